This design comes from an exercise in tuning for small area on the open sky130 flow, not from production work.
RTL that was checked went through simulation tests only; none was proved equivalent to the original.
Order is by start time. A run may have started before the one above it ended, and the first run may already hold edits.
Some runs may be left out. An edit can pass the tests and still lose a function that they never use.
Function not checked in runs 3 and 4: the RTL went through the layout flow alone.

==> design.v <==
package ntt_defines_pkg;
parameter NTT_REG_SIZE = 23;  
localparam ct =3'd0,
           gs =3'd1,
           pwm=3'd2,
           pwa=3'd3,
           pws=3'd4;
typedef logic [2:0] mode_t;
typedef struct packed {
    logic [NTT_REG_SIZE-1:0] u00_i;
    logic [NTT_REG_SIZE-1:0] u01_i;
    logic [NTT_REG_SIZE-1:0] v00_i;
    logic [NTT_REG_SIZE-1:0] v01_i;
    logic [NTT_REG_SIZE-1:0] w00_i;
    logic [NTT_REG_SIZE-1:0] w01_i;
    logic [NTT_REG_SIZE-1:0] w10_i;
    logic [NTT_REG_SIZE-1:0] w11_i;
} bf_uvwi_t;
typedef struct packed {
    logic [NTT_REG_SIZE-1:0] u20_o;
    logic [NTT_REG_SIZE-1:0] u21_o;
    logic [NTT_REG_SIZE-1:0] v20_o;
    logic [NTT_REG_SIZE-1:0] v21_o;
} bf_uvo_t;
typedef struct packed {
    logic [13:0] src_base_addr;
    logic [13:0] interim_base_addr;
    logic [13:0] dest_base_addr;
} ntt_mem_addr_t;
typedef struct packed {
    logic [13:0] pw_base_addr_a;
    logic [13:0] pw_base_addr_b;
    logic [13:0] pw_base_addr_c;
} pwo_mem_addr_t;
typedef struct packed {
    logic [NTT_REG_SIZE-1:0] u0_i;
    logic [NTT_REG_SIZE-1:0] u1_i;
    logic [NTT_REG_SIZE-1:0] u2_i;
    logic [NTT_REG_SIZE-1:0] u3_i;
    logic [NTT_REG_SIZE-1:0] v0_i;
    logic [NTT_REG_SIZE-1:0] v1_i;
    logic [NTT_REG_SIZE-1:0] v2_i;
    logic [NTT_REG_SIZE-1:0] v3_i;
    logic [NTT_REG_SIZE-1:0] w0_i;
    logic [NTT_REG_SIZE-1:0] w1_i;
    logic [NTT_REG_SIZE-1:0] w2_i;
    logic [NTT_REG_SIZE-1:0] w3_i;
} pwo_uvwi_t;
typedef struct packed {
    logic [NTT_REG_SIZE-1:0] uv0;
    logic [NTT_REG_SIZE-1:0] uv1;
    logic [NTT_REG_SIZE-1:0] uv2;
    logic [NTT_REG_SIZE-1:0] uv3;
} pwo_t;
typedef enum logic [2:0] {RD_IDLE, RD_STAGE, RD_BUF, RD_EXEC, EXEC_WAIT} ntt_read_state_t;
typedef enum logic [2:0] {WR_IDLE, WR_STAGE, WR_BUF, WR_MEM, WR_WAIT} ntt_write_state_t;
endpackage
module abr_adder #(
    parameter RADIX          = 8
)
(
    input  wire [RADIX-1:0]  a_i,
    input  wire [RADIX-1:0]  b_i,
    input  wire              cin_i,
    output wire [RADIX-1:0]  s_o,
    output wire              cout_o
);
    logic [RADIX : 0]   s_full;
    always_comb begin
        s_full = a_i + b_i + cin_i;
    end
    assign s_o = s_full[RADIX-1 : 0];
    assign cout_o = s_full[RADIX];
endmodule
module abr_add_sub_mod #(
    parameter REG_SIZE      = 384
    )
    (
    input wire           clk,
    input wire           reset_n,
    input wire           zeroize,
    input  wire                 add_en_i,
    input  wire                 sub_i,
    input  wire  [REG_SIZE-1:0] opa_i,
    input  wire  [REG_SIZE-1:0] opb_i,
    input  wire  [REG_SIZE-1:0] prime_i,
    output logic [REG_SIZE-1:0] res_o,
    output logic                ready_o
);
    logic [REG_SIZE-1 : 0] opb0;
    logic [REG_SIZE-1 : 0] opb1;
    logic [REG_SIZE-1 : 0] r0;
    logic [REG_SIZE-1 : 0] r1;
    logic                  carry0; 
    logic                  sub_n;
    logic [REG_SIZE-1 : 0] r0_reg;
    logic                  carry0_reg;
    logic                  carry1;
    logic [1 : 0]          push_result_reg;
    abr_adder #(
        .RADIX(REG_SIZE)
        ) 
        adder_inst_0(
        .a_i(opa_i),
        .b_i(opb0),
        .cin_i(sub_i),
        .s_o(r0),
        .cout_o(carry0)
    );
    abr_adder #(
        .RADIX(REG_SIZE)
        ) 
        adder_inst_1(
        .a_i(r0_reg),
        .b_i(opb1),
        .cin_i(sub_n),
        .s_o(r1),
        .cout_o(carry1)
    );
    assign opb0 = sub_i ? ~opb_i : opb_i;
    always_ff @(posedge clk or negedge reset_n) 
    begin
        if(!reset_n) begin
            r0_reg <= '0;
            carry0_reg <= '0;
            sub_n <= '0;
            opb1 <= '0;
        end
        else if (zeroize) begin
            r0_reg <= '0;
            carry0_reg <= '0;
            sub_n <= '0;
            opb1 <= '0;
        end
        else if (add_en_i) begin 
            r0_reg <= r0;
            carry0_reg <= carry0;
            sub_n <= !sub_i;
            if (sub_i)
                opb1 <= prime_i;
            else
                opb1 <= ~prime_i;
        end
    end
    always_ff @(posedge clk or negedge reset_n) begin
        if (!reset_n)
            push_result_reg <= 2'b0;
        else if (zeroize)
            push_result_reg <= 2'b0;
        else if (add_en_i)
            push_result_reg <= 2'b10;
        else  
            push_result_reg <= 2'(push_result_reg >> 1);
    end
    assign ready_o = push_result_reg[0];
    assign res_o = sub_n ? (carry0_reg ^ carry1)? r1 : r0_reg : (carry0_reg) ? r0_reg : r1;
endmodule
module ntt_mult_dsp #(
    parameter RADIX = 32
)
(
    input  wire  [RADIX-1 : 0]        A_i,
    input  wire  [RADIX-1 : 0]        B_i,
    output logic [(2*RADIX)-1 : 0]    P_o
);
    always_comb begin
        P_o = A_i * B_i;
    end
endmodule
module ntt_special_adder #(
    parameter REG_SIZE      = 24
    )
    (
    input wire           clk,
    input wire           reset_n,
    input wire           zeroize,
    input  wire                 add_en_i,
    input  wire  [10:0]         opa_i,
    input  wire  [12:0]         opb_i,
    input  wire  [REG_SIZE-1:0] prime_i,
    output logic [REG_SIZE-1:0] res_o,
    output logic                ready_o
);
    logic [REG_SIZE-1 : 0] opb1;
    logic [REG_SIZE-1 : 0] r0;
    logic [REG_SIZE-1 : 0] r1;
    logic                  carry0; 
    logic [REG_SIZE-1 : 0] r0_reg;
    logic                  carry0_reg;
    logic                  carry1;
    logic [1 : 0]          push_result_reg;
    always_comb {carry0, r0} = {opa_i, opb_i};
    always_comb opb1 = ~prime_i;
    abr_adder #(
        .RADIX(REG_SIZE)
        ) 
        adder_inst_1(
        .a_i(r0_reg),
        .b_i(opb1),
        .cin_i(1'b1),
        .s_o(r1),
        .cout_o(carry1)
    );
    always_ff @(posedge clk or negedge reset_n) 
    begin
        if(!reset_n) begin
            r0_reg <= '0;
            carry0_reg <= '0;
        end
        else if (zeroize) begin
            r0_reg <= '0;
            carry0_reg <= '0;
        end
        else if (add_en_i) begin 
            r0_reg <= r0;
            carry0_reg <= carry0;
        end
    end
    always_ff @(posedge clk or negedge reset_n) begin
        if (!reset_n)
            push_result_reg <= 2'b0;
        else if (zeroize)
            push_result_reg <= 2'b0;
        else if (add_en_i)
            push_result_reg <= 2'b10;
        else  
            push_result_reg <= 2'(push_result_reg >> 1);
    end
    assign ready_o = push_result_reg[0];
    assign res_o = (carry0_reg ^ carry1)? r1 : r0_reg;
endmodule
module ntt_div2
    #(
        parameter REG_SIZE      = 23,
        parameter MLDSA_Q   = 23'd8380417,
        parameter MLDSA_Q_DIV2_ODD = (MLDSA_Q + 1) / 2
    )
    (
        input  wire  [REG_SIZE-1:0] op_i,
        output logic [REG_SIZE-1:0] res_o
    );
    always_comb res_o = op_i[0] ? (op_i >> 1) + MLDSA_Q_DIV2_ODD
                                             : REG_SIZE'(op_i >> 1);
endmodule
module ntt_mult_reduction #(
    parameter REG_SIZE = 23,
    parameter PRIME = 23'd8380417
)
(
    input wire clk,
    input wire reset_n,
    input wire zeroize,
    input wire [(2*REG_SIZE)-1:0] opa_i,
    output logic [REG_SIZE-1:0] res_o,
    output logic ready_o
);
    logic [2*REG_SIZE-1:0] z;
    logic [2*REG_SIZE-1:0] z_f;
    logic [11:0] c;
    logic [10:0] d;
    logic [REG_SIZE-1:0] e;
    logic [13:0] f;
    logic [REG_SIZE-1:0] g_reduced;
    logic [REG_SIZE-1:0] res;
    logic ready;
    logic ready_e, ready_g_reduced;
    logic enable_reg;
    logic [1:0] push_result_reg;
    always_ff @(posedge clk or negedge reset_n) begin
        if (!reset_n) begin
            z_f <= 'h0;
        end
        else if (zeroize) begin
            z_f <= 'h0;
        end
        else begin
            z_f <= opa_i;
        end
    end
    always_comb begin
        c = z_f[45:43] + z_f[42:33] + z_f[32:23] + z_f[22:13];
        d = c[11:10] + c[9:0];
        f = z_f[45:43] + z_f[45:33] + c[11:10];
    end
    abr_add_sub_mod #(
        .REG_SIZE(REG_SIZE)
        )
        mod_add_inst_0(
        .clk(clk),
        .reset_n(reset_n),
        .zeroize(zeroize),
        .add_en_i(1'b1),  
        .sub_i(1'b0),
        .opa_i({{REG_SIZE-14{1'b0}},f[13:0]}),
        .opb_i(z_f[45:23]),
        .prime_i(PRIME),
        .res_o(e),
        .ready_o()  
    );
    ntt_special_adder #(
        .REG_SIZE(REG_SIZE)
        )
        mod_add_inst_1(
        .clk(clk),
        .reset_n(reset_n),
        .zeroize(zeroize),
        .add_en_i(1'b1),  
        .opa_i(d[10:0]),
        .opb_i(z_f[12:0]),  
        .prime_i(PRIME),
        .res_o(g_reduced),
        .ready_o()  
    );
    abr_add_sub_mod #(
        .REG_SIZE(REG_SIZE)
        )
        mod_sub_inst_0(
        .clk(clk),
        .reset_n(reset_n),
        .zeroize(zeroize),
        .add_en_i(1'b1),  
        .sub_i(1'b1),
        .opa_i(g_reduced),
        .opb_i(e[22:0]),
        .prime_i(PRIME),
        .res_o(res),
        .ready_o()  
    );
    always_ff @(posedge clk or negedge reset_n) begin
        if (!reset_n) begin
            res_o <= 'h0;
        end
        else if (zeroize) begin
            res_o <= 'h0;
        end
        else begin  
            res_o <= res;
        end
    end
endmodule
import ntt_defines_pkg::*;
module ntt_butterfly
#(
    parameter REG_SIZE  = 23,
    parameter MLDSA_Q     = 23'd8380417,
    parameter MLDSA_Q_DIV2_ODD = (MLDSA_Q + 1) / 2
)
(
    input wire clk,
    input wire reset_n,
    input wire zeroize,
    input ntt_defines_pkg::mode_t mode,
    input wire accumulate,
    input wire   [REG_SIZE-1:0] opu_i,
    input wire   [REG_SIZE-1:0] opv_i,
    input wire   [REG_SIZE-1:0] opw_i,
    output logic [REG_SIZE-1:0]   u_o,
    output logic [REG_SIZE-1:0]   v_o,
    output logic [REG_SIZE-1:0]   pwm_res_o
);
    logic [REG_SIZE-1:0] u_reg, u_reg_d2, u_reg_d3, u_reg_d4;
    logic [REG_SIZE-1:0] w_reg, w_reg_d2, w_reg_d3, w_reg_d4;  
    logic [(2*REG_SIZE)-1:0] vw, vw_reg, mul_res;
    logic [REG_SIZE-1:0] mul_res_reduced;
    logic [REG_SIZE-1:0] mul_opa, mul_opb;
    logic [REG_SIZE-1:0] u_minus_v, u_minus_v_div2;
    logic [REG_SIZE-1:0] add_opa, add_opb;
    logic [REG_SIZE-1:0] add_res, add_res_d1, add_res_d2, add_res_d3, add_res_d4, sub_res;
    logic [REG_SIZE-1:0] add_res_div2, sub_res_div2, mul_res_reduced_div2;
    always_ff @(posedge clk or negedge reset_n) begin
        if (!reset_n) begin
            u_reg    <= 'h0;
            u_reg_d2 <= 'h0;
            u_reg_d3 <= 'h0; 
            u_reg_d4 <= 'h0;
            w_reg    <= 'h0; 
            w_reg_d2 <= 'h0; 
            w_reg_d3 <= 'h0; 
            w_reg_d4 <= 'h0;
        end
        else if (zeroize) begin
            u_reg    <= 'h0;
            u_reg_d2 <= 'h0;
            u_reg_d3 <= 'h0; 
            u_reg_d4 <= 'h0;
            w_reg    <= 'h0; 
            w_reg_d2 <= 'h0; 
            w_reg_d3 <= 'h0; 
            w_reg_d4 <= 'h0;
        end
        else begin
            u_reg    <= opu_i;
            u_reg_d2 <= u_reg;
            u_reg_d3 <= u_reg_d2; 
            u_reg_d4 <= u_reg_d3;
            w_reg    <= opw_i; 
            w_reg_d2 <= w_reg; 
            w_reg_d3 <= w_reg_d2; 
            w_reg_d4 <= w_reg_d3;
        end
    end
    always_ff @(posedge clk or negedge reset_n) begin
        if (!reset_n) begin
            add_res_d1 <= 'h0;
            add_res_d2 <= 'h0;
            add_res_d3 <= 'h0;
            add_res_d4 <= 'h0;
        end
        else if (zeroize) begin
            add_res_d1 <= 'h0;
            add_res_d2 <= 'h0;
            add_res_d3 <= 'h0;
            add_res_d4 <= 'h0;
        end
        else begin
            add_res_d1 <= add_res;
            add_res_d2 <= add_res_d1;
            add_res_d3 <= add_res_d2;
            add_res_d4 <= add_res_d3;
        end
    end
    always_comb begin
        unique case(mode)
            ct: begin
                u_o = add_res;
                v_o = sub_res;
                pwm_res_o = 'h0;
            end
            gs: begin
                u_o = add_res_div2;
                v_o = mul_res_reduced;  
                pwm_res_o = 'h0;
            end
            pwm:begin
                u_o = accumulate ? add_res : mul_res_reduced;  
                v_o = 'h0;
                pwm_res_o = accumulate ? add_res : mul_res_reduced;
            end
            pwa:begin
                u_o = add_res;
                v_o = 'h0;
                pwm_res_o = add_res;
            end
            pws:begin
                u_o = u_minus_v;
                v_o = 'h0;
                pwm_res_o = u_minus_v;
            end
            default: begin
                u_o = 'h0;
                v_o = 'h0;
                pwm_res_o = 'h0;
            end
        endcase
    end
    always_comb begin
        unique case(mode)
            ct: begin
                add_opa = u_reg_d4;
                add_opb = mul_res_reduced;
                mul_opa = opv_i;
                mul_opb = opw_i;
            end
            gs: begin
                add_opa = opu_i;
                add_opb = opv_i;
                mul_opa = u_minus_v_div2;  
                mul_opb = w_reg;
            end
            pwm:begin
                add_opa = w_reg_d4;
                add_opb = mul_res_reduced;
                mul_opa = opu_i;
                mul_opb = opv_i;
            end
            pwa:begin
                add_opa = opu_i;
                add_opb = opv_i;
                mul_opa = 'h0;
                mul_opb = 'h0;
            end
            default: begin
                add_opa = 'h0;
                add_opb = 'h0;
                mul_opa = 'h0;
                mul_opb = 'h0;
            end
        endcase
    end
    abr_add_sub_mod #(
        .REG_SIZE(REG_SIZE)
        )
        sub_inst_0(
        .clk(clk),
        .reset_n(reset_n),
        .zeroize(zeroize),
        .add_en_i(1'b1),
        .sub_i(1'b1),
        .opa_i(opu_i),
        .opb_i(opv_i),
        .prime_i(MLDSA_Q),  
        .res_o(u_minus_v),
        .ready_o()
    );
    abr_add_sub_mod #(
        .REG_SIZE(REG_SIZE)
        )
        sub_inst_1(
        .clk(clk),
        .reset_n(reset_n),
        .zeroize(zeroize),
        .add_en_i(1'b1),
        .sub_i(1'b1),
        .opa_i(u_reg_d4),
        .opb_i(mul_res_reduced),
        .prime_i(MLDSA_Q),
        .res_o(sub_res),
        .ready_o()
    );
    abr_add_sub_mod #(
        .REG_SIZE(REG_SIZE)
        )
        add_inst_0(
        .clk(clk),
        .reset_n(reset_n),
        .zeroize(zeroize),
        .add_en_i(1'b1),
        .sub_i(1'b0),
        .opa_i(add_opa),
        .opb_i(add_opb),
        .prime_i(MLDSA_Q),
        .res_o(add_res),
        .ready_o()
    );
    ntt_mult_dsp #(
        .RADIX(REG_SIZE)
        )
        mul_inst_0 (
        .A_i(mul_opa),
        .B_i(mul_opb),
        .P_o(mul_res)
    );
    ntt_mult_reduction #(
        .REG_SIZE(REG_SIZE),
        .PRIME(MLDSA_Q)
        )
        mul_redux_inst_0 (
        .clk(clk),
        .reset_n(reset_n),
        .zeroize(zeroize),
        .opa_i(mul_res),
        .res_o(mul_res_reduced),
        .ready_o()
    );
    ntt_div2 #(
        .REG_SIZE(REG_SIZE),
        .MLDSA_Q(MLDSA_Q)
    )
    div2_inst_0 (
        .op_i (add_res_d4),
        .res_o (add_res_div2)
    );
    ntt_div2 #(
        .REG_SIZE(REG_SIZE),
        .MLDSA_Q(MLDSA_Q)
    )
    div2_inst_2 (
        .op_i (u_minus_v),
        .res_o (u_minus_v_div2)
    );
endmodule
import ntt_defines_pkg::*;
module ntt_butterfly2x2
#(
    parameter REG_SIZE = 23,
    parameter MLDSA_Q = 23'd8380417,
    parameter MLDSA_Q_DIV2_ODD = (MLDSA_Q + 1) / 2,
    parameter BF_LATENCY = 10,  
    parameter PWM_LATENCY = 5,  
    parameter PWA_LATENCY = 1,  
    parameter PWS_LATENCY = 1,   
    parameter BF_STAGE1_LATENCY = BF_LATENCY/2
)
(
    input wire clk,
    input wire reset_n,
    input wire zeroize,
    input ntt_defines_pkg::mode_t mode,
    input wire enable,
    input ntt_defines_pkg::bf_uvwi_t uvw_i,
    input ntt_defines_pkg::pwo_uvwi_t pw_uvw_i,
    input wire accumulate,
    output ntt_defines_pkg::bf_uvo_t uv_o,
    output ntt_defines_pkg::pwo_t pwo_uv_o,
    output logic ready_o
);
    logic [REG_SIZE-1:0] u00;
    logic [REG_SIZE-1:0] u01;
    logic [REG_SIZE-1:0] v00;
    logic [REG_SIZE-1:0] v01;
    logic [REG_SIZE-1:0] u10_int, u10;
    logic [REG_SIZE-1:0] u11_int, u11;
    logic [REG_SIZE-1:0] v10_int, v10;
    logic [REG_SIZE-1:0] v11_int, v11;
    logic [REG_SIZE-1:0] w00;
    logic [REG_SIZE-1:0] w01;
    logic [REG_SIZE-1:0] w10; 
    logic [REG_SIZE-1:0] w11;
    logic [BF_STAGE1_LATENCY-1:0][REG_SIZE-1:0] w10_reg, w11_reg;  
    logic pwo_mode;
    logic [BF_LATENCY-1:0] ready_reg;
    always_ff @(posedge clk or negedge reset_n) begin
        if (!reset_n) begin
            w10_reg <= 'h0;
            w11_reg <= 'h0;
        end
        else if (zeroize) begin
            w10_reg <= 'h0;
            w11_reg <= 'h0;
        end
        else begin
            w10_reg <= {uvw_i.w10_i, w10_reg[BF_STAGE1_LATENCY-1:1]};
            w11_reg <= {uvw_i.w11_i, w11_reg[BF_STAGE1_LATENCY-1:1]};
        end
    end
    assign pwo_mode = ((mode == pwm) || (mode == pwa) || (mode == pws));
    always_comb begin
        if (pwo_mode) begin
            u00 = pw_uvw_i.u0_i;
            v00 = pw_uvw_i.v0_i;
            w00 = pw_uvw_i.w0_i;
            u01 = pw_uvw_i.u1_i;
            v01 = pw_uvw_i.v1_i;
            w01 = pw_uvw_i.w1_i;
            u10 = pw_uvw_i.u2_i;
            v10 = pw_uvw_i.v2_i;
            w10 = pw_uvw_i.w2_i;
            u11 = pw_uvw_i.u3_i;
            v11 = pw_uvw_i.v3_i;
            w11 = pw_uvw_i.w3_i;
        end
        else begin
            u00 = uvw_i.u00_i;
            v00 = uvw_i.v00_i;
            w00 = uvw_i.w00_i;
            u01 = uvw_i.u01_i;
            v01 = uvw_i.v01_i;
            w01 = uvw_i.w01_i;
            u10 = u10_int;
            v10 = v10_int;
            w10 = w10_reg[0];
            u11 = u11_int;
            v11 = v11_int;
            w11 = w11_reg[0];
        end
    end
    ntt_butterfly #(
        .REG_SIZE(REG_SIZE),
        .MLDSA_Q(MLDSA_Q)
    )
    bf_inst00(
        .clk(clk),
        .reset_n(reset_n),
        .zeroize(zeroize),
        .mode(mode),
        .opu_i(u00),
        .opv_i(v00),
        .opw_i(w00),
        .accumulate(accumulate),
        .u_o(u10_int),
        .v_o(u11_int),
        .pwm_res_o(pwo_uv_o.uv0)
    );
    ntt_butterfly #(
        .REG_SIZE(REG_SIZE),
        .MLDSA_Q(MLDSA_Q)
    )
    bf_inst01(
        .clk(clk),
        .reset_n(reset_n),
        .zeroize(zeroize),
        .mode(mode),
        .opu_i(u01),
        .opv_i(v01),
        .opw_i(w01),
        .accumulate(accumulate),
        .u_o(v10_int),
        .v_o(v11_int),
        .pwm_res_o(pwo_uv_o.uv1)
    );
    ntt_butterfly #(
        .REG_SIZE(REG_SIZE),
        .MLDSA_Q(MLDSA_Q)
    )
    bf_inst10(
        .clk(clk),
        .reset_n(reset_n),
        .zeroize(zeroize),
        .mode(mode),
        .opu_i(u10),
        .opv_i(v10),
        .opw_i(w10),  
        .accumulate(accumulate),
        .u_o(uv_o.u20_o),
        .v_o(uv_o.v20_o),
        .pwm_res_o(pwo_uv_o.uv2)
    );
    ntt_butterfly #(
        .REG_SIZE(REG_SIZE),
        .MLDSA_Q(MLDSA_Q)
    )
    bf_inst11(
        .clk(clk),
        .reset_n(reset_n),
        .zeroize(zeroize),
        .mode(mode),
        .opu_i(u11),
        .opv_i(v11),
        .opw_i(w11),  
        .accumulate(accumulate),
        .u_o(uv_o.u21_o),
        .v_o(uv_o.v21_o),
        .pwm_res_o(pwo_uv_o.uv3)
    );
    always_ff @(posedge clk or negedge reset_n) begin
        if (!reset_n)
            ready_reg <= 'b0;
        else if (zeroize)
            ready_reg <= 'b0;
        else begin
            unique case(mode)
                ct:  ready_reg <= {enable, ready_reg[BF_LATENCY-1:1]};
                gs:  ready_reg <= {enable, ready_reg[BF_LATENCY-1:1]};
                pwm: ready_reg <= accumulate ? {5'h0, enable, ready_reg[PWM_LATENCY-1:1]} : {6'h0, enable, ready_reg[PWM_LATENCY-2:1]};
                pwa: ready_reg <= {9'h0, enable};
                pws: ready_reg <= {9'h0, enable};
                default: ready_reg <= 'h0;
            endcase
        end
    end
    assign ready_o = ready_reg[0];
endmodule
module ntt_bf2x2_top (
    input  wire         clk,
    input  wire         reset_n,
    input  wire         zeroize,
    input  wire [2:0]   mode,
    input  wire         enable,
    input  wire [183:0] uvw_i,
    input  wire [275:0] pw_uvw_i,
    input  wire         accumulate,
    output wire [91:0]  uv_o,
    output wire [91:0]  pwo_uv_o,
    output wire         ready_o
);
    ntt_butterfly2x2 #(
        .REG_SIZE(23),
        .MLDSA_Q(23'd8380417)
    ) u_bf2x2 (
        .clk(clk),
        .reset_n(reset_n),
        .zeroize(zeroize),
        .mode(mode),
        .enable(enable),
        .uvw_i(uvw_i),
        .pw_uvw_i(pw_uvw_i),
        .accumulate(accumulate),
        .uv_o(uv_o),
        .pwo_uv_o(pwo_uv_o),
        .ready_o(ready_o)
    );
endmodule
==> run.sh <==
#!/bin/bash
# synth_recipe.tcl (not shown) runs the flow's synth.tcl, then flattens the netlist and writes it again
# the make line also repeats each setting of config.mk as NAME=value (left out here)
make -C /OpenROAD-flow-scripts/flow DESIGN_CONFIG=/design/flow/config.mk WORK_HOME=/design/flow/orfs CLKGATE_MAP_FILE= SYNTH_SCRIPT=/design/flow/synth_recipe.tcl finish
==> config.mk <==
export PLATFORM = sky130hd
export DESIGN_NAME = ntt_bf2x2_top
export DESIGN_NICKNAME = ntt_bf2x2_top
export VERILOG_FILES = /design/flow/design.v
export SDC_FILE = /design/flow/constraint.sdc
export NUM_CORES = 4
export LEC_CHECK = 0
export CAP_MARGIN = 30
export CORE_MARGIN = 2
export CORE_UTILIZATION = 35
export PLACE_DENSITY = 0.5
export SLEW_MARGIN = 30
==> constraint.sdc <==
create_clock -name core_clock -period 11.0 [get_ports {clk}]
set_input_delay 2.2000 -clock core_clock [delete_from_list [all_inputs] [get_ports {clk}]]
set_output_delay 2.2000 -clock core_clock [all_outputs]
set_load 0.01 [all_outputs]
==> results of run 1 <==
-- metal layers --
layer | track usage [%] | share of wire [%] | up-vias
met2 | 43.62 | 43 | 5495
met3 | 5.853 | 7.5 | 1322
met1 | 38.14 | 43 | 80319
met4 | 14.09 | 6.0 | 54
met5 | 0 | 0.074 | -
li1 | - | - | 72696
-- layout by cell type (no fill, tap or decap), types with 298 or more instances in the layout --
cell	netlist	layout
inv_1	2600	2599
nand2_1	2419	2413
dfrtp_1	2197	2196
nor2_1	1916	1897
fa_1	1852	1852
ha_1	1500	1498
nor2b_1	1433	1433
buf_4	7	1203
a21oi_1	906	898
xnor2_1	661	652
clkdlybuf4s50_1	0	646
o21ai_0	624	602
xor2_1	518	512
nor3_1	417	413
mux2i_1	347	343
nand3_1	315	314
a211oi_1	300	298
-- critical path, delay by kind of cell (launching register included) --
family	cells	cell delay (ps)
AO/OA/AOI/OAI	7	1600
AND/OR/NAND/NOR	10	2170
flip-flops	1	560
buffers and inverters	11	1320
XOR/XNOR	3	690
adder cells (fa/ha/maj)	9	4030
-- final timing paths --
check / startpoint / to / slack (ps)
setup reg to reg: flip-flop / u_bf2x2.bf_inst11.mul_redux_inst_0.z_f[45] / 370
max in group asynchronous: reset_n / u_bf2x2.bf_inst10.add_res_d3[0] / 7470
min in group asynchronous: reset_n / u_bf2x2.bf_inst01.w_reg_d2[6] / 1280
setup / recovery: flip-flop / u_bf2x2.bf_inst11.mul_redux_inst_0.z_f[45] / 370
hold / removal: u_bf2x2.w11_reg[42] / u_bf2x2.w11_reg[19] / 380
hold reg to reg: u_bf2x2.w11_reg[42] / u_bf2x2.w11_reg[19] / 380
-- through the flow --
| stage | std cells | area [um2] | hold slack, ps | TNS, ps | util [%] |
|---|---|---|---|---|---|
| CTS | 30502 | 229800 | 406.0 | 0 | 41.23 |
| floorplan | 21560 | 196100 | 427.7 | 0 | - |
| finish | 30557 | 230200 | 380.7 | 0 | 41.30 |
| global placement | 30014 | 220200 | 432.0 | 0 | 39.51 |
| detailed placement | 30016 | 220300 | 441.9 | -121.2 | 39.52 |
| global route | 30513 | 230100 | 411.3 | -2.766 | 41.28 |
-- area by class of cell --
class / count / area share (%)
multi-input combinational: 15778 / 55.73
sequential: 2197 / 23.88
timing repair buffer: 1987 / 7.896
inverter: 2606 / 4.256
tap: 7452 / 4.050
clock buffer: 373 / 3.380
clock inverter: 113 / 0.7490
antenna: 51 / 0.05544
-- repair_timing --
action | 4_1_cts | 5_1_grt
gates resized for setup | 0 | 35
buffers inserted | 0 | 1
setup endpoints to repair | 0 | 37
hold buffers | 0 | 0
-- cells by family after synthesis --
group | after synthesis | synth area share, %
fa+ha+maj | 3352 | 28.47
xor+xnor | 1179 | 5.265
buf+inv | 3585 | 6.929
simple gates | 7568 | 18.33
flops | 2197 | 28.03
mux | 390 | 2.053
compound gates | 3289 | 10.92
==> flow_summary.toml, run 1 <==
[status]
status = "no timing/DRC/antenna violations"

[cells_and_area]
final-seq-area_um2 = 54980
multi_input_area_um2 = 128300
area_growth_syn_to_layout_pct = 17.37
num-fill-cells = 55859
nets = 26662
drive_above_1_share_pct = 9.031

[die]
pin_count = 653
core_um2 = 557400
die_x_um = 752.6
initial_core_util_pct = 35.18
die_area_um2 = 566400
die_y_um = 752.6
rows = 274

[sta]
drv_slew = 0
tightest_slew_ps = 1124
finClkSkew_ps = 75.82
setup_viol = 0
hold_violations = 0
layout_min_cycle_time_ps = 10630
timing.final.crit_share_pct = 96.60
clock.fmax_mhz = 94.11
setup_slack_ps = 373.8
slew_headroom_pct = 25.04

[worst_setup_path]
crit_path_start_kind = "flip-flop"
cp.required_ps = 11790
max_stage_delay_ps = 610
r2r_cells = 40
arrival_ps = 11420
worstPathMaxFanout = 11
crit_top_cell = "fa_1"
cp_slowest_cell = "or4_1"
end_kind = "flip-flop"
path_class = "reg -> reg"

[routing]
wirelength_um = 818800
dr_total_vias = 159886
detail_route.wl_per_cell_um = 26.80
viasPerCell = 5.232
post-route-drc-count = 0
ant_nets = 0
dr.pass1.iters = 6
drt_iter0_markers = 13603

[logic_synthesis]
yosys.area.top_type = "dfrtp_1"
synth_cells = 21560
yosysWarnings = 8
synth_area_um2 = 196100
ys_seq_area_share_pct = 28.03
synth_ff_type = "dfrtp_1"
synth_top_area_share_pct = 28.03
yosys_register_bits = 2197
ys_types = 114
synth_edf_count = 0
async_flop_share_pct = 100.0
yosys-top-cells-count = "inv_1 (2,600), nand2_1 (2,419), dfrtp_1 (2,197), nor2_1 (1,916), fa_1 (1,852)"
yosysMostFrequentCell = "inv_1"
synthTopCellsByArea = "dfrtp_1 (28%), fa_1 (19%), ha_1 (9.6%)"
synth_area_per_cell_um2 = 9.097

[global_routing]
grt_pass1_wl_um = 1167000
antenna_found_initial = 96
grt_max_degree = 184
overflow = 0
grt_use_total_pct = 28.41
grt_pass1_vias = 159710

[clock_tree]
root_buffer = "clkbuf_16"
cts.clk_slew.worst_paths_ps = 60
cts_made_buffers = 272
cts_tree = "built"
clock_sinks = 2197
htree_levels = 5
clk_path_buf_depth = 4
clk_latency_ps = 990

[place]
place.gp.congestion = 1.001
port_buffers = 652
pre_cts_ws_ps = -74.91
dp_hpwl_um = 678400

[job]
max-cap-violations = 0

[hold_path]
hp-class = "reg -> reg"
hold_depth = 1
Power of run 1 is not shown: the default activity estimate is doubtful for this run.
==> run 2, diff against run 1 <==
==> design.v (replaced) <==
package ntt_defines_pkg;
parameter NTT_REG_SIZE = 23;  
localparam ct =3'd0,
           gs =3'd1,
           pwm=3'd2,
           pwa=3'd3,
           pws=3'd4;
typedef logic [2:0] mode_t;
typedef struct packed {
    logic [NTT_REG_SIZE-1:0] u00_i;
    logic [NTT_REG_SIZE-1:0] u01_i;
    logic [NTT_REG_SIZE-1:0] v00_i;
    logic [NTT_REG_SIZE-1:0] v01_i;
    logic [NTT_REG_SIZE-1:0] w00_i;
    logic [NTT_REG_SIZE-1:0] w01_i;
    logic [NTT_REG_SIZE-1:0] w10_i;
    logic [NTT_REG_SIZE-1:0] w11_i;
} bf_uvwi_t;
typedef struct packed {
    logic [NTT_REG_SIZE-1:0] u20_o;
    logic [NTT_REG_SIZE-1:0] u21_o;
    logic [NTT_REG_SIZE-1:0] v20_o;
    logic [NTT_REG_SIZE-1:0] v21_o;
} bf_uvo_t;
typedef struct packed {
    logic [13:0] src_base_addr;
    logic [13:0] interim_base_addr;
    logic [13:0] dest_base_addr;
} ntt_mem_addr_t;
typedef struct packed {
    logic [13:0] pw_base_addr_a;
    logic [13:0] pw_base_addr_b;
    logic [13:0] pw_base_addr_c;
} pwo_mem_addr_t;
typedef struct packed {
    logic [NTT_REG_SIZE-1:0] u0_i;
    logic [NTT_REG_SIZE-1:0] u1_i;
    logic [NTT_REG_SIZE-1:0] u2_i;
    logic [NTT_REG_SIZE-1:0] u3_i;
    logic [NTT_REG_SIZE-1:0] v0_i;
    logic [NTT_REG_SIZE-1:0] v1_i;
    logic [NTT_REG_SIZE-1:0] v2_i;
    logic [NTT_REG_SIZE-1:0] v3_i;
    logic [NTT_REG_SIZE-1:0] w0_i;
    logic [NTT_REG_SIZE-1:0] w1_i;
    logic [NTT_REG_SIZE-1:0] w2_i;
    logic [NTT_REG_SIZE-1:0] w3_i;
} pwo_uvwi_t;
typedef struct packed {
    logic [NTT_REG_SIZE-1:0] uv0;
    logic [NTT_REG_SIZE-1:0] uv1;
    logic [NTT_REG_SIZE-1:0] uv2;
    logic [NTT_REG_SIZE-1:0] uv3;
} pwo_t;
typedef enum logic [2:0] {RD_IDLE, RD_STAGE, RD_BUF, RD_EXEC, EXEC_WAIT} ntt_read_state_t;
typedef enum logic [2:0] {WR_IDLE, WR_STAGE, WR_BUF, WR_MEM, WR_WAIT} ntt_write_state_t;
endpackage
import ntt_defines_pkg::*;
module ntt_butterfly
#(
    parameter REG_SIZE  = 23,
    parameter MLDSA_Q   = 23'd8380417
)
(
    input wire clk,
    input wire sa_uv, sa_u4, sa_w4, sb_p4,
    input wire sm_vw, sm_gs, sm_uv,
    input wire ou_ar, ou_d4, ou_p4, ou_umv,
    input wire ov_sr, ov_p4,
    input wire pw_en,
    input wire   [REG_SIZE-1:0] opu_i,
    input wire   [REG_SIZE-1:0] opv_i,
    input wire   [REG_SIZE-1:0] opw_i,
    output logic [REG_SIZE-1:0] u_o,
    output logic [REG_SIZE-1:0] v_o,
    output logic [REG_SIZE-1:0] pwm_res_o
);
    localparam [23:0] Q24 = {1'b0, MLDSA_Q};
    localparam [22:0] QH  = (MLDSA_Q + 1) / 2;
    function automatic [22:0] fadd_corr(input [23:0] s);    
        fadd_corr = (s >= Q24) ? 23'(s - Q24) : s[22:0];
    endfunction
    function automatic [22:0] fsub_corr(input [23:0] d);    
        fsub_corr = d[23] ? 23'(d[22:0] + MLDSA_Q) : d[22:0];
    endfunction
    function automatic [22:0] fdiv2(input [22:0] x);
        fdiv2 = x[0] ? 23'({1'b0, x[22:1]} + QH) : {1'b0, x[22:1]};
    endfunction
    logic [22:0] u1, u2, u3, u4, w1, w2, w3, w4;
    logic [22:0] d1, d2, d3, d4;
    logic [23:0] umv_r, ar_r, sr_r;
    logic [22:0] umv, ar, sr, p4;
    logic [22:0] add_a, add_b, mul_a, mul_b;
    assign add_a = ({23{sa_uv}} & opu_i) | ({23{sa_u4}} & u4) | ({23{sa_w4}} & w4);
    assign add_b = ({23{sa_uv}} & opv_i) | ({23{sb_p4}} & p4);
    assign mul_a = ({23{sm_vw}} & opv_i) | ({23{sm_gs}} & fdiv2(umv)) | ({23{sm_uv}} & opu_i);
    assign mul_b = ({23{sm_vw}} & opw_i) | ({23{sm_gs}} & w1) | ({23{sm_uv}} & opv_i);
    always_ff @(posedge clk) begin
        u1 <= opu_i; u2 <= u1; u3 <= u2; u4 <= u3;
        w1 <= opw_i; w2 <= w1; w3 <= w2; w4 <= w3;
        umv_r <= {1'b0, opu_i} - {1'b0, opv_i};
        ar_r  <= {1'b0, add_a} + {1'b0, add_b};
        sr_r  <= {1'b0, u4} - {1'b0, p4};
        d1 <= ar; d2 <= d1; d3 <= d2; d4 <= d3;
    end
    assign umv = fsub_corr(umv_r);
    assign ar  = fadd_corr(ar_r);
    assign sr  = fsub_corr(sr_r);
    logic [45:0] zf;
    logic [22:0] e_r;
    logic [23:0] g_r;
    logic [23:0] res_r;
    logic [11:0] c;
    logic [10:0] d;
    logic [13:0] f;
    always_comb begin
        c = zf[45:43] + zf[42:33] + zf[32:23] + zf[22:13];
        d = c[11:10] + c[9:0];
        f = zf[45:43] + zf[45:33] + c[11:10];
    end
    always_ff @(posedge clk) begin
        zf    <= mul_a * mul_b;
        e_r   <= 23'(f + zf[45:23]);           
        g_r   <= {d, zf[12:0]};
        res_r <= {1'b0, fadd_corr(g_r)} - {1'b0, e_r};
        p4    <= fsub_corr(res_r);
    end
    assign u_o = ({23{ou_ar}} & ar) | ({23{ou_d4}} & fdiv2(d4)) | ({23{ou_p4}} & p4) | ({23{ou_umv}} & umv);
    assign v_o = ({23{ov_sr}} & sr) | ({23{ov_p4}} & p4);
    assign pwm_res_o = {23{pw_en}} & u_o;
endmodule
import ntt_defines_pkg::*;
module ntt_butterfly2x2
#(
    parameter REG_SIZE = 23,
    parameter MLDSA_Q = 23'd8380417,
    parameter MLDSA_Q_DIV2_ODD = (MLDSA_Q + 1) / 2,
    parameter BF_LATENCY = 10,
    parameter PWM_LATENCY = 5,
    parameter PWA_LATENCY = 1,
    parameter PWS_LATENCY = 1,
    parameter BF_STAGE1_LATENCY = BF_LATENCY/2
)
(
    input wire clk,
    input wire reset_n,
    input wire zeroize,
    input ntt_defines_pkg::mode_t mode,
    input wire enable,
    input ntt_defines_pkg::bf_uvwi_t uvw_i,
    input ntt_defines_pkg::pwo_uvwi_t pw_uvw_i,
    input wire accumulate,
    output ntt_defines_pkg::bf_uvo_t uv_o,
    output ntt_defines_pkg::pwo_t pwo_uv_o,
    output logic ready_o
);
    logic [5:1] zf;
    always_ff @(posedge clk or negedge reset_n) begin
        if (!reset_n) zf <= 5'h1f;
        else          zf <= {zf[4:1] | {4{zeroize}}, zeroize};
    end
    logic m_ct, m_gs, m_pwm, m_pwa, m_pws, pwo_mode;
    assign m_ct  = (mode == ct);
    assign m_gs  = (mode == gs);
    assign m_pwm = (mode == pwm);
    assign m_pwa = (mode == pwa);
    assign m_pws = (mode == pws);
    assign pwo_mode = m_pwm | m_pwa | m_pws;
    logic sa_uv, sa_u4, sa_w4, sb_p4, sm_vw, sm_gs, sm_uv;
    logic ou_ar, ou_d4, ou_p4, ou_umv, ov_sr, ov_p4;
    assign sa_uv  = m_gs | m_pwa;
    assign sa_u4  = m_ct & ~zf[4];
    assign sa_w4  = m_pwm & ~zf[4];
    assign sb_p4  = (m_ct | m_pwm) & ~zf[4];
    assign sm_vw  = m_ct;
    assign sm_gs  = m_gs & ~zf[1];
    assign sm_uv  = m_pwm;
    assign ou_ar  = (m_ct | m_pwa | (m_pwm & accumulate)) & ~zf[1];
    assign ou_d4  = m_gs & ~zf[5];
    assign ou_p4  = m_pwm & ~accumulate & ~zf[4];
    assign ou_umv = m_pws & ~zf[1];
    assign ov_sr  = m_ct & ~zf[5];
    assign ov_p4  = m_gs & ~zf[4];
    logic [BF_STAGE1_LATENCY-1:0][REG_SIZE-1:0] w10_reg, w11_reg;
    always_ff @(posedge clk) begin
        w10_reg <= {uvw_i.w10_i, w10_reg[BF_STAGE1_LATENCY-1:1]};
        w11_reg <= {uvw_i.w11_i, w11_reg[BF_STAGE1_LATENCY-1:1]};
    end
    logic [REG_SIZE-1:0] u00, u01, v00, v01, w00, w01;
    logic [REG_SIZE-1:0] u10, u11, v10, v11, w10, w11;
    logic [REG_SIZE-1:0] u10_int, u11_int, v10_int, v11_int;
    logic [REG_SIZE-1:0] pw00, pw01;
    logic w2_sel;
    assign w2_sel = ~pwo_mode & ~zf[5];
    assign u00 = pwo_mode ? pw_uvw_i.u0_i : uvw_i.u00_i;
    assign v00 = pwo_mode ? pw_uvw_i.v0_i : uvw_i.v00_i;
    assign w00 = pwo_mode ? pw_uvw_i.w0_i : uvw_i.w00_i;
    assign u01 = pwo_mode ? pw_uvw_i.u1_i : uvw_i.u01_i;
    assign v01 = pwo_mode ? pw_uvw_i.v1_i : uvw_i.v01_i;
    assign w01 = pwo_mode ? pw_uvw_i.w1_i : uvw_i.w01_i;
    assign u10 = pwo_mode ? pw_uvw_i.u2_i : u10_int;
    assign v10 = pwo_mode ? pw_uvw_i.v2_i : v10_int;
    assign w10 = (pwo_mode ? pw_uvw_i.w2_i : '0) | (w2_sel ? w10_reg[0] : '0);
    assign u11 = pwo_mode ? pw_uvw_i.u3_i : u11_int;
    assign v11 = pwo_mode ? pw_uvw_i.v3_i : v11_int;
    assign w11 = (pwo_mode ? pw_uvw_i.w3_i : '0) | (w2_sel ? w11_reg[0] : '0);
    ntt_butterfly #(.REG_SIZE(REG_SIZE), .MLDSA_Q(MLDSA_Q)) bf_inst00 (.clk(clk), .sa_uv(sa_uv), .sa_u4(sa_u4), .sa_w4(sa_w4), .sb_p4(sb_p4), 
        .sm_vw(sm_vw), .sm_gs(sm_gs), .sm_uv(sm_uv), .ou_ar(ou_ar), .ou_d4(ou_d4), 
        .ou_p4(ou_p4), .ou_umv(ou_umv), .ov_sr(ov_sr), .ov_p4(ov_p4), .pw_en(pwo_mode),
        .opu_i(u00), .opv_i(v00), .opw_i(w00),
        .u_o(u10_int), .v_o(u11_int), .pwm_res_o(pwo_uv_o.uv0));
    ntt_butterfly #(.REG_SIZE(REG_SIZE), .MLDSA_Q(MLDSA_Q)) bf_inst01 (.clk(clk), .sa_uv(sa_uv), .sa_u4(sa_u4), .sa_w4(sa_w4), .sb_p4(sb_p4), 
        .sm_vw(sm_vw), .sm_gs(sm_gs), .sm_uv(sm_uv), .ou_ar(ou_ar), .ou_d4(ou_d4), 
        .ou_p4(ou_p4), .ou_umv(ou_umv), .ov_sr(ov_sr), .ov_p4(ov_p4), .pw_en(pwo_mode),
        .opu_i(u01), .opv_i(v01), .opw_i(w01),
        .u_o(v10_int), .v_o(v11_int), .pwm_res_o(pwo_uv_o.uv1));
    ntt_butterfly #(.REG_SIZE(REG_SIZE), .MLDSA_Q(MLDSA_Q)) bf_inst10 (.clk(clk), .sa_uv(sa_uv), .sa_u4(sa_u4), .sa_w4(sa_w4), .sb_p4(sb_p4), 
        .sm_vw(sm_vw), .sm_gs(sm_gs), .sm_uv(sm_uv), .ou_ar(ou_ar), .ou_d4(ou_d4), 
        .ou_p4(ou_p4), .ou_umv(ou_umv), .ov_sr(ov_sr), .ov_p4(ov_p4), .pw_en(pwo_mode),
        .opu_i(u10), .opv_i(v10), .opw_i(w10),
        .u_o(uv_o.u20_o), .v_o(uv_o.v20_o), .pwm_res_o(pwo_uv_o.uv2));
    ntt_butterfly #(.REG_SIZE(REG_SIZE), .MLDSA_Q(MLDSA_Q)) bf_inst11 (.clk(clk), .sa_uv(sa_uv), .sa_u4(sa_u4), .sa_w4(sa_w4), .sb_p4(sb_p4), 
        .sm_vw(sm_vw), .sm_gs(sm_gs), .sm_uv(sm_uv), .ou_ar(ou_ar), .ou_d4(ou_d4), 
        .ou_p4(ou_p4), .ou_umv(ou_umv), .ov_sr(ov_sr), .ov_p4(ov_p4), .pw_en(pwo_mode),
        .opu_i(u11), .opv_i(v11), .opw_i(w11),
        .u_o(uv_o.u21_o), .v_o(uv_o.v21_o), .pwm_res_o(pwo_uv_o.uv3));
    logic [BF_LATENCY-1:0] ready_reg;
    always_ff @(posedge clk or negedge reset_n) begin
        if (!reset_n)
            ready_reg <= 'b0;
        else if (zeroize)
            ready_reg <= 'b0;
        else begin
            unique case(mode)
                ct:  ready_reg <= {enable, ready_reg[BF_LATENCY-1:1]};
                gs:  ready_reg <= {enable, ready_reg[BF_LATENCY-1:1]};
                pwm: ready_reg <= accumulate ? {5'h0, enable, ready_reg[PWM_LATENCY-1:1]} : {6'h0, enable, ready_reg[PWM_LATENCY-2:1]};
                pwa: ready_reg <= {9'h0, enable};
                pws: ready_reg <= {9'h0, enable};
                default: ready_reg <= 'h0;
            endcase
        end
    end
    assign ready_o = ready_reg[0];
endmodule
module ntt_bf2x2_top (
    input  wire         clk,
    input  wire         reset_n,
    input  wire         zeroize,
    input  wire [2:0]   mode,
    input  wire         enable,
    input  wire [183:0] uvw_i,
    input  wire [275:0] pw_uvw_i,
    input  wire         accumulate,
    output wire [91:0]  uv_o,
    output wire [91:0]  pwo_uv_o,
    output wire         ready_o
);
    ntt_butterfly2x2 #(
        .REG_SIZE(23),
        .MLDSA_Q(23'd8380417)
    ) u_bf2x2 (
        .clk(clk),
        .reset_n(reset_n),
        .zeroize(zeroize),
        .mode(mode),
        .enable(enable),
        .uvw_i(uvw_i),
        .pw_uvw_i(pw_uvw_i),
        .accumulate(accumulate),
        .uv_o(uv_o),
        .pwo_uv_o(pwo_uv_o),
        .ready_o(ready_o)
    );
endmodule
==> flow_summary.toml, run 2 <==
[status]
status = "no timing/DRC/antenna violations"

[logic_synthesis]
synth_top_area_share_pct = 26.90
yosys.area.top_type = "dfxtp_1"
yosysMostFrequentCell = "inv_1"
ys_seq_area_share_pct = 27.14
yosys_register_bits = 2197
async_flop_share_pct = 0.6827
synth_area_um2 = 162400
yosys-top-cells-count = "inv_1 (2,543), nand2_1 (2,411), dfxtp_1 (2,182), fa_1 (1,844), ha_1 (1,320)"
synth_area_per_cell_um2 = 9.170
synth_cells = 17708
ys_types = 111
synth_edf_count = 0
yosysWarnings = 2
synth_ff_type = "dfxtp_1"
synthTopCellsByArea = "dfxtp_1 (27%), fa_1 (23%), ha_1 (10%)"

[die]
pin_count = 653
core_um2 = 462900
initial_core_util_pct = 35.08
die_x_um = 685.1
die_y_um = 685.1
rows = 250
die_area_um2 = 469400

[global_routing]
overflow = 0
grt_pass1_vias = 130220
grt_use_total_pct = 26.55
antenna_found_initial = 61
grt_max_degree = 113
grt_pass1_wl_um = 907300

[worst_setup_path]
max_stage_delay_ps = 580
crit_top_cell = "fa_1"
cp.required_ps = 11900
end_kind = "flip-flop"
path_class = "in -> reg"
crit_path_start_kind = "primary input"
worstPathMaxFanout = 13
arrival_ps = 11500
cp_slowest_cell = "fa_1"

[clock_tree]
root_buffer = "clkbuf_16"
cts.clk_slew.worst_paths_ps = 70
htree_levels = 4
clk_path_buf_depth = 4
cts_tree = "built"
clock_sinks = 2197
cts_made_buffers = 243
post_cts.repair.setup_buffers = 0
clk_latency_ps = 1010

[cells_and_area]
postLayoutCellArea_um2 = 197500
final_cells = 25977
nets = 23191
drive_above_1_share_pct = 11.48
area_growth_syn_to_layout_pct = 21.62
layout_common_cells = "inv_1 (2,542), nand2_1 (2,406), dfxtp_1 (2,182)"
layout_commonest_cell = "inv_1"
finish.utilization_pct = 42.66

[routing]
dr_total_vias = 129825
viasPerCell = 4.998
wirelength_um = 633500
drt_iter0_markers = 9370
detail_route.wl_per_cell_um = 24.39
post-route-drc-count = 0
dr.pass1.iters = 9
ant_nets = 0

[sta]
drv_slew = 0
hold_violations = 0
tightest_slew_ps = 1107
slew_headroom_pct = 25.83
rsz0062_at_grt = "no"
setup_viol = 0
setup_slack_ps = 399.7
timing.final.crit_share_pct = 96.37
layout_min_cycle_time_ps = 10600
clock.fmax_mhz = 94.34
finClkSkew_ps = 83.85

[hold_path]
hp-class = "reg -> reg"

[place]
dp_cells = 25486
dp_hpwl_um = 542700
port_buffers = 652
place.gp.congestion = 1.027
pre_cts_ws_ps = -573.0
post_dp_cell_area_um2 = 188700

[job]
max-cap-violations = 0
==> run 2: cell count changes after synthesis, moves of 90 or more <==
cell / change
clkbuf_1: -293
nor3_1: -181
dfxtp_1: +2182
a211oi_1: -245
ha_1: -180
mux2i_1: -122
a21oi_1: -189
dfrtp_1: -2187
nor2_1: -856
nor2b_1: -1312
and2_1: +127
xor2_1: -90
nand3_1: -111
==> run 2: critical path, delay by kind of cell <==
family / cells / cell delay (ps)
compound gates: 11 / 2890
xor+xnor: 1 / 160
fa+ha+maj: 8 / 3910
buf+inv: 8 / 1350
simple gates: 6 / 980
==> run 2: path summary, 6_finish.rpt <==
path | start | depth (start not counted) | slack [ps] | end
max | accumulate | 34 | 400 | u_bf2x2.bf_inst10.zf[44]
min | u_bf2x2.bf_inst01.d3[16] | 0 | 280 | u_bf2x2.bf_inst01.d4[16]
max in group asynchronous | reset_n | 1 | 8900 | u_bf2x2.ready_reg[3]
min in group asynchronous | reset_n | 1 | 1630 | u_bf2x2.ready_reg[0]
max reg2reg | u_bf2x2.bf_inst01.umv_r[0] | 31 | 610 | u_bf2x2.bf_inst01.zf[44]
min reg2reg | u_bf2x2.bf_inst01.d3[16] | 0 | 280 | u_bf2x2.bf_inst01.d4[16]
==> run 2: final cells by class <==
class / instances / area (um2)
multi-input combinational: 12302 / 106700
inverter: 2543 / 9547
clock buffer: 323 / 6804
fill: 46106 / 265500
sequential: 2197 / 44060
antenna: 41 / 102.6
tap: 6174 / 7725
clock inverter: 125 / 1837
timing repair buffer: 2272 / 20710
==> run 2: metrics by stage <==
step,hold slack (ps),TNS (ps)
after detailed placement,312.1,-14540
after CTS,284.0,0
after floorplan,309.6,0
final,278.1,0
after global routing,284.3,0
after global placement,309.6,-12480
==> run 2: timing repair <==
action                                  4_1_cts  5_1_grt
gates resized for setup                       0        2
hold buffers                                  0        0
endpoints found under the setup margin        0        5
==> run 2: logic make-up (layout without fill, tap and decap cells) <==
group                    count (synthesis)  after routing  synth area share, %
AND/OR/NAND/NOR                       5132           5132                14.34
buffers and inverters                 3209           5263                7.510
adder cells (fa/ha/maj)               3164           3164                32.91
AO/OA/AOI/OAI                         2604           2604                10.36
flip-flops                            2197           2197                27.14
XOR/XNOR                              1167           1167                6.299
multiplexers                           235            235                1.456
other                                    0             41                    0
==> run 2: routing by layer <==
metal  vias to the layer above  track usage (%)  wire length (um)
li1                      60828                -                 -
met1                     64117            34.05            267400
met2                      3937            43.28            288400
met3                       935            3.589             35440
met4                         8            14.52             42210
met5                         -                0                45
Power of run 2 is not shown: the default activity estimate is doubtful for this run.
--- run 3: outline of the changes from run 2 ---
design.v: 275 -> 1613 lines; modules unchanged: 1
  bfa: new, 4 lines
  bha: new, 4 lines
  bhan: new, 4 lines
  ntt_mul23_csa: new, 1086 lines, shown in part
  ntt_mult_reduction: new, 224 lines
  ntt_butterfly: edited, 73 -> 83 lines
  ntt_butterfly2x2: edited, 113 -> 119 lines
==> module bfa as of run 3 <==
module bfa (input wire a, input wire b, input wire c, output wire s, output wire co);
    assign s  = a ^ b ^ c;
    assign co = (a & b) | (a & c) | (b & c);
endmodule
==> module bha as of run 3 <==
module bha (input wire a, input wire b, output wire s, output wire co);
    assign s  = a ^ b;
    assign co = a & b;
endmodule
==> module bhan as of run 3 <==
module bhan (input wire a, input wire b, output wire s, output wire co);
    assign s  = ~(a ^ b);
    assign co = a | b;
endmodule
==> module ntt_mul23_csa as of run 3, first 13 of 1086 lines <==
module ntt_mul23_csa (input wire [22:0] a, input wire [22:0] b, output wire [45:0] sn, output wire [45:0] cn);
    wire pp0_0, pp0_1, pp0_2, pp0_3, pp0_4, pp0_5, pp0_6, pp0_7, pp0_8, pp0_9, pp0_10, pp0_11, pp0_12, pp0_13, pp0_14, pp0_15;
    wire pp0_16, pp0_17, pp0_18, pp0_19, pp0_20, pp0_21, pp0_22, pp1_0, pp1_1, pp1_2, pp1_3, pp1_4, pp1_5, pp1_6, pp1_7, pp1_8;
    wire pp1_9, pp1_10, pp1_11, pp1_12, pp1_13, pp1_14, pp1_15, pp1_16, pp1_17, pp1_18, pp1_19, pp1_20, pp1_21, pp1_22, pp2_0, pp2_1;
    wire pp2_2, pp2_3, pp2_4, pp2_5, pp2_6, pp2_7, pp2_8, pp2_9, pp2_10, pp2_11, pp2_12, pp2_13, pp2_14, pp2_15, pp2_16, pp2_17;
    wire pp2_18, pp2_19, pp2_20, pp2_21, pp2_22, pp3_0, pp3_1, pp3_2, pp3_3, pp3_4, pp3_5, pp3_6, pp3_7, pp3_8, pp3_9, pp3_10;
    wire pp3_11, pp3_12, pp3_13, pp3_14, pp3_15, pp3_16, pp3_17, pp3_18, pp3_19, pp3_20, pp3_21, pp3_22, pp4_0, pp4_1, pp4_2, pp4_3;
    wire pp4_4, pp4_5, pp4_6, pp4_7, pp4_8, pp4_9, pp4_10, pp4_11, pp4_12, pp4_13, pp4_14, pp4_15, pp4_16, pp4_17, pp4_18, pp4_19;
    wire pp4_20, pp4_21, pp4_22, pp5_0, pp5_1, pp5_2, pp5_3, pp5_4, pp5_5, pp5_6, pp5_7, pp5_8, pp5_9, pp5_10, pp5_11, pp5_12;
    wire pp5_13, pp5_14, pp5_15, pp5_16, pp5_17, pp5_18, pp5_19, pp5_20, pp5_21, pp5_22, pp6_0, pp6_1, pp6_2, pp6_3, pp6_4, pp6_5;
    wire pp6_6, pp6_7, pp6_8, pp6_9, pp6_10, pp6_11, pp6_12, pp6_13, pp6_14, pp6_15, pp6_16, pp6_17, pp6_18, pp6_19, pp6_20, pp6_21;
    wire pp6_22, pp7_0, pp7_1, pp7_2, pp7_3, pp7_4, pp7_5, pp7_6, pp7_7, pp7_8, pp7_9, pp7_10, pp7_11, pp7_12, pp7_13, pp7_14;
    wire pp7_15, pp7_16, pp7_17, pp7_18, pp7_19, pp7_20, pp7_21, pp7_22, pp8_0, pp8_1, pp8_2, pp8_3, pp8_4, pp8_5, pp8_6, pp8_7;
==> module ntt_mult_reduction as of run 3 <==
module ntt_mult_reduction (
    input  wire        clk,
    input  wire [22:0] a_i,
    input  wire [22:0] b_i,
    output logic [22:0] res_o
);
    function automatic [22:0] corr_add(input [23:0] s);
        logic [12:0] fl;
        logic [9:0]  fu;
        logic        lnz, ge;
        lnz = |s[12:0];
        ge  = s[23] | ((&s[22:13]) & lnz);
        fl[0] = 1'b1;
        for (int i = 1; i < 13; i++) fl[i] = fl[i-1] & ~s[i-1];
        fu[0] = lnz;
        for (int j = 1; j < 10; j++) fu[j] = fu[j-1] & s[13+j-1];
        corr_add = s[22:0] ^ ({23{ge}} & {fu, fl});
    endfunction
    function automatic [22:0] corr_sub(input [23:0] d);
        logic [12:0] fl;
        logic [9:0]  fu;
        logic        c;
        fl[0] = 1'b1;
        for (int i = 1; i < 13; i++) fl[i] = fl[i-1] & d[i-1];
        c = &d[12:0];
        fu[0] = ~c;
        for (int j = 1; j < 10; j++) fu[j] = fu[j-1] & ~d[13+j-1];
        corr_sub = d[22:0] ^ ({23{d[23]}} & {fu, fl});
    endfunction
    function automatic [22:0] div2(input [22:0] x);
        logic [21:0] y;
        logic [11:0] fl;
        logic [9:0]  fu;
        logic        c, b;
        y = x[22:1];
        fl[0] = 1'b1;
        for (int i = 1; i < 12; i++) fl[i] = fl[i-1] & y[i-1];
        c = &y[11:0];
        fu[0] = ~c;
        for (int j = 1; j < 10; j++) fu[j] = fu[j-1] & ~y[12+j-1];
        b = ~c & ~(|y[21:12]);
        div2 = {x[0] & ~b, y ^ ({22{x[0]}} & {fu, fl})};
    endfunction
    wire [45:0] sn, cn;
    logic [50:0] zn;
    wire  [50:0] zp;
    wire  [24:0] h0, h1;
    logic [24:0] s_r;
    wire n1, n2, n3, n4, n5, n6, n7, n8, n9, n10, n11, n12, n13, n14, n15, n16;
    wire n17, n18, n19, n20, n21, n22, n23, n24, n25, n26, n27, n28, n29, n30, n31, n32;
    wire n33, n34, n35, n36, n37, n38, n39, n40, n41, n42, n43, n44, n45, n46, n47, n48;
    wire n49, n50, n51, n52, n53, n54, n55, n56, n57, n58, n59, n60, n61, n62, n63, n64;
    wire n65, n66, n67, n68, n69, n70, n71, n72, n73, n74, n75, n76, n77, n78, n79, n80;
    wire n81, n82, n83, n84, n85, n86, n87, n88, n89, n90, n91, n92, n93, n94, n95, n96;
    wire n97, n98, n99, n100, n101, n102, n103, n104, n105, n106, n107, n108, n109, n110, n111, n112;
    wire n113, n114, n115, n116, n117, n118, n119, n120, n121, n122, n123, n124, n125, n126, n127, n128;
    wire n129, n130, n131, n132, n133, n134, n135, n136, n137, n138, n139, n140, n141, n142, n143, n144;
    wire n145, n146, n147, n148, n149, n150, n151, n152, n153, n154, n155, n156, n157, n158, n159, n160;
    wire n161, n162, n163, n164, n165, n166, n167, n168, n169, n170, n171, n172, n173, n174, n175, n176;
    wire n177, n178, n179, n180, n181, n182, n183, n184, n185, n186, n187, n188, n189, n190, n191, n192;
    wire n193, n194, n195, n196, n197, n198, n199, n200, n201, n202, n203, n204, n205, n206, n207, n208;
    wire n209, n210, n211, n212, n213, n214, n215, n216, n217, n218, n219, n220, n221, n222, n223, n224;
    wire n225, n226, n227, n228, n229, n230, n231, n232, n233, n234, n235, n236, n237, n238, n239, n240;
    wire n241, n242, n243, n244, n245, n246, n247, n248, n249, n250, n251, n252, n253, n254, n255, n256;
    wire n257, n258, n259, n260, n261, n262, n263, n264, n265, n266, n267, n268, n269, n270;
    ntt_mul23_csa u_tree (.a(a_i), .b(b_i), .sn(sn), .cn(cn));
    bhan ni1 (.a(sn[0]), .b(cn[0]), .s(n1), .co(n2));
    bfa ni2 (.a(sn[1]), .b(cn[1]), .c(n2), .s(n3), .co(n4));
    bfa ni3 (.a(sn[2]), .b(cn[2]), .c(n4), .s(n5), .co(n6));
    bfa ni4 (.a(sn[3]), .b(cn[3]), .c(n6), .s(n7), .co(n8));
    bfa ni5 (.a(sn[4]), .b(cn[4]), .c(n8), .s(n9), .co(n10));
    bfa ni6 (.a(sn[5]), .b(cn[5]), .c(n10), .s(n11), .co(n12));
    bfa ni7 (.a(sn[6]), .b(cn[6]), .c(n12), .s(n13), .co(n14));
    bhan ni8 (.a(sn[7]), .b(cn[7]), .s(n15), .co(n16));
    bfa ni9 (.a(sn[8]), .b(cn[8]), .c(n16), .s(n17), .co(n18));
    bfa ni10 (.a(sn[9]), .b(cn[9]), .c(n18), .s(n19), .co(n20));
    bfa ni11 (.a(sn[10]), .b(cn[10]), .c(n20), .s(n21), .co(n22));
    bfa ni12 (.a(sn[11]), .b(cn[11]), .c(n22), .s(n23), .co(n24));
    bfa ni13 (.a(sn[12]), .b(cn[12]), .c(n24), .s(n25), .co(n26));
    bhan ni14 (.a(sn[13]), .b(cn[13]), .s(n27), .co(n28));
    bfa ni15 (.a(sn[14]), .b(cn[14]), .c(n28), .s(n29), .co(n30));
    bfa ni16 (.a(sn[15]), .b(cn[15]), .c(n30), .s(n31), .co(n32));
    bfa ni17 (.a(sn[16]), .b(cn[16]), .c(n32), .s(n33), .co(n34));
    bfa ni18 (.a(sn[17]), .b(cn[17]), .c(n34), .s(n35), .co(n36));
    bfa ni19 (.a(sn[18]), .b(cn[18]), .c(n36), .s(n37), .co(n38));
    bfa ni20 (.a(sn[19]), .b(cn[19]), .c(n38), .s(n39), .co(n40));
    bfa ni21 (.a(sn[20]), .b(cn[20]), .c(n40), .s(n41), .co(n42));
    bfa ni22 (.a(sn[21]), .b(cn[21]), .c(n42), .s(n43), .co(n44));
    bfa ni23 (.a(sn[22]), .b(cn[22]), .c(n44), .s(n45), .co(n46));
    bhan ni24 (.a(sn[23]), .b(cn[23]), .s(n47), .co(n48));
    bfa ni25 (.a(sn[24]), .b(cn[24]), .c(n48), .s(n49), .co(n50));
    bfa ni26 (.a(sn[25]), .b(cn[25]), .c(n50), .s(n51), .co(n52));
    bfa ni27 (.a(sn[26]), .b(cn[26]), .c(n52), .s(n53), .co(n54));
    bfa ni28 (.a(sn[27]), .b(cn[27]), .c(n54), .s(n55), .co(n56));
    bfa ni29 (.a(sn[28]), .b(cn[28]), .c(n56), .s(n57), .co(n58));
    bfa ni30 (.a(sn[29]), .b(cn[29]), .c(n58), .s(n59), .co(n60));
    bfa ni31 (.a(sn[30]), .b(cn[30]), .c(n60), .s(n61), .co(n62));
    bfa ni32 (.a(sn[31]), .b(cn[31]), .c(n62), .s(n63), .co(n64));
    bfa ni33 (.a(sn[32]), .b(cn[32]), .c(n64), .s(n65), .co(n66));
    bhan ni34 (.a(sn[33]), .b(cn[33]), .s(n67), .co(n68));
    bfa ni35 (.a(sn[34]), .b(cn[34]), .c(n68), .s(n69), .co(n70));
    bfa ni36 (.a(sn[35]), .b(cn[35]), .c(n70), .s(n71), .co(n72));
    bfa ni37 (.a(sn[36]), .b(cn[36]), .c(n72), .s(n73), .co(n74));
    bfa ni38 (.a(sn[37]), .b(cn[37]), .c(n74), .s(n75), .co(n76));
    bfa ni39 (.a(sn[38]), .b(cn[38]), .c(n76), .s(n77), .co(n78));
    bfa ni40 (.a(sn[39]), .b(cn[39]), .c(n78), .s(n79), .co(n80));
    bfa ni41 (.a(sn[40]), .b(cn[40]), .c(n80), .s(n81), .co(n82));
    bfa ni42 (.a(sn[41]), .b(cn[41]), .c(n82), .s(n83), .co(n84));
    bfa ni43 (.a(sn[42]), .b(cn[42]), .c(n84), .s(n85), .co(n86));
    bhan ni44 (.a(sn[43]), .b(cn[43]), .s(n87), .co(n88));
    bfa ni45 (.a(sn[44]), .b(cn[44]), .c(n88), .s(n89), .co(n90));
    bfa ni46 (.a(sn[45]), .b(cn[45]), .c(n90), .s(n91), .co(n92));
    always_ff @(posedge clk) begin
        zn <= {n86, n66, n46, n26, n14, n91, n89, n87, n85, n83, n81, n79, n77, n75, n73, n71, n69, n67, n65, n63, n61, n59, n57, n55, n53, n51, n49, n47, n45, n43, n41, n39, n37, n35, n33, n31, n29, n27, n25, n23, n21, n19, n17, n15, n13, n11, n9, n7, n5, n3, n1};
    end
    bha ni47 (.a(zp[13]), .b(zp[47]), .s(n93), .co(n94));
    bfa ni48 (.a(zp[0]), .b(zn[23]), .c(zn[48]), .s(n95), .co(n96));
    bfa ni49 (.a(n93), .b(zp[23]), .c(zp[48]), .s(n97), .co(n98));
    bha ni50 (.a(zp[33]), .b(zp[49]), .s(n99), .co(n100));
    bfa ni51 (.a(zp[14]), .b(zp[24]), .c(zp[34]), .s(n101), .co(n102));
    bha ni52 (.a(zp[15]), .b(zp[25]), .s(n103), .co(n104));
    bfa ni53 (.a(n95), .b(zn[33]), .c(zn[49]), .s(n105), .co(n106));
    bfa ni54 (.a(zp[1]), .b(zn[24]), .c(zn[34]), .s(n107), .co(n108));
    bha ni55 (.a(zp[2]), .b(zn[25]), .s(n109), .co(n110));
    bha ni56 (.a(zp[3]), .b(zn[26]), .s(n111), .co(n112));
    bha ni57 (.a(zp[4]), .b(zn[27]), .s(n113), .co(n114));
    bha ni58 (.a(zp[5]), .b(zn[28]), .s(n115), .co(n116));
    bha ni59 (.a(zp[6]), .b(zn[29]), .s(n117), .co(n118));
    bfa ni60 (.a(zp[7]), .b(zp[46]), .c(zn[30]), .s(n119), .co(n120));
    bha ni61 (.a(zp[8]), .b(zn[31]), .s(n121), .co(n122));
    bha ni62 (.a(zp[9]), .b(zn[32]), .s(n123), .co(n124));
    bfa ni63 (.a(zp[10]), .b(zn[33]), .c(zn[49]), .s(n125), .co(n126));
    bha ni64 (.a(zn[43]), .b(zn[50]), .s(n127), .co(n128));
    bha ni65 (.a(zp[11]), .b(zn[34]), .s(n129), .co(n130));
    bha ni66 (.a(zp[12]), .b(zn[35]), .s(n131), .co(n132));
    bfa ni67 (.a(n97), .b(n99), .c(zn[36]), .s(n133), .co(n134));
    bha ni68 (.a(zp[43]), .b(zp[50]), .s(n135), .co(n136));
    bfa ni69 (.a(n101), .b(zn[37]), .c(zp[44]), .s(n137), .co(n138));
    bfa ni70 (.a(n94), .b(n98), .c(n100), .s(n139), .co(n140));
    bfa ni71 (.a(n103), .b(zp[35]), .c(zn[38]), .s(n141), .co(n142));
    bhan ni72 (.a(zp[45]), .b(n102), .s(n143), .co(n144));
    bfa ni73 (.a(zp[16]), .b(zp[26]), .c(zp[36]), .s(n145), .co(n146));
    bhan ni74 (.a(zn[39]), .b(n104), .s(n147), .co(n148));
    bfa ni75 (.a(zp[17]), .b(zp[27]), .c(zp[37]), .s(n149), .co(n150));
    assign n151 = ~zn[40];
    assign n152 = zn[40];
    bfa ni76 (.a(zp[18]), .b(zp[28]), .c(zp[38]), .s(n153), .co(n154));
    assign n155 = ~zn[41];
    assign n156 = zn[41];
    bfa ni77 (.a(zp[19]), .b(zp[29]), .c(zp[39]), .s(n157), .co(n158));
    assign n159 = ~zn[42];
    assign n160 = zn[42];
    bfa ni78 (.a(zp[20]), .b(zp[30]), .c(zp[40]), .s(n161), .co(n162));
    bha ni79 (.a(zn[43]), .b(zn[50]), .s(n163), .co(n164));
    bfa ni80 (.a(zp[21]), .b(zp[31]), .c(zp[41]), .s(n165), .co(n166));
    assign n167 = ~zn[44];
    assign n168 = zn[44];
    bfa ni81 (.a(zp[22]), .b(zp[32]), .c(zp[42]), .s(n169), .co(n170));
    assign n171 = ~zn[45];
    assign n172 = zn[45];
    bha ni82 (.a(n105), .b(zn[43]), .s(n173), .co(n174));
    bfa ni83 (.a(n107), .b(zn[44]), .c(n96), .s(n175), .co(n176));
    bfa ni84 (.a(n109), .b(zn[35]), .c(zn[45]), .s(n177), .co(n178));
    bfa ni85 (.a(n111), .b(zn[36]), .c(n110), .s(n179), .co(n180));
    bfa ni86 (.a(n113), .b(zn[37]), .c(n112), .s(n181), .co(n182));
    bfa ni87 (.a(n115), .b(zn[38]), .c(n114), .s(n183), .co(n184));
    bfa ni88 (.a(n117), .b(zn[39]), .c(n116), .s(n185), .co(n186));
    bfa ni89 (.a(n119), .b(zn[40]), .c(n118), .s(n187), .co(n188));
    bfa ni90 (.a(n121), .b(zn[41]), .c(n120), .s(n189), .co(n190));
    bfa ni91 (.a(n123), .b(zn[42]), .c(n122), .s(n191), .co(n192));
    bfa ni92 (.a(n125), .b(n127), .c(n124), .s(n193), .co(n194));
    bfa ni93 (.a(n129), .b(zn[44]), .c(n126), .s(n195), .co(n196));
    bfa ni94 (.a(n131), .b(zn[45]), .c(n130), .s(n197), .co(n198));
    bfa ni95 (.a(n133), .b(n135), .c(n132), .s(n199), .co(n200));
    bfa ni96 (.a(n137), .b(n139), .c(n134), .s(n201), .co(n202));
    bfa ni97 (.a(n141), .b(n143), .c(n138), .s(n203), .co(n204));
    bfa ni98 (.a(n145), .b(n147), .c(n142), .s(n205), .co(n206));
    bfa ni99 (.a(n149), .b(n151), .c(n146), .s(n207), .co(n208));
    bfa ni100 (.a(n153), .b(n155), .c(n150), .s(n209), .co(n210));
    bfa ni101 (.a(n157), .b(n159), .c(n154), .s(n211), .co(n212));
    bfa ni102 (.a(n161), .b(n163), .c(n158), .s(n213), .co(n214));
    bfa ni103 (.a(n165), .b(n167), .c(n162), .s(n215), .co(n216));
    bfa ni104 (.a(n169), .b(n171), .c(n166), .s(n217), .co(n218));
    bha ni105 (.a(n170), .b(n172), .s(n219), .co(n220));
    bha ni106 (.a(n173), .b(zn[50]), .s(n221), .co(n222));
    bfa ni107 (.a(n175), .b(n106), .c(n174), .s(n223), .co(n224));
    bfa ni108 (.a(n177), .b(n108), .c(n176), .s(n225), .co(n226));
    bhan ni109 (.a(n179), .b(n178), .s(n227), .co(n228));
    bhan ni110 (.a(n181), .b(n180), .s(n229), .co(n230));
    bhan ni111 (.a(n183), .b(n182), .s(n231), .co(n232));
    bhan ni112 (.a(n185), .b(n184), .s(n233), .co(n234));
    bhan ni113 (.a(n187), .b(n186), .s(n235), .co(n236));
    bhan ni114 (.a(n189), .b(n188), .s(n237), .co(n238));
    bhan ni115 (.a(n191), .b(n190), .s(n239), .co(n240));
    bhan ni116 (.a(n193), .b(n192), .s(n241), .co(n242));
    bfa ni117 (.a(n195), .b(n128), .c(n194), .s(n243), .co(n244));
    bhan ni118 (.a(n197), .b(n196), .s(n245), .co(n246));
    bhan ni119 (.a(n199), .b(n198), .s(n247), .co(n248));
    bfa ni120 (.a(n201), .b(n136), .c(n200), .s(n249), .co(n250));
    bfa ni121 (.a(n203), .b(n140), .c(n202), .s(n251), .co(n252));
    bfa ni122 (.a(n205), .b(n144), .c(n204), .s(n253), .co(n254));
    bfa ni123 (.a(n207), .b(n148), .c(n206), .s(n255), .co(n256));
    bfa ni124 (.a(n209), .b(n152), .c(n208), .s(n257), .co(n258));
    bfa ni125 (.a(n211), .b(n156), .c(n210), .s(n259), .co(n260));
    bfa ni126 (.a(n213), .b(n160), .c(n212), .s(n261), .co(n262));
    bfa ni127 (.a(n215), .b(n164), .c(n214), .s(n263), .co(n264));
    bfa ni128 (.a(n217), .b(n168), .c(n216), .s(n265), .co(n266));
    bhan ni129 (.a(n219), .b(n218), .s(n267), .co(n268));
    assign n269 = ~n220;
    assign n270 = n220;
    assign zp = ~zn;
    assign h0 = {n269, n267, n265, n263, n261, n259, n257, n255, n253, n251, n249, n247, n245, n243, n241, n239, n237, n235, n233, n231, n229, n227, n225, n223, n221};
    assign h1 = {n268, n266, n264, n262, n260, n258, n256, n254, n252, n250, n248, n246, n244, n242, n240, n238, n236, n234, n232, n230, n228, n226, n224, n222, 1'b1};
    logic [1:0]  k0;
    logic [23:0] wv;
    always_comb begin
        k0 = s_r[24:23];
        wv = {1'b0, s_r[22:0]} + {9'd0, k0, 13'd0} - {22'd0, k0};
    end
    always_ff @(posedge clk) begin
        s_r   <= h0 + h1;
        res_o <= corr_add(wv);
    end
endmodule
==> module ntt_butterfly as of run 3 <==
module ntt_butterfly
#(
    parameter REG_SIZE  = 23,
    parameter MLDSA_Q   = 23'd8380417
)
(
    input wire clk,
    input wire sa_uv, sa_u4, sa_w4, sb_p4,    
    input wire sx_v, sx_g,                    
    input wire bs_w1, bs_w2, bs_u1,           
    input wire ou_ar, ou_d4, ou_p4, ou_umv,   
    input wire ov_sr, ov_p4,                  
    input wire pw_en,                         
    input wire   [REG_SIZE-1:0] opu_i,
    input wire   [REG_SIZE-1:0] opv_i,
    input wire   [REG_SIZE-1:0] opw_i,
    output logic [REG_SIZE-1:0] u_o,
    output logic [REG_SIZE-1:0] v_o,
    output logic [REG_SIZE-1:0] pwm_res_o
);
    function automatic [22:0] corr_add(input [23:0] s);
        logic [12:0] fl;
        logic [9:0]  fu;
        logic        lnz, ge;
        lnz = |s[12:0];
        ge  = s[23] | ((&s[22:13]) & lnz);
        fl[0] = 1'b1;
        for (int i = 1; i < 13; i++) fl[i] = fl[i-1] & ~s[i-1];
        fu[0] = lnz;
        for (int j = 1; j < 10; j++) fu[j] = fu[j-1] & s[13+j-1];
        corr_add = s[22:0] ^ ({23{ge}} & {fu, fl});
    endfunction
    function automatic [22:0] corr_sub(input [23:0] d);
        logic [12:0] fl;
        logic [9:0]  fu;
        logic        c;
        fl[0] = 1'b1;
        for (int i = 1; i < 13; i++) fl[i] = fl[i-1] & d[i-1];
        c = &d[12:0];
        fu[0] = ~c;
        for (int j = 1; j < 10; j++) fu[j] = fu[j-1] & ~d[13+j-1];
        corr_sub = d[22:0] ^ ({23{d[23]}} & {fu, fl});
    endfunction
    function automatic [22:0] div2(input [22:0] x);
        logic [21:0] y;
        logic [11:0] fl;
        logic [9:0]  fu;
        logic        c, b;
        y = x[22:1];
        fl[0] = 1'b1;
        for (int i = 1; i < 12; i++) fl[i] = fl[i-1] & y[i-1];
        c = &y[11:0];
        fu[0] = ~c;
        for (int j = 1; j < 10; j++) fu[j] = fu[j-1] & ~y[12+j-1];
        b = ~c & ~(|y[21:12]);
        div2 = {x[0] & ~b, y ^ ({22{x[0]}} & {fu, fl})};
    endfunction
    logic [22:0] u1, u2, u3, u4, w1, w2, w3, w4;
    logic [22:0] h1, h2, h3, h4;               
    logic [23:0] umv_r, ar_r, sr_r;
    logic [22:0] umv, ar, sr, p4;
    logic [22:0] xa;                           
    logic [22:0] add_a, add_b, mul_b;
    assign add_a = ({23{sa_uv}} & opu_i) | ({23{sa_u4}} & u4) | ({23{sa_w4}} & w4);
    assign add_b = ({23{sa_uv}} & opv_i) | ({23{sb_p4}} & p4);
    assign mul_b = ({23{bs_w1}} & w1) | ({23{bs_w2}} & w2) | ({23{bs_u1}} & u1);
    always_ff @(posedge clk) begin
        u1 <= opu_i; u2 <= u1; u3 <= u2; u4 <= u3;
        w1 <= opw_i; w2 <= w1; w3 <= w2; w4 <= w3;
        umv_r <= {1'b0, opu_i} - {1'b0, opv_i};
        ar_r  <= {1'b0, add_a} + {1'b0, add_b};
        sr_r  <= {1'b0, u4} - {1'b0, p4};
        h1 <= div2(ar); h2 <= h1; h3 <= h2; h4 <= h3;
        xa <= ({23{sx_v}} & opv_i) | ({23{sx_g}} & div2(umv));
    end
    assign umv = corr_sub(umv_r);
    assign ar  = corr_add(ar_r);
    assign sr  = corr_sub(sr_r);
    ntt_mult_reduction u_mul (.clk(clk), .a_i(xa), .b_i(mul_b), .res_o(p4));
    assign u_o = ({23{ou_ar}} & ar) | ({23{ou_d4}} & h4) | ({23{ou_p4}} & p4) | ({23{ou_umv}} & umv);
    assign v_o = ({23{ov_sr}} & sr) | ({23{ov_p4}} & p4);
    assign pwm_res_o = {23{pw_en}} & u_o;
endmodule
==> module ntt_butterfly2x2, changes in run 3 <==
@@ -35,5 +35,6 @@
     assign m_pws = (mode == pws);
     assign pwo_mode = m_pwm | m_pwa | m_pws;
-    logic sa_uv, sa_u4, sa_w4, sb_p4, sm_vw, sm_gs, sm_uv;
+    logic sa_uv, sa_u4, sa_w4, sb_p4, sx_v, sx_g;
+    logic ct_d, gs_d, pwm_d, bs_w1, bs_w2, bs_u1;
     logic ou_ar, ou_d4, ou_p4, ou_umv, ov_sr, ov_p4;
     assign sa_uv  = m_gs | m_pwa;
@@ -41,7 +42,12 @@
     assign sa_w4  = m_pwm & ~zf[4];
     assign sb_p4  = (m_ct | m_pwm) & ~zf[4];
-    assign sm_vw  = m_ct;
-    assign sm_gs  = m_gs & ~zf[1];
-    assign sm_uv  = m_pwm;
+    assign sx_v   = m_ct | m_pwm;
+    assign sx_g   = m_gs & ~zf[1];
+    always_ff @(posedge clk) begin
+        ct_d <= m_ct; gs_d <= m_gs; pwm_d <= m_pwm;
+    end
+    assign bs_w1 = ct_d & ~zf[1];
+    assign bs_w2 = gs_d & ~zf[2];
+    assign bs_u1 = pwm_d & ~zf[1];
     assign ou_ar  = (m_ct | m_pwa | (m_pwm & accumulate)) & ~zf[1];
     assign ou_d4  = m_gs & ~zf[5];
@@ -74,20 +80,20 @@
     assign w11 = (pwo_mode ? pw_uvw_i.w3_i : '0) | (w2_sel ? w11_reg[0] : '0);
     ntt_butterfly #(.REG_SIZE(REG_SIZE), .MLDSA_Q(MLDSA_Q)) bf_inst00 (.clk(clk), .sa_uv(sa_uv), .sa_u4(sa_u4), .sa_w4(sa_w4), .sb_p4(sb_p4), 
-        .sm_vw(sm_vw), .sm_gs(sm_gs), .sm_uv(sm_uv), .ou_ar(ou_ar), .ou_d4(ou_d4), 
+        .sx_v(sx_v), .sx_g(sx_g), .bs_w1(bs_w1), .bs_w2(bs_w2), .bs_u1(bs_u1), .ou_ar(ou_ar), .ou_d4(ou_d4), 
         .ou_p4(ou_p4), .ou_umv(ou_umv), .ov_sr(ov_sr), .ov_p4(ov_p4), .pw_en(pwo_mode),
         .opu_i(u00), .opv_i(v00), .opw_i(w00),
         .u_o(u10_int), .v_o(u11_int), .pwm_res_o(pwo_uv_o.uv0));
     ntt_butterfly #(.REG_SIZE(REG_SIZE), .MLDSA_Q(MLDSA_Q)) bf_inst01 (.clk(clk), .sa_uv(sa_uv), .sa_u4(sa_u4), .sa_w4(sa_w4), .sb_p4(sb_p4), 
-        .sm_vw(sm_vw), .sm_gs(sm_gs), .sm_uv(sm_uv), .ou_ar(ou_ar), .ou_d4(ou_d4), 
+        .sx_v(sx_v), .sx_g(sx_g), .bs_w1(bs_w1), .bs_w2(bs_w2), .bs_u1(bs_u1), .ou_ar(ou_ar), .ou_d4(ou_d4), 
         .ou_p4(ou_p4), .ou_umv(ou_umv), .ov_sr(ov_sr), .ov_p4(ov_p4), .pw_en(pwo_mode),
         .opu_i(u01), .opv_i(v01), .opw_i(w01),
         .u_o(v10_int), .v_o(v11_int), .pwm_res_o(pwo_uv_o.uv1));
     ntt_butterfly #(.REG_SIZE(REG_SIZE), .MLDSA_Q(MLDSA_Q)) bf_inst10 (.clk(clk), .sa_uv(sa_uv), .sa_u4(sa_u4), .sa_w4(sa_w4), .sb_p4(sb_p4), 
-        .sm_vw(sm_vw), .sm_gs(sm_gs), .sm_uv(sm_uv), .ou_ar(ou_ar), .ou_d4(ou_d4), 
+        .sx_v(sx_v), .sx_g(sx_g), .bs_w1(bs_w1), .bs_w2(bs_w2), .bs_u1(bs_u1), .ou_ar(ou_ar), .ou_d4(ou_d4), 
         .ou_p4(ou_p4), .ou_umv(ou_umv), .ov_sr(ov_sr), .ov_p4(ov_p4), .pw_en(pwo_mode),
         .opu_i(u10), .opv_i(v10), .opw_i(w10),
         .u_o(uv_o.u20_o), .v_o(uv_o.v20_o), .pwm_res_o(pwo_uv_o.uv2));
     ntt_butterfly #(.REG_SIZE(REG_SIZE), .MLDSA_Q(MLDSA_Q)) bf_inst11 (.clk(clk), .sa_uv(sa_uv), .sa_u4(sa_u4), .sa_w4(sa_w4), .sb_p4(sb_p4), 
-        .sm_vw(sm_vw), .sm_gs(sm_gs), .sm_uv(sm_uv), .ou_ar(ou_ar), .ou_d4(ou_d4), 
+        .sx_v(sx_v), .sx_g(sx_g), .bs_w1(bs_w1), .bs_w2(bs_w2), .bs_u1(bs_u1), .ou_ar(ou_ar), .ou_d4(ou_d4), 
         .ou_p4(ou_p4), .ou_umv(ou_umv), .ov_sr(ov_sr), .ov_p4(ov_p4), .pw_en(pwo_mode),
         .opu_i(u11), .opv_i(v11), .opw_i(w11),
--- a/config.mk
+++ b/config.mk
@@ -11,2 +11,3 @@
 export PLACE_DENSITY = 0.5
 export SLEW_MARGIN = 30
+export SYNTH_HIERARCHICAL = 1
==> flow_summary.toml, run 3 <==
[clock_tree]
clk_latency_ps = 960
clk_path_buf_depth = 4
htree_levels = 4
cts.clk_slew.worst_paths_ps = 60
cts_made_buffers = 238
post_cts.repair.setup_buffers = 0
clock_sinks = 2128
cts_tree = "built"
cts.repair.resized = 0
cts_hold_buf = 0
root_buffer = "clkbuf_16"

[cells_and_area]
nets = 18656
area_growth_syn_to_layout_pct = 10.61
layout_commonest_cell = "nand2_1"
postLayoutCellArea_um2 = 170300
layout_common_cells = "nand2_1 (2,599), fa_1 (2,148), dfxtp_1 (2,104)"
drive_above_1_share_pct = 6.114
finish.utilization_pct = 38.88

[worst_setup_path]
path_cells = "nor2b_4 > buf_4 > a222oi_1 > inv_1 > nand2_1 > fa_1 > fa_1 > fa_1 > fa_1 > fa_1 > fa_1 > fa_1 > inv_1 > ha_1 > inv_1 > fa_1 > fa_1 > fa_1 > fa_1 > fa_1 > fa_1 > fa_1 > fa_1 > fa_1"
cp.required_ps = 11810
max_stage_delay_ps = 700
startpoint = "u_bf2x2.zf[1]"
cp_top_family = "adder cells"
crit_top_cell = "fa_1"
arrival_ps = 10730
crit_end = "u_bf2x2.bf_inst10.u_mul.zn[32]"
r2r-start = "u_bf2x2.zf[1]"
cp_num_cells = 24
crit_path_start_kind = "flip-flop"
r2r_slack_ps = 1080
end_kind = "flip-flop"
cp_slowest_cell = "inv_1"
path_class = "reg -> reg"
worstPathMaxFanout = 46
r2r_end = "u_bf2x2.bf_inst10.u_mul.zn[32]"
critPathBufInv = 4
r2r_cells = 24

[routing]
wirelength_um = 547000
viasPerCell = 5.170
dr.pass1.iters = 10
wl_met1_um = 233800
detail_route.wl_per_cell_um = 25.47
dr_total_vias = 111058
post-route-drc-count = 0
dr_wl_met3_um = 38540
drt_iter0_markers = 10064
topRoutingLayerUsed = "met5"
ant_nets = 0
routed-wl-met2_um = 244400

[die]
pin_count = 653
die_x_um = 667.3
initial_core_util_pct = 35.15
core_um2 = 438100
die_y_um = 667.3
rows = 243
die_area_um2 = 445300

[logic_synthesis]
synth_fa_ha_area_share_pct = 33.90
ys_types = 101
synth_area_um2 = 154000
synth_compound_area_share_pct = 10.07
synth_area_per_cell_um2 = 10.16
yosysMostFrequentCell = "nand2_1"
yosys.area.top_type = "fa_1"
synth_cells = 15154
yosysWarnings = 9
synthTopCellsByArea = "fa_1 (28%), dfxtp_1 (27%), nand2_1 (6.3%)"
synth_top_family_by_area = "adder cells"
ys_seq_area_share_pct = 27.72
yosys-top-cells-count = "nand2_1 (2,599), fa_1 (2,148), dfxtp_1 (2,113), inv_1 (1,554), ha_1 (732)"
synth_edf_count = 0
synthMuxAreaShare_pct = 2.285
async_flop_share_pct = 0.7049
synth_ff_type = "dfxtp_1"
yosys_register_bits = 2128
synth_top_area_share_pct = 27.92
synth_xor_area_share_pct = 4.160
synthSimpleGateAreaFrac_pct = 12.72

[sta]
slew_headroom_pct = 22.51
timing.final.crit_share_pct = 90.20
finClkSkew_ps = 64.50
setup_viol = 0
layout_min_cycle_time_ps = 9922
clock.fmax_mhz = 100.8
hold_violations = 0
rsz0062_at_grt = "no"
drv_slew = 0
tightest_slew_ps = 1150
fin_setup_tns_ps = 0

[global_routing]
grt_use_total_pct = 24.27
antenna_found_initial = 70
grt_max_degree = 123
grt_pass1_wl_um = 792200
overflow = 0
grt_pass1_vias = 114735

[job]
max-cap-violations = 0

[place]
place.gp.congestion = 0.9484
port_buffers = 652
dp_hpwl_um = 436000
post_dp_cell_area_um2 = 162000

[hold_path]
worstHoldStart = "u_bf2x2.bf_inst11.u3[13]"
hp-class = "reg -> reg"

[status]
status = "no timing/DRC/antenna violations"
run 3: cell count changes in the layout (fill, tap and decap cells not counted), sizes merged, moves of 193 or more:
cell | previous run | this run
a21oi | 718 | 393
a222oi | 5 | 244
and2 | 387 | 131
buf | 1621 | 272
fa | 1844 | 2148
ha | 1320 | 732
inv | 2573 | 1574
mux2 | 10 | 284
mux2i | 225 | 32
nor2 | 1061 | 567
xnor2 | 739 | 464
run 3: worst min-delay path by stage:
stage                                          end  slack (ps)  cells after the start
after floorplan            u_bf2x2.bf_inst00.h2[0]         310                      0
after global placement         u_bf2x2.w10_reg[61]         310                      0
after detailed placement   u_bf2x2.bf_inst00.h2[1]         310                      0
after CTS                  u_bf2x2.bf_inst11.u3[5]         300                      0
after global routing       u_bf2x2.bf_inst11.w4[5]         300                      0
final                     u_bf2x2.bf_inst11.u4[13]         300                      0
run 3: routing by layer:
metal	up-vias	global-route usage [%]
met5	-	0
met4	14	11.79
met3	897	3.991
met2	4341	38.26
met1	56022	32.35
li1	49784	-
run 3: cell families after synthesis:
group,count (synthesis)
fa+ha+maj,2884
buf+inv,2572
flops,2128
xor+xnor,728
other cells,4
simple gates,4416
compound gates,2106
mux,316
run 3: cell type report:
class / instances / area (um2)
Antenna cell: 95 / 237.7
Clock buffer: 318 / 6659
Clock inverter: 119 / 1396
Fill cell: 43522 / 267800
Inverter: 1554 / 5833
Multi-Input combinational cell: 10462 / 97470
Sequential cell: 2128 / 42690
Tap cell: 5880 / 7357
Timing Repair Buffer: 924 / 8687
run 3: modules after synthesis, one instance, submodules excluded, a selection:
module	flops+latches	cells inside	cell area (um2)	copies in the design
bfa	0	1	20.02	2128
ntt_mult_reduction	99	683	5724	4
bhan	0	5	27.53	164
bha	0	1	12.51	72
ntt_mul23_csa	0	714	3716	4
run 3: stage by stage:
step / cells / setup WS, ps / hold WS [ps]
global route: 21465 / 747.2 / 302.7
CTS: 21385 / 1032 / 295.3
global placement: 20945 / 1146 / 309.5
finish: 21480 / 1078 / 301.2
floorplan: 15162 / 1719 / 309.6
detailed placement: 20948 / 1048 / 312.1
Power of run 3 is not shown: the default activity estimate is doubtful for this run.
==> run 4, diff against run 3 <==
--- a/config.mk
+++ b/config.mk
@@ -9,4 +9,5 @@
 export CORE_MARGIN = 2
 export CORE_UTILIZATION = 35
+export GPL_TIMING_DRIVEN = 0
 export PLACE_DENSITY = 0.5
 export SLEW_MARGIN = 30
==> flow_summary.toml, run 4 <==
[logic_synthesis]
synthMuxAreaShare_pct = 2.285
yosys_register_bits = 2128
yosys-top-cells-count = "nand2_1 (2,599), fa_1 (2,148), dfxtp_1 (2,113), inv_1 (1,554), ha_1 (732)"
yosysMostFrequentCell = "nand2_1"
synth_area_per_cell_um2 = 10.16
synth_top_family_by_area = "adder cells"
synth_xor_area_share_pct = 4.160
synth_compound_area_share_pct = 10.07
synth_cells = 15154
synth_fa_ha_area_share_pct = 33.90
synth_ff_type = "dfxtp_1"
synth_area_um2 = 154000
yosysWarnings = 9
synthSimpleGateAreaFrac_pct = 12.72
synthTopCellsByArea = "fa_1 (28%), dfxtp_1 (27%), nand2_1 (6.3%)"
synth_edf_count = 0
ys_seq_area_share_pct = 27.72
synth_top_area_share_pct = 27.92
ys_types = 101
async_flop_share_pct = 0.7049
yosys.area.top_type = "fa_1"

[clock_tree]
cts.repair.resized = 0
clk_latency_ps = 1000
clk_path_buf_depth = 4
root_buffer = "clkbuf_16"
cts.clk_slew.worst_paths_ps = 60
cts_made_buffers = 237
clock_sinks = 2128
post_cts.repair.setup_buffers = 0
htree_levels = 4
cts_hold_buf = 0
cts_tree = "built"

[routing]
wirelength_um = 559500
drt_iter0_markers = 10411
dr.pass1.iters = 9
detail_route.wl_per_cell_um = 25.13
post-route-drc-count = 0
dr_total_vias = 113101
viasPerCell = 5.079
ant_nets = 0

[global_routing]
grt_max_degree = 30
overflow = 0
grt_use_total_pct = 24.91
antenna_found_initial = 86
grt_pass1_vias = 116418
grt_pass1_wl_um = 809400

[sta]
setup_viol = 0
timing.final.crit_share_pct = 97.81
rsz0062_at_grt = "no"
clock.fmax_mhz = 92.95
layout_min_cycle_time_ps = 10760
tightest_slew_ps = 1023
drv_slew = 0
hold_violations = 0
finClkSkew_ps = 93.73
slew_headroom_pct = 31.37

[die]
die_x_um = 667.3
die_area_um2 = 445300
rows = 243
core_um2 = 438100
initial_core_util_pct = 35.15
die_y_um = 667.3
pin_count = 653

[cells_and_area]
layout_common_cells = "nand2_1 (2,599), fa_1 (2,148), dfxtp_1 (2,113)"
layout_commonest_cell = "nand2_1"
drive_above_1_share_pct = 9.529
postLayoutCellArea_um2 = 177200
nets = 19449
area_growth_syn_to_layout_pct = 15.07
num-fill-cells = 43083

[worst_setup_path]
max_stage_delay_ps = 640
arrival_ps = 11580
worstPathMaxFanout = 10
cp.required_ps = 11820
cp_top_family = "adder cells"
cp_num_cells = 28
critPathBufInv = 8
cp_slowest_cell = "clkbuf_1"
crit_top_cell = "fa_1"
path_class = "reg -> reg"
end_kind = "flip-flop"
r2r_cells = 28
crit_path_start_kind = "flip-flop"

[place]
port_buffers = 652
post_dp_cell_area_um2 = 168800
dp_hpwl_um = 466300
place.gp.congestion = 0.9674

[hold_path]
hp-class = "reg -> reg"
hold_depth = 0

[job]
max-cap-violations = 0

[status]
status = "no timing/DRC/antenna violations"
run 4: path summary, 6_finish.rpt:
kind | startpoint | to | slack, ps
hold reg to reg | u_bf2x2.bf_inst10.w3[15] | u_bf2x2.bf_inst10.w4[15] | 280
min in group asynchronous | reset_n | u_bf2x2.ready_reg[0] | 1730
setup reg to reg | u_bf2x2.zf[1] | u_bf2x2.bf_inst00.u_mul.zn[32] | 240
setup / recovery | u_bf2x2.zf[1] | u_bf2x2.bf_inst00.u_mul.zn[32] | 240
hold / removal | u_bf2x2.bf_inst10.w3[15] | u_bf2x2.bf_inst10.w4[15] | 280
max in group asynchronous | reset_n | u_bf2x2.ready_reg[5] | 8780
run 4: metal layers:
metal / GRT usage, % / wire, um / vias to the layer above
li1: - / - / 51356
met5: 0 / 179 / -
met2: 39.45 / 250700 / 4129
met4: 11.78 / 30220 / 30
met3: 3.892 / 37610 / 876
met1: 33.30 / 240900 / 56710
run 4: modules after synthesis (local to each module, per instance), excerpt:
module | times used | cells inside | flops+latches | area [um2]
bfa | 2128 | 1 | 0 | 20.02
bha | 72 | 1 | 0 | 12.51
bhan | 164 | 5 | 0 | 27.53
ntt_mul23_csa | 4 | 714 | 0 | 3716
ntt_mult_reduction | 4 | 683 | 99 | 5724
run 4: cell families (layout without fill, tap and decap cells):
logic type | count (synthesis) | in the layout
flip-flops | 2128 | 2128
AO/OA/AOI/OAI | 2106 | 2106
buffers and inverters | 2572 | 3707
AND/OR/NAND/NOR | 4416 | 4416
XOR/XNOR | 728 | 728
multiplexers | 316 | 316
adder cells (fa/ha/maj) | 2884 | 2884
other | 4 | 103
run 4: worst register-to-register path, delay by kind of cell (launching register included):
kind                       cells  cell delay [ps]
AOI/OAI and AO/OA              1              260
adders and majority gates     17             7430
buffers and inverters          8             2150
DFF                            1              450
and+or+nand+nor                2              390
run 4: metrics by stage:
| stage | worst slack [ps] | instances | setup TNS [ps] | utilization [%] | hold WS [ps] |
|---|---|---|---|---|---|
| 6_report | 241.0 | 22268 | 0 | 40.45 | 279.5 |
| 5_1_grt | 28.28 | 22254 | 0 | 40.44 | 293.2 |
| 4_1_cts | 314.3 | 22177 | 0 | 40.40 | 281.8 |
| 3_5_place_dp | 296.1 | 21742 | 0 | 38.52 | 312.1 |
| 3_3_place_gp | -4267 | 21694 | -888010 | 38.33 | 309.8 |
| 2_1_floorplan | 1719 | 15162 | 0 | - | 309.6 |
run 4: layout make-up:
cell class	instances	area (um2)	area share [%]
antenna	91	227.7	0.1285
buffer	1018	8255	4.658
clock buffer	296	6504	3.670
clock inverter	139	1703	0.9609
inverter	1554	5833	3.292
multi-input combinational	10462	97430	54.98
sequential	2128	42680	24.09
tap	5880	7357	4.152
timing repair buffer	700	7218	4.073
Power of run 4 is not shown: the default activity estimate is doubtful for this run.
==> run 5, diff against run 4 <==
--- a/design.v
+++ b/design.v
@@ -64,8 +64,4 @@
     assign co = a & b;
 endmodule
-module bhan (input wire a, input wire b, output wire s, output wire co);
-    assign s  = ~(a ^ b);
-    assign co = a | b;
-endmodule
 module ntt_mul23_csa (input wire [22:0] a, input wire [22:0] b, output wire [45:0] sn, output wire [45:0] cn);
     wire pp0_0, pp0_1, pp0_2, pp0_3, pp0_4, pp0_5, pp0_6, pp0_7, pp0_8, pp0_9, pp0_10, pp0_11, pp0_12, pp0_13, pp0_14, pp0_15;
@@ -689,18 +685,18 @@
     assign pp22_21 = ~(a[22] & b[21]);
     assign pp22_22 = ~(a[22] & b[22]);
-    bhan h0 (.a(pp0_19), .b(pp1_18), .s(t1), .co(t2));
+    bfa h0 (.a(pp0_19), .b(pp1_18), .c(1'b1), .s(t1), .co(t2));
     bfa f1 (.a(pp0_20), .b(pp1_19), .c(pp2_18), .s(t3), .co(t4));
-    bhan h2 (.a(pp3_17), .b(pp4_16), .s(t5), .co(t6));
+    bfa h2 (.a(pp3_17), .b(pp4_16), .c(1'b1), .s(t5), .co(t6));
     bfa f3 (.a(pp0_21), .b(pp1_20), .c(pp2_19), .s(t7), .co(t8));
     bfa f4 (.a(pp3_18), .b(pp4_17), .c(pp5_16), .s(t9), .co(t10));
-    bhan h5 (.a(pp6_15), .b(pp7_14), .s(t11), .co(t12));
+    bfa h5 (.a(pp6_15), .b(pp7_14), .c(1'b1), .s(t11), .co(t12));
     bfa f6 (.a(pp0_22), .b(pp1_21), .c(pp2_20), .s(t13), .co(t14));
     bfa f7 (.a(pp3_19), .b(pp4_18), .c(pp5_17), .s(t15), .co(t16));
     bfa f8 (.a(pp6_16), .b(pp7_15), .c(pp8_14), .s(t17), .co(t18));
-    bhan h9 (.a(pp9_13), .b(pp10_12), .s(t19), .co(t20));
+    bfa h9 (.a(pp9_13), .b(pp10_12), .c(1'b1), .s(t19), .co(t20));
     bfa f10 (.a(pp1_22), .b(pp2_21), .c(pp3_20), .s(t21), .co(t22));
     bfa f11 (.a(pp4_19), .b(pp5_18), .c(pp6_17), .s(t23), .co(t24));
     bfa f12 (.a(pp7_16), .b(pp8_15), .c(pp9_14), .s(t25), .co(t26));
-    bhan h13 (.a(pp10_13), .b(pp11_12), .s(t27), .co(t28));
+    bfa h13 (.a(pp10_13), .b(pp11_12), .c(1'b1), .s(t27), .co(t28));
     bfa f14 (.a(pp2_22), .b(pp3_21), .c(pp4_20), .s(t29), .co(t30));
     bfa f15 (.a(pp5_19), .b(pp6_18), .c(pp7_17), .s(t31), .co(t32));
@@ -709,19 +705,19 @@
     bfa f18 (.a(pp6_19), .b(pp7_18), .c(pp8_17), .s(t37), .co(t38));
     bfa f19 (.a(pp4_22), .b(pp5_21), .c(pp6_20), .s(t39), .co(t40));
-    bhan h20 (.a(pp0_13), .b(pp1_12), .s(t41), .co(t42));
+    bfa h20 (.a(pp0_13), .b(pp1_12), .c(1'b1), .s(t41), .co(t42));
     bfa f21 (.a(pp0_14), .b(pp1_13), .c(pp2_12), .s(t43), .co(t44));
-    bhan h22 (.a(pp3_11), .b(pp4_10), .s(t45), .co(t46));
+    bfa h22 (.a(pp3_11), .b(pp4_10), .c(1'b1), .s(t45), .co(t46));
     bfa f23 (.a(pp0_15), .b(pp1_14), .c(pp2_13), .s(t47), .co(t48));
     bfa f24 (.a(pp3_12), .b(pp4_11), .c(pp5_10), .s(t49), .co(t50));
-    bhan h25 (.a(pp6_9), .b(pp7_8), .s(t51), .co(t52));
+    bfa h25 (.a(pp6_9), .b(pp7_8), .c(1'b1), .s(t51), .co(t52));
     bfa f26 (.a(pp0_16), .b(pp1_15), .c(pp2_14), .s(t53), .co(t54));
     bfa f27 (.a(pp3_13), .b(pp4_12), .c(pp5_11), .s(t55), .co(t56));
     bfa f28 (.a(pp6_10), .b(pp7_9), .c(pp8_8), .s(t57), .co(t58));
-    bhan h29 (.a(pp9_7), .b(pp10_6), .s(t59), .co(t60));
+    bfa h29 (.a(pp9_7), .b(pp10_6), .c(1'b1), .s(t59), .co(t60));
     bfa f30 (.a(pp0_17), .b(pp1_16), .c(pp2_15), .s(t61), .co(t62));
     bfa f31 (.a(pp3_14), .b(pp4_13), .c(pp5_12), .s(t63), .co(t64));
     bfa f32 (.a(pp6_11), .b(pp7_10), .c(pp8_9), .s(t65), .co(t66));
     bfa f33 (.a(pp9_8), .b(pp10_7), .c(pp11_6), .s(t67), .co(t68));
-    bhan h34 (.a(pp12_5), .b(pp13_4), .s(t69), .co(t70));
+    bfa h34 (.a(pp12_5), .b(pp13_4), .c(1'b1), .s(t69), .co(t70));
     bfa f35 (.a(pp0_18), .b(pp1_17), .c(pp2_16), .s(t71), .co(t72));
     bfa f36 (.a(pp3_15), .b(pp4_14), .c(pp5_13), .s(t73), .co(t74));
@@ -729,5 +725,5 @@
     bfa f38 (.a(pp9_9), .b(pp10_8), .c(pp11_7), .s(t77), .co(t78));
     bfa f39 (.a(pp12_6), .b(pp13_5), .c(pp14_4), .s(t79), .co(t80));
-    bhan h40 (.a(pp15_3), .b(pp16_2), .s(t81), .co(t82));
+    bfa h40 (.a(pp15_3), .b(pp16_2), .c(1'b1), .s(t81), .co(t82));
     bfa f41 (.a(t1), .b(pp2_17), .c(pp3_16), .s(t83), .co(t84));
     bfa f42 (.a(pp4_15), .b(pp5_14), .c(pp6_13), .s(t85), .co(t86));
@@ -799,14 +795,14 @@
     bfa f108 (.a(pp12_19), .b(pp13_18), .c(pp14_17), .s(t217), .co(t218));
     bfa f109 (.a(pp10_22), .b(pp11_21), .c(pp12_20), .s(t219), .co(t220));
-    bhan h110 (.a(pp0_9), .b(pp1_8), .s(t221), .co(t222));
+    bfa h110 (.a(pp0_9), .b(pp1_8), .c(1'b1), .s(t221), .co(t222));
     bfa f111 (.a(pp0_10), .b(pp1_9), .c(pp2_8), .s(t223), .co(t224));
-    bhan h112 (.a(pp3_7), .b(pp4_6), .s(t225), .co(t226));
+    bfa h112 (.a(pp3_7), .b(pp4_6), .c(1'b1), .s(t225), .co(t226));
     bfa f113 (.a(pp0_11), .b(pp1_10), .c(pp2_9), .s(t227), .co(t228));
     bfa f114 (.a(pp3_8), .b(pp4_7), .c(pp5_6), .s(t229), .co(t230));
-    bhan h115 (.a(pp6_5), .b(pp7_4), .s(t231), .co(t232));
+    bfa h115 (.a(pp6_5), .b(pp7_4), .c(1'b1), .s(t231), .co(t232));
     bfa f116 (.a(pp0_12), .b(pp1_11), .c(pp2_10), .s(t233), .co(t234));
     bfa f117 (.a(pp3_9), .b(pp4_8), .c(pp5_7), .s(t235), .co(t236));
     bfa f118 (.a(pp6_6), .b(pp7_5), .c(pp8_4), .s(t237), .co(t238));
-    bhan h119 (.a(pp9_3), .b(pp10_2), .s(t239), .co(t240));
+    bfa h119 (.a(pp9_3), .b(pp10_2), .c(1'b1), .s(t239), .co(t240));
     bfa f120 (.a(t41), .b(pp2_11), .c(pp3_10), .s(t241), .co(t242));
     bfa f121 (.a(pp4_9), .b(pp5_8), .c(pp6_7), .s(t243), .co(t244));
@@ -899,10 +895,10 @@
     bfa f208 (.a(pp16_19), .b(pp17_18), .c(pp18_17), .s(t417), .co(t418));
     bfa f209 (.a(pp14_22), .b(pp15_21), .c(pp16_20), .s(t419), .co(t420));
-    bhan h210 (.a(pp0_6), .b(pp1_5), .s(t421), .co(t422));
+    bfa h210 (.a(pp0_6), .b(pp1_5), .c(1'b1), .s(t421), .co(t422));
     bfa f211 (.a(pp0_7), .b(pp1_6), .c(pp2_5), .s(t423), .co(t424));
-    bhan h212 (.a(pp3_4), .b(pp4_3), .s(t425), .co(t426));
+    bfa h212 (.a(pp3_4), .b(pp4_3), .c(1'b1), .s(t425), .co(t426));
     bfa f213 (.a(pp0_8), .b(pp1_7), .c(pp2_6), .s(t427), .co(t428));
     bfa f214 (.a(pp3_5), .b(pp4_4), .c(pp5_3), .s(t429), .co(t430));
-    bhan h215 (.a(pp6_2), .b(pp7_1), .s(t431), .co(t432));
+    bfa h215 (.a(pp6_2), .b(pp7_1), .c(1'b1), .s(t431), .co(t432));
     bfa f216 (.a(t221), .b(pp2_7), .c(pp3_6), .s(t433), .co(t434));
     bfa f217 (.a(pp4_5), .b(pp5_4), .c(pp6_3), .s(t435), .co(t436));
@@ -995,7 +991,7 @@
     bfa f304 (.a(pp19_19), .b(pp20_18), .c(pp21_17), .s(t609), .co(t610));
     bfa f305 (.a(pp17_22), .b(pp18_21), .c(pp19_20), .s(t611), .co(t612));
-    bhan h306 (.a(pp0_4), .b(pp1_3), .s(t613), .co(t614));
+    bfa h306 (.a(pp0_4), .b(pp1_3), .c(1'b1), .s(t613), .co(t614));
     bfa f307 (.a(pp0_5), .b(pp1_4), .c(pp2_3), .s(t615), .co(t616));
-    bhan h308 (.a(pp3_2), .b(pp4_1), .s(t617), .co(t618));
+    bfa h308 (.a(pp3_2), .b(pp4_1), .c(1'b1), .s(t617), .co(t618));
     bfa f309 (.a(t421), .b(pp2_4), .c(pp3_3), .s(t619), .co(t620));
     bfa f310 (.a(pp4_2), .b(pp5_1), .c(pp6_0), .s(t621), .co(t622));
@@ -1069,5 +1065,5 @@
     bfa f378 (.a(pp21_19), .b(pp22_18), .c(t612), .s(t757), .co(t758));
     bfa f379 (.a(pp19_22), .b(pp20_21), .c(pp21_20), .s(t759), .co(t760));
-    bhan h380 (.a(pp0_3), .b(pp1_2), .s(t761), .co(t762));
+    bfa h380 (.a(pp0_3), .b(pp1_2), .c(1'b1), .s(t761), .co(t762));
     bfa f381 (.a(t613), .b(pp2_2), .c(pp3_1), .s(t763), .co(t764));
     bfa f382 (.a(t615), .b(t617), .c(pp5_0), .s(t765), .co(t766));
@@ -1109,5 +1105,5 @@
     bfa f418 (.a(t759), .b(pp22_19), .c(t756), .s(t837), .co(t838));
     bfa f419 (.a(pp20_22), .b(pp21_21), .c(pp22_20), .s(t839), .co(t840));
-    bhan h420 (.a(pp0_2), .b(pp1_1), .s(t841), .co(t842));
+    bfa h420 (.a(pp0_2), .b(pp1_1), .c(1'b1), .s(t841), .co(t842));
     bfa f421 (.a(t761), .b(pp2_1), .c(pp3_0), .s(t843), .co(t844));
     bfa f422 (.a(t763), .b(pp4_0), .c(t762), .s(t845), .co(t846));
@@ -1154,4 +1150,290 @@
     assign cn = {1'b1, t924, t922, t920, t918, t916, t914, t912, t910, t908, t906, t904, t902, t900, t898, t896, t894, t892, t890, t888, t886, t884, t882, t880, t878, t876, t874, t872, t870, t868, t866, t864, t862, t860, t858, t856, t854, t852, t850, t848, t846, t844, t842, pp2_0, pp1_0, 1'b1};
 endmodule
+module ntt_add23_ci (input wire [22:0] a, input wire [22:0] b, output wire [23:0] s);
+    wire s0_0, c0_0, s0_1, c0_1, s0_2, c0_2, s0_3, c0_3, s0_4, c0_4, cb0, s0_5, c0_5, s0_6, c0_6, s0_7;
+    wire c0_7, s0_8, c0_8, s0_9, c0_9, s0_10, c0_10, t_6, t_7, t_8, t_9, t_10, all1, cb1, s0_11, c0_11;
+    wire s0_12, c0_12, s0_13, c0_13, s0_14, c0_14, s0_15, c0_15, s0_16, c0_16, t_12, t_13, t_14, t_15, t_16, all2;
+    wire cb2, s0_17, c0_17, s0_18, c0_18, s0_19, c0_19, s0_20, c0_20, s0_21, c0_21, s0_22, c0_22, t_18, t_19, t_20;
+    wire t_21, t_22, all3, cb3;
+    bha h0 (.a(a[0]), .b(b[0]), .s(s0_0), .co(c0_0));
+    bfa f1 (.a(a[1]), .b(b[1]), .c(c0_0), .s(s0_1), .co(c0_1));
+    bfa f2 (.a(a[2]), .b(b[2]), .c(c0_1), .s(s0_2), .co(c0_2));
+    bfa f3 (.a(a[3]), .b(b[3]), .c(c0_2), .s(s0_3), .co(c0_3));
+    bfa f4 (.a(a[4]), .b(b[4]), .c(c0_3), .s(s0_4), .co(c0_4));
+    assign s[0] = s0_0;
+    assign s[1] = s0_1;
+    assign s[2] = s0_2;
+    assign s[3] = s0_3;
+    assign s[4] = s0_4;
+    assign cb0 = c0_4;
+    bha h5 (.a(a[5]), .b(b[5]), .s(s0_5), .co(c0_5));
+    bfa f6 (.a(a[6]), .b(b[6]), .c(c0_5), .s(s0_6), .co(c0_6));
+    bfa f7 (.a(a[7]), .b(b[7]), .c(c0_6), .s(s0_7), .co(c0_7));
+    bfa f8 (.a(a[8]), .b(b[8]), .c(c0_7), .s(s0_8), .co(c0_8));
+    bfa f9 (.a(a[9]), .b(b[9]), .c(c0_8), .s(s0_9), .co(c0_9));
+    bfa f10 (.a(a[10]), .b(b[10]), .c(c0_9), .s(s0_10), .co(c0_10));
+    assign s[5] = s0_5 ^ cb0;
+    assign t_6 = cb0 & s0_5;
+    assign s[6] = s0_6 ^ t_6;
+    assign t_7 = t_6 & s0_6;
+    assign s[7] = s0_7 ^ t_7;
+    assign t_8 = t_7 & s0_7;
+    assign s[8] = s0_8 ^ t_8;
+    assign t_9 = t_8 & s0_8;
+    assign s[9] = s0_9 ^ t_9;
+    assign t_10 = t_9 & s0_9;
+    assign s[10] = s0_10 ^ t_10;
+    assign all1 = s0_5 & s0_6 & s0_7 & s0_8 & s0_9 & s0_10;
+    assign cb1 = c0_10 | (cb0 & all1);
+    bha h11 (.a(a[11]), .b(b[11]), .s(s0_11), .co(c0_11));
+    bfa f12 (.a(a[12]), .b(b[12]), .c(c0_11), .s(s0_12), .co(c0_12));
+    bfa f13 (.a(a[13]), .b(b[13]), .c(c0_12), .s(s0_13), .co(c0_13));
+    bfa f14 (.a(a[14]), .b(b[14]), .c(c0_13), .s(s0_14), .co(c0_14));
+    bfa f15 (.a(a[15]), .b(b[15]), .c(c0_14), .s(s0_15), .co(c0_15));
+    bfa f16 (.a(a[16]), .b(b[16]), .c(c0_15), .s(s0_16), .co(c0_16));
+    assign s[11] = s0_11 ^ cb1;
+    assign t_12 = cb1 & s0_11;
+    assign s[12] = s0_12 ^ t_12;
+    assign t_13 = t_12 & s0_12;
+    assign s[13] = s0_13 ^ t_13;
+    assign t_14 = t_13 & s0_13;
+    assign s[14] = s0_14 ^ t_14;
+    assign t_15 = t_14 & s0_14;
+    assign s[15] = s0_15 ^ t_15;
+    assign t_16 = t_15 & s0_15;
+    assign s[16] = s0_16 ^ t_16;
+    assign all2 = s0_11 & s0_12 & s0_13 & s0_14 & s0_15 & s0_16;
+    assign cb2 = c0_16 | (cb1 & all2);
+    bha h17 (.a(a[17]), .b(b[17]), .s(s0_17), .co(c0_17));
+    bfa f18 (.a(a[18]), .b(b[18]), .c(c0_17), .s(s0_18), .co(c0_18));
+    bfa f19 (.a(a[19]), .b(b[19]), .c(c0_18), .s(s0_19), .co(c0_19));
+    bfa f20 (.a(a[20]), .b(b[20]), .c(c0_19), .s(s0_20), .co(c0_20));
+    bfa f21 (.a(a[21]), .b(b[21]), .c(c0_20), .s(s0_21), .co(c0_21));
+    bfa f22 (.a(a[22]), .b(b[22]), .c(c0_21), .s(s0_22), .co(c0_22));
+    assign s[17] = s0_17 ^ cb2;
+    assign t_18 = cb2 & s0_17;
+    assign s[18] = s0_18 ^ t_18;
+    assign t_19 = t_18 & s0_18;
+    assign s[19] = s0_19 ^ t_19;
+    assign t_20 = t_19 & s0_19;
+    assign s[20] = s0_20 ^ t_20;
+    assign t_21 = t_20 & s0_20;
+    assign s[21] = s0_21 ^ t_21;
+    assign t_22 = t_21 & s0_21;
+    assign s[22] = s0_22 ^ t_22;
+    assign all3 = s0_17 & s0_18 & s0_19 & s0_20 & s0_21 & s0_22;
+    assign cb3 = c0_22 | (cb2 & all3);
+    assign s[23] = cb3;
+endmodule
+module ntt_sub23_ci (input wire [22:0] a, input wire [22:0] b, output wire [23:0] s);
+    wire [22:0] bn;
+    assign bn = ~b;
+    wire s0_0, c0_0, s0_1, c0_1, s0_2, c0_2, s0_3, c0_3, s0_4, c0_4, cb0, s0_5, c0_5, s0_6, c0_6, s0_7;
+    wire c0_7, s0_8, c0_8, s0_9, c0_9, s0_10, c0_10, t_6, t_7, t_8, t_9, t_10, all1, cb1, s0_11, c0_11;
+    wire s0_12, c0_12, s0_13, c0_13, s0_14, c0_14, s0_15, c0_15, s0_16, c0_16, t_12, t_13, t_14, t_15, t_16, all2;
+    wire cb2, s0_17, c0_17, s0_18, c0_18, s0_19, c0_19, s0_20, c0_20, s0_21, c0_21, s0_22, c0_22, t_18, t_19, t_20;
+    wire t_21, t_22, all3, cb3;
+    bfa f0 (.a(a[0]), .b(bn[0]), .c(1'b1), .s(s0_0), .co(c0_0));
+    bfa f1 (.a(a[1]), .b(bn[1]), .c(c0_0), .s(s0_1), .co(c0_1));
+    bfa f2 (.a(a[2]), .b(bn[2]), .c(c0_1), .s(s0_2), .co(c0_2));
+    bfa f3 (.a(a[3]), .b(bn[3]), .c(c0_2), .s(s0_3), .co(c0_3));
+    bfa f4 (.a(a[4]), .b(bn[4]), .c(c0_3), .s(s0_4), .co(c0_4));
+    assign s[0] = s0_0;
+    assign s[1] = s0_1;
+    assign s[2] = s0_2;
+    assign s[3] = s0_3;
+    assign s[4] = s0_4;
+    assign cb0 = c0_4;
+    bha h5 (.a(a[5]), .b(bn[5]), .s(s0_5), .co(c0_5));
+    bfa f6 (.a(a[6]), .b(bn[6]), .c(c0_5), .s(s0_6), .co(c0_6));
+    bfa f7 (.a(a[7]), .b(bn[7]), .c(c0_6), .s(s0_7), .co(c0_7));
+    bfa f8 (.a(a[8]), .b(bn[8]), .c(c0_7), .s(s0_8), .co(c0_8));
+    bfa f9 (.a(a[9]), .b(bn[9]), .c(c0_8), .s(s0_9), .co(c0_9));
+    bfa f10 (.a(a[10]), .b(bn[10]), .c(c0_9), .s(s0_10), .co(c0_10));
+    assign s[5] = s0_5 ^ cb0;
+    assign t_6 = cb0 & s0_5;
+    assign s[6] = s0_6 ^ t_6;
+    assign t_7 = t_6 & s0_6;
+    assign s[7] = s0_7 ^ t_7;
+    assign t_8 = t_7 & s0_7;
+    assign s[8] = s0_8 ^ t_8;
+    assign t_9 = t_8 & s0_8;
+    assign s[9] = s0_9 ^ t_9;
+    assign t_10 = t_9 & s0_9;
+    assign s[10] = s0_10 ^ t_10;
+    assign all1 = s0_5 & s0_6 & s0_7 & s0_8 & s0_9 & s0_10;
+    assign cb1 = c0_10 | (cb0 & all1);
+    bha h11 (.a(a[11]), .b(bn[11]), .s(s0_11), .co(c0_11));
+    bfa f12 (.a(a[12]), .b(bn[12]), .c(c0_11), .s(s0_12), .co(c0_12));
+    bfa f13 (.a(a[13]), .b(bn[13]), .c(c0_12), .s(s0_13), .co(c0_13));
+    bfa f14 (.a(a[14]), .b(bn[14]), .c(c0_13), .s(s0_14), .co(c0_14));
+    bfa f15 (.a(a[15]), .b(bn[15]), .c(c0_14), .s(s0_15), .co(c0_15));
+    bfa f16 (.a(a[16]), .b(bn[16]), .c(c0_15), .s(s0_16), .co(c0_16));
+    assign s[11] = s0_11 ^ cb1;
+    assign t_12 = cb1 & s0_11;
+    assign s[12] = s0_12 ^ t_12;
+    assign t_13 = t_12 & s0_12;
+    assign s[13] = s0_13 ^ t_13;
+    assign t_14 = t_13 & s0_13;
+    assign s[14] = s0_14 ^ t_14;
+    assign t_15 = t_14 & s0_14;
+    assign s[15] = s0_15 ^ t_15;
+    assign t_16 = t_15 & s0_15;
+    assign s[16] = s0_16 ^ t_16;
+    assign all2 = s0_11 & s0_12 & s0_13 & s0_14 & s0_15 & s0_16;
+    assign cb2 = c0_16 | (cb1 & all2);
+    bha h17 (.a(a[17]), .b(bn[17]), .s(s0_17), .co(c0_17));
+    bfa f18 (.a(a[18]), .b(bn[18]), .c(c0_17), .s(s0_18), .co(c0_18));
+    bfa f19 (.a(a[19]), .b(bn[19]), .c(c0_18), .s(s0_19), .co(c0_19));
+    bfa f20 (.a(a[20]), .b(bn[20]), .c(c0_19), .s(s0_20), .co(c0_20));
+    bfa f21 (.a(a[21]), .b(bn[21]), .c(c0_20), .s(s0_21), .co(c0_21));
+    bfa f22 (.a(a[22]), .b(bn[22]), .c(c0_21), .s(s0_22), .co(c0_22));
+    assign s[17] = s0_17 ^ cb2;
+    assign t_18 = cb2 & s0_17;
+    assign s[18] = s0_18 ^ t_18;
+    assign t_19 = t_18 & s0_18;
+    assign s[19] = s0_19 ^ t_19;
+    assign t_20 = t_19 & s0_19;
+    assign s[20] = s0_20 ^ t_20;
+    assign t_21 = t_20 & s0_20;
+    assign s[21] = s0_21 ^ t_21;
+    assign t_22 = t_21 & s0_21;
+    assign s[22] = s0_22 ^ t_22;
+    assign all3 = s0_17 & s0_18 & s0_19 & s0_20 & s0_21 & s0_22;
+    assign cb3 = c0_22 | (cb2 & all3);
+    assign s[23] = cb3;
+endmodule
+module ntt_sub23_rc (input wire [22:0] a, input wire [22:0] b, output wire [23:0] s);
+    wire [22:0] bn;
+    assign bn = ~b;
+    wire s0_0, c0_0, s0_1, c0_1, s0_2, c0_2, s0_3, c0_3, s0_4, c0_4, s0_5, c0_5, s0_6, c0_6, s0_7, c0_7;
+    wire s0_8, c0_8, s0_9, c0_9, s0_10, c0_10, s0_11, c0_11, s0_12, c0_12, s0_13, c0_13, s0_14, c0_14, s0_15, c0_15;
+    wire s0_16, c0_16, s0_17, c0_17, s0_18, c0_18, s0_19, c0_19, s0_20, c0_20, s0_21, c0_21, s0_22, c0_22, cb0;
+    bfa f0 (.a(a[0]), .b(bn[0]), .c(1'b1), .s(s0_0), .co(c0_0));
+    bfa f1 (.a(a[1]), .b(bn[1]), .c(c0_0), .s(s0_1), .co(c0_1));
+    bfa f2 (.a(a[2]), .b(bn[2]), .c(c0_1), .s(s0_2), .co(c0_2));
+    bfa f3 (.a(a[3]), .b(bn[3]), .c(c0_2), .s(s0_3), .co(c0_3));
+    bfa f4 (.a(a[4]), .b(bn[4]), .c(c0_3), .s(s0_4), .co(c0_4));
+    bfa f5 (.a(a[5]), .b(bn[5]), .c(c0_4), .s(s0_5), .co(c0_5));
+    bfa f6 (.a(a[6]), .b(bn[6]), .c(c0_5), .s(s0_6), .co(c0_6));
+    bfa f7 (.a(a[7]), .b(bn[7]), .c(c0_6), .s(s0_7), .co(c0_7));
+    bfa f8 (.a(a[8]), .b(bn[8]), .c(c0_7), .s(s0_8), .co(c0_8));
+    bfa f9 (.a(a[9]), .b(bn[9]), .c(c0_8), .s(s0_9), .co(c0_9));
+    bfa f10 (.a(a[10]), .b(bn[10]), .c(c0_9), .s(s0_10), .co(c0_10));
+    bfa f11 (.a(a[11]), .b(bn[11]), .c(c0_10), .s(s0_11), .co(c0_11));
+    bfa f12 (.a(a[12]), .b(bn[12]), .c(c0_11), .s(s0_12), .co(c0_12));
+    bfa f13 (.a(a[13]), .b(bn[13]), .c(c0_12), .s(s0_13), .co(c0_13));
+    bfa f14 (.a(a[14]), .b(bn[14]), .c(c0_13), .s(s0_14), .co(c0_14));
+    bfa f15 (.a(a[15]), .b(bn[15]), .c(c0_14), .s(s0_15), .co(c0_15));
+    bfa f16 (.a(a[16]), .b(bn[16]), .c(c0_15), .s(s0_16), .co(c0_16));
+    bfa f17 (.a(a[17]), .b(bn[17]), .c(c0_16), .s(s0_17), .co(c0_17));
+    bfa f18 (.a(a[18]), .b(bn[18]), .c(c0_17), .s(s0_18), .co(c0_18));
+    bfa f19 (.a(a[19]), .b(bn[19]), .c(c0_18), .s(s0_19), .co(c0_19));
+    bfa f20 (.a(a[20]), .b(bn[20]), .c(c0_19), .s(s0_20), .co(c0_20));
+    bfa f21 (.a(a[21]), .b(bn[21]), .c(c0_20), .s(s0_21), .co(c0_21));
+    bfa f22 (.a(a[22]), .b(bn[22]), .c(c0_21), .s(s0_22), .co(c0_22));
+    assign s[0] = s0_0;
+    assign s[1] = s0_1;
+    assign s[2] = s0_2;
+    assign s[3] = s0_3;
+    assign s[4] = s0_4;
+    assign s[5] = s0_5;
+    assign s[6] = s0_6;
+    assign s[7] = s0_7;
+    assign s[8] = s0_8;
+    assign s[9] = s0_9;
+    assign s[10] = s0_10;
+    assign s[11] = s0_11;
+    assign s[12] = s0_12;
+    assign s[13] = s0_13;
+    assign s[14] = s0_14;
+    assign s[15] = s0_15;
+    assign s[16] = s0_16;
+    assign s[17] = s0_17;
+    assign s[18] = s0_18;
+    assign s[19] = s0_19;
+    assign s[20] = s0_20;
+    assign s[21] = s0_21;
+    assign s[22] = s0_22;
+    assign cb0 = c0_22;
+    assign s[23] = cb0;
+endmodule
+module ntt_add25_ci (input wire [24:0] a, input wire [24:0] b, output wire [25:0] s);
+    wire s0_0, c0_0, s0_1, c0_1, s0_2, c0_2, s0_3, c0_3, s0_4, c0_4, s0_5, c0_5, s0_6, c0_6, s0_7, c0_7;
+    wire s0_8, c0_8, cb0, s0_9, c0_9, s0_10, c0_10, s0_11, c0_11, s0_12, c0_12, s0_13, c0_13, s0_14, c0_14, s0_15;
+    wire c0_15, s0_16, c0_16, t_10, t_11, t_12, t_13, t_14, t_15, t_16, all1, cb1, s0_17, c0_17, s0_18, c0_18;
+    wire s0_19, c0_19, s0_20, c0_20, s0_21, c0_21, s0_22, c0_22, s0_23, c0_23, s0_24, c0_24, t_18, t_19, t_20, t_21;
+    wire t_22, t_23, t_24, all2, cb2;
+    bha h0 (.a(a[0]), .b(b[0]), .s(s0_0), .co(c0_0));
+    bfa f1 (.a(a[1]), .b(b[1]), .c(c0_0), .s(s0_1), .co(c0_1));
+    bfa f2 (.a(a[2]), .b(b[2]), .c(c0_1), .s(s0_2), .co(c0_2));
+    bfa f3 (.a(a[3]), .b(b[3]), .c(c0_2), .s(s0_3), .co(c0_3));
+    bfa f4 (.a(a[4]), .b(b[4]), .c(c0_3), .s(s0_4), .co(c0_4));
+    bfa f5 (.a(a[5]), .b(b[5]), .c(c0_4), .s(s0_5), .co(c0_5));
+    bfa f6 (.a(a[6]), .b(b[6]), .c(c0_5), .s(s0_6), .co(c0_6));
+    bfa f7 (.a(a[7]), .b(b[7]), .c(c0_6), .s(s0_7), .co(c0_7));
+    bfa f8 (.a(a[8]), .b(b[8]), .c(c0_7), .s(s0_8), .co(c0_8));
+    assign s[0] = s0_0;
+    assign s[1] = s0_1;
+    assign s[2] = s0_2;
+    assign s[3] = s0_3;
+    assign s[4] = s0_4;
+    assign s[5] = s0_5;
+    assign s[6] = s0_6;
+    assign s[7] = s0_7;
+    assign s[8] = s0_8;
+    assign cb0 = c0_8;
+    bha h9 (.a(a[9]), .b(b[9]), .s(s0_9), .co(c0_9));
+    bfa f10 (.a(a[10]), .b(b[10]), .c(c0_9), .s(s0_10), .co(c0_10));
+    bfa f11 (.a(a[11]), .b(b[11]), .c(c0_10), .s(s0_11), .co(c0_11));
+    bfa f12 (.a(a[12]), .b(b[12]), .c(c0_11), .s(s0_12), .co(c0_12));
+    bfa f13 (.a(a[13]), .b(b[13]), .c(c0_12), .s(s0_13), .co(c0_13));
+    bfa f14 (.a(a[14]), .b(b[14]), .c(c0_13), .s(s0_14), .co(c0_14));
+    bfa f15 (.a(a[15]), .b(b[15]), .c(c0_14), .s(s0_15), .co(c0_15));
+    bfa f16 (.a(a[16]), .b(b[16]), .c(c0_15), .s(s0_16), .co(c0_16));
+    assign s[9] = s0_9 ^ cb0;
+    assign t_10 = cb0 & s0_9;
+    assign s[10] = s0_10 ^ t_10;
+    assign t_11 = t_10 & s0_10;
+    assign s[11] = s0_11 ^ t_11;
+    assign t_12 = t_11 & s0_11;
+    assign s[12] = s0_12 ^ t_12;
+    assign t_13 = t_12 & s0_12;
+    assign s[13] = s0_13 ^ t_13;
+    assign t_14 = t_13 & s0_13;
+    assign s[14] = s0_14 ^ t_14;
+    assign t_15 = t_14 & s0_14;
+    assign s[15] = s0_15 ^ t_15;
+    assign t_16 = t_15 & s0_15;
+    assign s[16] = s0_16 ^ t_16;
+    assign all1 = s0_9 & s0_10 & s0_11 & s0_12 & s0_13 & s0_14 & s0_15 & s0_16;
+    assign cb1 = c0_16 | (cb0 & all1);
+    bha h17 (.a(a[17]), .b(b[17]), .s(s0_17), .co(c0_17));
+    bfa f18 (.a(a[18]), .b(b[18]), .c(c0_17), .s(s0_18), .co(c0_18));
+    bfa f19 (.a(a[19]), .b(b[19]), .c(c0_18), .s(s0_19), .co(c0_19));
+    bfa f20 (.a(a[20]), .b(b[20]), .c(c0_19), .s(s0_20), .co(c0_20));
+    bfa f21 (.a(a[21]), .b(b[21]), .c(c0_20), .s(s0_21), .co(c0_21));
+    bfa f22 (.a(a[22]), .b(b[22]), .c(c0_21), .s(s0_22), .co(c0_22));
+    bfa f23 (.a(a[23]), .b(b[23]), .c(c0_22), .s(s0_23), .co(c0_23));
+    bfa f24 (.a(a[24]), .b(b[24]), .c(c0_23), .s(s0_24), .co(c0_24));
+    assign s[17] = s0_17 ^ cb1;
+    assign t_18 = cb1 & s0_17;
+    assign s[18] = s0_18 ^ t_18;
+    assign t_19 = t_18 & s0_18;
+    assign s[19] = s0_19 ^ t_19;
+    assign t_20 = t_19 & s0_19;
+    assign s[20] = s0_20 ^ t_20;
+    assign t_21 = t_20 & s0_20;
+    assign s[21] = s0_21 ^ t_21;
+    assign t_22 = t_21 & s0_21;
+    assign s[22] = s0_22 ^ t_22;
+    assign t_23 = t_22 & s0_22;
+    assign s[23] = s0_23 ^ t_23;
+    assign t_24 = t_23 & s0_23;
+    assign s[24] = s0_24 ^ t_24;
+    assign all2 = s0_17 & s0_18 & s0_19 & s0_20 & s0_21 & s0_22 & s0_23 & s0_24;
+    assign cb2 = c0_24 | (cb1 & all2);
+    assign s[25] = cb2;
+endmodule
 module ntt_mult_reduction (
     input  wire        clk,
@@ -1201,4 +1483,5 @@
     wire  [50:0] zp;
     wire  [24:0] h0, h1;
+    wire  [25:0]   hs;
     logic [24:0] s_r;
     wire n1, n2, n3, n4, n5, n6, n7, n8, n9, n10, n11, n12, n13, n14, n15, n16;
@@ -1220,5 +1503,6 @@
     wire n257, n258, n259, n260, n261, n262, n263, n264, n265, n266, n267, n268, n269, n270;
     ntt_mul23_csa u_tree (.a(a_i), .b(b_i), .sn(sn), .cn(cn));
-    bhan ni1 (.a(sn[0]), .b(cn[0]), .s(n1), .co(n2));
+    ntt_add25_ci u_sum (.a(h0), .b(h1), .s(hs));
+    bfa ni1 (.a(sn[0]), .b(cn[0]), .c(1'b1), .s(n1), .co(n2));
     bfa ni2 (.a(sn[1]), .b(cn[1]), .c(n2), .s(n3), .co(n4));
     bfa ni3 (.a(sn[2]), .b(cn[2]), .c(n4), .s(n5), .co(n6));
@@ -1227,5 +1511,5 @@
     bfa ni6 (.a(sn[5]), .b(cn[5]), .c(n10), .s(n11), .co(n12));
     bfa ni7 (.a(sn[6]), .b(cn[6]), .c(n12), .s(n13), .co(n14));
-    bhan ni8 (.a(sn[7]), .b(cn[7]), .s(n15), .co(n16));
+    bfa ni8 (.a(sn[7]), .b(cn[7]), .c(1'b1), .s(n15), .co(n16));
     bfa ni9 (.a(sn[8]), .b(cn[8]), .c(n16), .s(n17), .co(n18));
     bfa ni10 (.a(sn[9]), .b(cn[9]), .c(n18), .s(n19), .co(n20));
@@ -1233,5 +1517,5 @@
     bfa ni12 (.a(sn[11]), .b(cn[11]), .c(n22), .s(n23), .co(n24));
     bfa ni13 (.a(sn[12]), .b(cn[12]), .c(n24), .s(n25), .co(n26));
-    bhan ni14 (.a(sn[13]), .b(cn[13]), .s(n27), .co(n28));
+    bfa ni14 (.a(sn[13]), .b(cn[13]), .c(1'b1), .s(n27), .co(n28));
     bfa ni15 (.a(sn[14]), .b(cn[14]), .c(n28), .s(n29), .co(n30));
     bfa ni16 (.a(sn[15]), .b(cn[15]), .c(n30), .s(n31), .co(n32));
@@ -1243,5 +1527,5 @@
     bfa ni22 (.a(sn[21]), .b(cn[21]), .c(n42), .s(n43), .co(n44));
     bfa ni23 (.a(sn[22]), .b(cn[22]), .c(n44), .s(n45), .co(n46));
-    bhan ni24 (.a(sn[23]), .b(cn[23]), .s(n47), .co(n48));
+    bfa ni24 (.a(sn[23]), .b(cn[23]), .c(1'b1), .s(n47), .co(n48));
     bfa ni25 (.a(sn[24]), .b(cn[24]), .c(n48), .s(n49), .co(n50));
     bfa ni26 (.a(sn[25]), .b(cn[25]), .c(n50), .s(n51), .co(n52));
@@ -1253,5 +1537,5 @@
     bfa ni32 (.a(sn[31]), .b(cn[31]), .c(n62), .s(n63), .co(n64));
     bfa ni33 (.a(sn[32]), .b(cn[32]), .c(n64), .s(n65), .co(n66));
-    bhan ni34 (.a(sn[33]), .b(cn[33]), .s(n67), .co(n68));
+    bfa ni34 (.a(sn[33]), .b(cn[33]), .c(1'b1), .s(n67), .co(n68));
     bfa ni35 (.a(sn[34]), .b(cn[34]), .c(n68), .s(n69), .co(n70));
     bfa ni36 (.a(sn[35]), .b(cn[35]), .c(n70), .s(n71), .co(n72));
@@ -1263,5 +1547,5 @@
     bfa ni42 (.a(sn[41]), .b(cn[41]), .c(n82), .s(n83), .co(n84));
     bfa ni43 (.a(sn[42]), .b(cn[42]), .c(n84), .s(n85), .co(n86));
-    bhan ni44 (.a(sn[43]), .b(cn[43]), .s(n87), .co(n88));
+    bfa ni44 (.a(sn[43]), .b(cn[43]), .c(1'b1), .s(n87), .co(n88));
     bfa ni45 (.a(sn[44]), .b(cn[44]), .c(n88), .s(n89), .co(n90));
     bfa ni46 (.a(sn[45]), .b(cn[45]), .c(n90), .s(n91), .co(n92));
@@ -1294,7 +1578,7 @@
     bfa ni70 (.a(n94), .b(n98), .c(n100), .s(n139), .co(n140));
     bfa ni71 (.a(n103), .b(zp[35]), .c(zn[38]), .s(n141), .co(n142));
-    bhan ni72 (.a(zp[45]), .b(n102), .s(n143), .co(n144));
+    bfa ni72 (.a(zp[45]), .b(n102), .c(1'b1), .s(n143), .co(n144));
     bfa ni73 (.a(zp[16]), .b(zp[26]), .c(zp[36]), .s(n145), .co(n146));
-    bhan ni74 (.a(zn[39]), .b(n104), .s(n147), .co(n148));
+    bfa ni74 (.a(zn[39]), .b(n104), .c(1'b1), .s(n147), .co(n148));
     bfa ni75 (.a(zp[17]), .b(zp[27]), .c(zp[37]), .s(n149), .co(n150));
     assign n151 = ~zn[40];
@@ -1341,15 +1625,15 @@
     bfa ni107 (.a(n175), .b(n106), .c(n174), .s(n223), .co(n224));
     bfa ni108 (.a(n177), .b(n108), .c(n176), .s(n225), .co(n226));
-    bhan ni109 (.a(n179), .b(n178), .s(n227), .co(n228));
-    bhan ni110 (.a(n181), .b(n180), .s(n229), .co(n230));
-    bhan ni111 (.a(n183), .b(n182), .s(n231), .co(n232));
-    bhan ni112 (.a(n185), .b(n184), .s(n233), .co(n234));
-    bhan ni113 (.a(n187), .b(n186), .s(n235), .co(n236));
-    bhan ni114 (.a(n189), .b(n188), .s(n237), .co(n238));
-    bhan ni115 (.a(n191), .b(n190), .s(n239), .co(n240));
-    bhan ni116 (.a(n193), .b(n192), .s(n241), .co(n242));
+    bfa ni109 (.a(n179), .b(n178), .c(1'b1), .s(n227), .co(n228));
+    bfa ni110 (.a(n181), .b(n180), .c(1'b1), .s(n229), .co(n230));
+    bfa ni111 (.a(n183), .b(n182), .c(1'b1), .s(n231), .co(n232));
+    bfa ni112 (.a(n185), .b(n184), .c(1'b1), .s(n233), .co(n234));
+    bfa ni113 (.a(n187), .b(n186), .c(1'b1), .s(n235), .co(n236));
+    bfa ni114 (.a(n189), .b(n188), .c(1'b1), .s(n237), .co(n238));
+    bfa ni115 (.a(n191), .b(n190), .c(1'b1), .s(n239), .co(n240));
+    bfa ni116 (.a(n193), .b(n192), .c(1'b1), .s(n241), .co(n242));
     bfa ni117 (.a(n195), .b(n128), .c(n194), .s(n243), .co(n244));
-    bhan ni118 (.a(n197), .b(n196), .s(n245), .co(n246));
-    bhan ni119 (.a(n199), .b(n198), .s(n247), .co(n248));
+    bfa ni118 (.a(n197), .b(n196), .c(1'b1), .s(n245), .co(n246));
+    bfa ni119 (.a(n199), .b(n198), .c(1'b1), .s(n247), .co(n248));
     bfa ni120 (.a(n201), .b(n136), .c(n200), .s(n249), .co(n250));
     bfa ni121 (.a(n203), .b(n140), .c(n202), .s(n251), .co(n252));
@@ -1361,5 +1645,5 @@
     bfa ni127 (.a(n215), .b(n164), .c(n214), .s(n263), .co(n264));
     bfa ni128 (.a(n217), .b(n168), .c(n216), .s(n265), .co(n266));
-    bhan ni129 (.a(n219), .b(n218), .s(n267), .co(n268));
+    bfa ni129 (.a(n219), .b(n218), .c(1'b1), .s(n267), .co(n268));
     assign n269 = ~n220;
     assign n270 = n220;
@@ -1374,5 +1658,5 @@
     end
     always_ff @(posedge clk) begin
-        s_r   <= h0 + h1;
+        s_r   <= hs[24:0];
         res_o <= corr_add(wv);
     end
@@ -1442,13 +1726,17 @@
     logic [22:0] xa;                           
     logic [22:0] add_a, add_b, mul_b;
+    wire  [23:0] umv_s, ar_s, sr_s;            
     assign add_a = ({23{sa_uv}} & opu_i) | ({23{sa_u4}} & u4) | ({23{sa_w4}} & w4);
     assign add_b = ({23{sa_uv}} & opv_i) | ({23{sb_p4}} & p4);
     assign mul_b = ({23{bs_w1}} & w1) | ({23{bs_w2}} & w2) | ({23{bs_u1}} & u1);
+    ntt_sub23_ci u_umv (.a(opu_i), .b(opv_i), .s(umv_s));
+    ntt_add23_ci u_ar  (.a(add_a), .b(add_b), .s(ar_s));
+    ntt_sub23_rc u_sr  (.a(u4), .b(p4), .s(sr_s));
     always_ff @(posedge clk) begin
         u1 <= opu_i; u2 <= u1; u3 <= u2; u4 <= u3;
         w1 <= opw_i; w2 <= w1; w3 <= w2; w4 <= w3;
-        umv_r <= {1'b0, opu_i} - {1'b0, opv_i};
-        ar_r  <= {1'b0, add_a} + {1'b0, add_b};
-        sr_r  <= {1'b0, u4} - {1'b0, p4};
+        umv_r <= {~umv_s[23], umv_s[22:0]};
+        ar_r  <= ar_s;
+        sr_r  <= {~sr_s[23], sr_s[22:0]};
         h1 <= div2(ar); h2 <= h1; h3 <= h2; h4 <= h3;
         xa <= ({23{sx_v}} & opv_i) | ({23{sx_g}} & div2(umv));
--- a/config.mk
+++ b/config.mk
@@ -9,5 +9,5 @@
 export CORE_MARGIN = 2
 export CORE_UTILIZATION = 35
-export GPL_TIMING_DRIVEN = 0
+export CTS_BUF_LIST = sky130_fd_sc_hd__clkbuf_4 sky130_fd_sc_hd__clkbuf_8
 export PLACE_DENSITY = 0.5
 export SLEW_MARGIN = 30
==> flow_summary.toml, run 5 <==
[routing]
dr.pass1.iters = 9
detail_route.wl_per_cell_um = 26.97
ant_nets = 0
wirelength_um = 520400
dr_total_vias = 97753
drt_iter0_markers = 9138
viasPerCell = 5.066
post-route-drc-count = 0

[cells_and_area]
nets = 16765
num-fill-cells = 41104
layout_common_cells = "fa_1 (2,632), nand2_1 (2,451), dfxtp_1 (2,105)"
area_growth_syn_to_layout_pct = 10.75
layout_commonest_cell = "fa_1"
drive_above_1_share_pct = 9.314

[logic_synthesis]
yosysWarnings = 9
synth_area_per_cell_um2 = 11.42
synth_area_um2 = 148200
synth_cells = 12982

[die]
core_um2 = 420800
initial_core_util_pct = 35.22
die_x_um = 654.7
die_y_um = 654.7
die_area_um2 = 428700
rows = 238
pin_count = 653

[clock_tree]
root_buffer = "clkbuf_8"
cts.repair.resized = 0
htree_levels = 5
cts_hold_buf = 0
clk_latency_ps = 1120
clock_sinks = 2128
cts_made_buffers = 375
cts_tree = "built"
post_cts.repair.setup_buffers = 0
clk_path_buf_depth = 4
cts.clk_slew.worst_paths_ps = 70

[global_routing]
grt_use_total_pct = 24.12
grt_pass1_vias = 102720
grt_max_degree = 102
antenna_found_initial = 32
grt_pass1_wl_um = 744700
overflow = 0

[place]
place.gp.congestion = 0.9431
port_buffers = 652
dp_hpwl_um = 417200

[worst_setup_path]
worstPathMaxFanout = 46
crit_path_start_kind = "flip-flop"
cp.required_ps = 11890
critPathBufInv = 2
r2r-start = "u_bf2x2.zf[1]"
r2r_cells = 22
path_class = "reg -> reg"
cp_slowest_cell = "dfstp_2"
r2r_slack_ps = 1120
max_stage_delay_ps = 680
crit_top_cell = "fa_1"
r2r_end = "u_bf2x2.bf_inst00.u_mul.zn[32]"
end_kind = "flip-flop"
cp_top_family = "adder cells"
arrival_ps = 10770
path_cells = "nor2b_4 > buf_12 > a222oi_1 > inv_1 > nand2_1 > fa_1 > fa_1 > fa_1 > fa_1 > fa_1 > fa_1 > fa_1 > fa_1 > fa_1 > fa_1 > fa_1 > fa_1 > fa_1 > fa_1 > fa_1 > fa_1 > fa_1"

[sta]
fin_setup_tns_ps = 0
slew_headroom_pct = 27.27
hold_violations = 0
tightest_slew_ps = 1091
drv_slew = 0
setup_viol = 0
clock.fmax_mhz = 101.2
finClkSkew_ps = 109.8
rsz0062_at_grt = "no"
timing.final.crit_share_pct = 89.80
layout_min_cycle_time_ps = 9878

[status]
status = "no timing/DRC/antenna violations"

[hold_path]
hp-class = "reg -> reg"
hold_depth = 0
worstHoldStart = "u_bf2x2.bf_inst00.h2[0]"
holdPathEnd = "u_bf2x2.bf_inst00.h3[0]"

[job]
max-cap-violations = 0
run 5: area by class of cell:
type                    instances  area, um2  area share, %
well taps                    5640       7057          4.299
diodes                        106      265.3         0.1616
multi-input cells            8994      93580          57.02
clock inverters               131       1665          1.015
flip-flops and latches       2128      42700          26.01
inverters                     810       3040          1.852
clock buffers                 546       6970          4.247
repair buffers                940       8859          5.397
run 5: routing by layer:
metal	global-route usage, %	routed length, um	share of wire, %
met3	3.804	34940	6.7
met5	0	48	0.0092
met1	32.14	217200	42
met4	11.46	28120	5.4
met2	38.38	240100	46
run 5: stage by stage:
| step | hold WS (ps) | setup WS, ps | util [%] | std cells | cell area (um2) |
|---|---|---|---|---|---|
| CTS | 250.5 | 1125 | 38.95 | 19189 | 163900 |
| detailed placement | 312.1 | 1183 | 36.89 | 18512 | 155200 |
| finish | 246.6 | 1122 | 39.01 | 19295 | 164100 |
| global route | 250.4 | 855.7 | 39.00 | 19275 | 164100 |
| global placement | 309.6 | 1206 | 36.89 | 18510 | 155200 |
| floorplan | 309.6 | 1483 | - | 13154 | 148900 |
run 5: worst max path at each step:
stage / slack, ps / endpoint / startpoint / depth (start not counted)
3_5_place_dp: 1180 / u_bf2x2.bf_inst00.sr_r[22] / u_bf2x2.bf_inst00.u_mul.res_o[0] / 24
3_3_place_gp: 1210 / u_bf2x2.bf_inst00.sr_r[22] / u_bf2x2.bf_inst00.u_mul.res_o[0] / 24
2_1_floorplan: 1480 / u_bf2x2.bf_inst00.u_mul.zn[32] / u_bf2x2.zf[1] / 24
6_report: 1120 / u_bf2x2.bf_inst00.u_mul.zn[32] / u_bf2x2.zf[1] / 22
4_1_cts: 1120 / u_bf2x2.bf_inst00.u_mul.zn[32] / u_bf2x2.zf[1] / 23
5_1_grt: 860 / u_bf2x2.bf_inst00.sr_r[22] / u_bf2x2.bf_inst00.u_mul.res_o[0] / 24
run 5: worst reg2reg max path, cell delays in order, from the launching register on:
cell and delay [ps]:
dfstp_2 680, nor2b_4 90, buf_12 170, a222oi_1 450, inv_1 390, nand2_1 220, fa_1 440, fa_1 580
fa_1 450, fa_1 520, fa_1 540, fa_1 520, fa_1 530, fa_1 460, fa_1 400, fa_1 390
fa_1 420, fa_1 410, fa_1 390, fa_1 400, fa_1 390, fa_1 390, fa_1 440
Power of run 5 is not shown: the default activity estimate is doubtful for this run.
==> run 6, diff against run 5 <==
--- a/config.mk
+++ b/config.mk
@@ -9,5 +9,4 @@
 export CORE_MARGIN = 2
 export CORE_UTILIZATION = 35
-export CTS_BUF_LIST = sky130_fd_sc_hd__clkbuf_4 sky130_fd_sc_hd__clkbuf_8
 export PLACE_DENSITY = 0.5
 export SLEW_MARGIN = 30
==> flow_summary.toml, run 6 <==
[status]
status = "no timing/DRC/antenna violations"

[routing]
dr_total_vias = 97164
viasPerCell = 5.098
post-route-drc-count = 0
ant_nets = 0
drt_iter0_markers = 8886
wirelength_um = 519100
dr.pass1.iters = 8
detail_route.wl_per_cell_um = 27.23

[worst_setup_path]
cp.required_ps = 11760
worstPathMaxFanout = 46
arrival_ps = 10660
path_class = "reg -> reg"
r2r_end = "u_bf2x2.bf_inst00.u_mul.zn[32]"
r2r-start = "u_bf2x2.zf[1]"
end_kind = "flip-flop"
r2r_cells = 23
crit_path_start_kind = "flip-flop"
r2r_slack_ps = 1100

[cells_and_area]
area_growth_syn_to_layout_pct = 10.65
nets = 16629
layout_common_cells = "fa_1 (2,632), nand2_1 (2,451), dfxtp_1 (2,105)"
num-fill-cells = 40924
drive_above_1_share_pct = 7.572
layout_commonest_cell = "fa_1"

[logic_synthesis]
synth_cells = 12982
yosysWarnings = 9
synth_area_per_cell_um2 = 11.42
synth_area_um2 = 148200

[global_routing]
grt_pass1_vias = 101508
overflow = 0
antenna_found_initial = 32
grt_pass1_wl_um = 741800
grt_use_total_pct = 24.05
grt_max_degree = 102

[clock_tree]
htree_levels = 4
cts_hold_buf = 0
root_buffer = "clkbuf_16"
clock_sinks = 2128
clk_path_buf_depth = 4
cts_tree = "built"
clk_latency_ps = 980
cts.clk_slew.worst_paths_ps = 70
cts_made_buffers = 239
post_cts.repair.setup_buffers = 0
cts.repair.resized = 0

[die]
pin_count = 653
die_area_um2 = 428700
die_x_um = 654.7
die_y_um = 654.7
rows = 238
core_um2 = 420800
initial_core_util_pct = 35.22

[sta]
drv_slew = 0
timing.final.crit_share_pct = 90.00
finClkSkew_ps = 96.63
fin_setup_tns_ps = 0
tightest_slew_ps = 1090
setup_viol = 0
rsz0062_at_grt = "no"
layout_min_cycle_time_ps = 9900
hold_ws_ps = 241.1
clock.fmax_mhz = 101.0
slew_headroom_pct = 27.21
hold_violations = 0

[hold_path]
hold_depth = 0
holdPathEnd = "u_bf2x2.bf_inst00.h2[4]"
hp-class = "reg -> reg"
worstHoldStart = "u_bf2x2.bf_inst00.h1[4]"

[place]
port_buffers = 652
place.gp.congestion = 0.9431
dp_hpwl_um = 417200

[job]
max-cap-violations = 0
run 6: worst max-delay path, stage by stage, from the launching register on:
cell and delay [ps]:
dfstp_2 680, nor2b_4 90, buf_12 170, a222oi_1 430, inv_1 300, buf_4 300, nand2_1 110, fa_1 440
fa_1 510, fa_1 530, fa_1 480, fa_1 590, fa_1 460, fa_1 480, fa_1 430, fa_1 400
fa_1 390, fa_1 420, fa_1 410, fa_1 390, fa_1 400, fa_1 390, fa_1 390, fa_1 440
run 6: how the worst max path moves through the flow:
stage,slack (ps),start,cells past startpoint,to
floorplan,1480,u_bf2x2.zf[1],24,u_bf2x2.bf_inst00.u_mul.zn[32]
CTS,1120,u_bf2x2.zf[1],22,u_bf2x2.bf_inst01.u_mul.zn[32]
global placement,1210,u_bf2x2.bf_inst00.u_mul.res_o[0],24,u_bf2x2.bf_inst00.sr_r[22]
detailed placement,1180,u_bf2x2.bf_inst00.u_mul.res_o[0],24,u_bf2x2.bf_inst00.sr_r[22]
finish,1100,u_bf2x2.zf[1],23,u_bf2x2.bf_inst00.u_mul.zn[32]
global route,850,u_bf2x2.zf[1],22,u_bf2x2.bf_inst01.u_mul.zn[32]
run 6: metal layers:
metal / wire, um / share of wire [%] / global-route usage (%)
met5: 13 / 0.0025 / 0
met2: 240600 / 46 / 38.40
met3: 34410 / 6.6 / 3.636
met4: 26280 / 5.1 / 10.97
met1: 217800 / 42 / 32.20
run 6: cell type report:
cell class | count | area, um2 | share of cell area (%)
inverters | 810 | 3040 | 1.854
clock buffers | 285 | 6434 | 3.923
multi-input cells | 8994 | 93580 | 57.06
diodes | 108 | 270.3 | 0.1648
repair buffers | 940 | 8859 | 5.402
well taps | 5640 | 7057 | 4.303
clock inverters | 156 | 2057 | 1.254
flip-flops and latches | 2128 | 42700 | 26.03
run 6: per-stage QoR:
stage               instances  utilization (%)  setup WS [ps]  instance area (um2)
floorplan               13154                -           1483               148900
global placement        18510            36.89           1206               155200
detailed placement      18512            36.89           1183               155200
CTS                     18953            38.91           1116               163700
global route            19050            38.97          846.6               164000
finish                  19061            38.98           1100               164000
Power of run 6 is not shown: the default activity estimate is doubtful for this run.
==> run 7, diff against run 6 <==
--- a/config.mk
+++ b/config.mk
@@ -8,6 +8,8 @@
 export CAP_MARGIN = 30
 export CORE_MARGIN = 2
-export CORE_UTILIZATION = 35
-export PLACE_DENSITY = 0.5
+export CORE_UTILIZATION = 50
+export CTS_CLUSTER_DIAMETER = 100
+export CTS_CLUSTER_SIZE = 25
+export PLACE_DENSITY = 0.65
 export SLEW_MARGIN = 30
 export SYNTH_HIERARCHICAL = 1
==> flow_summary.toml, run 7 <==
[global_routing]
antenna_found_initial = 41
grt_pass1_vias = 105363
grt_max_degree = 135
grt_use_total_pct = 32.10
use_met1_pct = 41.17
use_met3_pct = 7.639
use_met2_pct = 50.68
overflow = 0
grt_pass1_wl_um = 705600
grt-busiest-layer = "met2"

[worst_setup_path]
path_class = "reg -> reg"
crit_path_start_kind = "flip-flop"
r2r_end = "u_bf2x2.bf_inst11.u_mul.zn[32]"
crit_top_cell = "fa_1"
r2r_cells = 22
worstPathMaxFanout = 46
cp_top_family = "adder cells"
end_kind = "flip-flop"
startpoint = "u_bf2x2.zf[1]"
arrival_ps = 10790
cp.required_ps = 11790
r2r_slack_ps = 1000
r2r-start = "u_bf2x2.zf[1]"
critPathBufInv = 2
path_cells = "nor2b_4 > buf_12 > a222oi_1 > inv_1 > nand2_1 > fa_1 > fa_1 > fa_1 > fa_1 > fa_1 > fa_1 > fa_1 > fa_1 > fa_1 > fa_1 > fa_1 > fa_1 > fa_1 > fa_1 > fa_1 > fa_1 > fa_1"
cp_slowest_cell = "inv_1"
max_stage_delay_ps = 620

[clock_tree]
post_cts.repair.setup_buffers = 0
cts_made_buffers = 118
root_buffer = "clkbuf_16"
cts.repair.resized = 0
cts_tree = "built"
htree_levels = 3
clk_path_buf_depth = 4
cts_hold_buf = 0
clk_latency_ps = 940
clock_sinks = 2128
cts.clk_slew.worst_paths_ps = 100

[logic_synthesis]
synth_cells = 12982
synth_area_um2 = 148200
synth_area_per_cell_um2 = 11.42
yosysWarnings = 9

[sta]
setup_viol = 0
layout_min_cycle_time_ps = 10000
fin_setup_tns_ps = 0
slew_headroom_pct = 28.03
drv_slew = 0
finClkSkew_ps = 70.01
tightest_slew_ps = 1068
clock.fmax_mhz = 99.99
timing.final.crit_share_pct = 90.91
rsz0062_at_grt = "no"
hold_violations = 0

[die]
die_x_um = 548.4
die_y_um = 548.4
initial_core_util_pct = 50.36
die_area_um2 = 300800
pin_count = 653
core_um2 = 294300
rows = 199

[routing]
drt_iter0_markers = 10807
dr.pass1.iters = 8
dr_total_vias = 99491
detail_route.wl_per_cell_um = 28.56
viasPerCell = 5.857
wirelength_um = 485100
post-route-drc-count = 0
ant_nets = 0

[place]
dp_cells = 16768
dp_hpwl_um = 390700
place.gp.congestion = 1.018
port_buffers = 652

[cells_and_area]
area_growth_syn_to_layout_pct = 5.766
drive_above_1_share_pct = 5.476
num-fill-cells = 25420
multi_input_area_um2 = 93550
nets = 16488
layout_commonest_cell = "fa_1"
final-seq-area_um2 = 42680
layout_common_cells = "fa_1 (2,632), nand2_1 (2,451), dfxtp_1 (2,112)"
final_cells = 16988

[hold_path]
holdPathEnd = "u_bf2x2.bf_inst10.u3[20]"
hold_depth = 0
hp-class = "reg -> reg"
worstHoldStart = "u_bf2x2.bf_inst10.u2[20]"

[job]
max-cap-violations = 0

[status]
status = "no timing/DRC/antenna violations"
-- run 7: changes by cell type in the layout (fill, tap and decap cells not counted), sizes merged --
cell / before / now
bufinv: 33 / 3
clkinv: 60 / 15
buf: 288 / 268
clkinvlp: 29 / 1
inv: 844 / 832
diode: 108 / 49
clkbuf: 285 / 127
-- run 7: metrics by stage --
step	utilization, %	setup WS [ps]	hold slack (ps)	area, um2
final	53.26	999.4	309.0	156800
after global routing	53.24	722.7	317.3	156700
after detailed placement	51.93	1053	312.1	152800
after global placement	51.92	1183	309.8	152800
after CTS	53.21	1001	307.2	156600
after floorplan	-	1483	309.6	148900
-- run 7: metal layers --
metal  share of wire, %  up-vias
li1                   -    41442
met4                5.8       16
met3                9.7     1105
met2                 46     5650
met5              0.026        -
met1                 39    51278
-- run 7: worst max-delay path by stage --
stage | to | slack (ps) | cells after the start
after floorplan | u_bf2x2.bf_inst00.u_mul.zn[32] | 1480 | 24
after global placement | u_bf2x2.bf_inst10.u_mul.zn[32] | 1180 | 22
after detailed placement | u_bf2x2.bf_inst10.u_mul.zn[32] | 1050 | 22
after CTS | u_bf2x2.bf_inst10.u_mul.zn[32] | 1000 | 22
after global routing | u_bf2x2.bf_inst11.u_mul.zn[32] | 720 | 22
final | u_bf2x2.bf_inst11.u_mul.zn[32] | 1000 | 22
-- run 7: final cells by class --
| class | instances | share of cell area, % |
|---|---|---|
| Timing Repair Buffer | 920 | 5.540 |
| Tap cell | 3919 | 3.128 |
| Multi-Input combinational cell | 8994 | 59.68 |
| Clock buffer | 127 | 1.951 |
| Inverter | 810 | 1.940 |
| Antenna cell | 49 | 0.07822 |
| Sequential cell | 2128 | 27.23 |
| Clock inverter | 41 | 0.4550 |
Power of run 7 is not shown: the default activity estimate is doubtful for this run.
==> run 8, diff against run 7 <==
==> flow/run.sh (new file) <==
#!/bin/bash
# The standard layout (standard.sh, standard synthesis included), with
# one change: the input and output ports are buffered with the smallest
# buffer cell instead of the default delay-buffer cell. Timing repair later
# resizes any port buffer that needs more drive.
set -euo pipefail
export BUFFER_PORTS_ARGS="-buffer_cell sky130_fd_sc_hd__buf_1"
# make's own output; each ORFS step also writes its full log under orfs/logs/
bash standard.sh > standard_make.log 2>&1
==> standard.sh (new file) <==
#!/bin/bash
# synth_recipe.tcl (not shown) runs the flow's synth.tcl, then flattens the netlist and writes it again
# the make line also repeats each setting of config.mk as NAME=value (left out here)
make -C /OpenROAD-flow-scripts/flow DESIGN_CONFIG=/design/flow/config.mk WORK_HOME=/design/flow/orfs CLKGATE_MAP_FILE= SYNTH_SCRIPT=/design/flow/synth_recipe.tcl "${@:-finish}"
--- a/config.mk
+++ b/config.mk
@@ -8,8 +8,8 @@
 export CAP_MARGIN = 30
 export CORE_MARGIN = 2
-export CORE_UTILIZATION = 50
+export CORE_UTILIZATION = 60
 export CTS_CLUSTER_DIAMETER = 100
 export CTS_CLUSTER_SIZE = 25
-export PLACE_DENSITY = 0.65
+export PLACE_DENSITY = 0.75
 export SLEW_MARGIN = 30
 export SYNTH_HIERARCHICAL = 1
removed: run.sh
==> flow_summary.toml, run 8 <==
[status]
status = "no timing/DRC/antenna violations"

[cells_and_area]
finish.utilization_pct = 61.62
multi_input_area_um2 = 93560
num-fill-cells = 19543
nets = 16481
layout_commonest_cell = "fa_1"
final_cells = 16260
final-seq-area_um2 = 42680
layout_common_cells = "fa_1 (2,632), nand2_1 (2,451), dfxtp_1 (2,111)"
area_growth_syn_to_layout_pct = 2.165
drive_above_1_share_pct = 5.432

[clock_tree]
post_cts.repair.setup_buffers = 0
cts_hold_buf = 0
cts.clk_slew.worst_paths_ps = 100
htree_levels = 3
cts_made_buffers = 110
clock_sinks = 2128
root_buffer = "clkbuf_16"
cts.repair.resized = 0
cts_tree = "built"
clk_latency_ps = 850
clk_path_buf_depth = 3

[place]
dp_cells = 16070
dp_hpwl_um = 376600
port_buffers = 652
place.gp.congestion = 1.047
pre_cts_ws_ps = 960.5

[die]
initial_core_util_pct = 60.32
die_y_um = 501
die_x_um = 501
die_area_um2 = 251000
rows = 182
core_um2 = 245700
pin_count = 653

[global_routing]
grt_max_degree = 93
grt_pass1_vias = 105989
grt_use_total_pct = 37.72
grt_pass1_wl_um = 691900
overflow = 0
antenna_found_initial = 20

[routing]
drt_iter0_markers = 11472
dr.pass1.iters = 12
post-route-drc-count = 0
viasPerCell = 6.156
dr_total_vias = 100104
wirelength_um = 473300
detail_route.wl_per_cell_um = 29.11
ant_nets = 0

[worst_setup_path]
path_class = "reg -> reg"
crit_path_start_kind = "flip-flop"
cp.required_ps = 11670
worstPathMaxFanout = 46
end_kind = "flip-flop"
arrival_ps = 10810

[logic_synthesis]
synth_area_per_cell_um2 = 11.42
yosysWarnings = 9
synth_area_um2 = 148200
synth_cells = 12982

[sta]
clock.fmax_mhz = 98.59
finClkSkew_ps = 64.36
drv_slew = 0
hold_violations = 0
rsz0062_at_grt = "no"
tightest_slew_ps = 1066
layout_min_cycle_time_ps = 10140
setup_slack_ps = 856.6
fin_setup_tns_ps = 0
timing.final.crit_share_pct = 92.21
setup_viol = 0
slew_headroom_pct = 28.86

[job]
max-cap-violations = 0

[hold_path]
hp-class = "reg -> reg"
[run 8: metal layers]
metal / track usage, % / vias up / routed length [um]
li1: - / 41384 / -
met1: 46.77 / 50707 / 168500
met2: 57.30 / 6489 / 210400
met3: 11.02 / 1516 / 54520
met4: 25.54 / 8 / 39790
met5: 0 / - / 57
[run 8: path summary, 6_finish.rpt]
path | slack [ps] | from | depth (start not counted) | endpoint
setup / recovery | 860 | u_bf2x2.zf[1] | 23 | u_bf2x2.bf_inst11.u_mul.zn[32]
hold / removal | 310 | u_bf2x2.bf_inst01.w3[16] | 0 | u_bf2x2.bf_inst01.w4[16]
setup reg to reg | 860 | u_bf2x2.zf[1] | 23 | u_bf2x2.bf_inst11.u_mul.zn[32]
hold reg to reg | 310 | u_bf2x2.bf_inst01.w3[16] | 0 | u_bf2x2.bf_inst01.w4[16]
max in group asynchronous | 9370 | reset_n | 2 | u_bf2x2.zf[4]
min in group asynchronous | 1320 | reset_n | 2 | u_bf2x2.ready_reg[5]
[run 8: final cells by class]
cell class,instances,share of cell area [%]
multi-input cells,8994,61.79
flip-flops and latches,2128,28.19
repair buffers,921,3.009
well taps,3220,2.661
inverters,810,2.008
clock buffers,125,1.924
clock inverters,38,0.3801
diodes,24,0.03966
[run 8: worst max-delay path: stages (launching register included)]
cell	delay [ps]
dfstp_2	460
nor2b_4	130
buf_4	520
a222oi_1	170
inv_1	500
buf_4	350
nand2_1	100
fa_1	510
fa_1	530
fa_1	540
fa_1	470
fa_1	570
fa_1	450
fa_1	460
fa_1	410
fa_1	410
fa_1	420
fa_1	400
fa_1	400
fa_1	420
fa_1	480
fa_1	440
fa_1	390
fa_1	430
[run 8: per-stage QoR]
step | hold WS [ps] | instance area, um2
6_report | 311.8 | 151400
5_1_grt | 305.3 | 151400
4_1_cts | 305.5 | 151300
3_5_place_dp | 312.1 | 147800
3_3_place_gp | 309.6 | 147800
2_1_floorplan | 309.6 | 148900
Power of run 8 is not shown: the default activity estimate is doubtful for this run.
==> run 9, diff against run 8 <==
--- a/design.v
+++ b/design.v
@@ -1226,7 +1226,5 @@
     assign s[23] = cb3;
 endmodule
-module ntt_sub23_ci (input wire [22:0] a, input wire [22:0] b, output wire [23:0] s);
-    wire [22:0] bn;
-    assign bn = ~b;
+module ntt_sub23_ci (input wire [22:0] a, input wire [22:0] bn, output wire [23:0] s);
     wire s0_0, c0_0, s0_1, c0_1, s0_2, c0_2, s0_3, c0_3, s0_4, c0_4, cb0, s0_5, c0_5, s0_6, c0_6, s0_7;
     wire c0_7, s0_8, c0_8, s0_9, c0_9, s0_10, c0_10, t_6, t_7, t_8, t_9, t_10, all1, cb1, s0_11, c0_11;
@@ -1304,7 +1302,5 @@
     assign s[23] = cb3;
 endmodule
-module ntt_sub23_rc (input wire [22:0] a, input wire [22:0] b, output wire [23:0] s);
-    wire [22:0] bn;
-    assign bn = ~b;
+module ntt_sub23_rc (input wire [22:0] a, input wire [22:0] bn, output wire [23:0] s);
     wire s0_0, c0_0, s0_1, c0_1, s0_2, c0_2, s0_3, c0_3, s0_4, c0_4, s0_5, c0_5, s0_6, c0_6, s0_7, c0_7;
     wire s0_8, c0_8, s0_9, c0_9, s0_10, c0_10, s0_11, c0_11, s0_12, c0_12, s0_13, c0_13, s0_14, c0_14, s0_15, c0_15;
@@ -1663,23 +1659,27 @@
 endmodule
 import ntt_defines_pkg::*;
-module ntt_butterfly
+module ntt_butterfly2x2
 #(
-    parameter REG_SIZE  = 23,
-    parameter MLDSA_Q   = 23'd8380417
+    parameter REG_SIZE = 23,
+    parameter MLDSA_Q = 23'd8380417,
+    parameter MLDSA_Q_DIV2_ODD = (MLDSA_Q + 1) / 2,
+    parameter BF_LATENCY = 10,
+    parameter PWM_LATENCY = 5,
+    parameter PWA_LATENCY = 1,
+    parameter PWS_LATENCY = 1,
+    parameter BF_STAGE1_LATENCY = BF_LATENCY/2
 )
 (
     input wire clk,
-    input wire sa_uv, sa_u4, sa_w4, sb_p4,    
-    input wire sx_v, sx_g,                    
-    input wire bs_w1, bs_w2, bs_u1,           
-    input wire ou_ar, ou_d4, ou_p4, ou_umv,   
-    input wire ov_sr, ov_p4,                  
-    input wire pw_en,                         
-    input wire   [REG_SIZE-1:0] opu_i,
-    input wire   [REG_SIZE-1:0] opv_i,
-    input wire   [REG_SIZE-1:0] opw_i,
-    output logic [REG_SIZE-1:0] u_o,
-    output logic [REG_SIZE-1:0] v_o,
-    output logic [REG_SIZE-1:0] pwm_res_o
+    input wire reset_n,
+    input wire zeroize,
+    input ntt_defines_pkg::mode_t mode,
+    input wire enable,
+    input ntt_defines_pkg::bf_uvwi_t uvw_i,
+    input ntt_defines_pkg::pwo_uvwi_t pw_uvw_i,
+    input wire accumulate,
+    output ntt_defines_pkg::bf_uvo_t uv_o,
+    output ntt_defines_pkg::pwo_t pwo_uv_o,
+    output logic ready_o
 );
     function automatic [22:0] corr_add(input [23:0] s);
@@ -1720,59 +1720,4 @@
         div2 = {x[0] & ~b, y ^ ({22{x[0]}} & {fu, fl})};
     endfunction
-    logic [22:0] u1, u2, u3, u4, w1, w2, w3, w4;
-    logic [22:0] h1, h2, h3, h4;               
-    logic [23:0] umv_r, ar_r, sr_r;
-    logic [22:0] umv, ar, sr, p4;
-    logic [22:0] xa;                           
-    logic [22:0] add_a, add_b, mul_b;
-    wire  [23:0] umv_s, ar_s, sr_s;            
-    assign add_a = ({23{sa_uv}} & opu_i) | ({23{sa_u4}} & u4) | ({23{sa_w4}} & w4);
-    assign add_b = ({23{sa_uv}} & opv_i) | ({23{sb_p4}} & p4);
-    assign mul_b = ({23{bs_w1}} & w1) | ({23{bs_w2}} & w2) | ({23{bs_u1}} & u1);
-    ntt_sub23_ci u_umv (.a(opu_i), .b(opv_i), .s(umv_s));
-    ntt_add23_ci u_ar  (.a(add_a), .b(add_b), .s(ar_s));
-    ntt_sub23_rc u_sr  (.a(u4), .b(p4), .s(sr_s));
-    always_ff @(posedge clk) begin
-        u1 <= opu_i; u2 <= u1; u3 <= u2; u4 <= u3;
-        w1 <= opw_i; w2 <= w1; w3 <= w2; w4 <= w3;
-        umv_r <= {~umv_s[23], umv_s[22:0]};
-        ar_r  <= ar_s;
-        sr_r  <= {~sr_s[23], sr_s[22:0]};
-        h1 <= div2(ar); h2 <= h1; h3 <= h2; h4 <= h3;
-        xa <= ({23{sx_v}} & opv_i) | ({23{sx_g}} & div2(umv));
-    end
-    assign umv = corr_sub(umv_r);
-    assign ar  = corr_add(ar_r);
-    assign sr  = corr_sub(sr_r);
-    ntt_mult_reduction u_mul (.clk(clk), .a_i(xa), .b_i(mul_b), .res_o(p4));
-    assign u_o = ({23{ou_ar}} & ar) | ({23{ou_d4}} & h4) | ({23{ou_p4}} & p4) | ({23{ou_umv}} & umv);
-    assign v_o = ({23{ov_sr}} & sr) | ({23{ov_p4}} & p4);
-    assign pwm_res_o = {23{pw_en}} & u_o;
-endmodule
-import ntt_defines_pkg::*;
-module ntt_butterfly2x2
-#(
-    parameter REG_SIZE = 23,
-    parameter MLDSA_Q = 23'd8380417,
-    parameter MLDSA_Q_DIV2_ODD = (MLDSA_Q + 1) / 2,
-    parameter BF_LATENCY = 10,
-    parameter PWM_LATENCY = 5,
-    parameter PWA_LATENCY = 1,
-    parameter PWS_LATENCY = 1,
-    parameter BF_STAGE1_LATENCY = BF_LATENCY/2
-)
-(
-    input wire clk,
-    input wire reset_n,
-    input wire zeroize,
-    input ntt_defines_pkg::mode_t mode,
-    input wire enable,
-    input ntt_defines_pkg::bf_uvwi_t uvw_i,
-    input ntt_defines_pkg::pwo_uvwi_t pw_uvw_i,
-    input wire accumulate,
-    output ntt_defines_pkg::bf_uvo_t uv_o,
-    output ntt_defines_pkg::pwo_t pwo_uv_o,
-    output logic ready_o
-);
     logic [5:1] zf;
     always_ff @(posedge clk or negedge reset_n) begin
@@ -1790,16 +1735,16 @@
     logic ct_d, gs_d, pwm_d, bs_w1, bs_w2, bs_u1;
     logic ou_ar, ou_d4, ou_p4, ou_umv, ov_sr, ov_p4;
-    assign sa_uv  = m_gs | m_pwa;
-    assign sa_u4  = m_ct & ~zf[4];
-    assign sa_w4  = m_pwm & ~zf[4];
+    assign sa_uv  = m_gs | m_pwa;                  
+    assign sa_u4  = m_ct & ~zf[4];                 
+    assign sa_w4  = m_pwm & ~zf[4];                
     assign sb_p4  = (m_ct | m_pwm) & ~zf[4];
-    assign sx_v   = m_ct | m_pwm;
-    assign sx_g   = m_gs & ~zf[1];
+    assign sx_v   = m_ct | m_pwm;                  
+    assign sx_g   = m_gs & ~zf[1];                 
     always_ff @(posedge clk) begin
         ct_d <= m_ct; gs_d <= m_gs; pwm_d <= m_pwm;
     end
-    assign bs_w1 = ct_d & ~zf[1];
-    assign bs_w2 = gs_d & ~zf[2];
-    assign bs_u1 = pwm_d & ~zf[1];
+    assign bs_w1  = ct_d & ~zf[1];
+    assign bs_w2  = gs_d & ~zf[2];
+    assign bs_u1  = pwm_d & ~zf[1];
     assign ou_ar  = (m_ct | m_pwa | (m_pwm & accumulate)) & ~zf[1];
     assign ou_d4  = m_gs & ~zf[5];
@@ -1813,42 +1758,58 @@
         w11_reg <= {uvw_i.w11_i, w11_reg[BF_STAGE1_LATENCY-1:1]};
     end
-    logic [REG_SIZE-1:0] u00, u01, v00, v01, w00, w01;
-    logic [REG_SIZE-1:0] u10, u11, v10, v11, w10, w11;
-    logic [REG_SIZE-1:0] u10_int, u11_int, v10_int, v11_int;
-    logic [REG_SIZE-1:0] pw00, pw01;
     logic w2_sel;
     assign w2_sel = ~pwo_mode & ~zf[5];
-    assign u00 = pwo_mode ? pw_uvw_i.u0_i : uvw_i.u00_i;
-    assign v00 = pwo_mode ? pw_uvw_i.v0_i : uvw_i.v00_i;
-    assign w00 = pwo_mode ? pw_uvw_i.w0_i : uvw_i.w00_i;
-    assign u01 = pwo_mode ? pw_uvw_i.u1_i : uvw_i.u01_i;
-    assign v01 = pwo_mode ? pw_uvw_i.v1_i : uvw_i.v01_i;
-    assign w01 = pwo_mode ? pw_uvw_i.w1_i : uvw_i.w01_i;
-    assign u10 = pwo_mode ? pw_uvw_i.u2_i : u10_int;
-    assign v10 = pwo_mode ? pw_uvw_i.v2_i : v10_int;
-    assign w10 = (pwo_mode ? pw_uvw_i.w2_i : '0) | (w2_sel ? w10_reg[0] : '0);
-    assign u11 = pwo_mode ? pw_uvw_i.u3_i : u11_int;
-    assign v11 = pwo_mode ? pw_uvw_i.v3_i : v11_int;
-    assign w11 = (pwo_mode ? pw_uvw_i.w3_i : '0) | (w2_sel ? w11_reg[0] : '0);
-    ntt_butterfly #(.REG_SIZE(REG_SIZE), .MLDSA_Q(MLDSA_Q)) bf_inst00 (.clk(clk), .sa_uv(sa_uv), .sa_u4(sa_u4), .sa_w4(sa_w4), .sb_p4(sb_p4), 
-        .sx_v(sx_v), .sx_g(sx_g), .bs_w1(bs_w1), .bs_w2(bs_w2), .bs_u1(bs_u1), .ou_ar(ou_ar), .ou_d4(ou_d4), 
-        .ou_p4(ou_p4), .ou_umv(ou_umv), .ov_sr(ov_sr), .ov_p4(ov_p4), .pw_en(pwo_mode),
-        .opu_i(u00), .opv_i(v00), .opw_i(w00),
-        .u_o(u10_int), .v_o(u11_int), .pwm_res_o(pwo_uv_o.uv0));
-    ntt_butterfly #(.REG_SIZE(REG_SIZE), .MLDSA_Q(MLDSA_Q)) bf_inst01 (.clk(clk), .sa_uv(sa_uv), .sa_u4(sa_u4), .sa_w4(sa_w4), .sb_p4(sb_p4), 
-        .sx_v(sx_v), .sx_g(sx_g), .bs_w1(bs_w1), .bs_w2(bs_w2), .bs_u1(bs_u1), .ou_ar(ou_ar), .ou_d4(ou_d4), 
-        .ou_p4(ou_p4), .ou_umv(ou_umv), .ov_sr(ov_sr), .ov_p4(ov_p4), .pw_en(pwo_mode),
-        .opu_i(u01), .opv_i(v01), .opw_i(w01),
-        .u_o(v10_int), .v_o(v11_int), .pwm_res_o(pwo_uv_o.uv1));
-    ntt_butterfly #(.REG_SIZE(REG_SIZE), .MLDSA_Q(MLDSA_Q)) bf_inst10 (.clk(clk), .sa_uv(sa_uv), .sa_u4(sa_u4), .sa_w4(sa_w4), .sb_p4(sb_p4), 
-        .sx_v(sx_v), .sx_g(sx_g), .bs_w1(bs_w1), .bs_w2(bs_w2), .bs_u1(bs_u1), .ou_ar(ou_ar), .ou_d4(ou_d4), 
-        .ou_p4(ou_p4), .ou_umv(ou_umv), .ov_sr(ov_sr), .ov_p4(ov_p4), .pw_en(pwo_mode),
-        .opu_i(u10), .opv_i(v10), .opw_i(w10),
-        .u_o(uv_o.u20_o), .v_o(uv_o.v20_o), .pwm_res_o(pwo_uv_o.uv2));
-    ntt_butterfly #(.REG_SIZE(REG_SIZE), .MLDSA_Q(MLDSA_Q)) bf_inst11 (.clk(clk), .sa_uv(sa_uv), .sa_u4(sa_u4), .sa_w4(sa_w4), .sb_p4(sb_p4), 
-        .sx_v(sx_v), .sx_g(sx_g), .bs_w1(bs_w1), .bs_w2(bs_w2), .bs_u1(bs_u1), .ou_ar(ou_ar), .ou_d4(ou_d4), 
-        .ou_p4(ou_p4), .ou_umv(ou_umv), .ov_sr(ov_sr), .ov_p4(ov_p4), .pw_en(pwo_mode),
-        .opu_i(u11), .opv_i(v11), .opw_i(w11),
-        .u_o(uv_o.u21_o), .v_o(uv_o.v21_o), .pwm_res_o(pwo_uv_o.uv3));
+    logic [3:0][22:0] opu, opv, opw, u_o, v_o, pw_o;
+    assign opu[0] = pwo_mode ? pw_uvw_i.u0_i : uvw_i.u00_i;
+    assign opv[0] = pwo_mode ? pw_uvw_i.v0_i : uvw_i.v00_i;
+    assign opw[0] = pwo_mode ? pw_uvw_i.w0_i : uvw_i.w00_i;
+    assign opu[1] = pwo_mode ? pw_uvw_i.u1_i : uvw_i.u01_i;
+    assign opv[1] = pwo_mode ? pw_uvw_i.v1_i : uvw_i.v01_i;
+    assign opw[1] = pwo_mode ? pw_uvw_i.w1_i : uvw_i.w01_i;
+    assign opu[2] = pwo_mode ? pw_uvw_i.u2_i : u_o[0];
+    assign opv[2] = pwo_mode ? pw_uvw_i.v2_i : u_o[1];
+    assign opw[2] = (pwo_mode ? pw_uvw_i.w2_i : '0) | (w2_sel ? w10_reg[0] : '0);
+    assign opu[3] = pwo_mode ? pw_uvw_i.u3_i : v_o[0];
+    assign opv[3] = pwo_mode ? pw_uvw_i.v3_i : v_o[1];
+    assign opw[3] = (pwo_mode ? pw_uvw_i.w3_i : '0) | (w2_sel ? w11_reg[0] : '0);
+    assign uv_o.u20_o = u_o[2];
+    assign uv_o.v20_o = v_o[2];
+    assign uv_o.u21_o = u_o[3];
+    assign uv_o.v21_o = v_o[3];
+    assign pwo_uv_o.uv0 = pw_o[0];
+    assign pwo_uv_o.uv1 = pw_o[1];
+    assign pwo_uv_o.uv2 = pw_o[2];
+    assign pwo_uv_o.uv3 = pw_o[3];
+    for (genvar g = 0; g < 4; g++) begin : bf
+        logic [22:0] u1, u2, u3, u4, w1, w2, w3, w4;
+        logic [22:0] h1, h2, h3, h4;           
+        logic [23:0] umv_r, ar_r, sr_r;
+        logic [22:0] umv, ar, sr, p4;
+        logic [22:0] xa;                       
+        logic [22:0] add_a, add_b, mul_b;
+        wire  [23:0] umv_s, ar_s, sr_s;        
+        assign add_a = ({23{sa_uv}} & opu[g]) | ({23{sa_u4}} & u4) | ({23{sa_w4}} & w4);
+        assign add_b = ({23{sa_uv}} & opv[g]) | ({23{sb_p4}} & p4);
+        assign mul_b = ({23{bs_w1}} & w1) | ({23{bs_w2}} & w2) | ({23{bs_u1}} & u1);
+        ntt_sub23_ci u_umv (.a(opu[g]), .bn(~opv[g]), .s(umv_s));
+        ntt_add23_ci u_ar  (.a(add_a), .b(add_b), .s(ar_s));
+        ntt_sub23_rc u_sr  (.a(u4), .bn(~p4), .s(sr_s));
+        always_ff @(posedge clk) begin
+            u1 <= opu[g]; u2 <= u1; u3 <= u2; u4 <= u3;
+            w1 <= opw[g]; w2 <= w1; w3 <= w2; w4 <= w3;
+            umv_r <= {~umv_s[23], umv_s[22:0]};
+            ar_r  <= ar_s;
+            sr_r  <= {~sr_s[23], sr_s[22:0]};
+            h1 <= div2(ar); h2 <= h1; h3 <= h2; h4 <= h3;
+            xa <= ({23{sx_v}} & opv[g]) | ({23{sx_g}} & div2(umv));
+        end
+        assign umv = corr_sub(umv_r);
+        assign ar  = corr_add(ar_r);
+        assign sr  = corr_sub(sr_r);
+        ntt_mult_reduction u_mul (.clk(clk), .a_i(xa), .b_i(mul_b), .res_o(p4));
+        assign u_o[g]  = ({23{ou_ar}} & ar) | ({23{ou_d4}} & h4) | ({23{ou_p4}} & p4) | ({23{ou_umv}} & umv);
+        assign v_o[g]  = ({23{ov_sr}} & sr) | ({23{ov_p4}} & p4);
+        assign pw_o[g] = {23{pwo_mode}} & u_o[g];
+    end
     logic [BF_LATENCY-1:0] ready_reg;
     always_ff @(posedge clk or negedge reset_n) begin
==> flow/run.sh (replaced) <==
#!/bin/bash
set -euo pipefail
export BUFFER_PORTS_ARGS="-buffer_cell sky130_fd_sc_hd__buf_1"
export CTS_ARGS="-sink_clustering_enable -repair_clock_nets -sink_clustering_size 25 -sink_clustering_max_diameter 100 -dont_use_dummy_load"
# make's own output; each ORFS step also writes its full log under orfs/logs/
bash standard.sh > standard_make.log 2>&1
==> flow_summary.toml, run 9 <==
[place]
dp_hpwl_um = 364800
place.gp.congestion = 1.046
pre_cts_ws_ps = 1020
port_buffers = 652
post_dp_cell_area_um2 = 146800

[cells_and_area]
area_growth_syn_to_layout_pct = 1.859
num-fill-cells = 19581
layout_common_cells = "nand2_1 (3,039), fa_1 (2,632), dfxtp_1 (2,113)"
drive_above_1_share_pct = 4.882
layout_commonest_cell = "nand2_1"
postLayoutCellArea_um2 = 149700
largest_reg_flops = 204
nets = 16791

[die]
die_y_um = 498.9
core_um2 = 243500
rows = 181
initial_core_util_pct = 60.35
pin_count = 653
die_x_um = 498.9
die_area_um2 = 248900

[sta]
drv_slew = 0
finClkSkew_ps = 67.58
rsz0062_at_grt = "no"
layout_min_cycle_time_ps = 10170
clock.fmax_mhz = 98.31
hold_violations = 0
setup_viol = 0
fin_setup_tns_ps = 0
tightest_slew_ps = 1113
timing.final.crit_share_pct = 92.47
slew_headroom_pct = 23.64
setup_slack_ps = 828.2

[global_routing]
antenna_found_initial = 27
grt_pass1_vias = 102989
grt_max_degree = 181
grt_use_total_pct = 37.08
grt_pass1_wl_um = 673200
overflow = 0

[clock_tree]
cts_tree = "built"
root_buffer = "clkbuf_16"
cts_made_buffers = 108
post_cts.repair.setup_buffers = 0
cts_hold_buf = 0
cts.repair.resized = 0
clock_sinks = 2128
clk_path_buf_depth = 3
clk_latency_ps = 850
htree_levels = 3
cts.clk_slew.worst_paths_ps = 90

[routing]
detail_route.wl_per_cell_um = 27.87
dr.pass1.iters = 9
post-route-drc-count = 0
dr_total_vias = 100147
wirelength_um = 459700
ant_nets = 0
viasPerCell = 6.071
drt_iter0_markers = 10910

[logic_synthesis]
yosysWarnings = 8
synth_cells = 13315
synth_area_um2 = 146900
synth_area_per_cell_um2 = 11.04

[worst_setup_path]
path_cells = "nor2b_4 > buf_12 > nand2_1 > nand2_1 > nand2_1 > fa_1 > fa_1 > fa_1 > fa_1 > fa_1 > fa_1 > fa_1 > fa_1 > fa_1 > fa_1 > fa_1 > fa_1 > fa_1 > fa_1 > fa_1 > fa_1 > fa_1"
crit_path_start_kind = "flip-flop"
end_kind = "flip-flop"
arrival_ps = 10820
cp_slowest_cell = "dfstp_2"
worstPathMaxFanout = 92
max_stage_delay_ps = 700
path_class = "reg -> reg"
cp.required_ps = 11650
crit_top_cell = "fa_1"

[hold_path]
hp-class = "reg -> reg"

[status]
status = "no timing/DRC/antenna violations"

[job]
max-cap-violations = 0
-- run 9: per-layer routing --
layer  vias up  part of all wire [%]  GRT usage (%)
met2      6347                    43          55.12
met4        14                   8.1          24.37
li1      42072                     -              -
met5         -                 0.016              0
met1     50425                    37          47.73
met3      1289                    12          10.35
-- run 9: critical path: cells and delay by family (launching register included) --
kind,cells,cell delay (ps)
adder cells (fa/ha/maj),17,7790
AND/OR/NAND/NOR,4,1010
buffers and inverters,1,180
flip-flops,1,700
-- run 9: final timing paths --
path	cells after the start	start	to	slack [ps]
worst max-delay path	22	u_bf2x2.zf[1]	u_bf2x2.bf[1].u_mul.zn[32]	830
worst min-delay path	0	u_bf2x2.w10_reg[109]	u_bf2x2.w10_reg[86]	300
worst max register to register	22	u_bf2x2.zf[1]	u_bf2x2.bf[1].u_mul.zn[32]	830
worst min register to register	0	u_bf2x2.w10_reg[109]	u_bf2x2.w10_reg[86]	300
max in group asynchronous	2	reset_n	u_bf2x2.zf[4]	9390
min in group asynchronous	2	reset_n	u_bf2x2.ready_reg[2]	1330
-- run 9: stage by stage --
step / hold WS [ps] / cells / util, %
after CTS: 293.9 / 16472 / 61.41
final: 297.8 / 16497 / 61.48
after global placement: 309.5 / 16360 / 60.28
after floorplan: 309.6 / 13487 / -
after detailed placement: 312.1 / 16364 / 60.30
after global routing: 299.1 / 16486 / 61.46
-- run 9: cell type report --
type                            count  area [um2]  area share [%]
Tap cell                         3202        4006           2.677
Antenna cell                       22       55.05         0.03678
Multi-Input combinational cell   9578       93540           62.50
Clock buffer                      108        2703           1.806
Inverter                          517        1941           1.297
Timing Repair Buffer              942        4736           3.164
Sequential cell                  2128       42680           28.52
Power of run 9 is not shown: the default activity estimate is doubtful for this run.
==> run 10, diff against run 9 <==
--- a/design.v
+++ b/design.v
@@ -1432,4 +1432,35 @@
     assign s[25] = cb2;
 endmodule
+module ntt_inc #(parameter N = 10) (input wire [N-1:0] x, input wire cin, output wire [N-1:0] s, output wire cout);
+    wire [N:0] t;
+    assign t[0] = cin;
+    for (genvar i = 0; i < N; i++) begin : c
+        bha u (.a(x[i]), .b(t[i]), .s(s[i]), .co(t[i+1]));
+    end
+    assign cout = t[N];
+endmodule
+module ntt_dec #(parameter N = 10) (input wire [N-1:0] x, input wire bin, output wire [N-1:0] s, output wire bout);
+    wire [N-1:0] sn;
+    ntt_inc #(.N(N)) u (.x(~x), .cin(bin), .s(sn), .cout(bout));
+    assign s = ~sn;
+endmodule
+module ntt_corr_add (input wire [23:0] s, output wire [22:0] r);
+    wire lnz, ge, b_unused, c_unused;
+    assign lnz = |s[12:0];
+    assign ge  = s[23] | ((&s[22:13]) & lnz);
+    ntt_dec #(.N(13)) u_lo (.x(s[12:0]),  .bin(ge),       .s(r[12:0]),  .bout(b_unused));
+    ntt_inc #(.N(10)) u_hi (.x(s[22:13]), .cin(ge & lnz), .s(r[22:13]), .cout(c_unused));
+endmodule
+module ntt_corr_sub (input wire [23:0] d, output wire [22:0] r);
+    wire c, b_unused;
+    ntt_inc #(.N(13)) u_lo (.x(d[12:0]),  .cin(d[23]),      .s(r[12:0]),  .cout(c));
+    ntt_dec #(.N(10)) u_hi (.x(d[22:13]), .bin(d[23] & ~c), .s(r[22:13]), .bout(b_unused));
+endmodule
+module ntt_div2 (input wire [22:0] x, output wire [22:0] r);
+    wire c, b;
+    ntt_inc #(.N(12)) u_lo (.x(x[12:1]),  .cin(x[0]),      .s(r[11:0]),  .cout(c));
+    ntt_dec #(.N(10)) u_hi (.x(x[22:13]), .bin(x[0] & ~c), .s(r[21:12]), .bout(b));
+    assign r[22] = x[0] & ~b;
+endmodule
 module ntt_mult_reduction (
     input  wire        clk,
@@ -1647,10 +1678,34 @@
     assign h0 = {n269, n267, n265, n263, n261, n259, n257, n255, n253, n251, n249, n247, n245, n243, n241, n239, n237, n235, n233, n231, n229, n227, n225, n223, n221};
     assign h1 = {n268, n266, n264, n262, n260, n258, n256, n254, n252, n250, n248, n246, n244, n242, n240, n238, n236, n234, n232, n230, n228, n226, n224, n222, 1'b1};
-    logic [1:0]  k0;
-    logic [23:0] wv;
-    always_comb begin
-        k0 = s_r[24:23];
-        wv = {1'b0, s_r[22:0]} + {9'd0, k0, 13'd0} - {22'd0, k0};
-    end
+    wire  [1:0]  k0;
+    wire  [14:0] m;
+    wire  [23:0] wv;
+    wire  [22:0] wc;
+    assign k0 = s_r[24:23];
+    assign m  = {k0 == 2'd3, k0 == 2'd2, {11{|k0}}, ^k0, k0[0]};
+    assign wc[0] = 1'b0;
+    bha u_w0 (.a(s_r[0]), .b(m[0]), .s(wv[0]), .co(wc[1]));
+    bfa u_w1 (.a(s_r[1]), .b(m[1]), .c(wc[1]), .s(wv[1]), .co(wc[2]));
+    bfa u_w2 (.a(s_r[2]), .b(m[2]), .c(wc[2]), .s(wv[2]), .co(wc[3]));
+    bfa u_w3 (.a(s_r[3]), .b(m[3]), .c(wc[3]), .s(wv[3]), .co(wc[4]));
+    bfa u_w4 (.a(s_r[4]), .b(m[4]), .c(wc[4]), .s(wv[4]), .co(wc[5]));
+    bfa u_w5 (.a(s_r[5]), .b(m[5]), .c(wc[5]), .s(wv[5]), .co(wc[6]));
+    bfa u_w6 (.a(s_r[6]), .b(m[6]), .c(wc[6]), .s(wv[6]), .co(wc[7]));
+    bfa u_w7 (.a(s_r[7]), .b(m[7]), .c(wc[7]), .s(wv[7]), .co(wc[8]));
+    bfa u_w8 (.a(s_r[8]), .b(m[8]), .c(wc[8]), .s(wv[8]), .co(wc[9]));
+    bfa u_w9 (.a(s_r[9]), .b(m[9]), .c(wc[9]), .s(wv[9]), .co(wc[10]));
+    bfa u_w10 (.a(s_r[10]), .b(m[10]), .c(wc[10]), .s(wv[10]), .co(wc[11]));
+    bfa u_w11 (.a(s_r[11]), .b(m[11]), .c(wc[11]), .s(wv[11]), .co(wc[12]));
+    bfa u_w12 (.a(s_r[12]), .b(m[12]), .c(wc[12]), .s(wv[12]), .co(wc[13]));
+    bfa u_w13 (.a(s_r[13]), .b(m[13]), .c(wc[13]), .s(wv[13]), .co(wc[14]));
+    bfa u_w14 (.a(s_r[14]), .b(m[14]), .c(wc[14]), .s(wv[14]), .co(wc[15]));
+    bha u_w15 (.a(s_r[15]), .b(wc[15]), .s(wv[15]), .co(wc[16]));
+    bha u_w16 (.a(s_r[16]), .b(wc[16]), .s(wv[16]), .co(wc[17]));
+    bha u_w17 (.a(s_r[17]), .b(wc[17]), .s(wv[17]), .co(wc[18]));
+    bha u_w18 (.a(s_r[18]), .b(wc[18]), .s(wv[18]), .co(wc[19]));
+    bha u_w19 (.a(s_r[19]), .b(wc[19]), .s(wv[19]), .co(wc[20]));
+    bha u_w20 (.a(s_r[20]), .b(wc[20]), .s(wv[20]), .co(wc[21]));
+    bha u_w21 (.a(s_r[21]), .b(wc[21]), .s(wv[21]), .co(wc[22]));
+    bha u_w22 (.a(s_r[22]), .b(wc[22]), .s(wv[22]), .co(wv[23]));
     always_ff @(posedge clk) begin
         s_r   <= hs[24:0];
@@ -1787,4 +1842,5 @@
         logic [22:0] umv, ar, sr, p4;
         logic [22:0] xa;                       
+        wire  [22:0] ar_h, umv_h;              
         logic [22:0] add_a, add_b, mul_b;
         wire  [23:0] umv_s, ar_s, sr_s;        
@@ -1801,10 +1857,12 @@
             ar_r  <= ar_s;
             sr_r  <= {~sr_s[23], sr_s[22:0]};
-            h1 <= div2(ar); h2 <= h1; h3 <= h2; h4 <= h3;
-            xa <= ({23{sx_v}} & opv[g]) | ({23{sx_g}} & div2(umv));
+            h1 <= ar_h; h2 <= h1; h3 <= h2; h4 <= h3;
+            xa <= ({23{sx_v}} & opv[g]) | ({23{sx_g}} & umv_h);
         end
-        assign umv = corr_sub(umv_r);
-        assign ar  = corr_add(ar_r);
+        ntt_corr_sub u_cumv (.d(umv_r), .r(umv));
+        ntt_corr_add u_car  (.s(ar_r), .r(ar));
         assign sr  = corr_sub(sr_r);
+        ntt_div2 u_har (.x(ar), .r(ar_h));
+        ntt_div2 u_hum (.x(umv), .r(umv_h));
         ntt_mult_reduction u_mul (.clk(clk), .a_i(xa), .b_i(mul_b), .res_o(p4));
         assign u_o[g]  = ({23{ou_ar}} & ar) | ({23{ou_d4}} & h4) | ({23{ou_p4}} & p4) | ({23{ou_umv}} & umv);
==> flow_summary.toml, run 10 <==
[die]
rows = 178
pin_count = 653
initial_core_util_pct = 60.30
core_um2 = 235000
die_x_um = 489.9
die_y_um = 489.9
die_area_um2 = 240000

[worst_setup_path]
end_kind = "flip-flop"
r2r_end = "u_bf2x2.bf[0].u_mul.zn[32]"
max_stage_delay_ps = 710
path_cells = "nor2b_4 > buf_12 > a22oi_1 > nand2_1 > nand2_1 > fa_1 > fa_1 > fa_1 > fa_1 > fa_1 > fa_1 > fa_1 > fa_1 > fa_1 > fa_1 > fa_1 > fa_1 > fa_1 > fa_1 > fa_1 > fa_1 > fa_1"
r2r_cells = 22
r2r-start = "u_bf2x2.zf[1]"
path_class = "reg -> reg"
cp_slowest_cell = "dfstp_2"
arrival_ps = 10710
cp.required_ps = 11640
crit_top_cell = "fa_1"
r2r_slack_ps = 930
crit_path_start_kind = "flip-flop"
worstPathMaxFanout = 92

[global_routing]
grt_use_total_pct = 37.43
antenna_found_initial = 34
grt_pass1_wl_um = 653400
overflow = 0
grt_pass1_vias = 99052
grt_max_degree = 126

[routing]
routed-wl-met2_um = 193800
dr_wl_met3_um = 51330
drt_iter0_markers = 10202
dr.pass1.iters = 10
viasPerCell = 5.989
ant_nets = 0
dr_total_vias = 92100
wirelength_um = 447800
post-route-drc-count = 0
topRoutingLayerUsed = "met5"
detail_route.wl_per_cell_um = 29.12
wl_met1_um = 165000

[clock_tree]
clock_sinks = 2128
post_cts.repair.setup_buffers = 0
cts_tree = "built"
clk_latency_ps = 820
cts.clk_slew.worst_paths_ps = 100
htree_levels = 3
cts_hold_buf = 0
cts.repair.resized = 0
root_buffer = "clkbuf_16"
clk_path_buf_depth = 3
cts_made_buffers = 107

[cells_and_area]
postLayoutCellArea_um2 = 144300
area_growth_syn_to_layout_pct = 1.833
largest_reg_flops = 204
drive_above_1_share_pct = 4.789
layout_common_cells = "nand2_1 (2,884), fa_1 (2,684), dfxtp_1 (2,110)"
layout_commonest_cell = "nand2_1"
nets = 16052

[sta]
slew_headroom_pct = 25.73
tightest_slew_ps = 1114
layout_min_cycle_time_ps = 10070
rsz0062_at_grt = "no"
fin_setup_tns_ps = 0
setup_viol = 0
drv_slew = 0
clock.fmax_mhz = 99.27
hold_violations = 0
timing.final.crit_share_pct = 91.58
finClkSkew_ps = 60.64

[place]
port_buffers = 652
place.gp.congestion = 1.052
post_dp_cell_area_um2 = 141500
dp_hpwl_um = 357200

[logic_synthesis]
synth_cells = 12165
synth_area_per_cell_um2 = 11.65
yosysWarnings = 8
synth_area_um2 = 141700

[status]
status = "no timing/DRC/antenna violations"

[hold_path]
hold_depth = 0
worstHoldStart = "u_bf2x2.bf[2].u2[21]"
hp-class = "reg -> reg"
holdPathEnd = "u_bf2x2.bf[2].u3[21]"

[job]
max-cap-violations = 0
## run 10: worst max path at each step
stage | slack (ps) | from | end
6_report | 930 | u_bf2x2.zf[1] | u_bf2x2.bf[0].u_mul.zn[32]
2_1_floorplan | 1580 | u_bf2x2.bf[3].u_mul.res_o[0] | u_bf2x2.bf[3].sr_r[22]
3_3_place_gp | 1290 | u_bf2x2.bf[2].u_mul.res_o[0] | u_bf2x2.bf[2].sr_r[22]
3_5_place_dp | 1170 | u_bf2x2.bf[1].u_mul.res_o[0] | u_bf2x2.bf[1].sr_r[22]
4_1_cts | 1120 | u_bf2x2.bf[3].u_mul.res_o[0] | u_bf2x2.bf[3].sr_r[22]
5_1_grt | 820 | u_bf2x2.bf[2].u_mul.res_o[0] | u_bf2x2.bf[2].sr_r[22]
## run 10: final cells by class
cell class	instances	area (um2)
sequential	2128	42690
clock buffer	107	2678
timing repair buffer	918	4537
tap	3150	3941
inverter	713	2676
fill	18561	90690
antenna	34	85.08
multi-input combinational	8328	87670
## run 10: stage by stage
stage          hold slack [ps]  cells  worst slack [ps]  utilization (%)
2_1_floorplan            309.6  12337              1580                -
3_3_place_gp             309.8  15236              1288            60.19
3_5_place_dp             312.1  15236              1170            60.21
4_1_cts                  302.7  15343              1121            61.35
5_1_grt                  303.0  15371             816.4            61.39
6_report                 301.0  15378             926.4            61.40
## run 10: routing by layer
metal,vias to the layer above,track usage (%)
li1,37611,-
met1,46856,48.29
met2,6195,55.35
met3,1428,10.70
met4,10,24.72
met5,-,0
## run 10: critical path, delay by kind of cell (launching register included)
family / cells / cell delay [ps]
buffers and inverters: 1 / 220
AO/OA/AOI/OAI: 1 / 320
flip-flops: 1 / 710
adder cells (fa/ha/maj): 17 / 7670
AND/OR/NAND/NOR: 3 / 750
Power of run 10 is not shown: the default activity estimate is doubtful for this run.
==> run 11, diff against run 10 <==
--- a/design.v
+++ b/design.v
@@ -64,4 +64,10 @@
     assign co = a & b;
 endmodule
+module bxn (input wire a, input wire b, output wire y);
+    assign y = ~(a ^ b);
+endmodule
+module bor (input wire a, input wire b, output wire y);
+    assign y = a | b;
+endmodule
 module ntt_mul23_csa (input wire [22:0] a, input wire [22:0] b, output wire [45:0] sn, output wire [45:0] cn);
     wire pp0_0, pp0_1, pp0_2, pp0_3, pp0_4, pp0_5, pp0_6, pp0_7, pp0_8, pp0_9, pp0_10, pp0_11, pp0_12, pp0_13, pp0_14, pp0_15;
@@ -685,18 +691,23 @@
     assign pp22_21 = ~(a[22] & b[21]);
     assign pp22_22 = ~(a[22] & b[22]);
-    bfa h0 (.a(pp0_19), .b(pp1_18), .c(1'b1), .s(t1), .co(t2));
+    bxn h0 (.a(pp0_19), .b(pp1_18), .y(t1));
+    bor o0 (.a(pp0_19), .b(pp1_18), .y(t2));
     bfa f1 (.a(pp0_20), .b(pp1_19), .c(pp2_18), .s(t3), .co(t4));
-    bfa h2 (.a(pp3_17), .b(pp4_16), .c(1'b1), .s(t5), .co(t6));
+    bxn h2 (.a(pp3_17), .b(pp4_16), .y(t5));
+    bor o2 (.a(pp3_17), .b(pp4_16), .y(t6));
     bfa f3 (.a(pp0_21), .b(pp1_20), .c(pp2_19), .s(t7), .co(t8));
     bfa f4 (.a(pp3_18), .b(pp4_17), .c(pp5_16), .s(t9), .co(t10));
-    bfa h5 (.a(pp6_15), .b(pp7_14), .c(1'b1), .s(t11), .co(t12));
+    bxn h5 (.a(pp6_15), .b(pp7_14), .y(t11));
+    bor o5 (.a(pp6_15), .b(pp7_14), .y(t12));
     bfa f6 (.a(pp0_22), .b(pp1_21), .c(pp2_20), .s(t13), .co(t14));
     bfa f7 (.a(pp3_19), .b(pp4_18), .c(pp5_17), .s(t15), .co(t16));
     bfa f8 (.a(pp6_16), .b(pp7_15), .c(pp8_14), .s(t17), .co(t18));
-    bfa h9 (.a(pp9_13), .b(pp10_12), .c(1'b1), .s(t19), .co(t20));
+    bxn h9 (.a(pp9_13), .b(pp10_12), .y(t19));
+    bor o9 (.a(pp9_13), .b(pp10_12), .y(t20));
     bfa f10 (.a(pp1_22), .b(pp2_21), .c(pp3_20), .s(t21), .co(t22));
     bfa f11 (.a(pp4_19), .b(pp5_18), .c(pp6_17), .s(t23), .co(t24));
     bfa f12 (.a(pp7_16), .b(pp8_15), .c(pp9_14), .s(t25), .co(t26));
-    bfa h13 (.a(pp10_13), .b(pp11_12), .c(1'b1), .s(t27), .co(t28));
+    bxn h13 (.a(pp10_13), .b(pp11_12), .y(t27));
+    bor o13 (.a(pp10_13), .b(pp11_12), .y(t28));
     bfa f14 (.a(pp2_22), .b(pp3_21), .c(pp4_20), .s(t29), .co(t30));
     bfa f15 (.a(pp5_19), .b(pp6_18), .c(pp7_17), .s(t31), .co(t32));
@@ -705,19 +716,24 @@
     bfa f18 (.a(pp6_19), .b(pp7_18), .c(pp8_17), .s(t37), .co(t38));
     bfa f19 (.a(pp4_22), .b(pp5_21), .c(pp6_20), .s(t39), .co(t40));
-    bfa h20 (.a(pp0_13), .b(pp1_12), .c(1'b1), .s(t41), .co(t42));
+    bxn h20 (.a(pp0_13), .b(pp1_12), .y(t41));
+    bor o20 (.a(pp0_13), .b(pp1_12), .y(t42));
     bfa f21 (.a(pp0_14), .b(pp1_13), .c(pp2_12), .s(t43), .co(t44));
-    bfa h22 (.a(pp3_11), .b(pp4_10), .c(1'b1), .s(t45), .co(t46));
+    bxn h22 (.a(pp3_11), .b(pp4_10), .y(t45));
+    bor o22 (.a(pp3_11), .b(pp4_10), .y(t46));
     bfa f23 (.a(pp0_15), .b(pp1_14), .c(pp2_13), .s(t47), .co(t48));
     bfa f24 (.a(pp3_12), .b(pp4_11), .c(pp5_10), .s(t49), .co(t50));
-    bfa h25 (.a(pp6_9), .b(pp7_8), .c(1'b1), .s(t51), .co(t52));
+    bxn h25 (.a(pp6_9), .b(pp7_8), .y(t51));
+    bor o25 (.a(pp6_9), .b(pp7_8), .y(t52));
     bfa f26 (.a(pp0_16), .b(pp1_15), .c(pp2_14), .s(t53), .co(t54));
     bfa f27 (.a(pp3_13), .b(pp4_12), .c(pp5_11), .s(t55), .co(t56));
     bfa f28 (.a(pp6_10), .b(pp7_9), .c(pp8_8), .s(t57), .co(t58));
-    bfa h29 (.a(pp9_7), .b(pp10_6), .c(1'b1), .s(t59), .co(t60));
+    bxn h29 (.a(pp9_7), .b(pp10_6), .y(t59));
+    bor o29 (.a(pp9_7), .b(pp10_6), .y(t60));
     bfa f30 (.a(pp0_17), .b(pp1_16), .c(pp2_15), .s(t61), .co(t62));
     bfa f31 (.a(pp3_14), .b(pp4_13), .c(pp5_12), .s(t63), .co(t64));
     bfa f32 (.a(pp6_11), .b(pp7_10), .c(pp8_9), .s(t65), .co(t66));
     bfa f33 (.a(pp9_8), .b(pp10_7), .c(pp11_6), .s(t67), .co(t68));
-    bfa h34 (.a(pp12_5), .b(pp13_4), .c(1'b1), .s(t69), .co(t70));
+    bxn h34 (.a(pp12_5), .b(pp13_4), .y(t69));
+    bor o34 (.a(pp12_5), .b(pp13_4), .y(t70));
     bfa f35 (.a(pp0_18), .b(pp1_17), .c(pp2_16), .s(t71), .co(t72));
     bfa f36 (.a(pp3_15), .b(pp4_14), .c(pp5_13), .s(t73), .co(t74));
@@ -725,5 +741,6 @@
     bfa f38 (.a(pp9_9), .b(pp10_8), .c(pp11_7), .s(t77), .co(t78));
     bfa f39 (.a(pp12_6), .b(pp13_5), .c(pp14_4), .s(t79), .co(t80));
-    bfa h40 (.a(pp15_3), .b(pp16_2), .c(1'b1), .s(t81), .co(t82));
+    bxn h40 (.a(pp15_3), .b(pp16_2), .y(t81));
+    bor o40 (.a(pp15_3), .b(pp16_2), .y(t82));
     bfa f41 (.a(t1), .b(pp2_17), .c(pp3_16), .s(t83), .co(t84));
     bfa f42 (.a(pp4_15), .b(pp5_14), .c(pp6_13), .s(t85), .co(t86));
@@ -795,14 +812,18 @@
     bfa f108 (.a(pp12_19), .b(pp13_18), .c(pp14_17), .s(t217), .co(t218));
     bfa f109 (.a(pp10_22), .b(pp11_21), .c(pp12_20), .s(t219), .co(t220));
-    bfa h110 (.a(pp0_9), .b(pp1_8), .c(1'b1), .s(t221), .co(t222));
+    bxn h110 (.a(pp0_9), .b(pp1_8), .y(t221));
+    bor o110 (.a(pp0_9), .b(pp1_8), .y(t222));
     bfa f111 (.a(pp0_10), .b(pp1_9), .c(pp2_8), .s(t223), .co(t224));
-    bfa h112 (.a(pp3_7), .b(pp4_6), .c(1'b1), .s(t225), .co(t226));
+    bxn h112 (.a(pp3_7), .b(pp4_6), .y(t225));
+    bor o112 (.a(pp3_7), .b(pp4_6), .y(t226));
     bfa f113 (.a(pp0_11), .b(pp1_10), .c(pp2_9), .s(t227), .co(t228));
     bfa f114 (.a(pp3_8), .b(pp4_7), .c(pp5_6), .s(t229), .co(t230));
-    bfa h115 (.a(pp6_5), .b(pp7_4), .c(1'b1), .s(t231), .co(t232));
+    bxn h115 (.a(pp6_5), .b(pp7_4), .y(t231));
+    bor o115 (.a(pp6_5), .b(pp7_4), .y(t232));
     bfa f116 (.a(pp0_12), .b(pp1_11), .c(pp2_10), .s(t233), .co(t234));
     bfa f117 (.a(pp3_9), .b(pp4_8), .c(pp5_7), .s(t235), .co(t236));
     bfa f118 (.a(pp6_6), .b(pp7_5), .c(pp8_4), .s(t237), .co(t238));
-    bfa h119 (.a(pp9_3), .b(pp10_2), .c(1'b1), .s(t239), .co(t240));
+    bxn h119 (.a(pp9_3), .b(pp10_2), .y(t239));
+    bor o119 (.a(pp9_3), .b(pp10_2), .y(t240));
     bfa f120 (.a(t41), .b(pp2_11), .c(pp3_10), .s(t241), .co(t242));
     bfa f121 (.a(pp4_9), .b(pp5_8), .c(pp6_7), .s(t243), .co(t244));
@@ -895,10 +916,13 @@
     bfa f208 (.a(pp16_19), .b(pp17_18), .c(pp18_17), .s(t417), .co(t418));
     bfa f209 (.a(pp14_22), .b(pp15_21), .c(pp16_20), .s(t419), .co(t420));
-    bfa h210 (.a(pp0_6), .b(pp1_5), .c(1'b1), .s(t421), .co(t422));
+    bxn h210 (.a(pp0_6), .b(pp1_5), .y(t421));
+    bor o210 (.a(pp0_6), .b(pp1_5), .y(t422));
     bfa f211 (.a(pp0_7), .b(pp1_6), .c(pp2_5), .s(t423), .co(t424));
-    bfa h212 (.a(pp3_4), .b(pp4_3), .c(1'b1), .s(t425), .co(t426));
+    bxn h212 (.a(pp3_4), .b(pp4_3), .y(t425));
+    bor o212 (.a(pp3_4), .b(pp4_3), .y(t426));
     bfa f213 (.a(pp0_8), .b(pp1_7), .c(pp2_6), .s(t427), .co(t428));
     bfa f214 (.a(pp3_5), .b(pp4_4), .c(pp5_3), .s(t429), .co(t430));
-    bfa h215 (.a(pp6_2), .b(pp7_1), .c(1'b1), .s(t431), .co(t432));
+    bxn h215 (.a(pp6_2), .b(pp7_1), .y(t431));
+    bor o215 (.a(pp6_2), .b(pp7_1), .y(t432));
     bfa f216 (.a(t221), .b(pp2_7), .c(pp3_6), .s(t433), .co(t434));
     bfa f217 (.a(pp4_5), .b(pp5_4), .c(pp6_3), .s(t435), .co(t436));
@@ -991,7 +1015,9 @@
     bfa f304 (.a(pp19_19), .b(pp20_18), .c(pp21_17), .s(t609), .co(t610));
     bfa f305 (.a(pp17_22), .b(pp18_21), .c(pp19_20), .s(t611), .co(t612));
-    bfa h306 (.a(pp0_4), .b(pp1_3), .c(1'b1), .s(t613), .co(t614));
+    bxn h306 (.a(pp0_4), .b(pp1_3), .y(t613));
+    bor o306 (.a(pp0_4), .b(pp1_3), .y(t614));
     bfa f307 (.a(pp0_5), .b(pp1_4), .c(pp2_3), .s(t615), .co(t616));
-    bfa h308 (.a(pp3_2), .b(pp4_1), .c(1'b1), .s(t617), .co(t618));
+    bxn h308 (.a(pp3_2), .b(pp4_1), .y(t617));
+    bor o308 (.a(pp3_2), .b(pp4_1), .y(t618));
     bfa f309 (.a(t421), .b(pp2_4), .c(pp3_3), .s(t619), .co(t620));
     bfa f310 (.a(pp4_2), .b(pp5_1), .c(pp6_0), .s(t621), .co(t622));
@@ -1065,5 +1091,6 @@
     bfa f378 (.a(pp21_19), .b(pp22_18), .c(t612), .s(t757), .co(t758));
     bfa f379 (.a(pp19_22), .b(pp20_21), .c(pp21_20), .s(t759), .co(t760));
-    bfa h380 (.a(pp0_3), .b(pp1_2), .c(1'b1), .s(t761), .co(t762));
+    bxn h380 (.a(pp0_3), .b(pp1_2), .y(t761));
+    bor o380 (.a(pp0_3), .b(pp1_2), .y(t762));
     bfa f381 (.a(t613), .b(pp2_2), .c(pp3_1), .s(t763), .co(t764));
     bfa f382 (.a(t615), .b(t617), .c(pp5_0), .s(t765), .co(t766));
@@ -1105,5 +1132,6 @@
     bfa f418 (.a(t759), .b(pp22_19), .c(t756), .s(t837), .co(t838));
     bfa f419 (.a(pp20_22), .b(pp21_21), .c(pp22_20), .s(t839), .co(t840));
-    bfa h420 (.a(pp0_2), .b(pp1_1), .c(1'b1), .s(t841), .co(t842));
+    bxn h420 (.a(pp0_2), .b(pp1_1), .y(t841));
+    bor o420 (.a(pp0_2), .b(pp1_1), .y(t842));
     bfa f421 (.a(t761), .b(pp2_1), .c(pp3_0), .s(t843), .co(t844));
     bfa f422 (.a(t763), .b(pp4_0), .c(t762), .s(t845), .co(t846));
@@ -1232,5 +1260,6 @@
     wire cb2, s0_17, c0_17, s0_18, c0_18, s0_19, c0_19, s0_20, c0_20, s0_21, c0_21, s0_22, c0_22, t_18, t_19, t_20;
     wire t_21, t_22, all3, cb3;
-    bfa f0 (.a(a[0]), .b(bn[0]), .c(1'b1), .s(s0_0), .co(c0_0));
+    bxn x0 (.a(a[0]), .b(bn[0]), .y(s0_0));
+    bor o0 (.a(a[0]), .b(bn[0]), .y(c0_0));
     bfa f1 (.a(a[1]), .b(bn[1]), .c(c0_0), .s(s0_1), .co(c0_1));
     bfa f2 (.a(a[2]), .b(bn[2]), .c(c0_1), .s(s0_2), .co(c0_2));
@@ -1306,5 +1335,6 @@
     wire s0_8, c0_8, s0_9, c0_9, s0_10, c0_10, s0_11, c0_11, s0_12, c0_12, s0_13, c0_13, s0_14, c0_14, s0_15, c0_15;
     wire s0_16, c0_16, s0_17, c0_17, s0_18, c0_18, s0_19, c0_19, s0_20, c0_20, s0_21, c0_21, s0_22, c0_22, cb0;
-    bfa f0 (.a(a[0]), .b(bn[0]), .c(1'b1), .s(s0_0), .co(c0_0));
+    bxn x0 (.a(a[0]), .b(bn[0]), .y(s0_0));
+    bor o0 (.a(a[0]), .b(bn[0]), .y(c0_0));
     bfa f1 (.a(a[1]), .b(bn[1]), .c(c0_0), .s(s0_1), .co(c0_1));
     bfa f2 (.a(a[2]), .b(bn[2]), .c(c0_1), .s(s0_2), .co(c0_2));
@@ -1531,5 +1561,6 @@
     ntt_mul23_csa u_tree (.a(a_i), .b(b_i), .sn(sn), .cn(cn));
     ntt_add25_ci u_sum (.a(h0), .b(h1), .s(hs));
-    bfa ni1 (.a(sn[0]), .b(cn[0]), .c(1'b1), .s(n1), .co(n2));
+    bxn nx1 (.a(sn[0]), .b(cn[0]), .y(n1));
+    bor no1 (.a(sn[0]), .b(cn[0]), .y(n2));
     bfa ni2 (.a(sn[1]), .b(cn[1]), .c(n2), .s(n3), .co(n4));
     bfa ni3 (.a(sn[2]), .b(cn[2]), .c(n4), .s(n5), .co(n6));
@@ -1538,5 +1569,6 @@
     bfa ni6 (.a(sn[5]), .b(cn[5]), .c(n10), .s(n11), .co(n12));
     bfa ni7 (.a(sn[6]), .b(cn[6]), .c(n12), .s(n13), .co(n14));
-    bfa ni8 (.a(sn[7]), .b(cn[7]), .c(1'b1), .s(n15), .co(n16));
+    bxn nx8 (.a(sn[7]), .b(cn[7]), .y(n15));
+    bor no8 (.a(sn[7]), .b(cn[7]), .y(n16));
     bfa ni9 (.a(sn[8]), .b(cn[8]), .c(n16), .s(n17), .co(n18));
     bfa ni10 (.a(sn[9]), .b(cn[9]), .c(n18), .s(n19), .co(n20));
@@ -1544,5 +1576,6 @@
     bfa ni12 (.a(sn[11]), .b(cn[11]), .c(n22), .s(n23), .co(n24));
     bfa ni13 (.a(sn[12]), .b(cn[12]), .c(n24), .s(n25), .co(n26));
-    bfa ni14 (.a(sn[13]), .b(cn[13]), .c(1'b1), .s(n27), .co(n28));
+    bxn nx14 (.a(sn[13]), .b(cn[13]), .y(n27));
+    bor no14 (.a(sn[13]), .b(cn[13]), .y(n28));
     bfa ni15 (.a(sn[14]), .b(cn[14]), .c(n28), .s(n29), .co(n30));
     bfa ni16 (.a(sn[15]), .b(cn[15]), .c(n30), .s(n31), .co(n32));
@@ -1554,5 +1587,6 @@
     bfa ni22 (.a(sn[21]), .b(cn[21]), .c(n42), .s(n43), .co(n44));
     bfa ni23 (.a(sn[22]), .b(cn[22]), .c(n44), .s(n45), .co(n46));
-    bfa ni24 (.a(sn[23]), .b(cn[23]), .c(1'b1), .s(n47), .co(n48));
+    bxn nx24 (.a(sn[23]), .b(cn[23]), .y(n47));
+    bor no24 (.a(sn[23]), .b(cn[23]), .y(n48));
     bfa ni25 (.a(sn[24]), .b(cn[24]), .c(n48), .s(n49), .co(n50));
     bfa ni26 (.a(sn[25]), .b(cn[25]), .c(n50), .s(n51), .co(n52));
@@ -1564,5 +1598,6 @@
     bfa ni32 (.a(sn[31]), .b(cn[31]), .c(n62), .s(n63), .co(n64));
     bfa ni33 (.a(sn[32]), .b(cn[32]), .c(n64), .s(n65), .co(n66));
-    bfa ni34 (.a(sn[33]), .b(cn[33]), .c(1'b1), .s(n67), .co(n68));
+    bxn nx34 (.a(sn[33]), .b(cn[33]), .y(n67));
+    bor no34 (.a(sn[33]), .b(cn[33]), .y(n68));
     bfa ni35 (.a(sn[34]), .b(cn[34]), .c(n68), .s(n69), .co(n70));
     bfa ni36 (.a(sn[35]), .b(cn[35]), .c(n70), .s(n71), .co(n72));
@@ -1574,5 +1609,6 @@
     bfa ni42 (.a(sn[41]), .b(cn[41]), .c(n82), .s(n83), .co(n84));
     bfa ni43 (.a(sn[42]), .b(cn[42]), .c(n84), .s(n85), .co(n86));
-    bfa ni44 (.a(sn[43]), .b(cn[43]), .c(1'b1), .s(n87), .co(n88));
+    bxn nx44 (.a(sn[43]), .b(cn[43]), .y(n87));
+    bor no44 (.a(sn[43]), .b(cn[43]), .y(n88));
     bfa ni45 (.a(sn[44]), .b(cn[44]), .c(n88), .s(n89), .co(n90));
     bfa ni46 (.a(sn[45]), .b(cn[45]), .c(n90), .s(n91), .co(n92));
@@ -1605,7 +1641,9 @@
     bfa ni70 (.a(n94), .b(n98), .c(n100), .s(n139), .co(n140));
     bfa ni71 (.a(n103), .b(zp[35]), .c(zn[38]), .s(n141), .co(n142));
-    bfa ni72 (.a(zp[45]), .b(n102), .c(1'b1), .s(n143), .co(n144));
+    bxn nx72 (.a(zp[45]), .b(n102), .y(n143));
+    bor no72 (.a(zp[45]), .b(n102), .y(n144));
     bfa ni73 (.a(zp[16]), .b(zp[26]), .c(zp[36]), .s(n145), .co(n146));
-    bfa ni74 (.a(zn[39]), .b(n104), .c(1'b1), .s(n147), .co(n148));
+    bxn nx74 (.a(zn[39]), .b(n104), .y(n147));
+    bor no74 (.a(zn[39]), .b(n104), .y(n148));
     bfa ni75 (.a(zp[17]), .b(zp[27]), .c(zp[37]), .s(n149), .co(n150));
     assign n151 = ~zn[40];
@@ -1652,15 +1690,25 @@
     bfa ni107 (.a(n175), .b(n106), .c(n174), .s(n223), .co(n224));
     bfa ni108 (.a(n177), .b(n108), .c(n176), .s(n225), .co(n226));
-    bfa ni109 (.a(n179), .b(n178), .c(1'b1), .s(n227), .co(n228));
-    bfa ni110 (.a(n181), .b(n180), .c(1'b1), .s(n229), .co(n230));
-    bfa ni111 (.a(n183), .b(n182), .c(1'b1), .s(n231), .co(n232));
-    bfa ni112 (.a(n185), .b(n184), .c(1'b1), .s(n233), .co(n234));
-    bfa ni113 (.a(n187), .b(n186), .c(1'b1), .s(n235), .co(n236));
-    bfa ni114 (.a(n189), .b(n188), .c(1'b1), .s(n237), .co(n238));
-    bfa ni115 (.a(n191), .b(n190), .c(1'b1), .s(n239), .co(n240));
-    bfa ni116 (.a(n193), .b(n192), .c(1'b1), .s(n241), .co(n242));
+    bxn nx109 (.a(n179), .b(n178), .y(n227));
+    bor no109 (.a(n179), .b(n178), .y(n228));
+    bxn nx110 (.a(n181), .b(n180), .y(n229));
+    bor no110 (.a(n181), .b(n180), .y(n230));
+    bxn nx111 (.a(n183), .b(n182), .y(n231));
+    bor no111 (.a(n183), .b(n182), .y(n232));
+    bxn nx112 (.a(n185), .b(n184), .y(n233));
+    bor no112 (.a(n185), .b(n184), .y(n234));
+    bxn nx113 (.a(n187), .b(n186), .y(n235));
+    bor no113 (.a(n187), .b(n186), .y(n236));
+    bxn nx114 (.a(n189), .b(n188), .y(n237));
+    bor no114 (.a(n189), .b(n188), .y(n238));
+    bxn nx115 (.a(n191), .b(n190), .y(n239));
+    bor no115 (.a(n191), .b(n190), .y(n240));
+    bxn nx116 (.a(n193), .b(n192), .y(n241));
+    bor no116 (.a(n193), .b(n192), .y(n242));
     bfa ni117 (.a(n195), .b(n128), .c(n194), .s(n243), .co(n244));
-    bfa ni118 (.a(n197), .b(n196), .c(1'b1), .s(n245), .co(n246));
-    bfa ni119 (.a(n199), .b(n198), .c(1'b1), .s(n247), .co(n248));
+    bxn nx118 (.a(n197), .b(n196), .y(n245));
+    bor no118 (.a(n197), .b(n196), .y(n246));
+    bxn nx119 (.a(n199), .b(n198), .y(n247));
+    bor no119 (.a(n199), .b(n198), .y(n248));
     bfa ni120 (.a(n201), .b(n136), .c(n200), .s(n249), .co(n250));
     bfa ni121 (.a(n203), .b(n140), .c(n202), .s(n251), .co(n252));
@@ -1672,5 +1720,6 @@
     bfa ni127 (.a(n215), .b(n164), .c(n214), .s(n263), .co(n264));
     bfa ni128 (.a(n217), .b(n168), .c(n216), .s(n265), .co(n266));
-    bfa ni129 (.a(n219), .b(n218), .c(1'b1), .s(n267), .co(n268));
+    bxn nx129 (.a(n219), .b(n218), .y(n267));
+    bor no129 (.a(n219), .b(n218), .y(n268));
     assign n269 = ~n220;
     assign n270 = n220;
==> flow_summary.toml, run 11 <==
[routing]
dr_total_vias = 92576
viasPerCell = 6.022
detail_route.wl_per_cell_um = 29.00
drt_iter0_markers = 10267
ant_nets = 0
post-route-drc-count = 0
dr.pass1.iters = 10
wirelength_um = 445800

[clock_tree]
clk_path_buf_depth = 3
clk_latency_ps = 830
root_buffer = "clkbuf_16"
htree_levels = 3
cts.clk_slew.worst_paths_ps = 100
post_cts.repair.setup_buffers = 0
clock_sinks = 2128
cts_hold_buf = 0
cts_tree = "built"
cts.repair.resized = 0
cts_made_buffers = 107

[worst_setup_path]
path_class = "reg -> reg"
cp.required_ps = 11660
cp_top_family = "adder cells"
crit_top_cell = "fa_1"
max_stage_delay_ps = 600
worstPathMaxFanout = 44
end_kind = "flip-flop"
cp_slowest_cell = "nand2_1"
crit_path_start_kind = "flip-flop"
critPathBufInv = 1
arrival_ps = 10570
path_cells = "nor2b_4 > buf_4 > nand2_1 > nand2_1 > nand2_1 > fa_1 > fa_1 > fa_1 > fa_1 > fa_1 > fa_1 > fa_1 > or2_1 > fa_1 > fa_1 > fa_1 > fa_1 > fa_1 > fa_1 > fa_1 > fa_1 > fa_1"

[sta]
setup_viol = 0
slew_headroom_pct = 23.40
tightest_slew_ps = 1117
clock.fmax_mhz = 100.9
rsz0062_at_grt = "no"
fin_setup_tns_ps = 0
layout_min_cycle_time_ps = 9914
hold_violations = 0
timing.final.crit_share_pct = 90.13
drv_slew = 0
finClkSkew_ps = 100.9

[cells_and_area]
finish.utilization_pct = 61.34
drive_above_1_share_pct = 4.937
nets = 15901
postLayoutCellArea_um2 = 142900
layout_commonest_cell = "nand2_1"
final-seq-area_um2 = 42690
area_growth_syn_to_layout_pct = 1.503
largest_reg_flops = 204
multi_input_area_um2 = 86150
layout_common_cells = "nand2_1 (2,884), fa_1 (2,512), dfxtp_1 (2,109)"
num-fill-cells = 18834

[die]
die_y_um = 488.4
pin_count = 653
die_x_um = 488.4
rows = 177
core_um2 = 233000
die_area_um2 = 238500
initial_core_util_pct = 60.43

[status]
status = "no timing/DRC/antenna violations"

[global_routing]
grt_max_degree = 139
grt_pass1_wl_um = 648200
antenna_found_initial = 38
grt_use_total_pct = 37.69
overflow = 0
grt_pass1_vias = 98655

[logic_synthesis]
synth_area_per_cell_um2 = 11.42
yosysWarnings = 8
synth_cells = 12329
synth_area_um2 = 140800

[place]
port_buffers = 652
dp_hpwl_um = 354800
place.gp.congestion = 1.050
post_dp_cell_area_um2 = 140100

[hold_path]
hp-class = "reg -> reg"

[job]
max-cap-violations = 0
==> run 11: layout make-up <==
type,instances,share of cell area [%]
Clock buffer,107,1.874
Timing Repair Buffer,939,3.308
Inverter,713,1.873
Multi-Input combinational cell,8328,60.29
Antenna cell,25,0.04378
Tap cell,3132,2.742
Sequential cell,2128,29.87
==> run 11: per-layer routing <==
metal / wire length [um] / GRT usage [%]
met1: 164500 / 48.02
met5: 88 / 0
met4: 38570 / 25.72
met2: 193200 / 56.11
met3: 49450 / 10.50
==> run 11: worst paths after layout <==
check                                    start                         end  slack, ps  depth (start not counted)
min in group asynchronous              reset_n        u_bf2x2.ready_reg[0]       1340                          2
min reg2reg                u_bf2x2.w11_reg[37]         u_bf2x2.w11_reg[14]        290                          0
max in group asynchronous              reset_n               u_bf2x2.zf[5]       9340                          2
max reg2reg                      u_bf2x2.zf[1]  u_bf2x2.bf[0].u_mul.zn[32]       1090                         22
max                              u_bf2x2.zf[1]  u_bf2x2.bf[0].u_mul.zn[32]       1090                         22
min                        u_bf2x2.w11_reg[37]         u_bf2x2.w11_reg[14]        290                          0
==> run 11: per-stage QoR <==
stage / instances / setup slack (ps) / hold WS (ps)
floorplan: 12337 / 1752 / 309.6
CTS: 15345 / 1122 / 294.0
global placement: 15237 / 1255 / 309.6
detailed placement: 15238 / 1202 / 312.1
finish: 15372 / 1086 / 292.8
global route: 15364 / 880.2 / 289.9
Power of run 11 is not shown: the default activity estimate is doubtful for this run.
--- run 12: outline of the changes from run 11 ---
design.v: 1969 -> 1797 lines; modules unchanged: 15
  ntt_mul23_csa: edited, 1108 -> 931 lines, shown in part
  ntt_bsa: new, 3 lines
  ntt_bxr: new, 3 lines
  ntt_mult_reduction: edited, 269 -> 268 lines
==> module ntt_mul23_csa as of run 12, first 17 of 931 lines <==
module ntt_mul23_csa (input wire [22:0] a, input wire [22:0] b, output wire [46:0] s, output wire [46:0] c);
    wire [11:0] one, two;
    wire [10:0] neg, negn;
    wire p0_0, p0_1, q0_1, p0_2, q0_2, p0_3, q0_3, p0_4, q0_4, p0_5, q0_5, p0_6, q0_6, p0_7, q0_7, p0_8;
    wire q0_8, p0_9, q0_9, p0_10, q0_10, p0_11, q0_11, p0_12, q0_12, p0_13, q0_13, p0_14, q0_14, p0_15, q0_15, p0_16;
    wire q0_16, p0_17, q0_17, p0_18, q0_18, p0_19, q0_19, p0_20, q0_20, p0_21, q0_21, p0_22, q0_22, p0_23, p1_0, p1_1;
    wire q1_1, p1_2, q1_2, p1_3, q1_3, p1_4, q1_4, p1_5, q1_5, p1_6, q1_6, p1_7, q1_7, p1_8, q1_8, p1_9;
    wire q1_9, p1_10, q1_10, p1_11, q1_11, p1_12, q1_12, p1_13, q1_13, p1_14, q1_14, p1_15, q1_15, p1_16, q1_16, p1_17;
    wire q1_17, p1_18, q1_18, p1_19, q1_19, p1_20, q1_20, p1_21, q1_21, p1_22, q1_22, p1_23, p2_0, p2_1, q2_1, p2_2;
    wire q2_2, p2_3, q2_3, p2_4, q2_4, p2_5, q2_5, p2_6, q2_6, p2_7, q2_7, p2_8, q2_8, p2_9, q2_9, p2_10;
    wire q2_10, p2_11, q2_11, p2_12, q2_12, p2_13, q2_13, p2_14, q2_14, p2_15, q2_15, p2_16, q2_16, p2_17, q2_17, p2_18;
    wire q2_18, p2_19, q2_19, p2_20, q2_20, p2_21, q2_21, p2_22, q2_22, p2_23, p3_0, p3_1, q3_1, p3_2, q3_2, p3_3;
    wire q3_3, p3_4, q3_4, p3_5, q3_5, p3_6, q3_6, p3_7, q3_7, p3_8, q3_8, p3_9, q3_9, p3_10, q3_10, p3_11;
    wire q3_11, p3_12, q3_12, p3_13, q3_13, p3_14, q3_14, p3_15, q3_15, p3_16, q3_16, p3_17, q3_17, p3_18, q3_18, p3_19;
    wire q3_19, p3_20, q3_20, p3_21, q3_21, p3_22, q3_22, p3_23, p4_0, p4_1, q4_1, p4_2, q4_2, p4_3, q4_3, p4_4;
    wire q4_4, p4_5, q4_5, p4_6, q4_6, p4_7, q4_7, p4_8, q4_8, p4_9, q4_9, p4_10, q4_10, p4_11, q4_11, p4_12;
    wire q4_12, p4_13, q4_13, p4_14, q4_14, p4_15, q4_15, p4_16, q4_16, p4_17, q4_17, p4_18, q4_18, p4_19, q4_19, p4_20;
==> module ntt_bsa as of run 12 <==
module ntt_bsa (input wire one, input wire two, input wire x1, input wire x2, output wire y);
    assign y = (one & x1) | (two & x2);
endmodule
==> module ntt_bxr as of run 12 <==
module ntt_bxr (input wire a, input wire b, output wire y);
    assign y = a ^ b;
endmodule
==> module ntt_mult_reduction as of run 12 <==
module ntt_mult_reduction (
    input  wire        clk,
    input  wire [22:0] a_i,
    input  wire [22:0] b_i,
    output logic [22:0] res_o
);
    function automatic [22:0] corr_add(input [23:0] s);
        logic [12:0] fl;
        logic [9:0]  fu;
        logic        lnz, ge;
        lnz = |s[12:0];
        ge  = s[23] | ((&s[22:13]) & lnz);
        fl[0] = 1'b1;
        for (int i = 1; i < 13; i++) fl[i] = fl[i-1] & ~s[i-1];
        fu[0] = lnz;
        for (int j = 1; j < 10; j++) fu[j] = fu[j-1] & s[13+j-1];
        corr_add = s[22:0] ^ ({23{ge}} & {fu, fl});
    endfunction
    function automatic [22:0] corr_sub(input [23:0] d);
        logic [12:0] fl;
        logic [9:0]  fu;
        logic        c;
        fl[0] = 1'b1;
        for (int i = 1; i < 13; i++) fl[i] = fl[i-1] & d[i-1];
        c = &d[12:0];
        fu[0] = ~c;
        for (int j = 1; j < 10; j++) fu[j] = fu[j-1] & ~d[13+j-1];
        corr_sub = d[22:0] ^ ({23{d[23]}} & {fu, fl});
    endfunction
    function automatic [22:0] div2(input [22:0] x);
        logic [21:0] y;
        logic [11:0] fl;
        logic [9:0]  fu;
        logic        c, b;
        y = x[22:1];
        fl[0] = 1'b1;
        for (int i = 1; i < 12; i++) fl[i] = fl[i-1] & y[i-1];
        c = &y[11:0];
        fu[0] = ~c;
        for (int j = 1; j < 10; j++) fu[j] = fu[j-1] & ~y[12+j-1];
        b = ~c & ~(|y[21:12]);
        div2 = {x[0] & ~b, y ^ ({22{x[0]}} & {fu, fl})};
    endfunction
    wire [46:0] s, c;
    logic [51:0] z_r;
    wire  [51:0] z_n;
    wire  [24:0] h0, h1;
    wire  [25:0]   hs;
    logic [24:0] s_r;
    wire n1, n2, n3, n4, n5, n6, n7, n8, n9, n10, n11, n12, n13, n14, n15, n16;
    wire n17, n18, n19, n20, n21, n22, n23, n24, n25, n26, n27, n28, n29, n30, n31, n32;
    wire n33, n34, n35, n36, n37, n38, n39, n40, n41, n42, n43, n44, n45, n46, n47, n48;
    wire n49, n50, n51, n52, n53, n54, n55, n56, n57, n58, n59, n60, n61, n62, n63, n64;
    wire n65, n66, n67, n68, n69, n70, n71, n72, n73, n74, n75, n76, n77, n78, n79, n80;
    wire n81, n82, n83, n84, n85, n86, n87, n88, n89, n90, n91, n92, n93, n94, n95, n96;
    wire n97, n98, n99, n100, n101, n102, n103, n104, n105, n106, n107, n108, n109, n110, n111, n112;
    wire n113, n114, n115, n116, n117, n118, n119, n120, n121, n122, n123, n124, n125, n126, n127, n128;
    wire n129, n130, n131, n132, n133, n134, n135, n136, n137, n138, n139, n140, n141, n142, n143, n144;
    wire n145, n146, n147, n148, n149, n150, n151, n152, n153, n154, n155, n156, n157, n158, n159, n160;
    wire n161, n162, n163, n164, n165, n166, n167, n168, n169, n170, n171, n172, n173, n174, n175, n176;
    wire n177, n178, n179, n180, n181, n182, n183, n184, n185, n186, n187, n188, n189, n190, n191, n192;
    wire n193, n194, n195, n196, n197, n198, n199, n200, n201, n202, n203, n204, n205, n206, n207, n208;
    wire n209, n210, n211, n212, n213, n214, n215, n216, n217, n218, n219, n220, n221, n222, n223, n224;
    wire n225, n226, n227, n228, n229, n230, n231, n232, n233, n234, n235, n236, n237, n238, n239, n240;
    wire n241, n242, n243, n244, n245, n246, n247, n248, n249, n250, n251, n252, n253, n254, n255, n256;
    wire n257, n258, n259, n260, n261, n262, n263, n264, n265, n266, n267, n268, n269, n270, n271, n272;
    wire n273, n274, n275, n276, n277, n278, n279, n280;
    ntt_mul23_csa u_tree (.a(b_i), .b(a_i), .s(s), .c(c));    
    ntt_add25_ci u_sum (.a(h0), .b(h1), .s(hs));
    bha ni1 (.a(s[0]), .b(c[0]), .s(n1), .co(n2));
    bfa ni2 (.a(s[1]), .b(c[1]), .c(n2), .s(n3), .co(n4));
    bfa ni3 (.a(s[2]), .b(c[2]), .c(n4), .s(n5), .co(n6));
    bfa ni4 (.a(s[3]), .b(c[3]), .c(n6), .s(n7), .co(n8));
    bfa ni5 (.a(s[4]), .b(c[4]), .c(n8), .s(n9), .co(n10));
    bfa ni6 (.a(s[5]), .b(c[5]), .c(n10), .s(n11), .co(n12));
    bfa ni7 (.a(s[6]), .b(c[6]), .c(n12), .s(n13), .co(n14));
    bha ni8 (.a(s[7]), .b(c[7]), .s(n15), .co(n16));
    bfa ni9 (.a(s[8]), .b(c[8]), .c(n16), .s(n17), .co(n18));
    bfa ni10 (.a(s[9]), .b(c[9]), .c(n18), .s(n19), .co(n20));
    bfa ni11 (.a(s[10]), .b(c[10]), .c(n20), .s(n21), .co(n22));
    bfa ni12 (.a(s[11]), .b(c[11]), .c(n22), .s(n23), .co(n24));
    bfa ni13 (.a(s[12]), .b(c[12]), .c(n24), .s(n25), .co(n26));
    bha ni14 (.a(s[13]), .b(c[13]), .s(n27), .co(n28));
    bfa ni15 (.a(s[14]), .b(c[14]), .c(n28), .s(n29), .co(n30));
    bfa ni16 (.a(s[15]), .b(c[15]), .c(n30), .s(n31), .co(n32));
    bfa ni17 (.a(s[16]), .b(c[16]), .c(n32), .s(n33), .co(n34));
    bfa ni18 (.a(s[17]), .b(c[17]), .c(n34), .s(n35), .co(n36));
    bfa ni19 (.a(s[18]), .b(c[18]), .c(n36), .s(n37), .co(n38));
    bfa ni20 (.a(s[19]), .b(c[19]), .c(n38), .s(n39), .co(n40));
    bfa ni21 (.a(s[20]), .b(c[20]), .c(n40), .s(n41), .co(n42));
    bfa ni22 (.a(s[21]), .b(c[21]), .c(n42), .s(n43), .co(n44));
    bfa ni23 (.a(s[22]), .b(c[22]), .c(n44), .s(n45), .co(n46));
    bha ni24 (.a(s[23]), .b(c[23]), .s(n47), .co(n48));
    bfa ni25 (.a(s[24]), .b(c[24]), .c(n48), .s(n49), .co(n50));
    bfa ni26 (.a(s[25]), .b(c[25]), .c(n50), .s(n51), .co(n52));
    bfa ni27 (.a(s[26]), .b(c[26]), .c(n52), .s(n53), .co(n54));
    bfa ni28 (.a(s[27]), .b(c[27]), .c(n54), .s(n55), .co(n56));
    bfa ni29 (.a(s[28]), .b(c[28]), .c(n56), .s(n57), .co(n58));
    bfa ni30 (.a(s[29]), .b(c[29]), .c(n58), .s(n59), .co(n60));
    bfa ni31 (.a(s[30]), .b(c[30]), .c(n60), .s(n61), .co(n62));
    bfa ni32 (.a(s[31]), .b(c[31]), .c(n62), .s(n63), .co(n64));
    bfa ni33 (.a(s[32]), .b(c[32]), .c(n64), .s(n65), .co(n66));
    bha ni34 (.a(s[33]), .b(c[33]), .s(n67), .co(n68));
    bfa ni35 (.a(s[34]), .b(c[34]), .c(n68), .s(n69), .co(n70));
    bfa ni36 (.a(s[35]), .b(c[35]), .c(n70), .s(n71), .co(n72));
    bfa ni37 (.a(s[36]), .b(c[36]), .c(n72), .s(n73), .co(n74));
    bfa ni38 (.a(s[37]), .b(c[37]), .c(n74), .s(n75), .co(n76));
    bfa ni39 (.a(s[38]), .b(c[38]), .c(n76), .s(n77), .co(n78));
    bfa ni40 (.a(s[39]), .b(c[39]), .c(n78), .s(n79), .co(n80));
    bfa ni41 (.a(s[40]), .b(c[40]), .c(n80), .s(n81), .co(n82));
    bfa ni42 (.a(s[41]), .b(c[41]), .c(n82), .s(n83), .co(n84));
    bfa ni43 (.a(s[42]), .b(c[42]), .c(n84), .s(n85), .co(n86));
    bha ni44 (.a(s[43]), .b(c[43]), .s(n87), .co(n88));
    bfa ni45 (.a(s[44]), .b(c[44]), .c(n88), .s(n89), .co(n90));
    bfa ni46 (.a(s[45]), .b(c[45]), .c(n90), .s(n91), .co(n92));
    bfa ni47 (.a(s[46]), .b(c[46]), .c(n92), .s(n93), .co(n94));
    always_ff @(posedge clk) begin
        z_r <= {n86, n66, n46, n26, n14, n93, n91, n89, n87, n85, n83, n81, n79, n77, n75, n73, n71, n69, n67, n65, n63, n61, n59, n57, n55, n53, n51, n49, n47, n45, n43, n41, n39, n37, n35, n33, n31, n29, n27, n25, n23, n21, n19, n17, n15, n13, n11, n9, n7, n5, n3, n1};
    end
    bha ni48 (.a(z_r[13]), .b(z_r[48]), .s(n95), .co(n96));
    bfa ni49 (.a(z_r[0]), .b(z_n[23]), .c(z_n[49]), .s(n97), .co(n98));
    bha ni50 (.a(z_n[33]), .b(z_n[50]), .s(n99), .co(n100));
    bfa ni51 (.a(n95), .b(z_r[23]), .c(z_r[49]), .s(n101), .co(n102));
    bha ni52 (.a(z_r[33]), .b(z_r[50]), .s(n103), .co(n104));
    bfa ni53 (.a(z_r[14]), .b(z_r[24]), .c(z_r[34]), .s(n105), .co(n106));
    bfa ni54 (.a(z_n[37]), .b(z_r[44]), .c(z_n[46]), .s(n107), .co(n108));
    bha ni55 (.a(z_r[15]), .b(z_r[25]), .s(n109), .co(n110));
    bha ni56 (.a(z_r[16]), .b(z_r[26]), .s(n111), .co(n112));
    bfa ni57 (.a(n97), .b(n99), .c(z_n[43]), .s(n113), .co(n114));
    bfa ni58 (.a(z_r[1]), .b(z_n[24]), .c(z_n[34]), .s(n115), .co(n116));
    bha ni59 (.a(z_n[44]), .b(n98), .s(n117), .co(n118));
    bfa ni60 (.a(z_r[2]), .b(z_n[25]), .c(z_n[35]), .s(n119), .co(n120));
    bha ni61 (.a(z_r[3]), .b(z_n[26]), .s(n121), .co(n122));
    bha ni62 (.a(z_r[4]), .b(z_n[27]), .s(n123), .co(n124));
    bha ni63 (.a(z_r[5]), .b(z_n[28]), .s(n125), .co(n126));
    bha ni64 (.a(z_r[6]), .b(z_n[29]), .s(n127), .co(n128));
    bfa ni65 (.a(z_r[7]), .b(z_r[47]), .c(z_n[30]), .s(n129), .co(n130));
    bha ni66 (.a(z_r[8]), .b(z_n[31]), .s(n131), .co(n132));
    bha ni67 (.a(z_r[9]), .b(z_n[32]), .s(n133), .co(n134));
    bfa ni68 (.a(z_r[10]), .b(z_n[33]), .c(z_n[50]), .s(n135), .co(n136));
    bha ni69 (.a(z_n[43]), .b(z_n[51]), .s(n137), .co(n138));
    bha ni70 (.a(z_r[11]), .b(z_n[34]), .s(n139), .co(n140));
    bha ni71 (.a(z_r[12]), .b(z_n[35]), .s(n141), .co(n142));
    bfa ni72 (.a(n101), .b(n103), .c(z_n[36]), .s(n143), .co(n144));
    bha ni73 (.a(z_r[43]), .b(z_r[51]), .s(n145), .co(n146));
    bfa ni74 (.a(n105), .b(n107), .c(n96), .s(n147), .co(n148));
    bxn nx75 (.a(n102), .b(n104), .y(n149));
    bor no75 (.a(n102), .b(n104), .y(n150));
    bfa ni76 (.a(n109), .b(z_r[35]), .c(z_n[38]), .s(n151), .co(n152));
    bfa ni77 (.a(z_r[45]), .b(n106), .c(n108), .s(n153), .co(n154));
    bfa ni78 (.a(n111), .b(z_r[36]), .c(z_n[39]), .s(n155), .co(n156));
    bxn nx79 (.a(z_r[46]), .b(n110), .y(n157));
    bor no79 (.a(z_r[46]), .b(n110), .y(n158));
    bfa ni80 (.a(z_r[17]), .b(z_r[27]), .c(z_r[37]), .s(n159), .co(n160));
    bxn nx81 (.a(z_n[40]), .b(n112), .y(n161));
    bor no81 (.a(z_n[40]), .b(n112), .y(n162));
    bfa ni82 (.a(z_r[18]), .b(z_r[28]), .c(z_r[38]), .s(n163), .co(n164));
    assign n165 = ~z_n[41];
    assign n166 = z_n[41];
    bfa ni83 (.a(z_r[19]), .b(z_r[29]), .c(z_r[39]), .s(n167), .co(n168));
    assign n169 = ~z_n[42];
    assign n170 = z_n[42];
    bfa ni84 (.a(z_r[20]), .b(z_r[30]), .c(z_r[40]), .s(n171), .co(n172));
    bha ni85 (.a(z_n[43]), .b(z_n[51]), .s(n173), .co(n174));
    bfa ni86 (.a(z_r[21]), .b(z_r[31]), .c(z_r[41]), .s(n175), .co(n176));
    assign n177 = ~z_n[44];
    assign n178 = z_n[44];
    bfa ni87 (.a(z_r[22]), .b(z_r[32]), .c(z_r[42]), .s(n179), .co(n180));
    assign n181 = ~z_n[45];
    assign n182 = z_n[45];
    bha ni88 (.a(n113), .b(z_n[51]), .s(n183), .co(n184));
    bfa ni89 (.a(n115), .b(n117), .c(n100), .s(n185), .co(n186));
    bfa ni90 (.a(n119), .b(z_n[45]), .c(n116), .s(n187), .co(n188));
    bfa ni91 (.a(n121), .b(z_n[36]), .c(z_n[46]), .s(n189), .co(n190));
    bfa ni92 (.a(n123), .b(z_n[37]), .c(n122), .s(n191), .co(n192));
    bfa ni93 (.a(n125), .b(z_n[38]), .c(n124), .s(n193), .co(n194));
    bfa ni94 (.a(n127), .b(z_n[39]), .c(n126), .s(n195), .co(n196));
    bfa ni95 (.a(n129), .b(z_n[40]), .c(n128), .s(n197), .co(n198));
    bfa ni96 (.a(n131), .b(z_n[41]), .c(n130), .s(n199), .co(n200));
    bfa ni97 (.a(n133), .b(z_n[42]), .c(n132), .s(n201), .co(n202));
    bfa ni98 (.a(n135), .b(n137), .c(n134), .s(n203), .co(n204));
    bfa ni99 (.a(n139), .b(z_n[44]), .c(n136), .s(n205), .co(n206));
    bfa ni100 (.a(n141), .b(z_n[45]), .c(n140), .s(n207), .co(n208));
    bfa ni101 (.a(n143), .b(n145), .c(n142), .s(n209), .co(n210));
    bfa ni102 (.a(n147), .b(n149), .c(n144), .s(n211), .co(n212));
    bfa ni103 (.a(n151), .b(n153), .c(n148), .s(n213), .co(n214));
    bfa ni104 (.a(n155), .b(n157), .c(n152), .s(n215), .co(n216));
    bfa ni105 (.a(n159), .b(n161), .c(n156), .s(n217), .co(n218));
    bfa ni106 (.a(n163), .b(n165), .c(n160), .s(n219), .co(n220));
    bfa ni107 (.a(n167), .b(n169), .c(n164), .s(n221), .co(n222));
    bfa ni108 (.a(n171), .b(n173), .c(n168), .s(n223), .co(n224));
    bfa ni109 (.a(n175), .b(n177), .c(n172), .s(n225), .co(n226));
    bfa ni110 (.a(n179), .b(n181), .c(n176), .s(n227), .co(n228));
    bha ni111 (.a(n180), .b(n182), .s(n229), .co(n230));
    bha ni112 (.a(n183), .b(z_r[46]), .s(n231), .co(n232));
    bfa ni113 (.a(n185), .b(n114), .c(n184), .s(n233), .co(n234));
    bfa ni114 (.a(n187), .b(n118), .c(n186), .s(n235), .co(n236));
    bfa ni115 (.a(n189), .b(n120), .c(n188), .s(n237), .co(n238));
    bxn nx116 (.a(n191), .b(n190), .y(n239));
    bor no116 (.a(n191), .b(n190), .y(n240));
    bxn nx117 (.a(n193), .b(n192), .y(n241));
    bor no117 (.a(n193), .b(n192), .y(n242));
    bxn nx118 (.a(n195), .b(n194), .y(n243));
    bor no118 (.a(n195), .b(n194), .y(n244));
    bxn nx119 (.a(n197), .b(n196), .y(n245));
    bor no119 (.a(n197), .b(n196), .y(n246));
    bxn nx120 (.a(n199), .b(n198), .y(n247));
    bor no120 (.a(n199), .b(n198), .y(n248));
    bxn nx121 (.a(n201), .b(n200), .y(n249));
    bor no121 (.a(n201), .b(n200), .y(n250));
    bxn nx122 (.a(n203), .b(n202), .y(n251));
    bor no122 (.a(n203), .b(n202), .y(n252));
    bfa ni123 (.a(n205), .b(n138), .c(n204), .s(n253), .co(n254));
    bxn nx124 (.a(n207), .b(n206), .y(n255));
    bor no124 (.a(n207), .b(n206), .y(n256));
    bxn nx125 (.a(n209), .b(n208), .y(n257));
    bor no125 (.a(n209), .b(n208), .y(n258));
    bfa ni126 (.a(n211), .b(n146), .c(n210), .s(n259), .co(n260));
    bfa ni127 (.a(n213), .b(n150), .c(n212), .s(n261), .co(n262));
    bfa ni128 (.a(n215), .b(n154), .c(n214), .s(n263), .co(n264));
    bfa ni129 (.a(n217), .b(n158), .c(n216), .s(n265), .co(n266));
    bfa ni130 (.a(n219), .b(n162), .c(n218), .s(n267), .co(n268));
    bfa ni131 (.a(n221), .b(n166), .c(n220), .s(n269), .co(n270));
    bfa ni132 (.a(n223), .b(n170), .c(n222), .s(n271), .co(n272));
    bfa ni133 (.a(n225), .b(n174), .c(n224), .s(n273), .co(n274));
    bfa ni134 (.a(n227), .b(n178), .c(n226), .s(n275), .co(n276));
    bxn nx135 (.a(n229), .b(n228), .y(n277));
    bor no135 (.a(n229), .b(n228), .y(n278));
    assign n279 = ~n230;
    assign n280 = n230;
    assign z_n = ~z_r;
    assign h0 = {n279, n277, n275, n273, n271, n269, n267, n265, n263, n261, n259, n257, n255, n253, n251, n249, n247, n245, n243, n241, n239, n237, n235, n233, n231};
    assign h1 = {n278, n276, n274, n272, n270, n268, n266, n264, n262, n260, n258, n256, n254, n252, n250, n248, n246, n244, n242, n240, n238, n236, n234, n232, 1'b1};
    wire  [1:0]  k0;
    wire  [14:0] m;
    wire  [23:0] wv;
    wire  [22:0] wc;
    assign k0 = s_r[24:23];
    assign m  = {k0 == 2'd3, k0 == 2'd2, {11{|k0}}, ^k0, k0[0]};
    assign wc[0] = 1'b0;
    bha u_w0 (.a(s_r[0]), .b(m[0]), .s(wv[0]), .co(wc[1]));
    bfa u_w1 (.a(s_r[1]), .b(m[1]), .c(wc[1]), .s(wv[1]), .co(wc[2]));
    bfa u_w2 (.a(s_r[2]), .b(m[2]), .c(wc[2]), .s(wv[2]), .co(wc[3]));
    bfa u_w3 (.a(s_r[3]), .b(m[3]), .c(wc[3]), .s(wv[3]), .co(wc[4]));
    bfa u_w4 (.a(s_r[4]), .b(m[4]), .c(wc[4]), .s(wv[4]), .co(wc[5]));
    bfa u_w5 (.a(s_r[5]), .b(m[5]), .c(wc[5]), .s(wv[5]), .co(wc[6]));
    bfa u_w6 (.a(s_r[6]), .b(m[6]), .c(wc[6]), .s(wv[6]), .co(wc[7]));
    bfa u_w7 (.a(s_r[7]), .b(m[7]), .c(wc[7]), .s(wv[7]), .co(wc[8]));
    bfa u_w8 (.a(s_r[8]), .b(m[8]), .c(wc[8]), .s(wv[8]), .co(wc[9]));
    bfa u_w9 (.a(s_r[9]), .b(m[9]), .c(wc[9]), .s(wv[9]), .co(wc[10]));
    bfa u_w10 (.a(s_r[10]), .b(m[10]), .c(wc[10]), .s(wv[10]), .co(wc[11]));
    bfa u_w11 (.a(s_r[11]), .b(m[11]), .c(wc[11]), .s(wv[11]), .co(wc[12]));
    bfa u_w12 (.a(s_r[12]), .b(m[12]), .c(wc[12]), .s(wv[12]), .co(wc[13]));
    bfa u_w13 (.a(s_r[13]), .b(m[13]), .c(wc[13]), .s(wv[13]), .co(wc[14]));
    bfa u_w14 (.a(s_r[14]), .b(m[14]), .c(wc[14]), .s(wv[14]), .co(wc[15]));
    bha u_w15 (.a(s_r[15]), .b(wc[15]), .s(wv[15]), .co(wc[16]));
    bha u_w16 (.a(s_r[16]), .b(wc[16]), .s(wv[16]), .co(wc[17]));
    bha u_w17 (.a(s_r[17]), .b(wc[17]), .s(wv[17]), .co(wc[18]));
    bha u_w18 (.a(s_r[18]), .b(wc[18]), .s(wv[18]), .co(wc[19]));
    bha u_w19 (.a(s_r[19]), .b(wc[19]), .s(wv[19]), .co(wc[20]));
    bha u_w20 (.a(s_r[20]), .b(wc[20]), .s(wv[20]), .co(wc[21]));
    bha u_w21 (.a(s_r[21]), .b(wc[21]), .s(wv[21]), .co(wc[22]));
    bha u_w22 (.a(s_r[22]), .b(wc[22]), .s(wv[22]), .co(wv[23]));
    always_ff @(posedge clk) begin
        s_r   <= hs[24:0];
        res_o <= corr_add(wv);
    end
endmodule
==> flow_summary.toml, run 12 <==
[status]
status = "no timing/DRC/antenna violations"

[worst_setup_path]
cp_top_family = "adder cells"
arrival_ps = 10520
critPathBufInv = 1
crit_top_cell = "fa_1"
end_kind = "flip-flop"
worstPathMaxFanout = 3
path_class = "reg -> reg"
cp.required_ps = 11660
cp_slowest_cell = "fa_1"
path_cells = "inv_1 > or2_1 > fa_1 > fa_1 > fa_1 > fa_1 > fa_1 > fa_1 > fa_1 > fa_1 > fa_1 > fa_1 > fa_1 > fa_1 > fa_1 > fa_1 > fa_1 > fa_1 > fa_1 > fa_1 > fa_1 > fa_1 > fa_1 > fa_1"
crit_path_start_kind = "flip-flop"
max_stage_delay_ps = 470

[cells_and_area]
multi_input_area_um2 = 82030
nets = 14601
drive_above_1_share_pct = 5.616
area_growth_syn_to_layout_pct = 4.386
postLayoutCellArea_um2 = 138600
final-seq-area_um2 = 42760
layout_common_cells = "dfxtp_1 (2,115), fa_1 (1,644), xor2_1 (1,092)"
largest_reg_flops = 208
layout_commonest_cell = "dfxtp_1"
num-fill-cells = 17443

[die]
pin_count = 653
die_y_um = 474.5
initial_core_util_pct = 60.39
rows = 172
die_area_um2 = 225100
core_um2 = 219900
die_x_um = 474.5

[sta]
rsz0062_at_grt = "no"
timing.final.crit_share_pct = 89.63
clock.fmax_mhz = 101.4
hold_violations = 0
tightest_slew_ps = 1095
drv_slew = 0
fin_setup_tns_ps = 0
finClkSkew_ps = 72.93
setup_viol = 0
slew_headroom_pct = 26.23
layout_min_cycle_time_ps = 9859

[clock_tree]
cts_hold_buf = 0
root_buffer = "clkbuf_16"
htree_levels = 3
clk_path_buf_depth = 3
clk_latency_ps = 830
cts_made_buffers = 106
cts.repair.resized = 0
post_cts.repair.setup_buffers = 0
cts.clk_slew.worst_paths_ps = 100
clock_sinks = 2132
cts_tree = "built"

[hold_path]
hp-class = "reg -> reg"

[routing]
wirelength_um = 436400
viasPerCell = 6.274
detail_route.wl_per_cell_um = 29.81
dr.pass1.iters = 7
post-route-drc-count = 0
dr_total_vias = 91847
drt_iter0_markers = 10947
ant_nets = 0

[logic_synthesis]
synth_area_per_cell_um2 = 11.61
synth_cells = 11437
yosysWarnings = 8
synth_area_um2 = 132800

[place]
place.gp.congestion = 1.037
dp_hpwl_um = 339500
post_dp_cell_area_um2 = 135900
port_buffers = 652

[global_routing]
overflow = 0
grt_use_total_pct = 38.37
grt_max_degree = 80
antenna_found_initial = 32
grt_pass1_vias = 94245
grt_pass1_wl_um = 631500

[job]
max-cap-violations = 0
-- run 12: cell count changes in the layout (fill, tap and decap cells not counted), moves of 64 or more --
| cell | before | now |
|---|---|---|
| a22o_1 | 15 | 1071 |
| fa_1 | 2512 | 1644 |
| ha_1 | 704 | 824 |
| nand2_1 | 2884 | 808 |
| nand3_1 | 42 | 106 |
| xor2_1 | 61 | 1092 |
-- run 12: worst paths after layout --
kind	from	end	slack [ps]	cells after the start
setup reg to reg	u_bf2x2.bf[2].u_mul.res_o[0]	u_bf2x2.bf[2].sr_r[22]	1140	24
setup / recovery	u_bf2x2.bf[2].u_mul.res_o[0]	u_bf2x2.bf[2].sr_r[22]	1140	24
max in group asynchronous	reset_n	u_bf2x2.zf[5]	9350	2
hold / removal	u_bf2x2.w11_reg[80]	u_bf2x2.w11_reg[57]	270	0
min in group asynchronous	reset_n	u_bf2x2.ready_reg[0]	1330	2
hold reg to reg	u_bf2x2.w11_reg[80]	u_bf2x2.w11_reg[57]	270	0
-- run 12: area by class of cell --
class,instances,share of cell area [%]
well taps,2958,2.669
clock buffers,106,1.913
inverters,669,1.811
flip-flops and latches,2132,30.84
multi-input cells,7780,59.17
diodes,19,0.03429
repair buffers,976,3.560
-- run 12: layer usage --
metal	routed length (um)	part of all wire, %	vias to the layer above	global-route usage [%]
li1	-	-	38870	-
met1	167600	38	46367	49.98
met2	193300	44	5440	58.74
met3	41550	9.5	1156	7.488
met4	33760	7.7	14	24.72
met5	111	0.025	-	0
-- run 12: metrics by stage --
stage | hold WS, ps | worst slack [ps] | instances | util (%)
3_3_place_gp | 309.7 | 1374 | 14515 | 61.79
5_1_grt | 273.2 | 950.2 | 14634 | 63.03
3_5_place_dp | 312.1 | 1328 | 14515 | 61.80
4_1_cts | 278.9 | 1295 | 14621 | 63.00
2_1_floorplan | 309.6 | 1675 | 11445 | -
6_report | 274.2 | 1141 | 14640 | 63.04
Power of run 12 is not shown: the default activity estimate is doubtful for this run.
==> run 13, diff against run 12 <==
==> flow/run.sh (replaced) <==
#!/bin/bash
# The standard layout (standard.sh, standard synthesis included), with
# two changes:
#  - the input and output ports are buffered with the smallest buffer cell
#    instead of the default delay-buffer cell (timing repair later resizes any
#    port buffer that needs more drive);
#  - clock tree synthesis clusters at most 16 registers within 80 um per
#    clkbuf_8 leaf buffer and inserts no dummy loads.
set -euo pipefail
export BUFFER_PORTS_ARGS="-buffer_cell sky130_fd_sc_hd__buf_1"
export CTS_ARGS="-sink_clustering_enable -repair_clock_nets -sink_clustering_size 16 -sink_clustering_max_diameter 80 -dont_use_dummy_load -buf_list sky130_fd_sc_hd__clkbuf_8"
# make's own output; each ORFS step also writes its full log under orfs/logs/
bash standard.sh > standard_make.log 2>&1
--- a/config.mk
+++ b/config.mk
@@ -8,8 +8,8 @@
 export CAP_MARGIN = 30
 export CORE_MARGIN = 2
-export CORE_UTILIZATION = 60
-export CTS_CLUSTER_DIAMETER = 100
-export CTS_CLUSTER_SIZE = 25
-export PLACE_DENSITY = 0.75
+export CORE_UTILIZATION = 70
+export CTS_CLUSTER_DIAMETER = 80
+export CTS_CLUSTER_SIZE = 16
+export PLACE_DENSITY = 0.85
 export SLEW_MARGIN = 30
 export SYNTH_HIERARCHICAL = 1
==> flow_summary.toml, run 13 <==
[cells_and_area]
final-seq-area_um2 = 42760
layout_common_cells = "dfxtp_1 (2,116), fa_1 (1,644), xor2_1 (1,092)"
nets = 14626
area_growth_syn_to_layout_pct = 3.479
multi_input_area_um2 = 82020
layout_commonest_cell = "dfxtp_1"
drive_above_1_share_pct = 5.818
largest_reg_flops = 208
num-fill-cells = 13172
final_cells = 14217

[sta]
drv_slew = 0
setup_viol = 0
finClkSkew_ps = 121.2
fin_setup_tns_ps = 0
hold_ws_ps = 263.2
clock.fmax_mhz = 101.7
layout_min_cycle_time_ps = 9830
setup_slack_ps = 1170
tightest_slew_ps = 1095
timing.final.crit_share_pct = 89.36
hold_violations = 0
slew_headroom_pct = 26.81
rsz0062_at_grt = "no"

[routing]
ant_nets = 0
wirelength_um = 430800
dr.pass1.iters = 10
detail_route.wl_per_cell_um = 30.30
post-route-drc-count = 0
dr_total_vias = 93333
drt_iter0_markers = 11015
viasPerCell = 6.565

[global_routing]
grt-busiest-layer = "met2"
grt_use_total_pct = 44.37
use_met2_pct = 68.12
grt_max_degree = 141
grt_pass1_wl_um = 629400
grt_pass1_vias = 96741
antenna_found_initial = 28
use_met1_pct = 54.84
use_met3_pct = 10.86
overflow = 0

[logic_synthesis]
yosysWarnings = 8
synth_area_um2 = 132800
synth_cells = 11437
synth_area_per_cell_um2 = 11.61

[worst_setup_path]
r2r-start = "u_bf2x2.bf[2].u_mul.res_o[0]"
cp.required_ps = 11850
arrival_ps = 10680
worstPathMaxFanout = 3
crit_path_start_kind = "flip-flop"
r2r_slack_ps = 1170
end_kind = "flip-flop"
path_class = "reg -> reg"
r2r_end = "u_bf2x2.bf[2].sr_r[22]"
r2r_cells = 24

[clock_tree]
cts_made_buffers = 159
cts_hold_buf = 0
clk_latency_ps = 990
post_cts.repair.setup_buffers = 0
cts_tree = "built"
root_buffer = "clkbuf_8"
clk_path_buf_depth = 3
cts.repair.resized = 0
htree_levels = 4
cts.clk_slew.worst_paths_ps = 110
clock_sinks = 2132

[place]
port_buffers = 652
place.gp.congestion = 1.033
dp_hpwl_um = 332100
dp_cells = 14022
pre_cts_ws_ps = 1330

[job]
max-cap-violations = 0

[die]
die_x_um = 439.6
initial_core_util_pct = 70.57
core_um2 = 188200
die_area_um2 = 193200
pin_count = 653
die_y_um = 439.6
rows = 159

[hold_path]
hp-class = "reg -> reg"
holdPathEnd = "u_bf2x2.bf[1].h4[9]"
hold_depth = 0
worstHoldStart = "u_bf2x2.bf[1].h3[9]"

[status]
status = "no timing/DRC/antenna violations"
[run 13: changes by cell type in the layout (fill, tap and decap cells not counted), moves of 2 or more]
cell,previous run,this run
clkbuf_16,106,0
o21ai_0,149,152
buf_12,4,6
mux2i_1,137,133
mux2i_2,4,8
diode_2,19,34
clkbuf_8,0,159
o21ai_1,103,105
buf_4,320,289
o21ai_2,17,12
[run 13: layout make-up]
cell class	instances	share of cell area, %
Sequential cell	2132	31.11
Antenna cell	34	0.06190
Timing Repair Buffer	948	3.457
Tap cell	2495	2.271
Multi-Input combinational cell	7780	59.68
Inverter	669	1.827
Clock buffer	159	1.592
[run 13: per-layer routing]
metal  part of all wire (%)  up-vias
li1                       -    38940
met1                     36    46791
met3                     10     1475
met4                    8.8       14
met5                  0.025        -
met2                     45     6113
[run 13: how the worst max path moves through the flow]
| stage | to | cells past startpoint | start | slack (ps) |
|---|---|---|---|---|
| floorplan | u_bf2x2.bf[0].u_mul.z_r[32] | 21 | u_bf2x2.bf[0].xa[5] | 1670 |
| global placement | u_bf2x2.bf[2].sr_r[22] | 24 | u_bf2x2.bf[2].u_mul.res_o[0] | 1340 |
| detailed placement | u_bf2x2.bf[2].sr_r[22] | 24 | u_bf2x2.bf[2].u_mul.res_o[0] | 1330 |
| CTS | u_bf2x2.bf[2].sr_r[22] | 24 | u_bf2x2.bf[2].u_mul.res_o[0] | 1310 |
| global route | u_bf2x2.bf[2].sr_r[22] | 24 | u_bf2x2.bf[2].u_mul.res_o[0] | 990 |
| finish | u_bf2x2.bf[2].sr_r[22] | 24 | u_bf2x2.bf[2].u_mul.res_o[0] | 1170 |
[run 13: critical path, stage by stage (launching register included)]
cell and delay [ps]:
dfxtp_1 370, inv_1 80, or2_1 240, fa_1 400
fa_1 410, fa_1 390, fa_1 400, fa_1 390
fa_1 420, fa_1 400, fa_1 390, fa_1 420
fa_1 410, fa_1 400, fa_1 490, fa_1 430
fa_1 410, fa_1 400, fa_1 410, fa_1 430
fa_1 390, fa_1 400, fa_1 390, fa_1 410
fa_1 460
[run 13: stage by stage]
| step | area (um2) | utilization (%) |
|---|---|---|
| 6_report | 137400 | 73.03 |
| 5_1_grt | 137400 | 73.02 |
| 4_1_cts | 137300 | 72.96 |
| 3_5_place_dp | 135100 | 71.79 |
| 3_3_place_gp | 135100 | 71.79 |
| 2_1_floorplan | 132900 | - |
Power of run 13 is not shown: the default activity estimate is doubtful for this run.
==> run 14, diff against run 13 <==
--- a/config.mk
+++ b/config.mk
@@ -8,8 +8,8 @@
 export CAP_MARGIN = 30
 export CORE_MARGIN = 2
-export CORE_UTILIZATION = 70
+export CORE_UTILIZATION = 60
 export CTS_CLUSTER_DIAMETER = 80
 export CTS_CLUSTER_SIZE = 16
-export PLACE_DENSITY = 0.85
+export PLACE_DENSITY = 0.75
 export SLEW_MARGIN = 30
 export SYNTH_HIERARCHICAL = 1
==> flow_summary.toml, run 14 <==
[sta]
rsz0062_at_grt = "no"
fin_setup_tns_ps = 0
tightest_slew_ps = 1108
timing.final.crit_share_pct = 88.93
slew_headroom_pct = 25.33
drv_slew = 0
setup_viol = 0
clock.fmax_mhz = 102.2
layout_min_cycle_time_ps = 9782
finClkSkew_ps = 120.7
hold_violations = 0

[routing]
post-route-drc-count = 0
ant_nets = 0
drt_iter0_markers = 10908
dr.pass1.iters = 14
wirelength_um = 437200
detail_route.wl_per_cell_um = 29.74
dr_total_vias = 92207
viasPerCell = 6.271

[clock_tree]
clock_sinks = 2132
cts.clk_slew.worst_paths_ps = 100
cts.repair.resized = 0
clk_path_buf_depth = 3
cts_made_buffers = 166
root_buffer = "clkbuf_8"
htree_levels = 4
cts_tree = "built"
clk_latency_ps = 980
cts_hold_buf = 0
post_cts.repair.setup_buffers = 0

[worst_setup_path]
worstPathMaxFanout = 3
startpoint = "u_bf2x2.bf[2].u_mul.res_o[0]"
end_kind = "flip-flop"
crit_path_start_kind = "flip-flop"
arrival_ps = 10620
path_class = "reg -> reg"
r2r-start = "u_bf2x2.bf[2].u_mul.res_o[0]"
cp.required_ps = 11840
r2r_slack_ps = 1220

[global_routing]
grt_max_degree = 80
overflow = 0
antenna_found_initial = 32
grt_pass1_vias = 94661
grt_pass1_wl_um = 632200
grt_use_total_pct = 38.46

[place]
dp_cells = 14515
place.gp.congestion = 1.037
port_buffers = 652
dp_hpwl_um = 339500

[logic_synthesis]
synth_area_per_cell_um2 = 11.61
yosysWarnings = 8
synth_area_um2 = 132800
synth_cells = 11437

[cells_and_area]
layout_commonest_cell = "dfxtp_1"
area_growth_syn_to_layout_pct = 4.123
drive_above_1_share_pct = 6.116
layout_common_cells = "dfxtp_1 (2,115), fa_1 (1,644), xor2_1 (1,091)"
largest_reg_flops = 208
nets = 14661
final_cells = 14703

[die]
die_area_um2 = 225100
core_um2 = 219900
die_x_um = 474.5
initial_core_util_pct = 60.39
die_y_um = 474.5
rows = 172
pin_count = 653

[hold_path]
hp-class = "reg -> reg"
worstHoldStart = "u_bf2x2.bf[2].h1[11]"

[status]
status = "no timing/DRC/antenna violations"

[job]
max-cap-violations = 0
run 14: routing by layer:
| metal | global-route usage, % | wire, um | vias to the layer above |
|---|---|---|---|
| met2 | 58.74 | 193700 | 5590 |
| met1 | 49.71 | 166800 | 46406 |
| met3 | 8.218 | 42910 | 1210 |
| met4 | 24.89 | 33690 | 14 |
| met5 | 0 | 103 | - |
| li1 | - | - | 38987 |
run 14: cell type report:
cell class | instances | area, um2
tap | 2958 | 3701
inverter | 669 | 2511
timing repair buffer | 976 | 4936
fill | 17512 | 81640
antenna | 22 | 55.05
clock buffer | 166 | 2285
multi-input combinational | 7780 | 82040
sequential | 2132 | 42760
run 14: stage by stage:
stage	hold slack (ps)	area, um2	setup slack, ps	utilization [%]
5_1_grt	248.2	138300	990.2	62.87
3_5_place_dp	312.1	135900	1328	61.80
6_report	249.9	138300	1218	62.88
3_3_place_gp	309.7	135900	1374	61.79
4_1_cts	252.1	138200	1299	62.84
2_1_floorplan	309.6	132900	1675	-
run 14: path summary, 6_finish.rpt:
path | endpoint | cells past startpoint
max | u_bf2x2.bf[2].sr_r[22] | 24
min | u_bf2x2.bf[2].h2[11] | 0
max reg2reg | u_bf2x2.bf[2].sr_r[22] | 24
min reg2reg | u_bf2x2.bf[2].h2[11] | 0
max in group asynchronous | u_bf2x2.zf[1] | 2
min in group asynchronous | u_bf2x2.ready_reg[0] | 2
run 14: critical path, cell delays in order, from the launching register on:
cell and delay, ps:
dfxtp_1 370, inv_1 100, or2_1 250, fa_1 390
fa_1 400, fa_1 400, fa_1 410, fa_1 410
fa_1 400, fa_1 410, fa_1 410, fa_1 420
fa_1 450, fa_1 420, fa_1 400, fa_1 400
fa_1 420, fa_1 400, fa_1 400, fa_1 390
fa_1 390, fa_1 390, fa_1 390, fa_1 390
fa_1 460
Power of run 14 is not shown: the default activity estimate is doubtful for this run.
==> run 15, diff against run 14 <==
--- a/design.v
+++ b/design.v
@@ -1739,5 +1739,5 @@
         ntt_corr_sub u_cumv (.d(umv_r), .r(umv));
         ntt_corr_add u_car  (.s(ar_r), .r(ar));
-        assign sr  = corr_sub(sr_r);
+        ntt_corr_sub u_csr  (.d(sr_r), .r(sr));
         ntt_div2 u_har (.x(ar), .r(ar_h));
         ntt_div2 u_hum (.x(umv), .r(umv_h));
--- a/config.mk
+++ b/config.mk
@@ -8,8 +8,8 @@
 export CAP_MARGIN = 30
 export CORE_MARGIN = 2
-export CORE_UTILIZATION = 60
+export CORE_UTILIZATION = 70
 export CTS_CLUSTER_DIAMETER = 80
 export CTS_CLUSTER_SIZE = 16
-export PLACE_DENSITY = 0.75
+export PLACE_DENSITY = 0.85
 export SLEW_MARGIN = 30
 export SYNTH_HIERARCHICAL = 1
==> flow_summary.toml, run 15 <==
[worst_setup_path]
arrival_ps = 10750
worstPathMaxFanout = 4
end_kind = "flip-flop"
cp_top_family = "adder cells"
path_class = "reg -> reg"
cp_slowest_cell = "fa_1"
crit_path_start_kind = "flip-flop"
r2r_slack_ps = 1090
cp.required_ps = 11840
critPathBufInv = 1
startpoint = "u_bf2x2.bf[2].u_mul.res_o[0]"
path_cells = "inv_1 > or2_1 > fa_1 > fa_1 > fa_1 > fa_1 > fa_1 > fa_1 > fa_1 > fa_1 > fa_1 > fa_1 > fa_1 > fa_1 > fa_1 > fa_1 > fa_1 > fa_1 > fa_1 > fa_1 > fa_1 > fa_1 > fa_1 > fa_1"
max_stage_delay_ps = 460
r2r-start = "u_bf2x2.bf[2].u_mul.res_o[0]"
crit_top_cell = "fa_1"

[sta]
drv_slew = 0
timing.final.crit_share_pct = 90.06
layout_min_cycle_time_ps = 9907
slew_headroom_pct = 21.57
rsz0062_at_grt = "no"
fin_setup_tns_ps = 0
setup_slack_ps = 1093
tightest_slew_ps = 1171
clock.fmax_mhz = 100.9
finClkSkew_ps = 87.26
setup_viol = 0
hold_violations = 0

[clock_tree]
clock_sinks = 2132
root_buffer = "clkbuf_8"
post_cts.repair.setup_buffers = 0
clk_path_buf_depth = 3
cts.repair.resized = 0
cts_tree = "built"
cts.clk_slew.worst_paths_ps = 100
clk_latency_ps = 970
cts_hold_buf = 0
cts_made_buffers = 161
htree_levels = 4

[place]
place.gp.congestion = 1.031
port_buffers = 652
post_dp_cell_area_um2 = 135200
pre_cts_ws_ps = 1281
dp_hpwl_um = 330600

[routing]
drt_iter0_markers = 10452
dr_total_vias = 91668
post-route-drc-count = 0
dr.pass1.iters = 30
routed-wl-met2_um = 192400
ant_nets = 0
viasPerCell = 6.540
topRoutingLayerUsed = "met5"
detail_route.wl_per_cell_um = 30.55
wirelength_um = 428100
wl_met1_um = 153200
dr_wl_met3_um = 42900

[logic_synthesis]
yosysWarnings = 8
synth_area_per_cell_um2 = 11.84
synth_area_um2 = 132300
synth_cells = 11173

[global_routing]
antenna_found_initial = 42
grt_use_total_pct = 44.11
overflow = 0
grt_max_degree = 139
grt_pass1_wl_um = 622400
grt_pass1_vias = 94830

[die]
die_x_um = 438.8
die_y_um = 438.8
pin_count = 653
rows = 159
die_area_um2 = 192500
core_um2 = 187800
initial_core_util_pct = 70.46

[job]
max-cap-violations = 0

[hold_path]
worstHoldStart = "u_bf2x2.w11_reg[79]"
hp-class = "reg -> reg"

[cells_and_area]
postLayoutCellArea_um2 = 137600
nets = 14517
area_growth_syn_to_layout_pct = 3.972
num-fill-cells = 13004
drive_above_1_share_pct = 6.179
layout_common_cells = "dfxtp_1 (2,117), fa_1 (1,644), a22o_1 (1,148)"
layout_commonest_cell = "dfxtp_1"
finish.utilization_pct = 73.26
final-seq-area_um2 = 42760
largest_reg_flops = 208
multi_input_area_um2 = 81330

[status]
status = "no timing/DRC/antenna violations"
run 15: final timing paths:
path,to,cells past startpoint
max in group asynchronous,u_bf2x2.zf[3],1
worst min-delay path,u_bf2x2.w11_reg[56],0
worst max register to register,u_bf2x2.bf[2].sr_r[22],24
worst max-delay path,u_bf2x2.bf[2].sr_r[22],24
min in group asynchronous,u_bf2x2.ready_reg[2],1
worst min register to register,u_bf2x2.w11_reg[56],0
run 15: layer usage:
layer	GRT usage [%]	up-vias
met5	0	-
met2	68.16	6053
li1	-	38300
met1	54.56	45879
met4	33.03	12
met3	9.577	1424
run 15: stage by stage:
step | instances | hold slack, ps
final | 14016 | 271.9
after global routing | 14009 | 249.9
after CTS | 13981 | 257.9
after detailed placement | 13820 | 312.1
after global placement | 13815 | 309.5
after floorplan | 11181 | 309.6
run 15: area by class of cell:
cell class | instances | area share, %
multi-input cells | 7427 | 59.11
repair buffers | 1014 | 3.808
flip-flops and latches | 2132 | 31.08
well taps | 2495 | 2.269
inverters | 757 | 2.065
clock buffers | 161 | 1.611
diodes | 30 | 0.05456
Power of run 15 is not shown: the default activity estimate is doubtful for this run.
==> run 16, diff against run 15 <==
--- a/design.v
+++ b/design.v
@@ -139,5 +139,5 @@
     wire t465, t466, t467, t468, t469, t470, t471, t472, t473, t474, t475, t476, t477, t478, t479, t480;
     wire t481, t482, t483, t484, t485, t486, t487, t488, t489, t490, t491, t492, t493, t494, t495, t496;
-    wire t497, t498, t499, t500, t501, t502, t503, t504, t505, t506, t507, t508, t509, t510;
+    wire t497, t498, t499, t500;
     assign one[0] = b[0];
     assign two[0] = b[1] & ~b[0];
@@ -728,13 +728,13 @@
     assign p11_23 = (two[11] & a[22]);
     assign negn = ~neg;
-    bfa ti1 (.a(p0_16), .b(p1_14), .c(p2_12), .s(t1), .co(t2));
+    bha ti1 (.a(p0_16), .b(p1_14), .s(t1), .co(t2));
     bfa ti2 (.a(p0_17), .b(p1_15), .c(p2_13), .s(t3), .co(t4));
     bfa ti3 (.a(p0_18), .b(p1_16), .c(p2_14), .s(t5), .co(t6));
-    bfa ti4 (.a(p3_12), .b(p4_10), .c(p5_8), .s(t7), .co(t8));
+    bha ti4 (.a(p3_12), .b(p4_10), .s(t7), .co(t8));
     bfa ti5 (.a(p0_19), .b(p1_17), .c(p2_15), .s(t9), .co(t10));
     bfa ti6 (.a(p3_13), .b(p4_11), .c(p5_9), .s(t11), .co(t12));
     bfa ti7 (.a(p0_20), .b(p1_18), .c(p2_16), .s(t13), .co(t14));
     bfa ti8 (.a(p3_14), .b(p4_12), .c(p5_10), .s(t15), .co(t16));
-    bfa ti9 (.a(p6_8), .b(p7_6), .c(p8_4), .s(t17), .co(t18));
+    bha ti9 (.a(p6_8), .b(p7_6), .s(t17), .co(t18));
     bfa ti10 (.a(p0_21), .b(p1_19), .c(p2_17), .s(t19), .co(t20));
     bfa ti11 (.a(p3_15), .b(p4_13), .c(p5_11), .s(t21), .co(t22));
@@ -743,261 +743,250 @@
     bfa ti14 (.a(p3_16), .b(p4_14), .c(p5_12), .s(t27), .co(t28));
     bfa ti15 (.a(p6_10), .b(p7_8), .c(p8_6), .s(t29), .co(t30));
-    bha ti16 (.a(p9_4), .b(p10_2), .s(t31), .co(t32));
-    bfa ti17 (.a(p0_23), .b(p1_21), .c(p2_19), .s(t33), .co(t34));
-    bfa ti18 (.a(p3_17), .b(p4_15), .c(p5_13), .s(t35), .co(t36));
-    bfa ti19 (.a(p6_11), .b(p7_9), .c(p8_7), .s(t37), .co(t38));
-    bha ti20 (.a(p9_5), .b(p10_3), .s(t39), .co(t40));
-    bfa ti21 (.a(negn[0]), .b(p1_22), .c(p2_20), .s(t41), .co(t42));
-    bfa ti22 (.a(p3_18), .b(p4_16), .c(p5_14), .s(t43), .co(t44));
-    bfa ti23 (.a(p6_12), .b(p7_10), .c(p8_8), .s(t45), .co(t46));
-    bha ti24 (.a(p9_6), .b(p10_4), .s(t47), .co(t48));
-    bfa ti25 (.a(p1_23), .b(p2_21), .c(p3_19), .s(t49), .co(t50));
-    bfa ti26 (.a(p4_17), .b(p5_15), .c(p6_13), .s(t51), .co(t52));
-    bfa ti27 (.a(p7_11), .b(p8_9), .c(p9_7), .s(t53), .co(t54));
-    bfa ti28 (.a(negn[1]), .b(p2_22), .c(p3_20), .s(t55), .co(t56));
-    bfa ti29 (.a(p4_18), .b(p5_16), .c(p6_14), .s(t57), .co(t58));
-    bha ti30 (.a(p7_12), .b(p8_10), .s(t59), .co(t60));
-    bfa ti31 (.a(p2_23), .b(p3_21), .c(p4_19), .s(t61), .co(t62));
-    bfa ti32 (.a(p5_17), .b(p6_15), .c(p7_13), .s(t63), .co(t64));
-    bfa ti33 (.a(negn[2]), .b(p3_22), .c(p4_20), .s(t65), .co(t66));
-    bha ti34 (.a(p5_18), .b(p6_16), .s(t67), .co(t68));
-    bfa ti35 (.a(p3_23), .b(p4_21), .c(p5_19), .s(t69), .co(t70));
-    bha ti36 (.a(negn[3]), .b(p4_22), .s(t71), .co(t72));
-    bha ti37 (.a(p0_8), .b(p1_6), .s(t73), .co(t74));
-    bfa ti38 (.a(p0_10), .b(p1_8), .c(p2_6), .s(t75), .co(t76));
-    bha ti39 (.a(p0_11), .b(p1_9), .s(t77), .co(t78));
-    bfa ti40 (.a(p0_12), .b(p1_10), .c(p2_8), .s(t79), .co(t80));
-    bfa ti41 (.a(p3_6), .b(p4_4), .c(p5_2), .s(t81), .co(t82));
-    bfa ti42 (.a(p0_13), .b(p1_11), .c(p2_9), .s(t83), .co(t84));
-    bfa ti43 (.a(p3_7), .b(p4_5), .c(p5_3), .s(t85), .co(t86));
-    bfa ti44 (.a(p0_14), .b(p1_12), .c(p2_10), .s(t87), .co(t88));
-    bfa ti45 (.a(p3_8), .b(p4_6), .c(p5_4), .s(t89), .co(t90));
-    bha ti46 (.a(p6_2), .b(p7_0), .s(t91), .co(t92));
-    bfa ti47 (.a(p0_15), .b(p1_13), .c(p2_11), .s(t93), .co(t94));
-    bfa ti48 (.a(p3_9), .b(p4_7), .c(p5_5), .s(t95), .co(t96));
-    bxn tx49 (.a(p6_3), .b(p7_1), .y(t97));
-    bor to49 (.a(p6_3), .b(p7_1), .y(t98));
-    bfa ti50 (.a(t1), .b(p3_10), .c(p4_8), .s(t99), .co(t100));
-    bfa ti51 (.a(p5_6), .b(p6_4), .c(p7_2), .s(t101), .co(t102));
-    bxn tx52 (.a(p8_0), .b(neg[8]), .y(t103));
-    bor to52 (.a(p8_0), .b(neg[8]), .y(t104));
-    bfa ti53 (.a(t3), .b(p3_11), .c(p4_9), .s(t105), .co(t106));
-    bfa ti54 (.a(p5_7), .b(p6_5), .c(p7_3), .s(t107), .co(t108));
-    bxn tx55 (.a(p8_1), .b(t2), .y(t109));
-    bor to55 (.a(p8_1), .b(t2), .y(t110));
-    bfa ti56 (.a(t5), .b(t7), .c(p6_6), .s(t111), .co(t112));
-    bfa ti57 (.a(p7_4), .b(p8_2), .c(p9_0), .s(t113), .co(t114));
-    bxn tx58 (.a(neg[9]), .b(t4), .y(t115));
-    bor to58 (.a(neg[9]), .b(t4), .y(t116));
-    bfa ti59 (.a(t9), .b(t11), .c(p6_7), .s(t117), .co(t118));
-    bfa ti60 (.a(p7_5), .b(p8_3), .c(p9_1), .s(t119), .co(t120));
-    bxn tx61 (.a(t6), .b(t8), .y(t121));
-    bor to61 (.a(t6), .b(t8), .y(t122));
-    bfa ti62 (.a(t13), .b(t15), .c(t17), .s(t123), .co(t124));
-    bfa ti63 (.a(p9_2), .b(p10_0), .c(neg[10]), .s(t125), .co(t126));
-    bxn tx64 (.a(t10), .b(t12), .y(t127));
-    bor to64 (.a(t10), .b(t12), .y(t128));
-    bfa ti65 (.a(t19), .b(t21), .c(t23), .s(t129), .co(t130));
-    bfa ti66 (.a(p9_3), .b(p10_1), .c(t14), .s(t131), .co(t132));
-    bxn tx67 (.a(t16), .b(t18), .y(t133));
-    bor to67 (.a(t16), .b(t18), .y(t134));
-    bfa ti68 (.a(t25), .b(t27), .c(t29), .s(t135), .co(t136));
-    bfa ti69 (.a(t31), .b(p11_0), .c(t20), .s(t137), .co(t138));
-    bxn tx70 (.a(t22), .b(t24), .y(t139));
-    bor to70 (.a(t22), .b(t24), .y(t140));
-    bfa ti71 (.a(t33), .b(t35), .c(t37), .s(t141), .co(t142));
-    bfa ti72 (.a(t39), .b(p11_1), .c(t26), .s(t143), .co(t144));
-    bfa ti73 (.a(t28), .b(t30), .c(t32), .s(t145), .co(t146));
-    bfa ti74 (.a(t41), .b(t43), .c(t45), .s(t147), .co(t148));
-    bfa ti75 (.a(t47), .b(p11_2), .c(t34), .s(t149), .co(t150));
-    bfa ti76 (.a(t36), .b(t38), .c(t40), .s(t151), .co(t152));
-    bfa ti77 (.a(t49), .b(t51), .c(t53), .s(t153), .co(t154));
-    bfa ti78 (.a(p10_5), .b(p11_3), .c(t42), .s(t155), .co(t156));
-    bfa ti79 (.a(t44), .b(t46), .c(t48), .s(t157), .co(t158));
-    bfa ti80 (.a(t55), .b(t57), .c(t59), .s(t159), .co(t160));
-    bfa ti81 (.a(p9_8), .b(p10_6), .c(p11_4), .s(t161), .co(t162));
-    bfa ti82 (.a(t50), .b(t52), .c(t54), .s(t163), .co(t164));
-    bfa ti83 (.a(t61), .b(t63), .c(p8_11), .s(t165), .co(t166));
-    bfa ti84 (.a(p9_9), .b(p10_7), .c(p11_5), .s(t167), .co(t168));
-    bfa ti85 (.a(t56), .b(t58), .c(t60), .s(t169), .co(t170));
-    bfa ti86 (.a(t65), .b(t67), .c(p7_14), .s(t171), .co(t172));
-    bfa ti87 (.a(p8_12), .b(p9_10), .c(p10_8), .s(t173), .co(t174));
-    bfa ti88 (.a(p11_6), .b(t62), .c(t64), .s(t175), .co(t176));
-    bfa ti89 (.a(t69), .b(p6_17), .c(p7_15), .s(t177), .co(t178));
-    bfa ti90 (.a(p8_13), .b(p9_11), .c(p10_9), .s(t179), .co(t180));
-    bfa ti91 (.a(p11_7), .b(t66), .c(t68), .s(t181), .co(t182));
-    bfa ti92 (.a(t71), .b(p5_20), .c(p6_18), .s(t183), .co(t184));
-    bfa ti93 (.a(p7_16), .b(p8_14), .c(p9_12), .s(t185), .co(t186));
-    bfa ti94 (.a(p10_10), .b(p11_8), .c(t70), .s(t187), .co(t188));
-    bfa ti95 (.a(p4_23), .b(p5_21), .c(p6_19), .s(t189), .co(t190));
-    bfa ti96 (.a(p7_17), .b(p8_15), .c(p9_13), .s(t191), .co(t192));
-    bfa ti97 (.a(p10_11), .b(p11_9), .c(t72), .s(t193), .co(t194));
-    bfa ti98 (.a(negn[4]), .b(p5_22), .c(p6_20), .s(t195), .co(t196));
-    bfa ti99 (.a(p7_18), .b(p8_16), .c(p9_14), .s(t197), .co(t198));
-    bha ti100 (.a(p10_12), .b(p11_10), .s(t199), .co(t200));
-    bfa ti101 (.a(p5_23), .b(p6_21), .c(p7_19), .s(t201), .co(t202));
-    bfa ti102 (.a(p8_17), .b(p9_15), .c(p10_13), .s(t203), .co(t204));
-    bfa ti103 (.a(negn[5]), .b(p6_22), .c(p7_20), .s(t205), .co(t206));
-    bha ti104 (.a(p8_18), .b(p9_16), .s(t207), .co(t208));
-    bfa ti105 (.a(p6_23), .b(p7_21), .c(p8_19), .s(t209), .co(t210));
-    bha ti106 (.a(negn[6]), .b(p7_22), .s(t211), .co(t212));
-    bha ti107 (.a(p0_4), .b(p1_2), .s(t213), .co(t214));
-    bfa ti108 (.a(p0_6), .b(p1_4), .c(p2_2), .s(t215), .co(t216));
-    bha ti109 (.a(p0_7), .b(p1_5), .s(t217), .co(t218));
-    bfa ti110 (.a(t73), .b(p2_4), .c(p3_2), .s(t219), .co(t220));
-    bha ti111 (.a(p4_0), .b(neg[4]), .s(t221), .co(t222));
-    bfa ti112 (.a(p0_9), .b(p1_7), .c(p2_5), .s(t223), .co(t224));
-    bfa ti113 (.a(p3_3), .b(p4_1), .c(t74), .s(t225), .co(t226));
-    bfa ti114 (.a(t75), .b(p3_4), .c(p4_2), .s(t227), .co(t228));
-    bxn tx115 (.a(p5_0), .b(neg[5]), .y(t229));
-    bor to115 (.a(p5_0), .b(neg[5]), .y(t230));
-    bfa ti116 (.a(t77), .b(p2_7), .c(p3_5), .s(t231), .co(t232));
-    bfa ti117 (.a(p4_3), .b(p5_1), .c(t76), .s(t233), .co(t234));
-    bfa ti118 (.a(t79), .b(t81), .c(p6_0), .s(t235), .co(t236));
-    bxn tx119 (.a(neg[6]), .b(t78), .y(t237));
-    bor to119 (.a(neg[6]), .b(t78), .y(t238));
-    bfa ti120 (.a(t83), .b(t85), .c(p6_1), .s(t239), .co(t240));
-    bxn tx121 (.a(t80), .b(t82), .y(t241));
-    bor to121 (.a(t80), .b(t82), .y(t242));
-    bfa ti122 (.a(t87), .b(t89), .c(t91), .s(t243), .co(t244));
-    bfa ti123 (.a(neg[7]), .b(t84), .c(t86), .s(t245), .co(t246));
-    bfa ti124 (.a(t93), .b(t95), .c(t97), .s(t247), .co(t248));
-    bfa ti125 (.a(t88), .b(t90), .c(t92), .s(t249), .co(t250));
-    bfa ti126 (.a(t99), .b(t101), .c(t103), .s(t251), .co(t252));
-    bfa ti127 (.a(t94), .b(t96), .c(t98), .s(t253), .co(t254));
-    bfa ti128 (.a(t105), .b(t107), .c(t109), .s(t255), .co(t256));
-    bfa ti129 (.a(t100), .b(t102), .c(t104), .s(t257), .co(t258));
-    bfa ti130 (.a(t111), .b(t113), .c(t115), .s(t259), .co(t260));
-    bfa ti131 (.a(t106), .b(t108), .c(t110), .s(t261), .co(t262));
-    bfa ti132 (.a(t117), .b(t119), .c(t121), .s(t263), .co(t264));
-    bfa ti133 (.a(t112), .b(t114), .c(t116), .s(t265), .co(t266));
-    bfa ti134 (.a(t123), .b(t125), .c(t127), .s(t267), .co(t268));
-    bfa ti135 (.a(t118), .b(t120), .c(t122), .s(t269), .co(t270));
-    bfa ti136 (.a(t129), .b(t131), .c(t133), .s(t271), .co(t272));
-    bfa ti137 (.a(t124), .b(t126), .c(t128), .s(t273), .co(t274));
-    bfa ti138 (.a(t135), .b(t137), .c(t139), .s(t275), .co(t276));
-    bfa ti139 (.a(t130), .b(t132), .c(t134), .s(t277), .co(t278));
-    bfa ti140 (.a(t141), .b(t143), .c(t145), .s(t279), .co(t280));
-    bfa ti141 (.a(t136), .b(t138), .c(t140), .s(t281), .co(t282));
-    bfa ti142 (.a(t147), .b(t149), .c(t151), .s(t283), .co(t284));
-    bfa ti143 (.a(t142), .b(t144), .c(t146), .s(t285), .co(t286));
-    bfa ti144 (.a(t153), .b(t155), .c(t157), .s(t287), .co(t288));
-    bfa ti145 (.a(t148), .b(t150), .c(t152), .s(t289), .co(t290));
-    bfa ti146 (.a(t159), .b(t161), .c(t163), .s(t291), .co(t292));
-    bfa ti147 (.a(t154), .b(t156), .c(t158), .s(t293), .co(t294));
-    bfa ti148 (.a(t165), .b(t167), .c(t169), .s(t295), .co(t296));
-    bfa ti149 (.a(t160), .b(t162), .c(t164), .s(t297), .co(t298));
-    bfa ti150 (.a(t171), .b(t173), .c(t175), .s(t299), .co(t300));
-    bfa ti151 (.a(t166), .b(t168), .c(t170), .s(t301), .co(t302));
-    bfa ti152 (.a(t177), .b(t179), .c(t181), .s(t303), .co(t304));
-    bfa ti153 (.a(t172), .b(t174), .c(t176), .s(t305), .co(t306));
-    bfa ti154 (.a(t183), .b(t185), .c(t187), .s(t307), .co(t308));
-    bfa ti155 (.a(t178), .b(t180), .c(t182), .s(t309), .co(t310));
-    bfa ti156 (.a(t189), .b(t191), .c(t193), .s(t311), .co(t312));
-    bfa ti157 (.a(t184), .b(t186), .c(t188), .s(t313), .co(t314));
-    bfa ti158 (.a(t195), .b(t197), .c(t199), .s(t315), .co(t316));
-    bfa ti159 (.a(t190), .b(t192), .c(t194), .s(t317), .co(t318));
-    bfa ti160 (.a(t201), .b(t203), .c(p11_11), .s(t319), .co(t320));
-    bfa ti161 (.a(t196), .b(t198), .c(t200), .s(t321), .co(t322));
-    bfa ti162 (.a(t205), .b(t207), .c(p10_14), .s(t323), .co(t324));
-    bfa ti163 (.a(p11_12), .b(t202), .c(t204), .s(t325), .co(t326));
-    bfa ti164 (.a(t209), .b(p9_17), .c(p10_15), .s(t327), .co(t328));
-    bfa ti165 (.a(p11_13), .b(t206), .c(t208), .s(t329), .co(t330));
-    bfa ti166 (.a(t211), .b(p8_20), .c(p9_18), .s(t331), .co(t332));
-    bfa ti167 (.a(p10_16), .b(p11_14), .c(t210), .s(t333), .co(t334));
-    bfa ti168 (.a(p7_23), .b(p8_21), .c(p9_19), .s(t335), .co(t336));
-    bfa ti169 (.a(p10_17), .b(p11_15), .c(t212), .s(t337), .co(t338));
-    bfa ti170 (.a(negn[7]), .b(p8_22), .c(p9_20), .s(t339), .co(t340));
-    bha ti171 (.a(p10_18), .b(p11_16), .s(t341), .co(t342));
-    bfa ti172 (.a(p8_23), .b(p9_21), .c(p10_19), .s(t343), .co(t344));
-    bha ti173 (.a(negn[8]), .b(p9_22), .s(t345), .co(t346));
-    bha ti174 (.a(t213), .b(p2_0), .s(t347), .co(t348));
-    bfa ti175 (.a(p0_5), .b(p1_3), .c(p2_1), .s(t349), .co(t350));
-    bfa ti176 (.a(t215), .b(p3_0), .c(neg[3]), .s(t351), .co(t352));
-    bfa ti177 (.a(t217), .b(p2_3), .c(p3_1), .s(t353), .co(t354));
-    bfa ti178 (.a(t219), .b(t221), .c(t218), .s(t355), .co(t356));
-    bfa ti179 (.a(t223), .b(t225), .c(t220), .s(t357), .co(t358));
-    bfa ti180 (.a(t227), .b(t229), .c(t224), .s(t359), .co(t360));
-    bfa ti181 (.a(t231), .b(t233), .c(t228), .s(t361), .co(t362));
-    bfa ti182 (.a(t235), .b(t237), .c(t232), .s(t363), .co(t364));
-    bfa ti183 (.a(t239), .b(t241), .c(t236), .s(t365), .co(t366));
-    bfa ti184 (.a(t243), .b(t245), .c(t240), .s(t367), .co(t368));
-    bfa ti185 (.a(t247), .b(t249), .c(t244), .s(t369), .co(t370));
-    bfa ti186 (.a(t251), .b(t253), .c(t248), .s(t371), .co(t372));
-    bfa ti187 (.a(t255), .b(t257), .c(t252), .s(t373), .co(t374));
-    bfa ti188 (.a(t259), .b(t261), .c(t256), .s(t375), .co(t376));
-    bfa ti189 (.a(t263), .b(t265), .c(t260), .s(t377), .co(t378));
-    bfa ti190 (.a(t267), .b(t269), .c(t264), .s(t379), .co(t380));
-    bfa ti191 (.a(t271), .b(t273), .c(t268), .s(t381), .co(t382));
-    bfa ti192 (.a(t275), .b(t277), .c(t272), .s(t383), .co(t384));
-    bfa ti193 (.a(t279), .b(t281), .c(t276), .s(t385), .co(t386));
-    bfa ti194 (.a(t283), .b(t285), .c(t280), .s(t387), .co(t388));
-    bfa ti195 (.a(t287), .b(t289), .c(t284), .s(t389), .co(t390));
-    bfa ti196 (.a(t291), .b(t293), .c(t288), .s(t391), .co(t392));
-    bfa ti197 (.a(t295), .b(t297), .c(t292), .s(t393), .co(t394));
-    bfa ti198 (.a(t299), .b(t301), .c(t296), .s(t395), .co(t396));
-    bfa ti199 (.a(t303), .b(t305), .c(t300), .s(t397), .co(t398));
-    bfa ti200 (.a(t307), .b(t309), .c(t304), .s(t399), .co(t400));
-    bfa ti201 (.a(t311), .b(t313), .c(t308), .s(t401), .co(t402));
-    bfa ti202 (.a(t315), .b(t317), .c(t312), .s(t403), .co(t404));
-    bfa ti203 (.a(t319), .b(t321), .c(t316), .s(t405), .co(t406));
-    bfa ti204 (.a(t323), .b(t325), .c(t320), .s(t407), .co(t408));
-    bfa ti205 (.a(t327), .b(t329), .c(t324), .s(t409), .co(t410));
-    bfa ti206 (.a(t331), .b(t333), .c(t328), .s(t411), .co(t412));
-    bfa ti207 (.a(t335), .b(t337), .c(t332), .s(t413), .co(t414));
-    bfa ti208 (.a(t339), .b(t341), .c(t336), .s(t415), .co(t416));
-    bfa ti209 (.a(t343), .b(p11_17), .c(t340), .s(t417), .co(t418));
-    bfa ti210 (.a(t345), .b(p10_20), .c(p11_18), .s(t419), .co(t420));
-    bfa ti211 (.a(p9_23), .b(p10_21), .c(p11_19), .s(t421), .co(t422));
-    bha ti212 (.a(negn[9]), .b(p10_22), .s(t423), .co(t424));
-    bha ti213 (.a(p0_2), .b(p1_0), .s(t425), .co(t426));
-    bxn tx214 (.a(p0_3), .b(p1_1), .y(t427));
-    bor to214 (.a(p0_3), .b(p1_1), .y(t428));
-    bxn tx215 (.a(t347), .b(neg[2]), .y(t429));
-    bor to215 (.a(t347), .b(neg[2]), .y(t430));
-    bfa ti216 (.a(t349), .b(t214), .c(t348), .s(t431), .co(t432));
-    bxn tx217 (.a(t351), .b(t350), .y(t433));
-    bor to217 (.a(t351), .b(t350), .y(t434));
-    bfa ti218 (.a(t353), .b(t216), .c(t352), .s(t435), .co(t436));
-    bxn tx219 (.a(t355), .b(t354), .y(t437));
-    bor to219 (.a(t355), .b(t354), .y(t438));
-    bfa ti220 (.a(t357), .b(t222), .c(t356), .s(t439), .co(t440));
-    bfa ti221 (.a(t359), .b(t226), .c(t358), .s(t441), .co(t442));
-    bfa ti222 (.a(t361), .b(t230), .c(t360), .s(t443), .co(t444));
-    bfa ti223 (.a(t363), .b(t234), .c(t362), .s(t445), .co(t446));
-    bfa ti224 (.a(t365), .b(t238), .c(t364), .s(t447), .co(t448));
-    bfa ti225 (.a(t367), .b(t242), .c(t366), .s(t449), .co(t450));
-    bfa ti226 (.a(t369), .b(t246), .c(t368), .s(t451), .co(t452));
-    bfa ti227 (.a(t371), .b(t250), .c(t370), .s(t453), .co(t454));
-    bfa ti228 (.a(t373), .b(t254), .c(t372), .s(t455), .co(t456));
-    bfa ti229 (.a(t375), .b(t258), .c(t374), .s(t457), .co(t458));
-    bfa ti230 (.a(t377), .b(t262), .c(t376), .s(t459), .co(t460));
-    bfa ti231 (.a(t379), .b(t266), .c(t378), .s(t461), .co(t462));
-    bfa ti232 (.a(t381), .b(t270), .c(t380), .s(t463), .co(t464));
-    bfa ti233 (.a(t383), .b(t274), .c(t382), .s(t465), .co(t466));
-    bfa ti234 (.a(t385), .b(t278), .c(t384), .s(t467), .co(t468));
-    bfa ti235 (.a(t387), .b(t282), .c(t386), .s(t469), .co(t470));
-    bfa ti236 (.a(t389), .b(t286), .c(t388), .s(t471), .co(t472));
-    bfa ti237 (.a(t391), .b(t290), .c(t390), .s(t473), .co(t474));
-    bfa ti238 (.a(t393), .b(t294), .c(t392), .s(t475), .co(t476));
-    bfa ti239 (.a(t395), .b(t298), .c(t394), .s(t477), .co(t478));
-    bfa ti240 (.a(t397), .b(t302), .c(t396), .s(t479), .co(t480));
-    bfa ti241 (.a(t399), .b(t306), .c(t398), .s(t481), .co(t482));
-    bfa ti242 (.a(t401), .b(t310), .c(t400), .s(t483), .co(t484));
-    bfa ti243 (.a(t403), .b(t314), .c(t402), .s(t485), .co(t486));
-    bfa ti244 (.a(t405), .b(t318), .c(t404), .s(t487), .co(t488));
-    bfa ti245 (.a(t407), .b(t322), .c(t406), .s(t489), .co(t490));
-    bfa ti246 (.a(t409), .b(t326), .c(t408), .s(t491), .co(t492));
-    bfa ti247 (.a(t411), .b(t330), .c(t410), .s(t493), .co(t494));
-    bfa ti248 (.a(t413), .b(t334), .c(t412), .s(t495), .co(t496));
-    bfa ti249 (.a(t415), .b(t338), .c(t414), .s(t497), .co(t498));
-    bfa ti250 (.a(t417), .b(t342), .c(t416), .s(t499), .co(t500));
-    bfa ti251 (.a(t419), .b(t344), .c(t418), .s(t501), .co(t502));
-    bfa ti252 (.a(t421), .b(t346), .c(t420), .s(t503), .co(t504));
-    bfa ti253 (.a(t423), .b(p11_20), .c(t422), .s(t505), .co(t506));
-    bfa ti254 (.a(p10_23), .b(p11_21), .c(t424), .s(t507), .co(t508));
-    bha ti255 (.a(negn[10]), .b(p11_22), .s(t509), .co(t510));
-    assign s = {1'b0, p11_23, t509, t507, t505, t503, t501, t499, t497, t495, t493, t491, t489, t487, t485, t483, t481, t479, t477, t475, t473, t471, t469, t467, t465, t463, t461, t459, t457, t455, t453, t451, t449, t447, t445, t443, t441, t439, t437, t435, t433, t431, t429, t427, t425, p0_1, p0_0};
-    assign c = {1'b0, t510, t508, t506, t504, t502, t500, t498, t496, t494, t492, t490, t488, t486, t484, t482, t480, t478, t476, t474, t472, t470, t468, t466, t464, t462, t460, t458, t456, t454, t452, t450, t448, t446, t444, t442, t440, t438, t436, t434, t432, t430, t428, t426, neg[1], 1'b0, neg[0]};
+    bfa ti16 (.a(p0_23), .b(p1_21), .c(p2_19), .s(t31), .co(t32));
+    bfa ti17 (.a(p3_17), .b(p4_15), .c(p5_13), .s(t33), .co(t34));
+    bfa ti18 (.a(p6_11), .b(p7_9), .c(p8_7), .s(t35), .co(t36));
+    bfa ti19 (.a(negn[0]), .b(p1_22), .c(p2_20), .s(t37), .co(t38));
+    bfa ti20 (.a(p3_18), .b(p4_16), .c(p5_14), .s(t39), .co(t40));
+    bfa ti21 (.a(p6_12), .b(p7_10), .c(p8_8), .s(t41), .co(t42));
+    bfa ti22 (.a(p1_23), .b(p2_21), .c(p3_19), .s(t43), .co(t44));
+    bfa ti23 (.a(p4_17), .b(p5_15), .c(p6_13), .s(t45), .co(t46));
+    bha ti24 (.a(p7_11), .b(p8_9), .s(t47), .co(t48));
+    bfa ti25 (.a(negn[1]), .b(p2_22), .c(p3_20), .s(t49), .co(t50));
+    bfa ti26 (.a(p4_18), .b(p5_16), .c(p6_14), .s(t51), .co(t52));
+    bfa ti27 (.a(p7_12), .b(p8_10), .c(p9_8), .s(t53), .co(t54));
+    bfa ti28 (.a(p2_23), .b(p3_21), .c(p4_19), .s(t55), .co(t56));
+    bfa ti29 (.a(p5_17), .b(p6_15), .c(p7_13), .s(t57), .co(t58));
+    bfa ti30 (.a(negn[2]), .b(p3_22), .c(p4_20), .s(t59), .co(t60));
+    bfa ti31 (.a(p5_18), .b(p6_16), .c(p7_14), .s(t61), .co(t62));
+    bfa ti32 (.a(p3_23), .b(p4_21), .c(p5_19), .s(t63), .co(t64));
+    bfa ti33 (.a(negn[3]), .b(p4_22), .c(p5_20), .s(t65), .co(t66));
+    bha ti34 (.a(p0_10), .b(p1_8), .s(t67), .co(t68));
+    bha ti35 (.a(p0_11), .b(p1_9), .s(t69), .co(t70));
+    bfa ti36 (.a(p0_12), .b(p1_10), .c(p2_8), .s(t71), .co(t72));
+    bha ti37 (.a(p3_6), .b(p4_4), .s(t73), .co(t74));
+    bfa ti38 (.a(p0_13), .b(p1_11), .c(p2_9), .s(t75), .co(t76));
+    bha ti39 (.a(p3_7), .b(p4_5), .s(t77), .co(t78));
+    bfa ti40 (.a(p0_14), .b(p1_12), .c(p2_10), .s(t79), .co(t80));
+    bfa ti41 (.a(p3_8), .b(p4_6), .c(p5_4), .s(t81), .co(t82));
+    bha ti42 (.a(p6_2), .b(p7_0), .s(t83), .co(t84));
+    bfa ti43 (.a(p0_15), .b(p1_13), .c(p2_11), .s(t85), .co(t86));
+    bfa ti44 (.a(p3_9), .b(p4_7), .c(p5_5), .s(t87), .co(t88));
+    bxn tx45 (.a(p6_3), .b(p7_1), .y(t89));
+    bor to45 (.a(p6_3), .b(p7_1), .y(t90));
+    bfa ti46 (.a(t1), .b(p2_12), .c(p3_10), .s(t91), .co(t92));
+    bfa ti47 (.a(p4_8), .b(p5_6), .c(p6_4), .s(t93), .co(t94));
+    bfa ti48 (.a(p7_2), .b(p8_0), .c(neg[8]), .s(t95), .co(t96));
+    bfa ti49 (.a(t3), .b(p3_11), .c(p4_9), .s(t97), .co(t98));
+    bfa ti50 (.a(p5_7), .b(p6_5), .c(p7_3), .s(t99), .co(t100));
+    bxn tx51 (.a(p8_1), .b(t2), .y(t101));
+    bor to51 (.a(p8_1), .b(t2), .y(t102));
+    bfa ti52 (.a(t5), .b(t7), .c(p5_8), .s(t103), .co(t104));
+    bfa ti53 (.a(p6_6), .b(p7_4), .c(p8_2), .s(t105), .co(t106));
+    bfa ti54 (.a(p9_0), .b(neg[9]), .c(t4), .s(t107), .co(t108));
+    bfa ti55 (.a(t9), .b(t11), .c(p6_7), .s(t109), .co(t110));
+    bfa ti56 (.a(p7_5), .b(p8_3), .c(p9_1), .s(t111), .co(t112));
+    bxn tx57 (.a(t6), .b(t8), .y(t113));
+    bor to57 (.a(t6), .b(t8), .y(t114));
+    bfa ti58 (.a(t13), .b(t15), .c(t17), .s(t115), .co(t116));
+    bfa ti59 (.a(p8_4), .b(p9_2), .c(p10_0), .s(t117), .co(t118));
+    bfa ti60 (.a(neg[10]), .b(t10), .c(t12), .s(t119), .co(t120));
+    bfa ti61 (.a(t19), .b(t21), .c(t23), .s(t121), .co(t122));
+    bfa ti62 (.a(p9_3), .b(p10_1), .c(t14), .s(t123), .co(t124));
+    bxn tx63 (.a(t16), .b(t18), .y(t125));
+    bor to63 (.a(t16), .b(t18), .y(t126));
+    bfa ti64 (.a(t25), .b(t27), .c(t29), .s(t127), .co(t128));
+    bfa ti65 (.a(p9_4), .b(p10_2), .c(p11_0), .s(t129), .co(t130));
+    bfa ti66 (.a(t20), .b(t22), .c(t24), .s(t131), .co(t132));
+    bfa ti67 (.a(t31), .b(t33), .c(t35), .s(t133), .co(t134));
+    bfa ti68 (.a(p9_5), .b(p10_3), .c(p11_1), .s(t135), .co(t136));
+    bfa ti69 (.a(t26), .b(t28), .c(t30), .s(t137), .co(t138));
+    bfa ti70 (.a(t37), .b(t39), .c(t41), .s(t139), .co(t140));
+    bfa ti71 (.a(p9_6), .b(p10_4), .c(p11_2), .s(t141), .co(t142));
+    bfa ti72 (.a(t32), .b(t34), .c(t36), .s(t143), .co(t144));
+    bfa ti73 (.a(t43), .b(t45), .c(t47), .s(t145), .co(t146));
+    bfa ti74 (.a(p9_7), .b(p10_5), .c(p11_3), .s(t147), .co(t148));
+    bfa ti75 (.a(t38), .b(t40), .c(t42), .s(t149), .co(t150));
+    bfa ti76 (.a(t49), .b(t51), .c(t53), .s(t151), .co(t152));
+    bfa ti77 (.a(p10_6), .b(p11_4), .c(t44), .s(t153), .co(t154));
+    bxn tx78 (.a(t46), .b(t48), .y(t155));
+    bor to78 (.a(t46), .b(t48), .y(t156));
+    bfa ti79 (.a(t55), .b(t57), .c(p8_11), .s(t157), .co(t158));
+    bfa ti80 (.a(p9_9), .b(p10_7), .c(p11_5), .s(t159), .co(t160));
+    bfa ti81 (.a(t50), .b(t52), .c(t54), .s(t161), .co(t162));
+    bfa ti82 (.a(t59), .b(t61), .c(p8_12), .s(t163), .co(t164));
+    bfa ti83 (.a(p9_10), .b(p10_8), .c(p11_6), .s(t165), .co(t166));
+    bxn tx84 (.a(t56), .b(t58), .y(t167));
+    bor to84 (.a(t56), .b(t58), .y(t168));
+    bfa ti85 (.a(t63), .b(p6_17), .c(p7_15), .s(t169), .co(t170));
+    bfa ti86 (.a(p8_13), .b(p9_11), .c(p10_9), .s(t171), .co(t172));
+    bfa ti87 (.a(p11_7), .b(t60), .c(t62), .s(t173), .co(t174));
+    bfa ti88 (.a(t65), .b(p6_18), .c(p7_16), .s(t175), .co(t176));
+    bfa ti89 (.a(p8_14), .b(p9_12), .c(p10_10), .s(t177), .co(t178));
+    bxn tx90 (.a(p11_8), .b(t64), .y(t179));
+    bor to90 (.a(p11_8), .b(t64), .y(t180));
+    bfa ti91 (.a(p4_23), .b(p5_21), .c(p6_19), .s(t181), .co(t182));
+    bfa ti92 (.a(p7_17), .b(p8_15), .c(p9_13), .s(t183), .co(t184));
+    bfa ti93 (.a(p10_11), .b(p11_9), .c(t66), .s(t185), .co(t186));
+    bfa ti94 (.a(negn[4]), .b(p5_22), .c(p6_20), .s(t187), .co(t188));
+    bfa ti95 (.a(p7_18), .b(p8_16), .c(p9_14), .s(t189), .co(t190));
+    bxn tx96 (.a(p10_12), .b(p11_10), .y(t191));
+    bor to96 (.a(p10_12), .b(p11_10), .y(t192));
+    bfa ti97 (.a(p5_23), .b(p6_21), .c(p7_19), .s(t193), .co(t194));
+    bfa ti98 (.a(p8_17), .b(p9_15), .c(p10_13), .s(t195), .co(t196));
+    bfa ti99 (.a(negn[5]), .b(p6_22), .c(p7_20), .s(t197), .co(t198));
+    bfa ti100 (.a(p8_18), .b(p9_16), .c(p10_14), .s(t199), .co(t200));
+    bfa ti101 (.a(p6_23), .b(p7_21), .c(p8_19), .s(t201), .co(t202));
+    bha ti102 (.a(negn[6]), .b(p7_22), .s(t203), .co(t204));
+    bha ti103 (.a(p0_6), .b(p1_4), .s(t205), .co(t206));
+    bha ti104 (.a(p0_7), .b(p1_5), .s(t207), .co(t208));
+    bfa ti105 (.a(p0_8), .b(p1_6), .c(p2_4), .s(t209), .co(t210));
+    bha ti106 (.a(p3_2), .b(p4_0), .s(t211), .co(t212));
+    bfa ti107 (.a(p0_9), .b(p1_7), .c(p2_5), .s(t213), .co(t214));
+    bha ti108 (.a(p3_3), .b(p4_1), .s(t215), .co(t216));
+    bfa ti109 (.a(t67), .b(p2_6), .c(p3_4), .s(t217), .co(t218));
+    bfa ti110 (.a(p4_2), .b(p5_0), .c(neg[5]), .s(t219), .co(t220));
+    bfa ti111 (.a(t69), .b(p2_7), .c(p3_5), .s(t221), .co(t222));
+    bfa ti112 (.a(p4_3), .b(p5_1), .c(t68), .s(t223), .co(t224));
+    bfa ti113 (.a(t71), .b(t73), .c(p5_2), .s(t225), .co(t226));
+    bfa ti114 (.a(p6_0), .b(neg[6]), .c(t70), .s(t227), .co(t228));
+    bfa ti115 (.a(t75), .b(t77), .c(p5_3), .s(t229), .co(t230));
+    bfa ti116 (.a(p6_1), .b(t72), .c(t74), .s(t231), .co(t232));
+    bfa ti117 (.a(t79), .b(t81), .c(t83), .s(t233), .co(t234));
+    bfa ti118 (.a(neg[7]), .b(t76), .c(t78), .s(t235), .co(t236));
+    bfa ti119 (.a(t85), .b(t87), .c(t89), .s(t237), .co(t238));
+    bfa ti120 (.a(t80), .b(t82), .c(t84), .s(t239), .co(t240));
+    bfa ti121 (.a(t91), .b(t93), .c(t95), .s(t241), .co(t242));
+    bfa ti122 (.a(t86), .b(t88), .c(t90), .s(t243), .co(t244));
+    bfa ti123 (.a(t97), .b(t99), .c(t101), .s(t245), .co(t246));
+    bfa ti124 (.a(t92), .b(t94), .c(t96), .s(t247), .co(t248));
+    bfa ti125 (.a(t103), .b(t105), .c(t107), .s(t249), .co(t250));
+    bfa ti126 (.a(t98), .b(t100), .c(t102), .s(t251), .co(t252));
+    bfa ti127 (.a(t109), .b(t111), .c(t113), .s(t253), .co(t254));
+    bfa ti128 (.a(t104), .b(t106), .c(t108), .s(t255), .co(t256));
+    bfa ti129 (.a(t115), .b(t117), .c(t119), .s(t257), .co(t258));
+    bfa ti130 (.a(t110), .b(t112), .c(t114), .s(t259), .co(t260));
+    bfa ti131 (.a(t121), .b(t123), .c(t125), .s(t261), .co(t262));
+    bfa ti132 (.a(t116), .b(t118), .c(t120), .s(t263), .co(t264));
+    bfa ti133 (.a(t127), .b(t129), .c(t131), .s(t265), .co(t266));
+    bfa ti134 (.a(t122), .b(t124), .c(t126), .s(t267), .co(t268));
+    bfa ti135 (.a(t133), .b(t135), .c(t137), .s(t269), .co(t270));
+    bfa ti136 (.a(t128), .b(t130), .c(t132), .s(t271), .co(t272));
+    bfa ti137 (.a(t139), .b(t141), .c(t143), .s(t273), .co(t274));
+    bfa ti138 (.a(t134), .b(t136), .c(t138), .s(t275), .co(t276));
+    bfa ti139 (.a(t145), .b(t147), .c(t149), .s(t277), .co(t278));
+    bfa ti140 (.a(t140), .b(t142), .c(t144), .s(t279), .co(t280));
+    bfa ti141 (.a(t151), .b(t153), .c(t155), .s(t281), .co(t282));
+    bfa ti142 (.a(t146), .b(t148), .c(t150), .s(t283), .co(t284));
+    bfa ti143 (.a(t157), .b(t159), .c(t161), .s(t285), .co(t286));
+    bfa ti144 (.a(t152), .b(t154), .c(t156), .s(t287), .co(t288));
+    bfa ti145 (.a(t163), .b(t165), .c(t167), .s(t289), .co(t290));
+    bfa ti146 (.a(t158), .b(t160), .c(t162), .s(t291), .co(t292));
+    bfa ti147 (.a(t169), .b(t171), .c(t173), .s(t293), .co(t294));
+    bfa ti148 (.a(t164), .b(t166), .c(t168), .s(t295), .co(t296));
+    bfa ti149 (.a(t175), .b(t177), .c(t179), .s(t297), .co(t298));
+    bfa ti150 (.a(t170), .b(t172), .c(t174), .s(t299), .co(t300));
+    bfa ti151 (.a(t181), .b(t183), .c(t185), .s(t301), .co(t302));
+    bfa ti152 (.a(t176), .b(t178), .c(t180), .s(t303), .co(t304));
+    bfa ti153 (.a(t187), .b(t189), .c(t191), .s(t305), .co(t306));
+    bfa ti154 (.a(t182), .b(t184), .c(t186), .s(t307), .co(t308));
+    bfa ti155 (.a(t193), .b(t195), .c(p11_11), .s(t309), .co(t310));
+    bfa ti156 (.a(t188), .b(t190), .c(t192), .s(t311), .co(t312));
+    bfa ti157 (.a(t197), .b(t199), .c(p11_12), .s(t313), .co(t314));
+    bxn tx158 (.a(t194), .b(t196), .y(t315));
+    bor to158 (.a(t194), .b(t196), .y(t316));
+    bfa ti159 (.a(t201), .b(p9_17), .c(p10_15), .s(t317), .co(t318));
+    bfa ti160 (.a(p11_13), .b(t198), .c(t200), .s(t319), .co(t320));
+    bfa ti161 (.a(t203), .b(p8_20), .c(p9_18), .s(t321), .co(t322));
+    bfa ti162 (.a(p10_16), .b(p11_14), .c(t202), .s(t323), .co(t324));
+    bfa ti163 (.a(p7_23), .b(p8_21), .c(p9_19), .s(t325), .co(t326));
+    bfa ti164 (.a(p10_17), .b(p11_15), .c(t204), .s(t327), .co(t328));
+    bfa ti165 (.a(negn[7]), .b(p8_22), .c(p9_20), .s(t329), .co(t330));
+    bha ti166 (.a(p10_18), .b(p11_16), .s(t331), .co(t332));
+    bfa ti167 (.a(p8_23), .b(p9_21), .c(p10_19), .s(t333), .co(t334));
+    bha ti168 (.a(negn[8]), .b(p9_22), .s(t335), .co(t336));
+    bha ti169 (.a(p0_4), .b(p1_2), .s(t337), .co(t338));
+    bha ti170 (.a(p0_5), .b(p1_3), .s(t339), .co(t340));
+    bfa ti171 (.a(t205), .b(p2_2), .c(p3_0), .s(t341), .co(t342));
+    bfa ti172 (.a(t207), .b(p2_3), .c(p3_1), .s(t343), .co(t344));
+    bfa ti173 (.a(t209), .b(t211), .c(neg[4]), .s(t345), .co(t346));
+    bfa ti174 (.a(t213), .b(t215), .c(t210), .s(t347), .co(t348));
+    bfa ti175 (.a(t217), .b(t219), .c(t214), .s(t349), .co(t350));
+    bfa ti176 (.a(t221), .b(t223), .c(t218), .s(t351), .co(t352));
+    bfa ti177 (.a(t225), .b(t227), .c(t222), .s(t353), .co(t354));
+    bfa ti178 (.a(t229), .b(t231), .c(t226), .s(t355), .co(t356));
+    bfa ti179 (.a(t233), .b(t235), .c(t230), .s(t357), .co(t358));
+    bfa ti180 (.a(t237), .b(t239), .c(t234), .s(t359), .co(t360));
+    bfa ti181 (.a(t241), .b(t243), .c(t238), .s(t361), .co(t362));
+    bfa ti182 (.a(t245), .b(t247), .c(t242), .s(t363), .co(t364));
+    bfa ti183 (.a(t249), .b(t251), .c(t246), .s(t365), .co(t366));
+    bfa ti184 (.a(t253), .b(t255), .c(t250), .s(t367), .co(t368));
+    bfa ti185 (.a(t257), .b(t259), .c(t254), .s(t369), .co(t370));
+    bfa ti186 (.a(t261), .b(t263), .c(t258), .s(t371), .co(t372));
+    bfa ti187 (.a(t265), .b(t267), .c(t262), .s(t373), .co(t374));
+    bfa ti188 (.a(t269), .b(t271), .c(t266), .s(t375), .co(t376));
+    bfa ti189 (.a(t273), .b(t275), .c(t270), .s(t377), .co(t378));
+    bfa ti190 (.a(t277), .b(t279), .c(t274), .s(t379), .co(t380));
+    bfa ti191 (.a(t281), .b(t283), .c(t278), .s(t381), .co(t382));
+    bfa ti192 (.a(t285), .b(t287), .c(t282), .s(t383), .co(t384));
+    bfa ti193 (.a(t289), .b(t291), .c(t286), .s(t385), .co(t386));
+    bfa ti194 (.a(t293), .b(t295), .c(t290), .s(t387), .co(t388));
+    bfa ti195 (.a(t297), .b(t299), .c(t294), .s(t389), .co(t390));
+    bfa ti196 (.a(t301), .b(t303), .c(t298), .s(t391), .co(t392));
+    bfa ti197 (.a(t305), .b(t307), .c(t302), .s(t393), .co(t394));
+    bfa ti198 (.a(t309), .b(t311), .c(t306), .s(t395), .co(t396));
+    bfa ti199 (.a(t313), .b(t315), .c(t310), .s(t397), .co(t398));
+    bfa ti200 (.a(t317), .b(t319), .c(t314), .s(t399), .co(t400));
+    bfa ti201 (.a(t321), .b(t323), .c(t318), .s(t401), .co(t402));
+    bfa ti202 (.a(t325), .b(t327), .c(t322), .s(t403), .co(t404));
+    bfa ti203 (.a(t329), .b(t331), .c(t326), .s(t405), .co(t406));
+    bfa ti204 (.a(t333), .b(p11_17), .c(t330), .s(t407), .co(t408));
+    bfa ti205 (.a(t335), .b(p10_20), .c(p11_18), .s(t409), .co(t410));
+    bfa ti206 (.a(p9_23), .b(p10_21), .c(p11_19), .s(t411), .co(t412));
+    bha ti207 (.a(negn[9]), .b(p10_22), .s(t413), .co(t414));
+    bha ti208 (.a(p0_2), .b(p1_0), .s(t415), .co(t416));
+    bha ti209 (.a(p0_3), .b(p1_1), .s(t417), .co(t418));
+    bfa ti210 (.a(t337), .b(p2_0), .c(neg[2]), .s(t419), .co(t420));
+    bfa ti211 (.a(t339), .b(p2_1), .c(t338), .s(t421), .co(t422));
+    bfa ti212 (.a(t341), .b(neg[3]), .c(t340), .s(t423), .co(t424));
+    bfa ti213 (.a(t343), .b(t206), .c(t342), .s(t425), .co(t426));
+    bfa ti214 (.a(t345), .b(t208), .c(t344), .s(t427), .co(t428));
+    bfa ti215 (.a(t347), .b(t212), .c(t346), .s(t429), .co(t430));
+    bfa ti216 (.a(t349), .b(t216), .c(t348), .s(t431), .co(t432));
+    bfa ti217 (.a(t351), .b(t220), .c(t350), .s(t433), .co(t434));
+    bfa ti218 (.a(t353), .b(t224), .c(t352), .s(t435), .co(t436));
+    bfa ti219 (.a(t355), .b(t228), .c(t354), .s(t437), .co(t438));
+    bfa ti220 (.a(t357), .b(t232), .c(t356), .s(t439), .co(t440));
+    bfa ti221 (.a(t359), .b(t236), .c(t358), .s(t441), .co(t442));
+    bfa ti222 (.a(t361), .b(t240), .c(t360), .s(t443), .co(t444));
+    bfa ti223 (.a(t363), .b(t244), .c(t362), .s(t445), .co(t446));
+    bfa ti224 (.a(t365), .b(t248), .c(t364), .s(t447), .co(t448));
+    bfa ti225 (.a(t367), .b(t252), .c(t366), .s(t449), .co(t450));
+    bfa ti226 (.a(t369), .b(t256), .c(t368), .s(t451), .co(t452));
+    bfa ti227 (.a(t371), .b(t260), .c(t370), .s(t453), .co(t454));
+    bfa ti228 (.a(t373), .b(t264), .c(t372), .s(t455), .co(t456));
+    bfa ti229 (.a(t375), .b(t268), .c(t374), .s(t457), .co(t458));
+    bfa ti230 (.a(t377), .b(t272), .c(t376), .s(t459), .co(t460));
+    bfa ti231 (.a(t379), .b(t276), .c(t378), .s(t461), .co(t462));
+    bfa ti232 (.a(t381), .b(t280), .c(t380), .s(t463), .co(t464));
+    bfa ti233 (.a(t383), .b(t284), .c(t382), .s(t465), .co(t466));
+    bfa ti234 (.a(t385), .b(t288), .c(t384), .s(t467), .co(t468));
+    bfa ti235 (.a(t387), .b(t292), .c(t386), .s(t469), .co(t470));
+    bfa ti236 (.a(t389), .b(t296), .c(t388), .s(t471), .co(t472));
+    bfa ti237 (.a(t391), .b(t300), .c(t390), .s(t473), .co(t474));
+    bfa ti238 (.a(t393), .b(t304), .c(t392), .s(t475), .co(t476));
+    bfa ti239 (.a(t395), .b(t308), .c(t394), .s(t477), .co(t478));
+    bfa ti240 (.a(t397), .b(t312), .c(t396), .s(t479), .co(t480));
+    bfa ti241 (.a(t399), .b(t316), .c(t398), .s(t481), .co(t482));
+    bfa ti242 (.a(t401), .b(t320), .c(t400), .s(t483), .co(t484));
+    bfa ti243 (.a(t403), .b(t324), .c(t402), .s(t485), .co(t486));
+    bfa ti244 (.a(t405), .b(t328), .c(t404), .s(t487), .co(t488));
+    bfa ti245 (.a(t407), .b(t332), .c(t406), .s(t489), .co(t490));
+    bfa ti246 (.a(t409), .b(t334), .c(t408), .s(t491), .co(t492));
+    bfa ti247 (.a(t411), .b(t336), .c(t410), .s(t493), .co(t494));
+    bfa ti248 (.a(t413), .b(p11_20), .c(t412), .s(t495), .co(t496));
+    bfa ti249 (.a(p10_23), .b(p11_21), .c(t414), .s(t497), .co(t498));
+    bha ti250 (.a(negn[10]), .b(p11_22), .s(t499), .co(t500));
+    assign s = {1'b0, p11_23, t499, t497, t495, t493, t491, t489, t487, t485, t483, t481, t479, t477, t475, t473, t471, t469, t467, t465, t463, t461, t459, t457, t455, t453, t451, t449, t447, t445, t443, t441, t439, t437, t435, t433, t431, t429, t427, t425, t423, t421, t419, t417, t415, p0_1, p0_0};
+    assign c = {1'b0, t500, t498, t496, t494, t492, t490, t488, t486, t484, t482, t480, t478, t476, t474, t472, t470, t468, t466, t464, t462, t460, t458, t456, t454, t452, t450, t448, t446, t444, t442, t440, t438, t436, t434, t432, t430, t428, t426, t424, t422, t420, t418, t416, neg[1], 1'b1, neg[0]};
 endmodule
 module ntt_bsa (input wire one, input wire two, input wire x1, input wire x2, output wire y);
==> flow_summary.toml, run 16 <==
[worst_setup_path]
cp_slowest_cell = "fa_1"
max_stage_delay_ps = 450
path_class = "reg -> reg"
cp.required_ps = 11840
arrival_ps = 10780
path_cells = "inv_1 > or2_1 > fa_1 > fa_1 > fa_1 > fa_1 > fa_1 > fa_1 > fa_1 > fa_1 > fa_1 > fa_1 > fa_1 > fa_1 > fa_1 > fa_1 > fa_1 > fa_1 > fa_1 > fa_1 > fa_1 > fa_1 > fa_1 > fa_1"
r2r_cells = 24
worstPathMaxFanout = 4
end_kind = "flip-flop"
crit_top_cell = "fa_1"
r2r_slack_ps = 1060
r2r-start = "u_bf2x2.bf[2].u_mul.res_o[0]"
crit_path_start_kind = "flip-flop"
r2r_end = "u_bf2x2.bf[2].sr_r[22]"

[sta]
finClkSkew_ps = 94.46
setup_viol = 0
tightest_slew_ps = 1105
hold_ws_ps = 286.2
hold_violations = 0
clock.fmax_mhz = 100.6
rsz0062_at_grt = "no"
layout_min_cycle_time_ps = 9942
fin_setup_tns_ps = 0
timing.final.crit_share_pct = 90.38
drv_slew = 0
slew_headroom_pct = 26.16

[routing]
dr.pass1.iters = 14
ant_nets = 0
post-route-drc-count = 0
detail_route.wl_per_cell_um = 30.24
dr_total_vias = 92105
wirelength_um = 422300
viasPerCell = 6.596
drt_iter0_markers = 11303

[die]
core_um2 = 187600
rows = 159
initial_core_util_pct = 70.38
die_area_um2 = 192100
die_y_um = 438.3
pin_count = 653
die_x_um = 438.3

[cells_and_area]
area_growth_syn_to_layout_pct = 3.955
final_cells = 13964
postLayoutCellArea_um2 = 137300
layout_commonest_cell = "dfxtp_1"
layout_common_cells = "dfxtp_1 (2,116), fa_1 (1,644), a22o_1 (1,148)"
nets = 14470
largest_reg_flops = 208
drive_above_1_share_pct = 6.241

[clock_tree]
cts_made_buffers = 159
clk_path_buf_depth = 3
cts.repair.resized = 0
clk_latency_ps = 970
root_buffer = "clkbuf_8"
cts_hold_buf = 0
post_cts.repair.setup_buffers = 0
cts_tree = "built"
cts.clk_slew.worst_paths_ps = 90
clock_sinks = 2132
htree_levels = 4

[hold_path]
holdPathEnd = "u_bf2x2.bf[0].w4[2]"
hold_depth = 0
worstHoldStart = "u_bf2x2.bf[0].w3[2]"
hp-class = "reg -> reg"

[logic_synthesis]
yosysWarnings = 8
synth_area_um2 = 132000
synth_cells = 11133
synth_area_per_cell_um2 = 11.86

[global_routing]
grt_max_degree = 93
grt_use_total_pct = 43.76
grt_pass1_vias = 94870
antenna_found_initial = 42
overflow = 0
grt_pass1_wl_um = 618900

[job]
max-cap-violations = 0

[place]
port_buffers = 652
dp_hpwl_um = 324200
place.gp.congestion = 1.060
post_dp_cell_area_um2 = 134900
dp_cells = 13774

[status]
status = "no timing/DRC/antenna violations"
## run 16: layer usage
metal / routed length, um / GRT usage, % / up-vias
met5: 139 / 0 / -
met4: 41920 / 34.77 / 20
met3: 46020 / 11.46 / 1601
met2: 186700 / 66.41 / 6454
met1: 147500 / 53.11 / 45851
li1: - / - / 38179
## run 16: worst max path at each step
stage	slack [ps]	endpoint	cells past startpoint	from
detailed placement	1230	u_bf2x2.bf[2].sr_r[22]	24	u_bf2x2.bf[2].u_mul.res_o[0]
CTS	1170	u_bf2x2.bf[2].sr_r[22]	24	u_bf2x2.bf[2].u_mul.res_o[0]
floorplan	1680	u_bf2x2.bf[0].u_mul.z_r[32]	21	u_bf2x2.bf[0].xa[7]
global route	910	u_bf2x2.bf[2].sr_r[22]	24	u_bf2x2.bf[2].u_mul.res_o[0]
finish	1060	u_bf2x2.bf[2].sr_r[22]	24	u_bf2x2.bf[2].u_mul.res_o[0]
global placement	1330	u_bf2x2.bf[2].sr_r[22]	24	u_bf2x2.bf[2].u_mul.res_o[0]
## run 16: final cells by class
type | count | area [um2]
diodes | 29 | 72.57
clock buffers | 159 | 2188
fillers | 12922 | 50350
inverters | 757 | 2841
multi-input cells | 7383 | 81090
flip-flops and latches | 2132 | 42760
well taps | 2495 | 3122
repair buffers | 1009 | 5171
## run 16: per-stage QoR
| stage | util (%) | setup slack, ps |
|---|---|---|
| finish | 73.16 | 1058 |
| global placement | 71.85 | 1335 |
| detailed placement | 71.93 | 1229 |
| CTS | 73.10 | 1174 |
| floorplan | - | 1682 |
| global route | 73.15 | 907.3 |
## run 16: worst max-delay path, delay by kind of cell (launching register included)
kind	cells	cell delay [ps]
adders and majority gates	22	9060
DFF	1	390
and+or+nand+nor	1	270
buffers and inverters	1	90
Power of run 16 is not shown: the default activity estimate is doubtful for this run.
==> run 17, diff against run 16 <==
==> flow/run.sh (replaced) <==
#!/bin/bash
set -euo pipefail
export BUFFER_PORTS_ARGS="-buffer_cell sky130_fd_sc_hd__buf_1"
export CTS_ARGS="-sink_clustering_enable -repair_clock_nets -sink_clustering_size 25 -sink_clustering_max_diameter 100 -dont_use_dummy_load"
# make's own output; each ORFS step also writes its full log under orfs/logs/
bash standard.sh > standard_make.log 2>&1
--- a/config.mk
+++ b/config.mk
@@ -9,6 +9,6 @@
 export CORE_MARGIN = 2
 export CORE_UTILIZATION = 70
-export CTS_CLUSTER_DIAMETER = 80
-export CTS_CLUSTER_SIZE = 16
+export CTS_CLUSTER_DIAMETER = 100
+export CTS_CLUSTER_SIZE = 25
 export PLACE_DENSITY = 0.85
 export SLEW_MARGIN = 30
==> flow_summary.toml, run 17 <==
[status]
status = "no timing/DRC/antenna violations"

[clock_tree]
clk_path_buf_depth = 3
clock_sinks = 2132
cts.clk_slew.worst_paths_ps = 90
cts_made_buffers = 101
cts_hold_buf = 0
post_cts.repair.setup_buffers = 0
cts.repair.resized = 0
clk_latency_ps = 840
htree_levels = 3
root_buffer = "clkbuf_16"
cts_tree = "built"

[sta]
drv_slew = 0
slew_headroom_pct = 24.71
rsz0062_at_grt = "no"
tightest_slew_ps = 1098
timing.final.crit_share_pct = 91.05
fin_setup_tns_ps = 0
layout_min_cycle_time_ps = 10020
clock.fmax_mhz = 99.84
setup_viol = 0
finClkSkew_ps = 128.8
hold_violations = 0

[die]
die_x_um = 438.3
die_y_um = 438.3
die_area_um2 = 192100
initial_core_util_pct = 70.38
core_um2 = 187600
rows = 159
pin_count = 653

[routing]
wirelength_um = 422800
detail_route.wl_per_cell_um = 30.40
drt_iter0_markers = 11359
dr_total_vias = 92130
ant_nets = 0
dr.pass1.iters = 10
viasPerCell = 6.626
post-route-drc-count = 0

[cells_and_area]
multi_input_area_um2 = 81110
nets = 14411
drive_above_1_share_pct = 5.764
num-fill-cells = 12805
final-seq-area_um2 = 42760
largest_reg_flops = 208
layout_commonest_cell = "dfxtp_1"
layout_common_cells = "dfxtp_1 (2,116), fa_1 (1,644), a22o_1 (1,148)"
area_growth_syn_to_layout_pct = 4.217

[global_routing]
overflow = 0
grt_pass1_vias = 94735
grt_use_total_pct = 43.82
antenna_found_initial = 43
grt_pass1_wl_um = 619600
grt_max_degree = 93

[logic_synthesis]
yosysWarnings = 8
synth_cells = 11133
synth_area_per_cell_um2 = 11.86
synth_area_um2 = 132000

[worst_setup_path]
max_stage_delay_ps = 450
path_class = "reg -> reg"
arrival_ps = 10670
r2r-start = "u_bf2x2.bf[2].u_mul.res_o[0]"
cp_slowest_cell = "fa_1"
r2r_cells = 24
cp.required_ps = 11660
r2r_slack_ps = 980
crit_path_start_kind = "flip-flop"
critPathBufInv = 1
path_cells = "inv_1 > or2_1 > fa_1 > fa_1 > fa_1 > fa_1 > fa_1 > fa_1 > fa_1 > fa_1 > fa_1 > fa_1 > fa_1 > fa_1 > fa_1 > fa_1 > fa_1 > fa_1 > fa_1 > fa_1 > fa_1 > fa_1 > fa_1 > fa_1"
end_kind = "flip-flop"
crit_top_cell = "fa_1"
r2r_end = "u_bf2x2.bf[2].sr_r[22]"
worstPathMaxFanout = 4
cp_top_family = "adder cells"

[job]
max-cap-violations = 0

[hold_path]
worstHoldStart = "u_bf2x2.bf[2].u2[5]"
holdPathEnd = "u_bf2x2.bf[2].u3[5]"
hold_depth = 0
hp-class = "reg -> reg"

[place]
dp_hpwl_um = 324200
place.gp.congestion = 1.060
port_buffers = 652
run 17: changes by cell type in the layout (fill, tap and decap cells not counted), sizes merged:
cell and delta:
clkbuf -59
run 17: layout make-up:
class	count	share of cell area [%]
multi-input cells	7383	58.94
flip-flops and latches	2132	31.08
repair buffers	1008	3.755
well taps	2495	2.269
inverters	757	2.065
clock buffers	101	1.837
diodes	29	0.05274
run 17: worst max path at each step:
stage | from | end | slack [ps] | cells after the start
6_report | u_bf2x2.bf[2].u_mul.res_o[0] | u_bf2x2.bf[2].sr_r[22] | 980 | 24
5_1_grt | u_bf2x2.bf[2].u_mul.res_o[0] | u_bf2x2.bf[2].sr_r[22] | 850 | 24
4_1_cts | u_bf2x2.bf[2].u_mul.res_o[0] | u_bf2x2.bf[2].sr_r[22] | 1090 | 24
3_5_place_dp | u_bf2x2.bf[2].u_mul.res_o[0] | u_bf2x2.bf[2].sr_r[22] | 1230 | 24
3_3_place_gp | u_bf2x2.bf[2].u_mul.res_o[0] | u_bf2x2.bf[2].sr_r[22] | 1330 | 24
2_1_floorplan | u_bf2x2.bf[0].xa[7] | u_bf2x2.bf[0].u_mul.z_r[32] | 1680 | 21
run 17: routing by layer:
metal | part of all wire [%] | GRT usage (%)
met3 | 11 | 11.14
met1 | 35 | 53.35
met4 | 10 | 34.61
met2 | 44 | 66.66
met5 | 0.052 | 0
run 17: worst reg2reg max path, stage by stage, from the launching register on:
cell	delay, ps
dfxtp_1	410
inv_1	90
or2_1	260
fa_1	410
fa_1	420
fa_1	440
fa_1	430
fa_1	400
fa_1	400
fa_1	400
fa_1	390
fa_1	450
fa_1	420
fa_1	430
fa_1	400
fa_1	440
fa_1	410
fa_1	400
fa_1	400
fa_1	390
fa_1	390
fa_1	400
fa_1	400
fa_1	400
fa_1	450
run 17: per-stage QoR:
step	setup WS (ps)	area (um2)	utilization [%]	hold slack, ps	std cells
2_1_floorplan	1682	132000	-	309.6	11137
3_3_place_gp	1335	134800	71.85	309.6	13765
3_5_place_dp	1229	134900	71.93	312.1	13774
4_1_cts	1087	137500	73.28	253.5	13875
5_1_grt	852.9	137600	73.33	273.5	13895
6_report	984.5	137600	73.35	272.3	13905
Power of run 17 is not shown: the default activity estimate is doubtful for this run.

[separate check: timing with driven ports]
In the flow no input, the clock included, has a driving cell. The finished layouts below were timed again as built, in two steps.
Step 1 assumes that a clkbuf_16 drives the clock port and a buf_2 every other input.
Step 2 moves the port delays by t, midway between the first and last clock arrival at a register: inputs arrive t later, outputs are due t later. That takes back most of the time a late clock gives input paths.
Slacks: ideal / step 1 / step 2; pairs: ideal / step 1.
| run | t (ns) | setup WS [ns] | clock arrival spread, ns | worst register clock-pin slew, ns | worst slew at a driven data input, ns |
|---|---|---|---|---|---|
| run 1 | 1.095 | 0.374 / 0.374 / -0.039 | 0.090 / 0.090 | 0.07 / 0.07 | 0.34 |
| run 2 | 1.089 | 0.400 / 0.495 / -0.595 | 0.092 / 0.093 | 0.08 / 0.08 | 0.30 |
| run 3 | 1.034 | 1.078 / 1.078 / 1.078 | 0.064 / 0.065 | 0.07 / 0.07 | 0.11 |
| run 4 | 1.054 | 0.241 / 0.241 / 0.241 | 0.094 / 0.094 | 0.07 / 0.07 | 0.11 |
| run 5 | 1.171 | 1.122 / 1.122 / 1.122 | 0.118 / 0.119 | 0.08 / 0.08 | 0.14 |
| run 6 | 1.046 | 1.100 / 1.100 / 1.100 | 0.101 / 0.102 | 0.08 / 0.08 | 0.14 |
| run 7 | 1.012 | 0.999 / 0.999 / 0.999 | 0.073 / 0.072 | 0.11 / 0.11 | 0.19 |
| run 8 | 0.920 | 0.857 / 0.857 / 0.857 | 0.070 / 0.070 | 0.11 / 0.11 | 0.29 |
| run 9 | 0.898 | 0.828 / 0.828 / 0.828 | 0.078 / 0.078 | 0.10 / 0.10 | 0.21 |
| run 10 | 0.892 | 0.926 / 0.926 / 0.926 | 0.071 / 0.070 | 0.11 / 0.11 | 0.23 |
| run 11 | 0.877 | 1.086 / 1.086 / 1.086 | 0.102 / 0.103 | 0.10 / 0.10 | 0.24 |
| run 12 | 0.875 | 1.141 / 1.141 / 1.141 | 0.095 / 0.095 | 0.11 / 0.11 | 0.25 |
| run 13 | 1.018 | 1.170 / 1.170 / 1.170 | 0.157 / 0.157 | 0.12 / 0.12 | 0.23 |
| run 14 | 1.033 | 1.218 / 1.218 / 1.218 | 0.142 / 0.142 | 0.11 / 0.11 | 0.23 |
| run 15 | 1.030 | 1.093 / 1.093 / 1.093 | 0.102 / 0.101 | 0.11 / 0.11 | 0.24 |
| run 16 | 1.012 | 1.058 / 1.058 / 1.058 | 0.113 / 0.113 | 0.12 / 0.12 | 0.28 |
| run 17 | 0.871 | 0.984 / 0.984 / 0.984 | 0.132 / 0.133 | 0.11 / 0.11 | 0.26 |
Met with ideal ports but missed after step 2: setup timing in run 1 and run 2. The setup slack of run 2, which loses most, moves by +0.095 ns with the drivers and by -0.995 ns with both steps.
